Source: an optimization exercise on an open RTL-to-GDS flow (aim: small area and a short achievable clock period). Production flows keep margins and buffers that such runs may drop.
At most, simulation tests tie the RTL to the original design; equivalence was not proved.
Order is by start time. A run may have started before the one above it ended, and the first run may already hold edits.
Some runs may be left out. An edit can pass the tests and still lose a function that they never use.
For runs 2 to 4, 9, 11 to 14, 16 and 19, only the layout was checked, not whether the RTL still works.
Power figures rest on the tool's default switching activity, not on a simulated workload.

===== flow/run.sh =====
#!/bin/bash
# synth_recipe.tcl (not shown) runs the flow's synth.tcl, then flattens the netlist and writes it again
# the make line also repeats each setting of config.mk as NAME=value (left out here)
make -C /OpenROAD-flow-scripts/flow DESIGN_CONFIG=/design/flow/config.mk WORK_HOME=/design/flow/orfs CLKGATE_MAP_FILE= SYNTH_SCRIPT=/design/flow/synth_recipe.tcl finish

===== flow/config.mk =====
export PLATFORM = sky130hd
export DESIGN_NAME = mult
export DESIGN_NICKNAME = mult
export VERILOG_FILES = /design/flow/design.v
export SDC_FILE = /design/flow/constraint.sdc
export NUM_CORES = 4
export LEC_CHECK = 0
export CAP_MARGIN = 20
export CORE_MARGIN = 2
export CORE_UTILIZATION = 40
export SLEW_MARGIN = 20

===== flow/constraint.sdc =====
create_clock -name core_clock -period 8.0 [get_ports {clock}]
set_input_delay 1.6000 -clock core_clock [delete_from_list [all_inputs] [get_ports {clock}]]
set_output_delay 1.6000 -clock core_clock [all_outputs]
set_load 0.01 [all_outputs]

===== flow/design.v =====
module mult_stage(clock,
                  reset,
                  enable,
                  product_in,
                  mplier_in,
                  mcand_in,
                  ROB_num_in,
                  PRN_num_in,
                  start,
                  product_out,
                  mplier_out,
                  mcand_out,
                  ROB_num_out,
                  PRN_num_out,
                  done);
  input         clock,  reset,  start,  enable;
  input [63:0]  product_in, mplier_in, mcand_in;
  input  [5:0]  ROB_num_in;
  input  [6:0]  PRN_num_in;
  output        done;
  output [63:0] product_out, mplier_out, mcand_out;
  output  [5:0] ROB_num_out;
  output  [6:0] PRN_num_out;
  reg  [63:0]   prod_in_reg, partial_prod_reg;
  wire [63:0]   partial_product, next_mplier, next_mcand;
  wire  [5:0]   next_ROB_num;
  wire  [6:0]   next_PRN_num;
  reg [63:0]    mplier_out, mcand_out;
  reg  [5:0]    ROB_num_out;
  reg  [6:0]    PRN_num_out;
  reg done;
  assign product_out = prod_in_reg + partial_prod_reg;
  assign partial_product = mplier_in[15:0] * mcand_in;
  assign next_mplier = {16'b0,mplier_in[63:16]};
  assign next_mcand = {mcand_in[47:0],16'b0};
  assign next_ROB_num = ROB_num_in;
  assign next_PRN_num = PRN_num_in;
  always @(posedge clock)
  begin
    if(enable)
    begin
    prod_in_reg      <= product_in;
    partial_prod_reg <= partial_product;
    mplier_out       <= next_mplier;
    mcand_out        <= next_mcand;
    ROB_num_out      <= next_ROB_num;
    PRN_num_out      <= next_PRN_num;
    end
  end
  always @(posedge clock)
  begin
    if(reset)
      done <= 1'b0;
    else if(enable)
      done <= start;
  end
endmodule
module mult(clock,
           reset,
           enable,
           mplier,
           mcand,
           ROB_num_in,
           dest_PRN_in,
           start,
           product,
           ROB_num_out,
           dest_PRN_out,
           done);
  input         clock, reset, start, enable;
  input  [63:0] mcand, mplier;
  input   [5:0] ROB_num_in;
  input   [6:0] dest_PRN_in;
  output [63:0] product;
  output  [5:0] ROB_num_out;
  output  [6:0] dest_PRN_out;
  output        done;
  wire   [63:0] mcand_out, mplier_out;
  wire [(3*64)-1:0] internal_products, internal_mcands, internal_mpliers;
  wire  [(3*6)-1:0] internal_ROB_num;
  wire  [(3*7)-1:0] internal_PRN_num;
  wire        [2:0] internal_dones;
  mult_stage mstage [3:0](.enable(enable),
                          .clock(clock),
                          .reset(reset),
                          .product_in({internal_products,64'h0}),
                          .mplier_in({internal_mpliers,mplier}),
                          .mcand_in({internal_mcands,mcand}),
                          .ROB_num_in({internal_ROB_num,ROB_num_in}),
                          .PRN_num_in({internal_PRN_num,dest_PRN_in}),
                          .start({internal_dones,start}),
                          .product_out({product,internal_products}),
                          .mplier_out({mplier_out,internal_mpliers}),
                          .mcand_out({mcand_out,internal_mcands}),
                          .ROB_num_out({ROB_num_out,internal_ROB_num}),
                          .PRN_num_out({dest_PRN_out,internal_PRN_num}),
                          .done({done,internal_dones}));
endmodule

==> results of run 1 <==
kinds of logic (layout without fill, tap and decap cells):
group | Yosys count | after routing | share of synthesized area
buffers and inverters | 2275 | 2685 | 0.104
and+or+nand+nor | 2566 | 2566 | 0.140
xor gates and xnor gates | 318 | 318 | 0.0332
DFF | 600 | 600 | 0.215
AOI/OAI and AO/OA | 665 | 665 | 0.0517
muxes | 6 | 6 | 0.000717
other | 0 | 1 | 0
adders and majority gates | 2052 | 2052 | 0.456
area by class of cell:
type                            count  area, sq um  area share
Timing Repair Buffer              679         6060      0.0642
Clock inverter                     55          492     0.00521
Multi-Input combinational cell   5607        57300       0.607
Sequential cell                   600        18000       0.190
Tap cell                         2788         3490      0.0370
Inverter                         1857         6970      0.0739
Antenna cell                        1         2.50   0.0000265
Clock buffer                       94         2120      0.0224
per-stage QoR:
step / setup WS, ns / utilization
CTS: 0.0205 / 0.453
global placement: -0.735 / 0.441
global route: -0.0121 / 0.454
detailed placement: -0.842 / 0.441
finish: 0.188 / 0.454
floorplan: 0.121 / -
how the worst max path moves through the flow:
stage                                           endpoint  cells after the start  slack (ns)
final                     mstage[0].partial_prod_reg[59]                     23        0.19
after global routing      mstage[0].partial_prod_reg[58]                     27       -0.01
after CTS                 mstage[0].partial_prod_reg[61]                     24        0.02
after detailed placement  mstage[0].partial_prod_reg[61]                     24       -0.84
after global placement    mstage[0].partial_prod_reg[56]                     26       -0.73
after floorplan           mstage[0].partial_prod_reg[58]                     23        0.12
Yosys cell counts, types with 48 or more instances:
cell type / count
nor2_1: 151
xnor2_1: 248
a21oi_1: 202
xor2_1: 70
clkbuf_1: 359
fa_1: 1667
inv_1: 1857
nand2_1: 1560
and2_1: 646
buf_4: 48
edfxtp_1: 596
ha_1: 385
a21o_1: 89
o21ai_0: 122
timing repair:
item / 4_1_cts / 5_1_grt
cloned: 0 / 0
pin swaps: 0 / 14
gates resized for setup: 3 / 47
setup endpoints to repair: 7 / 20
setup buffers: 0 / 2
layer usage:
| layer | routed length [um] | share of wire | vias to the layer above |
|---|---|---|---|
| met5 | 38 | 0.00017 | - |
| met4 | 7440 | 0.034 | 6 |
| met3 | 14200 | 0.064 | 379 |
| met2 | 104000 | 0.47 | 1957 |
| met1 | 96000 | 0.43 | 30100 |
| li1 | - | - | 26100 |
worst max-delay path: cells and delay by family:
kind,cells,cell delay (ns)
XOR/XNOR,1,0.16
AND/OR/NAND/NOR,1,0.14
buffers and inverters,5,1.04
AO/OA/AOI/OAI,9,1.79
adder cells (fa/ha/maj),7,3.49
==> impl_metrics.ini, run 1 <==
[global_route]
grt_pass1_vias = 63900
grt_pass1_wl_um = 355000
busiest_layer = met2
grt_max_degree = 151
grt_use_total = 0.213
antenna_found_initial = 5
grt_util_met1 = 0.292
use_met2 = 0.350
overflow = 0
grtUsageMet3 = 0.0293

[yosys]
synth_area_leader_cell = fa_1
synth_top_area_frac = 0.398
synthDistinctLibCells = 78
synthArstFlopShare = 0
synth_edf_count = 596
syn_inst = 8482
synth_flop_cell = edfxtp_1
ys_seq_area_frac = 0.215
netlist_area_sq_um = 83800
yosys_warnings = 1
netlist_top_cells_area = fa_1 (40%), edfxtp_1 (21%), inv_1 (8.3%)
syn_area_per_cell_sq_um = 9.88
ys_ff_latch = 600

[min_path]
min_path_type = reg -> reg
min_to = mstage[1].prod_in_reg[46]
holdPathStages = 0
min_from = mstage[0].partial_prod_reg[46]

[placed_design]
dp.cells = 11500
port_buffers = 222
gp_congestion = 0.905
dp_hpwl_um = 179000
placed_area_sq_um = 91500

[sta]
tightest_slew_ns = 1.12
setup-tns-final_ns = 0
report.final.slew_viol_count = 0
relSlewSlack = 0.250
max_freq_mhz = 128
whs_ns = 0.386
post-route-period-util = 0.976
hold_violations = 0
layout_min_cycle_time_ns = 7.81
skew_ns = 0.0348
setup_violations = 0

[critical_path]
worstRegToRegCells = 23
ff2ff_setup_slack_ns = 0.43
r2r-start = mstage[0].mplier_out[7]
critPathMostFrequentCell = fa_1
crit_slowest_cell = clkdlybuf4s50_1
cpPeakStageDelay_ns = 0.69
critPathMaxFanout = 7
crit_start = mcand[25]
critPathCaptureType = flip-flop
worstReg2RegEnd = mstage[1].partial_prod_reg[62]
critPathArrivalTime_ns = 8.24
path_class = in -> reg
required_ns = 8.43
cp-start-kind = primary input
worstPathCellList = clkdlybuf4s50_1, nand2_1, fa_1, fa_1, fa_1, inv_1, fa_1, fa_1, inv_1, fa_1, inv_1, ha_1, a21oi_1, o22ai_1, o21ai_0, a21oi_1, o21ai_1, o21ai_2, a21oi_1, buf_4, o41ai_2, a21boi_0, xnor2_1

[floorplanning]
io_pins = 223
core_sq_um = 208000
dieArea_sq_um = 213000
start_util = 0.403
chipHeight_um = 462
num_rows = 167
die_w_um = 462

[finish]
fin_nets = 11000
fin_cells = 11700
postLayoutCellArea_sq_um = 94400
final_cell_mix = inv_1 (1,857), fa_1 (1,661), nand2_1 (1,558)
largest_reg_flops = 192
drive_gt1_frac = 0.0733
fillers = 19800
final_common_cell = inv_1
area_growth_pct = 12.6

[clocking]
clk_pin_slew_ns = 0.06
htree_levels = 3
numCtsBuffers = 81
root_buffer = clkbuf_16
worstSkewPairLatency_ns = 0.71
cts_sinks = 600
postCtsHoldBufs = 0
tritoncts = done
cts.path.max_buffers = 3

[route]
routed_wl_um = 221000
drtIter0Drc = 3984
wl_per_cell_um = 18.9
drc = 0
antenna_left = 0
vias = 58600
via_per_inst = 5.01
firstDrtPassIters = 5

[run]
cap_violations = 0

[outcome]
status = no timing/DRC/antenna violations
Power of run 1 is not shown: default switching activity piles up to over one toggle a cycle in this logic, so the estimate is an artifact.
--- run 2: outline of the changes from run 1 ---
flow/design.v: 98 -> 6535 lines; modules unchanged: 0
  mult: edited, 41 -> 6535 lines, shown in part
  removed: mult_stage
==> module mult as of run 2, first 16 of 6535 lines <==
module mult(clock, reset, enable, mplier, mcand, ROB_num_in, dest_PRN_in, start,
            product, ROB_num_out, dest_PRN_out, done);
  input         clock, reset, start, enable;
  input  [63:0] mcand, mplier;
  input   [5:0] ROB_num_in;
  input   [6:0] dest_PRN_in;
  output [63:0] product;
  output  [5:0] ROB_num_out;
  output  [6:0] dest_PRN_out;
  output        done;
  reg [63:0] x1;
  reg [31:0] one1, two1, neg1;
  reg [5:0] rob1, rob2, rob3, rob4;
  reg [6:0] prn1, prn2, prn3, prn4;
  reg d1, d2, d3, d4;
  reg [63:0] p4;
==> run 2 against run 1 <==
Compared with the run above:
- cell area decreased by 24%
- critical path depth decreased by 12
- first-iteration DRC count increased by 81%
- worst hold slack improved by 0.029 ns
- non-clock buffer count decreased by 316
- highest routed layer unchanged
==> impl_metrics.ini, run 2 <==
[critical_path]
critPathMostFrequentCell = fa_1
critPathMaxFanout = 23
crit_slowest_cell = clkinv_2
worstReg2RegEnd = r2_132
r2r-start = neg1[5]
worstPathCellList = buf_4, clkinv_2, buf_4, xnor2_1, fa_1, inv_1, fa_1, inv_1, fa_1, inv_1, fa_1
cpPeakStageDelay_ns = 0.70
cp-start-kind = flip-flop
ff2ff_setup_slack_ns = 3.13
worstRegToRegCells = 11
critPathArrivalTime_ns = 5.28
path_class = reg -> reg
required_ns = 8.41
critPathCaptureType = flip-flop

[yosys]
synth_top_area_frac = 0.302
synth_area_leader_cell = edfxtp_1
synth_flop_cell = edfxtp_1
synthArstFlopShare = 0
ys_seq_area_frac = 0.303
netlist_area_sq_um = 65200
ys_top_cells_by_count = a22oi_1 (1,024), fa_1 (891), inv_1 (778)
post-synth-top-count-cell = a22oi_1
netlist_top_cells_area = edfxtp_1 (30%), fa_1 (27%), a22oi_1 (12%)
synthDistinctLibCells = 58
ys_ff_latch = 660
yosys_warnings = 1
syn_inst = 5736
synth_edf_count = 656
syn_area_per_cell_sq_um = 11.4

[clocking]
worstSkewPairLatency_ns = 0.72
cts_resized = 0
cts.path.max_buffers = 3
clk_pin_slew_ns = 0.06
numCtsBuffers = 81
root_buffer = clkbuf_16
postCtsSetupBuffers = 0
cts_sinks = 660
tritoncts = done
htree_levels = 3
postCtsHoldBufs = 0

[sta]
rsz0062_at_grt = false
skew_ns = 0.0556
post-route-period-util = 0.608
report.final.slew_viol_count = 0
relSlewSlack = 0.149
tightest_slew_ns = 1.28
hold_violations = 0
layout_min_cycle_time_ns = 4.87
setup-tns-final_ns = 0
max_freq_mhz = 206
setup_violations = 0

[global_route]
grt_pass1_vias = 50900
antenna_found_initial = 5
grt_pass1_wl_um = 353000
grt_max_degree = 160
grt_use_total = 0.289
overflow = 0

[min_path]
min_from = rob2[0]
min_path_type = reg -> reg
holdPathStages = 0
min_to = rob3[0]

[finish]
final_cell_mix = a22oi_1 (1,024), fa_1 (891), inv_1 (778)
area_growth_pct = 10.2
final_common_cell = a22oi_1
drive_gt1_frac = 0.0504
postLayoutCellArea_sq_um = 71900
post-route-util = 0.443
fin_nets = 6741

[floorplanning]
io_pins = 223
num_rows = 148
core_sq_um = 162000
dieArea_sq_um = 166000
chipHeight_um = 408
die_w_um = 408
start_util = 0.402

[route]
firstDrtPassIters = 7
via_per_inst = 6.16
vias = 48200
antenna_left = 0
drtIter0Drc = 7227
drc = 0
routed_wl_um = 243000
wl_per_cell_um = 31.0

[placed_design]
port_buffers = 222
dp_hpwl_um = 144000
placed_area_sq_um = 69100
gp_congestion = 0.922

[outcome]
status = no timing/DRC/antenna violations

[run]
cap_violations = 0
run 2: cell types whose count changed in the layout (fill, tap and decap cells not counted), sizes merged, moves of 60 or more:
cell / change
nand2: -1488
inv: -1081
a22oi: +1023
fa: -776
and2: -641
xor2: +561
buf: -329
xnor2: +327
ha: -278
a21oi: -145
nor2: -117
o21ai: -63
edfxtp: +60
run 2: logic make-up after synthesis:
kind of cell	Yosys count	share of synthesized area
adder cells (fa/ha/maj)	998	0.294
AO/OA/AOI/OAI	1247	0.140
XOR/XNOR	1206	0.162
buffers and inverters	1366	0.0788
flip-flops	660	0.303
multiplexers	17	0.00274
AND/OR/NAND/NOR	242	0.0198
run 2: routing by layer:
layer / global-route usage / vias to the layer above / routed length (um)
met4: 0.177 / 8 / 18600
met1: 0.368 / 24000 / 88800
li1: - / 18900 / -
met2: 0.417 / 4215 / 101000
met3: 0.106 / 1173 / 34300
met5: 0.00460 / - / 126
run 2: worst max-delay path by stage:
| stage | startpoint | endpoint | slack, ns | depth (start not counted) |
|---|---|---|---|---|
| after floorplan | neg1[8] | r2_172 | 4.06 | 10 |
| after global placement | neg1[5] | r2_147 | 3.37 | 11 |
| after detailed placement | neg1[5] | r2_132 | 3.33 | 11 |
| after CTS | neg1[5] | r2_132 | 3.30 | 11 |
| after global routing | neg1[5] | r2_117 | 3.13 | 11 |
| final | neg1[5] | r2_132 | 3.13 | 11 |
run 2: area by class of cell:
class | count | area (sq um)
antenna | 1 | 2.50
fill | 15000 | 90500
inverter | 782 | 2940
clock inverter | 48 | 611
tap | 2175 | 2720
clock buffer | 97 | 2150
sequential | 660 | 19800
multi-input combinational | 3710 | 40300
timing repair buffer | 363 | 3360
run 2: critical path, delay by kind of cell (launching register included):
family / cells / cell delay (ns)
flip-flops: 1 / 0.32
XOR/XNOR: 1 / 0.24
adder cells (fa/ha/maj): 4 / 2.02
buffers and inverters: 6 / 1.93
run 2: per-stage QoR:
stage	std cells	setup WS, ns	hold slack [ns]
after global routing	7835	3.13	0.424
after global placement	7688	3.37	0.401
after CTS	7834	3.30	0.415
after detailed placement	7689	3.33	0.405
after floorplan	5736	4.06	0.400
final	7836	3.13	0.415
Power of run 2 is not shown: the default activity estimate is doubtful for this run.
==> run 3: too many edits to list; what changed since run 2 <==
flow/design.v: 6535 -> 6567 lines; modules unchanged: 0
  mult: edited, 6535 -> 6567 lines, shown in part
==> module mult as of run 3, first 15 of 6567 lines <==
module mult(clock, reset, enable, mplier, mcand, ROB_num_in, dest_PRN_in, start,
            product, ROB_num_out, dest_PRN_out, done);
  input         clock, reset, start, enable;
  input  [63:0] mcand, mplier;
  input   [5:0] ROB_num_in;
  input   [6:0] dest_PRN_in;
  output [63:0] product;
  output  [5:0] ROB_num_out;
  output  [6:0] dest_PRN_out;
  output        done;
  reg [63:0] x1, y1;
  reg [5:0] rob1, rob2, rob3, rob4;
  reg [6:0] prn1, prn2, prn3, prn4;
  reg d1, d2, d3, d4;
  reg [63:0] p4;
==> run 3 against run 2 <==
Compared with the run above:
- still clean
- register-to-register slack worse by 0.62 ns
- fmax fell by 11%
- area after synthesis rose by 27%
- clock-buffer cell count fell by 4
- highest routed layer unchanged
==> impl_metrics.ini, run 3 <==
[outcome]
status = no timing/DRC/antenna violations

[yosys]
synthDistinctLibCells = 74
synthSimpleGateAreaFrac = 0.113
synth_top_area_frac = 0.226
synth_edf_count = 624
synth_xor_area_frac = 0.0292
syn_area_per_cell_sq_um = 8.29
synth-compound-area-share = 0.267
synth_top_family_by_area = compound AO/OA/AOI/OAI gates
netlist_top_cells_area = edfxtp_1 (23%), fa_1 (22%), a21oi_1 (6.0%)
ys_seq_area_frac = 0.227
synthArstFlopShare = 0
synth_mux_area_frac = 0.00228
ys_ff_latch = 628
netlist_area_sq_um = 82900
syn_inst = 9992
post-synth-top-count-cell = nand2_1
yosys_warnings = 1
synthAdderAreaFrac = 0.264
synth_area_leader_cell = edfxtp_1
synth_flop_cell = edfxtp_1
ys_top_cells_by_count = nand2_1 (1,174), clkbuf_1 (1,068), a21oi_1 (996)

[sta]
skew_ns = 0.0559
setup-tns-final_ns = 0
report.final.slew_viol_count = 0
layout_min_cycle_time_ns = 5.49
max_freq_mhz = 182
relSlewSlack = 0.153
hold_violations = 0
post-route-period-util = 0.686
setup_violations = 0
rsz0062_at_grt = false
tightest_slew_ns = 1.27

[clocking]
htree_levels = 3
cts_sinks = 628
cts.path.max_buffers = 3
numCtsBuffers = 81
clk_pin_slew_ns = 0.08
cts_resized = 0
tritoncts = done
postCtsSetupBuffers = 0
root_buffer = clkbuf_16
worstSkewPairLatency_ns = 0.78
postCtsHoldBufs = 0

[critical_path]
worstPathCellList = buf_4, buf_4, nor2_4, buf_4, buf_4, a211oi_1, nor2_1, a221oi_1, fa_1, fa_1, inv_1, fa_1, inv_1, fa_1
ff2ff_setup_slack_ns = 2.51
crit_slowest_cell = buf_4
critPathMaxFanout = 70
path_class = reg -> reg
cpPeakStageDelay_ns = 0.72
critPathArrivalTime_ns = 5.98
cp-start-kind = flip-flop
critPathBufInv = 6
required_ns = 8.49
critPathCaptureType = flip-flop
crit_family = adder cells

[global_route]
grt_use_total = 0.322
grt_pass1_vias = 71700
overflow = 0
grt_max_degree = 178
grt_pass1_wl_um = 506000
antenna_found_initial = 19

[finish]
multi_input_area_sq_um = 56100
fin_nets = 10400
post-route-util = 0.429
seq_area_sq_um = 18800
final_cell_mix = nand2_1 (1,169), a21oi_1 (996), fa_1 (891)
fillers = 20300
postLayoutCellArea_sq_um = 88600
final_common_cell = nand2_1
area_growth_pct = 6.99
drive_gt1_frac = 0.0480
fin_cells = 12000

[floorplanning]
io_pins = 223
chipHeight_um = 459
num_rows = 167
start_util = 0.401
dieArea_sq_um = 211000
die_w_um = 459
core_sq_um = 206000

[route]
routed_wl_um = 350000
vias = 78800
via_per_inst = 6.56
wl_per_cell_um = 29.1
firstDrtPassIters = 8
wl_met2_um = 148000
antenna_left = 0
drt-met1-wl_um = 133000
dr_wl_met3_um = 44500
routed.top_layer = met5
drc = 0
drtIter0Drc = 13000

[placed_design]
placed_area_sq_um = 85900
port_buffers = 222
dp.cells = 11900
dp_hpwl_um = 244000
gp_congestion = 0.983

[power]
leakagePower_nw = 33.0
power_mw = 36.6
ir_drop_mv = 0.313
powerDensity_nw_per_um2 = 413

[run]
cap_violations = 0

[min_path]
min_path_type = reg -> reg
run 3: area by class of cell:
class                           instances  area share
Clock inverter                         56     0.00714
Multi-Input combinational cell       7225       0.633
Antenna cell                            5    0.000141
Clock buffer                           93      0.0236
Tap cell                             2704      0.0382
Sequential cell                       628       0.212
Timing Repair Buffer                  482      0.0504
Inverter                              828      0.0351
run 3: worst register-to-register path: stages, from the launching register on:
cell and delay [ns]:
edfxtp_1 0.33, buf_4 0.55, buf_4 0.74, nor2_4 0.08, buf_4 0.30, buf_4 0.35
a211oi_1 0.30, nor2_1 0.06, a221oi_1 0.33, fa_1 0.57, fa_1 0.56, inv_1 0.05
fa_1 0.48, inv_1 0.05, fa_1 0.44
run 3: final timing paths:
path,from,endpoint,depth (start not counted)
max,y1[7],r2_91,14
min,prn3[2],prn4[2],0
max reg2reg,y1[7],r2_91,14
min reg2reg,prn3[2],prn4[2],0
run 3: layer usage:
layer	vias to the layer above	global-route usage
met2	5806	0.474
met5	-	0
li1	33600	-
met3	1063	0.0823
met4	6	0.185
met1	38400	0.427
run 3: through the flow:
stage | hold slack (ns) | worst slack (ns)
after floorplan | 0.400 | 3.45
after global placement | 0.401 | 2.68
after detailed placement | 0.405 | 2.63
after CTS | 0.416 | 2.58
after global routing | 0.422 | 2.33
final | 0.416 | 2.51
run 3: power by group:
group / internal [mW] / leakage (nW) / switching [mW]
clock network: 2.17 / 1.32 / 1.64
logic: 9.54 / 25.5 / 15.8
registers: 6.84 / 6.14 / 0.672
run 3: cell families (layout without fill, tap and decap cells):
| group | Yosys count | after routing |
|---|---|---|
| other cells | 0 | 5 |
| fa+ha+maj | 1266 | 1266 |
| simple gates | 2237 | 2237 |
| mux | 18 | 18 |
| xor+xnor | 275 | 275 |
| flops | 628 | 628 |
| compound gates | 3429 | 3429 |
| buf+inv | 2139 | 1459 |
## Run 4: large edit since run 3, in outline
flow/design.v: 6567 -> 6809 lines; modules unchanged: 0
  mult: edited, 6567 -> 6809 lines, shown in part
==> module mult as of run 4, first 16 of 6809 lines <==
module mult(clock, reset, enable, mplier, mcand, ROB_num_in, dest_PRN_in, start,
            product, ROB_num_out, dest_PRN_out, done);
  input         clock, reset, start, enable;
  input  [63:0] mcand, mplier;
  input   [5:0] ROB_num_in;
  input   [6:0] dest_PRN_in;
  output [63:0] product;
  output  [5:0] ROB_num_out;
  output  [6:0] dest_PRN_out;
  output        done;
  reg [63:0] x1;
  reg [31:0] one1, two1, neg1;
  reg [5:0] rob1, rob2, rob3, rob4;
  reg [6:0] prn1, prn2, prn3, prn4;
  reg d1, d2, d3, d4;
  reg [63:0] p4;
--- a/flow/config.mk
+++ b/flow/config.mk
@@ -8,4 +8,5 @@
 export CAP_MARGIN = 20
 export CORE_MARGIN = 2
 export CORE_UTILIZATION = 40
+export SETUP_SLACK_MARGIN = 5
 export SLEW_MARGIN = 20
==> run 4 against run 3 <==
Compared with the run above:
- the flow now stops in detailed routing
- area after synthesis shrank 12%
- synthesized cell count down 41%
==> impl_metrics.ini, run 4 <==
[outcome]
status = aborted with a tool error
stop_stage = detailed routing
error_line = Error: _00335_ 1 pin not visited #guides = 3

[global_route]
grt_max_degree = 173

[sta]
worst_endpoint = p4[44]$_DFFE_PP_/D
endpoint_type = register input

[yosys]
synth_edf_count = 930
netlist_top_cells_area = edfxtp_1 (38%), fa_1 (24%), a22oi_1 (10%)
ys_seq_area_frac = 0.382
synthArstFlopShare = 0
netlist_area_sq_um = 73200
ys_top_cells_by_count = a22oi_1 (1,023), edfxtp_1 (930), fa_1 (891)
yosys_warnings = 1
post-synth-top-count-cell = a22oi_1
synth_top_area_frac = 0.381
syn_area_per_cell_sq_um = 12.4
syn_inst = 5926
ys_ff_latch = 934
synth_area_leader_cell = edfxtp_1
synthDistinctLibCells = 66
synth_flop_cell = edfxtp_1

[placed_design]
placed_area_sq_um = 77500
port_buffers = 222
dp_hpwl_um = 159000
gp_congestion = 0.895
pre_cts_slack_ns = 3.65

[clocking]
cts.path.max_buffers = 3
postCtsHoldBufs = 0
root_buffer = clkbuf_16
postCtsSetupBuffers = 28
cts_sinks = 934
numCtsBuffers = 111
htree_levels = 3
cts_resized = 430

[floorplanning]
start_util = 0.401
num_rows = 157
die_w_um = 432
chipHeight_um = 432
io_pins = 223
[run 4: worst min-delay path by stage]
stage          startpoint       to  slack, ns  cells past startpoint
3_5_place_dp      prn2[2]  prn3[2]       0.40                      0
2_1_floorplan     prn1[0]  prn2[0]       0.40                      0
4_1_cts           rob2[1]  rob3[1]       0.41                      0
3_3_place_gp      rob2[2]  rob3[2]       0.40                      0
5_1_grt           rob2[1]  rob3[1]       0.42                      0
[run 4: cells by family after synthesis]
family | Yosys count | share of synthesized area
xor gates and xnor gates | 1205 | 0.144
and+or+nand+nor | 258 | 0.0187
DFF | 934 | 0.382
muxes | 21 | 0.00316
adders and majority gates | 998 | 0.262
buffers and inverters | 1242 | 0.0640
AOI/OAI and AO/OA | 1268 | 0.126
[run 4: stage by stage]
stage,hold slack (ns),cells,utilization
after CTS,0.410,8332,0.448
after detailed placement,0.405,8099,0.425
after global placement,0.400,8098,0.425
after floorplan,0.400,5926,-
## Run 5: large edit since run 4, in outline
flow/design.v: 6809 -> 3297 lines; modules unchanged: 0
  mult: edited, 6809 -> 3258 lines, shown in part
  mult_fa: new, 6 lines
  mult_pgp: new, 6 lines
  mult_pgp_g: new, 5 lines
  mult_pgn: new, 6 lines
  mult_pgn_g: new, 5 lines
  mult_ha: new, 6 lines
  mult_bsel: new, 5 lines
==> module mult as of run 5, first 27 of 3258 lines <==
module mult(clock, reset, enable, mplier, mcand, ROB_num_in, dest_PRN_in, start,
            product, ROB_num_out, dest_PRN_out, done);
  input         clock, reset, start, enable;
  input  [63:0] mcand, mplier;
  input   [5:0] ROB_num_in;
  input   [6:0] dest_PRN_in;
  output [63:0] product;
  output  [5:0] ROB_num_out;
  output  [6:0] dest_PRN_out;
  output        done;
  reg [63:0] x1;
  reg [31:0] one1, two1, neg1;
  reg [5:0] rob1, rob2, rob3, rob4;
  reg [6:0] prn1, prn2, prn3, prn4;
  reg d1, d2, d3, d4;
  reg [63:0] p4;
  wire [63:0] sum;
  reg r2_0, r2_1, r2_2, r2_3, r2_4, r2_5, r2_6, r2_7, r2_8, r2_9, r2_10, r2_11, r2_12, r2_13, r2_14, r2_15;
  reg r2_16, r2_17, r2_18, r2_19, r2_20, r2_21, r2_22, r2_23, r2_24, r2_25, r2_26, r2_27, r2_28, r2_29, r2_30, r2_31;
  reg r2_32, r2_33, r2_34, r2_35, r2_36, r2_37, r2_38, r2_39, r2_40, r2_41, r2_42, r2_43, r2_44, r2_45, r2_46, r2_47;
  reg r2_48, r2_49, r2_50, r2_51, r2_52, r2_53, r2_54, r2_55, r2_56, r2_57, r2_58, r2_59, r2_60, r2_61, r2_62, r2_63;
  reg r2_64, r2_65, r2_66, r2_67, r2_68, r2_69, r2_70, r2_71, r2_72, r2_73, r2_74, r2_75, r2_76, r2_77, r2_78, r2_79;
  reg r2_80, r2_81, r2_82, r2_83, r2_84, r2_85, r2_86, r2_87, r2_88, r2_89, r2_90, r2_91, r2_92, r2_93, r2_94, r2_95;
  reg r2_96, r2_97, r2_98, r2_99, r2_100, r2_101, r2_102, r2_103, r2_104, r2_105, r2_106, r2_107, r2_108, r2_109, r2_110, r2_111;
  reg r2_112, r2_113, r2_114, r2_115, r2_116, r2_117, r2_118, r2_119, r2_120, r2_121, r2_122, r2_123, r2_124, r2_125, r2_126, r2_127;
  reg r2_128, r2_129, r2_130, r2_131, r2_132, r2_133, r2_134, r2_135, r2_136, r2_137, r2_138, r2_139, r2_140, r2_141, r2_142, r2_143;
  reg r2_144, r2_145, r2_146, r2_147, r2_148, r2_149, r2_150, r2_151, r2_152, r2_153, r2_154, r2_155, r2_156, r2_157, r2_158, r2_159;
==> module mult_fa as of run 5 <==
module mult_fa(a, b, ci, s, co);
  input a, b, ci;
  output s, co;
  assign s  = a ^ b ^ ci;
  assign co = (a & b) | (a & ci) | (b & ci);
endmodule
==> module mult_pgp as of run 5 <==
module mult_pgp(gh, ph, gl, pl, g, p);
  input gh, ph, gl, pl;
  output g, p;
  assign g = ~(gh | (ph & gl));
  assign p = ~(ph & pl);
endmodule
==> module mult_pgp_g as of run 5 <==
module mult_pgp_g(gh, ph, gl, g);
  input gh, ph, gl;
  output g;
  assign g = ~(gh | (ph & gl));
endmodule
==> module mult_pgn as of run 5 <==
module mult_pgn(gh, ph, gl, pl, g, p);
  input gh, ph, gl, pl;
  output g, p;
  assign g = ~(gh & (ph | gl));
  assign p = ~(ph | pl);
endmodule
==> module mult_pgn_g as of run 5 <==
module mult_pgn_g(gh, ph, gl, g);
  input gh, ph, gl;
  output g;
  assign g = ~(gh & (ph | gl));
endmodule
==> module mult_ha as of run 5 <==
module mult_ha(a, b, s, co);
  input a, b;
  output s, co;
  assign s  = a ^ b;
  assign co = a & b;
endmodule
==> module mult_bsel as of run 5 <==
module mult_bsel(one, two, neg, x0, x1, pp);
  input one, two, neg, x0, x1;
  output pp;
  assign pp = ((one & x0) | (two & x1)) ^ neg;
endmodule
--- a/flow/config.mk
+++ b/flow/config.mk
@@ -7,6 +7,8 @@
 export LEC_CHECK = 0
 export CAP_MARGIN = 20
 export CORE_MARGIN = 2
-export CORE_UTILIZATION = 40
+export CORE_UTILIZATION = 35
 export SETUP_SLACK_MARGIN = 5
 export SLEW_MARGIN = 20
+export SYNTH_HIERARCHICAL = 1
+export SYNTH_MINIMUM_KEEP_SIZE = 0
==> run 5 against run 4 <==
Compared with the run above:
- now clean on timing, DRC and antenna
- area after synthesis shrank 3.5%
- synthesized cell count fell by 19%
==> impl_metrics.ini, run 5 <==
[outcome]
status = no timing/DRC/antenna violations

[yosys]
syn_inst = 4782
synth_flop_cell = edfxtp_1
ys_ff_latch = 780
synth_top_area_frac = 0.330
ys_seq_area_frac = 0.331
synth_xor_area_frac = 0.150
netlist_top_cells_area = edfxtp_1 (33%), fa_1 (26%), a22oi_2 (18%)
synth_edf_count = 776
synthArstFlopShare = 0
synth_area_leader_cell = edfxtp_1
netlist_area_sq_um = 70700
syn_area_per_cell_sq_um = 14.8
synth-compound-area-share = 0.220
synthSimpleGateAreaFrac = 0.0205
synthDistinctLibCells = 25
synth_top_family_by_area = adder cells
yosys_warnings = 7
synthAdderAreaFrac = 0.276
post-synth-top-count-cell = xnor2_1
synth_mux_area_frac = 0.000567
ys_top_cells_by_count = xnor2_1 (1,127), a22oi_2 (1,024), fa_1 (907)

[critical_path]
critPathCaptureType = flip-flop
worstPathCellList = buf_12, buf_12, buf_16, buf_16, buf_4, a22oi_2, xnor2_2, fa_2, fa_2, fa_2
cpPeakStageDelay_ns = 0.61
path_class = reg -> reg
crit_slowest_cell = fa_2
critPathMostFrequentCell = fa_2
critPathArrivalTime_ns = 3.78
required_ns = 8.53
critPathMaxFanout = 7
cp-start-kind = flip-flop

[sta]
hold_violations = 0
max_freq_mhz = 308
setup_violations = 0
skew_ns = 0.0455
post-route-period-util = 0.406
report.final.slew_viol_count = 0
rsz0062_at_grt = true
setup-tns-final_ns = 0
layout_min_cycle_time_ns = 3.25
relSlewSlack = 0.395
tightest_slew_ns = 0.908
fin_ws_ns = 4.75

[floorplanning]
start_util = 0.353
dieArea_sq_um = 206000
die_w_um = 453
num_rows = 164
chipHeight_um = 453
core_sq_um = 200000
io_pins = 223

[global_route]
grt_pass1_wl_um = 463000
grt_use_total = 0.330
grt_pass1_vias = 54700
overflow = 0
grt_max_degree = 164
antenna_found_initial = 25

[route]
wl_per_cell_um = 42.6
drtIter0Drc = 7921
routed_wl_um = 361000
drc = 0
vias = 54800
firstDrtPassIters = 7
antenna_left = 0
via_per_inst = 6.47

[finish]
drive_gt1_frac = 0.469
area_growth_pct = 29.3
final_cell_mix = a22oi_2 (1,024), xnor2_1 (1,015), edfxtp_1 (776)
final_common_cell = a22oi_2
fin_nets = 6885
fillers = 17600

[placed_design]
gp_congestion = 0.924
pre_cts_slack_ns = 3.78
dp_hpwl_um = 183000
port_buffers = 222

[clocking]
clk_pin_slew_ns = 0.06
numCtsBuffers = 99
worstSkewPairLatency_ns = 0.81
root_buffer = clkbuf_16
cts_sinks = 780
cts.path.max_buffers = 3
postCtsHoldBufs = 0
tritoncts = done
htree_levels = 3

[power]
ir_drop_mv = 0.562
powerDensity_nw_per_um2 = 486
leakagePower_nw = 30.1

[min_path]
min_path_type = reg -> reg

[run]
cap_violations = 0
==> run 5: worst max-delay path, delay by kind of cell (launching register included) <==
family          cells  cell delay [ns]
xor+xnor            1             0.10
fa+ha+maj           3             1.45
compound gates      1             0.20
buf+inv             5             0.78
flops               1             0.42
==> run 5: modules after synthesis (local to each module, per instance) <==
module      area (sq um)  flops+latches  times used
mult               26500            780           1
mult_pgn            12.5              0         106
mult_fa             20.0              0         907
mult_ha             12.5              0          53
mult_bsel           21.3              0        1024
mult_pgp            12.5              0         147
mult_pgp_g          8.76              0          21
mult_pgn_g          5.00              0          41
==> run 5: final cells by class <==
class | instances | area (sq um) | share of cell area
inverters | 16 | 60.1 | 0.000657
repair buffers | 832 | 11900 | 0.130
well taps | 2656 | 3320 | 0.0364
clock inverters | 72 | 753 | 0.00824
flip-flops and latches | 780 | 23400 | 0.256
diodes | 10 | 25.0 | 0.000274
clock buffers | 111 | 2520 | 0.0276
multi-input cells | 3996 | 49400 | 0.541
==> run 5: path summary, 6_finish.rpt <==
kind	start	end	slack, ns	depth (start not counted)
setup / recovery	one1[2]	r2_277	4.75	10
setup reg to reg	one1[2]	r2_277	4.75	10
hold / removal	prn3[4]	prn4[4]	0.41	0
hold reg to reg	prn3[4]	prn4[4]	0.41	0
==> run 5: kinds of logic (layout without fill, tap and decap cells) <==
group,count (synthesis),after routing
other cells,1,26
simple gates,381,381
flops,780,780
mux,4,4
buf+inv,21,1031
fa+ha+maj,1015,1015
xor+xnor,1209,1209
compound gates,1371,1371
==> run 5: where the power goes <==
part / total [mW] / internal (mW) / leakage (nW) / switching (mW)
Combinational: 30.6 / 12.0 / 20.9 / 18.5
Sequential: 9.22 / 8.29 / 7.62 / 0.934
Clock: 4.64 / 2.64 / 1.60 / 2.00
==> run 5: timing repair <==
action,4_1_cts,5_1_grt
gates resized for setup,753,335
buffers inserted,137,170
hold endpoints to repair,0,0
cloned,85,27
pin swaps,44,258
endpoints found under the setup margin,474,172
==> run 5: metrics by stage <==
stage,area [sq um],util,std cells,hold WS (ns),total power [mW]
3_5_place_dp,78700,0.393,7860,0.405,36.6
4_1_cts,88100,0.440,8265,0.413,42.4
6_report,91400,0.456,8473,0.414,44.4
2_1_floorplan,71600,-,4797,0.400,24.2
3_3_place_gp,78700,0.393,7860,0.402,36.1
5_1_grt,91400,0.456,8467,0.419,46.1
==> run 5: routing by layer <==
layer  up-vias  global-route usage  wire length [um]
li1      19800                   -                 -
met5         -              0.0112              1020
met1     27700               0.387            122000
met4        43               0.231             36000
met3      1908               0.157             57800
met2      5410               0.471            144000
==> run 6: changes to the inputs <==
--- a/flow/config.mk
+++ b/flow/config.mk
@@ -7,8 +7,8 @@
 export LEC_CHECK = 0
 export CAP_MARGIN = 20
 export CORE_MARGIN = 2
-export CORE_UTILIZATION = 35
-export SETUP_SLACK_MARGIN = 5
+export CORE_UTILIZATION = 40
+export SETUP_SLACK_MARGIN = 4.8
 export SLEW_MARGIN = 20
 export SYNTH_HIERARCHICAL = 1
 export SYNTH_MINIMUM_KEEP_SIZE = 0
==> run 6 against run 5 <==
Compared with the run above:
- still clean
- flip-flop and latch count unchanged
- clock power decreased by 4%
- power decreased by 5.6%
- sequential share of layout area increased by 2.2 points
- critical path depth decreased by 4
- final cell count decreased by 8.1%
- critical path type unchanged
- critical endpoint is now r2_223
- largest cell class unchanged
==> impl_metrics.ini, run 6 <==
[clocking]
clk_pin_slew_ns = 0.06
postCtsHoldBufs = 0
numCtsBuffers = 97
worstSkewPairLatency_ns = 0.78
cts.path.max_buffers = 3
htree_levels = 3
tritoncts = done
cts_sinks = 780
root_buffer = clkbuf_16

[floorplanning]
chipHeight_um = 424
num_rows = 154
dieArea_sq_um = 180000
die_w_um = 424
core_sq_um = 176000
start_util = 0.402
io_pins = 223

[placed_design]
gp_congestion = 0.968
pre_cts_slack_ns = 4.10
dp_hpwl_um = 178000
port_buffers = 222

[power]
power_mw = 41.9
powerDensity_nw_per_um2 = 498
ir_drop_mv = 0.456
leakagePower_nw = 26.6

[yosys]
synth_edf_count = 776
synthArstFlopShare = 0
netlist_area_sq_um = 70700
synth_top_area_frac = 0.330
yosys_warnings = 7
ys_top_cells_by_count = xnor2_1 (1,127), a22oi_2 (1,024), fa_1 (907)
ys_seq_area_frac = 0.331
netlist_top_cells_area = edfxtp_1 (33%), fa_1 (26%), a22oi_2 (18%)
syn_inst = 4782
post-synth-top-count-cell = xnor2_1
synth_area_leader_cell = edfxtp_1
synthDistinctLibCells = 25
ys_ff_latch = 780
synth_flop_cell = edfxtp_1
syn_area_per_cell_sq_um = 14.8

[outcome]
status = no timing/DRC/antenna violations

[finish]
final_common_cell = xnor2_1
final_cell_mix = xnor2_1 (1,119), a22oi_2 (1,024), edfxtp_1 (776)
fillers = 15300
fin_nets = 6528
post-route-util = 0.479
drive_gt1_frac = 0.383
area_growth_pct = 19.2

[route]
wl_per_cell_um = 38.7
vias = 49700
antenna_left = 0
routed_wl_um = 302000
drtIter0Drc = 6125
via_per_inst = 6.38
firstDrtPassIters = 6
drc = 0

[min_path]
min_path_type = reg -> reg

[sta]
rsz0062_at_grt = true
relSlewSlack = 0.315
layout_min_cycle_time_ns = 3.25
skew_ns = 0.0504
post-route-period-util = 0.407
report.final.slew_viol_count = 0
hold_violations = 0
fin_ws_ns = 4.75
max_freq_mhz = 307
setup-tns-final_ns = 0
setup_violations = 0
tightest_slew_ns = 1.03

[global_route]
grt_pass1_vias = 52500
grt_max_degree = 185
grt_use_total = 0.322
antenna_found_initial = 13
overflow = 0
grt_pass1_wl_um = 406000

[critical_path]
cp-start-kind = flip-flop
required_ns = 8.48
critPathCaptureType = flip-flop
critPathArrivalTime_ns = 3.73
critPathMaxFanout = 28
path_class = reg -> reg

[run]
cap_violations = 0
==> run 6: cell types whose count changed in the layout (fill, tap and decap cells not counted), sizes merged <==
cell           change
buf              -375
bufbuf            -21
bufinv             -2
clkbuf            -31
clkdlybuf4s15      -6
clkinv             -4
clkinvlp           +2
diode              -7
dlygate4sd2       +77
inv                -2
==> run 6: per-layer routing <==
metal | global-route usage | part of all wire
met5 | 0.00556 | 0.00043
met4 | 0.195 | 0.078
met3 | 0.0983 | 0.12
met2 | 0.490 | 0.43
met1 | 0.403 | 0.37
==> run 6: repair_timing <==
action                     CTS  global route
hold endpoints to repair     0             0
pin swaps                    0            15
gates resized for setup    357           106
setup endpoints to repair  425            89
gates cloned                14            18
setup buffers               23            14
==> run 6: where the power goes <==
part           internal (mW)  switching [mW]  total [mW]
clock                   2.55            1.92        4.47
sequential              8.28           0.902        9.18
combinational           11.2            17.1        28.3
==> run 6: path summary, 6_finish.rpt <==
kind	from	end	slack, ns	depth (start not counted)
setup / recovery	one1[18]	r2_223	4.75	6
hold / removal	r2_0	r3_0	0.42	0
setup reg to reg	one1[18]	r2_223	4.75	6
hold reg to reg	r2_0	r3_0	0.42	0
==> run 6: metrics by stage <==
stage          hold WS (ns)  cells  cell area (sq um)
6_report              0.417   7788              84300
5_1_grt               0.420   7785              84300
4_1_cts               0.417   7753              83200
3_5_place_dp          0.405   7540              78200
3_3_place_gp          0.401   7540              78200
2_1_floorplan         0.400   4797              71600
==> run 6: layout make-up <==
| cell class | instances | area [sq um] | area share |
|---|---|---|---|
| multi-input combinational | 3996 | 48400 | 0.574 |
| sequential | 780 | 23400 | 0.277 |
| timing repair buffer | 477 | 6320 | 0.0750 |
| inverter | 16 | 60.1 | 0.000713 |
| clock inverter | 66 | 687 | 0.00815 |
| tap | 2340 | 2930 | 0.0347 |
| antenna | 3 | 7.51 | 0.0000891 |
| clock buffer | 110 | 2500 | 0.0296 |
==> run 6: critical path: stages, from the launching register on <==
cell	delay, ns
edfxtp_1	0.32
buf_4	0.60
a22oi_2	0.19
xnor2_1	0.19
fa_1	0.53
fa_1	0.61
fa_2	0.46
==> run 6: cell families (layout without fill, tap and decap cells) <==
family	after synthesis	in the layout	synth area share
AOI/OAI and AO/OA	1371	1371	0.220
xor gates and xnor gates	1209	1209	0.150
adders and majority gates	1015	1015	0.276
buffers and inverters	21	669	0.00122
DFF	780	780	0.331
muxes	4	4	0.000567
other	1	19	0.0000531
and+or+nand+nor	381	381	0.0205
==> run 6: per-module statistics from Yosys, one instance, submodules excluded <==
module      area, sq um  times used
mult              26500           1
mult_pgn           12.5         106
mult_pgn_g         5.00          41
mult_bsel          21.3        1024
mult_pgp_g         8.76          21
mult_ha            12.5          53
mult_pgp           12.5         147
mult_fa            20.0         907
==> run 7: changes to the inputs <==
--- a/flow/config.mk
+++ b/flow/config.mk
@@ -8,7 +8,7 @@
 export CAP_MARGIN = 20
 export CORE_MARGIN = 2
 export CORE_UTILIZATION = 40
-export SETUP_SLACK_MARGIN = 4.8
+export SETUP_SLACK_MARGIN = 4.5
 export SLEW_MARGIN = 20
 export SYNTH_HIERARCHICAL = 1
 export SYNTH_MINIMUM_KEEP_SIZE = 0
==> run 7 against run 6 <==
Compared with the run above:
- critical path depth unchanged
- via count decreased by 2.4%
- setup slack got worse by 0.30 ns
- critical path type unchanged
- critical endpoint unchanged
- largest cell class unchanged
- highest routed layer unchanged
==> impl_metrics.ini, run 7 <==
[route]
via_per_inst = 6.25
drtIter0Drc = 5532
firstDrtPassIters = 6
antenna_left = 0
wl_per_cell_um = 36.2
drc = 0
vias = 48500
routed_wl_um = 280000

[finish]
fillers = 15500
area_growth_pct = 16.2
final_cell_mix = xnor2_1 (1,126), a22oi_2 (1,024), edfxtp_1 (776)
drive_gt1_frac = 0.371
final_common_cell = xnor2_1
fin_nets = 6484

[placed_design]
gp_congestion = 0.947
port_buffers = 222
dp_hpwl_um = 180000
pre_cts_slack_ns = 4.11

[clocking]
cts_sinks = 780
worstSkewPairLatency_ns = 0.77
tritoncts = done
cts.path.max_buffers = 3
root_buffer = clkbuf_16
htree_levels = 3
numCtsBuffers = 97
clk_pin_slew_ns = 0.08
postCtsHoldBufs = 0

[critical_path]
critPathCaptureType = flip-flop
critPathMaxFanout = 36
cp-start-kind = flip-flop
critPathArrivalTime_ns = 4.03
path_class = reg -> reg
required_ns = 8.48

[yosys]
syn_inst = 4782
synthArstFlopShare = 0
synth_top_area_frac = 0.330
netlist_area_sq_um = 70700
ys_seq_area_frac = 0.331
yosys_warnings = 7
netlist_top_cells_area = edfxtp_1 (33%), fa_1 (26%), a22oi_2 (18%)
post-synth-top-count-cell = xnor2_1
synth_edf_count = 776
synth_area_leader_cell = edfxtp_1
syn_area_per_cell_sq_um = 14.8
ys_ff_latch = 780
synth_flop_cell = edfxtp_1
synthDistinctLibCells = 25
ys_top_cells_by_count = xnor2_1 (1,127), a22oi_2 (1,024), fa_1 (907)

[sta]
post-route-period-util = 0.444
tightest_slew_ns = 1.27
setup-tns-final_ns = 0
hold_violations = 0
rsz0062_at_grt = true
fin_ws_ns = 4.45
relSlewSlack = 0.153
setup_violations = 0
max_freq_mhz = 282
whs_ns = 0.415
layout_min_cycle_time_ns = 3.55
skew_ns = 0.0704
report.final.slew_viol_count = 0

[global_route]
grt_use_total = 0.310
grt_pass1_wl_um = 394000
grt_pass1_vias = 51800
antenna_found_initial = 11
grt_max_degree = 168
overflow = 0

[outcome]
status = no timing/DRC/antenna violations

[floorplanning]
core_sq_um = 176000
die_w_um = 424
dieArea_sq_um = 180000
io_pins = 223
start_util = 0.402
chipHeight_um = 424
num_rows = 154

[min_path]
min_path_type = reg -> reg

[run]
cap_violations = 0
-- run 7: per-layer routing --
metal	global-route usage	up-vias	wire, um
met2	0.480	3411	125000
met4	0.154	6	15900
met1	0.395	25300	107000
met5	0	-	184
li1	-	18900	-
met3	0.0932	905	31900
-- run 7: per-module statistics from Yosys, one instance, submodules excluded --
module	area [sq um]	flops+latches	copies in the design
mult_fa	20.0	0	907
mult	26500	780	1
mult_pgn	12.5	0	106
mult_pgp	12.5	0	147
mult_ha	12.5	0	53
mult_pgp_g	8.76	0	21
mult_pgn_g	5.00	0	41
mult_bsel	21.3	0	1024
-- run 7: cell type report --
type / count / area, sq um / share of cell area
timing repair buffer: 433 / 4420 / 0.0538
antenna: 4 / 10.0 / 0.000122
multi-input combinational: 3996 / 48100 / 0.586
tap: 2340 / 2930 / 0.0357
clock buffer: 115 / 2520 / 0.0306
sequential: 780 / 23400 / 0.285
inverter: 16 / 60.1 / 0.000731
clock inverter: 64 / 666 / 0.00811
-- run 7: path summary, 6_finish.rpt --
| kind | start | endpoint | slack, ns | cells past startpoint |
|---|---|---|---|---|
| setup reg to reg | one1[12] | r2_223 | 4.45 | 6 |
| setup / recovery | one1[12] | r2_223 | 4.45 | 6 |
| hold / removal | prn3[0] | prn4[0] | 0.42 | 0 |
| hold reg to reg | prn3[0] | prn4[0] | 0.42 | 0 |
-- run 7: cells by family after synthesis --
family                     synth area share
other                             0.0000531
buffers and inverters               0.00122
xor gates and xnor gates              0.150
adders and majority gates             0.276
AOI/OAI and AO/OA                     0.220
muxes                              0.000567
and+or+nand+nor                      0.0205
DFF                                   0.331
-- run 7: what timing repair did --
action	4_1_cts	5_1_grt
gates resized for setup	92	51
gates cloned	0	0
setup buffers	9	11
endpoints found under the setup margin	227	50
-- run 7: stage by stage --
stage                     instance area (sq um)  instances  utilization
final                                     82100       7748        0.467
after global routing                      82100       7744        0.467
after CTS                                 81900       7733        0.465
after detailed placement                  78300       7545        0.445
after global placement                    78300       7545        0.445
after floorplan                           71600       4797            -
-- run 7: worst max-delay path, stage by stage (launching register included) --
cell and delay (ns):
edfxtp_1 0.58, buf_6 0.56, a22oi_2 0.18, xnor2_1 0.19, fa_1 0.48, fa_1 0.72
fa_2 0.48
Power of run 7 is not shown: the default activity estimate is doubtful for this run.
==> run 8: changes to the inputs <==
==> flow/config.mk (replaced) <==
export PLATFORM = sky130hd
export DESIGN_NAME = mult
export DESIGN_NICKNAME = mult
export VERILOG_FILES = /design/flow/design.v
export SDC_FILE = /design/flow/constraint.sdc
export NUM_CORES = 4
export LEC_CHECK = 0
export CAP_MARGIN = 0
export CORE_MARGIN = 2
export CORE_UTILIZATION = 50
export PLACE_DENSITY = 0.7
export SETUP_SLACK_MARGIN = 4.8
export SLEW_MARGIN = 0
export SYNTH_HIERARCHICAL = 1
export SYNTH_MINIMUM_KEEP_SIZE = 0
==> run 8 against run 7 <==
Compared with the run above:
- global-route usage up 7.0 points
- flip-flop and latch count is the same
- non-clock buffer count rose by 40
- synthesized cell count unchanged
- wire length up 2.6%
- clock skew shrank 0.025 ns
- sequential share of layout area shrank 0.45 points
- cell area increased by 1.6%
- area after synthesis is the same
==> impl_metrics.ini, run 8 <==
[critical_path]
critPathCaptureType = flip-flop
path_class = reg -> reg
worstRegToRegCells = 6
crit_start = x1[6]
required_ns = 8.49
critPathArrivalTime_ns = 3.74
ff2ff_setup_slack_ns = 4.75
r2r-start = x1[6]
critPathMaxFanout = 58
worstReg2RegEnd = r2_338
cp-start-kind = flip-flop

[yosys]
synth_edf_count = 776
synthDistinctLibCells = 25
yosys_warnings = 7
ys_seq_area_frac = 0.331
syn_inst = 4782
synth_flop_cell = edfxtp_1
netlist_area_sq_um = 70700
ys_top_cells_by_count = xnor2_1 (1,127), a22oi_2 (1,024), fa_1 (907)
synth_top_area_frac = 0.330
ys_ff_latch = 780
synth_area_leader_cell = edfxtp_1
synthArstFlopShare = 0
post-synth-top-count-cell = xnor2_1
netlist_top_cells_area = edfxtp_1 (33%), fa_1 (26%), a22oi_2 (18%)
syn_area_per_cell_sq_um = 14.8

[finish]
area_growth_pct = 18.0
fillers = 11000
drive_gt1_frac = 0.383
final_cell_mix = xnor2_1 (1,118), a22oi_2 (1,024), edfxtp_1 (776)
fin_cells = 7315
fin_nets = 6519
final_common_cell = xnor2_1
post-route-util = 0.596

[clocking]
cts.path.max_buffers = 3
worstSkewPairLatency_ns = 0.76
htree_levels = 3
tritoncts = done
postCtsHoldBufs = 0
clk_pin_slew_ns = 0.06
cts_sinks = 780
numCtsBuffers = 92
root_buffer = clkbuf_16

[min_path]
min_path_type = reg -> reg
min_to = rob2[2]
holdPathStages = 0
min_from = rob1[2]

[global_route]
antenna_found_initial = 8
overflow = 0
grt_pass1_vias = 52600
grt_use_total = 0.380
grt_pass1_wl_um = 389000
grt_max_degree = 178

[route]
routed_wl_um = 287000
via_per_inst = 6.92
drtIter0Drc = 6638
drc = 0
vias = 50600
wl_per_cell_um = 39.3
antenna_left = 0
firstDrtPassIters = 7

[floorplanning]
core_sq_um = 140000
chipHeight_um = 380
die_w_um = 380
dieArea_sq_um = 144000
num_rows = 137
io_pins = 223
start_util = 0.505

[power]
pwr-share-clk = 0.106
pwr-share-seq = 0.223
power.internal_mw = 21.8
p_sw_frac = 0.473
leakagePower_nw = 26.5
comb_power_share = 0.671
power_mw = 41.4
ir_drop_mv = 0.723
p_switching_mw = 19.6
powerDensity_nw_per_um2 = 496

[sta]
post-route-period-util = 0.406
tightest_slew_ns = 1.07
relSlewSlack = 0.288
rsz0062_at_grt = true
hold_violations = 0
setup-tns-final_ns = 0
setup_violations = 0
layout_min_cycle_time_ns = 3.25
skew_ns = 0.0455
report.final.slew_viol_count = 0
max_freq_mhz = 308

[placed_design]
dp.cells = 7069
port_buffers = 222
dp_hpwl_um = 169000
gp_congestion = 0.974

[outcome]
status = no timing/DRC/antenna violations

[run]
cap_violations = 0
-- run 8: cell counts after synthesis --
Identical to the previous run, type by type.
-- run 8: cells by family (layout without fill, tap and decap cells) --
family                     after synthesis  after routing  synth area share
AOI/OAI and AO/OA                     1371           1371             0.220
other                                    1             22         0.0000531
adders and majority gates             1015           1015             0.276
muxes                                    4              4          0.000567
and+or+nand+nor                        381            381            0.0205
DFF                                    780            780             0.331
buffers and inverters                   21            657           0.00122
xor gates and xnor gates              1209           1209             0.150
-- run 8: worst max-delay path, stage by stage, from the launching register on --
cell and delay [ns]:
edfxtp_1 0.38, buf_12 0.49, a22oi_2 0.18, xnor2_1 0.29, fa_1 0.51, fa_2 0.62, fa_2 0.44
-- run 8: worst max path at each step --
stage,to,slack [ns],cells past startpoint
after floorplan,r2_328,3.78,5
after global placement,r2_214,3.95,6
after detailed placement,r2_214,3.94,6
after CTS,product[21],4.80,1
after global routing,r2_231,4.76,6
final,r2_338,4.75,6
-- run 8: final cells by class --
cell class              count  area (sq um)  area share
diodes                      6          15.0    0.000180
clock buffers             104          2350      0.0281
clock inverters            64           754     0.00904
inverters                  16          60.1    0.000720
multi-input cells        3996         48400       0.580
flip-flops and latches    780         23400       0.280
well taps                1876          2350      0.0281
repair buffers            473          6140      0.0736
-- run 8: power groups by stage --
stage | Sequential, mW | Combinational (mW) | Clock, mW
floorplan | 9.76 | 14.5 | 0
global placement | 9.28 | 25.2 | 0
detailed placement | 9.32 | 25.8 | 0
CTS | 9.21 | 26.2 | 4.44
global route | 9.37 | 29.2 | 4.59
finish | 9.23 | 27.7 | 4.40
-- run 8: timing repair --
item,4_1_cts,5_1_grt
buffers inserted,22,16
endpoints found under the setup margin,423,79
resized for setup,353,104
pin swaps,4,8
gates cloned,12,22
-- run 8: per-module statistics from Yosys, one instance, submodules excluded --
| module | cells | copies in the design |
|---|---|---|
| mult | 1206 | 1 |
| mult_fa | 1 | 907 |
| mult_pgn_g | 1 | 41 |
| mult_bsel | 2 | 1024 |
| mult_ha | 1 | 53 |
| mult_pgn | 2 | 106 |
| mult_pgp_g | 1 | 21 |
| mult_pgp | 2 | 147 |
-- run 8: per-stage QoR --
step	hold slack [ns]	setup WS, ns	cell area, sq um
after detailed placement	0.405	3.94	77600
after global routing	0.419	4.76	83400
after global placement	0.401	3.95	77600
after floorplan	0.400	3.78	71600
after CTS	0.416	4.80	82400
final	0.416	4.75	83400
-- run 8: layer usage --
metal | vias up | track usage | part of all wire
met5 | - | 0.000992 | 0.00058
li1 | 19000 | - | -
met1 | 25700 | 0.480 | 0.35
met2 | 4545 | 0.560 | 0.42
met3 | 1386 | 0.141 | 0.15
met4 | 16 | 0.223 | 0.083
## Run 9: large edit since run 8, in outline
flow/design.v: 3297 -> 3378 lines; modules unchanged: 7
  mult: edited, 3258 -> 3339 lines, shown in part
==> module mult, changes in run 9, first 17 of 3032 lines <==
@@ -38,7 +38,11 @@
   reg r2_320, r2_321, r2_322, r2_323, r2_324, r2_325, r2_326, r2_327, r2_328, r2_329, r2_330, r2_331, r2_332, r2_333, r2_334, r2_335;
   reg r2_336, r2_337, r2_338, r2_339, r2_340, r2_341, r2_342, r2_343, r2_344, r2_345, r2_346, r2_347, r2_348, r2_349, r2_350, r2_351;
   reg r2_352, r2_353, r2_354, r2_355, r2_356, r2_357, r2_358, r2_359, r2_360, r2_361, r2_362, r2_363, r2_364, r2_365, r2_366, r2_367;
-  reg r2_368, r2_369;
+  reg r2_368, r2_369, r2_370, r2_371, r2_372, r2_373, r2_374, r2_375, r2_376, r2_377, r2_378, r2_379, r2_380, r2_381, r2_382, r2_383;
+  reg r2_384, r2_385, r2_386, r2_387, r2_388, r2_389, r2_390, r2_391, r2_392, r2_393, r2_394, r2_395, r2_396, r2_397, r2_398, r2_399;
+  reg r2_400, r2_401, r2_402, r2_403, r2_404, r2_405, r2_406, r2_407, r2_408, r2_409, r2_410, r2_411, r2_412, r2_413, r2_414, r2_415;
+  reg r2_416, r2_417, r2_418, r2_419, r2_420, r2_421, r2_422, r2_423, r2_424, r2_425, r2_426, r2_427, r2_428, r2_429, r2_430, r2_431;
+  reg r2_432, r2_433, r2_434, r2_435, r2_436;
   reg r3_0, r3_1, r3_2, r3_3, r3_4, r3_5, r3_6, r3_7, r3_8, r3_9, r3_10, r3_11, r3_12, r3_13, r3_14, r3_15;
   reg r3_16, r3_17, r3_18, r3_19, r3_20, r3_21, r3_22, r3_23, r3_24, r3_25, r3_26, r3_27, r3_28, r3_29, r3_30, r3_31;
   reg r3_32, r3_33, r3_34, r3_35, r3_36, r3_37, r3_38, r3_39, r3_40, r3_41, r3_42, r3_43, r3_44, r3_45, r3_46, r3_47;
@@ -47,7 +51,7 @@
   reg r3_80, r3_81, r3_82, r3_83, r3_84, r3_85, r3_86, r3_87, r3_88, r3_89, r3_90, r3_91, r3_92, r3_93, r3_94, r3_95;
   reg r3_96, r3_97, r3_98, r3_99, r3_100, r3_101, r3_102, r3_103, r3_104, r3_105, r3_106, r3_107, r3_108, r3_109, r3_110, r3_111;
   reg r3_112, r3_113, r3_114, r3_115, r3_116, r3_117, r3_118, r3_119, r3_120, r3_121, r3_122, r3_123, r3_124, r3_125, r3_126, r3_127;
==> flow/config.mk (replaced) <==
export PLATFORM = sky130hd
export DESIGN_NAME = mult
export DESIGN_NICKNAME = mult
export VERILOG_FILES = /design/flow/design.v
export SDC_FILE = /design/flow/constraint.sdc
export NUM_CORES = 4
export LEC_CHECK = 0
export CAP_MARGIN = 20
export CORE_MARGIN = 2
export CORE_UTILIZATION = 40
export SETUP_SLACK_MARGIN = 4.8
export SLEW_MARGIN = 20
export SYNTH_HIERARCHICAL = 1
export SYNTH_MINIMUM_KEEP_SIZE = 0
==> run 9 against run 8 <==
Compared with the run above:
- clock skew is 0.0018 ns higher
- area after synthesis increased by 3.3%
- register-to-register slack is essentially flat
- setup slack got worse by 0.0061 ns
- clock-buffer cell count is 24 higher
- global-route usage fell by 6.6 points
- cell area rose by 2.7%
- sequential share of layout area up 2.0 points
- flip-flop and latch count grew 77
==> impl_metrics.ini, run 9 <==
[outcome]
status = no timing/DRC/antenna violations

[clocking]
htree_levels = 3
cts_sinks = 857
root_buffer = clkbuf_16
clk_pin_slew_ns = 0.06
cts.path.max_buffers = 3
numCtsBuffers = 107
worstSkewPairLatency_ns = 0.78
tritoncts = done

[floorplanning]
core_sq_um = 181000
io_pins = 223
dieArea_sq_um = 186000
num_rows = 156
chipHeight_um = 431
die_w_um = 431
start_util = 0.403

[sta]
setup_violations = 0
rsz0062_at_grt = true
hold_violations = 0
setup-tns-final_ns = 0
report.final.slew_viol_count = 0
tightest_slew_ns = 1.22
relSlewSlack = 0.184
post-route-period-util = 0.407
layout_min_cycle_time_ns = 3.25
max_freq_mhz = 307
skew_ns = 0.0472

[placed_design]
dp_hpwl_um = 188000
port_buffers = 222
gp_congestion = 0.929

[route]
wl_per_cell_um = 37.3
routed_wl_um = 294000
drtIter0Drc = 5784
antenna_left = 0
vias = 49600
via_per_inst = 6.29
drc = 0
firstDrtPassIters = 5

[yosys]
synth_top_area_frac = 0.351
ys_seq_area_frac = 0.352
ys_ff_latch = 857
ys_top_cells_by_count = xnor2_1 (1,127), a22oi_2 (1,024), fa_1 (907)
syn_inst = 4859
post-synth-top-count-cell = xnor2_1
synth_flop_cell = edfxtp_1
syn_area_per_cell_sq_um = 15.0
synthDistinctLibCells = 25
synth_area_leader_cell = edfxtp_1
synthArstFlopShare = 0
synth_edf_count = 853
netlist_top_cells_area = edfxtp_1 (35%), fa_1 (25%), a22oi_2 (18%)
yosys_warnings = 7
netlist_area_sq_um = 73000

[finish]
final_common_cell = xnor2_1
seq_area_sq_um = 25700
fin_nets = 6581
multi_input_area_sq_um = 48500
area_growth_pct = 17.4
fillers = 15700
final_cell_mix = xnor2_1 (1,125), a22oi_2 (1,024), edfxtp_1 (853)
drive_gt1_frac = 0.377

[critical_path]
worstReg2RegEnd = r2_378
required_ns = 8.49
critPathBufInv = 0
crit_start = x1[50]
crit_family = adder cells
critPathMostFrequentCell = fa_2
worstPathCellList = a22oi_2, xnor2_1, fa_2, fa_2, fa_2
ff2ff_setup_slack_ns = 4.75
cpPeakStageDelay_ns = 1.16
critPathArrivalTime_ns = 3.74
r2r-start = x1[50]
crit_slowest_cell = edfxtp_1
critPathCaptureType = flip-flop
worstSetupEndpoint = r2_378
crit_cells = 5
path_class = reg -> reg
worstRegToRegCells = 5
critPathMaxFanout = 14
cp-start-kind = flip-flop

[min_path]
min_from = rob2[5]
min_path_type = reg -> reg

[global_route]
overflow = 0
grt_pass1_wl_um = 410000
grt_pass1_vias = 52900
antenna_found_initial = 12
grt_max_degree = 171
grt_use_total = 0.314

[run]
cap_violations = 0
-- run 9: cell types whose count changed in the layout (fill, tap and decap cells not counted), sizes merged --
cell,previous run,this run
edfxtp,776,853
bufbuf,11,0
dlygate4sd2,68,77
dlymetal6s2s,9,0
buf,208,211
diode,6,3
bufinv,12,14
clkbuf,138,140
clkinv,39,41
clkinvlp,9,11
inv,20,22
-- run 9: per-layer routing --
metal	share of wire	GRT usage	up-vias
li1	-	-	19200
met1	0.38	0.395	25900
met2	0.45	0.493	3484
met3	0.11	0.0832	1003
met4	0.063	0.174	14
met5	0.00034	0	-
-- run 9: cell type report --
type	instances	area share
Tap cell	2370	0.0346
Antenna cell	3	0.0000876
Inverter	16	0.000701
Clock inverter	72	0.00898
Clock buffer	128	0.0327
Multi-Input combinational cell	3996	0.566
Sequential cell	857	0.300
Timing Repair Buffer	443	0.0572
-- run 9: per-module statistics from Yosys (local to each module, per instance) --
module	times used	cell area [sq um]
mult	1	28800
mult_pgp_g	21	8.76
mult_pgp	147	12.5
mult_bsel	1024	21.3
mult_ha	53	12.5
mult_fa	907	20.0
mult_pgn_g	41	5.00
mult_pgn	106	12.5
-- run 9: worst min path at each step --
stage                         end  slack, ns  cells after the start
after floorplan           prn2[0]       0.40                      0
after global placement    prn3[4]       0.40                      0
after detailed placement  rob3[5]       0.40                      0
after CTS                 rob3[5]       0.42                      0
after global routing      prn3[4]       0.42                      0
final                     rob3[5]       0.42                      0
-- run 9: worst reg2reg max path: cells and delay by family, from the launching register on --
| family | cells | cell delay [ns] |
|---|---|---|
| adder cells (fa/ha/maj) | 3 | 1.31 |
| flip-flops | 1 | 1.16 |
| AO/OA/AOI/OAI | 1 | 0.30 |
| XOR/XNOR | 1 | 0.23 |
-- run 9: cells by family after synthesis --
family,after synthesis,share of synthesized area
compound gates,1371,0.214
xor+xnor,1209,0.146
fa+ha+maj,1015,0.267
flops,857,0.352
simple gates,381,0.0198
buf+inv,21,0.00118
mux,4,0.000549
other cells,1,0.0000514
-- run 9: repair_timing --
action | in CTS | in global routing
gates cloned | 0 | 2
hold buffers | 0 | 0
pin swaps | 15 | 11
endpoints found under the setup margin | 429 | 42
gates resized for setup | 315 | 91
setup buffers | 13 | 13
-- run 9: per-stage QoR --
| stage | instances | setup WS, ns | hold WS, ns | cell area [sq um] | utilization |
|---|---|---|---|---|---|
| after global routing | 7883 | 4.66 | 0.420 | 85700 | 0.474 |
| after floorplan | 4874 | 3.84 | 0.400 | 73900 | - |
| after CTS | 7866 | 4.73 | 0.418 | 85200 | 0.471 |
| final | 7885 | 4.75 | 0.416 | 85700 | 0.474 |
| after detailed placement | 7653 | 4.22 | 0.405 | 80600 | 0.445 |
| after global placement | 7653 | 4.27 | 0.401 | 80600 | 0.445 |
Power of run 9 is not shown: the default activity estimate is doubtful for this run.
==> run 10: changes to the inputs <==
==> flow/design.v: back to that of run 5 <==
==> flow/config.mk (replaced) <==
export PLATFORM = sky130hd
export DESIGN_NAME = mult
export DESIGN_NICKNAME = mult
export VERILOG_FILES = /design/flow/design.v
export SDC_FILE = /design/flow/constraint.sdc
export NUM_CORES = 4
export LEC_CHECK = 0
export CAP_MARGIN = 0
export CORE_MARGIN = 2
export CORE_UTILIZATION = 50
export PLACE_DENSITY = 0.7
export SETUP_SLACK_MARGIN = 4.7
export SLEW_MARGIN = 0
export SYNTH_HIERARCHICAL = 1
export SYNTH_MINIMUM_KEEP_SIZE = 0
==> run 10 against run 9 <==
Compared with the run above:
- area after synthesis decreased by 3.2%
- largest cell class unchanged
- register-to-register slack got worse by 0.08 ns
- fmax decreased by 2.3%
- critical endpoint is now r2_327
==> impl_metrics.ini, run 10 <==
[clocking]
cts_sinks = 780
postCtsHoldBufs = 0
root_buffer = clkbuf_16
htree_levels = 3
clk_pin_slew_ns = 0.06
worstSkewPairLatency_ns = 0.75
numCtsBuffers = 94
tritoncts = done
cts.path.max_buffers = 3

[yosys]
synth_area_leader_cell = edfxtp_1
netlist_top_cells_area = edfxtp_1 (33%), fa_1 (26%), a22oi_2 (18%)
ys_top_cells_by_count = xnor2_1 (1,127), a22oi_2 (1,024), fa_1 (907)
synth_top_area_frac = 0.330
synth_flop_cell = edfxtp_1
syn_area_per_cell_sq_um = 14.8
syn_inst = 4782
synth_edf_count = 776
synthArstFlopShare = 0
synthDistinctLibCells = 25
yosys_warnings = 7
ys_seq_area_frac = 0.331
netlist_area_sq_um = 70700
post-synth-top-count-cell = xnor2_1
ys_ff_latch = 780

[global_route]
grt_pass1_wl_um = 381000
antenna_found_initial = 16
grt_pass1_vias = 52600
grt_max_degree = 159
overflow = 0
grt_use_total = 0.370

[floorplanning]
die_w_um = 380
num_rows = 137
io_pins = 223
dieArea_sq_um = 144000
start_util = 0.505
chipHeight_um = 380
core_sq_um = 140000

[critical_path]
required_ns = 8.48
cp-start-kind = flip-flop
critPathMaxFanout = 20
worstRegToRegCells = 6
critPathArrivalTime_ns = 3.81
path_class = reg -> reg
critPathCaptureType = flip-flop

[route]
routed_wl_um = 270000
drc = 0
vias = 49300
drtIter0Drc = 6668
antenna_left = 0
wl_per_cell_um = 37.1
via_per_inst = 6.79
firstDrtPassIters = 6

[finish]
post-route-util = 0.589
fin_cells = 7271
drive_gt1_frac = 0.375
final_cell_mix = xnor2_1 (1,121), a22oi_2 (1,024), edfxtp_1 (776)
area_growth_pct = 16.5
final_common_cell = xnor2_1
fin_nets = 6482

[placed_design]
port_buffers = 222
dp_hpwl_um = 172000
dp.cells = 7069
gp_congestion = 0.947

[min_path]
holdPathStages = 0
min_path_type = reg -> reg

[sta]
skew_ns = 0.0403
report.final.slew_viol_count = 0
layout_min_cycle_time_ns = 3.33
post-route-period-util = 0.416
max_freq_mhz = 300
relSlewSlack = 0.263
setup_violations = 0
setup-tns-final_ns = 0
rsz0062_at_grt = false
tightest_slew_ns = 1.11
hold_violations = 0

[outcome]
status = no timing/DRC/antenna violations

[run]
cap_violations = 0
run 10: cell type report:
type / instances / area, sq um
Antenna cell: 2 / 5.00
Clock buffer: 110 / 2430
Clock inverter: 57 / 764
Fill cell: 11000 / 57500
Inverter: 16 / 60.1
Multi-Input combinational cell: 3996 / 48300
Sequential cell: 780 / 23400
Tap cell: 1876 / 2350
Timing Repair Buffer: 434 / 5090
run 10: logic make-up after synthesis:
logic type,synth area share
compound gates,0.220
buf+inv,0.00122
simple gates,0.0205
fa+ha+maj,0.276
xor+xnor,0.150
flops,0.331
other cells,0.0000531
mux,0.000567
run 10: worst max-delay path, stage by stage (launching register included):
cell and delay [ns]:
edfxtp_1 0.33, buf_4 0.44, a22oi_2 0.17, xnor2_1 0.60, fa_1 0.59, fa_2 0.45
fa_2 0.47
run 10: per-module statistics from Yosys (local to each module, per instance):
module | cells inside | cell area, sq um
mult | 1206 | 26500
mult_bsel | 2 | 21.3
mult_fa | 1 | 20.0
mult_ha | 1 | 12.5
mult_pgn | 2 | 12.5
mult_pgn_g | 1 | 5.00
mult_pgp | 2 | 12.5
mult_pgp_g | 1 | 8.76
run 10: final timing paths:
check | startpoint | endpoint | slack [ns]
worst max-delay path | x1[44] | r2_327 | 4.67
worst min-delay path | r2_16 | r3_11 | 0.41
worst max register to register | x1[44] | r2_327 | 4.67
worst min register to register | r2_16 | r3_11 | 0.41
run 10: routing by layer:
layer,global-route usage,wire length [um],up-vias
met5,0,345,-
met4,0.202,18400,18
met3,0.137,37400,1064
met2,0.556,117000,4121
met1,0.464,96700,25300
li1,-,-,18900
run 10: through the flow:
stage / hold slack (ns) / cell area [sq um] / worst slack (ns)
2_1_floorplan: 0.400 / 71600 / 3.78
4_1_cts: 0.418 / 81800 / 4.59
3_3_place_gp: 0.401 / 77600 / 4.00
5_1_grt: 0.426 / 82400 / 4.69
3_5_place_dp: 0.405 / 77600 / 3.99
6_report: 0.413 / 82400 / 4.67
run 10: repair_timing:
| action | 4_1_cts | 5_1_grt |
|---|---|---|
| setup endpoints to repair | 338 | 72 |
| setup buffers | 22 | 6 |
| cloned | 1 | 4 |
| pin swaps | 0 | 6 |
| resized for setup | 209 | 91 |
| endpoints found under the hold margin | 0 | 0 |
Power of run 10 is not shown: the default activity estimate is doubtful for this run.
## Run 11: large edit since run 10, in outline
flow/design.v: 3297 -> 3297 lines; modules unchanged: 7
  mult: edited, 3258 -> 3258 lines, shown in part
==> module mult as of run 11, first 27 of 3258 lines <==
module mult(clock, reset, enable, mplier, mcand, ROB_num_in, dest_PRN_in, start,
            product, ROB_num_out, dest_PRN_out, done);
  input         clock, reset, start, enable;
  input  [63:0] mcand, mplier;
  input   [5:0] ROB_num_in;
  input   [6:0] dest_PRN_in;
  output [63:0] product;
  output  [5:0] ROB_num_out;
  output  [6:0] dest_PRN_out;
  output        done;
  reg [63:0] x1;
  reg [31:0] one1, two1, neg1;
  reg [5:0] rob1, rob2, rob3, rob4;
  reg [6:0] prn1, prn2, prn3, prn4;
  reg d1, d2, d3, d4;
  reg [63:0] p4;
  wire [63:0] sum;
  reg r2_0, r2_1, r2_2, r2_3, r2_4, r2_5, r2_6, r2_7, r2_8, r2_9, r2_10, r2_11, r2_12, r2_13, r2_14, r2_15;
  reg r2_16, r2_17, r2_18, r2_19, r2_20, r2_21, r2_22, r2_23, r2_24, r2_25, r2_26, r2_27, r2_28, r2_29, r2_30, r2_31;
  reg r2_32, r2_33, r2_34, r2_35, r2_36, r2_37, r2_38, r2_39, r2_40, r2_41, r2_42, r2_43, r2_44, r2_45, r2_46, r2_47;
  reg r2_48, r2_49, r2_50, r2_51, r2_52, r2_53, r2_54, r2_55, r2_56, r2_57, r2_58, r2_59, r2_60, r2_61, r2_62, r2_63;
  reg r2_64, r2_65, r2_66, r2_67, r2_68, r2_69, r2_70, r2_71, r2_72, r2_73, r2_74, r2_75, r2_76, r2_77, r2_78, r2_79;
  reg r2_80, r2_81, r2_82, r2_83, r2_84, r2_85, r2_86, r2_87, r2_88, r2_89, r2_90, r2_91, r2_92, r2_93, r2_94, r2_95;
  reg r2_96, r2_97, r2_98, r2_99, r2_100, r2_101, r2_102, r2_103, r2_104, r2_105, r2_106, r2_107, r2_108, r2_109, r2_110, r2_111;
  reg r2_112, r2_113, r2_114, r2_115, r2_116, r2_117, r2_118, r2_119, r2_120, r2_121, r2_122, r2_123, r2_124, r2_125, r2_126, r2_127;
  reg r2_128, r2_129, r2_130, r2_131, r2_132, r2_133, r2_134, r2_135, r2_136, r2_137, r2_138, r2_139, r2_140, r2_141, r2_142, r2_143;
  reg r2_144, r2_145, r2_146, r2_147, r2_148, r2_149, r2_150, r2_151, r2_152, r2_153, r2_154, r2_155, r2_156, r2_157, r2_158, r2_159;
--- a/flow/config.mk
+++ b/flow/config.mk
@@ -8,8 +8,10 @@
 export CAP_MARGIN = 0
 export CORE_MARGIN = 2
 export CORE_UTILIZATION = 50
+export CTS_CLUSTER_DIAMETER = 100
+export CTS_CLUSTER_SIZE = 20
 export PLACE_DENSITY = 0.7
-export SETUP_SLACK_MARGIN = 4.7
+export SETUP_SLACK_MARGIN = 4.8
 export SLEW_MARGIN = 0
 export SYNTH_HIERARCHICAL = 1
 export SYNTH_MINIMUM_KEEP_SIZE = 0
==> run 11 against run 10 <==
Compared with the run above:
- still clean
- sequential share of layout area up 3.0 points
- fmax is 1.8% lower
- area after synthesis is 4.2% lower
- critical path depth increased by 5
- worst hold slack gained 0.0067 ns
- die area down 4.1%
- core utilization decreased by 3.7 points
- final cell count fell by 2.6%
- via count increased by 5.1%
- register-to-register slack got worse by 0.06 ns
- wire length decreased by 1.7%
- setup slack worse by 0.062 ns
- critical endpoint is now p4[63]
==> impl_metrics.ini, run 11 <==
[outcome]
status = no timing/DRC/antenna violations

[placed_design]
gp_congestion = 0.978
dp_hpwl_um = 154000
port_buffers = 222

[sta]
hold_violations = 0
max_freq_mhz = 295
layout_min_cycle_time_ns = 3.39
report.final.slew_viol_count = 0
setup_violations = 0
relSlewSlack = 0.335
skew_ns = 0.0431
tightest_slew_ns = 0.998
rsz0062_at_grt = true
setup-tns-final_ns = 0
post-route-period-util = 0.424

[clocking]
root_buffer = clkbuf_16
htree_levels = 2
cts.path.max_buffers = 3
cts_sinks = 780
clk_pin_slew_ns = 0.09
worstSkewPairLatency_ns = 0.74
postCtsHoldBufs = 0
tritoncts = done
numCtsBuffers = 50

[yosys]
netlist_area_sq_um = 67700
ys_seq_area_frac = 0.345
syn_area_per_cell_sq_um = 12.7
ys_ff_latch = 780
synthSimpleGateAreaFrac = 0.0215
synthArstFlopShare = 0
synth_edf_count = 776
synth_top_family_by_area = adder cells
synth_area_leader_cell = edfxtp_1
synth_xor_area_frac = 0.157
netlist_top_cells_area = edfxtp_1 (34%), fa_1 (27%), xnor2_1 (14%)
yosys_warnings = 7
synthAdderAreaFrac = 0.288
synth_mux_area_frac = 0.000591
ys_top_cells_by_count = xnor2_1 (1,121), a22oi_1 (1,024), fa_1 (907)
synth-compound-area-share = 0.154
synth_top_area_frac = 0.344
synth_flop_cell = edfxtp_1
post-synth-top-count-cell = xnor2_1
syn_inst = 5346
synthDistinctLibCells = 30

[floorplanning]
die_w_um = 372
num_rows = 135
io_pins = 223
start_util = 0.502
dieArea_sq_um = 138000
chipHeight_um = 372
core_sq_um = 135000

[global_route]
grt_use_total = 0.382
overflow = 0
grt_pass1_vias = 53000
grt_max_degree = 166
antenna_found_initial = 9
grt_pass1_wl_um = 375000

[critical_path]
critPathCaptureType = flip-flop
required_ns = 8.47
path_class = reg -> reg
critPathMaxFanout = 4
critPathArrivalTime_ns = 3.86
cp-start-kind = flip-flop
worstRegToRegCells = 11

[route]
via_per_inst = 7.33
wl_per_cell_um = 37.4
firstDrtPassIters = 15
antenna_left = 0
vias = 51900
drc = 0
drtIter0Drc = 9785
routed_wl_um = 265000

[finish]
final_cell_mix = xnor2_1 (1,117), a22oi_1 (1,024), fa_1 (905)
area_growth_pct = 10.1
final_common_cell = xnor2_1
fillers = 11100
drive_gt1_frac = 0.110
fin_nets = 6421

[min_path]
holdPathStages = 0
min_path_type = reg -> reg

[run]
cap_violations = 0
[run 11: through the flow]
stage	utilization	hold slack [ns]	setup slack [ns]	cells	instance area (sq um)
global placement	0.528	0.402	3.99	6948	71200
finish	0.552	0.419	4.61	7080	74500
floorplan	-	0.400	4.86	5361	67800
CTS	0.546	0.418	4.64	7054	73700
detailed placement	0.528	0.405	4.01	6948	71200
global route	0.552	0.429	4.59	7071	74500
[run 11: cell families (layout without fill, tap and decap cells)]
kind of cell	count (synthesis)	after routing
buffers and inverters	585	514
DFF	780	780
and+or+nand+nor	382	382
xor gates and xnor gates	1209	1209
adders and majority gates	1015	1015
other	1	25
AOI/OAI and AO/OA	1370	1370
muxes	4	4
[run 11: path summary, 6_finish.rpt]
check / to / start / slack, ns
worst max register to register: p4[63] / r3_85 / 4.61
worst min-delay path: r3_16 / r2_20 / 0.42
worst max-delay path: p4[63] / r3_85 / 4.61
worst min register to register: r3_16 / r2_20 / 0.42
[run 11: layer usage]
layer	vias to the layer above	wire length (um)	track usage
li1	18700	-	-
met1	25400	86800	0.462
met2	5933	107000	0.545
met3	1883	47200	0.193
met4	13	23600	0.228
met5	-	157	0.00664
[run 11: modules after synthesis, one instance, submodules excluded]
module,flip-flops and latches,cell area [sq um],times used,cells inside
mult_pgp_g,0,8.76,21,1
mult_ha,0,12.5,53,1
mult_fa,0,20.0,907,1
mult_pgp,0,12.5,147,2
mult_pgn,0,12.5,106,2
mult,780,45300,1,3818
mult_pgn_g,0,5.00,41,1
[run 11: worst max-delay path, stage by stage (launching register included)]
cell and delay [ns]:
edfxtp_1 0.59, ha_1 0.40, ha_1 0.42, nand2_1 0.17, nor2_2 0.27, nand2_1 0.17
nor2_2 0.22, nand2_1 0.12, o21ai_4 0.31, xnor2_4 0.17, xnor2_2 0.16, xnor2_1 0.13
[run 11: repair_timing]
item / 4_1_cts / 5_1_grt
setup endpoints to repair: 360 / 154
gates resized for setup: 200 / 164
pin swaps: 4 / 13
buffers inserted: 24 / 14
cloned: 1 / 3
[run 11: layout make-up]
type,count,area (sq um),share of cell area
Inverter,16,60.1,0.000806
Tap cell,1781,2230,0.0299
Sequential cell,780,23400,0.314
Clock inverter,19,255,0.00342
Timing Repair Buffer,417,4870,0.0654
Multi-Input combinational cell,3996,42400,0.569
Antenna cell,9,22.5,0.000302
Clock buffer,62,1310,0.0175
Power of run 11 is not shown: the default activity estimate is doubtful for this run.
==> run 12: changes to the inputs <==
--- a/flow/config.mk
+++ b/flow/config.mk
@@ -8,8 +8,6 @@
 export CAP_MARGIN = 0
 export CORE_MARGIN = 2
 export CORE_UTILIZATION = 50
-export CTS_CLUSTER_DIAMETER = 100
-export CTS_CLUSTER_SIZE = 20
 export PLACE_DENSITY = 0.7
 export SETUP_SLACK_MARGIN = 4.8
 export SLEW_MARGIN = 0
==> run 12 against run 11 <==
Compared with the run above:
- first-iteration DRC count is 0.45% lower
- non-clock buffer count grew 5
- worst hold slack got worse by 0.0012 ns
- final cell count up 1.2%
- wire length is 0.28% higher
- critical endpoint unchanged
- cell area rose by 2.5%
- sequential share of layout area down 0.77 points
- largest cell class unchanged
- synthesized cell count unchanged
- flip-flop and latch count did not move
- register-to-register slack hardly changed
==> impl_metrics.ini, run 12 <==
[global_route]
antenna_found_initial = 6
grt_pass1_wl_um = 377000
grt_use_total = 0.385
grt_pass1_vias = 53500
overflow = 0
grt_max_degree = 166

[clocking]
root_buffer = clkbuf_16
tritoncts = done
clk_pin_slew_ns = 0.06
cts_sinks = 780
postCtsHoldBufs = 0
worstSkewPairLatency_ns = 0.77
cts.path.max_buffers = 3
numCtsBuffers = 93
htree_levels = 3

[finish]
drive_gt1_frac = 0.123
fin_cells = 7168
fin_nets = 6469
final_common_cell = xnor2_1
area_growth_pct = 12.8
final_cell_mix = xnor2_1 (1,117), a22oi_1 (1,023), fa_1 (905)

[sta]
tightest_slew_ns = 1.02
report.final.slew_viol_count = 0
rsz0062_at_grt = true
skew_ns = 0.0660
hold_violations = 0
setup_violations = 0
layout_min_cycle_time_ns = 3.39
relSlewSlack = 0.320
max_freq_mhz = 295
fin_ws_ns = 4.61
whs_ns = 0.418
post-route-period-util = 0.424
setup-tns-final_ns = 0

[yosys]
ys_top_cells_by_count = xnor2_1 (1,121), a22oi_1 (1,024), fa_1 (907)
synth_top_area_frac = 0.344
netlist_top_cells_area = edfxtp_1 (34%), fa_1 (27%), xnor2_1 (14%)
synthArstFlopShare = 0
syn_inst = 5346
synthDistinctLibCells = 30
post-synth-top-count-cell = xnor2_1
ys_seq_area_frac = 0.345
netlist_area_sq_um = 67700
synth_edf_count = 776
ys_ff_latch = 780
syn_area_per_cell_sq_um = 12.7
yosys_warnings = 7
synth_area_leader_cell = edfxtp_1
synth_flop_cell = edfxtp_1

[placed_design]
gp_congestion = 0.978
dp.cells = 6948
dp_hpwl_um = 154000
port_buffers = 222
pre_cts_slack_ns = 4.01

[critical_path]
critPathArrivalTime_ns = 3.87
cp-start-kind = flip-flop
r2r-start = r3_85
path_class = reg -> reg
critPathMaxFanout = 4
required_ns = 8.48
critPathCaptureType = flip-flop
ff2ff_setup_slack_ns = 4.61
worstReg2RegEnd = p4[63]
worstRegToRegCells = 11

[floorplanning]
die_w_um = 372
core_sq_um = 135000
num_rows = 135
chipHeight_um = 372
io_pins = 223
dieArea_sq_um = 138000
start_util = 0.502

[route]
firstDrtPassIters = 11
antenna_left = 0
wl_per_cell_um = 37.1
vias = 51600
drtIter0Drc = 9741
drc = 0
via_per_inst = 7.20
routed_wl_um = 266000

[run]
cap_violations = 0

[min_path]
min_to = r3_2
holdPathStages = 0
min_path_type = reg -> reg
min_from = r2_2

[outcome]
status = no timing/DRC/antenna violations
-- run 12: cell types whose count changed in the layout (fill, tap and decap cells not counted), sizes merged --
cell and delta:
dlymetal6s2s -3, clkbuf +42, dlygate4sd2 +11, clkinvlp +4, diode -6, inv -7
clkdlybuf4s50 -8, buf +6, bufinv +18, clkinv +31
-- run 12: how the worst max path moves through the flow --
stage / startpoint / end / cells past startpoint
finish: r3_85 / p4[63] / 11
global route: r3_105 / p4[58] / 10
floorplan: neg1[4] / r2_182 / 6
detailed placement: r3_121 / p4[63] / 12
CTS: r3_115 / p4[63] / 12
global placement: r3_121 / p4[63] / 12
-- run 12: kinds of logic after synthesis --
family	synth area share
AO/OA/AOI/OAI	0.154
XOR/XNOR	0.157
adder cells (fa/ha/maj)	0.288
flip-flops	0.345
buffers and inverters	0.0335
AND/OR/NAND/NOR	0.0215
multiplexers	0.000591
other	0.0000554
-- run 12: worst max-delay path, stage by stage, from the launching register on --
cell,delay [ns]
edfxtp_1,0.57
ha_1,0.39
ha_1,0.41
nand2_1,0.16
nor2_2,0.27
nand2_1,0.16
nor2_1,0.27
nand2_1,0.14
o21ai_4,0.30
xnor2_4,0.17
xnor2_2,0.16
xnor2_1,0.12
-- run 12: layer usage --
| layer | track usage | routed length, um |
|---|---|---|
| met4 | 0.232 | 23100 |
| met3 | 0.205 | 47800 |
| met1 | 0.461 | 87200 |
| met5 | 0.00280 | 274 |
| met2 | 0.544 | 108000 |
-- run 12: metrics by stage --
step	cell area, sq um	utilization
after global routing	76400	0.566
after detailed placement	71200	0.528
after global placement	71200	0.528
after CTS	75500	0.560
final	76400	0.566
after floorplan	67800	-
-- run 12: area by class of cell --
type,instances,area [sq um]
Fill cell,10900,58600
Multi-Input combinational cell,3996,42400
Sequential cell,780,23400
Timing Repair Buffer,422,4910
Clock buffer,105,2370
Tap cell,1781,2230
Clock inverter,65,1010
Inverter,16,60.1
Antenna cell,3,7.51
-- run 12: modules after synthesis (local to each module, per instance) --
| module | flops+latches | times used |
|---|---|---|
| mult_fa | 0 | 907 |
| mult_pgn | 0 | 106 |
| mult_pgp | 0 | 147 |
| mult | 780 | 1 |
| mult_ha | 0 | 53 |
| mult_pgn_g | 0 | 41 |
| mult_pgp_g | 0 | 21 |
-- run 12: timing repair --
action,in CTS,in global routing
gates cloned,1,3
endpoints found under the setup margin,369,161
resized for setup,207,162
pin swaps,4,14
setup buffers,26,17
Power of run 12 is not shown: the default activity estimate is doubtful for this run.
==> run 13: changes to the inputs <==
--- a/flow/design.v
+++ b/flow/design.v
@@ -235,15 +235,15 @@
   wire s2945, c2946, s2947, c2948, s2949, c2950, s2951, c2952, s2953, c2954, s2955, c2956, s2957, c2958, s2959, c2960;
   wire s2961, c2962, s2963, c2964, s2965, c2966, s2967, c2968, s2969, c2970, s2971, c2972, s2973, c2974, s2975, c2976;
   wire s2977, c2978, s2979, c2980, s2981, c2982, s2983, c2984, s2985, c2986, s2987, c2988, s2989, c2990, s2991, c2992;
-  wire s2993, c2994, s2995, c2996, s2997, c2998, s2999, c3000, s3001, c3002, s3003, c3004, s3005, c3006, s3007, s3008;
-  wire G1_3009, G1_3010, P1_3011, G1_3012, P1_3013, G1_3014, P1_3015, G1_3016, P1_3017, G1_3018, P1_3019, G1_3020, P1_3021, G1_3022, P1_3023, G1_3024;
+  wire s2993, c2994, s2995, c2996, s2997, c2998, s2999, c3000, s3001, c3002, s3003, c3004, s3005, c3006, G1_3007, G1_3008;
+  wire P1_3009, G1_3010, P1_3011, G1_3012, P1_3013, G1_3014, P1_3015, G1_3016, P1_3017, G1_3018, P1_3019, G1_3020, P1_3021, G1_3022, P1_3023, G1_3024;
   wire P1_3025, G1_3026, P1_3027, G1_3028, P1_3029, G1_3030, P1_3031, G1_3032, P1_3033, G1_3034, P1_3035, G1_3036, P1_3037, G1_3038, P1_3039, G1_3040;
   wire P1_3041, G1_3042, P1_3043, G1_3044, P1_3045, G1_3046, P1_3047, G1_3048, P1_3049, G1_3050, P1_3051, G1_3052, P1_3053, G1_3054, P1_3055, G1_3056;
   wire P1_3057, G1_3058, P1_3059, G1_3060, P1_3061, G1_3062, P1_3063, G1_3064, P1_3065, G1_3066, P1_3067, G1_3068, P1_3069, G1_3070, P1_3071, G1_3072;
   wire P1_3073, G1_3074, P1_3075, G1_3076, P1_3077, G1_3078, P1_3079, G1_3080, P1_3081, G1_3082, P1_3083, G1_3084, P1_3085, G1_3086, P1_3087, G1_3088;
   wire P1_3089, G1_3090, P1_3091, G1_3092, P1_3093, G1_3094, P1_3095, G1_3096, P1_3097, G1_3098, P1_3099, G1_3100, P1_3101, G1_3102, P1_3103, G1_3104;
   wire P1_3105, G1_3106, P1_3107, G1_3108, P1_3109, G1_3110, P1_3111, G1_3112, P1_3113, G1_3114, P1_3115, G1_3116, P1_3117, G1_3118, P1_3119, G1_3120;
-  wire P1_3121, G1_3122, P1_3123, G1_3124, P1_3125, G1_3126, P1_3127, G1_3128, P1_3129, G1_3130, P1_3131, gi3132, G2_3133, G2_3134, G2_3135, P2_3136;
+  wire P1_3121, G1_3122, P1_3123, G1_3124, P1_3125, G1_3126, P1_3127, G1_3128, P1_3129, gi3130, G2_3131, G2_3132, G2_3133, P2_3134, G2_3135, P2_3136;
   wire G2_3137, P2_3138, G2_3139, P2_3140, G2_3141, P2_3142, G2_3143, P2_3144, G2_3145, P2_3146, G2_3147, P2_3148, G2_3149, P2_3150, G2_3151, P2_3152;
   wire G2_3153, P2_3154, G2_3155, P2_3156, G2_3157, P2_3158, G2_3159, P2_3160, G2_3161, P2_3162, G2_3163, P2_3164, G2_3165, P2_3166, G2_3167, P2_3168;
   wire G2_3169, P2_3170, G2_3171, P2_3172, G2_3173, P2_3174, G2_3175, P2_3176, G2_3177, P2_3178, G2_3179, P2_3180, G2_3181, P2_3182, G2_3183, P2_3184;
@@ -251,28 +251,28 @@
   wire G2_3201, P2_3202, G2_3203, P2_3204, G2_3205, P2_3206, G2_3207, P2_3208, G2_3209, P2_3210, G2_3211, P2_3212, G2_3213, P2_3214, G2_3215, P2_3216;
   wire G2_3217, P2_3218, G2_3219, P2_3220, G2_3221, P2_3222, G2_3223, P2_3224, G2_3225, P2_3226, G2_3227, P2_3228, G2_3229, P2_3230, G2_3231, P2_3232;
   wire G2_3233, P2_3234, G2_3235, P2_3236, G2_3237, P2_3238, G2_3239, P2_3240, G2_3241, P2_3242, G2_3243, P2_3244, G2_3245, P2_3246, G2_3247, P2_3248;
-  wire G2_3249, P2_3250, G2_3251, P2_3252, G3_3253, gi3254, G3_3255, G3_3256, G3_3257, G3_3258, P3_3259, G3_3260, P3_3261, G3_3262, P3_3263, G3_3264;
+  wire G2_3249, P2_3250, G3_3251, gi3252, G3_3253, G3_3254, G3_3255, G3_3256, P3_3257, G3_3258, P3_3259, G3_3260, P3_3261, G3_3262, P3_3263, G3_3264;
   wire P3_3265, G3_3266, P3_3267, G3_3268, P3_3269, G3_3270, P3_3271, G3_3272, P3_3273, G3_3274, P3_3275, G3_3276, P3_3277, G3_3278, P3_3279, G3_3280;
   wire P3_3281, G3_3282, P3_3283, G3_3284, P3_3285, G3_3286, P3_3287, G3_3288, P3_3289, G3_3290, P3_3291, G3_3292, P3_3293, G3_3294, P3_3295, G3_3296;
   wire P3_3297, G3_3298, P3_3299, G3_3300, P3_3301, G3_3302, P3_3303, G3_3304, P3_3305, G3_3306, P3_3307, G3_3308, P3_3309, G3_3310, P3_3311, G3_3312;
   wire P3_3313, G3_3314, P3_3315, G3_3316, P3_3317, G3_3318, P3_3319, G3_3320, P3_3321, G3_3322, P3_3323, G3_3324, P3_3325, G3_3326, P3_3327, G3_3328;
   wire P3_3329, G3_3330, P3_3331, G3_3332, P3_3333, G3_3334, P3_3335, G3_3336, P3_3337, G3_3338, P3_3339, G3_3340, P3_3341, G3_3342, P3_3343, G3_3344;
   wire P3_3345, G3_3346, P3_3347, G3_3348, P3_3349, G3_3350, P3_3351, G3_3352, P3_3353, G3_3354, P3_3355, G3_3356, P3_3357, G3_3358, P3_3359, G3_3360;
-  wire P3_3361, G3_3362, P3_3363, G3_3364, P3_3365, G3_3366, P3_3367, gi3368, G4_3369, G4_3370, gi3371, G4_3372, gi3373, G4_3374, G4_3375, G4_3376;
-  wire G4_3377, G4_3378, G4_3379, P4_3380, G4_3381, P4_3382, G4_3383, P4_3384, G4_3385, P4_3386, G4_3387, P4_3388, G4_3389, P4_3390, G4_3391, P4_3392;
+  wire P3_3361, G3_3362, P3_3363, G3_3364, P3_3365, gi3366, G4_3367, G4_3368, gi3369, G4_3370, gi3371, G4_3372, G4_3373, G4_3374, G4_3375, G4_3376;
+  wire G4_3377, P4_3378, G4_3379, P4_3380, G4_3381, P4_3382, G4_3383, P4_3384, G4_3385, P4_3386, G4_3387, P4_3388, G4_3389, P4_3390, G4_3391, P4_3392;
   wire G4_3393, P4_3394, G4_3395, P4_3396, G4_3397, P4_3398, G4_3399, P4_3400, G4_3401, P4_3402, G4_3403, P4_3404, G4_3405, P4_3406, G4_3407, P4_3408;
   wire G4_3409, P4_3410, G4_3411, P4_3412, G4_3413, P4_3414, G4_3415, P4_3416, G4_3417, P4_3418, G4_3419, P4_3420, G4_3421, P4_3422, G4_3423, P4_3424;
   wire G4_3425, P4_3426, G4_3427, P4_3428, G4_3429, P4_3430, G4_3431, P4_3432, G4_3433, P4_3434, G4_3435, P4_3436, G4_3437, P4_3438, G4_3439, P4_3440;
   wire G4_3441, P4_3442, G4_3443, P4_3444, G4_3445, P4_3446, G4_3447, P4_3448, G4_3449, P4_3450, G4_3451, P4_3452, G4_3453, P4_3454, G4_3455, P4_3456;
-  wire G4_3457, P4_3458, G4_3459, P4_3460, G4_3461, P4_3462, G4_3463, P4_3464, G4_3465, P4_3466, G4_3467, P4_3468, G4_3469, P4_3470, G4_3471, P4_3472;
-  wire G5_3473, gi3474, G5_3475, G5_3476, G5_3477, gi3478, G5_3479, gi3480, G5_3481, gi3482, G5_3483, gi3484, G5_3485, G5_3486, G5_3487, G5_3488;
-  wire G5_3489, G5_3490, G5_3491, G5_3492, G5_3493, G5_3494, P5_3495, G5_3496, P5_3497, G5_3498, P5_3499, G5_3500, P5_3501, G5_3502, P5_3503, G5_3504;
+  wire G4_3457, P4_3458, G4_3459, P4_3460, G4_3461, P4_3462, G4_3463, P4_3464, G4_3465, P4_3466, G4_3467, P4_3468, G4_3469, P4_3470, G5_3471, gi3472;
+  wire G5_3473, G5_3474, G5_3475, gi3476, G5_3477, gi3478, G5_3479, gi3480, G5_3481, gi3482, G5_3483, G5_3484, G5_3485, G5_3486, G5_3487, G5_3488;
+  wire G5_3489, G5_3490, G5_3491, G5_3492, P5_3493, G5_3494, P5_3495, G5_3496, P5_3497, G5_3498, P5_3499, G5_3500, P5_3501, G5_3502, P5_3503, G5_3504;
   wire P5_3505, G5_3506, P5_3507, G5_3508, P5_3509, G5_3510, P5_3511, G5_3512, P5_3513, G5_3514, P5_3515, G5_3516, P5_3517, G5_3518, P5_3519, G5_3520;
   wire P5_3521, G5_3522, P5_3523, G5_3524, P5_3525, G5_3526, P5_3527, G5_3528, P5_3529, G5_3530, P5_3531, G5_3532, P5_3533, G5_3534, P5_3535, G5_3536;
   wire P5_3537, G5_3538, P5_3539, G5_3540, P5_3541, G5_3542, P5_3543, G5_3544, P5_3545, G5_3546, P5_3547, G5_3548, P5_3549, G5_3550, P5_3551, G5_3552;
-  wire P5_3553, G5_3554, P5_3555, gi3556, G6_3557, G6_3558, gi3559, G6_3560, gi3561, G6_3562, G6_3563, G6_3564, G6_3565, G6_3566, gi3567, G6_3568;
-  wire gi3569, G6_3570, gi3571, G6_3572, gi3573, G6_3574, gi3575, G6_3576, gi3577, G6_3578, gi3579, G6_3580, gi3581, G6_3582, G6_3583, G6_3584;
-  wire G6_3585, G6_3586, G6_3587, G6_3588, G6_3589, G6_3590, G6_3591, G6_3592, G6_3593, G6_3594, G6_3595, G6_3596, G6_3597;
+  wire P5_3553, gi3554, G6_3555, G6_3556, gi3557, G6_3558, gi3559, G6_3560, G6_3561, G6_3562, G6_3563, G6_3564, gi3565, G6_3566, gi3567, G6_3568;
+  wire gi3569, G6_3570, gi3571, G6_3572, gi3573, G6_3574, gi3575, G6_3576, gi3577, G6_3578, gi3579, G6_3580, G6_3581, G6_3582, G6_3583, G6_3584;
+  wire G6_3585, G6_3586, G6_3587, G6_3588, G6_3589, G6_3590, G6_3591, G6_3592, G6_3593, G6_3594, G6_3595;
   assign pp1 = (one1[0] & x1[0]) ^ neg1[0];
   assign pp2 = ((one1[0] & x1[1]) | (two1[0] & x1[0])) ^ neg1[0];
   assign pp3 = ((one1[0] & x1[2]) | (two1[0] & x1[1])) ^ neg1[0];
@@ -2319,77 +2319,76 @@
   mult_fa u_s3001 (.a(r3_121), .b(r3_122), .ci(r3_123), .s(s3001), .co(c3002));
   mult_ha u_s3003 (.a(c2998), .b(s3001), .s(s3003), .co(c3004));
   mult_fa u_s3005 (.a(r3_124), .b(r3_125), .ci(c3002), .s(s3005), .co(c3006));
-  assign s3007 = r3_126 ^ r3_127 ^ r3_128;
-  assign s3008 = r3_129 ^ s3007;
-  wire [63:0] sa = {c3006, c3004, c3000, c2996, c2992, c2988, s2985, s2981, c2978, c2976, c2974, c2972, c2970, c2968, c2966, c2964, c2962, c2960, c2958, c2956, c2954, c2952, c2950, c2948, c2946, c2944, c2942, c2940, c2938, c2936, c2934, c2932, c2930, c2928, c2926, c2924, c2922, c2920, c2918, c2916, c2914, c2912, c2910, c2908, c2906, c2904, c2902, c2900, c2898, c2896, c2894, c2892, c2890, c2888, r3_12, r3_9, r3_8, r3_7, r3_6, r3_5, r3_4, r3_3, r3_2, r3_0};
-  wire [63:0] sb = {s3008, s3005, s3003, s2999, s2995, s2991, s2987, s2983, s2979, s2977, s2975, s2973, s2971, s2969, s2967, s2965, s2963, s2961, s2959, s2957, s2955, s2953, s2951, s2949, s2947, s2945, s2943, s2941, s2939, s2937, s2935, s2933, s2931, s2929, s2927, s2925, s2923, s2921, s2919, s2917, s2915, s2913, s2911, s2909, s2907, s2905, s2903, s2901, s2899, s2897, s2895, s2893, s2891, s2889, s2887, 1'b0, 1'b0, 1'b0, 1'b0, 1'b0, 1'b0, 1'b0, 1'b0, r3_1};
+  wire [63:0] sa = {1'b0, c3004, c3000, c2996, c2992, c2988, s2985, s2981, c2978, c2976, c2974, c2972, c2970, c2968, c2966, c2964, c2962, c2960, c2958, c2956, c2954, c2952, c2950, c2948, c2946, c2944, c2942, c2940, c2938, c2936, c2934, c2932, c2930, c2928, c2926, c2924, c2922, c2920, c2918, c2916, c2914, c2912, c2910, c2908, c2906, c2904, c2902, c2900, c2898, c2896, c2894, c2892, c2890, c2888, r3_12, r3_9, r3_8, r3_7, r3_6, r3_5, r3_4, r3_3, r3_2, r3_0};
+  wire [63:0] sb = {1'b0, s3005, s3003, s2999, s2995, s2991, s2987, s2983, s2979, s2977, s2975, s2973, s2971, s2969, s2967, s2965, s2963, s2961, s2959, s2957, s2955, s2953, s2951, s2949, s2947, s2945, s2943, s2941, s2939, s2937, s2935, s2933, s2931, s2929, s2927, s2925, s2923, s2921, s2919, s2917, s2915, s2913, s2911, s2909, s2907, s2905, s2903, s2901, s2899, s2897, s2895, s2893, s2891, s2889, s2887, 1'b0, 1'b0, 1'b0, 1'b0, 1'b0, 1'b0, 1'b0, 1'b0, r3_1};
   wire [63:0] g0 = sa & sb;
   wire [63:0] p0 = sa ^ sb;
-  mult_pgp_g u_G1_3009 (.gh(g0[1]), .ph(p0[1]), .gl(g0[0]), .g(G1_3009));
-  mult_pgp u_G1_3010 (.gh(g0[2]), .ph(p0[2]), .gl(g0[1]), .pl(p0[1]), .g(G1_3010), .p(P1_3011));
-  mult_pgp u_G1_3012 (.gh(g0[3]), .ph(p0[3]), .gl(g0[2]), .pl(p0[2]), .g(G1_3012), .p(P1_3013));
-  mult_pgp u_G1_3014 (.gh(g0[4]), .ph(p0[4]), .gl(g0[3]), .pl(p0[3]), .g(G1_3014), .p(P1_3015));
-  mult_pgp u_G1_3016 (.gh(g0[5]), .ph(p0[5]), .gl(g0[4]), .pl(p0[4]), .g(G1_3016), .p(P1_3017));
-  mult_pgp u_G1_3018 (.gh(g0[6]), .ph(p0[6]), .gl(g0[5]), .pl(p0[5]), .g(G1_3018), .p(P1_3019));
-  mult_pgp u_G1_3020 (.gh(g0[7]), .ph(p0[7]), .gl(g0[6]), .pl(p0[6]), .g(G1_3020), .p(P1_3021));
-  mult_pgp u_G1_3022 (.gh(g0[8]), .ph(p0[8]), .gl(g0[7]), .pl(p0[7]), .g(G1_3022), .p(P1_3023));
-  mult_pgp u_G1_3024 (.gh(g0[9]), .ph(p0[9]), .gl(g0[8]), .pl(p0[8]), .g(G1_3024), .p(P1_3025));
-  mult_pgp u_G1_3026 (.gh(g0[10]), .ph(p0[10]), .gl(g0[9]), .pl(p0[9]), .g(G1_3026), .p(P1_3027));
-  mult_pgp u_G1_3028 (.gh(g0[11]), .ph(p0[11]), .gl(g0[10]), .pl(p0[10]), .g(G1_3028), .p(P1_3029));
-  mult_pgp u_G1_3030 (.gh(g0[12]), .ph(p0[12]), .gl(g0[11]), .pl(p0[11]), .g(G1_3030), .p(P1_3031));
-  mult_pgp u_G1_3032 (.gh(g0[13]), .ph(p0[13]), .gl(g0[12]), .pl(p0[12]), .g(G1_3032), .p(P1_3033));
-  mult_pgp u_G1_3034 (.gh(g0[14]), .ph(p0[14]), .gl(g0[13]), .pl(p0[13]), .g(G1_3034), .p(P1_3035));
-  mult_pgp u_G1_3036 (.gh(g0[15]), .ph(p0[15]), .gl(g0[14]), .pl(p0[14]), .g(G1_3036), .p(P1_3037));
-  mult_pgp u_G1_3038 (.gh(g0[16]), .ph(p0[16]), .gl(g0[15]), .pl(p0[15]), .g(G1_3038), .p(P1_3039));
-  mult_pgp u_G1_3040 (.gh(g0[17]), .ph(p0[17]), .gl(g0[16]), .pl(p0[16]), .g(G1_3040), .p(P1_3041));
-  mult_pgp u_G1_3042 (.gh(g0[18]), .ph(p0[18]), .gl(g0[17]), .pl(p0[17]), .g(G1_3042), .p(P1_3043));
-  mult_pgp u_G1_3044 (.gh(g0[19]), .ph(p0[19]), .gl(g0[18]), .pl(p0[18]), .g(G1_3044), .p(P1_3045));
-  mult_pgp u_G1_3046 (.gh(g0[20]), .ph(p0[20]), .gl(g0[19]), .pl(p0[19]), .g(G1_3046), .p(P1_3047));
-  mult_pgp u_G1_3048 (.gh(g0[21]), .ph(p0[21]), .gl(g0[20]), .pl(p0[20]), .g(G1_3048), .p(P1_3049));
-  mult_pgp u_G1_3050 (.gh(g0[22]), .ph(p0[22]), .gl(g0[21]), .pl(p0[21]), .g(G1_3050), .p(P1_3051));
-  mult_pgp u_G1_3052 (.gh(g0[23]), .ph(p0[23]), .gl(g0[22]), .pl(p0[22]), .g(G1_3052), .p(P1_3053));
-  mult_pgp u_G1_3054 (.gh(g0[24]), .ph(p0[24]), .gl(g0[23]), .pl(p0[23]), .g(G1_3054), .p(P1_3055));
-  mult_pgp u_G1_3056 (.gh(g0[25]), .ph(p0[25]), .gl(g0[24]), .pl(p0[24]), .g(G1_3056), .p(P1_3057));
-  mult_pgp u_G1_3058 (.gh(g0[26]), .ph(p0[26]), .gl(g0[25]), .pl(p0[25]), .g(G1_3058), .p(P1_3059));
-  mult_pgp u_G1_3060 (.gh(g0[27]), .ph(p0[27]), .gl(g0[26]), .pl(p0[26]), .g(G1_3060), .p(P1_3061));
-  mult_pgp u_G1_3062 (.gh(g0[28]), .ph(p0[28]), .gl(g0[27]), .pl(p0[27]), .g(G1_3062), .p(P1_3063));
-  mult_pgp u_G1_3064 (.gh(g0[29]), .ph(p0[29]), .gl(g0[28]), .pl(p0[28]), .g(G1_3064), .p(P1_3065));
-  mult_pgp u_G1_3066 (.gh(g0[30]), .ph(p0[30]), .gl(g0[29]), .pl(p0[29]), .g(G1_3066), .p(P1_3067));
-  mult_pgp u_G1_3068 (.gh(g0[31]), .ph(p0[31]), .gl(g0[30]), .pl(p0[30]), .g(G1_3068), .p(P1_3069));
-  mult_pgp u_G1_3070 (.gh(g0[32]), .ph(p0[32]), .gl(g0[31]), .pl(p0[31]), .g(G1_3070), .p(P1_3071));
-  mult_pgp u_G1_3072 (.gh(g0[33]), .ph(p0[33]), .gl(g0[32]), .pl(p0[32]), .g(G1_3072), .p(P1_3073));
-  mult_pgp u_G1_3074 (.gh(g0[34]), .ph(p0[34]), .gl(g0[33]), .pl(p0[33]), .g(G1_3074), .p(P1_3075));
-  mult_pgp u_G1_3076 (.gh(g0[35]), .ph(p0[35]), .gl(g0[34]), .pl(p0[34]), .g(G1_3076), .p(P1_3077));
-  mult_pgp u_G1_3078 (.gh(g0[36]), .ph(p0[36]), .gl(g0[35]), .pl(p0[35]), .g(G1_3078), .p(P1_3079));
-  mult_pgp u_G1_3080 (.gh(g0[37]), .ph(p0[37]), .gl(g0[36]), .pl(p0[36]), .g(G1_3080), .p(P1_3081));
-  mult_pgp u_G1_3082 (.gh(g0[38]), .ph(p0[38]), .gl(g0[37]), .pl(p0[37]), .g(G1_3082), .p(P1_3083));
-  mult_pgp u_G1_3084 (.gh(g0[39]), .ph(p0[39]), .gl(g0[38]), .pl(p0[38]), .g(G1_3084), .p(P1_3085));
-  mult_pgp u_G1_3086 (.gh(g0[40]), .ph(p0[40]), .gl(g0[39]), .pl(p0[39]), .g(G1_3086), .p(P1_3087));
-  mult_pgp u_G1_3088 (.gh(g0[41]), .ph(p0[41]), .gl(g0[40]), .pl(p0[40]), .g(G1_3088), .p(P1_3089));
-  mult_pgp u_G1_3090 (.gh(g0[42]), .ph(p0[42]), .gl(g0[41]), .pl(p0[41]), .g(G1_3090), .p(P1_3091));
-  mult_pgp u_G1_3092 (.gh(g0[43]), .ph(p0[43]), .gl(g0[42]), .pl(p0[42]), .g(G1_3092), .p(P1_3093));
-  mult_pgp u_G1_3094 (.gh(g0[44]), .ph(p0[44]), .gl(g0[43]), .pl(p0[43]), .g(G1_3094), .p(P1_3095));
-  mult_pgp u_G1_3096 (.gh(g0[45]), .ph(p0[45]), .gl(g0[44]), .pl(p0[44]), .g(G1_3096), .p(P1_3097));
-  mult_pgp u_G1_3098 (.gh(g0[46]), .ph(p0[46]), .gl(g0[45]), .pl(p0[45]), .g(G1_3098), .p(P1_3099));
-  mult_pgp u_G1_3100 (.gh(g0[47]), .ph(p0[47]), .gl(g0[46]), .pl(p0[46]), .g(G1_3100), .p(P1_3101));
-  mult_pgp u_G1_3102 (.gh(g0[48]), .ph(p0[48]), .gl(g0[47]), .pl(p0[47]), .g(G1_3102), .p(P1_3103));
-  mult_pgp u_G1_3104 (.gh(g0[49]), .ph(p0[49]), .gl(g0[48]), .pl(p0[48]), .g(G1_3104), .p(P1_3105));
-  mult_pgp u_G1_3106 (.gh(g0[50]), .ph(p0[50]), .gl(g0[49]), .pl(p0[49]), .g(G1_3106), .p(P1_3107));
-  mult_pgp u_G1_3108 (.gh(g0[51]), .ph(p0[51]), .gl(g0[50]), .pl(p0[50]), .g(G1_3108), .p(P1_3109));
-  mult_pgp u_G1_3110 (.gh(g0[52]), .ph(p0[52]), .gl(g0[51]), .pl(p0[51]), .g(G1_3110), .p(P1_3111));
-  mult_pgp u_G1_3112 (.gh(g0[53]), .ph(p0[53]), .gl(g0[52]), .pl(p0[52]), .g(G1_3112), .p(P1_3113));
-  mult_pgp u_G1_3114 (.gh(g0[54]), .ph(p0[54]), .gl(g0[53]), .pl(p0[53]), .g(G1_3114), .p(P1_3115));
-  mult_pgp u_G1_3116 (.gh(g0[55]), .ph(p0[55]), .gl(g0[54]), .pl(p0[54]), .g(G1_3116), .p(P1_3117));
-  mult_pgp u_G1_3118 (.gh(g0[56]), .ph(p0[56]), .gl(g0[55]), .pl(p0[55]), .g(G1_3118), .p(P1_3119));
-  mult_pgp u_G1_3120 (.gh(g0[57]), .ph(p0[57]), .gl(g0[56]), .pl(p0[56]), .g(G1_3120), .p(P1_3121));
-  mult_pgp u_G1_3122 (.gh(g0[58]), .ph(p0[58]), .gl(g0[57]), .pl(p0[57]), .g(G1_3122), .p(P1_3123));
-  mult_pgp u_G1_3124 (.gh(g0[59]), .ph(p0[59]), .gl(g0[58]), .pl(p0[58]), .g(G1_3124), .p(P1_3125));
-  mult_pgp u_G1_3126 (.gh(g0[60]), .ph(p0[60]), .gl(g0[59]), .pl(p0[59]), .g(G1_3126), .p(P1_3127));
-  mult_pgp u_G1_3128 (.gh(g0[61]), .ph(p0[61]), .gl(g0[60]), .pl(p0[60]), .g(G1_3128), .p(P1_3129));
-  mult_pgp u_G1_3130 (.gh(g0[62]), .ph(p0[62]), .gl(g0[61]), .pl(p0[61]), .g(G1_3130), .p(P1_3131));
-  assign gi3132 = ~g0[0];
-  mult_pgn_g u_G2_3133 (.gh(G1_3010), .ph(P1_3011), .gl(gi3132), .g(G2_3133));
-  mult_pgn_g u_G2_3134 (.gh(G1_3012), .ph(P1_3013), .gl(G1_3009), .g(G2_3134));
+  mult_pgp_g u_G1_3007 (.gh(g0[1]), .ph(p0[1]), .gl(g0[0]), .g(G1_3007));
+  mult_pgp u_G1_3008 (.gh(g0[2]), .ph(p0[2]), .gl(g0[1]), .pl(p0[1]), .g(G1_3008), .p(P1_3009));
+  mult_pgp u_G1_3010 (.gh(g0[3]), .ph(p0[3]), .gl(g0[2]), .pl(p0[2]), .g(G1_3010), .p(P1_3011));
+  mult_pgp u_G1_3012 (.gh(g0[4]), .ph(p0[4]), .gl(g0[3]), .pl(p0[3]), .g(G1_3012), .p(P1_3013));
+  mult_pgp u_G1_3014 (.gh(g0[5]), .ph(p0[5]), .gl(g0[4]), .pl(p0[4]), .g(G1_3014), .p(P1_3015));
+  mult_pgp u_G1_3016 (.gh(g0[6]), .ph(p0[6]), .gl(g0[5]), .pl(p0[5]), .g(G1_3016), .p(P1_3017));
+  mult_pgp u_G1_3018 (.gh(g0[7]), .ph(p0[7]), .gl(g0[6]), .pl(p0[6]), .g(G1_3018), .p(P1_3019));
+  mult_pgp u_G1_3020 (.gh(g0[8]), .ph(p0[8]), .gl(g0[7]), .pl(p0[7]), .g(G1_3020), .p(P1_3021));
+  mult_pgp u_G1_3022 (.gh(g0[9]), .ph(p0[9]), .gl(g0[8]), .pl(p0[8]), .g(G1_3022), .p(P1_3023));
+  mult_pgp u_G1_3024 (.gh(g0[10]), .ph(p0[10]), .gl(g0[9]), .pl(p0[9]), .g(G1_3024), .p(P1_3025));
+  mult_pgp u_G1_3026 (.gh(g0[11]), .ph(p0[11]), .gl(g0[10]), .pl(p0[10]), .g(G1_3026), .p(P1_3027));
+  mult_pgp u_G1_3028 (.gh(g0[12]), .ph(p0[12]), .gl(g0[11]), .pl(p0[11]), .g(G1_3028), .p(P1_3029));
+  mult_pgp u_G1_3030 (.gh(g0[13]), .ph(p0[13]), .gl(g0[12]), .pl(p0[12]), .g(G1_3030), .p(P1_3031));
+  mult_pgp u_G1_3032 (.gh(g0[14]), .ph(p0[14]), .gl(g0[13]), .pl(p0[13]), .g(G1_3032), .p(P1_3033));
+  mult_pgp u_G1_3034 (.gh(g0[15]), .ph(p0[15]), .gl(g0[14]), .pl(p0[14]), .g(G1_3034), .p(P1_3035));
+  mult_pgp u_G1_3036 (.gh(g0[16]), .ph(p0[16]), .gl(g0[15]), .pl(p0[15]), .g(G1_3036), .p(P1_3037));
+  mult_pgp u_G1_3038 (.gh(g0[17]), .ph(p0[17]), .gl(g0[16]), .pl(p0[16]), .g(G1_3038), .p(P1_3039));
+  mult_pgp u_G1_3040 (.gh(g0[18]), .ph(p0[18]), .gl(g0[17]), .pl(p0[17]), .g(G1_3040), .p(P1_3041));
+  mult_pgp u_G1_3042 (.gh(g0[19]), .ph(p0[19]), .gl(g0[18]), .pl(p0[18]), .g(G1_3042), .p(P1_3043));
+  mult_pgp u_G1_3044 (.gh(g0[20]), .ph(p0[20]), .gl(g0[19]), .pl(p0[19]), .g(G1_3044), .p(P1_3045));
+  mult_pgp u_G1_3046 (.gh(g0[21]), .ph(p0[21]), .gl(g0[20]), .pl(p0[20]), .g(G1_3046), .p(P1_3047));
+  mult_pgp u_G1_3048 (.gh(g0[22]), .ph(p0[22]), .gl(g0[21]), .pl(p0[21]), .g(G1_3048), .p(P1_3049));
+  mult_pgp u_G1_3050 (.gh(g0[23]), .ph(p0[23]), .gl(g0[22]), .pl(p0[22]), .g(G1_3050), .p(P1_3051));
+  mult_pgp u_G1_3052 (.gh(g0[24]), .ph(p0[24]), .gl(g0[23]), .pl(p0[23]), .g(G1_3052), .p(P1_3053));
+  mult_pgp u_G1_3054 (.gh(g0[25]), .ph(p0[25]), .gl(g0[24]), .pl(p0[24]), .g(G1_3054), .p(P1_3055));
+  mult_pgp u_G1_3056 (.gh(g0[26]), .ph(p0[26]), .gl(g0[25]), .pl(p0[25]), .g(G1_3056), .p(P1_3057));
+  mult_pgp u_G1_3058 (.gh(g0[27]), .ph(p0[27]), .gl(g0[26]), .pl(p0[26]), .g(G1_3058), .p(P1_3059));
+  mult_pgp u_G1_3060 (.gh(g0[28]), .ph(p0[28]), .gl(g0[27]), .pl(p0[27]), .g(G1_3060), .p(P1_3061));
+  mult_pgp u_G1_3062 (.gh(g0[29]), .ph(p0[29]), .gl(g0[28]), .pl(p0[28]), .g(G1_3062), .p(P1_3063));
+  mult_pgp u_G1_3064 (.gh(g0[30]), .ph(p0[30]), .gl(g0[29]), .pl(p0[29]), .g(G1_3064), .p(P1_3065));
+  mult_pgp u_G1_3066 (.gh(g0[31]), .ph(p0[31]), .gl(g0[30]), .pl(p0[30]), .g(G1_3066), .p(P1_3067));
+  mult_pgp u_G1_3068 (.gh(g0[32]), .ph(p0[32]), .gl(g0[31]), .pl(p0[31]), .g(G1_3068), .p(P1_3069));
+  mult_pgp u_G1_3070 (.gh(g0[33]), .ph(p0[33]), .gl(g0[32]), .pl(p0[32]), .g(G1_3070), .p(P1_3071));
+  mult_pgp u_G1_3072 (.gh(g0[34]), .ph(p0[34]), .gl(g0[33]), .pl(p0[33]), .g(G1_3072), .p(P1_3073));
+  mult_pgp u_G1_3074 (.gh(g0[35]), .ph(p0[35]), .gl(g0[34]), .pl(p0[34]), .g(G1_3074), .p(P1_3075));
+  mult_pgp u_G1_3076 (.gh(g0[36]), .ph(p0[36]), .gl(g0[35]), .pl(p0[35]), .g(G1_3076), .p(P1_3077));
+  mult_pgp u_G1_3078 (.gh(g0[37]), .ph(p0[37]), .gl(g0[36]), .pl(p0[36]), .g(G1_3078), .p(P1_3079));
+  mult_pgp u_G1_3080 (.gh(g0[38]), .ph(p0[38]), .gl(g0[37]), .pl(p0[37]), .g(G1_3080), .p(P1_3081));
+  mult_pgp u_G1_3082 (.gh(g0[39]), .ph(p0[39]), .gl(g0[38]), .pl(p0[38]), .g(G1_3082), .p(P1_3083));
+  mult_pgp u_G1_3084 (.gh(g0[40]), .ph(p0[40]), .gl(g0[39]), .pl(p0[39]), .g(G1_3084), .p(P1_3085));
+  mult_pgp u_G1_3086 (.gh(g0[41]), .ph(p0[41]), .gl(g0[40]), .pl(p0[40]), .g(G1_3086), .p(P1_3087));
+  mult_pgp u_G1_3088 (.gh(g0[42]), .ph(p0[42]), .gl(g0[41]), .pl(p0[41]), .g(G1_3088), .p(P1_3089));
+  mult_pgp u_G1_3090 (.gh(g0[43]), .ph(p0[43]), .gl(g0[42]), .pl(p0[42]), .g(G1_3090), .p(P1_3091));
+  mult_pgp u_G1_3092 (.gh(g0[44]), .ph(p0[44]), .gl(g0[43]), .pl(p0[43]), .g(G1_3092), .p(P1_3093));
+  mult_pgp u_G1_3094 (.gh(g0[45]), .ph(p0[45]), .gl(g0[44]), .pl(p0[44]), .g(G1_3094), .p(P1_3095));
+  mult_pgp u_G1_3096 (.gh(g0[46]), .ph(p0[46]), .gl(g0[45]), .pl(p0[45]), .g(G1_3096), .p(P1_3097));
+  mult_pgp u_G1_3098 (.gh(g0[47]), .ph(p0[47]), .gl(g0[46]), .pl(p0[46]), .g(G1_3098), .p(P1_3099));
+  mult_pgp u_G1_3100 (.gh(g0[48]), .ph(p0[48]), .gl(g0[47]), .pl(p0[47]), .g(G1_3100), .p(P1_3101));
+  mult_pgp u_G1_3102 (.gh(g0[49]), .ph(p0[49]), .gl(g0[48]), .pl(p0[48]), .g(G1_3102), .p(P1_3103));
+  mult_pgp u_G1_3104 (.gh(g0[50]), .ph(p0[50]), .gl(g0[49]), .pl(p0[49]), .g(G1_3104), .p(P1_3105));
+  mult_pgp u_G1_3106 (.gh(g0[51]), .ph(p0[51]), .gl(g0[50]), .pl(p0[50]), .g(G1_3106), .p(P1_3107));
+  mult_pgp u_G1_3108 (.gh(g0[52]), .ph(p0[52]), .gl(g0[51]), .pl(p0[51]), .g(G1_3108), .p(P1_3109));
+  mult_pgp u_G1_3110 (.gh(g0[53]), .ph(p0[53]), .gl(g0[52]), .pl(p0[52]), .g(G1_3110), .p(P1_3111));
+  mult_pgp u_G1_3112 (.gh(g0[54]), .ph(p0[54]), .gl(g0[53]), .pl(p0[53]), .g(G1_3112), .p(P1_3113));
+  mult_pgp u_G1_3114 (.gh(g0[55]), .ph(p0[55]), .gl(g0[54]), .pl(p0[54]), .g(G1_3114), .p(P1_3115));
+  mult_pgp u_G1_3116 (.gh(g0[56]), .ph(p0[56]), .gl(g0[55]), .pl(p0[55]), .g(G1_3116), .p(P1_3117));
+  mult_pgp u_G1_3118 (.gh(g0[57]), .ph(p0[57]), .gl(g0[56]), .pl(p0[56]), .g(G1_3118), .p(P1_3119));
+  mult_pgp u_G1_3120 (.gh(g0[58]), .ph(p0[58]), .gl(g0[57]), .pl(p0[57]), .g(G1_3120), .p(P1_3121));
+  mult_pgp u_G1_3122 (.gh(g0[59]), .ph(p0[59]), .gl(g0[58]), .pl(p0[58]), .g(G1_3122), .p(P1_3123));
+  mult_pgp u_G1_3124 (.gh(g0[60]), .ph(p0[60]), .gl(g0[59]), .pl(p0[59]), .g(G1_3124), .p(P1_3125));
+  mult_pgp u_G1_3126 (.gh(g0[61]), .ph(p0[61]), .gl(g0[60]), .pl(p0[60]), .g(G1_3126), .p(P1_3127));
+  mult_pgp u_G1_3128 (.gh(g0[62]), .ph(p0[62]), .gl(g0[61]), .pl(p0[61]), .g(G1_3128), .p(P1_3129));
+  assign gi3130 = ~g0[0];
+  mult_pgn_g u_G2_3131 (.gh(G1_3008), .ph(P1_3009), .gl(gi3130), .g(G2_3131));
+  mult_pgn_g u_G2_3132 (.gh(G1_3010), .ph(P1_3011), .gl(G1_3007), .g(G2_3132));
+  mult_pgn u_G2_3133 (.gh(G1_3012), .ph(P1_3013), .gl(G1_3008), .pl(P1_3009), .g(G2_3133), .p(P2_3134));
   mult_pgn u_G2_3135 (.gh(G1_3014), .ph(P1_3015), .gl(G1_3010), .pl(P1_3011), .g(G2_3135), .p(P2_3136));
   mult_pgn u_G2_3137 (.gh(G1_3016), .ph(P1_3017), .gl(G1_3012), .pl(P1_3013), .g(G2_3137), .p(P2_3138));
   mult_pgn u_G2_3139 (.gh(G1_3018), .ph(P1_3019), .gl(G1_3014), .pl(P1_3015), .g(G2_3139), .p(P2_3140));
@@ -2448,12 +2447,12 @@
   mult_pgn u_G2_3245 (.gh(G1_3124), .ph(P1_3125), .gl(G1_3120), .pl(P1_3121), .g(G2_3245), .p(P2_3246));
   mult_pgn u_G2_3247 (.gh(G1_3126), .ph(P1_3127), .gl(G1_3122), .pl(P1_3123), .g(G2_3247), .p(P2_3248));
   mult_pgn u_G2_3249 (.gh(G1_3128), .ph(P1_3129), .gl(G1_3124), .pl(P1_3125), .g(G2_3249), .p(P2_3250));
-  mult_pgn u_G2_3251 (.gh(G1_3130), .ph(P1_3131), .gl(G1_3126), .pl(P1_3127), .g(G2_3251), .p(P2_3252));
-  mult_pgp_g u_G3_3253 (.gh(G2_3135), .ph(P2_3136), .gl(g0[0]), .g(G3_3253));
-  assign gi3254 = ~G1_3009;
-  mult_pgp_g u_G3_3255 (.gh(G2_3137), .ph(P2_3138), .gl(gi3254), .g(G3_3255));
-  mult_pgp_g u_G3_3256 (.gh(G2_3139), .ph(P2_3140), .gl(G2_3133), .g(G3_3256));
-  mult_pgp_g u_G3_3257 (.gh(G2_3141), .ph(P2_3142), .gl(G2_3134), .g(G3_3257));
+  mult_pgp_g u_G3_3251 (.gh(G2_3133), .ph(P2_3134), .gl(g0[0]), .g(G3_3251));
+  assign gi3252 = ~G1_3007;
+  mult_pgp_g u_G3_3253 (.gh(G2_3135), .ph(P2_3136), .gl(gi3252), .g(G3_3253));
+  mult_pgp_g u_G3_3254 (.gh(G2_3137), .ph(P2_3138), .gl(G2_3131), .g(G3_3254));
+  mult_pgp_g u_G3_3255 (.gh(G2_3139), .ph(P2_3140), .gl(G2_3132), .g(G3_3255));
+  mult_pgp u_G3_3256 (.gh(G2_3141), .ph(P2_3142), .gl(G2_3133), .pl(P2_3134), .g(G3_3256), .p(P3_3257));
   mult_pgp u_G3_3258 (.gh(G2_3143), .ph(P2_3144), .gl(G2_3135), .pl(P2_3136), .g(G3_3258), .p(P3_3259));
   mult_pgp u_G3_3260 (.gh(G2_3145), .ph(P2_3146), .gl(G2_3137), .pl(P2_3138), .g(G3_3260), .p(P3_3261));
   mult_pgp u_G3_3262 (.gh(G2_3147), .ph(P2_3148), .gl(G2_3139), .pl(P2_3140), .g(G3_3262), .p(P3_3263));
@@ -2508,18 +2507,18 @@
   mult_pgp u_G3_3360 (.gh(G2_3245), .ph(P2_3246), .gl(G2_3237), .pl(P2_3238), .g(G3_3360), .p(P3_3361));
   mult_pgp u_G3_3362 (.gh(G2_3247), .ph(P2_3248), .gl(G2_3239), .pl(P2_3240), .g(G3_3362), .p(P3_3363));
   mult_pgp u_G3_3364 (.gh(G2_3249), .ph(P2_3250), .gl(G2_3241), .pl(P2_3242), .g(G3_3364), .p(P3_3365));
-  mult_pgp u_G3_3366 (.gh(G2_3251), .ph(P2_3252), .gl(G2_3243), .pl(P2_3244), .g(G3_3366), .p(P3_3367));
-  assign gi3368 = ~g0[0];
-  mult_pgn_g u_G4_3369 (.gh(G3_3258), .ph(P3_3259), .gl(gi3368), .g(G4_3369));
-  mult_pgn_g u_G4_3370 (.gh(G3_3260), .ph(P3_3261), .gl(G1_3009), .g(G4_3370));
-  assign gi3371 = ~G2_3133;
+  assign gi3366 = ~g0[0];
+  mult_pgn_g u_G4_3367 (.gh(G3_3256), .ph(P3_3257), .gl(gi3366), .g(G4_3367));
+  mult_pgn_g u_G4_3368 (.gh(G3_3258), .ph(P3_3259), .gl(G1_3007), .g(G4_3368));
+  assign gi3369 = ~G2_3131;
+  mult_pgn_g u_G4_3370 (.gh(G3_3260), .ph(P3_3261), .gl(gi3369), .g(G4_3370));
+  assign gi3371 = ~G2_3132;
   mult_pgn_g u_G4_3372 (.gh(G3_3262), .ph(P3_3263), .gl(gi3371), .g(G4_3372));
-  assign gi3373 = ~G2_3134;
-  mult_pgn_g u_G4_3374 (.gh(G3_3264), .ph(P3_3265), .gl(gi3373), .g(G4_3374));
-  mult_pgn_g u_G4_3375 (.gh(G3_3266), .ph(P3_3267), .gl(G3_3253), .g(G4_3375));
-  mult_pgn_g u_G4_3376 (.gh(G3_3268), .ph(P3_3269), .gl(G3_3255), .g(G4_3376));
-  mult_pgn_g u_G4_3377 (.gh(G3_3270), .ph(P3_3271), .gl(G3_3256), .g(G4_3377));
-  mult_pgn_g u_G4_3378 (.gh(G3_3272), .ph(P3_3273), .gl(G3_3257), .g(G4_3378));
+  mult_pgn_g u_G4_3373 (.gh(G3_3264), .ph(P3_3265), .gl(G3_3251), .g(G4_3373));
+  mult_pgn_g u_G4_3374 (.gh(G3_3266), .ph(P3_3267), .gl(G3_3253), .g(G4_3374));
+  mult_pgn_g u_G4_3375 (.gh(G3_3268), .ph(P3_3269), .gl(G3_3254), .g(G4_3375));
+  mult_pgn_g u_G4_3376 (.gh(G3_3270), .ph(P3_3271), .gl(G3_3255), .g(G4_3376));
+  mult_pgn u_G4_3377 (.gh(G3_3272), .ph(P3_3273), .gl(G3_3256), .pl(P3_3257), .g(G4_3377), .p(P4_3378));
   mult_pgn u_G4_3379 (.gh(G3_3274), .ph(P3_3275), .gl(G3_3258), .pl(P3_3259), .g(G4_3379), .p(P4_3380));
   mult_pgn u_G4_3381 (.gh(G3_3276), .ph(P3_3277), .gl(G3_3260), .pl(P3_3261), .g(G4_3381), .p(P4_3382));
   mult_pgn u_G4_3383 (.gh(G3_3278), .ph(P3_3279), .gl(G3_3262), .pl(P3_3263), .g(G4_3383), .p(P4_3384));
@@ -2566,28 +2565,28 @@
   mult_pgn u_G4_3465 (.gh(G3_3360), .ph(P3_3361), .gl(G3_3344), .pl(P3_3345), .g(G4_3465), .p(P4_3466));
   mult_pgn u_G4_3467 (.gh(G3_3362), .ph(P3_3363), .gl(G3_3346), .pl(P3_3347), .g(G4_3467), .p(P4_3468));
   mult_pgn u_G4_3469 (.gh(G3_3364), .ph(P3_3365), .gl(G3_3348), .pl(P3_3349), .g(G4_3469), .p(P4_3470));
-  mult_pgn u_G4_3471 (.gh(G3_3366), .ph(P3_3367), .gl(G3_3350), .pl(P3_3351), .g(G4_3471), .p(P4_3472));
-  mult_pgp_g u_G5_3473 (.gh(G4_3379), .ph(P4_3380), .gl(g0[0]), .g(G5_3473));
-  assign gi3474 = ~G1_3009;
-  mult_pgp_g u_G5_3475 (.gh(G4_3381), .ph(P4_3382), .gl(gi3474), .g(G5_3475));
-  mult_pgp_g u_G5_3476 (.gh(G4_3383), .ph(P4_3384), .gl(G2_3133), .g(G5_3476));
-  mult_pgp_g u_G5_3477 (.gh(G4_3385), .ph(P4_3386), .gl(G2_3134), .g(G5_3477));
+  mult_pgp_g u_G5_3471 (.gh(G4_3377), .ph(P4_3378), .gl(g0[0]), .g(G5_3471));
+  assign gi3472 = ~G1_3007;
+  mult_pgp_g u_G5_3473 (.gh(G4_3379), .ph(P4_3380), .gl(gi3472), .g(G5_3473));
+  mult_pgp_g u_G5_3474 (.gh(G4_3381), .ph(P4_3382), .gl(G2_3131), .g(G5_3474));
+  mult_pgp_g u_G5_3475 (.gh(G4_3383), .ph(P4_3384), .gl(G2_3132), .g(G5_3475));
+  assign gi3476 = ~G3_3251;
+  mult_pgp_g u_G5_3477 (.gh(G4_3385), .ph(P4_3386), .gl(gi3476), .g(G5_3477));
   assign gi3478 = ~G3_3253;
   mult_pgp_g u_G5_3479 (.gh(G4_3387), .ph(P4_3388), .gl(gi3478), .g(G5_3479));
-  assign gi3480 = ~G3_3255;
+  assign gi3480 = ~G3_3254;
   mult_pgp_g u_G5_3481 (.gh(G4_3389), .ph(P4_3390), .gl(gi3480), .g(G5_3481));
-  assign gi3482 = ~G3_3256;
+  assign gi3482 = ~G3_3255;
   mult_pgp_g u_G5_3483 (.gh(G4_3391), .ph(P4_3392), .gl(gi3482), .g(G5_3483));
-  assign gi3484 = ~G3_3257;
-  mult_pgp_g u_G5_3485 (.gh(G4_3393), .ph(P4_3394), .gl(gi3484), .g(G5_3485));
-  mult_pgp_g u_G5_3486 (.gh(G4_3395), .ph(P4_3396), .gl(G4_3369), .g(G5_3486));
-  mult_pgp_g u_G5_3487 (.gh(G4_3397), .ph(P4_3398), .gl(G4_3370), .g(G5_3487));
-  mult_pgp_g u_G5_3488 (.gh(G4_3399), .ph(P4_3400), .gl(G4_3372), .g(G5_3488));
-  mult_pgp_g u_G5_3489 (.gh(G4_3401), .ph(P4_3402), .gl(G4_3374), .g(G5_3489));
-  mult_pgp_g u_G5_3490 (.gh(G4_3403), .ph(P4_3404), .gl(G4_3375), .g(G5_3490));
-  mult_pgp_g u_G5_3491 (.gh(G4_3405), .ph(P4_3406), .gl(G4_3376), .g(G5_3491));
-  mult_pgp_g u_G5_3492 (.gh(G4_3407), .ph(P4_3408), .gl(G4_3377), .g(G5_3492));
-  mult_pgp_g u_G5_3493 (.gh(G4_3409), .ph(P4_3410), .gl(G4_3378), .g(G5_3493));
+  mult_pgp_g u_G5_3484 (.gh(G4_3393), .ph(P4_3394), .gl(G4_3367), .g(G5_3484));
+  mult_pgp_g u_G5_3485 (.gh(G4_3395), .ph(P4_3396), .gl(G4_3368), .g(G5_3485));
+  mult_pgp_g u_G5_3486 (.gh(G4_3397), .ph(P4_3398), .gl(G4_3370), .g(G5_3486));
+  mult_pgp_g u_G5_3487 (.gh(G4_3399), .ph(P4_3400), .gl(G4_3372), .g(G5_3487));
+  mult_pgp_g u_G5_3488 (.gh(G4_3401), .ph(P4_3402), .gl(G4_3373), .g(G5_3488));
+  mult_pgp_g u_G5_3489 (.gh(G4_3403), .ph(P4_3404), .gl(G4_3374), .g(G5_3489));
+  mult_pgp_g u_G5_3490 (.gh(G4_3405), .ph(P4_3406), .gl(G4_3375), .g(G5_3490));
+  mult_pgp_g u_G5_3491 (.gh(G4_3407), .ph(P4_3408), .gl(G4_3376), .g(G5_3491));
+  mult_pgp u_G5_3492 (.gh(G4_3409), .ph(P4_3410), .gl(G4_3377), .pl(P4_3378), .g(G5_3492), .p(P5_3493));
   mult_pgp u_G5_3494 (.gh(G4_3411), .ph(P4_3412), .gl(G4_3379), .pl(P4_3380), .g(G5_3494), .p(P5_3495));
   mult_pgp u_G5_3496 (.gh(G4_3413), .ph(P4_3414), .gl(G4_3381), .pl(P4_3382), .g(G5_3496), .p(P5_3497));
   mult_pgp u_G5_3498 (.gh(G4_3415), .ph(P4_3416), .gl(G4_3383), .pl(P4_3384), .g(G5_3498), .p(P5_3499));
@@ -2618,113 +2617,112 @@
   mult_pgp u_G5_3548 (.gh(G4_3465), .ph(P4_3466), .gl(G4_3433), .pl(P4_3434), .g(G5_3548), .p(P5_3549));
   mult_pgp u_G5_3550 (.gh(G4_3467), .ph(P4_3468), .gl(G4_3435), .pl(P4_3436), .g(G5_3550), .p(P5_3551));
   mult_pgp u_G5_3552 (.gh(G4_3469), .ph(P4_3470), .gl(G4_3437), .pl(P4_3438), .g(G5_3552), .p(P5_3553));
-  mult_pgp u_G5_3554 (.gh(G4_3471), .ph(P4_3472), .gl(G4_3439), .pl(P4_3440), .g(G5_3554), .p(P5_3555));
-  assign gi3556 = ~g0[0];
-  mult_pgn_g u_G6_3557 (.gh(G5_3494), .ph(P5_3495), .gl(gi3556), .g(G6_3557));
-  mult_pgn_g u_G6_3558 (.gh(G5_3496), .ph(P5_3497), .gl(G1_3009), .g(G6_3558));
-  assign gi3559 = ~G2_3133;
+  assign gi3554 = ~g0[0];
+  mult_pgn_g u_G6_3555 (.gh(G5_3492), .ph(P5_3493), .gl(gi3554), .g(G6_3555));
+  mult_pgn_g u_G6_3556 (.gh(G5_3494), .ph(P5_3495), .gl(G1_3007), .g(G6_3556));
+  assign gi3557 = ~G2_3131;
+  mult_pgn_g u_G6_3558 (.gh(G5_3496), .ph(P5_3497), .gl(gi3557), .g(G6_3558));
+  assign gi3559 = ~G2_3132;
   mult_pgn_g u_G6_3560 (.gh(G5_3498), .ph(P5_3499), .gl(gi3559), .g(G6_3560));
-  assign gi3561 = ~G2_3134;
-  mult_pgn_g u_G6_3562 (.gh(G5_3500), .ph(P5_3501), .gl(gi3561), .g(G6_3562));
-  mult_pgn_g u_G6_3563 (.gh(G5_3502), .ph(P5_3503), .gl(G3_3253), .g(G6_3563));
-  mult_pgn_g u_G6_3564 (.gh(G5_3504), .ph(P5_3505), .gl(G3_3255), .g(G6_3564));
-  mult_pgn_g u_G6_3565 (.gh(G5_3506), .ph(P5_3507), .gl(G3_3256), .g(G6_3565));
-  mult_pgn_g u_G6_3566 (.gh(G5_3508), .ph(P5_3509), .gl(G3_3257), .g(G6_3566));
-  assign gi3567 = ~G4_3369;
+  mult_pgn_g u_G6_3561 (.gh(G5_3500), .ph(P5_3501), .gl(G3_3251), .g(G6_3561));
+  mult_pgn_g u_G6_3562 (.gh(G5_3502), .ph(P5_3503), .gl(G3_3253), .g(G6_3562));
+  mult_pgn_g u_G6_3563 (.gh(G5_3504), .ph(P5_3505), .gl(G3_3254), .g(G6_3563));
+  mult_pgn_g u_G6_3564 (.gh(G5_3506), .ph(P5_3507), .gl(G3_3255), .g(G6_3564));
+  assign gi3565 = ~G4_3367;
+  mult_pgn_g u_G6_3566 (.gh(G5_3508), .ph(P5_3509), .gl(gi3565), .g(G6_3566));
+  assign gi3567 = ~G4_3368;
   mult_pgn_g u_G6_3568 (.gh(G5_3510), .ph(P5_3511), .gl(gi3567), .g(G6_3568));
   assign gi3569 = ~G4_3370;
   mult_pgn_g u_G6_3570 (.gh(G5_3512), .ph(P5_3513), .gl(gi3569), .g(G6_3570));
   assign gi3571 = ~G4_3372;
   mult_pgn_g u_G6_3572 (.gh(G5_3514), .ph(P5_3515), .gl(gi3571), .g(G6_3572));
-  assign gi3573 = ~G4_3374;
+  assign gi3573 = ~G4_3373;
   mult_pgn_g u_G6_3574 (.gh(G5_3516), .ph(P5_3517), .gl(gi3573), .g(G6_3574));
-  assign gi3575 = ~G4_3375;
+  assign gi3575 = ~G4_3374;
   mult_pgn_g u_G6_3576 (.gh(G5_3518), .ph(P5_3519), .gl(gi3575), .g(G6_3576));
-  assign gi3577 = ~G4_3376;
+  assign gi3577 = ~G4_3375;
   mult_pgn_g u_G6_3578 (.gh(G5_3520), .ph(P5_3521), .gl(gi3577), .g(G6_3578));
-  assign gi3579 = ~G4_3377;
+  assign gi3579 = ~G4_3376;
   mult_pgn_g u_G6_3580 (.gh(G5_3522), .ph(P5_3523), .gl(gi3579), .g(G6_3580));
-  assign gi3581 = ~G4_3378;
-  mult_pgn_g u_G6_3582 (.gh(G5_3524), .ph(P5_3525), .gl(gi3581), .g(G6_3582));
-  mult_pgn_g u_G6_3583 (.gh(G5_3526), .ph(P5_3527), .gl(G5_3473), .g(G6_3583));
-  mult_pgn_g u_G6_3584 (.gh(G5_3528), .ph(P5_3529), .gl(G5_3475), .g(G6_3584));
-  mult_pgn_g u_G6_3585 (.gh(G5_3530), .ph(P5_3531), .gl(G5_3476), .g(G6_3585));
-  mult_pgn_g u_G6_3586 (.gh(G5_3532), .ph(P5_3533), .gl(G5_3477), .g(G6_3586));
-  mult_pgn_g u_G6_3587 (.gh(G5_3534), .ph(P5_3535), .gl(G5_3479), .g(G6_3587));
-  mult_pgn_g u_G6_3588 (.gh(G5_3536), .ph(P5_3537), .gl(G5_3481), .g(G6_3588));
-  mult_pgn_g u_G6_3589 (.gh(G5_3538), .ph(P5_3539), .gl(G5_3483), .g(G6_3589));
-  mult_pgn_g u_G6_3590 (.gh(G5_3540), .ph(P5_3541), .gl(G5_3485), .g(G6_3590));
-  mult_pgn_g u_G6_3591 (.gh(G5_3542), .ph(P5_3543), .gl(G5_3486), .g(G6_3591));
-  mult_pgn_g u_G6_3592 (.gh(G5_3544), .ph(P5_3545), .gl(G5_3487), .g(G6_3592));
-  mult_pgn_g u_G6_3593 (.gh(G5_3546), .ph(P5_3547), .gl(G5_3488), .g(G6_3593));
-  mult_pgn_g u_G6_3594 (.gh(G5_3548), .ph(P5_3549), .gl(G5_3489), .g(G6_3594));
-  mult_pgn_g u_G6_3595 (.gh(G5_3550), .ph(P5_3551), .gl(G5_3490), .g(G6_3595));
-  mult_pgn_g u_G6_3596 (.gh(G5_3552), .ph(P5_3553), .gl(G5_3491), .g(G6_3596));
-  mult_pgn_g u_G6_3597 (.gh(G5_3554), .ph(P5_3555), .gl(G5_3492), .g(G6_3597));
+  mult_pgn_g u_G6_3581 (.gh(G5_3524), .ph(P5_3525), .gl(G5_3471), .g(G6_3581));
+  mult_pgn_g u_G6_3582 (.gh(G5_3526), .ph(P5_3527), .gl(G5_3473), .g(G6_3582));
+  mult_pgn_g u_G6_3583 (.gh(G5_3528), .ph(P5_3529), .gl(G5_3474), .g(G6_3583));
+  mult_pgn_g u_G6_3584 (.gh(G5_3530), .ph(P5_3531), .gl(G5_3475), .g(G6_3584));
+  mult_pgn_g u_G6_3585 (.gh(G5_3532), .ph(P5_3533), .gl(G5_3477), .g(G6_3585));
+  mult_pgn_g u_G6_3586 (.gh(G5_3534), .ph(P5_3535), .gl(G5_3479), .g(G6_3586));
+  mult_pgn_g u_G6_3587 (.gh(G5_3536), .ph(P5_3537), .gl(G5_3481), .g(G6_3587));
+  mult_pgn_g u_G6_3588 (.gh(G5_3538), .ph(P5_3539), .gl(G5_3483), .g(G6_3588));
+  mult_pgn_g u_G6_3589 (.gh(G5_3540), .ph(P5_3541), .gl(G5_3484), .g(G6_3589));
+  mult_pgn_g u_G6_3590 (.gh(G5_3542), .ph(P5_3543), .gl(G5_3485), .g(G6_3590));
+  mult_pgn_g u_G6_3591 (.gh(G5_3544), .ph(P5_3545), .gl(G5_3486), .g(G6_3591));
+  mult_pgn_g u_G6_3592 (.gh(G5_3546), .ph(P5_3547), .gl(G5_3487), .g(G6_3592));
+  mult_pgn_g u_G6_3593 (.gh(G5_3548), .ph(P5_3549), .gl(G5_3488), .g(G6_3593));
+  mult_pgn_g u_G6_3594 (.gh(G5_3550), .ph(P5_3551), .gl(G5_3489), .g(G6_3594));
+  mult_pgn_g u_G6_3595 (.gh(G5_3552), .ph(P5_3553), .gl(G5_3490), .g(G6_3595));
   assign sum[0] = p0[0];
   assign sum[1] = p0[1] ^ g0[0];
-  assign sum[2] = ~(p0[2] ^ G1_3009);
-  assign sum[3] = p0[3] ^ G2_3133;
-  assign sum[4] = p0[4] ^ G2_3134;
-  assign sum[5] = ~(p0[5] ^ G3_3253);
-  assign sum[6] = ~(p0[6] ^ G3_3255);
-  assign sum[7] = ~(p0[7] ^ G3_3256);
-  assign sum[8] = ~(p0[8] ^ G3_3257);
-  assign sum[9] = p0[9] ^ G4_3369;
-  assign sum[10] = p0[10] ^ G4_3370;
-  assign sum[11] = p0[11] ^ G4_3372;
-  assign sum[12] = p0[12] ^ G4_3374;
-  assign sum[13] = p0[13] ^ G4_3375;
-  assign sum[14] = p0[14] ^ G4_3376;
-  assign sum[15] = p0[15] ^ G4_3377;
-  assign sum[16] = p0[16] ^ G4_3378;
-  assign sum[17] = ~(p0[17] ^ G5_3473);
-  assign sum[18] = ~(p0[18] ^ G5_3475);
-  assign sum[19] = ~(p0[19] ^ G5_3476);
-  assign sum[20] = ~(p0[20] ^ G5_3477);
-  assign sum[21] = ~(p0[21] ^ G5_3479);
-  assign sum[22] = ~(p0[22] ^ G5_3481);
-  assign sum[23] = ~(p0[23] ^ G5_3483);
-  assign sum[24] = ~(p0[24] ^ G5_3485);
-  assign sum[25] = ~(p0[25] ^ G5_3486);
-  assign sum[26] = ~(p0[26] ^ G5_3487);
-  assign sum[27] = ~(p0[27] ^ G5_3488);
-  assign sum[28] = ~(p0[28] ^ G5_3489);
-  assign sum[29] = ~(p0[29] ^ G5_3490);
-  assign sum[30] = ~(p0[30] ^ G5_3491);
-  assign sum[31] = ~(p0[31] ^ G5_3492);
-  assign sum[32] = ~(p0[32] ^ G5_3493);
-  assign sum[33] = p0[33] ^ G6_3557;
-  assign sum[34] = p0[34] ^ G6_3558;
-  assign sum[35] = p0[35] ^ G6_3560;
-  assign sum[36] = p0[36] ^ G6_3562;
-  assign sum[37] = p0[37] ^ G6_3563;
-  assign sum[38] = p0[38] ^ G6_3564;
-  assign sum[39] = p0[39] ^ G6_3565;
-  assign sum[40] = p0[40] ^ G6_3566;
-  assign sum[41] = p0[41] ^ G6_3568;
-  assign sum[42] = p0[42] ^ G6_3570;
-  assign sum[43] = p0[43] ^ G6_3572;
-  assign sum[44] = p0[44] ^ G6_3574;
-  assign sum[45] = p0[45] ^ G6_3576;
-  assign sum[46] = p0[46] ^ G6_3578;
-  assign sum[47] = p0[47] ^ G6_3580;
-  assign sum[48] = p0[48] ^ G6_3582;
-  assign sum[49] = p0[49] ^ G6_3583;
-  assign sum[50] = p0[50] ^ G6_3584;
-  assign sum[51] = p0[51] ^ G6_3585;
-  assign sum[52] = p0[52] ^ G6_3586;
-  assign sum[53] = p0[53] ^ G6_3587;
-  assign sum[54] = p0[54] ^ G6_3588;
-  assign sum[55] = p0[55] ^ G6_3589;
-  assign sum[56] = p0[56] ^ G6_3590;
-  assign sum[57] = p0[57] ^ G6_3591;
-  assign sum[58] = p0[58] ^ G6_3592;
-  assign sum[59] = p0[59] ^ G6_3593;
-  assign sum[60] = p0[60] ^ G6_3594;
-  assign sum[61] = p0[61] ^ G6_3595;
-  assign sum[62] = p0[62] ^ G6_3596;
-  assign sum[63] = p0[63] ^ G6_3597;
+  assign sum[2] = ~(p0[2] ^ G1_3007);
+  assign sum[3] = p0[3] ^ G2_3131;
+  assign sum[4] = p0[4] ^ G2_3132;
+  assign sum[5] = ~(p0[5] ^ G3_3251);
+  assign sum[6] = ~(p0[6] ^ G3_3253);
+  assign sum[7] = ~(p0[7] ^ G3_3254);
+  assign sum[8] = ~(p0[8] ^ G3_3255);
+  assign sum[9] = p0[9] ^ G4_3367;
+  assign sum[10] = p0[10] ^ G4_3368;
+  assign sum[11] = p0[11] ^ G4_3370;
+  assign sum[12] = p0[12] ^ G4_3372;
+  assign sum[13] = p0[13] ^ G4_3373;
+  assign sum[14] = p0[14] ^ G4_3374;
+  assign sum[15] = p0[15] ^ G4_3375;
+  assign sum[16] = p0[16] ^ G4_3376;
+  assign sum[17] = ~(p0[17] ^ G5_3471);
+  assign sum[18] = ~(p0[18] ^ G5_3473);
+  assign sum[19] = ~(p0[19] ^ G5_3474);
+  assign sum[20] = ~(p0[20] ^ G5_3475);
+  assign sum[21] = ~(p0[21] ^ G5_3477);
+  assign sum[22] = ~(p0[22] ^ G5_3479);
+  assign sum[23] = ~(p0[23] ^ G5_3481);
+  assign sum[24] = ~(p0[24] ^ G5_3483);
+  assign sum[25] = ~(p0[25] ^ G5_3484);
+  assign sum[26] = ~(p0[26] ^ G5_3485);
+  assign sum[27] = ~(p0[27] ^ G5_3486);
+  assign sum[28] = ~(p0[28] ^ G5_3487);
+  assign sum[29] = ~(p0[29] ^ G5_3488);
+  assign sum[30] = ~(p0[30] ^ G5_3489);
+  assign sum[31] = ~(p0[31] ^ G5_3490);
+  assign sum[32] = ~(p0[32] ^ G5_3491);
+  assign sum[33] = p0[33] ^ G6_3555;
+  assign sum[34] = p0[34] ^ G6_3556;
+  assign sum[35] = p0[35] ^ G6_3558;
+  assign sum[36] = p0[36] ^ G6_3560;
+  assign sum[37] = p0[37] ^ G6_3561;
+  assign sum[38] = p0[38] ^ G6_3562;
+  assign sum[39] = p0[39] ^ G6_3563;
+  assign sum[40] = p0[40] ^ G6_3564;
+  assign sum[41] = p0[41] ^ G6_3566;
+  assign sum[42] = p0[42] ^ G6_3568;
+  assign sum[43] = p0[43] ^ G6_3570;
+  assign sum[44] = p0[44] ^ G6_3572;
+  assign sum[45] = p0[45] ^ G6_3574;
+  assign sum[46] = p0[46] ^ G6_3576;
+  assign sum[47] = p0[47] ^ G6_3578;
+  assign sum[48] = p0[48] ^ G6_3580;
+  assign sum[49] = p0[49] ^ G6_3581;
+  assign sum[50] = p0[50] ^ G6_3582;
+  assign sum[51] = p0[51] ^ G6_3583;
+  assign sum[52] = p0[52] ^ G6_3584;
+  assign sum[53] = p0[53] ^ G6_3585;
+  assign sum[54] = p0[54] ^ G6_3586;
+  assign sum[55] = p0[55] ^ G6_3587;
+  assign sum[56] = p0[56] ^ G6_3588;
+  assign sum[57] = p0[57] ^ G6_3589;
+  assign sum[58] = p0[58] ^ G6_3590;
+  assign sum[59] = p0[59] ^ G6_3591;
+  assign sum[60] = p0[60] ^ G6_3592;
+  assign sum[61] = p0[61] ^ G6_3593;
+  assign sum[62] = p0[62] ^ G6_3594;
+  assign sum[63] = r3_126 ^ r3_127 ^ r3_128 ^ r3_129 ^ c3006 ^ G6_3595;
   assign product      = p4;
   assign ROB_num_out  = rob4;
   assign dest_PRN_out = prn4;
==> run 13 against run 12 <==
Compared with the run above:
- first-iteration DRC count fell by 0.15%
- still clean on timing, DRC and antenna
- worst hold slack got worse by 0.00061 ns
- cell area is 0.92% lower
- sequential share of layout area rose by 0.28 points
==> impl_metrics.ini, run 13 <==
[outcome]
status = no timing/DRC/antenna violations

[floorplanning]
die_w_um = 372
chipHeight_um = 372
start_util = 0.502
dieArea_sq_um = 138000
num_rows = 135
io_pins = 223
core_sq_um = 135000

[clocking]
numCtsBuffers = 93
worstSkewPairLatency_ns = 0.77
cts_sinks = 780
cts.path.max_buffers = 3
tritoncts = done
postCtsHoldBufs = 0
clk_pin_slew_ns = 0.06
htree_levels = 3
root_buffer = clkbuf_16

[global_route]
grt_max_degree = 161
grt_use_total = 0.382
grt_pass1_vias = 53700
antenna_found_initial = 10
grt_pass1_wl_um = 374000
overflow = 0

[sta]
layout_min_cycle_time_ns = 3.45
skew_ns = 0.0423
setup-tns-final_ns = 0
setup_violations = 0
tightest_slew_ns = 1.15
max_freq_mhz = 290
report.final.slew_viol_count = 0
relSlewSlack = 0.232
rsz0062_at_grt = true
post-route-period-util = 0.431
hold_violations = 0

[yosys]
netlist_top_cells_area = edfxtp_1 (34%), fa_1 (27%), xnor2_1 (14%)
ys_ff_latch = 780
yosys_warnings = 7
syn_area_per_cell_sq_um = 12.7
synth_top_area_frac = 0.344
synthArstFlopShare = 0
post-synth-top-count-cell = xnor2_1
netlist_area_sq_um = 67700
synthDistinctLibCells = 30
synth_area_leader_cell = edfxtp_1
syn_inst = 5346
synth_flop_cell = edfxtp_1
synth_edf_count = 776
ys_top_cells_by_count = xnor2_1 (1,121), a22oi_1 (1,024), fa_1 (907)
ys_seq_area_frac = 0.345

[finish]
area_growth_pct = 11.8
fin_cells = 7178
final_cell_mix = xnor2_1 (1,114), a22oi_1 (1,023), fa_1 (905)
drive_gt1_frac = 0.119
final_common_cell = xnor2_1
fin_nets = 6463

[placed_design]
port_buffers = 222
dp.cells = 6946
gp_congestion = 0.982
dp_hpwl_um = 152000

[critical_path]
critPathMaxFanout = 3
cp-start-kind = flip-flop
path_class = reg -> reg
required_ns = 8.46
ff2ff_setup_slack_ns = 4.55
critPathArrivalTime_ns = 3.91
critPathCaptureType = flip-flop

[min_path]
min_path_type = reg -> reg

[route]
vias = 52300
via_per_inst = 7.28
drc = 0
routed_wl_um = 267000
firstDrtPassIters = 14
drtIter0Drc = 9726
antenna_left = 0
wl_per_cell_um = 37.2

[run]
cap_violations = 0
[run 13: cell types whose count changed after synthesis]
cell,delta
clkbuf_1,+9
clkbuf_2,+1
buf_2,-3
buf_1,-7
[run 13: worst max-delay path: stages, from the launching register on]
cell and delay (ns):
edfxtp_1 0.40, fa_2 0.44, fa_2 0.66, ha_4 0.26, nand2_4 0.08, nor2_4 0.05, buf_6 0.12, a21oi_4 0.11
o21ai_2 0.07, a21oi_2 0.15, o21ai_4 0.15, xnor2_4 0.32, xnor2_2 0.14, xnor2_2 0.18
[run 13: layer usage]
metal  vias up  routed length (um)  share of wire  track usage
li1      18800                   -              -            -
met1     25400               86500           0.32        0.451
met2      6047              107000           0.40        0.534
met3      1957               47800           0.18        0.210
met4        28               24800          0.093        0.241
met5         -                 714         0.0027       0.0311
[run 13: path summary, 6_finish.rpt]
path | from | to | depth (start not counted)
setup / recovery | r3_121 | p4[63] | 13
hold / removal | rob2[0] | rob3[0] | 0
setup reg to reg | r3_121 | p4[63] | 13
hold reg to reg | rob2[0] | rob3[0] | 0
[run 13: cell families (layout without fill, tap and decap cells)]
kind of cell / count (synthesis) / count (layout) / share of synthesized area
compound gates: 1370 / 1370 / 0.154
xor+xnor: 1209 / 1209 / 0.157
fa+ha+maj: 1015 / 1015 / 0.288
flops: 780 / 780 / 0.345
buf+inv: 585 / 604 / 0.0334
simple gates: 382 / 382 / 0.0215
mux: 4 / 4 / 0.000591
other cells: 1 / 33 / 0.0000554
[run 13: modules after synthesis, one instance, submodules excluded]
module | flip-flops and latches | times used | cell area, sq um | cells
mult | 780 | 1 | 45300 | 3818
mult_pgp_g | 0 | 21 | 8.76 | 1
mult_pgn_g | 0 | 41 | 5.00 | 1
mult_ha | 0 | 53 | 12.5 | 1
mult_fa | 0 | 907 | 20.0 | 1
mult_pgp | 0 | 147 | 12.5 | 2
mult_pgn | 0 | 106 | 12.5 | 2
[run 13: stage by stage]
| stage | utilization | hold slack (ns) | setup WS (ns) | area [sq um] |
|---|---|---|---|---|
| 2_1_floorplan | - | 0.400 | 4.86 | 67800 |
| 3_3_place_gp | 0.528 | 0.400 | 3.82 | 71200 |
| 3_5_place_dp | 0.528 | 0.405 | 3.83 | 71200 |
| 4_1_cts | 0.555 | 0.419 | 4.62 | 74900 |
| 5_1_grt | 0.561 | 0.422 | 4.55 | 75700 |
| 6_report | 0.561 | 0.418 | 4.55 | 75700 |
[run 13: what timing repair did]
item                                    in CTS  in global routing
resized for setup                          220                136
endpoints found under the setup margin     343                144
cloned                                       0                  4
setup buffers                               19                 20
pin swaps                                   10                  8
[run 13: layout make-up]
cell class	count	area, sq um
clock buffer	107	2380
tap	1781	2230
timing repair buffer	416	4670
multi-input combinational	3996	42300
sequential	780	23400
inverter	16	60.1
antenna	17	42.5
fill	11000	59300
clock inverter	65	597
Power of run 13 is not shown: the default activity estimate is doubtful for this run.
## Run 14: large edit since run 13, in outline
flow/design.v: 3295 -> 3292 lines; modules unchanged: 7
  mult: edited, 3256 -> 3248 lines, shown in part
  mult_x2: new, 5 lines
==> module mult, changes in run 14, first 18 of 1736 lines <==
@@ -46,8 +46,7 @@
   reg r3_64, r3_65, r3_66, r3_67, r3_68, r3_69, r3_70, r3_71, r3_72, r3_73, r3_74, r3_75, r3_76, r3_77, r3_78, r3_79;
   reg r3_80, r3_81, r3_82, r3_83, r3_84, r3_85, r3_86, r3_87, r3_88, r3_89, r3_90, r3_91, r3_92, r3_93, r3_94, r3_95;
   reg r3_96, r3_97, r3_98, r3_99, r3_100, r3_101, r3_102, r3_103, r3_104, r3_105, r3_106, r3_107, r3_108, r3_109, r3_110, r3_111;
-  reg r3_112, r3_113, r3_114, r3_115, r3_116, r3_117, r3_118, r3_119, r3_120, r3_121, r3_122, r3_123, r3_124, r3_125, r3_126, r3_127;
-  reg r3_128, r3_129;
+  reg r3_112, r3_113, r3_114, r3_115, r3_116, r3_117, r3_118, r3_119, r3_120;
   wire pp1, pp2, pp3, pp4, pp5, pp6, pp7, pp8, pp9, pp10, pp11, pp12, pp13, pp14, pp15, pp16;
   wire pp17, pp18, pp19, pp20, pp21, pp22, pp23, pp24, pp25, pp26, pp27, pp28, pp29, pp30, pp31, pp32;
   wire pp33, pp34, pp35, pp36, pp37, pp38, pp39, pp40, pp41, pp42, pp43, pp44, pp45, pp46, pp47, pp48;
@@ -228,51 +227,51 @@
   wire c2833, s2834, c2835, s2836, c2837, s2838, c2839, s2840, c2841, s2842, c2843, s2844, c2845, s2846, c2847, s2848;
   wire c2849, s2850, c2851, s2852, c2853, s2854, c2855, s2856, c2857, s2858, c2859, s2860, c2861, s2862, c2863, s2864;
   wire c2865, s2866, c2867, s2868, c2869, s2870, c2871, s2872, c2873, s2874, c2875, s2876, c2877, s2878, c2879, s2880;
-  wire s2881, s2882, s2883, s2884, s2885, s2886, s2887, c2888, s2889, c2890, s2891, c2892, s2893, c2894, s2895, c2896;
-  wire s2897, c2898, s2899, c2900, s2901, c2902, s2903, c2904, s2905, c2906, s2907, c2908, s2909, c2910, s2911, c2912;
-  wire s2913, c2914, s2915, c2916, s2917, c2918, s2919, c2920, s2921, c2922, s2923, c2924, s2925, c2926, s2927, c2928;
-  wire s2929, c2930, s2931, c2932, s2933, c2934, s2935, c2936, s2937, c2938, s2939, c2940, s2941, c2942, s2943, c2944;
==> module mult_x2 as of run 14 <==
module mult_x2(a, b, y);
  input a, b;
  output y;
  assign y = a ^ b;
endmodule
removed: flow/run.sh
==> flow/flow/run.sh (new file) <==
#!/bin/bash
# Layout flow: the standard ORFS flow (standard.sh, unchanged synthesis and
# steps), except that buffer_ports uses sky130_fd_sc_hd__buf_2 for the port
# buffers instead of its default cell.  All tool output goes to
# standard_flow.log; ORFS's per-step logs are under orfs/logs/.
set -euo pipefail
bash standard.sh "BUFFER_PORTS_ARGS=-buffer_cell sky130_fd_sc_hd__buf_2" finish > standard_flow.log 2>&1
==> flow/standard.sh (new file) <==
#!/bin/bash
# synth_recipe.tcl (not shown) runs the flow's synth.tcl, then flattens the netlist and writes it again
# the make line also repeats each setting of config.mk as NAME=value (left out here)
make -C /OpenROAD-flow-scripts/flow DESIGN_CONFIG=/design/flow/config.mk WORK_HOME=/design/flow/orfs CLKGATE_MAP_FILE= SYNTH_SCRIPT=/design/flow/synth_recipe.tcl "${@:-finish}"
--- a/flow/config.mk
+++ b/flow/config.mk
@@ -8,8 +8,10 @@
 export CAP_MARGIN = 0
 export CORE_MARGIN = 2
 export CORE_UTILIZATION = 50
+export CTS_CLUSTER_DIAMETER = 100
+export CTS_CLUSTER_SIZE = 20
 export PLACE_DENSITY = 0.7
 export SETUP_SLACK_MARGIN = 4.8
-export SLEW_MARGIN = 0
+export SLEW_MARGIN = 60
 export SYNTH_HIERARCHICAL = 1
 export SYNTH_MINIMUM_KEEP_SIZE = 0
==> run 14 against run 13 <==
Compared with the run above:
- critical path depth shrank 7
- wire length is 1.3% lower
- area after synthesis is 0.37% lower
- core utilization decreased by 1.0 points
- setup slack better by 0.14 ns
- still clean on timing, DRC and antenna
- clock-buffer cell count decreased by 45
- global-route usage is 0.51 points lower
- die area decreased by 0.36%
- sequential share of layout area increased by 0.53 points
==> impl_metrics.ini, run 14 <==
[critical_path]
critPathBufInv = 1
critPathMostFrequentCell = fa_1
ff2ff_setup_slack_ns = 4.69
critPathArrivalTime_ns = 3.76
worstPathCellList = buf_6, a22oi_1, xnor2_1, fa_1, fa_1, fa_1
crit_family = adder cells
required_ns = 8.46
worstReg2RegEnd = r2_214
cpPeakStageDelay_ns = 0.52
critPathMaxFanout = 36
r2r-start = x1[28]
critPathCaptureType = flip-flop
worstRegToRegCells = 6
cp-start-kind = flip-flop
path_class = reg -> reg
crit_slowest_cell = fa_1

[global_route]
grt_max_degree = 94
overflow = 0
grt_pass1_vias = 53500
grt_use_total = 0.376
grt_pass1_wl_um = 370000
antenna_found_initial = 11

[yosys]
ys_seq_area_frac = 0.343
netlist_area_sq_um = 67500
syn_inst = 5339
yosys_warnings = 7
synth_flop_cell = edfxtp_1
netlist_top_cells_area = edfxtp_1 (34%), fa_1 (27%), xnor2_1 (15%)
synth_top_area_frac = 0.341
synthArstFlopShare = 0
syn_area_per_cell_sq_um = 12.6
synth_edf_count = 767
synth_area_leader_cell = edfxtp_1
post-synth-top-count-cell = xnor2_1
synthDistinctLibCells = 31
ys_ff_latch = 771
ys_top_cells_by_count = xnor2_1 (1,120), a22oi_1 (1,020), fa_1 (908)

[finish]
fin_nets = 6461
final_common_cell = xnor2_1
final_cell_mix = xnor2_1 (1,116), a22oi_1 (1,018), fa_1 (908)
fillers = 10900
multi_input_area_sq_um = 42200
postLayoutCellArea_sq_um = 73600
seq_area_sq_um = 23100
drive_gt1_frac = 0.154
post-route-util = 0.551
area_growth_pct = 9.04

[route]
routed_wl_um = 264000
vias = 51600
drtIter0Drc = 9453
wl_per_cell_um = 37.1
via_per_inst = 7.26
firstDrtPassIters = 11
drc = 0
antenna_left = 0

[placed_design]
port_buffers = 222
dp_hpwl_um = 157000
placed_area_sq_um = 70900
gp_congestion = 1.00

[clocking]
cts.path.max_buffers = 3
worstSkewPairLatency_ns = 0.71
clk_pin_slew_ns = 0.09
root_buffer = clkbuf_16
postCtsHoldBufs = 0
htree_levels = 2
numCtsBuffers = 49
tritoncts = done
cts_sinks = 771

[sta]
layout_min_cycle_time_ns = 3.31
tightest_slew_ns = 0.659
max_freq_mhz = 302
skew_ns = 0.0355
setup_violations = 0
relSlewSlack = 0.561
post-route-period-util = 0.413
hold_violations = 0
report.final.slew_viol_count = 0
rsz0062_at_grt = false
setup-tns-final_ns = 0

[floorplanning]
die_w_um = 371
core_sq_um = 134000
dieArea_sq_um = 138000
num_rows = 134
start_util = 0.505
io_pins = 223
chipHeight_um = 371

[outcome]
status = no timing/DRC/antenna violations

[run]
cap_violations = 0

[min_path]
min_to = rob4[4]
holdPathStages = 0
min_from = rob3[4]
min_path_type = reg -> reg
## run 14: cell count changes after synthesis, sizes merged
cell,previous run,this run
a22oi,1024,1023
a32oi,0,1
buf,179,207
clkbuf,390,363
edfxtp,776,767
fa,907,908
ha,108,106
mux2,0,1
nand2,236,238
nand3,1,0
nor2,139,140
xnor2,1122,1121
## run 14: cells by family after synthesis
kind of cell	synth area share
xor+xnor	0.157
fa+ha+maj	0.289
compound gates	0.155
flops	0.343
mux	0.000760
buf+inv	0.0336
other cells	0.0000556
simple gates	0.0216
## run 14: worst reg2reg max path: cells and delay by family (launching register included)
family	cells	cell delay, ns
xor gates and xnor gates	1	0.45
buffers and inverters	1	0.38
AOI/OAI and AO/OA	1	0.38
adders and majority gates	3	1.50
DFF	1	0.36
## run 14: metal layers
layer,up-vias,share of wire,GRT usage
met5,-,0.0026,0.0238
met4,22,0.086,0.233
met1,25100,0.32,0.449
met2,5901,0.41,0.539
li1,18700,-,-
met3,1868,0.18,0.189
## run 14: metrics by stage
step,setup WS [ns],cells,hold slack (ns)
finish,4.69,7109,0.414
global route,4.80,7099,0.429
CTS,4.79,7061,0.422
detailed placement,4.28,6972,0.405
global placement,4.22,6920,0.400
floorplan,4.86,5356,0.400
## run 14: layout make-up
class,count,area share
multi-input combinational,3999,0.574
tap,1768,0.0301
antenna,11,0.000374
timing repair buffer,465,0.0603
inverter,16,0.000816
clock inverter,17,0.00313
clock buffer,62,0.0173
sequential,771,0.314
## run 14: per-module statistics from Yosys (local to each module, per instance)
module	area [sq um]	cells inside	copies in the design
mult_pgp	12.5	2	147
mult	45100	3810	1
mult_pgp_g	8.76	1	21
mult_pgn_g	5.00	1	41
mult_fa	20.0	1	908
mult_ha	12.5	1	52
mult_pgn	12.5	2	106
mult_x2	8.76	1	1
## run 14: how the worst max path moves through the flow
stage	startpoint	to	cells past startpoint
6_report	x1[28]	r2_214	6
5_1_grt	neg1[0]	r2_222	6
4_1_cts	x1[9]	r2_70	7
3_5_place_dp	enable	prn4[3]	6
3_3_place_gp	enable	x1[14]	3
2_1_floorplan	neg1[4]	r2_182	6
## run 14: timing repair
item                       in CTS  in global routing
pin swaps                       0                  1
setup endpoints to repair     228                116
resized for setup              42                 53
gates cloned                    1                  5
buffers inserted                9                 15
Power of run 14 is not shown: the default activity estimate is doubtful for this run.
==> run 15: changes to the inputs <==
--- a/flow/design.v
+++ b/flow/design.v
@@ -10,6 +10,7 @@
   output        done;
   reg [63:0] x1;
   reg [31:0] one1, two1, neg1;
+  reg [11:0] one1b, two1b, neg1b;
   reg [5:0] rob1, rob2, rob3, rob4;
   reg [6:0] prn1, prn2, prn3, prn4;
   reg d1, d2, d3, d4;
@@ -304,38 +305,38 @@
   assign pp30 = ((one1[0] & x1[29]) | (two1[0] & x1[28])) ^ neg1[0];
   assign pp31 = ((one1[0] & x1[30]) | (two1[0] & x1[29])) ^ neg1[0];
   assign pp32 = ((one1[0] & x1[31]) | (two1[0] & x1[30])) ^ neg1[0];
-  assign pp33 = ((one1[0] & x1[32]) | (two1[0] & x1[31])) ^ neg1[0];
-  assign pp34 = ((one1[0] & x1[33]) | (two1[0] & x1[32])) ^ neg1[0];
-  assign pp35 = ((one1[0] & x1[34]) | (two1[0] & x1[33])) ^ neg1[0];
-  assign pp36 = ((one1[0] & x1[35]) | (two1[0] & x1[34])) ^ neg1[0];
-  assign pp37 = ((one1[0] & x1[36]) | (two1[0] & x1[35])) ^ neg1[0];
-  assign pp38 = ((one1[0] & x1[37]) | (two1[0] & x1[36])) ^ neg1[0];
-  assign pp39 = ((one1[0] & x1[38]) | (two1[0] & x1[37])) ^ neg1[0];
-  assign pp40 = ((one1[0] & x1[39]) | (two1[0] & x1[38])) ^ neg1[0];
-  assign pp41 = ((one1[0] & x1[40]) | (two1[0] & x1[39])) ^ neg1[0];
-  assign pp42 = ((one1[0] & x1[41]) | (two1[0] & x1[40])) ^ neg1[0];
-  assign pp43 = ((one1[0] & x1[42]) | (two1[0] & x1[41])) ^ neg1[0];
-  assign pp44 = ((one1[0] & x1[43]) | (two1[0] & x1[42])) ^ neg1[0];
-  assign pp45 = ((one1[0] & x1[44]) | (two1[0] & x1[43])) ^ neg1[0];
-  assign pp46 = ((one1[0] & x1[45]) | (two1[0] & x1[44])) ^ neg1[0];
-  assign pp47 = ((one1[0] & x1[46]) | (two1[0] & x1[45])) ^ neg1[0];
-  assign pp48 = ((one1[0] & x1[47]) | (two1[0] & x1[46])) ^ neg1[0];
-  assign pp49 = ((one1[0] & x1[48]) | (two1[0] & x1[47])) ^ neg1[0];
-  assign pp50 = ((one1[0] & x1[49]) | (two1[0] & x1[48])) ^ neg1[0];
-  assign pp51 = ((one1[0] & x1[50]) | (two1[0] & x1[49])) ^ neg1[0];
-  assign pp52 = ((one1[0] & x1[51]) | (two1[0] & x1[50])) ^ neg1[0];
-  assign pp53 = ((one1[0] & x1[52]) | (two1[0] & x1[51])) ^ neg1[0];
-  assign pp54 = ((one1[0] & x1[53]) | (two1[0] & x1[52])) ^ neg1[0];
-  assign pp55 = ((one1[0] & x1[54]) | (two1[0] & x1[53])) ^ neg1[0];
-  assign pp56 = ((one1[0] & x1[55]) | (two1[0] & x1[54])) ^ neg1[0];
-  assign pp57 = ((one1[0] & x1[56]) | (two1[0] & x1[55])) ^ neg1[0];
-  assign pp58 = ((one1[0] & x1[57]) | (two1[0] & x1[56])) ^ neg1[0];
-  assign pp59 = ((one1[0] & x1[58]) | (two1[0] & x1[57])) ^ neg1[0];
-  assign pp60 = ((one1[0] & x1[59]) | (two1[0] & x1[58])) ^ neg1[0];
-  assign pp61 = ((one1[0] & x1[60]) | (two1[0] & x1[59])) ^ neg1[0];
-  assign pp62 = ((one1[0] & x1[61]) | (two1[0] & x1[60])) ^ neg1[0];
-  assign pp63 = ((one1[0] & x1[62]) | (two1[0] & x1[61])) ^ neg1[0];
-  assign pp64 = ((one1[0] & x1[63]) | (two1[0] & x1[62])) ^ neg1[0];
+  assign pp33 = ((one1b[0] & x1[32]) | (two1b[0] & x1[31])) ^ neg1b[0];
+  assign pp34 = ((one1b[0] & x1[33]) | (two1b[0] & x1[32])) ^ neg1b[0];
+  assign pp35 = ((one1b[0] & x1[34]) | (two1b[0] & x1[33])) ^ neg1b[0];
+  assign pp36 = ((one1b[0] & x1[35]) | (two1b[0] & x1[34])) ^ neg1b[0];
+  assign pp37 = ((one1b[0] & x1[36]) | (two1b[0] & x1[35])) ^ neg1b[0];
+  assign pp38 = ((one1b[0] & x1[37]) | (two1b[0] & x1[36])) ^ neg1b[0];
+  assign pp39 = ((one1b[0] & x1[38]) | (two1b[0] & x1[37])) ^ neg1b[0];
+  assign pp40 = ((one1b[0] & x1[39]) | (two1b[0] & x1[38])) ^ neg1b[0];
+  assign pp41 = ((one1b[0] & x1[40]) | (two1b[0] & x1[39])) ^ neg1b[0];
+  assign pp42 = ((one1b[0] & x1[41]) | (two1b[0] & x1[40])) ^ neg1b[0];
+  assign pp43 = ((one1b[0] & x1[42]) | (two1b[0] & x1[41])) ^ neg1b[0];
+  assign pp44 = ((one1b[0] & x1[43]) | (two1b[0] & x1[42])) ^ neg1b[0];
+  assign pp45 = ((one1b[0] & x1[44]) | (two1b[0] & x1[43])) ^ neg1b[0];
+  assign pp46 = ((one1b[0] & x1[45]) | (two1b[0] & x1[44])) ^ neg1b[0];
+  assign pp47 = ((one1b[0] & x1[46]) | (two1b[0] & x1[45])) ^ neg1b[0];
+  assign pp48 = ((one1b[0] & x1[47]) | (two1b[0] & x1[46])) ^ neg1b[0];
+  assign pp49 = ((one1b[0] & x1[48]) | (two1b[0] & x1[47])) ^ neg1b[0];
+  assign pp50 = ((one1b[0] & x1[49]) | (two1b[0] & x1[48])) ^ neg1b[0];
+  assign pp51 = ((one1b[0] & x1[50]) | (two1b[0] & x1[49])) ^ neg1b[0];
+  assign pp52 = ((one1b[0] & x1[51]) | (two1b[0] & x1[50])) ^ neg1b[0];
+  assign pp53 = ((one1b[0] & x1[52]) | (two1b[0] & x1[51])) ^ neg1b[0];
+  assign pp54 = ((one1b[0] & x1[53]) | (two1b[0] & x1[52])) ^ neg1b[0];
+  assign pp55 = ((one1b[0] & x1[54]) | (two1b[0] & x1[53])) ^ neg1b[0];
+  assign pp56 = ((one1b[0] & x1[55]) | (two1b[0] & x1[54])) ^ neg1b[0];
+  assign pp57 = ((one1b[0] & x1[56]) | (two1b[0] & x1[55])) ^ neg1b[0];
+  assign pp58 = ((one1b[0] & x1[57]) | (two1b[0] & x1[56])) ^ neg1b[0];
+  assign pp59 = ((one1b[0] & x1[58]) | (two1b[0] & x1[57])) ^ neg1b[0];
+  assign pp60 = ((one1b[0] & x1[59]) | (two1b[0] & x1[58])) ^ neg1b[0];
+  assign pp61 = ((one1b[0] & x1[60]) | (two1b[0] & x1[59])) ^ neg1b[0];
+  assign pp62 = ((one1b[0] & x1[61]) | (two1b[0] & x1[60])) ^ neg1b[0];
+  assign pp63 = ((one1b[0] & x1[62]) | (two1b[0] & x1[61])) ^ neg1b[0];
+  assign pp64 = ((one1b[0] & x1[63]) | (two1b[0] & x1[62])) ^ neg1b[0];
   assign pp65 = (one1[1] & x1[0]) ^ neg1[1];
   assign pp66 = ((one1[1] & x1[1]) | (two1[1] & x1[0])) ^ neg1[1];
   assign pp67 = ((one1[1] & x1[2]) | (two1[1] & x1[1])) ^ neg1[1];
@@ -367,37 +368,37 @@
   assign pp93 = ((one1[1] & x1[28]) | (two1[1] & x1[27])) ^ neg1[1];
   assign pp94 = ((one1[1] & x1[29]) | (two1[1] & x1[28])) ^ neg1[1];
   assign pp95 = ((one1[1] & x1[30]) | (two1[1] & x1[29])) ^ neg1[1];
-  assign pp96 = ((one1[1] & x1[31]) | (two1[1] & x1[30])) ^ neg1[1];
-  assign pp97 = ((one1[1] & x1[32]) | (two1[1] & x1[31])) ^ neg1[1];
-  assign pp98 = ((one1[1] & x1[33]) | (two1[1] & x1[32])) ^ neg1[1];
-  assign pp99 = ((one1[1] & x1[34]) | (two1[1] & x1[33])) ^ neg1[1];
-  assign pp100 = ((one1[1] & x1[35]) | (two1[1] & x1[34])) ^ neg1[1];
-  assign pp101 = ((one1[1] & x1[36]) | (two1[1] & x1[35])) ^ neg1[1];
-  assign pp102 = ((one1[1] & x1[37]) | (two1[1] & x1[36])) ^ neg1[1];
-  assign pp103 = ((one1[1] & x1[38]) | (two1[1] & x1[37])) ^ neg1[1];
-  assign pp104 = ((one1[1] & x1[39]) | (two1[1] & x1[38])) ^ neg1[1];
-  assign pp105 = ((one1[1] & x1[40]) | (two1[1] & x1[39])) ^ neg1[1];
-  assign pp106 = ((one1[1] & x1[41]) | (two1[1] & x1[40])) ^ neg1[1];
-  assign pp107 = ((one1[1] & x1[42]) | (two1[1] & x1[41])) ^ neg1[1];
-  assign pp108 = ((one1[1] & x1[43]) | (two1[1] & x1[42])) ^ neg1[1];
-  assign pp109 = ((one1[1] & x1[44]) | (two1[1] & x1[43])) ^ neg1[1];
-  assign pp110 = ((one1[1] & x1[45]) | (two1[1] & x1[44])) ^ neg1[1];
-  assign pp111 = ((one1[1] & x1[46]) | (two1[1] & x1[45])) ^ neg1[1];
-  assign pp112 = ((one1[1] & x1[47]) | (two1[1] & x1[46])) ^ neg1[1];
-  assign pp113 = ((one1[1] & x1[48]) | (two1[1] & x1[47])) ^ neg1[1];
-  assign pp114 = ((one1[1] & x1[49]) | (two1[1] & x1[48])) ^ neg1[1];
-  assign pp115 = ((one1[1] & x1[50]) | (two1[1] & x1[49])) ^ neg1[1];
-  assign pp116 = ((one1[1] & x1[51]) | (two1[1] & x1[50])) ^ neg1[1];
-  assign pp117 = ((one1[1] & x1[52]) | (two1[1] & x1[51])) ^ neg1[1];
-  assign pp118 = ((one1[1] & x1[53]) | (two1[1] & x1[52])) ^ neg1[1];
-  assign pp119 = ((one1[1] & x1[54]) | (two1[1] & x1[53])) ^ neg1[1];
-  assign pp120 = ((one1[1] & x1[55]) | (two1[1] & x1[54])) ^ neg1[1];
-  assign pp121 = ((one1[1] & x1[56]) | (two1[1] & x1[55])) ^ neg1[1];
-  assign pp122 = ((one1[1] & x1[57]) | (two1[1] & x1[56])) ^ neg1[1];
-  assign pp123 = ((one1[1] & x1[58]) | (two1[1] & x1[57])) ^ neg1[1];
-  assign pp124 = ((one1[1] & x1[59]) | (two1[1] & x1[58])) ^ neg1[1];
-  assign pp125 = ((one1[1] & x1[60]) | (two1[1] & x1[59])) ^ neg1[1];
-  assign pp126 = ((one1[1] & x1[61]) | (two1[1] & x1[60])) ^ neg1[1];
+  assign pp96 = ((one1b[1] & x1[31]) | (two1b[1] & x1[30])) ^ neg1b[1];
+  assign pp97 = ((one1b[1] & x1[32]) | (two1b[1] & x1[31])) ^ neg1b[1];
+  assign pp98 = ((one1b[1] & x1[33]) | (two1b[1] & x1[32])) ^ neg1b[1];
+  assign pp99 = ((one1b[1] & x1[34]) | (two1b[1] & x1[33])) ^ neg1b[1];
+  assign pp100 = ((one1b[1] & x1[35]) | (two1b[1] & x1[34])) ^ neg1b[1];
+  assign pp101 = ((one1b[1] & x1[36]) | (two1b[1] & x1[35])) ^ neg1b[1];
+  assign pp102 = ((one1b[1] & x1[37]) | (two1b[1] & x1[36])) ^ neg1b[1];
+  assign pp103 = ((one1b[1] & x1[38]) | (two1b[1] & x1[37])) ^ neg1b[1];
+  assign pp104 = ((one1b[1] & x1[39]) | (two1b[1] & x1[38])) ^ neg1b[1];
+  assign pp105 = ((one1b[1] & x1[40]) | (two1b[1] & x1[39])) ^ neg1b[1];
+  assign pp106 = ((one1b[1] & x1[41]) | (two1b[1] & x1[40])) ^ neg1b[1];
+  assign pp107 = ((one1b[1] & x1[42]) | (two1b[1] & x1[41])) ^ neg1b[1];
+  assign pp108 = ((one1b[1] & x1[43]) | (two1b[1] & x1[42])) ^ neg1b[1];
+  assign pp109 = ((one1b[1] & x1[44]) | (two1b[1] & x1[43])) ^ neg1b[1];
+  assign pp110 = ((one1b[1] & x1[45]) | (two1b[1] & x1[44])) ^ neg1b[1];
+  assign pp111 = ((one1b[1] & x1[46]) | (two1b[1] & x1[45])) ^ neg1b[1];
+  assign pp112 = ((one1b[1] & x1[47]) | (two1b[1] & x1[46])) ^ neg1b[1];
+  assign pp113 = ((one1b[1] & x1[48]) | (two1b[1] & x1[47])) ^ neg1b[1];
+  assign pp114 = ((one1b[1] & x1[49]) | (two1b[1] & x1[48])) ^ neg1b[1];
+  assign pp115 = ((one1b[1] & x1[50]) | (two1b[1] & x1[49])) ^ neg1b[1];
+  assign pp116 = ((one1b[1] & x1[51]) | (two1b[1] & x1[50])) ^ neg1b[1];
+  assign pp117 = ((one1b[1] & x1[52]) | (two1b[1] & x1[51])) ^ neg1b[1];
+  assign pp118 = ((one1b[1] & x1[53]) | (two1b[1] & x1[52])) ^ neg1b[1];
+  assign pp119 = ((one1b[1] & x1[54]) | (two1b[1] & x1[53])) ^ neg1b[1];
+  assign pp120 = ((one1b[1] & x1[55]) | (two1b[1] & x1[54])) ^ neg1b[1];
+  assign pp121 = ((one1b[1] & x1[56]) | (two1b[1] & x1[55])) ^ neg1b[1];
+  assign pp122 = ((one1b[1] & x1[57]) | (two1b[1] & x1[56])) ^ neg1b[1];
+  assign pp123 = ((one1b[1] & x1[58]) | (two1b[1] & x1[57])) ^ neg1b[1];
+  assign pp124 = ((one1b[1] & x1[59]) | (two1b[1] & x1[58])) ^ neg1b[1];
+  assign pp125 = ((one1b[1] & x1[60]) | (two1b[1] & x1[59])) ^ neg1b[1];
+  assign pp126 = ((one1b[1] & x1[61]) | (two1b[1] & x1[60])) ^ neg1b[1];
   assign pp127 = (one1[2] & x1[0]) ^ neg1[2];
   assign pp128 = ((one1[2] & x1[1]) | (two1[2] & x1[0])) ^ neg1[2];
   assign pp129 = ((one1[2] & x1[2]) | (two1[2] & x1[1])) ^ neg1[2];
@@ -428,36 +429,36 @@
   assign pp154 = ((one1[2] & x1[27]) | (two1[2] & x1[26])) ^ neg1[2];
   assign pp155 = ((one1[2] & x1[28]) | (two1[2] & x1[27])) ^ neg1[2];
   assign pp156 = ((one1[2] & x1[29]) | (two1[2] & x1[28])) ^ neg1[2];
-  assign pp157 = ((one1[2] & x1[30]) | (two1[2] & x1[29])) ^ neg1[2];
-  assign pp158 = ((one1[2] & x1[31]) | (two1[2] & x1[30])) ^ neg1[2];
-  assign pp159 = ((one1[2] & x1[32]) | (two1[2] & x1[31])) ^ neg1[2];
-  assign pp160 = ((one1[2] & x1[33]) | (two1[2] & x1[32])) ^ neg1[2];
-  assign pp161 = ((one1[2] & x1[34]) | (two1[2] & x1[33])) ^ neg1[2];
-  assign pp162 = ((one1[2] & x1[35]) | (two1[2] & x1[34])) ^ neg1[2];
-  assign pp163 = ((one1[2] & x1[36]) | (two1[2] & x1[35])) ^ neg1[2];
-  assign pp164 = ((one1[2] & x1[37]) | (two1[2] & x1[36])) ^ neg1[2];
-  assign pp165 = ((one1[2] & x1[38]) | (two1[2] & x1[37])) ^ neg1[2];
-  assign pp166 = ((one1[2] & x1[39]) | (two1[2] & x1[38])) ^ neg1[2];
-  assign pp167 = ((one1[2] & x1[40]) | (two1[2] & x1[39])) ^ neg1[2];
-  assign pp168 = ((one1[2] & x1[41]) | (two1[2] & x1[40])) ^ neg1[2];
-  assign pp169 = ((one1[2] & x1[42]) | (two1[2] & x1[41])) ^ neg1[2];
-  assign pp170 = ((one1[2] & x1[43]) | (two1[2] & x1[42])) ^ neg1[2];
-  assign pp171 = ((one1[2] & x1[44]) | (two1[2] & x1[43])) ^ neg1[2];
-  assign pp172 = ((one1[2] & x1[45]) | (two1[2] & x1[44])) ^ neg1[2];
-  assign pp173 = ((one1[2] & x1[46]) | (two1[2] & x1[45])) ^ neg1[2];
-  assign pp174 = ((one1[2] & x1[47]) | (two1[2] & x1[46])) ^ neg1[2];
-  assign pp175 = ((one1[2] & x1[48]) | (two1[2] & x1[47])) ^ neg1[2];
-  assign pp176 = ((one1[2] & x1[49]) | (two1[2] & x1[48])) ^ neg1[2];
-  assign pp177 = ((one1[2] & x1[50]) | (two1[2] & x1[49])) ^ neg1[2];
-  assign pp178 = ((one1[2] & x1[51]) | (two1[2] & x1[50])) ^ neg1[2];
-  assign pp179 = ((one1[2] & x1[52]) | (two1[2] & x1[51])) ^ neg1[2];
-  assign pp180 = ((one1[2] & x1[53]) | (two1[2] & x1[52])) ^ neg1[2];
-  assign pp181 = ((one1[2] & x1[54]) | (two1[2] & x1[53])) ^ neg1[2];
-  assign pp182 = ((one1[2] & x1[55]) | (two1[2] & x1[54])) ^ neg1[2];
-  assign pp183 = ((one1[2] & x1[56]) | (two1[2] & x1[55])) ^ neg1[2];
-  assign pp184 = ((one1[2] & x1[57]) | (two1[2] & x1[56])) ^ neg1[2];
-  assign pp185 = ((one1[2] & x1[58]) | (two1[2] & x1[57])) ^ neg1[2];
-  assign pp186 = ((one1[2] & x1[59]) | (two1[2] & x1[58])) ^ neg1[2];
+  assign pp157 = ((one1b[2] & x1[30]) | (two1b[2] & x1[29])) ^ neg1b[2];
+  assign pp158 = ((one1b[2] & x1[31]) | (two1b[2] & x1[30])) ^ neg1b[2];
+  assign pp159 = ((one1b[2] & x1[32]) | (two1b[2] & x1[31])) ^ neg1b[2];
+  assign pp160 = ((one1b[2] & x1[33]) | (two1b[2] & x1[32])) ^ neg1b[2];
+  assign pp161 = ((one1b[2] & x1[34]) | (two1b[2] & x1[33])) ^ neg1b[2];
+  assign pp162 = ((one1b[2] & x1[35]) | (two1b[2] & x1[34])) ^ neg1b[2];
+  assign pp163 = ((one1b[2] & x1[36]) | (two1b[2] & x1[35])) ^ neg1b[2];
+  assign pp164 = ((one1b[2] & x1[37]) | (two1b[2] & x1[36])) ^ neg1b[2];
+  assign pp165 = ((one1b[2] & x1[38]) | (two1b[2] & x1[37])) ^ neg1b[2];
+  assign pp166 = ((one1b[2] & x1[39]) | (two1b[2] & x1[38])) ^ neg1b[2];
+  assign pp167 = ((one1b[2] & x1[40]) | (two1b[2] & x1[39])) ^ neg1b[2];
+  assign pp168 = ((one1b[2] & x1[41]) | (two1b[2] & x1[40])) ^ neg1b[2];
+  assign pp169 = ((one1b[2] & x1[42]) | (two1b[2] & x1[41])) ^ neg1b[2];
+  assign pp170 = ((one1b[2] & x1[43]) | (two1b[2] & x1[42])) ^ neg1b[2];
+  assign pp171 = ((one1b[2] & x1[44]) | (two1b[2] & x1[43])) ^ neg1b[2];
+  assign pp172 = ((one1b[2] & x1[45]) | (two1b[2] & x1[44])) ^ neg1b[2];
+  assign pp173 = ((one1b[2] & x1[46]) | (two1b[2] & x1[45])) ^ neg1b[2];
+  assign pp174 = ((one1b[2] & x1[47]) | (two1b[2] & x1[46])) ^ neg1b[2];
+  assign pp175 = ((one1b[2] & x1[48]) | (two1b[2] & x1[47])) ^ neg1b[2];
+  assign pp176 = ((one1b[2] & x1[49]) | (two1b[2] & x1[48])) ^ neg1b[2];
+  assign pp177 = ((one1b[2] & x1[50]) | (two1b[2] & x1[49])) ^ neg1b[2];
+  assign pp178 = ((one1b[2] & x1[51]) | (two1b[2] & x1[50])) ^ neg1b[2];
+  assign pp179 = ((one1b[2] & x1[52]) | (two1b[2] & x1[51])) ^ neg1b[2];
+  assign pp180 = ((one1b[2] & x1[53]) | (two1b[2] & x1[52])) ^ neg1b[2];
+  assign pp181 = ((one1b[2] & x1[54]) | (two1b[2] & x1[53])) ^ neg1b[2];
+  assign pp182 = ((one1b[2] & x1[55]) | (two1b[2] & x1[54])) ^ neg1b[2];
+  assign pp183 = ((one1b[2] & x1[56]) | (two1b[2] & x1[55])) ^ neg1b[2];
+  assign pp184 = ((one1b[2] & x1[57]) | (two1b[2] & x1[56])) ^ neg1b[2];
+  assign pp185 = ((one1b[2] & x1[58]) | (two1b[2] & x1[57])) ^ neg1b[2];
+  assign pp186 = ((one1b[2] & x1[59]) | (two1b[2] & x1[58])) ^ neg1b[2];
   assign pp187 = (one1[3] & x1[0]) ^ neg1[3];
   assign pp188 = ((one1[3] & x1[1]) | (two1[3] & x1[0])) ^ neg1[3];
   assign pp189 = ((one1[3] & x1[2]) | (two1[3] & x1[1])) ^ neg1[3];
@@ -487,35 +488,35 @@
   assign pp213 = ((one1[3] & x1[26]) | (two1[3] & x1[25])) ^ neg1[3];
   assign pp214 = ((one1[3] & x1[27]) | (two1[3] & x1[26])) ^ neg1[3];
   assign pp215 = ((one1[3] & x1[28]) | (two1[3] & x1[27])) ^ neg1[3];
-  assign pp216 = ((one1[3] & x1[29]) | (two1[3] & x1[28])) ^ neg1[3];
-  assign pp217 = ((one1[3] & x1[30]) | (two1[3] & x1[29])) ^ neg1[3];
-  assign pp218 = ((one1[3] & x1[31]) | (two1[3] & x1[30])) ^ neg1[3];
-  assign pp219 = ((one1[3] & x1[32]) | (two1[3] & x1[31])) ^ neg1[3];
-  assign pp220 = ((one1[3] & x1[33]) | (two1[3] & x1[32])) ^ neg1[3];
-  assign pp221 = ((one1[3] & x1[34]) | (two1[3] & x1[33])) ^ neg1[3];
-  assign pp222 = ((one1[3] & x1[35]) | (two1[3] & x1[34])) ^ neg1[3];
-  assign pp223 = ((one1[3] & x1[36]) | (two1[3] & x1[35])) ^ neg1[3];
-  assign pp224 = ((one1[3] & x1[37]) | (two1[3] & x1[36])) ^ neg1[3];
-  assign pp225 = ((one1[3] & x1[38]) | (two1[3] & x1[37])) ^ neg1[3];
-  assign pp226 = ((one1[3] & x1[39]) | (two1[3] & x1[38])) ^ neg1[3];
-  assign pp227 = ((one1[3] & x1[40]) | (two1[3] & x1[39])) ^ neg1[3];
-  assign pp228 = ((one1[3] & x1[41]) | (two1[3] & x1[40])) ^ neg1[3];
-  assign pp229 = ((one1[3] & x1[42]) | (two1[3] & x1[41])) ^ neg1[3];
-  assign pp230 = ((one1[3] & x1[43]) | (two1[3] & x1[42])) ^ neg1[3];
-  assign pp231 = ((one1[3] & x1[44]) | (two1[3] & x1[43])) ^ neg1[3];
-  assign pp232 = ((one1[3] & x1[45]) | (two1[3] & x1[44])) ^ neg1[3];
-  assign pp233 = ((one1[3] & x1[46]) | (two1[3] & x1[45])) ^ neg1[3];
-  assign pp234 = ((one1[3] & x1[47]) | (two1[3] & x1[46])) ^ neg1[3];
-  assign pp235 = ((one1[3] & x1[48]) | (two1[3] & x1[47])) ^ neg1[3];
-  assign pp236 = ((one1[3] & x1[49]) | (two1[3] & x1[48])) ^ neg1[3];
-  assign pp237 = ((one1[3] & x1[50]) | (two1[3] & x1[49])) ^ neg1[3];
-  assign pp238 = ((one1[3] & x1[51]) | (two1[3] & x1[50])) ^ neg1[3];
-  assign pp239 = ((one1[3] & x1[52]) | (two1[3] & x1[51])) ^ neg1[3];
-  assign pp240 = ((one1[3] & x1[53]) | (two1[3] & x1[52])) ^ neg1[3];
-  assign pp241 = ((one1[3] & x1[54]) | (two1[3] & x1[53])) ^ neg1[3];
-  assign pp242 = ((one1[3] & x1[55]) | (two1[3] & x1[54])) ^ neg1[3];
-  assign pp243 = ((one1[3] & x1[56]) | (two1[3] & x1[55])) ^ neg1[3];
-  assign pp244 = ((one1[3] & x1[57]) | (two1[3] & x1[56])) ^ neg1[3];
+  assign pp216 = ((one1b[3] & x1[29]) | (two1b[3] & x1[28])) ^ neg1b[3];
+  assign pp217 = ((one1b[3] & x1[30]) | (two1b[3] & x1[29])) ^ neg1b[3];
+  assign pp218 = ((one1b[3] & x1[31]) | (two1b[3] & x1[30])) ^ neg1b[3];
+  assign pp219 = ((one1b[3] & x1[32]) | (two1b[3] & x1[31])) ^ neg1b[3];
+  assign pp220 = ((one1b[3] & x1[33]) | (two1b[3] & x1[32])) ^ neg1b[3];
+  assign pp221 = ((one1b[3] & x1[34]) | (two1b[3] & x1[33])) ^ neg1b[3];
+  assign pp222 = ((one1b[3] & x1[35]) | (two1b[3] & x1[34])) ^ neg1b[3];
+  assign pp223 = ((one1b[3] & x1[36]) | (two1b[3] & x1[35])) ^ neg1b[3];
+  assign pp224 = ((one1b[3] & x1[37]) | (two1b[3] & x1[36])) ^ neg1b[3];
+  assign pp225 = ((one1b[3] & x1[38]) | (two1b[3] & x1[37])) ^ neg1b[3];
+  assign pp226 = ((one1b[3] & x1[39]) | (two1b[3] & x1[38])) ^ neg1b[3];
+  assign pp227 = ((one1b[3] & x1[40]) | (two1b[3] & x1[39])) ^ neg1b[3];
+  assign pp228 = ((one1b[3] & x1[41]) | (two1b[3] & x1[40])) ^ neg1b[3];
+  assign pp229 = ((one1b[3] & x1[42]) | (two1b[3] & x1[41])) ^ neg1b[3];
+  assign pp230 = ((one1b[3] & x1[43]) | (two1b[3] & x1[42])) ^ neg1b[3];
+  assign pp231 = ((one1b[3] & x1[44]) | (two1b[3] & x1[43])) ^ neg1b[3];
+  assign pp232 = ((one1b[3] & x1[45]) | (two1b[3] & x1[44])) ^ neg1b[3];
+  assign pp233 = ((one1b[3] & x1[46]) | (two1b[3] & x1[45])) ^ neg1b[3];
+  assign pp234 = ((one1b[3] & x1[47]) | (two1b[3] & x1[46])) ^ neg1b[3];
+  assign pp235 = ((one1b[3] & x1[48]) | (two1b[3] & x1[47])) ^ neg1b[3];
+  assign pp236 = ((one1b[3] & x1[49]) | (two1b[3] & x1[48])) ^ neg1b[3];
+  assign pp237 = ((one1b[3] & x1[50]) | (two1b[3] & x1[49])) ^ neg1b[3];
+  assign pp238 = ((one1b[3] & x1[51]) | (two1b[3] & x1[50])) ^ neg1b[3];
+  assign pp239 = ((one1b[3] & x1[52]) | (two1b[3] & x1[51])) ^ neg1b[3];
+  assign pp240 = ((one1b[3] & x1[53]) | (two1b[3] & x1[52])) ^ neg1b[3];
+  assign pp241 = ((one1b[3] & x1[54]) | (two1b[3] & x1[53])) ^ neg1b[3];
+  assign pp242 = ((one1b[3] & x1[55]) | (two1b[3] & x1[54])) ^ neg1b[3];
+  assign pp243 = ((one1b[3] & x1[56]) | (two1b[3] & x1[55])) ^ neg1b[3];
+  assign pp244 = ((one1b[3] & x1[57]) | (two1b[3] & x1[56])) ^ neg1b[3];
   assign pp245 = (one1[4] & x1[0]) ^ neg1[4];
   assign pp246 = ((one1[4] & x1[1]) | (two1[4] & x1[0])) ^ neg1[4];
   assign pp247 = ((one1[4] & x1[2]) | (two1[4] & x1[1])) ^ neg1[4];
@@ -544,34 +545,34 @@
   assign pp270 = ((one1[4] & x1[25]) | (two1[4] & x1[24])) ^ neg1[4];
   assign pp271 = ((one1[4] & x1[26]) | (two1[4] & x1[25])) ^ neg1[4];
   assign pp272 = ((one1[4] & x1[27]) | (two1[4] & x1[26])) ^ neg1[4];
-  assign pp273 = ((one1[4] & x1[28]) | (two1[4] & x1[27])) ^ neg1[4];
-  assign pp274 = ((one1[4] & x1[29]) | (two1[4] & x1[28])) ^ neg1[4];
-  assign pp275 = ((one1[4] & x1[30]) | (two1[4] & x1[29])) ^ neg1[4];
-  assign pp276 = ((one1[4] & x1[31]) | (two1[4] & x1[30])) ^ neg1[4];
-  assign pp277 = ((one1[4] & x1[32]) | (two1[4] & x1[31])) ^ neg1[4];
-  assign pp278 = ((one1[4] & x1[33]) | (two1[4] & x1[32])) ^ neg1[4];
-  assign pp279 = ((one1[4] & x1[34]) | (two1[4] & x1[33])) ^ neg1[4];
-  assign pp280 = ((one1[4] & x1[35]) | (two1[4] & x1[34])) ^ neg1[4];
-  assign pp281 = ((one1[4] & x1[36]) | (two1[4] & x1[35])) ^ neg1[4];
-  assign pp282 = ((one1[4] & x1[37]) | (two1[4] & x1[36])) ^ neg1[4];
-  assign pp283 = ((one1[4] & x1[38]) | (two1[4] & x1[37])) ^ neg1[4];
-  assign pp284 = ((one1[4] & x1[39]) | (two1[4] & x1[38])) ^ neg1[4];
-  assign pp285 = ((one1[4] & x1[40]) | (two1[4] & x1[39])) ^ neg1[4];
-  assign pp286 = ((one1[4] & x1[41]) | (two1[4] & x1[40])) ^ neg1[4];
-  assign pp287 = ((one1[4] & x1[42]) | (two1[4] & x1[41])) ^ neg1[4];
-  assign pp288 = ((one1[4] & x1[43]) | (two1[4] & x1[42])) ^ neg1[4];
-  assign pp289 = ((one1[4] & x1[44]) | (two1[4] & x1[43])) ^ neg1[4];
-  assign pp290 = ((one1[4] & x1[45]) | (two1[4] & x1[44])) ^ neg1[4];
-  assign pp291 = ((one1[4] & x1[46]) | (two1[4] & x1[45])) ^ neg1[4];
-  assign pp292 = ((one1[4] & x1[47]) | (two1[4] & x1[46])) ^ neg1[4];
-  assign pp293 = ((one1[4] & x1[48]) | (two1[4] & x1[47])) ^ neg1[4];
-  assign pp294 = ((one1[4] & x1[49]) | (two1[4] & x1[48])) ^ neg1[4];
-  assign pp295 = ((one1[4] & x1[50]) | (two1[4] & x1[49])) ^ neg1[4];
-  assign pp296 = ((one1[4] & x1[51]) | (two1[4] & x1[50])) ^ neg1[4];
-  assign pp297 = ((one1[4] & x1[52]) | (two1[4] & x1[51])) ^ neg1[4];
-  assign pp298 = ((one1[4] & x1[53]) | (two1[4] & x1[52])) ^ neg1[4];
-  assign pp299 = ((one1[4] & x1[54]) | (two1[4] & x1[53])) ^ neg1[4];
-  assign pp300 = ((one1[4] & x1[55]) | (two1[4] & x1[54])) ^ neg1[4];
+  assign pp273 = ((one1b[4] & x1[28]) | (two1b[4] & x1[27])) ^ neg1b[4];
+  assign pp274 = ((one1b[4] & x1[29]) | (two1b[4] & x1[28])) ^ neg1b[4];
+  assign pp275 = ((one1b[4] & x1[30]) | (two1b[4] & x1[29])) ^ neg1b[4];
+  assign pp276 = ((one1b[4] & x1[31]) | (two1b[4] & x1[30])) ^ neg1b[4];
+  assign pp277 = ((one1b[4] & x1[32]) | (two1b[4] & x1[31])) ^ neg1b[4];
+  assign pp278 = ((one1b[4] & x1[33]) | (two1b[4] & x1[32])) ^ neg1b[4];
+  assign pp279 = ((one1b[4] & x1[34]) | (two1b[4] & x1[33])) ^ neg1b[4];
+  assign pp280 = ((one1b[4] & x1[35]) | (two1b[4] & x1[34])) ^ neg1b[4];
+  assign pp281 = ((one1b[4] & x1[36]) | (two1b[4] & x1[35])) ^ neg1b[4];
+  assign pp282 = ((one1b[4] & x1[37]) | (two1b[4] & x1[36])) ^ neg1b[4];
+  assign pp283 = ((one1b[4] & x1[38]) | (two1b[4] & x1[37])) ^ neg1b[4];
+  assign pp284 = ((one1b[4] & x1[39]) | (two1b[4] & x1[38])) ^ neg1b[4];
+  assign pp285 = ((one1b[4] & x1[40]) | (two1b[4] & x1[39])) ^ neg1b[4];
+  assign pp286 = ((one1b[4] & x1[41]) | (two1b[4] & x1[40])) ^ neg1b[4];
+  assign pp287 = ((one1b[4] & x1[42]) | (two1b[4] & x1[41])) ^ neg1b[4];
+  assign pp288 = ((one1b[4] & x1[43]) | (two1b[4] & x1[42])) ^ neg1b[4];
+  assign pp289 = ((one1b[4] & x1[44]) | (two1b[4] & x1[43])) ^ neg1b[4];
+  assign pp290 = ((one1b[4] & x1[45]) | (two1b[4] & x1[44])) ^ neg1b[4];
+  assign pp291 = ((one1b[4] & x1[46]) | (two1b[4] & x1[45])) ^ neg1b[4];
+  assign pp292 = ((one1b[4] & x1[47]) | (two1b[4] & x1[46])) ^ neg1b[4];
+  assign pp293 = ((one1b[4] & x1[48]) | (two1b[4] & x1[47])) ^ neg1b[4];
+  assign pp294 = ((one1b[4] & x1[49]) | (two1b[4] & x1[48])) ^ neg1b[4];
+  assign pp295 = ((one1b[4] & x1[50]) | (two1b[4] & x1[49])) ^ neg1b[4];
+  assign pp296 = ((one1b[4] & x1[51]) | (two1b[4] & x1[50])) ^ neg1b[4];
+  assign pp297 = ((one1b[4] & x1[52]) | (two1b[4] & x1[51])) ^ neg1b[4];
+  assign pp298 = ((one1b[4] & x1[53]) | (two1b[4] & x1[52])) ^ neg1b[4];
+  assign pp299 = ((one1b[4] & x1[54]) | (two1b[4] & x1[53])) ^ neg1b[4];
+  assign pp300 = ((one1b[4] & x1[55]) | (two1b[4] & x1[54])) ^ neg1b[4];
   assign pp301 = (one1[5] & x1[0]) ^ neg1[5];
   assign pp302 = ((one1[5] & x1[1]) | (two1[5] & x1[0])) ^ neg1[5];
   assign pp303 = ((one1[5] & x1[2]) | (two1[5] & x1[1])) ^ neg1[5];
@@ -599,33 +600,33 @@
   assign pp325 = ((one1[5] & x1[24]) | (two1[5] & x1[23])) ^ neg1[5];
   assign pp326 = ((one1[5] & x1[25]) | (two1[5] & x1[24])) ^ neg1[5];
   assign pp327 = ((one1[5] & x1[26]) | (two1[5] & x1[25])) ^ neg1[5];
-  assign pp328 = ((one1[5] & x1[27]) | (two1[5] & x1[26])) ^ neg1[5];
-  assign pp329 = ((one1[5] & x1[28]) | (two1[5] & x1[27])) ^ neg1[5];
-  assign pp330 = ((one1[5] & x1[29]) | (two1[5] & x1[28])) ^ neg1[5];
-  assign pp331 = ((one1[5] & x1[30]) | (two1[5] & x1[29])) ^ neg1[5];
-  assign pp332 = ((one1[5] & x1[31]) | (two1[5] & x1[30])) ^ neg1[5];
-  assign pp333 = ((one1[5] & x1[32]) | (two1[5] & x1[31])) ^ neg1[5];
-  assign pp334 = ((one1[5] & x1[33]) | (two1[5] & x1[32])) ^ neg1[5];
-  assign pp335 = ((one1[5] & x1[34]) | (two1[5] & x1[33])) ^ neg1[5];
-  assign pp336 = ((one1[5] & x1[35]) | (two1[5] & x1[34])) ^ neg1[5];
-  assign pp337 = ((one1[5] & x1[36]) | (two1[5] & x1[35])) ^ neg1[5];
-  assign pp338 = ((one1[5] & x1[37]) | (two1[5] & x1[36])) ^ neg1[5];
-  assign pp339 = ((one1[5] & x1[38]) | (two1[5] & x1[37])) ^ neg1[5];
-  assign pp340 = ((one1[5] & x1[39]) | (two1[5] & x1[38])) ^ neg1[5];
-  assign pp341 = ((one1[5] & x1[40]) | (two1[5] & x1[39])) ^ neg1[5];
-  assign pp342 = ((one1[5] & x1[41]) | (two1[5] & x1[40])) ^ neg1[5];
-  assign pp343 = ((one1[5] & x1[42]) | (two1[5] & x1[41])) ^ neg1[5];
-  assign pp344 = ((one1[5] & x1[43]) | (two1[5] & x1[42])) ^ neg1[5];
-  assign pp345 = ((one1[5] & x1[44]) | (two1[5] & x1[43])) ^ neg1[5];
-  assign pp346 = ((one1[5] & x1[45]) | (two1[5] & x1[44])) ^ neg1[5];
-  assign pp347 = ((one1[5] & x1[46]) | (two1[5] & x1[45])) ^ neg1[5];
-  assign pp348 = ((one1[5] & x1[47]) | (two1[5] & x1[46])) ^ neg1[5];
-  assign pp349 = ((one1[5] & x1[48]) | (two1[5] & x1[47])) ^ neg1[5];
-  assign pp350 = ((one1[5] & x1[49]) | (two1[5] & x1[48])) ^ neg1[5];
-  assign pp351 = ((one1[5] & x1[50]) | (two1[5] & x1[49])) ^ neg1[5];
-  assign pp352 = ((one1[5] & x1[51]) | (two1[5] & x1[50])) ^ neg1[5];
-  assign pp353 = ((one1[5] & x1[52]) | (two1[5] & x1[51])) ^ neg1[5];
-  assign pp354 = ((one1[5] & x1[53]) | (two1[5] & x1[52])) ^ neg1[5];
+  assign pp328 = ((one1b[5] & x1[27]) | (two1b[5] & x1[26])) ^ neg1b[5];
+  assign pp329 = ((one1b[5] & x1[28]) | (two1b[5] & x1[27])) ^ neg1b[5];
+  assign pp330 = ((one1b[5] & x1[29]) | (two1b[5] & x1[28])) ^ neg1b[5];
+  assign pp331 = ((one1b[5] & x1[30]) | (two1b[5] & x1[29])) ^ neg1b[5];
+  assign pp332 = ((one1b[5] & x1[31]) | (two1b[5] & x1[30])) ^ neg1b[5];
+  assign pp333 = ((one1b[5] & x1[32]) | (two1b[5] & x1[31])) ^ neg1b[5];
+  assign pp334 = ((one1b[5] & x1[33]) | (two1b[5] & x1[32])) ^ neg1b[5];
+  assign pp335 = ((one1b[5] & x1[34]) | (two1b[5] & x1[33])) ^ neg1b[5];
+  assign pp336 = ((one1b[5] & x1[35]) | (two1b[5] & x1[34])) ^ neg1b[5];
+  assign pp337 = ((one1b[5] & x1[36]) | (two1b[5] & x1[35])) ^ neg1b[5];
+  assign pp338 = ((one1b[5] & x1[37]) | (two1b[5] & x1[36])) ^ neg1b[5];
+  assign pp339 = ((one1b[5] & x1[38]) | (two1b[5] & x1[37])) ^ neg1b[5];
+  assign pp340 = ((one1b[5] & x1[39]) | (two1b[5] & x1[38])) ^ neg1b[5];
+  assign pp341 = ((one1b[5] & x1[40]) | (two1b[5] & x1[39])) ^ neg1b[5];
+  assign pp342 = ((one1b[5] & x1[41]) | (two1b[5] & x1[40])) ^ neg1b[5];
+  assign pp343 = ((one1b[5] & x1[42]) | (two1b[5] & x1[41])) ^ neg1b[5];
+  assign pp344 = ((one1b[5] & x1[43]) | (two1b[5] & x1[42])) ^ neg1b[5];
+  assign pp345 = ((one1b[5] & x1[44]) | (two1b[5] & x1[43])) ^ neg1b[5];
+  assign pp346 = ((one1b[5] & x1[45]) | (two1b[5] & x1[44])) ^ neg1b[5];
+  assign pp347 = ((one1b[5] & x1[46]) | (two1b[5] & x1[45])) ^ neg1b[5];
+  assign pp348 = ((one1b[5] & x1[47]) | (two1b[5] & x1[46])) ^ neg1b[5];
+  assign pp349 = ((one1b[5] & x1[48]) | (two1b[5] & x1[47])) ^ neg1b[5];
+  assign pp350 = ((one1b[5] & x1[49]) | (two1b[5] & x1[48])) ^ neg1b[5];
+  assign pp351 = ((one1b[5] & x1[50]) | (two1b[5] & x1[49])) ^ neg1b[5];
+  assign pp352 = ((one1b[5] & x1[51]) | (two1b[5] & x1[50])) ^ neg1b[5];
+  assign pp353 = ((one1b[5] & x1[52]) | (two1b[5] & x1[51])) ^ neg1b[5];
+  assign pp354 = ((one1b[5] & x1[53]) | (two1b[5] & x1[52])) ^ neg1b[5];
   assign pp355 = (one1[6] & x1[0]) ^ neg1[6];
   assign pp356 = ((one1[6] & x1[1]) | (two1[6] & x1[0])) ^ neg1[6];
   assign pp357 = ((one1[6] & x1[2]) | (two1[6] & x1[1])) ^ neg1[6];
@@ -652,32 +653,32 @@
   assign pp378 = ((one1[6] & x1[23]) | (two1[6] & x1[22])) ^ neg1[6];
   assign pp379 = ((one1[6] & x1[24]) | (two1[6] & x1[23])) ^ neg1[6];
   assign pp380 = ((one1[6] & x1[25]) | (two1[6] & x1[24])) ^ neg1[6];
-  assign pp381 = ((one1[6] & x1[26]) | (two1[6] & x1[25])) ^ neg1[6];
-  assign pp382 = ((one1[6] & x1[27]) | (two1[6] & x1[26])) ^ neg1[6];
-  assign pp383 = ((one1[6] & x1[28]) | (two1[6] & x1[27])) ^ neg1[6];
-  assign pp384 = ((one1[6] & x1[29]) | (two1[6] & x1[28])) ^ neg1[6];
-  assign pp385 = ((one1[6] & x1[30]) | (two1[6] & x1[29])) ^ neg1[6];
-  assign pp386 = ((one1[6] & x1[31]) | (two1[6] & x1[30])) ^ neg1[6];
-  assign pp387 = ((one1[6] & x1[32]) | (two1[6] & x1[31])) ^ neg1[6];
-  assign pp388 = ((one1[6] & x1[33]) | (two1[6] & x1[32])) ^ neg1[6];
-  assign pp389 = ((one1[6] & x1[34]) | (two1[6] & x1[33])) ^ neg1[6];
-  assign pp390 = ((one1[6] & x1[35]) | (two1[6] & x1[34])) ^ neg1[6];
-  assign pp391 = ((one1[6] & x1[36]) | (two1[6] & x1[35])) ^ neg1[6];
-  assign pp392 = ((one1[6] & x1[37]) | (two1[6] & x1[36])) ^ neg1[6];
-  assign pp393 = ((one1[6] & x1[38]) | (two1[6] & x1[37])) ^ neg1[6];
-  assign pp394 = ((one1[6] & x1[39]) | (two1[6] & x1[38])) ^ neg1[6];
-  assign pp395 = ((one1[6] & x1[40]) | (two1[6] & x1[39])) ^ neg1[6];
-  assign pp396 = ((one1[6] & x1[41]) | (two1[6] & x1[40])) ^ neg1[6];
-  assign pp397 = ((one1[6] & x1[42]) | (two1[6] & x1[41])) ^ neg1[6];
-  assign pp398 = ((one1[6] & x1[43]) | (two1[6] & x1[42])) ^ neg1[6];
-  assign pp399 = ((one1[6] & x1[44]) | (two1[6] & x1[43])) ^ neg1[6];
-  assign pp400 = ((one1[6] & x1[45]) | (two1[6] & x1[44])) ^ neg1[6];
-  assign pp401 = ((one1[6] & x1[46]) | (two1[6] & x1[45])) ^ neg1[6];
-  assign pp402 = ((one1[6] & x1[47]) | (two1[6] & x1[46])) ^ neg1[6];
-  assign pp403 = ((one1[6] & x1[48]) | (two1[6] & x1[47])) ^ neg1[6];
-  assign pp404 = ((one1[6] & x1[49]) | (two1[6] & x1[48])) ^ neg1[6];
-  assign pp405 = ((one1[6] & x1[50]) | (two1[6] & x1[49])) ^ neg1[6];
-  assign pp406 = ((one1[6] & x1[51]) | (two1[6] & x1[50])) ^ neg1[6];
+  assign pp381 = ((one1b[6] & x1[26]) | (two1b[6] & x1[25])) ^ neg1b[6];
+  assign pp382 = ((one1b[6] & x1[27]) | (two1b[6] & x1[26])) ^ neg1b[6];
+  assign pp383 = ((one1b[6] & x1[28]) | (two1b[6] & x1[27])) ^ neg1b[6];
+  assign pp384 = ((one1b[6] & x1[29]) | (two1b[6] & x1[28])) ^ neg1b[6];
+  assign pp385 = ((one1b[6] & x1[30]) | (two1b[6] & x1[29])) ^ neg1b[6];
+  assign pp386 = ((one1b[6] & x1[31]) | (two1b[6] & x1[30])) ^ neg1b[6];
+  assign pp387 = ((one1b[6] & x1[32]) | (two1b[6] & x1[31])) ^ neg1b[6];
+  assign pp388 = ((one1b[6] & x1[33]) | (two1b[6] & x1[32])) ^ neg1b[6];
+  assign pp389 = ((one1b[6] & x1[34]) | (two1b[6] & x1[33])) ^ neg1b[6];
+  assign pp390 = ((one1b[6] & x1[35]) | (two1b[6] & x1[34])) ^ neg1b[6];
+  assign pp391 = ((one1b[6] & x1[36]) | (two1b[6] & x1[35])) ^ neg1b[6];
+  assign pp392 = ((one1b[6] & x1[37]) | (two1b[6] & x1[36])) ^ neg1b[6];
+  assign pp393 = ((one1b[6] & x1[38]) | (two1b[6] & x1[37])) ^ neg1b[6];
+  assign pp394 = ((one1b[6] & x1[39]) | (two1b[6] & x1[38])) ^ neg1b[6];
+  assign pp395 = ((one1b[6] & x1[40]) | (two1b[6] & x1[39])) ^ neg1b[6];
+  assign pp396 = ((one1b[6] & x1[41]) | (two1b[6] & x1[40])) ^ neg1b[6];
+  assign pp397 = ((one1b[6] & x1[42]) | (two1b[6] & x1[41])) ^ neg1b[6];
+  assign pp398 = ((one1b[6] & x1[43]) | (two1b[6] & x1[42])) ^ neg1b[6];
+  assign pp399 = ((one1b[6] & x1[44]) | (two1b[6] & x1[43])) ^ neg1b[6];
+  assign pp400 = ((one1b[6] & x1[45]) | (two1b[6] & x1[44])) ^ neg1b[6];
+  assign pp401 = ((one1b[6] & x1[46]) | (two1b[6] & x1[45])) ^ neg1b[6];
+  assign pp402 = ((one1b[6] & x1[47]) | (two1b[6] & x1[46])) ^ neg1b[6];
+  assign pp403 = ((one1b[6] & x1[48]) | (two1b[6] & x1[47])) ^ neg1b[6];
+  assign pp404 = ((one1b[6] & x1[49]) | (two1b[6] & x1[48])) ^ neg1b[6];
+  assign pp405 = ((one1b[6] & x1[50]) | (two1b[6] & x1[49])) ^ neg1b[6];
+  assign pp406 = ((one1b[6] & x1[51]) | (two1b[6] & x1[50])) ^ neg1b[6];
   assign pp407 = (one1[7] & x1[0]) ^ neg1[7];
   assign pp408 = ((one1[7] & x1[1]) | (two1[7] & x1[0])) ^ neg1[7];
   assign pp409 = ((one1[7] & x1[2]) | (two1[7] & x1[1])) ^ neg1[7];
@@ -703,31 +704,31 @@
   assign pp429 = ((one1[7] & x1[22]) | (two1[7] & x1[21])) ^ neg1[7];
   assign pp430 = ((one1[7] & x1[23]) | (two1[7] & x1[22])) ^ neg1[7];
   assign pp431 = ((one1[7] & x1[24]) | (two1[7] & x1[23])) ^ neg1[7];
-  assign pp432 = ((one1[7] & x1[25]) | (two1[7] & x1[24])) ^ neg1[7];
-  assign pp433 = ((one1[7] & x1[26]) | (two1[7] & x1[25])) ^ neg1[7];
-  assign pp434 = ((one1[7] & x1[27]) | (two1[7] & x1[26])) ^ neg1[7];
-  assign pp435 = ((one1[7] & x1[28]) | (two1[7] & x1[27])) ^ neg1[7];
-  assign pp436 = ((one1[7] & x1[29]) | (two1[7] & x1[28])) ^ neg1[7];
-  assign pp437 = ((one1[7] & x1[30]) | (two1[7] & x1[29])) ^ neg1[7];
-  assign pp438 = ((one1[7] & x1[31]) | (two1[7] & x1[30])) ^ neg1[7];
-  assign pp439 = ((one1[7] & x1[32]) | (two1[7] & x1[31])) ^ neg1[7];
-  assign pp440 = ((one1[7] & x1[33]) | (two1[7] & x1[32])) ^ neg1[7];
-  assign pp441 = ((one1[7] & x1[34]) | (two1[7] & x1[33])) ^ neg1[7];
-  assign pp442 = ((one1[7] & x1[35]) | (two1[7] & x1[34])) ^ neg1[7];
-  assign pp443 = ((one1[7] & x1[36]) | (two1[7] & x1[35])) ^ neg1[7];
-  assign pp444 = ((one1[7] & x1[37]) | (two1[7] & x1[36])) ^ neg1[7];
-  assign pp445 = ((one1[7] & x1[38]) | (two1[7] & x1[37])) ^ neg1[7];
-  assign pp446 = ((one1[7] & x1[39]) | (two1[7] & x1[38])) ^ neg1[7];
-  assign pp447 = ((one1[7] & x1[40]) | (two1[7] & x1[39])) ^ neg1[7];
-  assign pp448 = ((one1[7] & x1[41]) | (two1[7] & x1[40])) ^ neg1[7];
-  assign pp449 = ((one1[7] & x1[42]) | (two1[7] & x1[41])) ^ neg1[7];
-  assign pp450 = ((one1[7] & x1[43]) | (two1[7] & x1[42])) ^ neg1[7];
-  assign pp451 = ((one1[7] & x1[44]) | (two1[7] & x1[43])) ^ neg1[7];
-  assign pp452 = ((one1[7] & x1[45]) | (two1[7] & x1[44])) ^ neg1[7];
-  assign pp453 = ((one1[7] & x1[46]) | (two1[7] & x1[45])) ^ neg1[7];
-  assign pp454 = ((one1[7] & x1[47]) | (two1[7] & x1[46])) ^ neg1[7];
-  assign pp455 = ((one1[7] & x1[48]) | (two1[7] & x1[47])) ^ neg1[7];
-  assign pp456 = ((one1[7] & x1[49]) | (two1[7] & x1[48])) ^ neg1[7];
+  assign pp432 = ((one1b[7] & x1[25]) | (two1b[7] & x1[24])) ^ neg1b[7];
+  assign pp433 = ((one1b[7] & x1[26]) | (two1b[7] & x1[25])) ^ neg1b[7];
+  assign pp434 = ((one1b[7] & x1[27]) | (two1b[7] & x1[26])) ^ neg1b[7];
+  assign pp435 = ((one1b[7] & x1[28]) | (two1b[7] & x1[27])) ^ neg1b[7];
+  assign pp436 = ((one1b[7] & x1[29]) | (two1b[7] & x1[28])) ^ neg1b[7];
+  assign pp437 = ((one1b[7] & x1[30]) | (two1b[7] & x1[29])) ^ neg1b[7];
+  assign pp438 = ((one1b[7] & x1[31]) | (two1b[7] & x1[30])) ^ neg1b[7];
+  assign pp439 = ((one1b[7] & x1[32]) | (two1b[7] & x1[31])) ^ neg1b[7];
+  assign pp440 = ((one1b[7] & x1[33]) | (two1b[7] & x1[32])) ^ neg1b[7];
+  assign pp441 = ((one1b[7] & x1[34]) | (two1b[7] & x1[33])) ^ neg1b[7];
+  assign pp442 = ((one1b[7] & x1[35]) | (two1b[7] & x1[34])) ^ neg1b[7];
+  assign pp443 = ((one1b[7] & x1[36]) | (two1b[7] & x1[35])) ^ neg1b[7];
+  assign pp444 = ((one1b[7] & x1[37]) | (two1b[7] & x1[36])) ^ neg1b[7];
+  assign pp445 = ((one1b[7] & x1[38]) | (two1b[7] & x1[37])) ^ neg1b[7];
+  assign pp446 = ((one1b[7] & x1[39]) | (two1b[7] & x1[38])) ^ neg1b[7];
+  assign pp447 = ((one1b[7] & x1[40]) | (two1b[7] & x1[39])) ^ neg1b[7];
+  assign pp448 = ((one1b[7] & x1[41]) | (two1b[7] & x1[40])) ^ neg1b[7];
+  assign pp449 = ((one1b[7] & x1[42]) | (two1b[7] & x1[41])) ^ neg1b[7];
+  assign pp450 = ((one1b[7] & x1[43]) | (two1b[7] & x1[42])) ^ neg1b[7];
+  assign pp451 = ((one1b[7] & x1[44]) | (two1b[7] & x1[43])) ^ neg1b[7];
+  assign pp452 = ((one1b[7] & x1[45]) | (two1b[7] & x1[44])) ^ neg1b[7];
+  assign pp453 = ((one1b[7] & x1[46]) | (two1b[7] & x1[45])) ^ neg1b[7];
+  assign pp454 = ((one1b[7] & x1[47]) | (two1b[7] & x1[46])) ^ neg1b[7];
+  assign pp455 = ((one1b[7] & x1[48]) | (two1b[7] & x1[47])) ^ neg1b[7];
+  assign pp456 = ((one1b[7] & x1[49]) | (two1b[7] & x1[48])) ^ neg1b[7];
   assign pp457 = (one1[8] & x1[0]) ^ neg1[8];
   assign pp458 = ((one1[8] & x1[1]) | (two1[8] & x1[0])) ^ neg1[8];
   assign pp459 = ((one1[8] & x1[2]) | (two1[8] & x1[1])) ^ neg1[8];
@@ -752,30 +753,30 @@
   assign pp478 = ((one1[8] & x1[21]) | (two1[8] & x1[20])) ^ neg1[8];
   assign pp479 = ((one1[8] & x1[22]) | (two1[8] & x1[21])) ^ neg1[8];
   assign pp480 = ((one1[8] & x1[23]) | (two1[8] & x1[22])) ^ neg1[8];
-  assign pp481 = ((one1[8] & x1[24]) | (two1[8] & x1[23])) ^ neg1[8];
-  assign pp482 = ((one1[8] & x1[25]) | (two1[8] & x1[24])) ^ neg1[8];
-  assign pp483 = ((one1[8] & x1[26]) | (two1[8] & x1[25])) ^ neg1[8];
-  assign pp484 = ((one1[8] & x1[27]) | (two1[8] & x1[26])) ^ neg1[8];
-  assign pp485 = ((one1[8] & x1[28]) | (two1[8] & x1[27])) ^ neg1[8];
-  assign pp486 = ((one1[8] & x1[29]) | (two1[8] & x1[28])) ^ neg1[8];
-  assign pp487 = ((one1[8] & x1[30]) | (two1[8] & x1[29])) ^ neg1[8];
-  assign pp488 = ((one1[8] & x1[31]) | (two1[8] & x1[30])) ^ neg1[8];
-  assign pp489 = ((one1[8] & x1[32]) | (two1[8] & x1[31])) ^ neg1[8];
-  assign pp490 = ((one1[8] & x1[33]) | (two1[8] & x1[32])) ^ neg1[8];
-  assign pp491 = ((one1[8] & x1[34]) | (two1[8] & x1[33])) ^ neg1[8];
-  assign pp492 = ((one1[8] & x1[35]) | (two1[8] & x1[34])) ^ neg1[8];
-  assign pp493 = ((one1[8] & x1[36]) | (two1[8] & x1[35])) ^ neg1[8];
-  assign pp494 = ((one1[8] & x1[37]) | (two1[8] & x1[36])) ^ neg1[8];
-  assign pp495 = ((one1[8] & x1[38]) | (two1[8] & x1[37])) ^ neg1[8];
-  assign pp496 = ((one1[8] & x1[39]) | (two1[8] & x1[38])) ^ neg1[8];
-  assign pp497 = ((one1[8] & x1[40]) | (two1[8] & x1[39])) ^ neg1[8];
-  assign pp498 = ((one1[8] & x1[41]) | (two1[8] & x1[40])) ^ neg1[8];
-  assign pp499 = ((one1[8] & x1[42]) | (two1[8] & x1[41])) ^ neg1[8];
-  assign pp500 = ((one1[8] & x1[43]) | (two1[8] & x1[42])) ^ neg1[8];
-  assign pp501 = ((one1[8] & x1[44]) | (two1[8] & x1[43])) ^ neg1[8];
-  assign pp502 = ((one1[8] & x1[45]) | (two1[8] & x1[44])) ^ neg1[8];
-  assign pp503 = ((one1[8] & x1[46]) | (two1[8] & x1[45])) ^ neg1[8];
-  assign pp504 = ((one1[8] & x1[47]) | (two1[8] & x1[46])) ^ neg1[8];
+  assign pp481 = ((one1b[8] & x1[24]) | (two1b[8] & x1[23])) ^ neg1b[8];
+  assign pp482 = ((one1b[8] & x1[25]) | (two1b[8] & x1[24])) ^ neg1b[8];
+  assign pp483 = ((one1b[8] & x1[26]) | (two1b[8] & x1[25])) ^ neg1b[8];
+  assign pp484 = ((one1b[8] & x1[27]) | (two1b[8] & x1[26])) ^ neg1b[8];
+  assign pp485 = ((one1b[8] & x1[28]) | (two1b[8] & x1[27])) ^ neg1b[8];
+  assign pp486 = ((one1b[8] & x1[29]) | (two1b[8] & x1[28])) ^ neg1b[8];
+  assign pp487 = ((one1b[8] & x1[30]) | (two1b[8] & x1[29])) ^ neg1b[8];
+  assign pp488 = ((one1b[8] & x1[31]) | (two1b[8] & x1[30])) ^ neg1b[8];
+  assign pp489 = ((one1b[8] & x1[32]) | (two1b[8] & x1[31])) ^ neg1b[8];
+  assign pp490 = ((one1b[8] & x1[33]) | (two1b[8] & x1[32])) ^ neg1b[8];
+  assign pp491 = ((one1b[8] & x1[34]) | (two1b[8] & x1[33])) ^ neg1b[8];
+  assign pp492 = ((one1b[8] & x1[35]) | (two1b[8] & x1[34])) ^ neg1b[8];
+  assign pp493 = ((one1b[8] & x1[36]) | (two1b[8] & x1[35])) ^ neg1b[8];
+  assign pp494 = ((one1b[8] & x1[37]) | (two1b[8] & x1[36])) ^ neg1b[8];
+  assign pp495 = ((one1b[8] & x1[38]) | (two1b[8] & x1[37])) ^ neg1b[8];
+  assign pp496 = ((one1b[8] & x1[39]) | (two1b[8] & x1[38])) ^ neg1b[8];
+  assign pp497 = ((one1b[8] & x1[40]) | (two1b[8] & x1[39])) ^ neg1b[8];
+  assign pp498 = ((one1b[8] & x1[41]) | (two1b[8] & x1[40])) ^ neg1b[8];
+  assign pp499 = ((one1b[8] & x1[42]) | (two1b[8] & x1[41])) ^ neg1b[8];
+  assign pp500 = ((one1b[8] & x1[43]) | (two1b[8] & x1[42])) ^ neg1b[8];
+  assign pp501 = ((one1b[8] & x1[44]) | (two1b[8] & x1[43])) ^ neg1b[8];
+  assign pp502 = ((one1b[8] & x1[45]) | (two1b[8] & x1[44])) ^ neg1b[8];
+  assign pp503 = ((one1b[8] & x1[46]) | (two1b[8] & x1[45])) ^ neg1b[8];
+  assign pp504 = ((one1b[8] & x1[47]) | (two1b[8] & x1[46])) ^ neg1b[8];
   assign pp505 = (one1[9] & x1[0]) ^ neg1[9];
   assign pp506 = ((one1[9] & x1[1]) | (two1[9] & x1[0])) ^ neg1[9];
   assign pp507 = ((one1[9] & x1[2]) | (two1[9] & x1[1])) ^ neg1[9];
@@ -799,29 +800,29 @@
   assign pp525 = ((one1[9] & x1[20]) | (two1[9] & x1[19])) ^ neg1[9];
   assign pp526 = ((one1[9] & x1[21]) | (two1[9] & x1[20])) ^ neg1[9];
   assign pp527 = ((one1[9] & x1[22]) | (two1[9] & x1[21])) ^ neg1[9];
-  assign pp528 = ((one1[9] & x1[23]) | (two1[9] & x1[22])) ^ neg1[9];
-  assign pp529 = ((one1[9] & x1[24]) | (two1[9] & x1[23])) ^ neg1[9];
-  assign pp530 = ((one1[9] & x1[25]) | (two1[9] & x1[24])) ^ neg1[9];
-  assign pp531 = ((one1[9] & x1[26]) | (two1[9] & x1[25])) ^ neg1[9];
-  assign pp532 = ((one1[9] & x1[27]) | (two1[9] & x1[26])) ^ neg1[9];
-  assign pp533 = ((one1[9] & x1[28]) | (two1[9] & x1[27])) ^ neg1[9];
-  assign pp534 = ((one1[9] & x1[29]) | (two1[9] & x1[28])) ^ neg1[9];
-  assign pp535 = ((one1[9] & x1[30]) | (two1[9] & x1[29])) ^ neg1[9];
-  assign pp536 = ((one1[9] & x1[31]) | (two1[9] & x1[30])) ^ neg1[9];
-  assign pp537 = ((one1[9] & x1[32]) | (two1[9] & x1[31])) ^ neg1[9];
-  assign pp538 = ((one1[9] & x1[33]) | (two1[9] & x1[32])) ^ neg1[9];
-  assign pp539 = ((one1[9] & x1[34]) | (two1[9] & x1[33])) ^ neg1[9];
-  assign pp540 = ((one1[9] & x1[35]) | (two1[9] & x1[34])) ^ neg1[9];
-  assign pp541 = ((one1[9] & x1[36]) | (two1[9] & x1[35])) ^ neg1[9];
-  assign pp542 = ((one1[9] & x1[37]) | (two1[9] & x1[36])) ^ neg1[9];
-  assign pp543 = ((one1[9] & x1[38]) | (two1[9] & x1[37])) ^ neg1[9];
-  assign pp544 = ((one1[9] & x1[39]) | (two1[9] & x1[38])) ^ neg1[9];
-  assign pp545 = ((one1[9] & x1[40]) | (two1[9] & x1[39])) ^ neg1[9];
-  assign pp546 = ((one1[9] & x1[41]) | (two1[9] & x1[40])) ^ neg1[9];
-  assign pp547 = ((one1[9] & x1[42]) | (two1[9] & x1[41])) ^ neg1[9];
-  assign pp548 = ((one1[9] & x1[43]) | (two1[9] & x1[42])) ^ neg1[9];
-  assign pp549 = ((one1[9] & x1[44]) | (two1[9] & x1[43])) ^ neg1[9];
-  assign pp550 = ((one1[9] & x1[45]) | (two1[9] & x1[44])) ^ neg1[9];
+  assign pp528 = ((one1b[9] & x1[23]) | (two1b[9] & x1[22])) ^ neg1b[9];
+  assign pp529 = ((one1b[9] & x1[24]) | (two1b[9] & x1[23])) ^ neg1b[9];
+  assign pp530 = ((one1b[9] & x1[25]) | (two1b[9] & x1[24])) ^ neg1b[9];
+  assign pp531 = ((one1b[9] & x1[26]) | (two1b[9] & x1[25])) ^ neg1b[9];
+  assign pp532 = ((one1b[9] & x1[27]) | (two1b[9] & x1[26])) ^ neg1b[9];
+  assign pp533 = ((one1b[9] & x1[28]) | (two1b[9] & x1[27])) ^ neg1b[9];
+  assign pp534 = ((one1b[9] & x1[29]) | (two1b[9] & x1[28])) ^ neg1b[9];
+  assign pp535 = ((one1b[9] & x1[30]) | (two1b[9] & x1[29])) ^ neg1b[9];
+  assign pp536 = ((one1b[9] & x1[31]) | (two1b[9] & x1[30])) ^ neg1b[9];
+  assign pp537 = ((one1b[9] & x1[32]) | (two1b[9] & x1[31])) ^ neg1b[9];
+  assign pp538 = ((one1b[9] & x1[33]) | (two1b[9] & x1[32])) ^ neg1b[9];
+  assign pp539 = ((one1b[9] & x1[34]) | (two1b[9] & x1[33])) ^ neg1b[9];
+  assign pp540 = ((one1b[9] & x1[35]) | (two1b[9] & x1[34])) ^ neg1b[9];
+  assign pp541 = ((one1b[9] & x1[36]) | (two1b[9] & x1[35])) ^ neg1b[9];
+  assign pp542 = ((one1b[9] & x1[37]) | (two1b[9] & x1[36])) ^ neg1b[9];
+  assign pp543 = ((one1b[9] & x1[38]) | (two1b[9] & x1[37])) ^ neg1b[9];
+  assign pp544 = ((one1b[9] & x1[39]) | (two1b[9] & x1[38])) ^ neg1b[9];
+  assign pp545 = ((one1b[9] & x1[40]) | (two1b[9] & x1[39])) ^ neg1b[9];
+  assign pp546 = ((one1b[9] & x1[41]) | (two1b[9] & x1[40])) ^ neg1b[9];
+  assign pp547 = ((one1b[9] & x1[42]) | (two1b[9] & x1[41])) ^ neg1b[9];
+  assign pp548 = ((one1b[9] & x1[43]) | (two1b[9] & x1[42])) ^ neg1b[9];
+  assign pp549 = ((one1b[9] & x1[44]) | (two1b[9] & x1[43])) ^ neg1b[9];
+  assign pp550 = ((one1b[9] & x1[45]) | (two1b[9] & x1[44])) ^ neg1b[9];
   assign pp551 = (one1[10] & x1[0]) ^ neg1[10];
   assign pp552 = ((one1[10] & x1[1]) | (two1[10] & x1[0])) ^ neg1[10];
   assign pp553 = ((one1[10] & x1[2]) | (two1[10] & x1[1])) ^ neg1[10];
@@ -844,28 +845,28 @@
   assign pp570 = ((one1[10] & x1[19]) | (two1[10] & x1[18])) ^ neg1[10];
   assign pp571 = ((one1[10] & x1[20]) | (two1[10] & x1[19])) ^ neg1[10];
   assign pp572 = ((one1[10] & x1[21]) | (two1[10] & x1[20])) ^ neg1[10];
-  assign pp573 = ((one1[10] & x1[22]) | (two1[10] & x1[21])) ^ neg1[10];
-  assign pp574 = ((one1[10] & x1[23]) | (two1[10] & x1[22])) ^ neg1[10];
-  assign pp575 = ((one1[10] & x1[24]) | (two1[10] & x1[23])) ^ neg1[10];
-  assign pp576 = ((one1[10] & x1[25]) | (two1[10] & x1[24])) ^ neg1[10];
-  assign pp577 = ((one1[10] & x1[26]) | (two1[10] & x1[25])) ^ neg1[10];
-  assign pp578 = ((one1[10] & x1[27]) | (two1[10] & x1[26])) ^ neg1[10];
-  assign pp579 = ((one1[10] & x1[28]) | (two1[10] & x1[27])) ^ neg1[10];
-  assign pp580 = ((one1[10] & x1[29]) | (two1[10] & x1[28])) ^ neg1[10];
-  assign pp581 = ((one1[10] & x1[30]) | (two1[10] & x1[29])) ^ neg1[10];
-  assign pp582 = ((one1[10] & x1[31]) | (two1[10] & x1[30])) ^ neg1[10];
-  assign pp583 = ((one1[10] & x1[32]) | (two1[10] & x1[31])) ^ neg1[10];
-  assign pp584 = ((one1[10] & x1[33]) | (two1[10] & x1[32])) ^ neg1[10];
-  assign pp585 = ((one1[10] & x1[34]) | (two1[10] & x1[33])) ^ neg1[10];
-  assign pp586 = ((one1[10] & x1[35]) | (two1[10] & x1[34])) ^ neg1[10];
-  assign pp587 = ((one1[10] & x1[36]) | (two1[10] & x1[35])) ^ neg1[10];
-  assign pp588 = ((one1[10] & x1[37]) | (two1[10] & x1[36])) ^ neg1[10];
-  assign pp589 = ((one1[10] & x1[38]) | (two1[10] & x1[37])) ^ neg1[10];
-  assign pp590 = ((one1[10] & x1[39]) | (two1[10] & x1[38])) ^ neg1[10];
-  assign pp591 = ((one1[10] & x1[40]) | (two1[10] & x1[39])) ^ neg1[10];
-  assign pp592 = ((one1[10] & x1[41]) | (two1[10] & x1[40])) ^ neg1[10];
-  assign pp593 = ((one1[10] & x1[42]) | (two1[10] & x1[41])) ^ neg1[10];
-  assign pp594 = ((one1[10] & x1[43]) | (two1[10] & x1[42])) ^ neg1[10];
+  assign pp573 = ((one1b[10] & x1[22]) | (two1b[10] & x1[21])) ^ neg1b[10];
+  assign pp574 = ((one1b[10] & x1[23]) | (two1b[10] & x1[22])) ^ neg1b[10];
+  assign pp575 = ((one1b[10] & x1[24]) | (two1b[10] & x1[23])) ^ neg1b[10];
+  assign pp576 = ((one1b[10] & x1[25]) | (two1b[10] & x1[24])) ^ neg1b[10];
+  assign pp577 = ((one1b[10] & x1[26]) | (two1b[10] & x1[25])) ^ neg1b[10];
+  assign pp578 = ((one1b[10] & x1[27]) | (two1b[10] & x1[26])) ^ neg1b[10];
+  assign pp579 = ((one1b[10] & x1[28]) | (two1b[10] & x1[27])) ^ neg1b[10];
+  assign pp580 = ((one1b[10] & x1[29]) | (two1b[10] & x1[28])) ^ neg1b[10];
+  assign pp581 = ((one1b[10] & x1[30]) | (two1b[10] & x1[29])) ^ neg1b[10];
+  assign pp582 = ((one1b[10] & x1[31]) | (two1b[10] & x1[30])) ^ neg1b[10];
+  assign pp583 = ((one1b[10] & x1[32]) | (two1b[10] & x1[31])) ^ neg1b[10];
+  assign pp584 = ((one1b[10] & x1[33]) | (two1b[10] & x1[32])) ^ neg1b[10];
+  assign pp585 = ((one1b[10] & x1[34]) | (two1b[10] & x1[33])) ^ neg1b[10];
+  assign pp586 = ((one1b[10] & x1[35]) | (two1b[10] & x1[34])) ^ neg1b[10];
+  assign pp587 = ((one1b[10] & x1[36]) | (two1b[10] & x1[35])) ^ neg1b[10];
+  assign pp588 = ((one1b[10] & x1[37]) | (two1b[10] & x1[36])) ^ neg1b[10];
+  assign pp589 = ((one1b[10] & x1[38]) | (two1b[10] & x1[37])) ^ neg1b[10];
+  assign pp590 = ((one1b[10] & x1[39]) | (two1b[10] & x1[38])) ^ neg1b[10];
+  assign pp591 = ((one1b[10] & x1[40]) | (two1b[10] & x1[39])) ^ neg1b[10];
+  assign pp592 = ((one1b[10] & x1[41]) | (two1b[10] & x1[40])) ^ neg1b[10];
+  assign pp593 = ((one1b[10] & x1[42]) | (two1b[10] & x1[41])) ^ neg1b[10];
+  assign pp594 = ((one1b[10] & x1[43]) | (two1b[10] & x1[42])) ^ neg1b[10];
   assign pp595 = (one1[11] & x1[0]) ^ neg1[11];
   assign pp596 = ((one1[11] & x1[1]) | (two1[11] & x1[0])) ^ neg1[11];
   assign pp597 = ((one1[11] & x1[2]) | (two1[11] & x1[1])) ^ neg1[11];
@@ -887,27 +888,27 @@
   assign pp613 = ((one1[11] & x1[18]) | (two1[11] & x1[17])) ^ neg1[11];
   assign pp614 = ((one1[11] & x1[19]) | (two1[11] & x1[18])) ^ neg1[11];
   assign pp615 = ((one1[11] & x1[20]) | (two1[11] & x1[19])) ^ neg1[11];
-  assign pp616 = ((one1[11] & x1[21]) | (two1[11] & x1[20])) ^ neg1[11];
-  assign pp617 = ((one1[11] & x1[22]) | (two1[11] & x1[21])) ^ neg1[11];
-  assign pp618 = ((one1[11] & x1[23]) | (two1[11] & x1[22])) ^ neg1[11];
-  assign pp619 = ((one1[11] & x1[24]) | (two1[11] & x1[23])) ^ neg1[11];
-  assign pp620 = ((one1[11] & x1[25]) | (two1[11] & x1[24])) ^ neg1[11];
-  assign pp621 = ((one1[11] & x1[26]) | (two1[11] & x1[25])) ^ neg1[11];
-  assign pp622 = ((one1[11] & x1[27]) | (two1[11] & x1[26])) ^ neg1[11];
-  assign pp623 = ((one1[11] & x1[28]) | (two1[11] & x1[27])) ^ neg1[11];
-  assign pp624 = ((one1[11] & x1[29]) | (two1[11] & x1[28])) ^ neg1[11];
-  assign pp625 = ((one1[11] & x1[30]) | (two1[11] & x1[29])) ^ neg1[11];
-  assign pp626 = ((one1[11] & x1[31]) | (two1[11] & x1[30])) ^ neg1[11];
-  assign pp627 = ((one1[11] & x1[32]) | (two1[11] & x1[31])) ^ neg1[11];
-  assign pp628 = ((one1[11] & x1[33]) | (two1[11] & x1[32])) ^ neg1[11];
-  assign pp629 = ((one1[11] & x1[34]) | (two1[11] & x1[33])) ^ neg1[11];
-  assign pp630 = ((one1[11] & x1[35]) | (two1[11] & x1[34])) ^ neg1[11];
-  assign pp631 = ((one1[11] & x1[36]) | (two1[11] & x1[35])) ^ neg1[11];
-  assign pp632 = ((one1[11] & x1[37]) | (two1[11] & x1[36])) ^ neg1[11];
-  assign pp633 = ((one1[11] & x1[38]) | (two1[11] & x1[37])) ^ neg1[11];
-  assign pp634 = ((one1[11] & x1[39]) | (two1[11] & x1[38])) ^ neg1[11];
-  assign pp635 = ((one1[11] & x1[40]) | (two1[11] & x1[39])) ^ neg1[11];
-  assign pp636 = ((one1[11] & x1[41]) | (two1[11] & x1[40])) ^ neg1[11];
+  assign pp616 = ((one1b[11] & x1[21]) | (two1b[11] & x1[20])) ^ neg1b[11];
+  assign pp617 = ((one1b[11] & x1[22]) | (two1b[11] & x1[21])) ^ neg1b[11];
+  assign pp618 = ((one1b[11] & x1[23]) | (two1b[11] & x1[22])) ^ neg1b[11];
+  assign pp619 = ((one1b[11] & x1[24]) | (two1b[11] & x1[23])) ^ neg1b[11];
+  assign pp620 = ((one1b[11] & x1[25]) | (two1b[11] & x1[24])) ^ neg1b[11];
+  assign pp621 = ((one1b[11] & x1[26]) | (two1b[11] & x1[25])) ^ neg1b[11];
+  assign pp622 = ((one1b[11] & x1[27]) | (two1b[11] & x1[26])) ^ neg1b[11];
+  assign pp623 = ((one1b[11] & x1[28]) | (two1b[11] & x1[27])) ^ neg1b[11];
+  assign pp624 = ((one1b[11] & x1[29]) | (two1b[11] & x1[28])) ^ neg1b[11];
+  assign pp625 = ((one1b[11] & x1[30]) | (two1b[11] & x1[29])) ^ neg1b[11];
+  assign pp626 = ((one1b[11] & x1[31]) | (two1b[11] & x1[30])) ^ neg1b[11];
+  assign pp627 = ((one1b[11] & x1[32]) | (two1b[11] & x1[31])) ^ neg1b[11];
+  assign pp628 = ((one1b[11] & x1[33]) | (two1b[11] & x1[32])) ^ neg1b[11];
+  assign pp629 = ((one1b[11] & x1[34]) | (two1b[11] & x1[33])) ^ neg1b[11];
+  assign pp630 = ((one1b[11] & x1[35]) | (two1b[11] & x1[34])) ^ neg1b[11];
+  assign pp631 = ((one1b[11] & x1[36]) | (two1b[11] & x1[35])) ^ neg1b[11];
+  assign pp632 = ((one1b[11] & x1[37]) | (two1b[11] & x1[36])) ^ neg1b[11];
+  assign pp633 = ((one1b[11] & x1[38]) | (two1b[11] & x1[37])) ^ neg1b[11];
+  assign pp634 = ((one1b[11] & x1[39]) | (two1b[11] & x1[38])) ^ neg1b[11];
+  assign pp635 = ((one1b[11] & x1[40]) | (two1b[11] & x1[39])) ^ neg1b[11];
+  assign pp636 = ((one1b[11] & x1[41]) | (two1b[11] & x1[40])) ^ neg1b[11];
   assign pp637 = (one1[12] & x1[0]) ^ neg1[12];
   assign pp638 = ((one1[12] & x1[1]) | (two1[12] & x1[0])) ^ neg1[12];
   assign pp639 = ((one1[12] & x1[2]) | (two1[12] & x1[1])) ^ neg1[12];
@@ -3245,6 +3246,13 @@
       p4 <= sum;
     end
   end
+  always @(posedge clock) begin
+    if (enable & start) begin
+      one1b <= b_mid[11:0] ^ b_lo[11:0];
+      two1b <= (b_hi[11:0] & ~b_mid[11:0] & ~b_lo[11:0]) | (~b_hi[11:0] & b_mid[11:0] & b_lo[11:0]);
+      neg1b <= b_hi[11:0];
+    end
+  end
 endmodule
 module mult_fa(a, b, ci, s, co);
   input a, b, ci;
==> run 15 against run 14 <==
Compared with the run above:
- core utilization decreased by 0.39 points
- global-route usage decreased by 1.2 points
- synthesized cell count increased by 0.49%
- fmax increased by 2.5%
- setup slack improved by 0.081 ns
- critical path depth decreased by 1
- register-to-register slack improved by 0.08 ns
- worst hold slack improved by 0.0097 ns
- die area increased by 1.5%
- sequential share of layout area increased by 1.2 points
- final cell count increased by 0.73%
- clock-buffer cell count decreased by 3
==> impl_metrics.ini, run 15 <==
[sta]
post-route-period-util = 0.403
relSlewSlack = 0.525
layout_min_cycle_time_ns = 3.23
skew_ns = 0.0700
rsz0062_at_grt = true
setup-tns-final_ns = 0
tightest_slew_ns = 0.712
hold_violations = 0
report.final.slew_viol_count = 0
max_freq_mhz = 310
setup_violations = 0

[global_route]
grt_pass1_wl_um = 368000
antenna_found_initial = 18
grt_use_total = 0.365
overflow = 0
grt_max_degree = 79
grt_pass1_vias = 52800

[critical_path]
critPathArrivalTime_ns = 3.58
critPathMaxFanout = 1
r2r-start = r2_302
required_ns = 8.35
cp-start-kind = flip-flop
critPathCaptureType = flip-flop
path_class = reg -> reg
crit_start = r2_302

[yosys]
yosys_warnings = 7
synth_flop_cell = edfxtp_1
syn_inst = 5365
netlist_top_cells_area = edfxtp_1 (35%), fa_1 (27%), xnor2_1 (14%)
syn_area_per_cell_sq_um = 12.8
synth_top_area_frac = 0.352
netlist_area_sq_um = 68500
synthDistinctLibCells = 31
post-synth-top-count-cell = xnor2_1
ys_top_cells_by_count = xnor2_1 (1,121), a22oi_1 (1,024), fa_1 (908)
synth_area_leader_cell = edfxtp_1
ys_seq_area_frac = 0.353
synth_edf_count = 803
synthArstFlopShare = 0
ys_ff_latch = 807

[route]
drtIter0Drc = 8791
drc = 0
routed_wl_um = 260000
antenna_left = 0
via_per_inst = 7.11
firstDrtPassIters = 10
wl_per_cell_um = 36.4
vias = 50900

[placed_design]
gp_congestion = 0.952
dp_hpwl_um = 163000
port_buffers = 222

[floorplanning]
core_sq_um = 136000
chipHeight_um = 374
dieArea_sq_um = 140000
die_w_um = 374
num_rows = 135
start_util = 0.505
io_pins = 223

[finish]
seq_area_sq_um = 24200
fillers = 11200
area_growth_pct = 8.23
multi_input_area_sq_um = 42200
final_cell_mix = xnor2_1 (1,120), a22oi_1 (1,024), fa_1 (892)
post-route-util = 0.547
drive_gt1_frac = 0.156
fin_nets = 6509
final_common_cell = xnor2_1

[clocking]
cts_sinks = 807
worstSkewPairLatency_ns = 0.71
postCtsHoldBufs = 0
numCtsBuffers = 50
clk_pin_slew_ns = 0.08
cts.path.max_buffers = 3
tritoncts = done
root_buffer = clkbuf_16
htree_levels = 2

[min_path]
min_path_type = reg -> reg
min_from = prn3[0]

[run]
cap_violations = 0

[outcome]
status = no timing/DRC/antenna violations
run 15: layer usage:
layer | vias up | wire length [um] | global-route usage
met3 | 1583 | 46400 | 0.178
met5 | - | 324 | 0.00720
met2 | 5358 | 106000 | 0.517
li1 | 18900 | - | -
met1 | 25000 | 87200 | 0.453
met4 | 32 | 20000 | 0.208
run 15: cells by family after synthesis:
| group | synth area share |
|---|---|
| flip-flops | 0.353 |
| XOR/XNOR | 0.155 |
| AND/OR/NAND/NOR | 0.0213 |
| other | 0.0000547 |
| adder cells (fa/ha/maj) | 0.285 |
| buffers and inverters | 0.0327 |
| multiplexers | 0.000438 |
| AO/OA/AOI/OAI | 0.153 |
run 15: area by class of cell:
class                           instances  area share
Tap cell                             1781      0.0301
Inverter                               17    0.000861
Clock inverter                         18     0.00216
Sequential cell                       807       0.326
Multi-Input combinational cell       3998       0.569
Antenna cell                            5    0.000169
Clock buffer                           59      0.0176
Timing Repair Buffer                  476      0.0537
run 15: final timing paths:
kind,end,depth (start not counted),slack [ns]
max,r3_111,5,4.77
min,prn4[0],0,0.42
max reg2reg,r3_111,5,4.77
min reg2reg,prn4[0],0,0.42
run 15: metrics by stage:
stage / setup WS [ns] / cell area (sq um) / instances / hold WS, ns
final: 4.77 / 74100 / 7161 / 0.424
after global routing: 4.73 / 74100 / 7159 / 0.419
after CTS: 4.80 / 73600 / 7133 / 0.416
after detailed placement: 4.03 / 72100 / 7053 / 0.405
after global placement: 4.26 / 71000 / 6987 / 0.400
after floorplan: 4.84 / 68600 / 5382 / 0.400
run 15: per-module statistics from Yosys (local to each module, per instance), excerpt:
module / copies in the design / cells / area [sq um]
mult_pgp_g: 21 / 1 / 8.76
mult_pgn_g: 41 / 1 / 5.00
mult_ha: 52 / 1 / 12.5
mult: 1 / 3836 / 46100
mult_fa: 908 / 1 / 20.0
mult_x2: 1 / 1 / 8.76
run 15: what timing repair did:
action,in CTS,in global routing
setup endpoints to repair,174,130
setup buffers,3,9
pin swaps,0,11
gates cloned,0,4
endpoints found under the hold margin,0,0
resized for setup,18,29
run 15: critical path: stages (launching register included):
cell,delay (ns)
edfxtp_1,0.47
fa_1,0.52
fa_1,0.39
fa_1,0.44
fa_2,0.55
fa_2,0.52
Power of run 15 is not shown: the default activity estimate is doubtful for this run.
==> run 16: too many edits to list; what changed since run 15 <==
flow/design.v: 3300 -> 3157 lines; modules unchanged: 8
  mult: edited, 3256 -> 3113 lines, shown in part
==> module mult, changes in run 16, first 19 of 1612 lines <==
@@ -11,6 +11,7 @@
   reg [63:0] x1;
   reg [31:0] one1, two1, neg1;
   reg [11:0] one1b, two1b, neg1b;
+  reg [31:0] x1b;
   reg [5:0] rob1, rob2, rob3, rob4;
   reg [6:0] prn1, prn2, prn3, prn4;
   reg d1, d2, d3, d4;
@@ -239,40 +240,24 @@
   wire G1_3009, P1_3010, G1_3011, P1_3012, G1_3013, P1_3014, G1_3015, P1_3016, G1_3017, P1_3018, G1_3019, P1_3020, G1_3021, P1_3022, G1_3023, P1_3024;
   wire G1_3025, P1_3026, G1_3027, P1_3028, G1_3029, P1_3030, G1_3031, P1_3032, G1_3033, P1_3034, G1_3035, P1_3036, G1_3037, P1_3038, G1_3039, P1_3040;
   wire G1_3041, P1_3042, G1_3043, P1_3044, G1_3045, P1_3046, G1_3047, P1_3048, G1_3049, P1_3050, G1_3051, P1_3052, G1_3053, P1_3054, G1_3055, P1_3056;
-  wire G1_3057, P1_3058, G1_3059, P1_3060, G1_3061, P1_3062, G1_3063, P1_3064, G1_3065, P1_3066, G1_3067, P1_3068, G1_3069, P1_3070, G1_3071, P1_3072;
-  wire G1_3073, P1_3074, G1_3075, P1_3076, G1_3077, P1_3078, G1_3079, P1_3080, G1_3081, P1_3082, G1_3083, P1_3084, G1_3085, P1_3086, G1_3087, P1_3088;
-  wire G1_3089, P1_3090, G1_3091, P1_3092, G1_3093, P1_3094, G1_3095, P1_3096, G1_3097, P1_3098, G1_3099, P1_3100, G1_3101, P1_3102, G1_3103, P1_3104;
-  wire G1_3105, P1_3106, G1_3107, P1_3108, G1_3109, P1_3110, G1_3111, P1_3112, G1_3113, P1_3114, G1_3115, P1_3116, G1_3117, P1_3118, G1_3119, P1_3120;
-  wire G1_3121, P1_3122, G1_3123, P1_3124, G1_3125, P1_3126, G1_3127, P1_3128, G1_3129, P1_3130, gi3131, G2_3132, G2_3133, G2_3134, P2_3135, G2_3136;
-  wire P2_3137, G2_3138, P2_3139, G2_3140, P2_3141, G2_3142, P2_3143, G2_3144, P2_3145, G2_3146, P2_3147, G2_3148, P2_3149, G2_3150, P2_3151, G2_3152;
-  wire P2_3153, G2_3154, P2_3155, G2_3156, P2_3157, G2_3158, P2_3159, G2_3160, P2_3161, G2_3162, P2_3163, G2_3164, P2_3165, G2_3166, P2_3167, G2_3168;
==> run 16 against run 15 <==
Compared with the run above:
- still clean
- clock skew is 0.017 ns higher
- non-clock buffer count up 23
- die area is 0.92% lower
- sequential share of layout area is 1.5 points higher
- fmax decreased by 1.9%
- worst hold slack worse by 0.037 ns
- area after synthesis down 0.93%
- flip-flop and latch count is 32 higher
- wire length up 1.2%
- first-iteration DRC count grew 4.7%
- synthesized cell count is 4.5% lower
- core utilization fell by 0.13 points
- critical endpoint is now r2_347
- largest cell class unchanged
==> impl_metrics.ini, run 16 <==
[sta]
post-route-period-util = 0.411
report.final.slew_viol_count = 0
setup_violations = 0
setup-tns-final_ns = 0
max_freq_mhz = 304
whs_ns = 0.387
tightest_slew_ns = 0.699
skew_ns = 0.0872
rsz0062_at_grt = true
hold_violations = 0
layout_min_cycle_time_ns = 3.29
relSlewSlack = 0.534
fin_ws_ns = 4.71

[global_route]
grt_use_total = 0.380
grt_pass1_vias = 50200
grt_util_met1 = 0.457
use_met2 = 0.517
antenna_found_initial = 19
grt_max_degree = 120
busiest_layer = met2
grtUsageMet3 = 0.208
overflow = 0
grt_pass1_wl_um = 368000

[yosys]
ys_ff_latch = 839
synthDistinctLibCells = 31
synth_edf_count = 835
ys_top_cells_by_count = xnor2_1 (1,140), a22oi_1 (1,024), fa_1 (908)
synth_xor_area_frac = 0.156
yosys_warnings = 7
synth-compound-area-share = 0.139
ys_seq_area_frac = 0.371
netlist_top_cells_area = edfxtp_1 (37%), fa_1 (27%), xnor2_1 (15%)
synth_area_leader_cell = edfxtp_1
syn_inst = 5125
netlist_area_sq_um = 67900
syn_area_per_cell_sq_um = 13.2
synth_mux_area_frac = 0.000443
synth_top_family_by_area = adder cells
synthSimpleGateAreaFrac = 0.0144
synthArstFlopShare = 0
synthAdderAreaFrac = 0.287
post-synth-top-count-cell = xnor2_1
synth_top_area_frac = 0.369
synth_flop_cell = edfxtp_1

[floorplanning]
dieArea_sq_um = 139000
die_w_um = 372
io_pins = 223
start_util = 0.502
chipHeight_um = 372
core_sq_um = 135000
num_rows = 135

[clocking]
root_buffer = clkbuf_16
cts.path.max_buffers = 3
cts_sinks = 839
worstSkewPairLatency_ns = 0.75
htree_levels = 2
clk_pin_slew_ns = 0.08
numCtsBuffers = 52
tritoncts = done

[critical_path]
crit_family = adder cells
critPathCaptureType = flip-flop
crit_slowest_cell = fa_1
cp-start-kind = flip-flop
critPathBufInv = 1
cpPeakStageDelay_ns = 0.57
required_ns = 8.45
critPathMaxFanout = 30
worstPathCellList = buf_4, a22oi_1, xnor2_1, fa_1, fa_1, fa_1
critPathMostFrequentCell = fa_1
path_class = reg -> reg
critPathArrivalTime_ns = 3.74

[route]
antenna_left = 0
routed_wl_um = 263000
firstDrtPassIters = 15
drtIter0Drc = 9207
via_per_inst = 7.14
wl_per_cell_um = 37.9
drc = 0
vias = 49700

[outcome]
status = no timing/DRC/antenna violations

[placed_design]
port_buffers = 222
pre_cts_slack_ns = 4.55
dp_hpwl_um = 166000
gp_congestion = 0.984

[power]
ir_drop_mv = 0.951
powerDensity_nw_per_um2 = 482
leakagePower_nw = 25.3

[min_path]
min_path_type = reg -> reg

[finish]
drive_gt1_frac = 0.150
multi_input_area_sq_um = 40700
fin_nets = 6303
fillers = 11100
final_cell_mix = xnor2_1 (1,138), a22oi_1 (1,020), fa_1 (897)
area_growth_pct = 8.59
final_common_cell = xnor2_1
post-route-util = 0.545
seq_area_sq_um = 25200

[run]
cap_violations = 0
==> run 16: cell count changes after synthesis, sizes merged <==
| cell | before | now |
|---|---|---|
| a21oi | 169 | 115 |
| buf | 178 | 176 |
| clkbuf | 382 | 370 |
| edfxtp | 803 | 835 |
| nand2 | 236 | 161 |
| nor2 | 139 | 85 |
| o21ai | 178 | 103 |
| xnor2 | 1122 | 1141 |
| xor2 | 86 | 67 |
==> run 16: final cells by class <==
class / count / area share
Sequential cell: 839 / 0.341
Timing Repair Buffer: 499 / 0.0535
Antenna cell: 9 / 0.000306
Clock inverter: 18 / 0.00287
Tap cell: 1781 / 0.0302
Inverter: 17 / 0.000866
Clock buffer: 55 / 0.0181
Multi-Input combinational cell: 3735 / 0.553
==> run 16: Yosys stat by module (local to each module, per instance) <==
| module | area (sq um) | copies in the design | cells |
|---|---|---|---|
| mult | 47000 | 1 | 3854 |
| mult_fa | 20.0 | 908 | 1 |
| mult_ha | 12.5 | 52 | 1 |
| mult_pgn | 12.5 | 52 | 2 |
| mult_pgn_g | 5.00 | 20 | 1 |
| mult_pgp | 12.5 | 72 | 2 |
| mult_pgp_g | 8.76 | 42 | 1 |
| mult_x2 | 8.76 | 1 | 1 |
==> run 16: worst paths after layout <==
kind,startpoint,to,slack [ns],cells past startpoint
setup / recovery,one1[17],r2_347,4.71,6
hold / removal,rob3[1],rob4[1],0.39,0
setup reg to reg,one1[17],r2_347,4.71,6
hold reg to reg,rob3[1],rob4[1],0.39,0
==> run 16: per-layer routing <==
| layer | up-vias | routed length (um) |
|---|---|---|
| met5 | - | 426 |
| met4 | 30 | 24500 |
| met3 | 1742 | 46800 |
| met2 | 5444 | 104000 |
| met1 | 24300 | 87300 |
| li1 | 18200 | - |
==> run 16: repair_timing <==
action | in CTS | in global routing
gates resized for setup | 6 | 34
setup buffers | 7 | 4
hold buffers | 0 | 0
pin swaps | 0 | 4
setup endpoints to repair | 128 | 52
==> run 16: power breakdown <==
group          switching, mW  total (mW)  internal (mW)
Clock                   1.56        2.81           1.26
Combinational           13.8        23.3           9.46
Sequential             0.850        9.43           8.58
==> run 16: cell families (layout without fill, tap and decap cells) <==
group | Yosys count | in the layout
AOI/OAI and AO/OA | 1242 | 1242
muxes | 3 | 3
adders and majority gates | 1014 | 1014
other | 1 | 22
and+or+nand+nor | 254 | 254
DFF | 839 | 839
xor gates and xnor gates | 1209 | 1209
buffers and inverters | 563 | 589
==> run 16: per-stage QoR <==
| step | instance area (sq um) | total power, mW | std cells |
|---|---|---|---|
| 6_report | 73700 | 35.5 | 6953 |
| 4_1_cts | 73300 | 34.7 | 6932 |
| 3_5_place_dp | 71700 | 31.8 | 6852 |
| 5_1_grt | 73700 | 37.6 | 6946 |
| 3_3_place_gp | 70600 | 31.0 | 6783 |
| 2_1_floorplan | 67900 | 22.3 | 5137 |
==> run 17: changes to the inputs <==
--- a/flow/design.v
+++ b/flow/design.v
@@ -11,7 +11,6 @@
   reg [63:0] x1;
   reg [31:0] one1, two1, neg1;
   reg [11:0] one1b, two1b, neg1b;
-  reg [31:0] x1b;
   reg [5:0] rob1, rob2, rob3, rob4;
   reg [6:0] prn1, prn2, prn3, prn4;
   reg d1, d2, d3, d4;
@@ -323,38 +322,38 @@
   assign pp63 = ((one1b[0] & x1[62]) | (two1b[0] & x1[61])) ^ neg1b[0];
   assign pp64 = ((one1b[0] & x1[63]) | (two1b[0] & x1[62])) ^ neg1b[0];
   assign pp65 = (one1[1] & x1[0]) ^ neg1[1];
-  assign pp66 = ((one1[1] & x1b[1]) | (two1[1] & x1b[0])) ^ neg1[1];
-  assign pp67 = ((one1[1] & x1b[2]) | (two1[1] & x1b[1])) ^ neg1[1];
-  assign pp68 = ((one1[1] & x1b[3]) | (two1[1] & x1b[2])) ^ neg1[1];
-  assign pp69 = ((one1[1] & x1b[4]) | (two1[1] & x1b[3])) ^ neg1[1];
-  assign pp70 = ((one1[1] & x1b[5]) | (two1[1] & x1b[4])) ^ neg1[1];
-  assign pp71 = ((one1[1] & x1b[6]) | (two1[1] & x1b[5])) ^ neg1[1];
-  assign pp72 = ((one1[1] & x1b[7]) | (two1[1] & x1b[6])) ^ neg1[1];
-  assign pp73 = ((one1[1] & x1b[8]) | (two1[1] & x1b[7])) ^ neg1[1];
-  assign pp74 = ((one1[1] & x1b[9]) | (two1[1] & x1b[8])) ^ neg1[1];
-  assign pp75 = ((one1[1] & x1b[10]) | (two1[1] & x1b[9])) ^ neg1[1];
-  assign pp76 = ((one1[1] & x1b[11]) | (two1[1] & x1b[10])) ^ neg1[1];
-  assign pp77 = ((one1[1] & x1b[12]) | (two1[1] & x1b[11])) ^ neg1[1];
-  assign pp78 = ((one1[1] & x1b[13]) | (two1[1] & x1b[12])) ^ neg1[1];
-  assign pp79 = ((one1[1] & x1b[14]) | (two1[1] & x1b[13])) ^ neg1[1];
-  assign pp80 = ((one1[1] & x1b[15]) | (two1[1] & x1b[14])) ^ neg1[1];
-  assign pp81 = ((one1[1] & x1b[16]) | (two1[1] & x1b[15])) ^ neg1[1];
-  assign pp82 = ((one1[1] & x1b[17]) | (two1[1] & x1b[16])) ^ neg1[1];
-  assign pp83 = ((one1[1] & x1b[18]) | (two1[1] & x1b[17])) ^ neg1[1];
-  assign pp84 = ((one1[1] & x1b[19]) | (two1[1] & x1b[18])) ^ neg1[1];
-  assign pp85 = ((one1[1] & x1b[20]) | (two1[1] & x1b[19])) ^ neg1[1];
-  assign pp86 = ((one1[1] & x1b[21]) | (two1[1] & x1b[20])) ^ neg1[1];
-  assign pp87 = ((one1[1] & x1b[22]) | (two1[1] & x1b[21])) ^ neg1[1];
-  assign pp88 = ((one1[1] & x1b[23]) | (two1[1] & x1b[22])) ^ neg1[1];
-  assign pp89 = ((one1[1] & x1b[24]) | (two1[1] & x1b[23])) ^ neg1[1];
-  assign pp90 = ((one1[1] & x1b[25]) | (two1[1] & x1b[24])) ^ neg1[1];
-  assign pp91 = ((one1[1] & x1b[26]) | (two1[1] & x1b[25])) ^ neg1[1];
-  assign pp92 = ((one1[1] & x1b[27]) | (two1[1] & x1b[26])) ^ neg1[1];
-  assign pp93 = ((one1[1] & x1b[28]) | (two1[1] & x1b[27])) ^ neg1[1];
-  assign pp94 = ((one1[1] & x1b[29]) | (two1[1] & x1b[28])) ^ neg1[1];
-  assign pp95 = ((one1[1] & x1b[30]) | (two1[1] & x1b[29])) ^ neg1[1];
-  assign pp96 = ((one1b[1] & x1b[31]) | (two1b[1] & x1b[30])) ^ neg1b[1];
-  assign pp97 = ((one1b[1] & x1[32]) | (two1b[1] & x1b[31])) ^ neg1b[1];
+  assign pp66 = ((one1[1] & x1[1]) | (two1[1] & x1[0])) ^ neg1[1];
+  assign pp67 = ((one1[1] & x1[2]) | (two1[1] & x1[1])) ^ neg1[1];
+  assign pp68 = ((one1[1] & x1[3]) | (two1[1] & x1[2])) ^ neg1[1];
+  assign pp69 = ((one1[1] & x1[4]) | (two1[1] & x1[3])) ^ neg1[1];
+  assign pp70 = ((one1[1] & x1[5]) | (two1[1] & x1[4])) ^ neg1[1];
+  assign pp71 = ((one1[1] & x1[6]) | (two1[1] & x1[5])) ^ neg1[1];
+  assign pp72 = ((one1[1] & x1[7]) | (two1[1] & x1[6])) ^ neg1[1];
+  assign pp73 = ((one1[1] & x1[8]) | (two1[1] & x1[7])) ^ neg1[1];
+  assign pp74 = ((one1[1] & x1[9]) | (two1[1] & x1[8])) ^ neg1[1];
+  assign pp75 = ((one1[1] & x1[10]) | (two1[1] & x1[9])) ^ neg1[1];
+  assign pp76 = ((one1[1] & x1[11]) | (two1[1] & x1[10])) ^ neg1[1];
+  assign pp77 = ((one1[1] & x1[12]) | (two1[1] & x1[11])) ^ neg1[1];
+  assign pp78 = ((one1[1] & x1[13]) | (two1[1] & x1[12])) ^ neg1[1];
+  assign pp79 = ((one1[1] & x1[14]) | (two1[1] & x1[13])) ^ neg1[1];
+  assign pp80 = ((one1[1] & x1[15]) | (two1[1] & x1[14])) ^ neg1[1];
+  assign pp81 = ((one1[1] & x1[16]) | (two1[1] & x1[15])) ^ neg1[1];
+  assign pp82 = ((one1[1] & x1[17]) | (two1[1] & x1[16])) ^ neg1[1];
+  assign pp83 = ((one1[1] & x1[18]) | (two1[1] & x1[17])) ^ neg1[1];
+  assign pp84 = ((one1[1] & x1[19]) | (two1[1] & x1[18])) ^ neg1[1];
+  assign pp85 = ((one1[1] & x1[20]) | (two1[1] & x1[19])) ^ neg1[1];
+  assign pp86 = ((one1[1] & x1[21]) | (two1[1] & x1[20])) ^ neg1[1];
+  assign pp87 = ((one1[1] & x1[22]) | (two1[1] & x1[21])) ^ neg1[1];
+  assign pp88 = ((one1[1] & x1[23]) | (two1[1] & x1[22])) ^ neg1[1];
+  assign pp89 = ((one1[1] & x1[24]) | (two1[1] & x1[23])) ^ neg1[1];
+  assign pp90 = ((one1[1] & x1[25]) | (two1[1] & x1[24])) ^ neg1[1];
+  assign pp91 = ((one1[1] & x1[26]) | (two1[1] & x1[25])) ^ neg1[1];
+  assign pp92 = ((one1[1] & x1[27]) | (two1[1] & x1[26])) ^ neg1[1];
+  assign pp93 = ((one1[1] & x1[28]) | (two1[1] & x1[27])) ^ neg1[1];
+  assign pp94 = ((one1[1] & x1[29]) | (two1[1] & x1[28])) ^ neg1[1];
+  assign pp95 = ((one1[1] & x1[30]) | (two1[1] & x1[29])) ^ neg1[1];
+  assign pp96 = ((one1b[1] & x1[31]) | (two1b[1] & x1[30])) ^ neg1b[1];
+  assign pp97 = ((one1b[1] & x1[32]) | (two1b[1] & x1[31])) ^ neg1b[1];
   assign pp98 = ((one1b[1] & x1[33]) | (two1b[1] & x1[32])) ^ neg1b[1];
   assign pp99 = ((one1b[1] & x1[34]) | (two1b[1] & x1[33])) ^ neg1b[1];
   assign pp100 = ((one1b[1] & x1[35]) | (two1b[1] & x1[34])) ^ neg1b[1];
@@ -445,38 +444,38 @@
   assign pp185 = ((one1b[2] & x1[58]) | (two1b[2] & x1[57])) ^ neg1b[2];
   assign pp186 = ((one1b[2] & x1[59]) | (two1b[2] & x1[58])) ^ neg1b[2];
   assign pp187 = (one1[3] & x1[0]) ^ neg1[3];
-  assign pp188 = ((one1[3] & x1b[1]) | (two1[3] & x1b[0])) ^ neg1[3];
-  assign pp189 = ((one1[3] & x1b[2]) | (two1[3] & x1b[1])) ^ neg1[3];
-  assign pp190 = ((one1[3] & x1b[3]) | (two1[3] & x1b[2])) ^ neg1[3];
-  assign pp191 = ((one1[3] & x1b[4]) | (two1[3] & x1b[3])) ^ neg1[3];
-  assign pp192 = ((one1[3] & x1b[5]) | (two1[3] & x1b[4])) ^ neg1[3];
-  assign pp193 = ((one1[3] & x1b[6]) | (two1[3] & x1b[5])) ^ neg1[3];
-  assign pp194 = ((one1[3] & x1b[7]) | (two1[3] & x1b[6])) ^ neg1[3];
-  assign pp195 = ((one1[3] & x1b[8]) | (two1[3] & x1b[7])) ^ neg1[3];
-  assign pp196 = ((one1[3] & x1b[9]) | (two1[3] & x1b[8])) ^ neg1[3];
-  assign pp197 = ((one1[3] & x1b[10]) | (two1[3] & x1b[9])) ^ neg1[3];
-  assign pp198 = ((one1[3] & x1b[11]) | (two1[3] & x1b[10])) ^ neg1[3];
-  assign pp199 = ((one1[3] & x1b[12]) | (two1[3] & x1b[11])) ^ neg1[3];
-  assign pp200 = ((one1[3] & x1b[13]) | (two1[3] & x1b[12])) ^ neg1[3];
-  assign pp201 = ((one1[3] & x1b[14]) | (two1[3] & x1b[13])) ^ neg1[3];
-  assign pp202 = ((one1[3] & x1b[15]) | (two1[3] & x1b[14])) ^ neg1[3];
-  assign pp203 = ((one1[3] & x1b[16]) | (two1[3] & x1b[15])) ^ neg1[3];
-  assign pp204 = ((one1[3] & x1b[17]) | (two1[3] & x1b[16])) ^ neg1[3];
-  assign pp205 = ((one1[3] & x1b[18]) | (two1[3] & x1b[17])) ^ neg1[3];
-  assign pp206 = ((one1[3] & x1b[19]) | (two1[3] & x1b[18])) ^ neg1[3];
-  assign pp207 = ((one1[3] & x1b[20]) | (two1[3] & x1b[19])) ^ neg1[3];
-  assign pp208 = ((one1[3] & x1b[21]) | (two1[3] & x1b[20])) ^ neg1[3];
-  assign pp209 = ((one1[3] & x1b[22]) | (two1[3] & x1b[21])) ^ neg1[3];
-  assign pp210 = ((one1[3] & x1b[23]) | (two1[3] & x1b[22])) ^ neg1[3];
-  assign pp211 = ((one1[3] & x1b[24]) | (two1[3] & x1b[23])) ^ neg1[3];
-  assign pp212 = ((one1[3] & x1b[25]) | (two1[3] & x1b[24])) ^ neg1[3];
-  assign pp213 = ((one1[3] & x1b[26]) | (two1[3] & x1b[25])) ^ neg1[3];
-  assign pp214 = ((one1[3] & x1b[27]) | (two1[3] & x1b[26])) ^ neg1[3];
-  assign pp215 = ((one1[3] & x1b[28]) | (two1[3] & x1b[27])) ^ neg1[3];
-  assign pp216 = ((one1b[3] & x1b[29]) | (two1b[3] & x1b[28])) ^ neg1b[3];
-  assign pp217 = ((one1b[3] & x1b[30]) | (two1b[3] & x1b[29])) ^ neg1b[3];
-  assign pp218 = ((one1b[3] & x1b[31]) | (two1b[3] & x1b[30])) ^ neg1b[3];
-  assign pp219 = ((one1b[3] & x1[32]) | (two1b[3] & x1b[31])) ^ neg1b[3];
+  assign pp188 = ((one1[3] & x1[1]) | (two1[3] & x1[0])) ^ neg1[3];
+  assign pp189 = ((one1[3] & x1[2]) | (two1[3] & x1[1])) ^ neg1[3];
+  assign pp190 = ((one1[3] & x1[3]) | (two1[3] & x1[2])) ^ neg1[3];
+  assign pp191 = ((one1[3] & x1[4]) | (two1[3] & x1[3])) ^ neg1[3];
+  assign pp192 = ((one1[3] & x1[5]) | (two1[3] & x1[4])) ^ neg1[3];
+  assign pp193 = ((one1[3] & x1[6]) | (two1[3] & x1[5])) ^ neg1[3];
+  assign pp194 = ((one1[3] & x1[7]) | (two1[3] & x1[6])) ^ neg1[3];
+  assign pp195 = ((one1[3] & x1[8]) | (two1[3] & x1[7])) ^ neg1[3];
+  assign pp196 = ((one1[3] & x1[9]) | (two1[3] & x1[8])) ^ neg1[3];
+  assign pp197 = ((one1[3] & x1[10]) | (two1[3] & x1[9])) ^ neg1[3];
+  assign pp198 = ((one1[3] & x1[11]) | (two1[3] & x1[10])) ^ neg1[3];
+  assign pp199 = ((one1[3] & x1[12]) | (two1[3] & x1[11])) ^ neg1[3];
+  assign pp200 = ((one1[3] & x1[13]) | (two1[3] & x1[12])) ^ neg1[3];
+  assign pp201 = ((one1[3] & x1[14]) | (two1[3] & x1[13])) ^ neg1[3];
+  assign pp202 = ((one1[3] & x1[15]) | (two1[3] & x1[14])) ^ neg1[3];
+  assign pp203 = ((one1[3] & x1[16]) | (two1[3] & x1[15])) ^ neg1[3];
+  assign pp204 = ((one1[3] & x1[17]) | (two1[3] & x1[16])) ^ neg1[3];
+  assign pp205 = ((one1[3] & x1[18]) | (two1[3] & x1[17])) ^ neg1[3];
+  assign pp206 = ((one1[3] & x1[19]) | (two1[3] & x1[18])) ^ neg1[3];
+  assign pp207 = ((one1[3] & x1[20]) | (two1[3] & x1[19])) ^ neg1[3];
+  assign pp208 = ((one1[3] & x1[21]) | (two1[3] & x1[20])) ^ neg1[3];
+  assign pp209 = ((one1[3] & x1[22]) | (two1[3] & x1[21])) ^ neg1[3];
+  assign pp210 = ((one1[3] & x1[23]) | (two1[3] & x1[22])) ^ neg1[3];
+  assign pp211 = ((one1[3] & x1[24]) | (two1[3] & x1[23])) ^ neg1[3];
+  assign pp212 = ((one1[3] & x1[25]) | (two1[3] & x1[24])) ^ neg1[3];
+  assign pp213 = ((one1[3] & x1[26]) | (two1[3] & x1[25])) ^ neg1[3];
+  assign pp214 = ((one1[3] & x1[27]) | (two1[3] & x1[26])) ^ neg1[3];
+  assign pp215 = ((one1[3] & x1[28]) | (two1[3] & x1[27])) ^ neg1[3];
+  assign pp216 = ((one1b[3] & x1[29]) | (two1b[3] & x1[28])) ^ neg1b[3];
+  assign pp217 = ((one1b[3] & x1[30]) | (two1b[3] & x1[29])) ^ neg1b[3];
+  assign pp218 = ((one1b[3] & x1[31]) | (two1b[3] & x1[30])) ^ neg1b[3];
+  assign pp219 = ((one1b[3] & x1[32]) | (two1b[3] & x1[31])) ^ neg1b[3];
   assign pp220 = ((one1b[3] & x1[33]) | (two1b[3] & x1[32])) ^ neg1b[3];
   assign pp221 = ((one1b[3] & x1[34]) | (two1b[3] & x1[33])) ^ neg1b[3];
   assign pp222 = ((one1b[3] & x1[35]) | (two1b[3] & x1[34])) ^ neg1b[3];
@@ -559,38 +558,38 @@
   assign pp299 = ((one1b[4] & x1[54]) | (two1b[4] & x1[53])) ^ neg1b[4];
   assign pp300 = ((one1b[4] & x1[55]) | (two1b[4] & x1[54])) ^ neg1b[4];
   assign pp301 = (one1[5] & x1[0]) ^ neg1[5];
-  assign pp302 = ((one1[5] & x1b[1]) | (two1[5] & x1b[0])) ^ neg1[5];
-  assign pp303 = ((one1[5] & x1b[2]) | (two1[5] & x1b[1])) ^ neg1[5];
-  assign pp304 = ((one1[5] & x1b[3]) | (two1[5] & x1b[2])) ^ neg1[5];
-  assign pp305 = ((one1[5] & x1b[4]) | (two1[5] & x1b[3])) ^ neg1[5];
-  assign pp306 = ((one1[5] & x1b[5]) | (two1[5] & x1b[4])) ^ neg1[5];
-  assign pp307 = ((one1[5] & x1b[6]) | (two1[5] & x1b[5])) ^ neg1[5];
-  assign pp308 = ((one1[5] & x1b[7]) | (two1[5] & x1b[6])) ^ neg1[5];
-  assign pp309 = ((one1[5] & x1b[8]) | (two1[5] & x1b[7])) ^ neg1[5];
-  assign pp310 = ((one1[5] & x1b[9]) | (two1[5] & x1b[8])) ^ neg1[5];
-  assign pp311 = ((one1[5] & x1b[10]) | (two1[5] & x1b[9])) ^ neg1[5];
-  assign pp312 = ((one1[5] & x1b[11]) | (two1[5] & x1b[10])) ^ neg1[5];
-  assign pp313 = ((one1[5] & x1b[12]) | (two1[5] & x1b[11])) ^ neg1[5];
-  assign pp314 = ((one1[5] & x1b[13]) | (two1[5] & x1b[12])) ^ neg1[5];
-  assign pp315 = ((one1[5] & x1b[14]) | (two1[5] & x1b[13])) ^ neg1[5];
-  assign pp316 = ((one1[5] & x1b[15]) | (two1[5] & x1b[14])) ^ neg1[5];
-  assign pp317 = ((one1[5] & x1b[16]) | (two1[5] & x1b[15])) ^ neg1[5];
-  assign pp318 = ((one1[5] & x1b[17]) | (two1[5] & x1b[16])) ^ neg1[5];
-  assign pp319 = ((one1[5] & x1b[18]) | (two1[5] & x1b[17])) ^ neg1[5];
-  assign pp320 = ((one1[5] & x1b[19]) | (two1[5] & x1b[18])) ^ neg1[5];
-  assign pp321 = ((one1[5] & x1b[20]) | (two1[5] & x1b[19])) ^ neg1[5];
-  assign pp322 = ((one1[5] & x1b[21]) | (two1[5] & x1b[20])) ^ neg1[5];
-  assign pp323 = ((one1[5] & x1b[22]) | (two1[5] & x1b[21])) ^ neg1[5];
-  assign pp324 = ((one1[5] & x1b[23]) | (two1[5] & x1b[22])) ^ neg1[5];
-  assign pp325 = ((one1[5] & x1b[24]) | (two1[5] & x1b[23])) ^ neg1[5];
-  assign pp326 = ((one1[5] & x1b[25]) | (two1[5] & x1b[24])) ^ neg1[5];
-  assign pp327 = ((one1[5] & x1b[26]) | (two1[5] & x1b[25])) ^ neg1[5];
-  assign pp328 = ((one1b[5] & x1b[27]) | (two1b[5] & x1b[26])) ^ neg1b[5];
-  assign pp329 = ((one1b[5] & x1b[28]) | (two1b[5] & x1b[27])) ^ neg1b[5];
-  assign pp330 = ((one1b[5] & x1b[29]) | (two1b[5] & x1b[28])) ^ neg1b[5];
-  assign pp331 = ((one1b[5] & x1b[30]) | (two1b[5] & x1b[29])) ^ neg1b[5];
-  assign pp332 = ((one1b[5] & x1b[31]) | (two1b[5] & x1b[30])) ^ neg1b[5];
-  assign pp333 = ((one1b[5] & x1[32]) | (two1b[5] & x1b[31])) ^ neg1b[5];
+  assign pp302 = ((one1[5] & x1[1]) | (two1[5] & x1[0])) ^ neg1[5];
+  assign pp303 = ((one1[5] & x1[2]) | (two1[5] & x1[1])) ^ neg1[5];
+  assign pp304 = ((one1[5] & x1[3]) | (two1[5] & x1[2])) ^ neg1[5];
+  assign pp305 = ((one1[5] & x1[4]) | (two1[5] & x1[3])) ^ neg1[5];
+  assign pp306 = ((one1[5] & x1[5]) | (two1[5] & x1[4])) ^ neg1[5];
+  assign pp307 = ((one1[5] & x1[6]) | (two1[5] & x1[5])) ^ neg1[5];
+  assign pp308 = ((one1[5] & x1[7]) | (two1[5] & x1[6])) ^ neg1[5];
+  assign pp309 = ((one1[5] & x1[8]) | (two1[5] & x1[7])) ^ neg1[5];
+  assign pp310 = ((one1[5] & x1[9]) | (two1[5] & x1[8])) ^ neg1[5];
+  assign pp311 = ((one1[5] & x1[10]) | (two1[5] & x1[9])) ^ neg1[5];
+  assign pp312 = ((one1[5] & x1[11]) | (two1[5] & x1[10])) ^ neg1[5];
+  assign pp313 = ((one1[5] & x1[12]) | (two1[5] & x1[11])) ^ neg1[5];
+  assign pp314 = ((one1[5] & x1[13]) | (two1[5] & x1[12])) ^ neg1[5];
+  assign pp315 = ((one1[5] & x1[14]) | (two1[5] & x1[13])) ^ neg1[5];
+  assign pp316 = ((one1[5] & x1[15]) | (two1[5] & x1[14])) ^ neg1[5];
+  assign pp317 = ((one1[5] & x1[16]) | (two1[5] & x1[15])) ^ neg1[5];
+  assign pp318 = ((one1[5] & x1[17]) | (two1[5] & x1[16])) ^ neg1[5];
+  assign pp319 = ((one1[5] & x1[18]) | (two1[5] & x1[17])) ^ neg1[5];
+  assign pp320 = ((one1[5] & x1[19]) | (two1[5] & x1[18])) ^ neg1[5];
+  assign pp321 = ((one1[5] & x1[20]) | (two1[5] & x1[19])) ^ neg1[5];
+  assign pp322 = ((one1[5] & x1[21]) | (two1[5] & x1[20])) ^ neg1[5];
+  assign pp323 = ((one1[5] & x1[22]) | (two1[5] & x1[21])) ^ neg1[5];
+  assign pp324 = ((one1[5] & x1[23]) | (two1[5] & x1[22])) ^ neg1[5];
+  assign pp325 = ((one1[5] & x1[24]) | (two1[5] & x1[23])) ^ neg1[5];
+  assign pp326 = ((one1[5] & x1[25]) | (two1[5] & x1[24])) ^ neg1[5];
+  assign pp327 = ((one1[5] & x1[26]) | (two1[5] & x1[25])) ^ neg1[5];
+  assign pp328 = ((one1b[5] & x1[27]) | (two1b[5] & x1[26])) ^ neg1b[5];
+  assign pp329 = ((one1b[5] & x1[28]) | (two1b[5] & x1[27])) ^ neg1b[5];
+  assign pp330 = ((one1b[5] & x1[29]) | (two1b[5] & x1[28])) ^ neg1b[5];
+  assign pp331 = ((one1b[5] & x1[30]) | (two1b[5] & x1[29])) ^ neg1b[5];
+  assign pp332 = ((one1b[5] & x1[31]) | (two1b[5] & x1[30])) ^ neg1b[5];
+  assign pp333 = ((one1b[5] & x1[32]) | (two1b[5] & x1[31])) ^ neg1b[5];
   assign pp334 = ((one1b[5] & x1[33]) | (two1b[5] & x1[32])) ^ neg1b[5];
   assign pp335 = ((one1b[5] & x1[34]) | (two1b[5] & x1[33])) ^ neg1b[5];
   assign pp336 = ((one1b[5] & x1[35]) | (two1b[5] & x1[34])) ^ neg1b[5];
@@ -665,38 +664,38 @@
   assign pp405 = ((one1b[6] & x1[50]) | (two1b[6] & x1[49])) ^ neg1b[6];
   assign pp406 = ((one1b[6] & x1[51]) | (two1b[6] & x1[50])) ^ neg1b[6];
   assign pp407 = (one1[7] & x1[0]) ^ neg1[7];
-  assign pp408 = ((one1[7] & x1b[1]) | (two1[7] & x1b[0])) ^ neg1[7];
-  assign pp409 = ((one1[7] & x1b[2]) | (two1[7] & x1b[1])) ^ neg1[7];
-  assign pp410 = ((one1[7] & x1b[3]) | (two1[7] & x1b[2])) ^ neg1[7];
-  assign pp411 = ((one1[7] & x1b[4]) | (two1[7] & x1b[3])) ^ neg1[7];
-  assign pp412 = ((one1[7] & x1b[5]) | (two1[7] & x1b[4])) ^ neg1[7];
-  assign pp413 = ((one1[7] & x1b[6]) | (two1[7] & x1b[5])) ^ neg1[7];
-  assign pp414 = ((one1[7] & x1b[7]) | (two1[7] & x1b[6])) ^ neg1[7];
-  assign pp415 = ((one1[7] & x1b[8]) | (two1[7] & x1b[7])) ^ neg1[7];
-  assign pp416 = ((one1[7] & x1b[9]) | (two1[7] & x1b[8])) ^ neg1[7];
-  assign pp417 = ((one1[7] & x1b[10]) | (two1[7] & x1b[9])) ^ neg1[7];
-  assign pp418 = ((one1[7] & x1b[11]) | (two1[7] & x1b[10])) ^ neg1[7];
-  assign pp419 = ((one1[7] & x1b[12]) | (two1[7] & x1b[11])) ^ neg1[7];
-  assign pp420 = ((one1[7] & x1b[13]) | (two1[7] & x1b[12])) ^ neg1[7];
-  assign pp421 = ((one1[7] & x1b[14]) | (two1[7] & x1b[13])) ^ neg1[7];
-  assign pp422 = ((one1[7] & x1b[15]) | (two1[7] & x1b[14])) ^ neg1[7];
-  assign pp423 = ((one1[7] & x1b[16]) | (two1[7] & x1b[15])) ^ neg1[7];
-  assign pp424 = ((one1[7] & x1b[17]) | (two1[7] & x1b[16])) ^ neg1[7];
-  assign pp425 = ((one1[7] & x1b[18]) | (two1[7] & x1b[17])) ^ neg1[7];
-  assign pp426 = ((one1[7] & x1b[19]) | (two1[7] & x1b[18])) ^ neg1[7];
-  assign pp427 = ((one1[7] & x1b[20]) | (two1[7] & x1b[19])) ^ neg1[7];
-  assign pp428 = ((one1[7] & x1b[21]) | (two1[7] & x1b[20])) ^ neg1[7];
-  assign pp429 = ((one1[7] & x1b[22]) | (two1[7] & x1b[21])) ^ neg1[7];
-  assign pp430 = ((one1[7] & x1b[23]) | (two1[7] & x1b[22])) ^ neg1[7];
-  assign pp431 = ((one1[7] & x1b[24]) | (two1[7] & x1b[23])) ^ neg1[7];
-  assign pp432 = ((one1b[7] & x1b[25]) | (two1b[7] & x1b[24])) ^ neg1b[7];
-  assign pp433 = ((one1b[7] & x1b[26]) | (two1b[7] & x1b[25])) ^ neg1b[7];
-  assign pp434 = ((one1b[7] & x1b[27]) | (two1b[7] & x1b[26])) ^ neg1b[7];
-  assign pp435 = ((one1b[7] & x1b[28]) | (two1b[7] & x1b[27])) ^ neg1b[7];
-  assign pp436 = ((one1b[7] & x1b[29]) | (two1b[7] & x1b[28])) ^ neg1b[7];
-  assign pp437 = ((one1b[7] & x1b[30]) | (two1b[7] & x1b[29])) ^ neg1b[7];
-  assign pp438 = ((one1b[7] & x1b[31]) | (two1b[7] & x1b[30])) ^ neg1b[7];
-  assign pp439 = ((one1b[7] & x1[32]) | (two1b[7] & x1b[31])) ^ neg1b[7];
+  assign pp408 = ((one1[7] & x1[1]) | (two1[7] & x1[0])) ^ neg1[7];
+  assign pp409 = ((one1[7] & x1[2]) | (two1[7] & x1[1])) ^ neg1[7];
+  assign pp410 = ((one1[7] & x1[3]) | (two1[7] & x1[2])) ^ neg1[7];
+  assign pp411 = ((one1[7] & x1[4]) | (two1[7] & x1[3])) ^ neg1[7];
+  assign pp412 = ((one1[7] & x1[5]) | (two1[7] & x1[4])) ^ neg1[7];
+  assign pp413 = ((one1[7] & x1[6]) | (two1[7] & x1[5])) ^ neg1[7];
+  assign pp414 = ((one1[7] & x1[7]) | (two1[7] & x1[6])) ^ neg1[7];
+  assign pp415 = ((one1[7] & x1[8]) | (two1[7] & x1[7])) ^ neg1[7];
+  assign pp416 = ((one1[7] & x1[9]) | (two1[7] & x1[8])) ^ neg1[7];
+  assign pp417 = ((one1[7] & x1[10]) | (two1[7] & x1[9])) ^ neg1[7];
+  assign pp418 = ((one1[7] & x1[11]) | (two1[7] & x1[10])) ^ neg1[7];
+  assign pp419 = ((one1[7] & x1[12]) | (two1[7] & x1[11])) ^ neg1[7];
+  assign pp420 = ((one1[7] & x1[13]) | (two1[7] & x1[12])) ^ neg1[7];
+  assign pp421 = ((one1[7] & x1[14]) | (two1[7] & x1[13])) ^ neg1[7];
+  assign pp422 = ((one1[7] & x1[15]) | (two1[7] & x1[14])) ^ neg1[7];
+  assign pp423 = ((one1[7] & x1[16]) | (two1[7] & x1[15])) ^ neg1[7];
+  assign pp424 = ((one1[7] & x1[17]) | (two1[7] & x1[16])) ^ neg1[7];
+  assign pp425 = ((one1[7] & x1[18]) | (two1[7] & x1[17])) ^ neg1[7];
+  assign pp426 = ((one1[7] & x1[19]) | (two1[7] & x1[18])) ^ neg1[7];
+  assign pp427 = ((one1[7] & x1[20]) | (two1[7] & x1[19])) ^ neg1[7];
+  assign pp428 = ((one1[7] & x1[21]) | (two1[7] & x1[20])) ^ neg1[7];
+  assign pp429 = ((one1[7] & x1[22]) | (two1[7] & x1[21])) ^ neg1[7];
+  assign pp430 = ((one1[7] & x1[23]) | (two1[7] & x1[22])) ^ neg1[7];
+  assign pp431 = ((one1[7] & x1[24]) | (two1[7] & x1[23])) ^ neg1[7];
+  assign pp432 = ((one1b[7] & x1[25]) | (two1b[7] & x1[24])) ^ neg1b[7];
+  assign pp433 = ((one1b[7] & x1[26]) | (two1b[7] & x1[25])) ^ neg1b[7];
+  assign pp434 = ((one1b[7] & x1[27]) | (two1b[7] & x1[26])) ^ neg1b[7];
+  assign pp435 = ((one1b[7] & x1[28]) | (two1b[7] & x1[27])) ^ neg1b[7];
+  assign pp436 = ((one1b[7] & x1[29]) | (two1b[7] & x1[28])) ^ neg1b[7];
+  assign pp437 = ((one1b[7] & x1[30]) | (two1b[7] & x1[29])) ^ neg1b[7];
+  assign pp438 = ((one1b[7] & x1[31]) | (two1b[7] & x1[30])) ^ neg1b[7];
+  assign pp439 = ((one1b[7] & x1[32]) | (two1b[7] & x1[31])) ^ neg1b[7];
   assign pp440 = ((one1b[7] & x1[33]) | (two1b[7] & x1[32])) ^ neg1b[7];
   assign pp441 = ((one1b[7] & x1[34]) | (two1b[7] & x1[33])) ^ neg1b[7];
   assign pp442 = ((one1b[7] & x1[35]) | (two1b[7] & x1[34])) ^ neg1b[7];
@@ -763,38 +762,38 @@
   assign pp503 = ((one1b[8] & x1[46]) | (two1b[8] & x1[45])) ^ neg1b[8];
   assign pp504 = ((one1b[8] & x1[47]) | (two1b[8] & x1[46])) ^ neg1b[8];
   assign pp505 = (one1[9] & x1[0]) ^ neg1[9];
-  assign pp506 = ((one1[9] & x1b[1]) | (two1[9] & x1b[0])) ^ neg1[9];
-  assign pp507 = ((one1[9] & x1b[2]) | (two1[9] & x1b[1])) ^ neg1[9];
-  assign pp508 = ((one1[9] & x1b[3]) | (two1[9] & x1b[2])) ^ neg1[9];
-  assign pp509 = ((one1[9] & x1b[4]) | (two1[9] & x1b[3])) ^ neg1[9];
-  assign pp510 = ((one1[9] & x1b[5]) | (two1[9] & x1b[4])) ^ neg1[9];
-  assign pp511 = ((one1[9] & x1b[6]) | (two1[9] & x1b[5])) ^ neg1[9];
-  assign pp512 = ((one1[9] & x1b[7]) | (two1[9] & x1b[6])) ^ neg1[9];
-  assign pp513 = ((one1[9] & x1b[8]) | (two1[9] & x1b[7])) ^ neg1[9];
-  assign pp514 = ((one1[9] & x1b[9]) | (two1[9] & x1b[8])) ^ neg1[9];
-  assign pp515 = ((one1[9] & x1b[10]) | (two1[9] & x1b[9])) ^ neg1[9];
-  assign pp516 = ((one1[9] & x1b[11]) | (two1[9] & x1b[10])) ^ neg1[9];
-  assign pp517 = ((one1[9] & x1b[12]) | (two1[9] & x1b[11])) ^ neg1[9];
-  assign pp518 = ((one1[9] & x1b[13]) | (two1[9] & x1b[12])) ^ neg1[9];
-  assign pp519 = ((one1[9] & x1b[14]) | (two1[9] & x1b[13])) ^ neg1[9];
-  assign pp520 = ((one1[9] & x1b[15]) | (two1[9] & x1b[14])) ^ neg1[9];
-  assign pp521 = ((one1[9] & x1b[16]) | (two1[9] & x1b[15])) ^ neg1[9];
-  assign pp522 = ((one1[9] & x1b[17]) | (two1[9] & x1b[16])) ^ neg1[9];
-  assign pp523 = ((one1[9] & x1b[18]) | (two1[9] & x1b[17])) ^ neg1[9];
-  assign pp524 = ((one1[9] & x1b[19]) | (two1[9] & x1b[18])) ^ neg1[9];
-  assign pp525 = ((one1[9] & x1b[20]) | (two1[9] & x1b[19])) ^ neg1[9];
-  assign pp526 = ((one1[9] & x1b[21]) | (two1[9] & x1b[20])) ^ neg1[9];
-  assign pp527 = ((one1[9] & x1b[22]) | (two1[9] & x1b[21])) ^ neg1[9];
-  assign pp528 = ((one1b[9] & x1b[23]) | (two1b[9] & x1b[22])) ^ neg1b[9];
-  assign pp529 = ((one1b[9] & x1b[24]) | (two1b[9] & x1b[23])) ^ neg1b[9];
-  assign pp530 = ((one1b[9] & x1b[25]) | (two1b[9] & x1b[24])) ^ neg1b[9];
-  assign pp531 = ((one1b[9] & x1b[26]) | (two1b[9] & x1b[25])) ^ neg1b[9];
-  assign pp532 = ((one1b[9] & x1b[27]) | (two1b[9] & x1b[26])) ^ neg1b[9];
-  assign pp533 = ((one1b[9] & x1b[28]) | (two1b[9] & x1b[27])) ^ neg1b[9];
-  assign pp534 = ((one1b[9] & x1b[29]) | (two1b[9] & x1b[28])) ^ neg1b[9];
-  assign pp535 = ((one1b[9] & x1b[30]) | (two1b[9] & x1b[29])) ^ neg1b[9];
-  assign pp536 = ((one1b[9] & x1b[31]) | (two1b[9] & x1b[30])) ^ neg1b[9];
-  assign pp537 = ((one1b[9] & x1[32]) | (two1b[9] & x1b[31])) ^ neg1b[9];
+  assign pp506 = ((one1[9] & x1[1]) | (two1[9] & x1[0])) ^ neg1[9];
+  assign pp507 = ((one1[9] & x1[2]) | (two1[9] & x1[1])) ^ neg1[9];
+  assign pp508 = ((one1[9] & x1[3]) | (two1[9] & x1[2])) ^ neg1[9];
+  assign pp509 = ((one1[9] & x1[4]) | (two1[9] & x1[3])) ^ neg1[9];
+  assign pp510 = ((one1[9] & x1[5]) | (two1[9] & x1[4])) ^ neg1[9];
+  assign pp511 = ((one1[9] & x1[6]) | (two1[9] & x1[5])) ^ neg1[9];
+  assign pp512 = ((one1[9] & x1[7]) | (two1[9] & x1[6])) ^ neg1[9];
+  assign pp513 = ((one1[9] & x1[8]) | (two1[9] & x1[7])) ^ neg1[9];
+  assign pp514 = ((one1[9] & x1[9]) | (two1[9] & x1[8])) ^ neg1[9];
+  assign pp515 = ((one1[9] & x1[10]) | (two1[9] & x1[9])) ^ neg1[9];
+  assign pp516 = ((one1[9] & x1[11]) | (two1[9] & x1[10])) ^ neg1[9];
+  assign pp517 = ((one1[9] & x1[12]) | (two1[9] & x1[11])) ^ neg1[9];
+  assign pp518 = ((one1[9] & x1[13]) | (two1[9] & x1[12])) ^ neg1[9];
+  assign pp519 = ((one1[9] & x1[14]) | (two1[9] & x1[13])) ^ neg1[9];
+  assign pp520 = ((one1[9] & x1[15]) | (two1[9] & x1[14])) ^ neg1[9];
+  assign pp521 = ((one1[9] & x1[16]) | (two1[9] & x1[15])) ^ neg1[9];
+  assign pp522 = ((one1[9] & x1[17]) | (two1[9] & x1[16])) ^ neg1[9];
+  assign pp523 = ((one1[9] & x1[18]) | (two1[9] & x1[17])) ^ neg1[9];
+  assign pp524 = ((one1[9] & x1[19]) | (two1[9] & x1[18])) ^ neg1[9];
+  assign pp525 = ((one1[9] & x1[20]) | (two1[9] & x1[19])) ^ neg1[9];
+  assign pp526 = ((one1[9] & x1[21]) | (two1[9] & x1[20])) ^ neg1[9];
+  assign pp527 = ((one1[9] & x1[22]) | (two1[9] & x1[21])) ^ neg1[9];
+  assign pp528 = ((one1b[9] & x1[23]) | (two1b[9] & x1[22])) ^ neg1b[9];
+  assign pp529 = ((one1b[9] & x1[24]) | (two1b[9] & x1[23])) ^ neg1b[9];
+  assign pp530 = ((one1b[9] & x1[25]) | (two1b[9] & x1[24])) ^ neg1b[9];
+  assign pp531 = ((one1b[9] & x1[26]) | (two1b[9] & x1[25])) ^ neg1b[9];
+  assign pp532 = ((one1b[9] & x1[27]) | (two1b[9] & x1[26])) ^ neg1b[9];
+  assign pp533 = ((one1b[9] & x1[28]) | (two1b[9] & x1[27])) ^ neg1b[9];
+  assign pp534 = ((one1b[9] & x1[29]) | (two1b[9] & x1[28])) ^ neg1b[9];
+  assign pp535 = ((one1b[9] & x1[30]) | (two1b[9] & x1[29])) ^ neg1b[9];
+  assign pp536 = ((one1b[9] & x1[31]) | (two1b[9] & x1[30])) ^ neg1b[9];
+  assign pp537 = ((one1b[9] & x1[32]) | (two1b[9] & x1[31])) ^ neg1b[9];
   assign pp538 = ((one1b[9] & x1[33]) | (two1b[9] & x1[32])) ^ neg1b[9];
   assign pp539 = ((one1b[9] & x1[34]) | (two1b[9] & x1[33])) ^ neg1b[9];
   assign pp540 = ((one1b[9] & x1[35]) | (two1b[9] & x1[34])) ^ neg1b[9];
@@ -853,38 +852,38 @@
   assign pp593 = ((one1b[10] & x1[42]) | (two1b[10] & x1[41])) ^ neg1b[10];
   assign pp594 = ((one1b[10] & x1[43]) | (two1b[10] & x1[42])) ^ neg1b[10];
   assign pp595 = (one1[11] & x1[0]) ^ neg1[11];
-  assign pp596 = ((one1[11] & x1b[1]) | (two1[11] & x1b[0])) ^ neg1[11];
-  assign pp597 = ((one1[11] & x1b[2]) | (two1[11] & x1b[1])) ^ neg1[11];
-  assign pp598 = ((one1[11] & x1b[3]) | (two1[11] & x1b[2])) ^ neg1[11];
-  assign pp599 = ((one1[11] & x1b[4]) | (two1[11] & x1b[3])) ^ neg1[11];
-  assign pp600 = ((one1[11] & x1b[5]) | (two1[11] & x1b[4])) ^ neg1[11];
-  assign pp601 = ((one1[11] & x1b[6]) | (two1[11] & x1b[5])) ^ neg1[11];
-  assign pp602 = ((one1[11] & x1b[7]) | (two1[11] & x1b[6])) ^ neg1[11];
-  assign pp603 = ((one1[11] & x1b[8]) | (two1[11] & x1b[7])) ^ neg1[11];
-  assign pp604 = ((one1[11] & x1b[9]) | (two1[11] & x1b[8])) ^ neg1[11];
-  assign pp605 = ((one1[11] & x1b[10]) | (two1[11] & x1b[9])) ^ neg1[11];
-  assign pp606 = ((one1[11] & x1b[11]) | (two1[11] & x1b[10])) ^ neg1[11];
-  assign pp607 = ((one1[11] & x1b[12]) | (two1[11] & x1b[11])) ^ neg1[11];
-  assign pp608 = ((one1[11] & x1b[13]) | (two1[11] & x1b[12])) ^ neg1[11];
-  assign pp609 = ((one1[11] & x1b[14]) | (two1[11] & x1b[13])) ^ neg1[11];
-  assign pp610 = ((one1[11] & x1b[15]) | (two1[11] & x1b[14])) ^ neg1[11];
-  assign pp611 = ((one1[11] & x1b[16]) | (two1[11] & x1b[15])) ^ neg1[11];
-  assign pp612 = ((one1[11] & x1b[17]) | (two1[11] & x1b[16])) ^ neg1[11];
-  assign pp613 = ((one1[11] & x1b[18]) | (two1[11] & x1b[17])) ^ neg1[11];
-  assign pp614 = ((one1[11] & x1b[19]) | (two1[11] & x1b[18])) ^ neg1[11];
-  assign pp615 = ((one1[11] & x1b[20]) | (two1[11] & x1b[19])) ^ neg1[11];
-  assign pp616 = ((one1b[11] & x1b[21]) | (two1b[11] & x1b[20])) ^ neg1b[11];
-  assign pp617 = ((one1b[11] & x1b[22]) | (two1b[11] & x1b[21])) ^ neg1b[11];
-  assign pp618 = ((one1b[11] & x1b[23]) | (two1b[11] & x1b[22])) ^ neg1b[11];
-  assign pp619 = ((one1b[11] & x1b[24]) | (two1b[11] & x1b[23])) ^ neg1b[11];
-  assign pp620 = ((one1b[11] & x1b[25]) | (two1b[11] & x1b[24])) ^ neg1b[11];
-  assign pp621 = ((one1b[11] & x1b[26]) | (two1b[11] & x1b[25])) ^ neg1b[11];
-  assign pp622 = ((one1b[11] & x1b[27]) | (two1b[11] & x1b[26])) ^ neg1b[11];
-  assign pp623 = ((one1b[11] & x1b[28]) | (two1b[11] & x1b[27])) ^ neg1b[11];
-  assign pp624 = ((one1b[11] & x1b[29]) | (two1b[11] & x1b[28])) ^ neg1b[11];
-  assign pp625 = ((one1b[11] & x1b[30]) | (two1b[11] & x1b[29])) ^ neg1b[11];
-  assign pp626 = ((one1b[11] & x1b[31]) | (two1b[11] & x1b[30])) ^ neg1b[11];
-  assign pp627 = ((one1b[11] & x1[32]) | (two1b[11] & x1b[31])) ^ neg1b[11];
+  assign pp596 = ((one1[11] & x1[1]) | (two1[11] & x1[0])) ^ neg1[11];
+  assign pp597 = ((one1[11] & x1[2]) | (two1[11] & x1[1])) ^ neg1[11];
+  assign pp598 = ((one1[11] & x1[3]) | (two1[11] & x1[2])) ^ neg1[11];
+  assign pp599 = ((one1[11] & x1[4]) | (two1[11] & x1[3])) ^ neg1[11];
+  assign pp600 = ((one1[11] & x1[5]) | (two1[11] & x1[4])) ^ neg1[11];
+  assign pp601 = ((one1[11] & x1[6]) | (two1[11] & x1[5])) ^ neg1[11];
+  assign pp602 = ((one1[11] & x1[7]) | (two1[11] & x1[6])) ^ neg1[11];
+  assign pp603 = ((one1[11] & x1[8]) | (two1[11] & x1[7])) ^ neg1[11];
+  assign pp604 = ((one1[11] & x1[9]) | (two1[11] & x1[8])) ^ neg1[11];
+  assign pp605 = ((one1[11] & x1[10]) | (two1[11] & x1[9])) ^ neg1[11];
+  assign pp606 = ((one1[11] & x1[11]) | (two1[11] & x1[10])) ^ neg1[11];
+  assign pp607 = ((one1[11] & x1[12]) | (two1[11] & x1[11])) ^ neg1[11];
+  assign pp608 = ((one1[11] & x1[13]) | (two1[11] & x1[12])) ^ neg1[11];
+  assign pp609 = ((one1[11] & x1[14]) | (two1[11] & x1[13])) ^ neg1[11];
+  assign pp610 = ((one1[11] & x1[15]) | (two1[11] & x1[14])) ^ neg1[11];
+  assign pp611 = ((one1[11] & x1[16]) | (two1[11] & x1[15])) ^ neg1[11];
+  assign pp612 = ((one1[11] & x1[17]) | (two1[11] & x1[16])) ^ neg1[11];
+  assign pp613 = ((one1[11] & x1[18]) | (two1[11] & x1[17])) ^ neg1[11];
+  assign pp614 = ((one1[11] & x1[19]) | (two1[11] & x1[18])) ^ neg1[11];
+  assign pp615 = ((one1[11] & x1[20]) | (two1[11] & x1[19])) ^ neg1[11];
+  assign pp616 = ((one1b[11] & x1[21]) | (two1b[11] & x1[20])) ^ neg1b[11];
+  assign pp617 = ((one1b[11] & x1[22]) | (two1b[11] & x1[21])) ^ neg1b[11];
+  assign pp618 = ((one1b[11] & x1[23]) | (two1b[11] & x1[22])) ^ neg1b[11];
+  assign pp619 = ((one1b[11] & x1[24]) | (two1b[11] & x1[23])) ^ neg1b[11];
+  assign pp620 = ((one1b[11] & x1[25]) | (two1b[11] & x1[24])) ^ neg1b[11];
+  assign pp621 = ((one1b[11] & x1[26]) | (two1b[11] & x1[25])) ^ neg1b[11];
+  assign pp622 = ((one1b[11] & x1[27]) | (two1b[11] & x1[26])) ^ neg1b[11];
+  assign pp623 = ((one1b[11] & x1[28]) | (two1b[11] & x1[27])) ^ neg1b[11];
+  assign pp624 = ((one1b[11] & x1[29]) | (two1b[11] & x1[28])) ^ neg1b[11];
+  assign pp625 = ((one1b[11] & x1[30]) | (two1b[11] & x1[29])) ^ neg1b[11];
+  assign pp626 = ((one1b[11] & x1[31]) | (two1b[11] & x1[30])) ^ neg1b[11];
+  assign pp627 = ((one1b[11] & x1[32]) | (two1b[11] & x1[31])) ^ neg1b[11];
   assign pp628 = ((one1b[11] & x1[33]) | (two1b[11] & x1[32])) ^ neg1b[11];
   assign pp629 = ((one1b[11] & x1[34]) | (two1b[11] & x1[33])) ^ neg1b[11];
   assign pp630 = ((one1b[11] & x1[35]) | (two1b[11] & x1[34])) ^ neg1b[11];
@@ -935,38 +934,38 @@
   assign pp675 = ((one1[12] & x1[38]) | (two1[12] & x1[37])) ^ neg1[12];
   assign pp676 = ((one1[12] & x1[39]) | (two1[12] & x1[38])) ^ neg1[12];
   assign pp677 = (one1[13] & x1[0]) ^ neg1[13];
-  assign pp678 = ((one1[13] & x1b[1]) | (two1[13] & x1b[0])) ^ neg1[13];
-  assign pp679 = ((one1[13] & x1b[2]) | (two1[13] & x1b[1])) ^ neg1[13];
-  assign pp680 = ((one1[13] & x1b[3]) | (two1[13] & x1b[2])) ^ neg1[13];
-  assign pp681 = ((one1[13] & x1b[4]) | (two1[13] & x1b[3])) ^ neg1[13];
-  assign pp682 = ((one1[13] & x1b[5]) | (two1[13] & x1b[4])) ^ neg1[13];
-  assign pp683 = ((one1[13] & x1b[6]) | (two1[13] & x1b[5])) ^ neg1[13];
-  assign pp684 = ((one1[13] & x1b[7]) | (two1[13] & x1b[6])) ^ neg1[13];
-  assign pp685 = ((one1[13] & x1b[8]) | (two1[13] & x1b[7])) ^ neg1[13];
-  assign pp686 = ((one1[13] & x1b[9]) | (two1[13] & x1b[8])) ^ neg1[13];
-  assign pp687 = ((one1[13] & x1b[10]) | (two1[13] & x1b[9])) ^ neg1[13];
-  assign pp688 = ((one1[13] & x1b[11]) | (two1[13] & x1b[10])) ^ neg1[13];
-  assign pp689 = ((one1[13] & x1b[12]) | (two1[13] & x1b[11])) ^ neg1[13];
-  assign pp690 = ((one1[13] & x1b[13]) | (two1[13] & x1b[12])) ^ neg1[13];
-  assign pp691 = ((one1[13] & x1b[14]) | (two1[13] & x1b[13])) ^ neg1[13];
-  assign pp692 = ((one1[13] & x1b[15]) | (two1[13] & x1b[14])) ^ neg1[13];
-  assign pp693 = ((one1[13] & x1b[16]) | (two1[13] & x1b[15])) ^ neg1[13];
-  assign pp694 = ((one1[13] & x1b[17]) | (two1[13] & x1b[16])) ^ neg1[13];
-  assign pp695 = ((one1[13] & x1b[18]) | (two1[13] & x1b[17])) ^ neg1[13];
-  assign pp696 = ((one1[13] & x1b[19]) | (two1[13] & x1b[18])) ^ neg1[13];
-  assign pp697 = ((one1[13] & x1b[20]) | (two1[13] & x1b[19])) ^ neg1[13];
-  assign pp698 = ((one1[13] & x1b[21]) | (two1[13] & x1b[20])) ^ neg1[13];
-  assign pp699 = ((one1[13] & x1b[22]) | (two1[13] & x1b[21])) ^ neg1[13];
-  assign pp700 = ((one1[13] & x1b[23]) | (two1[13] & x1b[22])) ^ neg1[13];
-  assign pp701 = ((one1[13] & x1b[24]) | (two1[13] & x1b[23])) ^ neg1[13];
-  assign pp702 = ((one1[13] & x1b[25]) | (two1[13] & x1b[24])) ^ neg1[13];
-  assign pp703 = ((one1[13] & x1b[26]) | (two1[13] & x1b[25])) ^ neg1[13];
-  assign pp704 = ((one1[13] & x1b[27]) | (two1[13] & x1b[26])) ^ neg1[13];
-  assign pp705 = ((one1[13] & x1b[28]) | (two1[13] & x1b[27])) ^ neg1[13];
-  assign pp706 = ((one1[13] & x1b[29]) | (two1[13] & x1b[28])) ^ neg1[13];
-  assign pp707 = ((one1[13] & x1b[30]) | (two1[13] & x1b[29])) ^ neg1[13];
-  assign pp708 = ((one1[13] & x1b[31]) | (two1[13] & x1b[30])) ^ neg1[13];
-  assign pp709 = ((one1[13] & x1[32]) | (two1[13] & x1b[31])) ^ neg1[13];
+  assign pp678 = ((one1[13] & x1[1]) | (two1[13] & x1[0])) ^ neg1[13];
+  assign pp679 = ((one1[13] & x1[2]) | (two1[13] & x1[1])) ^ neg1[13];
+  assign pp680 = ((one1[13] & x1[3]) | (two1[13] & x1[2])) ^ neg1[13];
+  assign pp681 = ((one1[13] & x1[4]) | (two1[13] & x1[3])) ^ neg1[13];
+  assign pp682 = ((one1[13] & x1[5]) | (two1[13] & x1[4])) ^ neg1[13];
+  assign pp683 = ((one1[13] & x1[6]) | (two1[13] & x1[5])) ^ neg1[13];
+  assign pp684 = ((one1[13] & x1[7]) | (two1[13] & x1[6])) ^ neg1[13];
+  assign pp685 = ((one1[13] & x1[8]) | (two1[13] & x1[7])) ^ neg1[13];
+  assign pp686 = ((one1[13] & x1[9]) | (two1[13] & x1[8])) ^ neg1[13];
+  assign pp687 = ((one1[13] & x1[10]) | (two1[13] & x1[9])) ^ neg1[13];
+  assign pp688 = ((one1[13] & x1[11]) | (two1[13] & x1[10])) ^ neg1[13];
+  assign pp689 = ((one1[13] & x1[12]) | (two1[13] & x1[11])) ^ neg1[13];
+  assign pp690 = ((one1[13] & x1[13]) | (two1[13] & x1[12])) ^ neg1[13];
+  assign pp691 = ((one1[13] & x1[14]) | (two1[13] & x1[13])) ^ neg1[13];
+  assign pp692 = ((one1[13] & x1[15]) | (two1[13] & x1[14])) ^ neg1[13];
+  assign pp693 = ((one1[13] & x1[16]) | (two1[13] & x1[15])) ^ neg1[13];
+  assign pp694 = ((one1[13] & x1[17]) | (two1[13] & x1[16])) ^ neg1[13];
+  assign pp695 = ((one1[13] & x1[18]) | (two1[13] & x1[17])) ^ neg1[13];
+  assign pp696 = ((one1[13] & x1[19]) | (two1[13] & x1[18])) ^ neg1[13];
+  assign pp697 = ((one1[13] & x1[20]) | (two1[13] & x1[19])) ^ neg1[13];
+  assign pp698 = ((one1[13] & x1[21]) | (two1[13] & x1[20])) ^ neg1[13];
+  assign pp699 = ((one1[13] & x1[22]) | (two1[13] & x1[21])) ^ neg1[13];
+  assign pp700 = ((one1[13] & x1[23]) | (two1[13] & x1[22])) ^ neg1[13];
+  assign pp701 = ((one1[13] & x1[24]) | (two1[13] & x1[23])) ^ neg1[13];
+  assign pp702 = ((one1[13] & x1[25]) | (two1[13] & x1[24])) ^ neg1[13];
+  assign pp703 = ((one1[13] & x1[26]) | (two1[13] & x1[25])) ^ neg1[13];
+  assign pp704 = ((one1[13] & x1[27]) | (two1[13] & x1[26])) ^ neg1[13];
+  assign pp705 = ((one1[13] & x1[28]) | (two1[13] & x1[27])) ^ neg1[13];
+  assign pp706 = ((one1[13] & x1[29]) | (two1[13] & x1[28])) ^ neg1[13];
+  assign pp707 = ((one1[13] & x1[30]) | (two1[13] & x1[29])) ^ neg1[13];
+  assign pp708 = ((one1[13] & x1[31]) | (two1[13] & x1[30])) ^ neg1[13];
+  assign pp709 = ((one1[13] & x1[32]) | (two1[13] & x1[31])) ^ neg1[13];
   assign pp710 = ((one1[13] & x1[33]) | (two1[13] & x1[32])) ^ neg1[13];
   assign pp711 = ((one1[13] & x1[34]) | (two1[13] & x1[33])) ^ neg1[13];
   assign pp712 = ((one1[13] & x1[35]) | (two1[13] & x1[34])) ^ neg1[13];
@@ -1009,38 +1008,38 @@
   assign pp749 = ((one1[14] & x1[34]) | (two1[14] & x1[33])) ^ neg1[14];
   assign pp750 = ((one1[14] & x1[35]) | (two1[14] & x1[34])) ^ neg1[14];
   assign pp751 = (one1[15] & x1[0]) ^ neg1[15];
-  assign pp752 = ((one1[15] & x1b[1]) | (two1[15] & x1b[0])) ^ neg1[15];
-  assign pp753 = ((one1[15] & x1b[2]) | (two1[15] & x1b[1])) ^ neg1[15];
-  assign pp754 = ((one1[15] & x1b[3]) | (two1[15] & x1b[2])) ^ neg1[15];
-  assign pp755 = ((one1[15] & x1b[4]) | (two1[15] & x1b[3])) ^ neg1[15];
-  assign pp756 = ((one1[15] & x1b[5]) | (two1[15] & x1b[4])) ^ neg1[15];
-  assign pp757 = ((one1[15] & x1b[6]) | (two1[15] & x1b[5])) ^ neg1[15];
-  assign pp758 = ((one1[15] & x1b[7]) | (two1[15] & x1b[6])) ^ neg1[15];
-  assign pp759 = ((one1[15] & x1b[8]) | (two1[15] & x1b[7])) ^ neg1[15];
-  assign pp760 = ((one1[15] & x1b[9]) | (two1[15] & x1b[8])) ^ neg1[15];
-  assign pp761 = ((one1[15] & x1b[10]) | (two1[15] & x1b[9])) ^ neg1[15];
-  assign pp762 = ((one1[15] & x1b[11]) | (two1[15] & x1b[10])) ^ neg1[15];
-  assign pp763 = ((one1[15] & x1b[12]) | (two1[15] & x1b[11])) ^ neg1[15];
-  assign pp764 = ((one1[15] & x1b[13]) | (two1[15] & x1b[12])) ^ neg1[15];
-  assign pp765 = ((one1[15] & x1b[14]) | (two1[15] & x1b[13])) ^ neg1[15];
-  assign pp766 = ((one1[15] & x1b[15]) | (two1[15] & x1b[14])) ^ neg1[15];
-  assign pp767 = ((one1[15] & x1b[16]) | (two1[15] & x1b[15])) ^ neg1[15];
-  assign pp768 = ((one1[15] & x1b[17]) | (two1[15] & x1b[16])) ^ neg1[15];
-  assign pp769 = ((one1[15] & x1b[18]) | (two1[15] & x1b[17])) ^ neg1[15];
-  assign pp770 = ((one1[15] & x1b[19]) | (two1[15] & x1b[18])) ^ neg1[15];
-  assign pp771 = ((one1[15] & x1b[20]) | (two1[15] & x1b[19])) ^ neg1[15];
-  assign pp772 = ((one1[15] & x1b[21]) | (two1[15] & x1b[20])) ^ neg1[15];
-  assign pp773 = ((one1[15] & x1b[22]) | (two1[15] & x1b[21])) ^ neg1[15];
-  assign pp774 = ((one1[15] & x1b[23]) | (two1[15] & x1b[22])) ^ neg1[15];
-  assign pp775 = ((one1[15] & x1b[24]) | (two1[15] & x1b[23])) ^ neg1[15];
-  assign pp776 = ((one1[15] & x1b[25]) | (two1[15] & x1b[24])) ^ neg1[15];
-  assign pp777 = ((one1[15] & x1b[26]) | (two1[15] & x1b[25])) ^ neg1[15];
-  assign pp778 = ((one1[15] & x1b[27]) | (two1[15] & x1b[26])) ^ neg1[15];
-  assign pp779 = ((one1[15] & x1b[28]) | (two1[15] & x1b[27])) ^ neg1[15];
-  assign pp780 = ((one1[15] & x1b[29]) | (two1[15] & x1b[28])) ^ neg1[15];
-  assign pp781 = ((one1[15] & x1b[30]) | (two1[15] & x1b[29])) ^ neg1[15];
-  assign pp782 = ((one1[15] & x1b[31]) | (two1[15] & x1b[30])) ^ neg1[15];
-  assign pp783 = ((one1[15] & x1[32]) | (two1[15] & x1b[31])) ^ neg1[15];
+  assign pp752 = ((one1[15] & x1[1]) | (two1[15] & x1[0])) ^ neg1[15];
+  assign pp753 = ((one1[15] & x1[2]) | (two1[15] & x1[1])) ^ neg1[15];
+  assign pp754 = ((one1[15] & x1[3]) | (two1[15] & x1[2])) ^ neg1[15];
+  assign pp755 = ((one1[15] & x1[4]) | (two1[15] & x1[3])) ^ neg1[15];
+  assign pp756 = ((one1[15] & x1[5]) | (two1[15] & x1[4])) ^ neg1[15];
+  assign pp757 = ((one1[15] & x1[6]) | (two1[15] & x1[5])) ^ neg1[15];
+  assign pp758 = ((one1[15] & x1[7]) | (two1[15] & x1[6])) ^ neg1[15];
+  assign pp759 = ((one1[15] & x1[8]) | (two1[15] & x1[7])) ^ neg1[15];
+  assign pp760 = ((one1[15] & x1[9]) | (two1[15] & x1[8])) ^ neg1[15];
+  assign pp761 = ((one1[15] & x1[10]) | (two1[15] & x1[9])) ^ neg1[15];
+  assign pp762 = ((one1[15] & x1[11]) | (two1[15] & x1[10])) ^ neg1[15];
+  assign pp763 = ((one1[15] & x1[12]) | (two1[15] & x1[11])) ^ neg1[15];
+  assign pp764 = ((one1[15] & x1[13]) | (two1[15] & x1[12])) ^ neg1[15];
+  assign pp765 = ((one1[15] & x1[14]) | (two1[15] & x1[13])) ^ neg1[15];
+  assign pp766 = ((one1[15] & x1[15]) | (two1[15] & x1[14])) ^ neg1[15];
+  assign pp767 = ((one1[15] & x1[16]) | (two1[15] & x1[15])) ^ neg1[15];
+  assign pp768 = ((one1[15] & x1[17]) | (two1[15] & x1[16])) ^ neg1[15];
+  assign pp769 = ((one1[15] & x1[18]) | (two1[15] & x1[17])) ^ neg1[15];
+  assign pp770 = ((one1[15] & x1[19]) | (two1[15] & x1[18])) ^ neg1[15];
+  assign pp771 = ((one1[15] & x1[20]) | (two1[15] & x1[19])) ^ neg1[15];
+  assign pp772 = ((one1[15] & x1[21]) | (two1[15] & x1[20])) ^ neg1[15];
+  assign pp773 = ((one1[15] & x1[22]) | (two1[15] & x1[21])) ^ neg1[15];
+  assign pp774 = ((one1[15] & x1[23]) | (two1[15] & x1[22])) ^ neg1[15];
+  assign pp775 = ((one1[15] & x1[24]) | (two1[15] & x1[23])) ^ neg1[15];
+  assign pp776 = ((one1[15] & x1[25]) | (two1[15] & x1[24])) ^ neg1[15];
+  assign pp777 = ((one1[15] & x1[26]) | (two1[15] & x1[25])) ^ neg1[15];
+  assign pp778 = ((one1[15] & x1[27]) | (two1[15] & x1[26])) ^ neg1[15];
+  assign pp779 = ((one1[15] & x1[28]) | (two1[15] & x1[27])) ^ neg1[15];
+  assign pp780 = ((one1[15] & x1[29]) | (two1[15] & x1[28])) ^ neg1[15];
+  assign pp781 = ((one1[15] & x1[30]) | (two1[15] & x1[29])) ^ neg1[15];
+  assign pp782 = ((one1[15] & x1[31]) | (two1[15] & x1[30])) ^ neg1[15];
+  assign pp783 = ((one1[15] & x1[32]) | (two1[15] & x1[31])) ^ neg1[15];
   assign pp784 = ((one1[15] & x1[33]) | (two1[15] & x1[32])) ^ neg1[15];
   assign pp785 = (one1[16] & x1[0]) ^ neg1[16];
   assign pp786 = ((one1[16] & x1[1]) | (two1[16] & x1[0])) ^ neg1[16];
@@ -1075,35 +1074,35 @@
   assign pp815 = ((one1[16] & x1[30]) | (two1[16] & x1[29])) ^ neg1[16];
   assign pp816 = ((one1[16] & x1[31]) | (two1[16] & x1[30])) ^ neg1[16];
   assign pp817 = (one1[17] & x1[0]) ^ neg1[17];
-  assign pp818 = ((one1[17] & x1b[1]) | (two1[17] & x1b[0])) ^ neg1[17];
-  assign pp819 = ((one1[17] & x1b[2]) | (two1[17] & x1b[1])) ^ neg1[17];
-  assign pp820 = ((one1[17] & x1b[3]) | (two1[17] & x1b[2])) ^ neg1[17];
-  assign pp821 = ((one1[17] & x1b[4]) | (two1[17] & x1b[3])) ^ neg1[17];
-  assign pp822 = ((one1[17] & x1b[5]) | (two1[17] & x1b[4])) ^ neg1[17];
-  assign pp823 = ((one1[17] & x1b[6]) | (two1[17] & x1b[5])) ^ neg1[17];
-  assign pp824 = ((one1[17] & x1b[7]) | (two1[17] & x1b[6])) ^ neg1[17];
-  assign pp825 = ((one1[17] & x1b[8]) | (two1[17] & x1b[7])) ^ neg1[17];
-  assign pp826 = ((one1[17] & x1b[9]) | (two1[17] & x1b[8])) ^ neg1[17];
-  assign pp827 = ((one1[17] & x1b[10]) | (two1[17] & x1b[9])) ^ neg1[17];
-  assign pp828 = ((one1[17] & x1b[11]) | (two1[17] & x1b[10])) ^ neg1[17];
-  assign pp829 = ((one1[17] & x1b[12]) | (two1[17] & x1b[11])) ^ neg1[17];
-  assign pp830 = ((one1[17] & x1b[13]) | (two1[17] & x1b[12])) ^ neg1[17];
-  assign pp831 = ((one1[17] & x1b[14]) | (two1[17] & x1b[13])) ^ neg1[17];
-  assign pp832 = ((one1[17] & x1b[15]) | (two1[17] & x1b[14])) ^ neg1[17];
-  assign pp833 = ((one1[17] & x1b[16]) | (two1[17] & x1b[15])) ^ neg1[17];
-  assign pp834 = ((one1[17] & x1b[17]) | (two1[17] & x1b[16])) ^ neg1[17];
-  assign pp835 = ((one1[17] & x1b[18]) | (two1[17] & x1b[17])) ^ neg1[17];
-  assign pp836 = ((one1[17] & x1b[19]) | (two1[17] & x1b[18])) ^ neg1[17];
-  assign pp837 = ((one1[17] & x1b[20]) | (two1[17] & x1b[19])) ^ neg1[17];
-  assign pp838 = ((one1[17] & x1b[21]) | (two1[17] & x1b[20])) ^ neg1[17];
-  assign pp839 = ((one1[17] & x1b[22]) | (two1[17] & x1b[21])) ^ neg1[17];
-  assign pp840 = ((one1[17] & x1b[23]) | (two1[17] & x1b[22])) ^ neg1[17];
-  assign pp841 = ((one1[17] & x1b[24]) | (two1[17] & x1b[23])) ^ neg1[17];
-  assign pp842 = ((one1[17] & x1b[25]) | (two1[17] & x1b[24])) ^ neg1[17];
-  assign pp843 = ((one1[17] & x1b[26]) | (two1[17] & x1b[25])) ^ neg1[17];
-  assign pp844 = ((one1[17] & x1b[27]) | (two1[17] & x1b[26])) ^ neg1[17];
-  assign pp845 = ((one1[17] & x1b[28]) | (two1[17] & x1b[27])) ^ neg1[17];
-  assign pp846 = ((one1[17] & x1b[29]) | (two1[17] & x1b[28])) ^ neg1[17];
+  assign pp818 = ((one1[17] & x1[1]) | (two1[17] & x1[0])) ^ neg1[17];
+  assign pp819 = ((one1[17] & x1[2]) | (two1[17] & x1[1])) ^ neg1[17];
+  assign pp820 = ((one1[17] & x1[3]) | (two1[17] & x1[2])) ^ neg1[17];
+  assign pp821 = ((one1[17] & x1[4]) | (two1[17] & x1[3])) ^ neg1[17];
+  assign pp822 = ((one1[17] & x1[5]) | (two1[17] & x1[4])) ^ neg1[17];
+  assign pp823 = ((one1[17] & x1[6]) | (two1[17] & x1[5])) ^ neg1[17];
+  assign pp824 = ((one1[17] & x1[7]) | (two1[17] & x1[6])) ^ neg1[17];
+  assign pp825 = ((one1[17] & x1[8]) | (two1[17] & x1[7])) ^ neg1[17];
+  assign pp826 = ((one1[17] & x1[9]) | (two1[17] & x1[8])) ^ neg1[17];
+  assign pp827 = ((one1[17] & x1[10]) | (two1[17] & x1[9])) ^ neg1[17];
+  assign pp828 = ((one1[17] & x1[11]) | (two1[17] & x1[10])) ^ neg1[17];
+  assign pp829 = ((one1[17] & x1[12]) | (two1[17] & x1[11])) ^ neg1[17];
+  assign pp830 = ((one1[17] & x1[13]) | (two1[17] & x1[12])) ^ neg1[17];
+  assign pp831 = ((one1[17] & x1[14]) | (two1[17] & x1[13])) ^ neg1[17];
+  assign pp832 = ((one1[17] & x1[15]) | (two1[17] & x1[14])) ^ neg1[17];
+  assign pp833 = ((one1[17] & x1[16]) | (two1[17] & x1[15])) ^ neg1[17];
+  assign pp834 = ((one1[17] & x1[17]) | (two1[17] & x1[16])) ^ neg1[17];
+  assign pp835 = ((one1[17] & x1[18]) | (two1[17] & x1[17])) ^ neg1[17];
+  assign pp836 = ((one1[17] & x1[19]) | (two1[17] & x1[18])) ^ neg1[17];
+  assign pp837 = ((one1[17] & x1[20]) | (two1[17] & x1[19])) ^ neg1[17];
+  assign pp838 = ((one1[17] & x1[21]) | (two1[17] & x1[20])) ^ neg1[17];
+  assign pp839 = ((one1[17] & x1[22]) | (two1[17] & x1[21])) ^ neg1[17];
+  assign pp840 = ((one1[17] & x1[23]) | (two1[17] & x1[22])) ^ neg1[17];
+  assign pp841 = ((one1[17] & x1[24]) | (two1[17] & x1[23])) ^ neg1[17];
+  assign pp842 = ((one1[17] & x1[25]) | (two1[17] & x1[24])) ^ neg1[17];
+  assign pp843 = ((one1[17] & x1[26]) | (two1[17] & x1[25])) ^ neg1[17];
+  assign pp844 = ((one1[17] & x1[27]) | (two1[17] & x1[26])) ^ neg1[17];
+  assign pp845 = ((one1[17] & x1[28]) | (two1[17] & x1[27])) ^ neg1[17];
+  assign pp846 = ((one1[17] & x1[29]) | (two1[17] & x1[28])) ^ neg1[17];
   assign pp847 = (one1[18] & x1[0]) ^ neg1[18];
   assign pp848 = ((one1[18] & x1[1]) | (two1[18] & x1[0])) ^ neg1[18];
   assign pp849 = ((one1[18] & x1[2]) | (two1[18] & x1[1])) ^ neg1[18];
@@ -1133,31 +1132,31 @@
   assign pp873 = ((one1[18] & x1[26]) | (two1[18] & x1[25])) ^ neg1[18];
   assign pp874 = ((one1[18] & x1[27]) | (two1[18] & x1[26])) ^ neg1[18];
   assign pp875 = (one1[19] & x1[0]) ^ neg1[19];
-  assign pp876 = ((one1[19] & x1b[1]) | (two1[19] & x1b[0])) ^ neg1[19];
-  assign pp877 = ((one1[19] & x1b[2]) | (two1[19] & x1b[1])) ^ neg1[19];
-  assign pp878 = ((one1[19] & x1b[3]) | (two1[19] & x1b[2])) ^ neg1[19];
-  assign pp879 = ((one1[19] & x1b[4]) | (two1[19] & x1b[3])) ^ neg1[19];
-  assign pp880 = ((one1[19] & x1b[5]) | (two1[19] & x1b[4])) ^ neg1[19];
-  assign pp881 = ((one1[19] & x1b[6]) | (two1[19] & x1b[5])) ^ neg1[19];
-  assign pp882 = ((one1[19] & x1b[7]) | (two1[19] & x1b[6])) ^ neg1[19];
-  assign pp883 = ((one1[19] & x1b[8]) | (two1[19] & x1b[7])) ^ neg1[19];
-  assign pp884 = ((one1[19] & x1b[9]) | (two1[19] & x1b[8])) ^ neg1[19];
-  assign pp885 = ((one1[19] & x1b[10]) | (two1[19] & x1b[9])) ^ neg1[19];
-  assign pp886 = ((one1[19] & x1b[11]) | (two1[19] & x1b[10])) ^ neg1[19];
-  assign pp887 = ((one1[19] & x1b[12]) | (two1[19] & x1b[11])) ^ neg1[19];
-  assign pp888 = ((one1[19] & x1b[13]) | (two1[19] & x1b[12])) ^ neg1[19];
-  assign pp889 = ((one1[19] & x1b[14]) | (two1[19] & x1b[13])) ^ neg1[19];
-  assign pp890 = ((one1[19] & x1b[15]) | (two1[19] & x1b[14])) ^ neg1[19];
-  assign pp891 = ((one1[19] & x1b[16]) | (two1[19] & x1b[15])) ^ neg1[19];
-  assign pp892 = ((one1[19] & x1b[17]) | (two1[19] & x1b[16])) ^ neg1[19];
-  assign pp893 = ((one1[19] & x1b[18]) | (two1[19] & x1b[17])) ^ neg1[19];
-  assign pp894 = ((one1[19] & x1b[19]) | (two1[19] & x1b[18])) ^ neg1[19];
-  assign pp895 = ((one1[19] & x1b[20]) | (two1[19] & x1b[19])) ^ neg1[19];
-  assign pp896 = ((one1[19] & x1b[21]) | (two1[19] & x1b[20])) ^ neg1[19];
-  assign pp897 = ((one1[19] & x1b[22]) | (two1[19] & x1b[21])) ^ neg1[19];
-  assign pp898 = ((one1[19] & x1b[23]) | (two1[19] & x1b[22])) ^ neg1[19];
-  assign pp899 = ((one1[19] & x1b[24]) | (two1[19] & x1b[23])) ^ neg1[19];
-  assign pp900 = ((one1[19] & x1b[25]) | (two1[19] & x1b[24])) ^ neg1[19];
+  assign pp876 = ((one1[19] & x1[1]) | (two1[19] & x1[0])) ^ neg1[19];
+  assign pp877 = ((one1[19] & x1[2]) | (two1[19] & x1[1])) ^ neg1[19];
+  assign pp878 = ((one1[19] & x1[3]) | (two1[19] & x1[2])) ^ neg1[19];
+  assign pp879 = ((one1[19] & x1[4]) | (two1[19] & x1[3])) ^ neg1[19];
+  assign pp880 = ((one1[19] & x1[5]) | (two1[19] & x1[4])) ^ neg1[19];
+  assign pp881 = ((one1[19] & x1[6]) | (two1[19] & x1[5])) ^ neg1[19];
+  assign pp882 = ((one1[19] & x1[7]) | (two1[19] & x1[6])) ^ neg1[19];
+  assign pp883 = ((one1[19] & x1[8]) | (two1[19] & x1[7])) ^ neg1[19];
+  assign pp884 = ((one1[19] & x1[9]) | (two1[19] & x1[8])) ^ neg1[19];
+  assign pp885 = ((one1[19] & x1[10]) | (two1[19] & x1[9])) ^ neg1[19];
+  assign pp886 = ((one1[19] & x1[11]) | (two1[19] & x1[10])) ^ neg1[19];
+  assign pp887 = ((one1[19] & x1[12]) | (two1[19] & x1[11])) ^ neg1[19];
+  assign pp888 = ((one1[19] & x1[13]) | (two1[19] & x1[12])) ^ neg1[19];
+  assign pp889 = ((one1[19] & x1[14]) | (two1[19] & x1[13])) ^ neg1[19];
+  assign pp890 = ((one1[19] & x1[15]) | (two1[19] & x1[14])) ^ neg1[19];
+  assign pp891 = ((one1[19] & x1[16]) | (two1[19] & x1[15])) ^ neg1[19];
+  assign pp892 = ((one1[19] & x1[17]) | (two1[19] & x1[16])) ^ neg1[19];
+  assign pp893 = ((one1[19] & x1[18]) | (two1[19] & x1[17])) ^ neg1[19];
+  assign pp894 = ((one1[19] & x1[19]) | (two1[19] & x1[18])) ^ neg1[19];
+  assign pp895 = ((one1[19] & x1[20]) | (two1[19] & x1[19])) ^ neg1[19];
+  assign pp896 = ((one1[19] & x1[21]) | (two1[19] & x1[20])) ^ neg1[19];
+  assign pp897 = ((one1[19] & x1[22]) | (two1[19] & x1[21])) ^ neg1[19];
+  assign pp898 = ((one1[19] & x1[23]) | (two1[19] & x1[22])) ^ neg1[19];
+  assign pp899 = ((one1[19] & x1[24]) | (two1[19] & x1[23])) ^ neg1[19];
+  assign pp900 = ((one1[19] & x1[25]) | (two1[19] & x1[24])) ^ neg1[19];
   assign pp901 = (one1[20] & x1[0]) ^ neg1[20];
   assign pp902 = ((one1[20] & x1[1]) | (two1[20] & x1[0])) ^ neg1[20];
   assign pp903 = ((one1[20] & x1[2]) | (two1[20] & x1[1])) ^ neg1[20];
@@ -1183,27 +1182,27 @@
   assign pp923 = ((one1[20] & x1[22]) | (two1[20] & x1[21])) ^ neg1[20];
   assign pp924 = ((one1[20] & x1[23]) | (two1[20] & x1[22])) ^ neg1[20];
   assign pp925 = (one1[21] & x1[0]) ^ neg1[21];
-  assign pp926 = ((one1[21] & x1b[1]) | (two1[21] & x1b[0])) ^ neg1[21];
-  assign pp927 = ((one1[21] & x1b[2]) | (two1[21] & x1b[1])) ^ neg1[21];
-  assign pp928 = ((one1[21] & x1b[3]) | (two1[21] & x1b[2])) ^ neg1[21];
-  assign pp929 = ((one1[21] & x1b[4]) | (two1[21] & x1b[3])) ^ neg1[21];
-  assign pp930 = ((one1[21] & x1b[5]) | (two1[21] & x1b[4])) ^ neg1[21];
-  assign pp931 = ((one1[21] & x1b[6]) | (two1[21] & x1b[5])) ^ neg1[21];
-  assign pp932 = ((one1[21] & x1b[7]) | (two1[21] & x1b[6])) ^ neg1[21];
-  assign pp933 = ((one1[21] & x1b[8]) | (two1[21] & x1b[7])) ^ neg1[21];
-  assign pp934 = ((one1[21] & x1b[9]) | (two1[21] & x1b[8])) ^ neg1[21];
-  assign pp935 = ((one1[21] & x1b[10]) | (two1[21] & x1b[9])) ^ neg1[21];
-  assign pp936 = ((one1[21] & x1b[11]) | (two1[21] & x1b[10])) ^ neg1[21];
-  assign pp937 = ((one1[21] & x1b[12]) | (two1[21] & x1b[11])) ^ neg1[21];
-  assign pp938 = ((one1[21] & x1b[13]) | (two1[21] & x1b[12])) ^ neg1[21];
-  assign pp939 = ((one1[21] & x1b[14]) | (two1[21] & x1b[13])) ^ neg1[21];
-  assign pp940 = ((one1[21] & x1b[15]) | (two1[21] & x1b[14])) ^ neg1[21];
-  assign pp941 = ((one1[21] & x1b[16]) | (two1[21] & x1b[15])) ^ neg1[21];
-  assign pp942 = ((one1[21] & x1b[17]) | (two1[21] & x1b[16])) ^ neg1[21];
-  assign pp943 = ((one1[21] & x1b[18]) | (two1[21] & x1b[17])) ^ neg1[21];
-  assign pp944 = ((one1[21] & x1b[19]) | (two1[21] & x1b[18])) ^ neg1[21];
-  assign pp945 = ((one1[21] & x1b[20]) | (two1[21] & x1b[19])) ^ neg1[21];
-  assign pp946 = ((one1[21] & x1b[21]) | (two1[21] & x1b[20])) ^ neg1[21];
+  assign pp926 = ((one1[21] & x1[1]) | (two1[21] & x1[0])) ^ neg1[21];
+  assign pp927 = ((one1[21] & x1[2]) | (two1[21] & x1[1])) ^ neg1[21];
+  assign pp928 = ((one1[21] & x1[3]) | (two1[21] & x1[2])) ^ neg1[21];
+  assign pp929 = ((one1[21] & x1[4]) | (two1[21] & x1[3])) ^ neg1[21];
+  assign pp930 = ((one1[21] & x1[5]) | (two1[21] & x1[4])) ^ neg1[21];
+  assign pp931 = ((one1[21] & x1[6]) | (two1[21] & x1[5])) ^ neg1[21];
+  assign pp932 = ((one1[21] & x1[7]) | (two1[21] & x1[6])) ^ neg1[21];
+  assign pp933 = ((one1[21] & x1[8]) | (two1[21] & x1[7])) ^ neg1[21];
+  assign pp934 = ((one1[21] & x1[9]) | (two1[21] & x1[8])) ^ neg1[21];
+  assign pp935 = ((one1[21] & x1[10]) | (two1[21] & x1[9])) ^ neg1[21];
+  assign pp936 = ((one1[21] & x1[11]) | (two1[21] & x1[10])) ^ neg1[21];
+  assign pp937 = ((one1[21] & x1[12]) | (two1[21] & x1[11])) ^ neg1[21];
+  assign pp938 = ((one1[21] & x1[13]) | (two1[21] & x1[12])) ^ neg1[21];
+  assign pp939 = ((one1[21] & x1[14]) | (two1[21] & x1[13])) ^ neg1[21];
+  assign pp940 = ((one1[21] & x1[15]) | (two1[21] & x1[14])) ^ neg1[21];
+  assign pp941 = ((one1[21] & x1[16]) | (two1[21] & x1[15])) ^ neg1[21];
+  assign pp942 = ((one1[21] & x1[17]) | (two1[21] & x1[16])) ^ neg1[21];
+  assign pp943 = ((one1[21] & x1[18]) | (two1[21] & x1[17])) ^ neg1[21];
+  assign pp944 = ((one1[21] & x1[19]) | (two1[21] & x1[18])) ^ neg1[21];
+  assign pp945 = ((one1[21] & x1[20]) | (two1[21] & x1[19])) ^ neg1[21];
+  assign pp946 = ((one1[21] & x1[21]) | (two1[21] & x1[20])) ^ neg1[21];
   assign pp947 = (one1[22] & x1[0]) ^ neg1[22];
   assign pp948 = ((one1[22] & x1[1]) | (two1[22] & x1[0])) ^ neg1[22];
   assign pp949 = ((one1[22] & x1[2]) | (two1[22] & x1[1])) ^ neg1[22];
@@ -1225,23 +1224,23 @@
   assign pp965 = ((one1[22] & x1[18]) | (two1[22] & x1[17])) ^ neg1[22];
   assign pp966 = ((one1[22] & x1[19]) | (two1[22] & x1[18])) ^ neg1[22];
   assign pp967 = (one1[23] & x1[0]) ^ neg1[23];
-  assign pp968 = ((one1[23] & x1b[1]) | (two1[23] & x1b[0])) ^ neg1[23];
-  assign pp969 = ((one1[23] & x1b[2]) | (two1[23] & x1b[1])) ^ neg1[23];
-  assign pp970 = ((one1[23] & x1b[3]) | (two1[23] & x1b[2])) ^ neg1[23];
-  assign pp971 = ((one1[23] & x1b[4]) | (two1[23] & x1b[3])) ^ neg1[23];
-  assign pp972 = ((one1[23] & x1b[5]) | (two1[23] & x1b[4])) ^ neg1[23];
-  assign pp973 = ((one1[23] & x1b[6]) | (two1[23] & x1b[5])) ^ neg1[23];
-  assign pp974 = ((one1[23] & x1b[7]) | (two1[23] & x1b[6])) ^ neg1[23];
-  assign pp975 = ((one1[23] & x1b[8]) | (two1[23] & x1b[7])) ^ neg1[23];
-  assign pp976 = ((one1[23] & x1b[9]) | (two1[23] & x1b[8])) ^ neg1[23];
-  assign pp977 = ((one1[23] & x1b[10]) | (two1[23] & x1b[9])) ^ neg1[23];
-  assign pp978 = ((one1[23] & x1b[11]) | (two1[23] & x1b[10])) ^ neg1[23];
-  assign pp979 = ((one1[23] & x1b[12]) | (two1[23] & x1b[11])) ^ neg1[23];
-  assign pp980 = ((one1[23] & x1b[13]) | (two1[23] & x1b[12])) ^ neg1[23];
-  assign pp981 = ((one1[23] & x1b[14]) | (two1[23] & x1b[13])) ^ neg1[23];
-  assign pp982 = ((one1[23] & x1b[15]) | (two1[23] & x1b[14])) ^ neg1[23];
-  assign pp983 = ((one1[23] & x1b[16]) | (two1[23] & x1b[15])) ^ neg1[23];
-  assign pp984 = ((one1[23] & x1b[17]) | (two1[23] & x1b[16])) ^ neg1[23];
+  assign pp968 = ((one1[23] & x1[1]) | (two1[23] & x1[0])) ^ neg1[23];
+  assign pp969 = ((one1[23] & x1[2]) | (two1[23] & x1[1])) ^ neg1[23];
+  assign pp970 = ((one1[23] & x1[3]) | (two1[23] & x1[2])) ^ neg1[23];
+  assign pp971 = ((one1[23] & x1[4]) | (two1[23] & x1[3])) ^ neg1[23];
+  assign pp972 = ((one1[23] & x1[5]) | (two1[23] & x1[4])) ^ neg1[23];
+  assign pp973 = ((one1[23] & x1[6]) | (two1[23] & x1[5])) ^ neg1[23];
+  assign pp974 = ((one1[23] & x1[7]) | (two1[23] & x1[6])) ^ neg1[23];
+  assign pp975 = ((one1[23] & x1[8]) | (two1[23] & x1[7])) ^ neg1[23];
+  assign pp976 = ((one1[23] & x1[9]) | (two1[23] & x1[8])) ^ neg1[23];
+  assign pp977 = ((one1[23] & x1[10]) | (two1[23] & x1[9])) ^ neg1[23];
+  assign pp978 = ((one1[23] & x1[11]) | (two1[23] & x1[10])) ^ neg1[23];
+  assign pp979 = ((one1[23] & x1[12]) | (two1[23] & x1[11])) ^ neg1[23];
+  assign pp980 = ((one1[23] & x1[13]) | (two1[23] & x1[12])) ^ neg1[23];
+  assign pp981 = ((one1[23] & x1[14]) | (two1[23] & x1[13])) ^ neg1[23];
+  assign pp982 = ((one1[23] & x1[15]) | (two1[23] & x1[14])) ^ neg1[23];
+  assign pp983 = ((one1[23] & x1[16]) | (two1[23] & x1[15])) ^ neg1[23];
+  assign pp984 = ((one1[23] & x1[17]) | (two1[23] & x1[16])) ^ neg1[23];
   assign pp985 = (one1[24] & x1[0]) ^ neg1[24];
   assign pp986 = ((one1[24] & x1[1]) | (two1[24] & x1[0])) ^ neg1[24];
   assign pp987 = ((one1[24] & x1[2]) | (two1[24] & x1[1])) ^ neg1[24];
@@ -1259,19 +1258,19 @@
   assign pp999 = ((one1[24] & x1[14]) | (two1[24] & x1[13])) ^ neg1[24];
   assign pp1000 = ((one1[24] & x1[15]) | (two1[24] & x1[14])) ^ neg1[24];
   assign pp1001 = (one1[25] & x1[0]) ^ neg1[25];
-  assign pp1002 = ((one1[25] & x1b[1]) | (two1[25] & x1b[0])) ^ neg1[25];
-  assign pp1003 = ((one1[25] & x1b[2]) | (two1[25] & x1b[1])) ^ neg1[25];
-  assign pp1004 = ((one1[25] & x1b[3]) | (two1[25] & x1b[2])) ^ neg1[25];
-  assign pp1005 = ((one1[25] & x1b[4]) | (two1[25] & x1b[3])) ^ neg1[25];
-  assign pp1006 = ((one1[25] & x1b[5]) | (two1[25] & x1b[4])) ^ neg1[25];
-  assign pp1007 = ((one1[25] & x1b[6]) | (two1[25] & x1b[5])) ^ neg1[25];
-  assign pp1008 = ((one1[25] & x1b[7]) | (two1[25] & x1b[6])) ^ neg1[25];
-  assign pp1009 = ((one1[25] & x1b[8]) | (two1[25] & x1b[7])) ^ neg1[25];
-  assign pp1010 = ((one1[25] & x1b[9]) | (two1[25] & x1b[8])) ^ neg1[25];
-  assign pp1011 = ((one1[25] & x1b[10]) | (two1[25] & x1b[9])) ^ neg1[25];
-  assign pp1012 = ((one1[25] & x1b[11]) | (two1[25] & x1b[10])) ^ neg1[25];
-  assign pp1013 = ((one1[25] & x1b[12]) | (two1[25] & x1b[11])) ^ neg1[25];
-  assign pp1014 = ((one1[25] & x1b[13]) | (two1[25] & x1b[12])) ^ neg1[25];
+  assign pp1002 = ((one1[25] & x1[1]) | (two1[25] & x1[0])) ^ neg1[25];
+  assign pp1003 = ((one1[25] & x1[2]) | (two1[25] & x1[1])) ^ neg1[25];
+  assign pp1004 = ((one1[25] & x1[3]) | (two1[25] & x1[2])) ^ neg1[25];
+  assign pp1005 = ((one1[25] & x1[4]) | (two1[25] & x1[3])) ^ neg1[25];
+  assign pp1006 = ((one1[25] & x1[5]) | (two1[25] & x1[4])) ^ neg1[25];
+  assign pp1007 = ((one1[25] & x1[6]) | (two1[25] & x1[5])) ^ neg1[25];
+  assign pp1008 = ((one1[25] & x1[7]) | (two1[25] & x1[6])) ^ neg1[25];
+  assign pp1009 = ((one1[25] & x1[8]) | (two1[25] & x1[7])) ^ neg1[25];
+  assign pp1010 = ((one1[25] & x1[9]) | (two1[25] & x1[8])) ^ neg1[25];
+  assign pp1011 = ((one1[25] & x1[10]) | (two1[25] & x1[9])) ^ neg1[25];
+  assign pp1012 = ((one1[25] & x1[11]) | (two1[25] & x1[10])) ^ neg1[25];
+  assign pp1013 = ((one1[25] & x1[12]) | (two1[25] & x1[11])) ^ neg1[25];
+  assign pp1014 = ((one1[25] & x1[13]) | (two1[25] & x1[12])) ^ neg1[25];
   assign pp1015 = (one1[26] & x1[0]) ^ neg1[26];
   assign pp1016 = ((one1[26] & x1[1]) | (two1[26] & x1[0])) ^ neg1[26];
   assign pp1017 = ((one1[26] & x1[2]) | (two1[26] & x1[1])) ^ neg1[26];
@@ -1285,15 +1284,15 @@
   assign pp1025 = ((one1[26] & x1[10]) | (two1[26] & x1[9])) ^ neg1[26];
   assign pp1026 = ((one1[26] & x1[11]) | (two1[26] & x1[10])) ^ neg1[26];
   assign pp1027 = (one1[27] & x1[0]) ^ neg1[27];
-  assign pp1028 = ((one1[27] & x1b[1]) | (two1[27] & x1b[0])) ^ neg1[27];
-  assign pp1029 = ((one1[27] & x1b[2]) | (two1[27] & x1b[1])) ^ neg1[27];
-  assign pp1030 = ((one1[27] & x1b[3]) | (two1[27] & x1b[2])) ^ neg1[27];
-  assign pp1031 = ((one1[27] & x1b[4]) | (two1[27] & x1b[3])) ^ neg1[27];
-  assign pp1032 = ((one1[27] & x1b[5]) | (two1[27] & x1b[4])) ^ neg1[27];
-  assign pp1033 = ((one1[27] & x1b[6]) | (two1[27] & x1b[5])) ^ neg1[27];
-  assign pp1034 = ((one1[27] & x1b[7]) | (two1[27] & x1b[6])) ^ neg1[27];
-  assign pp1035 = ((one1[27] & x1b[8]) | (two1[27] & x1b[7])) ^ neg1[27];
-  assign pp1036 = ((one1[27] & x1b[9]) | (two1[27] & x1b[8])) ^ neg1[27];
+  assign pp1028 = ((one1[27] & x1[1]) | (two1[27] & x1[0])) ^ neg1[27];
+  assign pp1029 = ((one1[27] & x1[2]) | (two1[27] & x1[1])) ^ neg1[27];
+  assign pp1030 = ((one1[27] & x1[3]) | (two1[27] & x1[2])) ^ neg1[27];
+  assign pp1031 = ((one1[27] & x1[4]) | (two1[27] & x1[3])) ^ neg1[27];
+  assign pp1032 = ((one1[27] & x1[5]) | (two1[27] & x1[4])) ^ neg1[27];
+  assign pp1033 = ((one1[27] & x1[6]) | (two1[27] & x1[5])) ^ neg1[27];
+  assign pp1034 = ((one1[27] & x1[7]) | (two1[27] & x1[6])) ^ neg1[27];
+  assign pp1035 = ((one1[27] & x1[8]) | (two1[27] & x1[7])) ^ neg1[27];
+  assign pp1036 = ((one1[27] & x1[9]) | (two1[27] & x1[8])) ^ neg1[27];
   assign pp1037 = (one1[28] & x1[0]) ^ neg1[28];
   assign pp1038 = ((one1[28] & x1[1]) | (two1[28] & x1[0])) ^ neg1[28];
   assign pp1039 = ((one1[28] & x1[2]) | (two1[28] & x1[1])) ^ neg1[28];
@@ -1303,18 +1302,18 @@
   assign pp1043 = ((one1[28] & x1[6]) | (two1[28] & x1[5])) ^ neg1[28];
   assign pp1044 = ((one1[28] & x1[7]) | (two1[28] & x1[6])) ^ neg1[28];
   assign pp1045 = (one1[29] & x1[0]) ^ neg1[29];
-  assign pp1046 = ((one1[29] & x1b[1]) | (two1[29] & x1b[0])) ^ neg1[29];
-  assign pp1047 = ((one1[29] & x1b[2]) | (two1[29] & x1b[1])) ^ neg1[29];
-  assign pp1048 = ((one1[29] & x1b[3]) | (two1[29] & x1b[2])) ^ neg1[29];
-  assign pp1049 = ((one1[29] & x1b[4]) | (two1[29] & x1b[3])) ^ neg1[29];
-  assign pp1050 = ((one1[29] & x1b[5]) | (two1[29] & x1b[4])) ^ neg1[29];
+  assign pp1046 = ((one1[29] & x1[1]) | (two1[29] & x1[0])) ^ neg1[29];
+  assign pp1047 = ((one1[29] & x1[2]) | (two1[29] & x1[1])) ^ neg1[29];
+  assign pp1048 = ((one1[29] & x1[3]) | (two1[29] & x1[2])) ^ neg1[29];
+  assign pp1049 = ((one1[29] & x1[4]) | (two1[29] & x1[3])) ^ neg1[29];
+  assign pp1050 = ((one1[29] & x1[5]) | (two1[29] & x1[4])) ^ neg1[29];
   assign pp1051 = (one1[30] & x1[0]) ^ neg1[30];
   assign pp1052 = ((one1[30] & x1[1]) | (two1[30] & x1[0])) ^ neg1[30];
   assign pp1053 = ((one1[30] & x1[2]) | (two1[30] & x1[1])) ^ neg1[30];
   assign pp1054 = ((one1[30] & x1[3]) | (two1[30] & x1[2])) ^ neg1[30];
   assign pp1055 = one1[31] & x1[0];
   assign pp1056 = neg1[31] & ~(one1[31] & x1[0]);
-  assign pp1057 = ((one1[31] & x1b[1]) | (two1[31] & x1b[0])) ^ neg1[31];
+  assign pp1057 = ((one1[31] & x1[1]) | (two1[31] & x1[0])) ^ neg1[31];
   mult_fa u_s1058 (.a(neg1[1]), .b(pp3), .ci(pp65), .s(s1058), .co(c1059));
   mult_fa u_s1060 (.a(pp4), .b(pp66), .ci(c1059), .s(s1060), .co(c1061));
   mult_fa u_s1062 (.a(neg1[2]), .b(pp127), .ci(pp5), .s(s1062), .co(c1063));
@@ -3107,7 +3106,6 @@
       one1b <= b_mid[11:0] ^ b_lo[11:0];
       two1b <= (b_hi[11:0] & ~b_mid[11:0] & ~b_lo[11:0]) | (~b_hi[11:0] & b_mid[11:0] & b_lo[11:0]);
       neg1b <= b_hi[11:0];
-      x1b <= mcand[31:0];
     end
   end
 endmodule
==> run 17 against run 16 <==
Compared with the run above:
- power fell by 2.9%
- final cell count decreased by 0.65%
- wire length shrank 6.6%
- clock skew shrank 0.015 ns
- area after synthesis down 1.3%
- sequential share of layout area down 0.93 points
- clock-buffer cell count is 3 higher
- fmax increased by 0.95%
- flip-flop and latch count fell by 32
- clock power is 2% lower
- largest cell class unchanged
- largest power group unchanged
==> impl_metrics.ini, run 17 <==
[yosys]
synthSimpleGateAreaFrac = 0.0146
synth_top_family_by_area = adder cells
synthDistinctLibCells = 31
synth_edf_count = 803
yosys_warnings = 7
synth_area_leader_cell = edfxtp_1
synthAdderAreaFrac = 0.291
synth_mux_area_frac = 0.000448
syn_inst = 5107
netlist_top_cells_area = edfxtp_1 (36%), fa_1 (27%), xnor2_1 (15%)
synthArstFlopShare = 0
synth-compound-area-share = 0.140
ys_ff_latch = 807
ys_top_cells_by_count = xnor2_1 (1,137), a22oi_1 (1,024), fa_1 (908)
synth_flop_cell = edfxtp_1
ys_seq_area_frac = 0.361
netlist_area_sq_um = 67000
synth_xor_area_frac = 0.159
syn_area_per_cell_sq_um = 13.1
synth_top_area_frac = 0.360
post-synth-top-count-cell = xnor2_1

[sta]
report.final.slew_viol_count = 0
rsz0062_at_grt = true
tightest_slew_ns = 0.704
max_freq_mhz = 307
setup_violations = 0
layout_min_cycle_time_ns = 3.26
setup-tns-final_ns = 0
skew_ns = 0.0719
post-route-period-util = 0.407
relSlewSlack = 0.531
hold_violations = 0

[floorplanning]
dieArea_sq_um = 137000
io_pins = 223
chipHeight_um = 370
start_util = 0.503
core_sq_um = 133000
die_w_um = 370
num_rows = 134

[finish]
fin_cells = 6908
seq_area_sq_um = 24200
multi_input_area_sq_um = 40800
fillers = 10800
fin_nets = 6260
area_growth_pct = 8.76
final_cell_mix = xnor2_1 (1,134), a22oi_1 (1,019), fa_1 (893)
drive_gt1_frac = 0.149
final_common_cell = xnor2_1

[critical_path]
crit_slowest_cell = edfxtp_1
required_ns = 8.41
critPathMostFrequentCell = fa_1
worstRegToRegCells = 6
path_class = reg -> reg
worstPathCellList = buf_4, a22oi_1, xnor2_1, fa_1, fa_1, fa_1
critPathArrivalTime_ns = 3.67
cpPeakStageDelay_ns = 0.59
r2r-start = x1[2]
worstReg2RegEnd = r2_249
cp-start-kind = flip-flop
critPathCaptureType = flip-flop
crit_family = adder cells
ff2ff_setup_slack_ns = 4.74
critPathBufInv = 1
critPathMaxFanout = 10

[global_route]
grt_use_total = 0.356
grt_pass1_vias = 49200
antenna_found_initial = 20
overflow = 0
grt_max_degree = 77
grt_pass1_wl_um = 348000

[power]
p_sw_frac = 0.452
ir_drop_mv = 0.542
leakagePower_nw = 25.1
comb_power_share = 0.650
power.internal_mw = 18.9
pwr-share-seq = 0.270
p_switching_mw = 15.6
powerDensity_nw_per_um2 = 474
pwr-share-clk = 0.079

[route]
drc = 0
wl_per_cell_um = 35.6
vias = 48800
antenna_left = 0
routed_wl_um = 246000
firstDrtPassIters = 10
via_per_inst = 7.06
drtIter0Drc = 8654

[outcome]
status = no timing/DRC/antenna violations

[clocking]
tritoncts = done
worstSkewPairLatency_ns = 0.73
clk_pin_slew_ns = 0.10
cts.path.max_buffers = 3
cts_sinks = 807
htree_levels = 2
root_buffer = clkbuf_16
numCtsBuffers = 49

[min_path]
min_path_type = reg -> reg
min_to = r3_0
min_from = r2_0
holdPathStages = 0

[placed_design]
dp.cells = 6799
dp_hpwl_um = 159000
gp_congestion = 0.960
port_buffers = 222

[run]
cap_violations = 0
-- run 17: cell count changes in the layout (fill, tap and decap cells not counted), sizes merged --
| cell | delta |
|---|---|
| diode | +10 |
| clkbuf | +8 |
| edfxtp | -32 |
| inv | -1 |
| buf | -13 |
| bufinv | +1 |
| clkinv | -4 |
| clkinvlp | -1 |
-- run 17: stage by stage --
stage          total power, mW  utilization  setup WS (ns)  cell area [sq um]  hold WS (ns)
6_report                  34.5        0.547           4.74              72900         0.395
5_1_grt                   36.6        0.546           4.77              72800         0.400
4_1_cts                   33.9        0.543           4.74              72300         0.395
3_5_place_dp              31.1        0.531           4.20              70800         0.405
3_3_place_gp              30.1        0.520           4.16              69400         0.401
2_1_floorplan             22.2            -           4.84              67000         0.400
-- run 17: Yosys stat by module (local to each module, per instance) --
module / times used / flip-flops and latches / cell area (sq um) / cells
mult: 1 / 807 / 46100 / 3836
mult_fa: 908 / 0 / 20.0 / 1
mult_ha: 52 / 0 / 12.5 / 1
mult_pgn: 52 / 0 / 12.5 / 2
mult_pgp: 72 / 0 / 12.5 / 2
mult_pgp_g: 42 / 0 / 8.76 / 1
mult_x2: 1 / 0 / 8.76 / 1
mult_pgn_g: 20 / 0 / 5.00 / 1
-- run 17: cell type report --
type | instances | share of cell area
Tap cell | 1768 | 0.0304
Multi-Input combinational cell | 3735 | 0.560
Clock inverter | 13 | 0.00278
Antenna cell | 19 | 0.000653
Timing Repair Buffer | 491 | 0.0558
Clock buffer | 58 | 0.0174
Sequential cell | 807 | 0.332
Inverter | 17 | 0.000876
-- run 17: worst max-delay path by stage --
stage	slack, ns	from	cells past startpoint	endpoint
detailed placement	4.20	enable	5	p4[60]
CTS	4.74	x1[5]	7	r2_317
global placement	4.16	enable	3	p4[60]
global route	4.77	r3_12	11	p4[63]
floorplan	4.84	neg1[4]	6	r2_70
finish	4.74	x1[2]	6	r2_249
-- run 17: layer usage --
| metal | wire, um | up-vias | global-route usage |
|---|---|---|---|
| met4 | 17400 | 16 | 0.196 |
| li1 | - | 18000 | - |
| met1 | 82600 | 24100 | 0.442 |
| met2 | 103000 | 5273 | 0.508 |
| met3 | 42800 | 1354 | 0.174 |
| met5 | 231 | - | 0.00944 |
-- run 17: worst reg2reg max path: stages (launching register included) --
cell and delay, ns:
edfxtp_1 0.59, buf_4 0.28, a22oi_1 0.49, xnor2_1 0.27
fa_1 0.44, fa_1 0.43, fa_1 0.46
-- run 17: kinds of logic (layout without fill, tap and decap cells) --
kind of cell	after synthesis	after routing
AO/OA/AOI/OAI	1242	1242
XOR/XNOR	1209	1209
adder cells (fa/ha/maj)	1014	1014
buffers and inverters	577	579
flip-flops	807	807
multiplexers	3	3
other	1	32
AND/OR/NAND/NOR	254	254
-- run 17: power by group through the flow --
| stage | clock network [mW] | logic (mW) | registers [mW] |
|---|---|---|---|
| final | 2.74 | 22.4 | 9.33 |
| after global routing | 2.90 | 24.2 | 9.48 |
| after CTS | 2.78 | 21.8 | 9.33 |
| after detailed placement | 0 | 21.7 | 9.42 |
| after global placement | 0 | 20.6 | 9.47 |
| after floorplan | 0 | 13.1 | 9.15 |
-- run 17: timing repair --
| item | in CTS | in global routing |
|---|---|---|
| setup buffers | 0 | 9 |
| setup endpoints to repair | 143 | 75 |
| gates resized for setup | 26 | 36 |
| pin swaps | 4 | 7 |
| hold buffers | 0 | 0 |
| gates cloned | 0 | 0 |
==> run 18: changes to the inputs <==
--- a/flow/config.mk
+++ b/flow/config.mk
@@ -12,6 +12,6 @@
 export CTS_CLUSTER_SIZE = 20
 export PLACE_DENSITY = 0.7
 export SETUP_SLACK_MARGIN = 4.8
-export SLEW_MARGIN = 60
+export SLEW_MARGIN = 40
 export SYNTH_HIERARCHICAL = 1
 export SYNTH_MINIMUM_KEEP_SIZE = 0
==> run 18 against run 17 <==
Compared with the run above:
- largest cell class unchanged
- power is essentially flat
- largest power group unchanged
- clock power is essentially flat
- fmax shrank 1.4%
- via count shrank 1.0%
==> impl_metrics.ini, run 18 <==
[route]
firstDrtPassIters = 10
antenna_left = 0
routed_wl_um = 247000
vias = 48300
wl_per_cell_um = 35.9
via_per_inst = 7.04
drtIter0Drc = 8547
drc = 0

[finish]
area_growth_pct = 7.84
postLayoutCellArea_sq_um = 72200
drive_gt1_frac = 0.137
fin_nets = 6213
final_cell_mix = xnor2_1 (1,135), a22oi_1 (1,023), fa_1 (905)
final_common_cell = xnor2_1

[sta]
tightest_slew_ns = 0.980
max_freq_mhz = 303
whs_ns = 0.423
layout_min_cycle_time_ns = 3.30
setup_violations = 0
skew_ns = 0.0742
report.final.slew_viol_count = 0
setup-tns-final_ns = 0
post-route-period-util = 0.413
relSlewSlack = 0.346
hold_violations = 0
rsz0062_at_grt = false

[yosys]
syn_area_per_cell_sq_um = 13.1
ys_top_cells_by_count = xnor2_1 (1,137), a22oi_1 (1,024), fa_1 (908)
syn_inst = 5107
ys_seq_area_frac = 0.361
yosys_warnings = 7
synth_flop_cell = edfxtp_1
ys_ff_latch = 807
synthDistinctLibCells = 31
synth_edf_count = 803
synth_area_leader_cell = edfxtp_1
synthArstFlopShare = 0
synth_top_area_frac = 0.360
netlist_top_cells_area = edfxtp_1 (36%), fa_1 (27%), xnor2_1 (15%)
netlist_area_sq_um = 67000
post-synth-top-count-cell = xnor2_1

[critical_path]
critPathMostFrequentCell = fa_1
worstPathCellList = a22oi_1, xnor2_1, fa_1, fa_1, fa_1
ff2ff_setup_slack_ns = 4.70
crit_family = adder cells
path_class = reg -> reg
r2r-start = two1[25]
cp-start-kind = flip-flop
crit_slowest_cell = edfxtp_1
critPathCaptureType = flip-flop
worstRegToRegCells = 5
critPathMaxFanout = 13
required_ns = 8.41
critPathBufInv = 0
critPathArrivalTime_ns = 3.71
cpPeakStageDelay_ns = 0.98
worstReg2RegEnd = r2_258

[global_route]
grt_use_total = 0.356
grt_max_degree = 158
antenna_found_initial = 14
grt_pass1_wl_um = 347000
overflow = 0
grt_pass1_vias = 49100

[floorplanning]
start_util = 0.503
die_w_um = 370
dieArea_sq_um = 137000
core_sq_um = 133000
num_rows = 134
io_pins = 223
chipHeight_um = 370

[power]
ir_drop_mv = 0.519
leakagePower_nw = 24.8
powerDensity_nw_per_um2 = 478

[clocking]
worstSkewPairLatency_ns = 0.72
numCtsBuffers = 49
cts_sinks = 807
cts.path.max_buffers = 3
htree_levels = 2
root_buffer = clkbuf_16
tritoncts = done
postCtsHoldBufs = 0
clk_pin_slew_ns = 0.08

[min_path]
min_to = prn3[6]
min_from = prn2[6]
holdPathStages = 0
min_path_type = reg -> reg

[placed_design]
port_buffers = 222
placed_area_sq_um = 69900
dp_hpwl_um = 154000
gp_congestion = 0.960

[outcome]
status = no timing/DRC/antenna violations

[run]
cap_violations = 0
run 18: cell counts after synthesis:
No cell type changed its count.
run 18: power breakdown:
group          internal [mW]  switching [mW]
Combinational           9.21            13.2
Clock                   1.25            1.52
Sequential              8.41           0.948
run 18: metrics by stage:
| step | instances | total power, mW | setup WS, ns | util |
|---|---|---|---|---|
| 2_1_floorplan | 5119 | 22.2 | 4.84 | - |
| 3_3_place_gp | 6700 | 30.1 | 4.16 | 0.520 |
| 3_5_place_dp | 6736 | 30.9 | 4.14 | 0.524 |
| 4_1_cts | 6821 | 33.9 | 4.80 | 0.538 |
| 5_1_grt | 6852 | 36.5 | 4.79 | 0.542 |
| 6_report | 6858 | 34.5 | 4.70 | 0.542 |
run 18: Yosys stat by module (local to each module, per instance):
module,copies in the design,cell area (sq um),flops+latches
mult_ha,52,12.5,0
mult_pgp,72,12.5,0
mult_pgn,52,12.5,0
mult_x2,1,8.76,0
mult_fa,908,20.0,0
mult_pgp_g,42,8.76,0
mult_pgn_g,20,5.00,0
mult,1,46100,807
run 18: what timing repair did:
action                                  in CTS  in global routing
endpoints found under the setup margin     313                198
resized for setup                           40                 69
endpoints found under the hold margin        0                  0
setup buffers                               11                 19
pin swaps                                    1                  3
run 18: final cells by class:
class	instances	area, sq um
Clock buffer	59	1270
Sequential cell	807	24200
Antenna cell	13	32.5
Tap cell	1768	2210
Multi-Input combinational cell	3735	40700
Fill cell	10900	61100
Inverter	17	63.8
Clock inverter	15	233
Timing Repair Buffer	444	3500
run 18: worst max-delay path by stage:
stage / depth (start not counted) / startpoint / to
after global placement: 3 / enable / p4[60]
final: 5 / two1[25] / r2_258
after CTS: 10 / r3_98 / p4[59]
after floorplan: 6 / neg1[4] / r2_70
after global routing: 4 / enable / r2_256
after detailed placement: 3 / enable / p4[60]
run 18: worst register-to-register path, delay by kind of cell (launching register included):
kind            cells  cell delay (ns)
compound gates      1             0.32
xor+xnor            1             0.32
fa+ha+maj           3             1.40
flops               1             0.98
run 18: cell families after synthesis:
family | synth area share
AO/OA/AOI/OAI | 0.140
XOR/XNOR | 0.159
adder cells (fa/ha/maj) | 0.291
flip-flops | 0.361
buffers and inverters | 0.0334
AND/OR/NAND/NOR | 0.0146
multiplexers | 0.000448
other | 0.0000560
run 18: metal layers:
metal | GRT usage | vias up | routed length (um)
li1 | - | 17900 | -
met1 | 0.440 | 23900 | 82600
met2 | 0.506 | 5064 | 102000
met3 | 0.172 | 1399 | 42600
met4 | 0.209 | 10 | 18800
met5 | 0.00874 | - | 157
==> run 19: too many edits to list; what changed since run 18 <==
flow/design.v: 3155 -> 3137 lines; modules unchanged: 8
  mult: edited, 3111 -> 3093 lines, shown in part
==> module mult as of run 19, first 27 of 3093 lines <==
module mult(clock, reset, enable, mplier, mcand, ROB_num_in, dest_PRN_in, start,
            product, ROB_num_out, dest_PRN_out, done);
  input         clock, reset, start, enable;
  input  [63:0] mcand, mplier;
  input   [5:0] ROB_num_in;
  input   [6:0] dest_PRN_in;
  output [63:0] product;
  output  [5:0] ROB_num_out;
  output  [6:0] dest_PRN_out;
  output        done;
  reg [63:0] x1;
  reg [31:0] one1, two1, neg1;
  reg [11:0] one1b, two1b, neg1b;
  reg [5:0] rob1, rob2, rob3, rob4;
  reg [6:0] prn1, prn2, prn3, prn4;
  reg d1, d2, d3, d4;
  reg [63:0] p4;
  wire [63:0] sum;
  reg r2_0, r2_1, r2_2, r2_3, r2_4, r2_5, r2_6, r2_7, r2_8, r2_9, r2_10, r2_11, r2_12, r2_13, r2_14, r2_15;
  reg r2_16, r2_17, r2_18, r2_19, r2_20, r2_21, r2_22, r2_23, r2_24, r2_25, r2_26, r2_27, r2_28, r2_29, r2_30, r2_31;
  reg r2_32, r2_33, r2_34, r2_35, r2_36, r2_37, r2_38, r2_39, r2_40, r2_41, r2_42, r2_43, r2_44, r2_45, r2_46, r2_47;
  reg r2_48, r2_49, r2_50, r2_51, r2_52, r2_53, r2_54, r2_55, r2_56, r2_57, r2_58, r2_59, r2_60, r2_61, r2_62, r2_63;
  reg r2_64, r2_65, r2_66, r2_67, r2_68, r2_69, r2_70, r2_71, r2_72, r2_73, r2_74, r2_75, r2_76, r2_77, r2_78, r2_79;
  reg r2_80, r2_81, r2_82, r2_83, r2_84, r2_85, r2_86, r2_87, r2_88, r2_89, r2_90, r2_91, r2_92, r2_93, r2_94, r2_95;
  reg r2_96, r2_97, r2_98, r2_99, r2_100, r2_101, r2_102, r2_103, r2_104, r2_105, r2_106, r2_107, r2_108, r2_109, r2_110, r2_111;
  reg r2_112, r2_113, r2_114, r2_115, r2_116, r2_117, r2_118, r2_119, r2_120, r2_121, r2_122, r2_123, r2_124, r2_125, r2_126, r2_127;
  reg r2_128, r2_129, r2_130, r2_131, r2_132, r2_133, r2_134, r2_135, r2_136, r2_137, r2_138, r2_139, r2_140, r2_141, r2_142, r2_143;
--- a/flow/config.mk
+++ b/flow/config.mk
@@ -12,6 +12,6 @@
 export CTS_CLUSTER_SIZE = 20
 export PLACE_DENSITY = 0.7
 export SETUP_SLACK_MARGIN = 4.8
-export SLEW_MARGIN = 40
+export SLEW_MARGIN = 60
 export SYNTH_HIERARCHICAL = 1
 export SYNTH_MINIMUM_KEEP_SIZE = 0
==> run 19 against run 18 <==
Compared with the run above:
- fmax hardly changed
- area after synthesis is 0.75% lower
- clock skew is 0.010 ns higher
- highest routed layer unchanged
- first-iteration DRC count is 4.5% higher
- register-to-register slack hardly changed
- critical endpoint is now r2_352
- still clean
- sequential share of layout area is 1.4 points lower
==> impl_metrics.ini, run 19 <==
[yosys]
synth_flop_cell = edfxtp_1
synth_top_area_frac = 0.355
synth-compound-area-share = 0.142
netlist_area_sq_um = 66500
ys_seq_area_frac = 0.356
synthSimpleGateAreaFrac = 0.0147
post-synth-top-count-cell = xnor2_1
yosys_warnings = 7
synth_xor_area_frac = 0.160
ys_top_cells_by_count = xnor2_1 (1,139), a22oi_1 (1,020), fa_1 (908)
synthArstFlopShare = 0
synth_top_family_by_area = adder cells
synth_area_leader_cell = edfxtp_1
syn_inst = 5090
ys_ff_latch = 790
synthDistinctLibCells = 30
syn_area_per_cell_sq_um = 13.1
synth_edf_count = 786
netlist_top_cells_area = edfxtp_1 (36%), fa_1 (27%), xnor2_1 (15%)
synthAdderAreaFrac = 0.293
synth_mux_area_frac = 0.000452

[power]
powerDensity_nw_per_um2 = 463
power_mw = 34.2
leakagePower_nw = 25.6
ir_drop_mv = 0.481

[sta]
setup-tns-final_ns = 0
layout_min_cycle_time_ns = 3.31
tightest_slew_ns = 0.699
setup_violations = 0
max_freq_mhz = 302
skew_ns = 0.0845
hold_violations = 0
relSlewSlack = 0.534
report.final.slew_viol_count = 0
rsz0062_at_grt = true
fin_ws_ns = 4.69
whs_ns = 0.423
post-route-period-util = 0.413

[finish]
postLayoutCellArea_sq_um = 73800
fillers = 10700
seq_area_sq_um = 23700
final_common_cell = xnor2_1
final_cell_mix = xnor2_1 (1,131), a22oi_1 (984), fa_1 (879)
multi_input_area_sq_um = 41000
drive_gt1_frac = 0.171
fin_nets = 6310
area_growth_pct = 11.1

[placed_design]
pre_cts_slack_ns = 3.91
dp_hpwl_um = 162000
gp_congestion = 0.956
port_buffers = 222
placed_area_sq_um = 70200

[critical_path]
critPathMostFrequentCell = xnor2_1
critPathArrivalTime_ns = 3.79
critPathBufInv = 1
path_class = reg -> reg
critPathMaxFanout = 28
crit_slowest_cell = fa_1
cpPeakStageDelay_ns = 0.51
cp-start-kind = flip-flop
critPathCaptureType = flip-flop
crit_family = XOR/XNOR gates
required_ns = 8.48
worstPathCellList = buf_6, a22oi_2, xnor2_1, fa_1, fa_2, xor2_1, xnor2_1, xnor2_1, xnor2_1, xnor2_1, xnor3_1

[run]
cap_violations = 0

[global_route]
antenna_found_initial = 18
grt_use_total = 0.360
grt_max_degree = 77
overflow = 0
grt_pass1_vias = 48700
grt_pass1_wl_um = 351000

[route]
drt-met1-wl_um = 85600
wl_per_cell_um = 36.1
wl_met2_um = 103000
firstDrtPassIters = 8
drtIter0Drc = 8935
via_per_inst = 7.00
antenna_left = 0
dr_wl_met3_um = 40500
drc = 0
routed_wl_um = 251000
vias = 48600
routed.top_layer = met5

[floorplanning]
core_sq_um = 132000
dieArea_sq_um = 136000
start_util = 0.504
chipHeight_um = 369
die_w_um = 369
io_pins = 223
num_rows = 133

[clocking]
numCtsBuffers = 50
htree_levels = 2
root_buffer = clkbuf_16
clk_pin_slew_ns = 0.10
cts.path.max_buffers = 3
tritoncts = done
worstSkewPairLatency_ns = 0.74
cts_sinks = 790

[outcome]
status = no timing/DRC/antenna violations

[min_path]
min_path_type = reg -> reg
## run 19: cell types whose count changed after synthesis, moves of 4 or more
cell / before / now
a22oi_1: 1024 / 1020
a22oi_2: 0 / 4
buf_2: 22 / 37
clkbuf_1: 386 / 378
edfxtp_1: 803 / 786
xnor2_2: 4 / 0
## run 19: timing repair
action / in CTS / in global routing
pin swaps: 12 / 21
hold buffers: 0 / 0
cloned: 13 / 7
endpoints found under the setup margin: 285 / 149
gates resized for setup: 124 / 98
setup buffers: 49 / 13
## run 19: worst paths after layout
kind	cells past startpoint	slack, ns	start	end
max	11	4.69	x1[36]	r2_352
min	0	0.42	prn3[4]	prn4[4]
min reg2reg	0	0.42	prn3[4]	prn4[4]
max reg2reg	11	4.69	x1[36]	r2_352
## run 19: logic make-up after synthesis
family	count (synthesis)
flip-flops	790
other	1
XOR/XNOR	1209
adder cells (fa/ha/maj)	1014
AND/OR/NAND/NOR	254
multiplexers	3
AO/OA/AOI/OAI	1242
buffers and inverters	577
## run 19: area by class of cell
type	count	area share
Antenna cell	14	0.000474
Tap cell	1755	0.0297
Inverter	17	0.000864
Clock inverter	13	0.00278
Timing Repair Buffer	557	0.0722
Sequential cell	790	0.321
Multi-Input combinational cell	3735	0.556
Clock buffer	60	0.0175
## run 19: modules after synthesis, one instance, submodules excluded
module,times used,area [sq um],flops+latches
mult_pgp_g,42,8.76,0
mult_ha,52,12.5,0
mult_x2,1,8.76,0
mult_pgn,52,12.5,0
mult_fa,908,20.0,0
mult_pgp,72,12.5,0
mult_pgn_g,20,5.00,0
mult,1,45600,790
## run 19: power by group
group          switching [mW]  internal, mW
combinational            13.0          9.31
clock                    1.56          1.19
sequential              0.915          8.23
total                    15.5          18.7
## run 19: routing by layer
metal | vias to the layer above | global-route usage
li1 | 18100 | -
met1 | 24200 | 0.459
met2 | 4977 | 0.519
met3 | 1351 | 0.146
met4 | 14 | 0.207
met5 | - | 0.0110
## run 19: through the flow
| stage | utilization | cells |
|---|---|---|
| 2_1_floorplan | - | 5102 |
| 4_1_cts | 0.554 | 6904 |
| 6_report | 0.560 | 6941 |
| 3_5_place_dp | 0.533 | 6769 |
| 5_1_grt | 0.560 | 6935 |
| 3_3_place_gp | 0.522 | 6667 |
==> run 20: changes to the inputs <==
==> flow/design.v: back to that of run 17 <==
--- a/flow/config.mk
+++ b/flow/config.mk
@@ -11,7 +11,7 @@
 export CTS_CLUSTER_DIAMETER = 100
 export CTS_CLUSTER_SIZE = 20
 export PLACE_DENSITY = 0.7
-export SETUP_SLACK_MARGIN = 4.8
+export SETUP_SLACK_MARGIN = 4.9
 export SLEW_MARGIN = 60
 export SYNTH_HIERARCHICAL = 1
 export SYNTH_MINIMUM_KEEP_SIZE = 0
==> run 20 against run 19 <==
Compared with the run above:
- setup slack improved by 0.099 ns
- flip-flop and latch count up 17
- synthesized cell count up 0.33%
- final cell count is 0.59% lower
- clock skew decreased by 0.032 ns
- clock-buffer cell count fell by 9
- via count up 0.77%
- global-route usage grew 0.053 points
- critical path depth shrank 6
- critical path type unchanged
- largest cell class unchanged
==> impl_metrics.ini, run 20 <==
[critical_path]
crit_start = r2_321
worstPathCellList = fa_1, fa_2, fa_2, fa_1, fa_2
critPathMostFrequentCell = fa_2
cp-start-kind = flip-flop
worstReg2RegEnd = r3_115
path_class = reg -> reg
critPathArrivalTime_ns = 3.61
worstRegToRegCells = 5
r2r-start = r2_321
required_ns = 8.41
crit_slowest_cell = fa_1
critPathMaxFanout = 1
ff2ff_setup_slack_ns = 4.79
cpPeakStageDelay_ns = 0.56
critPathCaptureType = flip-flop

[outcome]
status = no timing/DRC/antenna violations

[yosys]
synth_edf_count = 803
netlist_area_sq_um = 67000
synth_flop_cell = edfxtp_1
syn_inst = 5107
synth_area_leader_cell = edfxtp_1
synthAdderAreaFrac = 0.291
ys_seq_area_frac = 0.361
ys_ff_latch = 807
synth_mux_area_frac = 0.000448
synth-compound-area-share = 0.140
synthSimpleGateAreaFrac = 0.0146
synth_xor_area_frac = 0.159
netlist_top_cells_area = edfxtp_1 (36%), fa_1 (27%), xnor2_1 (15%)
yosys_warnings = 7
post-synth-top-count-cell = xnor2_1
synthDistinctLibCells = 31
synth_top_family_by_area = adder cells
synthArstFlopShare = 0
syn_area_per_cell_sq_um = 13.1
synth_top_area_frac = 0.360
ys_top_cells_by_count = xnor2_1 (1,137), a22oi_1 (1,024), fa_1 (908)

[route]
wl_per_cell_um = 36.4
drtIter0Drc = 8666
routed_wl_um = 251000
antenna_left = 0
drc = 0
via_per_inst = 7.10
firstDrtPassIters = 13
vias = 49000

[clocking]
cts.path.max_buffers = 3
numCtsBuffers = 50
tritoncts = done
cts_sinks = 807
postCtsHoldBufs = 0
htree_levels = 2
root_buffer = clkbuf_16
clk_pin_slew_ns = 0.09
worstSkewPairLatency_ns = 0.74

[floorplanning]
num_rows = 134
io_pins = 223
die_w_um = 370
dieArea_sq_um = 137000
chipHeight_um = 370
core_sq_um = 133000
start_util = 0.503

[finish]
fin_nets = 6265
drive_gt1_frac = 0.164
final_common_cell = xnor2_1
area_growth_pct = 9.33
final_cell_mix = xnor2_1 (1,125), a22oi_1 (1,004), fa_1 (857)

[sta]
rsz0062_at_grt = true
relSlewSlack = 0.533
post-route-period-util = 0.401
hold_violations = 0
setup-tns-final_ns = 0
skew_ns = 0.0520
max_freq_mhz = 312
report.final.slew_viol_count = 0
layout_min_cycle_time_ns = 3.21
tightest_slew_ns = 0.700
setup_violations = 0

[global_route]
overflow = 0
grt_pass1_vias = 50200
grt_max_degree = 79
antenna_found_initial = 14
grt_pass1_wl_um = 353000
grt_use_total = 0.361

[placed_design]
dp_hpwl_um = 159000
port_buffers = 222
gp_congestion = 0.945

[min_path]
min_from = r2_4
min_to = r3_4
min_path_type = reg -> reg
holdPathStages = 0

[run]
cap_violations = 0
-- run 20: kinds of logic (layout without fill, tap and decap cells) --
group | count (synthesis) | after routing
adder cells (fa/ha/maj) | 1014 | 1014
XOR/XNOR | 1209 | 1209
other | 1 | 26
buffers and inverters | 577 | 577
AND/OR/NAND/NOR | 254 | 254
multiplexers | 3 | 3
AO/OA/AOI/OAI | 1242 | 1242
flip-flops | 807 | 807
-- run 20: per-module statistics from Yosys, one instance, submodules excluded --
module | area, sq um | flops+latches
mult | 46100 | 807
mult_fa | 20.0 | 0
mult_ha | 12.5 | 0
mult_pgn | 12.5 | 0
mult_pgn_g | 5.00 | 0
mult_pgp | 12.5 | 0
mult_pgp_g | 8.76 | 0
mult_x2 | 8.76 | 0
-- run 20: through the flow --
step / util / instances / hold slack, ns / setup WS [ns] / cell area (sq um)
after floorplan: - / 5119 / 0.400 / 4.90 / 67000
after global placement: 0.520 / 6700 / 0.401 / 4.15 / 69400
after detailed placement: 0.530 / 6790 / 0.405 / 4.23 / 70700
after CTS: 0.544 / 6862 / 0.416 / 4.85 / 72500
after global routing: 0.549 / 6891 / 0.426 / 4.82 / 73200
final: 0.549 / 6900 / 0.417 / 4.79 / 73200
-- run 20: critical path, delay by kind of cell, from the launching register on --
kind	cells	cell delay, ns
flip-flops	1	0.51
adder cells (fa/ha/maj)	5	2.38
-- run 20: worst max path at each step --
stage	to	slack (ns)	cells past startpoint
6_report	r3_115	4.79	5
5_1_grt	r3_115	4.82	5
4_1_cts	r3_115	4.85	5
3_5_place_dp	prn3[4]	4.23	5
3_3_place_gp	prn4[1]	4.15	3
2_1_floorplan	r2_175	4.90	6
-- run 20: repair_timing --
| action | CTS | global route |
|---|---|---|
| pin swaps | 25 | 34 |
| buffers inserted | 6 | 17 |
| resized for setup | 62 | 105 |
| endpoints found under the setup margin | 221 | 102 |
| cloned | 1 | 4 |
-- run 20: layout make-up --
class | count | area, sq um
Clock buffer | 51 | 1250
Fill cell | 10800 | 60100
Antenna cell | 13 | 32.5
Multi-Input combinational cell | 3735 | 41100
Inverter | 17 | 63.8
Sequential cell | 807 | 24200
Clock inverter | 14 | 200
Tap cell | 1768 | 2210
Timing Repair Buffer | 495 | 4190
-- run 20: per-layer routing --
layer,track usage,vias to the layer above,part of all wire
li1,-,18000,-
met1,0.445,24200,0.33
met2,0.513,5377,0.42
met3,0.174,1375,0.18
met4,0.214,14,0.075
met5,0.00175,-,0.0011
Power of run 20 is not shown: the default activity estimate is doubtful for this run.
==> run 21: changes to the inputs <==
--- a/flow/config.mk
+++ b/flow/config.mk
@@ -11,7 +11,7 @@
 export CTS_CLUSTER_DIAMETER = 100
 export CTS_CLUSTER_SIZE = 20
 export PLACE_DENSITY = 0.7
-export SETUP_SLACK_MARGIN = 4.9
+export SETUP_SLACK_MARGIN = 5
 export SLEW_MARGIN = 60
 export SYNTH_HIERARCHICAL = 1
 export SYNTH_MINIMUM_KEEP_SIZE = 0
==> run 21 against run 20 <==
Compared with the run above:
- critical endpoint is now r2_267
- global-route usage grew 0.97 points
- fmax grew 3.0%
- highest routed layer unchanged
- sequential share of layout area shrank 0.80 points
==> impl_metrics.ini, run 21 <==
[sta]
report.final.slew_viol_count = 0
relSlewSlack = 0.572
rsz0062_at_grt = true
tightest_slew_ns = 0.643
layout_min_cycle_time_ns = 3.12
max_freq_mhz = 321
setup-tns-final_ns = 0
post-route-period-util = 0.389
setup_violations = 0
whs_ns = 0.423
skew_ns = 0.0572
fin_ws_ns = 4.88
hold_violations = 0

[finish]
postLayoutCellArea_sq_um = 75100
post-route-util = 0.563
fin_nets = 6327
final_cell_mix = xnor2_1 (1,117), a22oi_1 (948), fa_1 (832)
fin_cells = 6979
final_common_cell = xnor2_1
drive_gt1_frac = 0.195
area_growth_pct = 12.0

[route]
drtIter0Drc = 9029
wl_per_cell_um = 37.9
drc = 0
firstDrtPassIters = 11
vias = 50200
antenna_left = 0
routed_wl_um = 264000
via_per_inst = 7.19

[clocking]
htree_levels = 2
root_buffer = clkbuf_16
numCtsBuffers = 51
worstSkewPairLatency_ns = 0.74
cts.path.max_buffers = 3
postCtsHoldBufs = 0
tritoncts = done
cts_sinks = 807
clk_pin_slew_ns = 0.10

[placed_design]
placed_area_sq_um = 70700
port_buffers = 222
gp_congestion = 0.925
pre_cts_slack_ns = 4.44
dp_hpwl_um = 158000
dp.cells = 6788

[critical_path]
crit_family = adder cells
crit_start = one1b[0]
worstPathCellList = buf_6, a22oi_1, xnor2_1, fa_1, fa_1, fa_1
worstReg2RegEnd = r2_267
cpPeakStageDelay_ns = 0.53
cp-start-kind = flip-flop
crit_slowest_cell = fa_1
r2r-start = one1b[0]
critPathBufInv = 1
critPathMostFrequentCell = fa_1
critPathMaxFanout = 32
path_class = reg -> reg
crit_cells = 6
critPathCaptureType = flip-flop
required_ns = 8.45
ff2ff_setup_slack_ns = 4.88
worstRegToRegCells = 6
worstSetupEndpoint = r2_267
critPathArrivalTime_ns = 3.56

[power]
pwr-share-seq = 0.262
p_switching_mw = 16.3
ir_drop_mv = 0.447
power.internal_mw = 19.5
comb_power_share = 0.660
p_sw_frac = 0.456
pwr-share-clk = 0.078
powerDensity_nw_per_um2 = 476
power_mw = 35.8
leakagePower_nw = 25.8

[yosys]
synth_top_area_frac = 0.360
yosys_warnings = 7
ys_ff_latch = 807
syn_area_per_cell_sq_um = 13.1
synth_edf_count = 803
synthDistinctLibCells = 31
ys_seq_area_frac = 0.361
synthArstFlopShare = 0
synth_area_leader_cell = edfxtp_1
post-synth-top-count-cell = xnor2_1
netlist_top_cells_area = edfxtp_1 (36%), fa_1 (27%), xnor2_1 (15%)
netlist_area_sq_um = 67000
ys_top_cells_by_count = xnor2_1 (1,137), a22oi_1 (1,024), fa_1 (908)
synth_flop_cell = edfxtp_1
syn_inst = 5107

[floorplanning]
num_rows = 134
dieArea_sq_um = 137000
start_util = 0.503
core_sq_um = 133000
chipHeight_um = 370
io_pins = 223
die_w_um = 370

[global_route]
overflow = 0
antenna_found_initial = 22
grt_pass1_wl_um = 360000
grt_max_degree = 76
grt_use_total = 0.371
grt_pass1_vias = 50900

[outcome]
status = no timing/DRC/antenna violations

[run]
cap_violations = 0

[min_path]
holdPathStages = 0
min_path_type = reg -> reg
[run 21: changes by cell type in the layout (fill, tap and decap cells not counted), sizes merged]
cell | previous run | this run
inv | 22 | 25
diode | 13 | 22
buf | 487 | 530
clkinv | 7 | 6
clkbuf | 59 | 84
bufbuf | 0 | 2
clkinvlp | 2 | 0
[run 21: worst reg2reg max path: cells and delay by family, from the launching register on]
kind / cells / cell delay, ns
buf+inv: 1 / 0.37
xor+xnor: 1 / 0.32
flops: 1 / 0.39
fa+ha+maj: 3 / 1.52
compound gates: 1 / 0.23
[run 21: worst min path at each step]
stage / slack (ns) / startpoint / endpoint
6_report: 0.42 / rob1[5] / rob2[5]
5_1_grt: 0.43 / prn3[1] / prn4[1]
4_1_cts: 0.42 / rob1[5] / rob2[5]
3_5_place_dp: 0.40 / prn1[0] / prn2[0]
3_3_place_gp: 0.40 / prn2[0] / prn3[0]
2_1_floorplan: 0.40 / prn1[0] / prn2[0]
[run 21: area by class of cell]
cell class                      count  area [sq um]
Antenna cell                       22          55.1
Clock buffer                       60          1310
Fill cell                       10600         58200
Tap cell                         1768          2210
Multi-Input combinational cell   3735         41600
Inverter                           17          63.8
Sequential cell                   807         24200
Clock inverter                     14           186
Timing Repair Buffer              556          5410
[run 21: modules after synthesis (local to each module, per instance), a selection]
module	flip-flops and latches	cells	copies in the design
mult	807	3836	1
mult_pgn	0	2	52
mult_pgp_g	0	1	42
mult_pgp	0	2	72
mult_x2	0	1	1
mult_fa	0	1	908
mult_pgn_g	0	1	20
[run 21: cell families (layout without fill, tap and decap cells)]
kind of cell,after synthesis,count (layout),share of synthesized area
xor+xnor,1209,1209,0.159
mux,3,3,0.000448
buf+inv,577,647,0.0334
flops,807,807,0.361
compound gates,1242,1242,0.140
simple gates,254,254,0.0146
other cells,1,35,0.0000560
fa+ha+maj,1014,1014,0.291
[run 21: routing by layer]
layer  part of all wire  up-vias  global-route usage
li1                   -    18200                   -
met1               0.32    24600               0.445
met2               0.40     5594               0.512
met3               0.18     1867               0.204
met4              0.095       33               0.238
met5             0.0033        -              0.0112
[run 21: what timing repair did]
item	CTS	global route
setup buffers	23	46
pin swaps	25	84
gates cloned	8	15
endpoints found under the setup margin	237	184
resized for setup	117	257
[run 21: power by group through the flow]
stage	registers (mW)	logic (mW)	clock network (mW)
6_report	9.37	23.6	2.80
4_1_cts	9.34	22.3	2.83
3_5_place_dp	9.44	21.7	0
5_1_grt	9.50	25.3	2.96
3_3_place_gp	9.46	20.7	0
2_1_floorplan	9.15	13.1	0

## re-timing with driven ports
The flow's constraints put no driver on any port. The routed layouts listed below were extracted and timed again, unchanged, in two steps. Step 1 sets driving cells, clkbuf_16 on the clock port and buf_2 on the other inputs (assumed; they add their load-dependent delay and slew). Step 2 moves the port delays by t, midway between the first and last clock arrival at a register: inputs arrive t later, outputs are due t later. That takes back most of the time a late clock gives input paths. Three values: ideal, step 1, step 2; two values: the first two.
run	shift t [ns]	setup WS [ns]	worst register clock-pin slew, ns
run 1	0.783	0.188 / 0.240 / -0.543	0.07 / 0.07
run 2	0.778	3.134 / 3.134 / 3.134	0.07 / 0.07
run 3	0.851	2.512 / 2.512 / 2.512	0.08 / 0.08
run 5	0.881	4.752 / 4.741 / 4.230	0.07 / 0.07
run 6	0.835	4.748 / 4.724 / 4.278	0.07 / 0.07
run 7	0.821	4.451 / 4.451 / 4.261	0.08 / 0.08
run 8	0.823	4.754 / 4.699 / 4.306	0.07 / 0.07
run 9	0.840	4.748 / 4.748 / 4.428	0.07 / 0.07
run 10	0.802	4.672 / 4.671 / 4.445	0.07 / 0.07
run 11	0.799	4.610 / 4.610 / 4.342	0.10 / 0.10
run 12	0.816	4.612 / 4.612 / 4.319	0.07 / 0.07
run 13	0.832	4.550 / 4.550 / 4.453	0.07 / 0.07
run 14	0.777	4.694 / 4.694 / 4.199	0.10 / 0.10
run 15	0.764	4.775 / 4.775 / 4.255	0.10 / 0.10
run 16	0.797	4.712 / 4.712 / 4.351	0.10 / 0.10
run 17	0.777	4.743 / 4.743 / 4.243	0.10 / 0.10
run 18	0.770	4.696 / 4.696 / 4.116	0.09 / 0.09
run 19	0.781	4.693 / 4.693 / 4.211	0.10 / 0.10
run 20	0.795	4.792 / 4.792 / 4.398	0.10 / 0.10
run 21	0.797	4.885 / 4.874 / 4.353	0.10 / 0.10
Met with ideal ports but missed after step 2: setup timing in run 1. The setup slack of run 1, which loses most, moves by +0.052 ns with the drivers and by -0.731 ns with both steps.
